Context: an optimization exercise on an open-source flow, tuned for small area. The choices shown serve that exercise and are no tape-out recipe.
At most, simulation tests tie the RTL to the original design; equivalence was not proved.
The runs stand in the order in which they began. Some may have run side by side, so a run need not build on the results above it, and the first need not be the original design.
Not every run is shown, and edits may drop behaviour that the tests do not exercise.
No functional check of the RTL was part of runs 20, 21 and 23.

===== flow/design.v =====
module ADD_step1
  (
   input  [31:0] floating_point1_in,
   input  [31:0] floating_point2_in,
   output 	 sign_shifted,
   output [25:0] frac_shifted,
   output 	 sign_not_shifted,
   output [25:0] frac_not_shifted,
   output [7:0]  exp_max
   );
   reg  [7:0] 	 unsigned_exp_diff;
   reg 		 cmp_out;  
   wire [31:0] 	 floating_point_shift;
   wire [31:0] 	 floating_point_not_shift;
   reg  [31:0] 	 shifted_floating_point;
   int_compare cmp_exponents (
			      .exp1(floating_point1_in[30:23]), 
			      .exp2(floating_point2_in[30:23]),
			      .u_diff(unsigned_exp_diff),
			      .cmp_out(cmp_out)
			      );
   assign floating_point_shift = cmp_out ? floating_point1_in : floating_point2_in;
   assign floating_point_not_shift = cmp_out ? floating_point2_in : floating_point1_in;
   assign exp_max = cmp_out ? floating_point2_in[30:23] : floating_point1_in[30:23];
   right_shift shift_frac_with_smaller_exp (
	       .fraction({1'b1, floating_point_shift[22:0], 2'b0}),
	       .shift_amount(unsigned_exp_diff),
	       .result(frac_shifted)
	       );
   assign frac_not_shifted = {1'b1, floating_point_not_shift[22:0], 2'b0};
   assign sign_not_shifted = floating_point_not_shift[31];
   assign sign_shifted     = floating_point_shift[31];
endmodule
module ADD_step2
  (
   input  [25:0] frac1,
   input         sign1,
   input  [25:0] frac2,
   input         sign2,
   input  [7:0]  exp_max_in, 
   output        sign_out,
   output [25:0] sum,
   output        carry_out,
   output reg [7:0]  exp_max_out
   );
   reg [26:0] 	 frac1_signed;
   reg [26:0] 	 frac2_signed;
   reg [26:0] 	 sum_signed;
   always_comb begin : exp_max_assignment
      if(sum_signed == 0) exp_max_out = 8'b00000000;
      else exp_max_out = exp_max_in;
   end
   u_to_s change_to_signed1(
			    .sign(sign1),
			    .frac_unsigned(frac1),
			    .frac_signed(frac1_signed)
			    );
   u_to_s change_to_signed2(
			    .sign(sign2),
			    .frac_unsigned(frac2),
			    .frac_signed(frac2_signed)
			    );
  adder_26b add_signed_fracs(
			     .frac1(frac1_signed),
			     .frac2(frac2_signed),
			     .sum(sum_signed),
			     .ovf(carry_out)
			     );
   s_to_u change_to_unsigned(
			     .frac_signed(sum_signed),
			     .sign(sign_out),
			     .frac_unsigned(sum)
			     );
endmodule
module ADD_step3
  (
   input 	 ovf_in,
   input 	 unf_in,
   input 	 dz,  
   input 	 inv,
   input [2:0] 	 frm,
   input [7:0] 	 exponent_max_in,
   input 	 sign_in,
   input [25:0]  frac_in,
   input 	 carry_out,
   output [31:0] floating_point_out,
   output [4:0]  flags
   );
   wire        inexact;
   wire        sign;
   wire [7:0]  exponent;
   wire [22:0] frac;
   assign {sign, exponent, frac} = floating_point_out;
   reg [7:0] exp_minus_shift_amount;
   reg [25:0] shifted_frac;
   reg [7:0]  shifted_amount;
   reg [7:0]  exp_out;
   reg        ovf;
   reg        unf;
   left_shift shift_left (
			  .fraction(frac_in),
			  .result(shifted_frac),
			  .shifted_amount(shifted_amount)
			  );
   subtract SUB (
		 .exp1(exponent_max_in),
		 .shifted_amount(shifted_amount),
		 .result(exp_minus_shift_amount)
		 );
   reg [24:0] round_this;
   always_comb begin
      ovf = 0;
      unf = 0;
      if(carry_out == 1) begin
	 round_this = frac_in[25:1];
	 exp_out    = exponent_max_in + 1;
	 if((exponent_max_in == 8'b11111110) && (~unf_in)) ovf = 1;
      end
      else begin
	 round_this = shifted_frac[24:0];
	 exp_out    = exp_minus_shift_amount;
	 if(({1'b0, exponent_max_in} < shifted_amount) && (~ovf_in)) unf = 1;
      end
   end
   reg [31:0] round_out;
   logic round_flag;
   rounder ROUND (
		  .frm(frm),
		  .sign(sign_in),
		  .exp_in(exp_out),
		  .fraction(round_this),
		  .round_out(round_out),
		  .rounded(round_flag)
		  );
   assign inexact                  = ovf_in | ovf | unf_in | unf | round_flag;
   assign flags                    = {inv, dz, (ovf | ovf_in), (unf | unf_in), inexact};
   assign floating_point_out[31]   = round_out[31];
   assign floating_point_out[30:0] = inv    ? 31'b1111111101111111111111111111111 :
				     ovf_in ? 31'b1111111100000000000000000000000 :
				     ovf    ? 31'b1111111100000000000000000000000 :
				     unf_in ? 31'b0000000000000000000000000000000 :
				     unf    ? 31'b0000000000000000000000000000000 :
				     round_out[30:0];
endmodule
module MUL_step1
  (
   input  [31:0] fp1_in,
   input  [31:0] fp2_in,
   output        sign1,
   output        sign2,
   output [7:0]  exp1,
   output [7:0]  exp2,
   output [25:0] product,
   output        carry_out
   );
   assign sign1 = fp1_in[31];
   assign sign2 = fp2_in[31];
   assign exp1  = fp1_in[30:23];
   assign exp2  = fp2_in[30:23];
   mul_26b MUL (
		.frac_in1({1'b1, fp1_in[22:0], 2'b00}),
		.frac_in2({1'b1, fp2_in[22:0], 2'b00}),
		.frac_out(product),
		.overflow(carry_out)
		);
endmodule  
module MUL_step2
  (
   input        sign1,
   input        sign2,
   input  [7:0] exp1,
   input  [7:0] exp2,
   output       sign_out,
   output [7:0] sum_exp,
   output reg   ovf,
   output reg   unf,
   input        carry
   );
   adder_8b add_EXPs(
		     .carry(carry),
		     .exp1(exp1),
		     .exp2(exp2),
		     .sum(sum_exp),
		     .ovf(ovf),
		     .unf(unf)
		     );
   assign sign_out = sign1 ^ sign2;
endmodule
module int_compare(
	input      [7:0] exp1,
	input      [7:0] exp2,
	output     [7:0] u_diff,
	output reg       cmp_out
);
wire [8:0] u_exp1 = {1'b0, exp1};
wire [8:0] u_exp2 = {1'b0, exp2}; 
reg  [8:0] diff;
assign u_diff = diff[7:0];
always_comb begin 
	diff = u_exp1 - u_exp2;
	case(diff[8]) 
		1'b0: cmp_out = 1'b0;
		1'b1: begin
		      cmp_out = 1'b1; 
		      diff = -diff;
		      end
	endcase
end 
endmodule
module right_shift(
	input      [25:0] fraction,
	input      [7:0]  shift_amount,
	output reg [25:0] result
);
	always_comb begin
		case(shift_amount)
			0 : result = fraction;
			1 : result =  {1'd0, fraction[25:1]}; 
			2 : result =  {2'd0, fraction[25:2]};
			3 : result =  {3'd0, fraction[25:3]};
			4 : result =  {4'd0, fraction[25:4]};
			5 : result =  {5'd0, fraction[25:5]};
			6 : result =  {6'd0, fraction[25:6]};
			7 : result =  {7'd0, fraction[25:7]};
			8 : result =  {8'd0, fraction[25:8]};
			9 : result =  {9'd0, fraction[25:9]};
			10: result = {10'd0, fraction[25:10]}; 
			11: result = {11'd0, fraction[25:11]};
			12: result = {12'd0, fraction[25:12]};
			13: result = {13'd0, fraction[25:13]};
			14: result = {14'd0, fraction[25:14]};
			15: result = {15'd0, fraction[25:15]};
			16: result = {16'd0, fraction[25:16]};
			17: result = {17'd0, fraction[25:17]};
			18: result = {18'd0, fraction[25:18]};
			19: result = {19'd0, fraction[25:19]};
			20: result = {20'd0, fraction[25:20]};
			21: result = {21'd0, fraction[25:21]};
			22: result = {22'd0, fraction[25:22]};
			23: result = {23'd0, fraction[25:23]};
			24: result = {24'd0, fraction[25:24]};
			25: result = {25'd0, fraction[25]};
		   default: result = 26'd0;
	        endcase
	end
endmodule
module u_to_s(
	input             sign,
	input      [25:0] frac_unsigned,
	output reg [26:0] frac_signed
);
always_comb begin
	frac_signed = {1'b0, frac_unsigned};
	if(sign == 1) begin
		frac_signed = -frac_signed;
	end
end
endmodule
module s_to_u(
	input      [26:0] frac_signed,
	output reg        sign,
	output     [25:0] frac_unsigned
);
reg [26:0] rfrac_signed;
assign frac_unsigned = rfrac_signed[25:0];
always_comb begin
        sign = 0;
	rfrac_signed = frac_signed;
	if(frac_signed[26] == 1) begin
		rfrac_signed = -frac_signed;
		sign         = 1;
	end
end
endmodule
module adder_26b(
	input      [26:0] frac1,
	input      [26:0] frac2, 
	output reg [26:0] sum, 
	output reg        ovf
);
always_comb begin 
   sum = frac1 + frac2;
   ovf = 0;
   if(frac1[26] == 1 && frac2[26]== 1 && sum[26] == 0) begin
      ovf = 1;
      sum[26] = 1;
   end
   if(frac1[26] == 0 && frac2[26]== 0 && sum[26] == 1) begin
      ovf = 1;
      sum[26] = 0;
   end
end
endmodule
module mul_26b
(
 input  [25:0] frac_in1,
 input  [25:0] frac_in2,
 output [25:0] frac_out,
 output        overflow
 );
   reg 	[51:0] frac_out_52b;
   assign overflow = frac_out_52b[51];
   assign frac_out = frac_out_52b[50:25];
   always_comb begin : MULTIPLY
      frac_out_52b = frac_in1 * frac_in2;
   end
endmodule   
module adder_8b(
	input carry,
	input [7:0]  exp1,
	input [7:0]  exp2, 
	output [7:0] sum, 
	output 	     ovf,
	output 	     unf
);
   reg [7:0] 	     r_exp1;
   reg [7:0] 	     r_exp2;
   reg [7:0] 	     r_sum;
   always_comb begin
      r_exp1 = exp1 - 8'b10000000;
      r_exp2 = exp2 - 8'b10000000;
      r_sum  = r_exp1 + r_exp2;
   end
   assign sum = (exp1 + exp2) - 8'b10000000;  
   assign ovf = r_sum[7] && ~r_exp1[7] && ~r_exp2[7];
   assign unf = ((carry != 1) || (sum != 8'b11111111)) && (~r_sum[7] && r_exp1[7] && r_exp2[7]);
endmodule
module subtract
(
 input  [7:0] exp1,
 input  [7:0] shifted_amount,
 output [7:0] result
);
   reg [8:0]  u_exp1;
   reg [8:0]  u_shifted_amount;
   reg [8:0]  u_result;
always_comb   begin
   u_exp1           = {1'b0, exp1};
   u_shifted_amount = {1'b0,shifted_amount};
   u_result         = u_exp1 - u_shifted_amount;
end
   assign result = u_result[7:0];
endmodule  
module rounder(
	       input      [2:0]  frm,
	       input 		 sign,
	       input      [7:0]  exp_in,
	       input      [24:0] fraction,
	       output reg [31:0] round_out,
	       output            rounded
	       );
   reg        round_amount;
   localparam RNE = 3'b000;
   localparam RZE = 3'b001;
   localparam RDN = 3'b010;
   localparam RUP = 3'b011;
   localparam RMM = 3'b100;
   always_comb begin
      round_amount = 0;
      if(fraction[24:2] != '1) begin
	 if(frm == RNE) begin
	    if(fraction[1:0] == 2'b11)
	      round_amount = 1;
	 end
	 else if(frm == RZE) begin
	    round_amount = 0;
	 end
	 else if(frm == RDN) begin
	 if(sign == 1 && ((fraction[0] == 1) || (fraction[1] == 1)))
	    round_amount = 1;
	 end
	 else if(frm == RUP) begin
	    if(sign == 0 && ((fraction[0] == 1) || (fraction[1] == 1)))
	      round_amount = 1;
	 end
	 else if(frm == RMM) begin
	    if(fraction[1] == 1)
	      round_amount = 1;
	 end
      end  
   end  
   assign rounded   = round_amount;
   assign round_out = {sign, exp_in, fraction[24:2] + round_amount};
endmodule
module left_shift(
	input      [25:0] fraction,
	output reg [25:0] result,
	output reg [7:0] shifted_amount
);
	always_comb begin
	        result = fraction; 
	        shifted_amount = 0;
		casez(fraction) 
			26'b01????????????????????????: begin result = {fraction[24:0], 1'd0}; shifted_amount = 1;  end
			26'b001???????????????????????: begin result = {fraction[23:0], 2'd0}; shifted_amount = 2;  end
			26'b0001??????????????????????: begin result = {fraction[22:0], 3'd0}; shifted_amount = 3;  end 
			26'b00001?????????????????????: begin result = {fraction[21:0], 4'd0}; shifted_amount = 4;  end
			26'b000001????????????????????: begin result = {fraction[20:0], 5'd0}; shifted_amount = 5;  end
			26'b0000001???????????????????: begin result = {fraction[19:0], 6'd0}; shifted_amount = 6;  end
			26'b00000001??????????????????: begin result = {fraction[18:0], 7'd0}; shifted_amount = 7;  end 
			26'b000000001?????????????????: begin result = {fraction[17:0], 8'd0}; shifted_amount = 8;  end
			26'b0000000001????????????????: begin result = {fraction[16:0], 9'd0}; shifted_amount = 9;  end
			26'b00000000001???????????????: begin result = {fraction[15:0],10'd0}; shifted_amount = 10; end
			26'b000000000001??????????????: begin result = {fraction[14:0],11'd0}; shifted_amount = 11; end
			26'b0000000000001?????????????: begin result = {fraction[13:0],12'd0}; shifted_amount = 12; end
			26'b00000000000001????????????: begin result = {fraction[12:0],13'd0}; shifted_amount = 13; end
			26'b000000000000001???????????: begin result = {fraction[11:0],14'd0}; shifted_amount = 14; end
			26'b0000000000000001??????????: begin result = {fraction[10:0],15'd0}; shifted_amount = 15; end
			26'b00000000000000001?????????: begin result = {fraction[9:0], 16'd0}; shifted_amount = 16; end
			26'b000000000000000001????????: begin result = {fraction[8:0], 17'd0}; shifted_amount = 17; end
			26'b0000000000000000001???????: begin result = {fraction[7:0], 18'd0}; shifted_amount = 18; end
			26'b00000000000000000001??????: begin result = {fraction[6:0], 19'd0}; shifted_amount = 19; end
			26'b000000000000000000001?????: begin result = {fraction[5:0], 20'd0}; shifted_amount = 20; end
			26'b0000000000000000000001????: begin result = {fraction[4:0], 21'd0}; shifted_amount = 21; end
			26'b00000000000000000000001???: begin result = {fraction[3:0], 22'd0}; shifted_amount = 22; end
			26'b000000000000000000000001??: begin result = {fraction[2:0], 23'd0}; shifted_amount = 23; end
			26'b0000000000000000000000001?: begin result = {fraction[1:0], 24'd0}; shifted_amount = 24; end
			26'b00000000000000000000000001: begin result = {fraction[0],   25'd0}; shifted_amount = 25; end
		endcase
	end
endmodule
module FPU_top_level
(
 input 	       clk,
 input 	       nrst,
 input  [31:0] floating_point1,
 input  [31:0] floating_point2,
 input  [2:0]  frm,
 input  [6:0]  funct7,
 output [31:0] floating_point_out,
 output [4:0]  flags
 );
   reg [2:0]   frm2;
   reg [2:0]   frm3;
   reg [6:0]   funct7_2;
   reg [6:0]   funct7_3;
   localparam ADD = 7'b0100000;
   localparam MUL = 7'b0000010;
   reg 	       sign_shifted;
   reg [25:0]  frac_shifted;
   reg 	       sign_not_shifted;
   reg [25:0]  frac_not_shifted;
   reg [7:0]   exp_max;
   reg         mul_sign1;
   reg         mul_sign2;
   reg [7:0]   mul_exp1;
   reg [7:0]   mul_exp2;
   reg [25:0]  product;
   reg         mul_carry_out;
   reg [61:0]  step1_to_step2;
   reg [61:0]  nxt_step1_to_step2;
   reg        add_sign_out;
   reg [25:0] add_sum;
   reg 	      add_carry_out;
   reg [7:0]  add_exp_max;
   reg        mul_sign_out;
   reg [7:0]  sum_exp;
   reg        mul_ovf;
   reg        mul_unf;
   reg        inv;
   reg        inv2;
   reg        inv3;
   reg [37:0] step2_to_step3;
   reg [37:0] nxt_step2_to_step3;
        ADD_step1 addStep1(
			   .floating_point1_in(floating_point1),
			   .floating_point2_in(floating_point2),
			   .sign_shifted(sign_shifted),
			   .frac_shifted(frac_shifted),
			   .sign_not_shifted(sign_not_shifted),
			   .frac_not_shifted(frac_not_shifted),
			   .exp_max(exp_max)
			   );
        MUL_step1 mulStep1(
			   .fp1_in(floating_point1),
			   .fp2_in(floating_point2),
			   .sign1(mul_sign1),
			   .sign2(mul_sign2),
			   .exp1(mul_exp1),
			   .exp2(mul_exp2),
			   .product(product),
			   .carry_out(mul_carry_out)
			   );
   always_comb begin : check_for_invalid_op
      inv = 0;
      if(funct7 == ADD) begin
	 if((floating_point1[30:0] == 31'h7F800000) && 
	    (floating_point2[30:0] == 31'h7F800000) && 
	    (floating_point1[31] ^ floating_point2[31])) begin
	        inv = 1;
	 end
      end
      if(funct7 == MUL) begin
	 if(((floating_point1[30:0] == 31'h00000000)  &&
	     (floating_point2[30:0] == 31'h7F800000)) ||
	    ((floating_point1[30:0] == 31'h7F800000)  &&
	     (floating_point2[30:0] == 31'h00000000))) begin
	        inv = 1;
	 end
      end
   end  
   always_comb begin : select_op_step1to2
      nxt_step1_to_step2 = '0;
      case(funct7)
	ADD: begin
	   nxt_step1_to_step2[61]    = sign_shifted;
	   nxt_step1_to_step2[60:35] = frac_shifted;
	   nxt_step1_to_step2[34]    = sign_not_shifted;
	   nxt_step1_to_step2[33:8]  = frac_not_shifted;
	   nxt_step1_to_step2[7:0]   = exp_max;
	end
	MUL: begin
	   nxt_step1_to_step2[61]    = mul_sign1;
	   nxt_step1_to_step2[60]    = mul_sign2;
           nxt_step1_to_step2[59:52] = mul_exp1;
	   nxt_step1_to_step2[51:44] = mul_exp2;
	   nxt_step1_to_step2[43:18] = product;
	   nxt_step1_to_step2[17]    = mul_carry_out;
	end
      endcase  
   end  
   always_ff @ (posedge clk, negedge nrst) begin : STEP1_to_STEP2
      if(nrst == 0) begin
         frm2           <= 0;
	 step1_to_step2 <= 0;
         funct7_2       <= 0;
	 inv2           <= 0;
      end
      else begin
         frm2           <= frm;
	 step1_to_step2 <= nxt_step1_to_step2;
	 funct7_2       <= funct7;
	 inv2           <= inv;
      end
   end 
	 ADD_step2 add_step2 (
			      .frac1(step1_to_step2[60:35]),     
			      .sign1(step1_to_step2[61]),        
			      .frac2(step1_to_step2[33:8]),      
			      .sign2(step1_to_step2[34]),        
			      .exp_max_in(step1_to_step2[7:0]),  
			      .sign_out(add_sign_out),
			      .sum(add_sum),
			      .carry_out(add_carry_out),
			      .exp_max_out(add_exp_max)
			      );
         MUL_step2 mul_step2 (
			      .sign1(step1_to_step2[61]),    
			      .sign2(step1_to_step2[60]),    
			      .exp1(step1_to_step2[59:52]),  
			      .exp2(step1_to_step2[51:44]),  
			      .sign_out(mul_sign_out),
			      .sum_exp(sum_exp),
			      .ovf(mul_ovf),
			      .unf(mul_unf),
			      .carry(step1_to_step2[17])
			      );
   always_comb begin : select_op_step2to3
      nxt_step2_to_step3 = '0;
      case(funct7_2)
	ADD: begin
	   nxt_step2_to_step3[37:36]= 2'b00;
	   nxt_step2_to_step3[35]   = add_sign_out;
	   nxt_step2_to_step3[34:9] = add_sum;
	   nxt_step2_to_step3[8]    = add_carry_out;
	   nxt_step2_to_step3[7:0]  = add_exp_max;
	end
	MUL: begin
	   nxt_step2_to_step3[37]   = mul_ovf;
       	   nxt_step2_to_step3[36]   = mul_unf;	      
	   nxt_step2_to_step3[35]   = mul_sign_out;
	   nxt_step2_to_step3[34:9] = step1_to_step2[43:18];  
	   nxt_step2_to_step3[8]    = step1_to_step2[17];     
	   nxt_step2_to_step3[7:0]  = sum_exp;
	end
      endcase  
   end  
   always_ff @ (posedge clk, negedge nrst) begin : STEP2_to_STEP3
      if(nrst == 0) begin
	 funct7_3       <= 0;
         step2_to_step3 <= 0;
	 frm3           <= 0;
	 inv3           <= 0;
      end
      else begin
	 funct7_3       <= funct7_2;
	 step2_to_step3 <= nxt_step2_to_step3;
	 frm3           <= frm2;
	 inv3           <= inv2;
      end 
   end  
   reg o;
   always_comb begin
      if((step2_to_step3[7:0] == 8'b11111111) && (step2_to_step3[36] == 1'b0) && (step2_to_step3[8] == 0)) o = 1;
      else o = step2_to_step3[37]; 
   end
   ADD_step3 step3 (
		    .ovf_in(o),
		    .unf_in(step2_to_step3[36]),
		    .dz(1'b0),
		    .inv(inv3),
		    .frm(frm3),
		    .exponent_max_in(step2_to_step3[7:0]),
		    .sign_in(step2_to_step3[35]),
		    .frac_in(step2_to_step3[34:9]),
		    .carry_out(step2_to_step3[8]),
		    .floating_point_out(floating_point_out),
		    .flags(flags)
		    );
 endmodule

===== flow/run.sh =====
#!/bin/bash
# synth_recipe.tcl (not shown) runs the flow's synth.tcl, then flattens the netlist and writes it again
# the make line also repeats each setting of config.mk as NAME=value (left out here)
make -C /OpenROAD-flow-scripts/flow DESIGN_CONFIG=/design/flow/config.mk WORK_HOME=/design/flow/orfs CLKGATE_MAP_FILE= SYNTH_SCRIPT=/design/flow/synth_recipe.tcl finish

===== flow/config.mk =====
export PLATFORM = sky130hd
export DESIGN_NAME = FPU_top_level
export DESIGN_NICKNAME = FPU_top_level
export VERILOG_FILES = /design/flow/design.v
export SDC_FILE = /design/flow/constraint.sdc
export NUM_CORES = 4
export LEC_CHECK = 0
export CAP_MARGIN = 20
export CORE_MARGIN = 2
export CORE_UTILIZATION = 40
export SLEW_MARGIN = 20

===== flow/constraint.sdc =====
create_clock -name core_clock -period 10.0 [get_ports {clk}]
set_input_delay 2.0000 -clock core_clock [delete_from_list [all_inputs] [get_ports {clk}]]
set_output_delay 2.0000 -clock core_clock [all_outputs]
set_load 0.01 [all_outputs]

==> metrics.md, run 1 <==
| Metric | Value |
|---|---|
| Run status | timing/DRC/antenna clean |
| Violation count after the first detailed-routing iteration | 3,633 |
| Number of remaining DRC errors | 0 |
| Number of global-route vias before repair | 32.0k |
| Setup TNS after final layout | 0 ns |
| Tightest slew margin relative to the limit | 28.0% |
| Area Overhead vs Synth | 9.99% |
| Category of the worst setup path capture point | register |
| Number of fillers in the final layout | 8,401 |
| Buffer levels on the longest clock path | 2 |
| First-pass GRT wire length | 187,000 um |
| Ratio of cells with drive above 1 in the final layout | 6.00% |
| Die area | 86,500 sq um |
| Number of flops mapped to enable cells by yosys | 0 |
| Total number of H-tree levels | 4 |
| Clock sinks | 113 |
| Place WS | 0.413 ns |
| Top achievable clock speed | 109 MHz |
| Max-cap violations | 0 |
| Wire length per cell after detailed routing | 22.4 um |
| Total routing resource utilization after global routing | 27.7% |
| Number of CTS-inserted buffers | 17 |
| Setup ws final | 0.815 ns |
| Endpoints failing hold | 0 |
| Total core area | 83,600 sq um |
| TritonCTS clock tree | done |
| RSZ-0062 raised after global routing | false |
| Actual transition at the worst max-transition pin | 1.05 ns |
| Port-buffer cells | 111 |
| Worst Clk Skew | 0.0202 ns |
| Synthesized area per cell | 7.98 sq um |
| Largest fanout on the critical path | 26 |
| Pins over their slew limit | 0 |
| Clock slew at the register clock pins of the worst setup and hold paths | 0.06 ns |
| Final RePlAce weighted congestion | 0.962 |
| Via total after detailed routing | 31.5k |
| Initial core utilization | 40.3% |
| Detailed placer's ending HPWL | 89,900 um |
| Wire length reported by the detailed router | 119,000 um |
| Nets | 4,996 |
| Post-DP Area | 36,400 sq um |
| Pre-Repair DR Iteration Count | 9 |
| Count of hold buffers inserted by post-cts repair | 0 |
| Netlist cell types | 96 |
| Clock latency on the worst-skew pair | 0.45 ns |
| Most used cells in the layout excluding fill and tap cells | sky130_fd_sc_hd__inv_1, sky130_fd_sc_hd__nand2_1, sky130_fd_sc_hd__fa_1 |
| Antenna violations before repair | 4 |
| Critical Setup Path Class | input port to register |
| Maximum number of pins on one net before global-route repair | 59 |
| Number of top-level design ports | 113 |
| Multi-input combinational cell area | 27,200 sq um |
| Post-synthesis cell count | 4,220 |
| Routed vias/inst | 5.95 |
| Total area of sequential cells | 2830 sq um |
| Most common library cell in the layout ignoring fill and taps | sky130_fd_sc_hd__inv_1 |
| End-of-flow core utilization | 44.3% |
| Final std cell area, no fill | 37,000 sq um |
| Proportion of synthesized chip area in sequential cells | 8.40% |
| Share of the clock period used by the worst path | 91.9% |
| Type of the most critical hold path | register to register |
| Placement row count | 106 |
| Number of antenna-violating nets in the routed design | 0 |
| Crit start category | input port |
| Required time worst endpoint | 10.30 ns |
| Proportion of register bits with asynchronous set or reset after synthesis | 100% |
| Number of cells upsized or downsized after cts | 0 |
| Root buffer selected by CTS | sky130_fd_sc_hd__clkbuf_16 |
| Width of the die | 294 um |
| Min cycle time layout | 9.19 ns |
| Vertical die dimension | 294 um |
| Endpoint arrival time on the critical path | 9.48 ns |
| Post-synth design cell area | 33,700 sq um |
| Remaining Overflow, GRT | 0 |
| Syn nets | 5,013 |
| Number of buffers inserted by post-CTS setup repair | 0 |
| Warnings, synthesis | 14 |
| Total of flip-flops plus latches after synthesis | 113 |
| Main flop type after synthesis | sky130_fd_sc_hd__dfrtp_1 |
| Setup violation total in the final timing report | 0 |
==> final cells by class <==
class,instances,share of cell area (%)
Clock buffer,17,1.15
Inverter,642,6.51
Antenna cell,3,0.0203
Tap cell,1080,3.65
Timing Repair Buffer,277,7.03
Sequential cell,113,7.64
Clock inverter,15,0.453
Multi-Input combinational cell,3152,73.6
==> worst max-delay path, cell delays in order <==
cell and delay, ns:
sky130_fd_sc_hd__clkdlybuf4s50_1 0.45, sky130_fd_sc_hd__buf_4 0.32, sky130_fd_sc_hd__nand2_1 0.13, sky130_fd_sc_hd__fa_1 0.52, sky130_fd_sc_hd__inv_1 0.06, sky130_fd_sc_hd__fa_1 0.52
sky130_fd_sc_hd__inv_1 0.05, sky130_fd_sc_hd__fa_1 0.50, sky130_fd_sc_hd__fa_1 0.54, sky130_fd_sc_hd__inv_1 0.07, sky130_fd_sc_hd__fa_1 0.50, sky130_fd_sc_hd__fa_1 0.49
sky130_fd_sc_hd__inv_1 0.05, sky130_fd_sc_hd__fa_1 0.49, sky130_fd_sc_hd__inv_1 0.05, sky130_fd_sc_hd__ha_1 0.32, sky130_fd_sc_hd__nand3_1 0.11, sky130_fd_sc_hd__or2_2 0.32
sky130_fd_sc_hd__nor4b_1 0.40, sky130_fd_sc_hd__o21ai_0 0.13, sky130_fd_sc_hd__buf_4 0.17, sky130_fd_sc_hd__o21ai_0 0.40, sky130_fd_sc_hd__or3_1 0.19, sky130_fd_sc_hd__a21bo_2 0.23
sky130_fd_sc_hd__xor2_1 0.35, sky130_fd_sc_hd__o22ai_1 0.12
==> through the flow <==
stage / cells / hold WS, ns
after detailed placement: 5264 / 0.339
after global routing: 5299 / 0.355
final: 5299 / 0.353
after floorplan: 4220 / 0.331
after CTS: 5296 / 0.354
after global placement: 5264 / 0.334
==> final timing paths <==
kind                       slack [ns]               start                 end  cells past startpoint
setup / recovery                 0.81  floating_point2[1]  step1_to_step2[34]                     26
hold reg to reg                  0.35             frm2[2]             frm3[2]                      0
hold / removal                   0.35             frm2[2]             frm3[2]                      0
min in group asynchronous        1.60                nrst         funct7_2[2]                      1
max in group asynchronous        7.16                nrst  step2_to_step3[18]                      2
setup reg to reg                 3.44  step1_to_step2[43]   step2_to_step3[5]                     20
==> metal layers <==
metal / wire length [um] / up-vias / global-route usage, %
met5: 0 / - / 0
met4: 5280 / 0 / 11.8
met3: 9720 / 328 / 3.66
met2: 54800 / 1653 / 45.1
met1: 49100 / 15500 / 36.8
li1: - / 14000 / -
==> cells by family (layout without fill, tap and decap cells) <==
kind of cell               count (synthesis)  in the layout  share of synthesized area (%)
adders and majority gates                717            717                           37.5
xor gates and xnor gates                 160            160                           4.16
muxes                                     42             42                           1.26
DFF                                      113            113                           8.40
AOI/OAI and AO/OA                        864            864                           17.3
and+or+nand+nor                         1368           1368                           20.5
buffers and inverters                    955            951                           10.9
other                                      1              4                         0.0111
==> flip-flops by register name (all words and copies together) (netlist names) <==
name            flops
inv3                1
frm2                3
frm3                3
step2_to_step3     38
funct7_2            7
step1_to_step2     60
inv2                1
==> synthesized netlist by cell type (28+ instances only) <==
| cell type | n | area share [%] |
|---|---|---|
| sky130_fd_sc_hd__clkbuf_1 | 286 | 3.2 |
| sky130_fd_sc_hd__a31oi_1 | 28 | 0.52 |
| sky130_fd_sc_hd__nand2b_1 | 32 | 0.59 |
| sky130_fd_sc_hd__o22ai_1 | 128 | 2.4 |
| sky130_fd_sc_hd__nand2_1 | 518 | 5.8 |
| sky130_fd_sc_hd__nand3_1 | 65 | 0.97 |
| sky130_fd_sc_hd__xor2_1 | 52 | 1.4 |
| sky130_fd_sc_hd__nor3_1 | 70 | 1.0 |
| sky130_fd_sc_hd__a21o_1 | 30 | 0.67 |
| sky130_fd_sc_hd__nor2_1 | 170 | 1.9 |
| sky130_fd_sc_hd__mux2i_1 | 40 | 1.2 |
| sky130_fd_sc_hd__inv_1 | 637 | 7.1 |
| sky130_fd_sc_hd__ha_1 | 228 | 8.5 |
| sky130_fd_sc_hd__nor4_1 | 52 | 0.97 |
| sky130_fd_sc_hd__nand4_1 | 30 | 0.56 |
| sky130_fd_sc_hd__o21ai_0 | 171 | 2.5 |
| sky130_fd_sc_hd__o31ai_1 | 29 | 0.65 |
| sky130_fd_sc_hd__a21oi_1 | 156 | 2.3 |
| sky130_fd_sc_hd__fa_1 | 489 | 29 |
| sky130_fd_sc_hd__and2_1 | 256 | 4.8 |
| sky130_fd_sc_hd__dfrtp_1 | 113 | 8.4 |
| sky130_fd_sc_hd__xnor2_1 | 108 | 2.8 |
Power of run 1 is not shown: the default activity estimate is doubtful for this run.
==> run 2: changes to the inputs <==
==> flow/design.v (replaced) <==
module ADD_step3
  (
   input         ovf_in,
   input         unf_in,
   input         inv,
   input  [1:0]  rmode,       
   input  [7:0]  exponent_max_in,
   input         sign_in,
   input  [25:0] frac_in,
   input         carry_out,
   output [31:0] floating_point_out,
   output [4:0]  flags
   );
   wire [25:0] norm;
   wire [4:0]  lz;
   left_shift nrm (.fraction(frac_in), .result(norm), .shifted_amount(lz));
   wire        fzero = lz[4] & lz[3] & lz[2];
   wire [24:0] round_this = carry_out ? frac_in[25:1] : norm[24:0];
   wire [4:0]  lzn = ~lz | {5{fzero}};
   wire [8:0]  exp_out;
   subtract sub (.a({1'b0, exponent_max_in}),
                 .b(carry_out ? 9'd0 : {4'b1111, lzn}),
                 .ci(1'b1), .s(exp_out));
   wire        ovf = carry_out & (exponent_max_in == 8'hFE) & ~unf_in;
   wire        unf = ~carry_out & exp_out[8] & ~ovf_in;
   wire [22:0] frac_r;
   wire        rounded;
   rounder rnd (.rmode(rmode), .fraction(round_this), .frac_out(frac_r), .rounded(rounded));
   wire        ovf_all = ovf | ovf_in;
   wire        unf_all = unf | unf_in;
   assign flags = {inv, 1'b0, ovf_all, unf_all, ovf_all | unf_all | rounded};
   assign floating_point_out[31]   = sign_in;
   assign floating_point_out[30:0] = inv     ? 31'h7FBFFFFF :
                                     ovf_all ? 31'h7F800000 :
                                     unf_all ? 31'h00000000 :
                                     {exp_out[7:0], frac_r};
endmodule
module int_compare(
	input  [30:0] a,
	input  [30:0] b,
	output        lt     
);
   assign lt = a < b;
endmodule
module right_shift(
	input      [25:0] fraction,
	input      [7:0]  shift_amount,
	output     [25:0] result
);
   wire [25:0] s = fraction >> shift_amount[4:0];
   assign result = (shift_amount[7:5] == 3'd0) ? s : 26'd0;
endmodule
module mul_26b (
  input  [22:0] ma,
  input  [22:0] mb,
  output [47:0] x,
  output [47:0] y
);
  wire [24:0] A = {2'b01, ma};
  wire [23:0] B = {1'b1, mb};
  wire one0 = B[0] ^ 1'b0;
  wire two0 = (B[1] & ~B[0] & ~1'b0) | (~B[1] & B[0] & 1'b0);
  wire neg0 = B[1] & ~(B[0] & 1'b0);
  wire p0_0 = (one0 & A[0]) ^ neg0;
  wire p0_1 = ((one0 & A[1]) | (two0 & A[0])) ^ neg0;
  wire p0_2 = ((one0 & A[2]) | (two0 & A[1])) ^ neg0;
  wire p0_3 = ((one0 & A[3]) | (two0 & A[2])) ^ neg0;
  wire p0_4 = ((one0 & A[4]) | (two0 & A[3])) ^ neg0;
  wire p0_5 = ((one0 & A[5]) | (two0 & A[4])) ^ neg0;
  wire p0_6 = ((one0 & A[6]) | (two0 & A[5])) ^ neg0;
  wire p0_7 = ((one0 & A[7]) | (two0 & A[6])) ^ neg0;
  wire p0_8 = ((one0 & A[8]) | (two0 & A[7])) ^ neg0;
  wire p0_9 = ((one0 & A[9]) | (two0 & A[8])) ^ neg0;
  wire p0_10 = ((one0 & A[10]) | (two0 & A[9])) ^ neg0;
  wire p0_11 = ((one0 & A[11]) | (two0 & A[10])) ^ neg0;
  wire p0_12 = ((one0 & A[12]) | (two0 & A[11])) ^ neg0;
  wire p0_13 = ((one0 & A[13]) | (two0 & A[12])) ^ neg0;
  wire p0_14 = ((one0 & A[14]) | (two0 & A[13])) ^ neg0;
  wire p0_15 = ((one0 & A[15]) | (two0 & A[14])) ^ neg0;
  wire p0_16 = ((one0 & A[16]) | (two0 & A[15])) ^ neg0;
  wire p0_17 = ((one0 & A[17]) | (two0 & A[16])) ^ neg0;
  wire p0_18 = ((one0 & A[18]) | (two0 & A[17])) ^ neg0;
  wire p0_19 = ((one0 & A[19]) | (two0 & A[18])) ^ neg0;
  wire p0_20 = ((one0 & A[20]) | (two0 & A[19])) ^ neg0;
  wire p0_21 = ((one0 & A[21]) | (two0 & A[20])) ^ neg0;
  wire p0_22 = ((one0 & A[22]) | (two0 & A[21])) ^ neg0;
  wire p0_23 = (one0 | (two0 & A[22])) ^ neg0;
  wire p0_24 = two0 ^ neg0;
  wire nn0 = ~neg0;
  wire one1 = B[2] ^ B[1];
  wire two1 = (B[3] & ~B[2] & ~B[1]) | (~B[3] & B[2] & B[1]);
  wire neg1 = B[3] & ~(B[2] & B[1]);
  wire p1_0 = (one1 & A[0]) ^ neg1;
  wire p1_1 = ((one1 & A[1]) | (two1 & A[0])) ^ neg1;
  wire p1_2 = ((one1 & A[2]) | (two1 & A[1])) ^ neg1;
  wire p1_3 = ((one1 & A[3]) | (two1 & A[2])) ^ neg1;
  wire p1_4 = ((one1 & A[4]) | (two1 & A[3])) ^ neg1;
  wire p1_5 = ((one1 & A[5]) | (two1 & A[4])) ^ neg1;
  wire p1_6 = ((one1 & A[6]) | (two1 & A[5])) ^ neg1;
  wire p1_7 = ((one1 & A[7]) | (two1 & A[6])) ^ neg1;
  wire p1_8 = ((one1 & A[8]) | (two1 & A[7])) ^ neg1;
  wire p1_9 = ((one1 & A[9]) | (two1 & A[8])) ^ neg1;
  wire p1_10 = ((one1 & A[10]) | (two1 & A[9])) ^ neg1;
  wire p1_11 = ((one1 & A[11]) | (two1 & A[10])) ^ neg1;
  wire p1_12 = ((one1 & A[12]) | (two1 & A[11])) ^ neg1;
  wire p1_13 = ((one1 & A[13]) | (two1 & A[12])) ^ neg1;
  wire p1_14 = ((one1 & A[14]) | (two1 & A[13])) ^ neg1;
  wire p1_15 = ((one1 & A[15]) | (two1 & A[14])) ^ neg1;
  wire p1_16 = ((one1 & A[16]) | (two1 & A[15])) ^ neg1;
  wire p1_17 = ((one1 & A[17]) | (two1 & A[16])) ^ neg1;
  wire p1_18 = ((one1 & A[18]) | (two1 & A[17])) ^ neg1;
  wire p1_19 = ((one1 & A[19]) | (two1 & A[18])) ^ neg1;
  wire p1_20 = ((one1 & A[20]) | (two1 & A[19])) ^ neg1;
  wire p1_21 = ((one1 & A[21]) | (two1 & A[20])) ^ neg1;
  wire p1_22 = ((one1 & A[22]) | (two1 & A[21])) ^ neg1;
  wire p1_23 = (one1 | (two1 & A[22])) ^ neg1;
  wire p1_24 = two1 ^ neg1;
  wire nn1 = ~neg1;
  wire one2 = B[4] ^ B[3];
  wire two2 = (B[5] & ~B[4] & ~B[3]) | (~B[5] & B[4] & B[3]);
  wire neg2 = B[5] & ~(B[4] & B[3]);
  wire p2_0 = (one2 & A[0]) ^ neg2;
  wire p2_1 = ((one2 & A[1]) | (two2 & A[0])) ^ neg2;
  wire p2_2 = ((one2 & A[2]) | (two2 & A[1])) ^ neg2;
  wire p2_3 = ((one2 & A[3]) | (two2 & A[2])) ^ neg2;
  wire p2_4 = ((one2 & A[4]) | (two2 & A[3])) ^ neg2;
  wire p2_5 = ((one2 & A[5]) | (two2 & A[4])) ^ neg2;
  wire p2_6 = ((one2 & A[6]) | (two2 & A[5])) ^ neg2;
  wire p2_7 = ((one2 & A[7]) | (two2 & A[6])) ^ neg2;
  wire p2_8 = ((one2 & A[8]) | (two2 & A[7])) ^ neg2;
  wire p2_9 = ((one2 & A[9]) | (two2 & A[8])) ^ neg2;
  wire p2_10 = ((one2 & A[10]) | (two2 & A[9])) ^ neg2;
  wire p2_11 = ((one2 & A[11]) | (two2 & A[10])) ^ neg2;
  wire p2_12 = ((one2 & A[12]) | (two2 & A[11])) ^ neg2;
  wire p2_13 = ((one2 & A[13]) | (two2 & A[12])) ^ neg2;
  wire p2_14 = ((one2 & A[14]) | (two2 & A[13])) ^ neg2;
  wire p2_15 = ((one2 & A[15]) | (two2 & A[14])) ^ neg2;
  wire p2_16 = ((one2 & A[16]) | (two2 & A[15])) ^ neg2;
  wire p2_17 = ((one2 & A[17]) | (two2 & A[16])) ^ neg2;
  wire p2_18 = ((one2 & A[18]) | (two2 & A[17])) ^ neg2;
  wire p2_19 = ((one2 & A[19]) | (two2 & A[18])) ^ neg2;
  wire p2_20 = ((one2 & A[20]) | (two2 & A[19])) ^ neg2;
  wire p2_21 = ((one2 & A[21]) | (two2 & A[20])) ^ neg2;
  wire p2_22 = ((one2 & A[22]) | (two2 & A[21])) ^ neg2;
  wire p2_23 = (one2 | (two2 & A[22])) ^ neg2;
  wire p2_24 = two2 ^ neg2;
  wire nn2 = ~neg2;
  wire one3 = B[6] ^ B[5];
  wire two3 = (B[7] & ~B[6] & ~B[5]) | (~B[7] & B[6] & B[5]);
  wire neg3 = B[7] & ~(B[6] & B[5]);
  wire p3_0 = (one3 & A[0]) ^ neg3;
  wire p3_1 = ((one3 & A[1]) | (two3 & A[0])) ^ neg3;
  wire p3_2 = ((one3 & A[2]) | (two3 & A[1])) ^ neg3;
  wire p3_3 = ((one3 & A[3]) | (two3 & A[2])) ^ neg3;
  wire p3_4 = ((one3 & A[4]) | (two3 & A[3])) ^ neg3;
  wire p3_5 = ((one3 & A[5]) | (two3 & A[4])) ^ neg3;
  wire p3_6 = ((one3 & A[6]) | (two3 & A[5])) ^ neg3;
  wire p3_7 = ((one3 & A[7]) | (two3 & A[6])) ^ neg3;
  wire p3_8 = ((one3 & A[8]) | (two3 & A[7])) ^ neg3;
  wire p3_9 = ((one3 & A[9]) | (two3 & A[8])) ^ neg3;
  wire p3_10 = ((one3 & A[10]) | (two3 & A[9])) ^ neg3;
  wire p3_11 = ((one3 & A[11]) | (two3 & A[10])) ^ neg3;
  wire p3_12 = ((one3 & A[12]) | (two3 & A[11])) ^ neg3;
  wire p3_13 = ((one3 & A[13]) | (two3 & A[12])) ^ neg3;
  wire p3_14 = ((one3 & A[14]) | (two3 & A[13])) ^ neg3;
  wire p3_15 = ((one3 & A[15]) | (two3 & A[14])) ^ neg3;
  wire p3_16 = ((one3 & A[16]) | (two3 & A[15])) ^ neg3;
  wire p3_17 = ((one3 & A[17]) | (two3 & A[16])) ^ neg3;
  wire p3_18 = ((one3 & A[18]) | (two3 & A[17])) ^ neg3;
  wire p3_19 = ((one3 & A[19]) | (two3 & A[18])) ^ neg3;
  wire p3_20 = ((one3 & A[20]) | (two3 & A[19])) ^ neg3;
  wire p3_21 = ((one3 & A[21]) | (two3 & A[20])) ^ neg3;
  wire p3_22 = ((one3 & A[22]) | (two3 & A[21])) ^ neg3;
  wire p3_23 = (one3 | (two3 & A[22])) ^ neg3;
  wire p3_24 = two3 ^ neg3;
  wire nn3 = ~neg3;
  wire one4 = B[8] ^ B[7];
  wire two4 = (B[9] & ~B[8] & ~B[7]) | (~B[9] & B[8] & B[7]);
  wire neg4 = B[9] & ~(B[8] & B[7]);
  wire p4_0 = (one4 & A[0]) ^ neg4;
  wire p4_1 = ((one4 & A[1]) | (two4 & A[0])) ^ neg4;
  wire p4_2 = ((one4 & A[2]) | (two4 & A[1])) ^ neg4;
  wire p4_3 = ((one4 & A[3]) | (two4 & A[2])) ^ neg4;
  wire p4_4 = ((one4 & A[4]) | (two4 & A[3])) ^ neg4;
  wire p4_5 = ((one4 & A[5]) | (two4 & A[4])) ^ neg4;
  wire p4_6 = ((one4 & A[6]) | (two4 & A[5])) ^ neg4;
  wire p4_7 = ((one4 & A[7]) | (two4 & A[6])) ^ neg4;
  wire p4_8 = ((one4 & A[8]) | (two4 & A[7])) ^ neg4;
  wire p4_9 = ((one4 & A[9]) | (two4 & A[8])) ^ neg4;
  wire p4_10 = ((one4 & A[10]) | (two4 & A[9])) ^ neg4;
  wire p4_11 = ((one4 & A[11]) | (two4 & A[10])) ^ neg4;
  wire p4_12 = ((one4 & A[12]) | (two4 & A[11])) ^ neg4;
  wire p4_13 = ((one4 & A[13]) | (two4 & A[12])) ^ neg4;
  wire p4_14 = ((one4 & A[14]) | (two4 & A[13])) ^ neg4;
  wire p4_15 = ((one4 & A[15]) | (two4 & A[14])) ^ neg4;
  wire p4_16 = ((one4 & A[16]) | (two4 & A[15])) ^ neg4;
  wire p4_17 = ((one4 & A[17]) | (two4 & A[16])) ^ neg4;
  wire p4_18 = ((one4 & A[18]) | (two4 & A[17])) ^ neg4;
  wire p4_19 = ((one4 & A[19]) | (two4 & A[18])) ^ neg4;
  wire p4_20 = ((one4 & A[20]) | (two4 & A[19])) ^ neg4;
  wire p4_21 = ((one4 & A[21]) | (two4 & A[20])) ^ neg4;
  wire p4_22 = ((one4 & A[22]) | (two4 & A[21])) ^ neg4;
  wire p4_23 = (one4 | (two4 & A[22])) ^ neg4;
  wire p4_24 = two4 ^ neg4;
  wire nn4 = ~neg4;
  wire one5 = B[10] ^ B[9];
  wire two5 = (B[11] & ~B[10] & ~B[9]) | (~B[11] & B[10] & B[9]);
  wire neg5 = B[11] & ~(B[10] & B[9]);
  wire p5_0 = (one5 & A[0]) ^ neg5;
  wire p5_1 = ((one5 & A[1]) | (two5 & A[0])) ^ neg5;
  wire p5_2 = ((one5 & A[2]) | (two5 & A[1])) ^ neg5;
  wire p5_3 = ((one5 & A[3]) | (two5 & A[2])) ^ neg5;
  wire p5_4 = ((one5 & A[4]) | (two5 & A[3])) ^ neg5;
  wire p5_5 = ((one5 & A[5]) | (two5 & A[4])) ^ neg5;
  wire p5_6 = ((one5 & A[6]) | (two5 & A[5])) ^ neg5;
  wire p5_7 = ((one5 & A[7]) | (two5 & A[6])) ^ neg5;
  wire p5_8 = ((one5 & A[8]) | (two5 & A[7])) ^ neg5;
  wire p5_9 = ((one5 & A[9]) | (two5 & A[8])) ^ neg5;
  wire p5_10 = ((one5 & A[10]) | (two5 & A[9])) ^ neg5;
  wire p5_11 = ((one5 & A[11]) | (two5 & A[10])) ^ neg5;
  wire p5_12 = ((one5 & A[12]) | (two5 & A[11])) ^ neg5;
  wire p5_13 = ((one5 & A[13]) | (two5 & A[12])) ^ neg5;
  wire p5_14 = ((one5 & A[14]) | (two5 & A[13])) ^ neg5;
  wire p5_15 = ((one5 & A[15]) | (two5 & A[14])) ^ neg5;
  wire p5_16 = ((one5 & A[16]) | (two5 & A[15])) ^ neg5;
  wire p5_17 = ((one5 & A[17]) | (two5 & A[16])) ^ neg5;
  wire p5_18 = ((one5 & A[18]) | (two5 & A[17])) ^ neg5;
  wire p5_19 = ((one5 & A[19]) | (two5 & A[18])) ^ neg5;
  wire p5_20 = ((one5 & A[20]) | (two5 & A[19])) ^ neg5;
  wire p5_21 = ((one5 & A[21]) | (two5 & A[20])) ^ neg5;
  wire p5_22 = ((one5 & A[22]) | (two5 & A[21])) ^ neg5;
  wire p5_23 = (one5 | (two5 & A[22])) ^ neg5;
  wire p5_24 = two5 ^ neg5;
  wire nn5 = ~neg5;
  wire one6 = B[12] ^ B[11];
  wire two6 = (B[13] & ~B[12] & ~B[11]) | (~B[13] & B[12] & B[11]);
  wire neg6 = B[13] & ~(B[12] & B[11]);
  wire p6_0 = (one6 & A[0]) ^ neg6;
  wire p6_1 = ((one6 & A[1]) | (two6 & A[0])) ^ neg6;
  wire p6_2 = ((one6 & A[2]) | (two6 & A[1])) ^ neg6;
  wire p6_3 = ((one6 & A[3]) | (two6 & A[2])) ^ neg6;
  wire p6_4 = ((one6 & A[4]) | (two6 & A[3])) ^ neg6;
  wire p6_5 = ((one6 & A[5]) | (two6 & A[4])) ^ neg6;
  wire p6_6 = ((one6 & A[6]) | (two6 & A[5])) ^ neg6;
  wire p6_7 = ((one6 & A[7]) | (two6 & A[6])) ^ neg6;
  wire p6_8 = ((one6 & A[8]) | (two6 & A[7])) ^ neg6;
  wire p6_9 = ((one6 & A[9]) | (two6 & A[8])) ^ neg6;
  wire p6_10 = ((one6 & A[10]) | (two6 & A[9])) ^ neg6;
  wire p6_11 = ((one6 & A[11]) | (two6 & A[10])) ^ neg6;
  wire p6_12 = ((one6 & A[12]) | (two6 & A[11])) ^ neg6;
  wire p6_13 = ((one6 & A[13]) | (two6 & A[12])) ^ neg6;
  wire p6_14 = ((one6 & A[14]) | (two6 & A[13])) ^ neg6;
  wire p6_15 = ((one6 & A[15]) | (two6 & A[14])) ^ neg6;
  wire p6_16 = ((one6 & A[16]) | (two6 & A[15])) ^ neg6;
  wire p6_17 = ((one6 & A[17]) | (two6 & A[16])) ^ neg6;
  wire p6_18 = ((one6 & A[18]) | (two6 & A[17])) ^ neg6;
  wire p6_19 = ((one6 & A[19]) | (two6 & A[18])) ^ neg6;
  wire p6_20 = ((one6 & A[20]) | (two6 & A[19])) ^ neg6;
  wire p6_21 = ((one6 & A[21]) | (two6 & A[20])) ^ neg6;
  wire p6_22 = ((one6 & A[22]) | (two6 & A[21])) ^ neg6;
  wire p6_23 = (one6 | (two6 & A[22])) ^ neg6;
  wire p6_24 = two6 ^ neg6;
  wire nn6 = ~neg6;
  wire one7 = B[14] ^ B[13];
  wire two7 = (B[15] & ~B[14] & ~B[13]) | (~B[15] & B[14] & B[13]);
  wire neg7 = B[15] & ~(B[14] & B[13]);
  wire p7_0 = (one7 & A[0]) ^ neg7;
  wire p7_1 = ((one7 & A[1]) | (two7 & A[0])) ^ neg7;
  wire p7_2 = ((one7 & A[2]) | (two7 & A[1])) ^ neg7;
  wire p7_3 = ((one7 & A[3]) | (two7 & A[2])) ^ neg7;
  wire p7_4 = ((one7 & A[4]) | (two7 & A[3])) ^ neg7;
  wire p7_5 = ((one7 & A[5]) | (two7 & A[4])) ^ neg7;
  wire p7_6 = ((one7 & A[6]) | (two7 & A[5])) ^ neg7;
  wire p7_7 = ((one7 & A[7]) | (two7 & A[6])) ^ neg7;
  wire p7_8 = ((one7 & A[8]) | (two7 & A[7])) ^ neg7;
  wire p7_9 = ((one7 & A[9]) | (two7 & A[8])) ^ neg7;
  wire p7_10 = ((one7 & A[10]) | (two7 & A[9])) ^ neg7;
  wire p7_11 = ((one7 & A[11]) | (two7 & A[10])) ^ neg7;
  wire p7_12 = ((one7 & A[12]) | (two7 & A[11])) ^ neg7;
  wire p7_13 = ((one7 & A[13]) | (two7 & A[12])) ^ neg7;
  wire p7_14 = ((one7 & A[14]) | (two7 & A[13])) ^ neg7;
  wire p7_15 = ((one7 & A[15]) | (two7 & A[14])) ^ neg7;
  wire p7_16 = ((one7 & A[16]) | (two7 & A[15])) ^ neg7;
  wire p7_17 = ((one7 & A[17]) | (two7 & A[16])) ^ neg7;
  wire p7_18 = ((one7 & A[18]) | (two7 & A[17])) ^ neg7;
  wire p7_19 = ((one7 & A[19]) | (two7 & A[18])) ^ neg7;
  wire p7_20 = ((one7 & A[20]) | (two7 & A[19])) ^ neg7;
  wire p7_21 = ((one7 & A[21]) | (two7 & A[20])) ^ neg7;
  wire p7_22 = ((one7 & A[22]) | (two7 & A[21])) ^ neg7;
  wire p7_23 = (one7 | (two7 & A[22])) ^ neg7;
  wire p7_24 = two7 ^ neg7;
  wire nn7 = ~neg7;
  wire one8 = B[16] ^ B[15];
  wire two8 = (B[17] & ~B[16] & ~B[15]) | (~B[17] & B[16] & B[15]);
  wire neg8 = B[17] & ~(B[16] & B[15]);
  wire p8_0 = (one8 & A[0]) ^ neg8;
  wire p8_1 = ((one8 & A[1]) | (two8 & A[0])) ^ neg8;
  wire p8_2 = ((one8 & A[2]) | (two8 & A[1])) ^ neg8;
  wire p8_3 = ((one8 & A[3]) | (two8 & A[2])) ^ neg8;
  wire p8_4 = ((one8 & A[4]) | (two8 & A[3])) ^ neg8;
  wire p8_5 = ((one8 & A[5]) | (two8 & A[4])) ^ neg8;
  wire p8_6 = ((one8 & A[6]) | (two8 & A[5])) ^ neg8;
  wire p8_7 = ((one8 & A[7]) | (two8 & A[6])) ^ neg8;
  wire p8_8 = ((one8 & A[8]) | (two8 & A[7])) ^ neg8;
  wire p8_9 = ((one8 & A[9]) | (two8 & A[8])) ^ neg8;
  wire p8_10 = ((one8 & A[10]) | (two8 & A[9])) ^ neg8;
  wire p8_11 = ((one8 & A[11]) | (two8 & A[10])) ^ neg8;
  wire p8_12 = ((one8 & A[12]) | (two8 & A[11])) ^ neg8;
  wire p8_13 = ((one8 & A[13]) | (two8 & A[12])) ^ neg8;
  wire p8_14 = ((one8 & A[14]) | (two8 & A[13])) ^ neg8;
  wire p8_15 = ((one8 & A[15]) | (two8 & A[14])) ^ neg8;
  wire p8_16 = ((one8 & A[16]) | (two8 & A[15])) ^ neg8;
  wire p8_17 = ((one8 & A[17]) | (two8 & A[16])) ^ neg8;
  wire p8_18 = ((one8 & A[18]) | (two8 & A[17])) ^ neg8;
  wire p8_19 = ((one8 & A[19]) | (two8 & A[18])) ^ neg8;
  wire p8_20 = ((one8 & A[20]) | (two8 & A[19])) ^ neg8;
  wire p8_21 = ((one8 & A[21]) | (two8 & A[20])) ^ neg8;
  wire p8_22 = ((one8 & A[22]) | (two8 & A[21])) ^ neg8;
  wire p8_23 = (one8 | (two8 & A[22])) ^ neg8;
  wire p8_24 = two8 ^ neg8;
  wire nn8 = ~neg8;
  wire one9 = B[18] ^ B[17];
  wire two9 = (B[19] & ~B[18] & ~B[17]) | (~B[19] & B[18] & B[17]);
  wire neg9 = B[19] & ~(B[18] & B[17]);
  wire p9_0 = (one9 & A[0]) ^ neg9;
  wire p9_1 = ((one9 & A[1]) | (two9 & A[0])) ^ neg9;
  wire p9_2 = ((one9 & A[2]) | (two9 & A[1])) ^ neg9;
  wire p9_3 = ((one9 & A[3]) | (two9 & A[2])) ^ neg9;
  wire p9_4 = ((one9 & A[4]) | (two9 & A[3])) ^ neg9;
  wire p9_5 = ((one9 & A[5]) | (two9 & A[4])) ^ neg9;
  wire p9_6 = ((one9 & A[6]) | (two9 & A[5])) ^ neg9;
  wire p9_7 = ((one9 & A[7]) | (two9 & A[6])) ^ neg9;
  wire p9_8 = ((one9 & A[8]) | (two9 & A[7])) ^ neg9;
  wire p9_9 = ((one9 & A[9]) | (two9 & A[8])) ^ neg9;
  wire p9_10 = ((one9 & A[10]) | (two9 & A[9])) ^ neg9;
  wire p9_11 = ((one9 & A[11]) | (two9 & A[10])) ^ neg9;
  wire p9_12 = ((one9 & A[12]) | (two9 & A[11])) ^ neg9;
  wire p9_13 = ((one9 & A[13]) | (two9 & A[12])) ^ neg9;
  wire p9_14 = ((one9 & A[14]) | (two9 & A[13])) ^ neg9;
  wire p9_15 = ((one9 & A[15]) | (two9 & A[14])) ^ neg9;
  wire p9_16 = ((one9 & A[16]) | (two9 & A[15])) ^ neg9;
  wire p9_17 = ((one9 & A[17]) | (two9 & A[16])) ^ neg9;
  wire p9_18 = ((one9 & A[18]) | (two9 & A[17])) ^ neg9;
  wire p9_19 = ((one9 & A[19]) | (two9 & A[18])) ^ neg9;
  wire p9_20 = ((one9 & A[20]) | (two9 & A[19])) ^ neg9;
  wire p9_21 = ((one9 & A[21]) | (two9 & A[20])) ^ neg9;
  wire p9_22 = ((one9 & A[22]) | (two9 & A[21])) ^ neg9;
  wire p9_23 = (one9 | (two9 & A[22])) ^ neg9;
  wire p9_24 = two9 ^ neg9;
  wire nn9 = ~neg9;
  wire one10 = B[20] ^ B[19];
  wire two10 = (B[21] & ~B[20] & ~B[19]) | (~B[21] & B[20] & B[19]);
  wire neg10 = B[21] & ~(B[20] & B[19]);
  wire p10_0 = (one10 & A[0]) ^ neg10;
  wire p10_1 = ((one10 & A[1]) | (two10 & A[0])) ^ neg10;
  wire p10_2 = ((one10 & A[2]) | (two10 & A[1])) ^ neg10;
  wire p10_3 = ((one10 & A[3]) | (two10 & A[2])) ^ neg10;
  wire p10_4 = ((one10 & A[4]) | (two10 & A[3])) ^ neg10;
  wire p10_5 = ((one10 & A[5]) | (two10 & A[4])) ^ neg10;
  wire p10_6 = ((one10 & A[6]) | (two10 & A[5])) ^ neg10;
  wire p10_7 = ((one10 & A[7]) | (two10 & A[6])) ^ neg10;
  wire p10_8 = ((one10 & A[8]) | (two10 & A[7])) ^ neg10;
  wire p10_9 = ((one10 & A[9]) | (two10 & A[8])) ^ neg10;
  wire p10_10 = ((one10 & A[10]) | (two10 & A[9])) ^ neg10;
  wire p10_11 = ((one10 & A[11]) | (two10 & A[10])) ^ neg10;
  wire p10_12 = ((one10 & A[12]) | (two10 & A[11])) ^ neg10;
  wire p10_13 = ((one10 & A[13]) | (two10 & A[12])) ^ neg10;
  wire p10_14 = ((one10 & A[14]) | (two10 & A[13])) ^ neg10;
  wire p10_15 = ((one10 & A[15]) | (two10 & A[14])) ^ neg10;
  wire p10_16 = ((one10 & A[16]) | (two10 & A[15])) ^ neg10;
  wire p10_17 = ((one10 & A[17]) | (two10 & A[16])) ^ neg10;
  wire p10_18 = ((one10 & A[18]) | (two10 & A[17])) ^ neg10;
  wire p10_19 = ((one10 & A[19]) | (two10 & A[18])) ^ neg10;
  wire p10_20 = ((one10 & A[20]) | (two10 & A[19])) ^ neg10;
  wire p10_21 = ((one10 & A[21]) | (two10 & A[20])) ^ neg10;
  wire p10_22 = ((one10 & A[22]) | (two10 & A[21])) ^ neg10;
  wire p10_23 = (one10 | (two10 & A[22])) ^ neg10;
  wire p10_24 = two10 ^ neg10;
  wire nn10 = ~neg10;
  wire one11 = B[22] ^ B[21];
  wire two11 = (B[23] & ~B[22] & ~B[21]) | (~B[23] & B[22] & B[21]);
  wire neg11 = B[23] & ~(B[22] & B[21]);
  wire p11_0 = (one11 & A[0]) ^ neg11;
  wire p11_1 = ((one11 & A[1]) | (two11 & A[0])) ^ neg11;
  wire p11_2 = ((one11 & A[2]) | (two11 & A[1])) ^ neg11;
  wire p11_3 = ((one11 & A[3]) | (two11 & A[2])) ^ neg11;
  wire p11_4 = ((one11 & A[4]) | (two11 & A[3])) ^ neg11;
  wire p11_5 = ((one11 & A[5]) | (two11 & A[4])) ^ neg11;
  wire p11_6 = ((one11 & A[6]) | (two11 & A[5])) ^ neg11;
  wire p11_7 = ((one11 & A[7]) | (two11 & A[6])) ^ neg11;
  wire p11_8 = ((one11 & A[8]) | (two11 & A[7])) ^ neg11;
  wire p11_9 = ((one11 & A[9]) | (two11 & A[8])) ^ neg11;
  wire p11_10 = ((one11 & A[10]) | (two11 & A[9])) ^ neg11;
  wire p11_11 = ((one11 & A[11]) | (two11 & A[10])) ^ neg11;
  wire p11_12 = ((one11 & A[12]) | (two11 & A[11])) ^ neg11;
  wire p11_13 = ((one11 & A[13]) | (two11 & A[12])) ^ neg11;
  wire p11_14 = ((one11 & A[14]) | (two11 & A[13])) ^ neg11;
  wire p11_15 = ((one11 & A[15]) | (two11 & A[14])) ^ neg11;
  wire p11_16 = ((one11 & A[16]) | (two11 & A[15])) ^ neg11;
  wire p11_17 = ((one11 & A[17]) | (two11 & A[16])) ^ neg11;
  wire p11_18 = ((one11 & A[18]) | (two11 & A[17])) ^ neg11;
  wire p11_19 = ((one11 & A[19]) | (two11 & A[18])) ^ neg11;
  wire p11_20 = ((one11 & A[20]) | (two11 & A[19])) ^ neg11;
  wire p11_21 = ((one11 & A[21]) | (two11 & A[20])) ^ neg11;
  wire p11_22 = ((one11 & A[22]) | (two11 & A[21])) ^ neg11;
  wire p11_23 = (one11 | (two11 & A[22])) ^ neg11;
  wire p11_24 = two11 ^ neg11;
  wire nn11 = ~neg11;
  wire hs0 = 1'b1 ^ A[1];
  wire hc0 = 1'b1 & A[1];
  wire hs1 = 1'b1 ^ A[2];
  wire hc1 = 1'b1 & A[2];
  wire hs2 = neg8 ^ p0_16;
  wire hc2 = neg8 & p0_16;
  wire hs3 = p0_17 ^ p1_15;
  wire hc3 = p0_17 & p1_15;
  wire fs4 = neg9 ^ p0_18 ^ p1_16;
  wire fc4 = (neg9 & p0_18) | (neg9 & p1_16) | (p0_18 & p1_16);
  wire hs5 = p2_14 ^ p3_12;
  wire hc5 = p2_14 & p3_12;
  wire fs6 = p0_19 ^ p1_17 ^ p2_15;
  wire fc6 = (p0_19 & p1_17) | (p0_19 & p2_15) | (p1_17 & p2_15);
  wire hs7 = p3_13 ^ p4_11;
  wire hc7 = p3_13 & p4_11;
  wire fs8 = neg10 ^ p0_20 ^ p1_18;
  wire fc8 = (neg10 & p0_20) | (neg10 & p1_18) | (p0_20 & p1_18);
  wire fs9 = p2_16 ^ p3_14 ^ p4_12;
  wire fc9 = (p2_16 & p3_14) | (p2_16 & p4_12) | (p3_14 & p4_12);
  wire hs10 = p5_10 ^ p6_8;
  wire hc10 = p5_10 & p6_8;
  wire fs11 = p0_21 ^ p1_19 ^ p2_17;
  wire fc11 = (p0_21 & p1_19) | (p0_21 & p2_17) | (p1_19 & p2_17);
  wire fs12 = p3_15 ^ p4_13 ^ p5_11;
  wire fc12 = (p3_15 & p4_13) | (p3_15 & p5_11) | (p4_13 & p5_11);
  wire hs13 = p6_9 ^ p7_7;
  wire hc13 = p6_9 & p7_7;
  wire fs14 = neg11 ^ p0_22 ^ p1_20;
  wire fc14 = (neg11 & p0_22) | (neg11 & p1_20) | (p0_22 & p1_20);
  wire fs15 = p2_18 ^ p3_16 ^ p4_14;
  wire fc15 = (p2_18 & p3_16) | (p2_18 & p4_14) | (p3_16 & p4_14);
  wire fs16 = p5_12 ^ p6_10 ^ p7_8;
  wire fc16 = (p5_12 & p6_10) | (p5_12 & p7_8) | (p6_10 & p7_8);
  wire hs17 = p8_6 ^ p9_4;
  wire hc17 = p8_6 & p9_4;
  wire fs18 = p0_23 ^ p1_21 ^ p2_19;
  wire fc18 = (p0_23 & p1_21) | (p0_23 & p2_19) | (p1_21 & p2_19);
  wire fs19 = p3_17 ^ p4_15 ^ p5_13;
  wire fc19 = (p3_17 & p4_15) | (p3_17 & p5_13) | (p4_15 & p5_13);
  wire fs20 = p6_11 ^ p7_9 ^ p8_7;
  wire fc20 = (p6_11 & p7_9) | (p6_11 & p8_7) | (p7_9 & p8_7);
  wire hs21 = p9_5 ^ p10_3;
  wire hc21 = p9_5 & p10_3;
  wire fs22 = A[0] ^ p0_24 ^ p1_22;
  wire fc22 = (A[0] & p0_24) | (A[0] & p1_22) | (p0_24 & p1_22);
  wire fs23 = p2_20 ^ p3_18 ^ p4_16;
  wire fc23 = (p2_20 & p3_18) | (p2_20 & p4_16) | (p3_18 & p4_16);
  wire fs24 = p5_14 ^ p6_12 ^ p7_10;
  wire fc24 = (p5_14 & p6_12) | (p5_14 & p7_10) | (p6_12 & p7_10);
  wire fs25 = p8_8 ^ p9_6 ^ p10_4;
  wire fc25 = (p8_8 & p9_6) | (p8_8 & p10_4) | (p9_6 & p10_4);
  wire fs26 = nn0 ^ hs0 ^ p1_23;
  wire fc26 = (nn0 & hs0) | (nn0 & p1_23) | (hs0 & p1_23);
  wire fs27 = p2_21 ^ p3_19 ^ p4_17;
  wire fc27 = (p2_21 & p3_19) | (p2_21 & p4_17) | (p3_19 & p4_17);
  wire fs28 = p5_15 ^ p6_13 ^ p7_11;
  wire fc28 = (p5_15 & p6_13) | (p5_15 & p7_11) | (p6_13 & p7_11);
  wire fs29 = p8_9 ^ p9_7 ^ p10_5;
  wire fc29 = (p8_9 & p9_7) | (p8_9 & p10_5) | (p9_7 & p10_5);
  wire fs30 = hc0 ^ hs1 ^ p1_24;
  wire fc30 = (hc0 & hs1) | (hc0 & p1_24) | (hs1 & p1_24);
  wire fs31 = p2_22 ^ p3_20 ^ p4_18;
  wire fc31 = (p2_22 & p3_20) | (p2_22 & p4_18) | (p3_20 & p4_18);
  wire fs32 = p5_16 ^ p6_14 ^ p7_12;
  wire fc32 = (p5_16 & p6_14) | (p5_16 & p7_12) | (p6_14 & p7_12);
  wire fs33 = p8_10 ^ p9_8 ^ p10_6;
  wire fc33 = (p8_10 & p9_8) | (p8_10 & p10_6) | (p9_8 & p10_6);
  wire fs34 = A[3] ^ nn1 ^ hc1;
  wire fc34 = (A[3] & nn1) | (A[3] & hc1) | (nn1 & hc1);
  wire fs35 = p2_23 ^ p3_21 ^ p4_19;
  wire fc35 = (p2_23 & p3_21) | (p2_23 & p4_19) | (p3_21 & p4_19);
  wire fs36 = p5_17 ^ p6_15 ^ p7_13;
  wire fc36 = (p5_17 & p6_15) | (p5_17 & p7_13) | (p6_15 & p7_13);
  wire fs37 = p8_11 ^ p9_9 ^ p10_7;
  wire fc37 = (p8_11 & p9_9) | (p8_11 & p10_7) | (p9_9 & p10_7);
  wire fs38 = 1'b1 ^ A[4] ^ p2_24;
  wire fc38 = (1'b1 & A[4]) | (1'b1 & p2_24) | (A[4] & p2_24);
  wire fs39 = p3_22 ^ p4_20 ^ p5_18;
  wire fc39 = (p3_22 & p4_20) | (p3_22 & p5_18) | (p4_20 & p5_18);
  wire fs40 = p6_16 ^ p7_14 ^ p8_12;
  wire fc40 = (p6_16 & p7_14) | (p6_16 & p8_12) | (p7_14 & p8_12);
  wire hs41 = p9_10 ^ p10_8;
  wire hc41 = p9_10 & p10_8;
  wire fs42 = A[5] ^ nn2 ^ p3_23;
  wire fc42 = (A[5] & nn2) | (A[5] & p3_23) | (nn2 & p3_23);
  wire fs43 = p4_21 ^ p5_19 ^ p6_17;
  wire fc43 = (p4_21 & p5_19) | (p4_21 & p6_17) | (p5_19 & p6_17);
  wire fs44 = p7_15 ^ p8_13 ^ p9_11;
  wire fc44 = (p7_15 & p8_13) | (p7_15 & p9_11) | (p8_13 & p9_11);
  wire fs45 = 1'b1 ^ A[6] ^ p3_24;
  wire fc45 = (1'b1 & A[6]) | (1'b1 & p3_24) | (A[6] & p3_24);
  wire fs46 = p4_22 ^ p5_20 ^ p6_18;
  wire fc46 = (p4_22 & p5_20) | (p4_22 & p6_18) | (p5_20 & p6_18);
  wire hs47 = p7_16 ^ p8_14;
  wire hc47 = p7_16 & p8_14;
  wire fs48 = A[7] ^ nn3 ^ p4_23;
  wire fc48 = (A[7] & nn3) | (A[7] & p4_23) | (nn3 & p4_23);
  wire fs49 = p5_21 ^ p6_19 ^ p7_17;
  wire fc49 = (p5_21 & p6_19) | (p5_21 & p7_17) | (p6_19 & p7_17);
  wire fs50 = 1'b1 ^ A[8] ^ p4_24;
  wire fc50 = (1'b1 & A[8]) | (1'b1 & p4_24) | (A[8] & p4_24);
  wire hs51 = p5_22 ^ p6_20;
  wire hc51 = p5_22 & p6_20;
  wire fs52 = A[9] ^ nn4 ^ p5_23;
  wire fc52 = (A[9] & nn4) | (A[9] & p5_23) | (nn4 & p5_23);
  wire hs53 = 1'b1 ^ A[10];
  wire hc53 = 1'b1 & A[10];
  wire hs54 = neg5 ^ p0_10;
  wire hc54 = neg5 & p0_10;
  wire hs55 = p0_11 ^ p1_9;
  wire hc55 = p0_11 & p1_9;
  wire fs56 = neg6 ^ p0_12 ^ p1_10;
  wire fc56 = (neg6 & p0_12) | (neg6 & p1_10) | (p0_12 & p1_10);
  wire hs57 = p2_8 ^ p3_6;
  wire hc57 = p2_8 & p3_6;
  wire fs58 = p0_13 ^ p1_11 ^ p2_9;
  wire fc58 = (p0_13 & p1_11) | (p0_13 & p2_9) | (p1_11 & p2_9);
  wire hs59 = p3_7 ^ p4_5;
  wire hc59 = p3_7 & p4_5;
  wire fs60 = neg7 ^ p0_14 ^ p1_12;
  wire fc60 = (neg7 & p0_14) | (neg7 & p1_12) | (p0_14 & p1_12);
  wire fs61 = p2_10 ^ p3_8 ^ p4_6;
  wire fc61 = (p2_10 & p3_8) | (p2_10 & p4_6) | (p3_8 & p4_6);
  wire hs62 = p5_4 ^ p6_2;
  wire hc62 = p5_4 & p6_2;
  wire fs63 = p0_15 ^ p1_13 ^ p2_11;
  wire fc63 = (p0_15 & p1_13) | (p0_15 & p2_11) | (p1_13 & p2_11);
  wire fs64 = p3_9 ^ p4_7 ^ p5_5;
  wire fc64 = (p3_9 & p4_7) | (p3_9 & p5_5) | (p4_7 & p5_5);
  wire hs65 = p6_3 ^ p7_1;
  wire hc65 = p6_3 & p7_1;
  wire fs66 = p1_14 ^ p2_12 ^ p3_10;
  wire fc66 = (p1_14 & p2_12) | (p1_14 & p3_10) | (p2_12 & p3_10);
  wire fs67 = p4_8 ^ p5_6 ^ p6_4;
  wire fc67 = (p4_8 & p5_6) | (p4_8 & p6_4) | (p5_6 & p6_4);
  wire fs68 = p7_2 ^ p8_0 ^ hs2;
  wire fc68 = (p7_2 & p8_0) | (p7_2 & hs2) | (p8_0 & hs2);
  wire fs69 = p2_13 ^ p3_11 ^ p4_9;
  wire fc69 = (p2_13 & p3_11) | (p2_13 & p4_9) | (p3_11 & p4_9);
  wire fs70 = p5_7 ^ p6_5 ^ p7_3;
  wire fc70 = (p5_7 & p6_5) | (p5_7 & p7_3) | (p6_5 & p7_3);
  wire fs71 = p8_1 ^ hc2 ^ hs3;
  wire fc71 = (p8_1 & hc2) | (p8_1 & hs3) | (hc2 & hs3);
  wire fs72 = p4_10 ^ p5_8 ^ p6_6;
  wire fc72 = (p4_10 & p5_8) | (p4_10 & p6_6) | (p5_8 & p6_6);
  wire fs73 = p7_4 ^ p8_2 ^ p9_0;
  wire fc73 = (p7_4 & p8_2) | (p7_4 & p9_0) | (p8_2 & p9_0);
  wire fs74 = hc3 ^ hs5 ^ fs4;
  wire fc74 = (hc3 & hs5) | (hc3 & fs4) | (hs5 & fs4);
  wire fs75 = p5_9 ^ p6_7 ^ p7_5;
  wire fc75 = (p5_9 & p6_7) | (p5_9 & p7_5) | (p6_7 & p7_5);
  wire fs76 = p8_3 ^ p9_1 ^ hc5;
  wire fc76 = (p8_3 & p9_1) | (p8_3 & hc5) | (p9_1 & hc5);
  wire fs77 = hs7 ^ fc4 ^ fs6;
  wire fc77 = (hs7 & fc4) | (hs7 & fs6) | (fc4 & fs6);
  wire fs78 = p7_6 ^ p8_4 ^ p9_2;
  wire fc78 = (p7_6 & p8_4) | (p7_6 & p9_2) | (p8_4 & p9_2);
  wire fs79 = p10_0 ^ hc7 ^ hs10;
  wire fc79 = (p10_0 & hc7) | (p10_0 & hs10) | (hc7 & hs10);
  wire fs80 = fc6 ^ fs8 ^ fs9;
  wire fc80 = (fc6 & fs8) | (fc6 & fs9) | (fs8 & fs9);
  wire fs81 = p8_5 ^ p9_3 ^ p10_1;
  wire fc81 = (p8_5 & p9_3) | (p8_5 & p10_1) | (p9_3 & p10_1);
  wire fs82 = hc10 ^ hs13 ^ fc8;
  wire fc82 = (hc10 & hs13) | (hc10 & fc8) | (hs13 & fc8);
  wire fs83 = fc9 ^ fs11 ^ fs12;
  wire fc83 = (fc9 & fs11) | (fc9 & fs12) | (fs11 & fs12);
  wire fs84 = p10_2 ^ p11_0 ^ hc13;
  wire fc84 = (p10_2 & p11_0) | (p10_2 & hc13) | (p11_0 & hc13);
  wire fs85 = hs17 ^ fc11 ^ fc12;
  wire fc85 = (hs17 & fc11) | (hs17 & fc12) | (fc11 & fc12);
  wire fs86 = fs14 ^ fs15 ^ fs16;
  wire fc86 = (fs14 & fs15) | (fs14 & fs16) | (fs15 & fs16);
  wire fs87 = p11_1 ^ hc17 ^ hs21;
  wire fc87 = (p11_1 & hc17) | (p11_1 & hs21) | (hc17 & hs21);
  wire fs88 = fc14 ^ fc15 ^ fc16;
  wire fc88 = (fc14 & fc15) | (fc14 & fc16) | (fc15 & fc16);
  wire fs89 = fs18 ^ fs19 ^ fs20;
  wire fc89 = (fs18 & fs19) | (fs18 & fs20) | (fs19 & fs20);
  wire fs90 = p11_2 ^ hc21 ^ fc18;
  wire fc90 = (p11_2 & hc21) | (p11_2 & fc18) | (hc21 & fc18);
  wire fs91 = fc19 ^ fc20 ^ fs22;
  wire fc91 = (fc19 & fc20) | (fc19 & fs22) | (fc20 & fs22);
  wire fs92 = fs23 ^ fs24 ^ fs25;
  wire fc92 = (fs23 & fs24) | (fs23 & fs25) | (fs24 & fs25);
  wire fs93 = p11_3 ^ fc22 ^ fc23;
  wire fc93 = (p11_3 & fc22) | (p11_3 & fc23) | (fc22 & fc23);
  wire fs94 = fc24 ^ fc25 ^ fs26;
  wire fc94 = (fc24 & fc25) | (fc24 & fs26) | (fc25 & fs26);
  wire fs95 = fs27 ^ fs28 ^ fs29;
  wire fc95 = (fs27 & fs28) | (fs27 & fs29) | (fs28 & fs29);
  wire fs96 = p11_4 ^ fc26 ^ fc27;
  wire fc96 = (p11_4 & fc26) | (p11_4 & fc27) | (fc26 & fc27);
  wire fs97 = fc28 ^ fc29 ^ fs30;
  wire fc97 = (fc28 & fc29) | (fc28 & fs30) | (fc29 & fs30);
  wire fs98 = fs31 ^ fs32 ^ fs33;
  wire fc98 = (fs31 & fs32) | (fs31 & fs33) | (fs32 & fs33);
  wire fs99 = p11_5 ^ fs34 ^ fc30;
  wire fc99 = (p11_5 & fs34) | (p11_5 & fc30) | (fs34 & fc30);
  wire fs100 = fc31 ^ fc32 ^ fc33;
  wire fc100 = (fc31 & fc32) | (fc31 & fc33) | (fc32 & fc33);
  wire fs101 = fs35 ^ fs36 ^ fs37;
  wire fc101 = (fs35 & fs36) | (fs35 & fs37) | (fs36 & fs37);
  wire fs102 = p11_6 ^ fc34 ^ hs41;
  wire fc102 = (p11_6 & fc34) | (p11_6 & hs41) | (fc34 & hs41);
  wire fs103 = fc35 ^ fc36 ^ fc37;
  wire fc103 = (fc35 & fc36) | (fc35 & fc37) | (fc36 & fc37);
  wire fs104 = fs38 ^ fs39 ^ fs40;
  wire fc104 = (fs38 & fs39) | (fs38 & fs40) | (fs39 & fs40);
  wire fs105 = p10_9 ^ p11_7 ^ hc41;
  wire fc105 = (p10_9 & p11_7) | (p10_9 & hc41) | (p11_7 & hc41);
  wire fs106 = fc38 ^ fc39 ^ fc40;
  wire fc106 = (fc38 & fc39) | (fc38 & fc40) | (fc39 & fc40);
  wire fs107 = fs42 ^ fs43 ^ fs44;
  wire fc107 = (fs42 & fs43) | (fs42 & fs44) | (fs43 & fs44);
  wire fs108 = p9_12 ^ p10_10 ^ p11_8;
  wire fc108 = (p9_12 & p10_10) | (p9_12 & p11_8) | (p10_10 & p11_8);
  wire fs109 = hs47 ^ fc42 ^ fc43;
  wire fc109 = (hs47 & fc42) | (hs47 & fc43) | (fc42 & fc43);
  wire fs110 = fc44 ^ fs45 ^ fs46;
  wire fc110 = (fc44 & fs45) | (fc44 & fs46) | (fs45 & fs46);
  wire fs111 = p8_15 ^ p9_13 ^ p10_11;
  wire fc111 = (p8_15 & p9_13) | (p8_15 & p10_11) | (p9_13 & p10_11);
  wire fs112 = p11_9 ^ hc47 ^ fc45;
  wire fc112 = (p11_9 & hc47) | (p11_9 & fc45) | (hc47 & fc45);
  wire fs113 = fc46 ^ fs48 ^ fs49;
  wire fc113 = (fc46 & fs48) | (fc46 & fs49) | (fs48 & fs49);
  wire fs114 = p7_18 ^ p8_16 ^ p9_14;
  wire fc114 = (p7_18 & p8_16) | (p7_18 & p9_14) | (p8_16 & p9_14);
  wire fs115 = p10_12 ^ p11_10 ^ hs51;
  wire fc115 = (p10_12 & p11_10) | (p10_12 & hs51) | (p11_10 & hs51);
  wire fs116 = fc48 ^ fc49 ^ fs50;
  wire fc116 = (fc48 & fc49) | (fc48 & fs50) | (fc49 & fs50);
  wire fs117 = p6_21 ^ p7_19 ^ p8_17;
  wire fc117 = (p6_21 & p7_19) | (p6_21 & p8_17) | (p7_19 & p8_17);
  wire fs118 = p9_15 ^ p10_13 ^ p11_11;
  wire fc118 = (p9_15 & p10_13) | (p9_15 & p11_11) | (p10_13 & p11_11);
  wire fs119 = hc51 ^ fc50 ^ fs52;
  wire fc119 = (hc51 & fc50) | (hc51 & fs52) | (fc50 & fs52);
  wire fs120 = hs53 ^ p5_24 ^ p6_22;
  wire fc120 = (hs53 & p5_24) | (hs53 & p6_22) | (p5_24 & p6_22);
  wire fs121 = p7_20 ^ p8_18 ^ p9_16;
  wire fc121 = (p7_20 & p8_18) | (p7_20 & p9_16) | (p8_18 & p9_16);
  wire fs122 = p10_14 ^ p11_12 ^ fc52;
  wire fc122 = (p10_14 & p11_12) | (p10_14 & fc52) | (p11_12 & fc52);
  wire fs123 = A[11] ^ nn5 ^ hc53;
  wire fc123 = (A[11] & nn5) | (A[11] & hc53) | (nn5 & hc53);
  wire fs124 = p6_23 ^ p7_21 ^ p8_19;
  wire fc124 = (p6_23 & p7_21) | (p6_23 & p8_19) | (p7_21 & p8_19);
  wire fs125 = p9_17 ^ p10_15 ^ p11_13;
  wire fc125 = (p9_17 & p10_15) | (p9_17 & p11_13) | (p10_15 & p11_13);
  wire fs126 = 1'b1 ^ A[12] ^ p6_24;
  wire fc126 = (1'b1 & A[12]) | (1'b1 & p6_24) | (A[12] & p6_24);
  wire fs127 = p7_22 ^ p8_20 ^ p9_18;
  wire fc127 = (p7_22 & p8_20) | (p7_22 & p9_18) | (p8_20 & p9_18);
  wire hs128 = p10_16 ^ p11_14;
  wire hc128 = p10_16 & p11_14;
  wire fs129 = A[13] ^ nn6 ^ p7_23;
  wire fc129 = (A[13] & nn6) | (A[13] & p7_23) | (nn6 & p7_23);
  wire fs130 = p8_21 ^ p9_19 ^ p10_17;
  wire fc130 = (p8_21 & p9_19) | (p8_21 & p10_17) | (p9_19 & p10_17);
  wire fs131 = 1'b1 ^ A[14] ^ p7_24;
  wire fc131 = (1'b1 & A[14]) | (1'b1 & p7_24) | (A[14] & p7_24);
  wire hs132 = p8_22 ^ p9_20;
  wire hc132 = p8_22 & p9_20;
  wire fs133 = A[15] ^ nn7 ^ p8_23;
  wire fc133 = (A[15] & nn7) | (A[15] & p8_23) | (nn7 & p8_23);
  wire hs134 = 1'b1 ^ A[16];
  wire hc134 = 1'b1 & A[16];
  wire hs135 = neg3 ^ p0_6;
  wire hc135 = neg3 & p0_6;
  wire hs136 = p0_7 ^ p1_5;
  wire hc136 = p0_7 & p1_5;
  wire fs137 = neg4 ^ p0_8 ^ p1_6;
  wire fc137 = (neg4 & p0_8) | (neg4 & p1_6) | (p0_8 & p1_6);
  wire hs138 = p2_4 ^ p3_2;
  wire hc138 = p2_4 & p3_2;
  wire fs139 = p0_9 ^ p1_7 ^ p2_5;
  wire fc139 = (p0_9 & p1_7) | (p0_9 & p2_5) | (p1_7 & p2_5);
  wire hs140 = p3_3 ^ p4_1;
  wire hc140 = p3_3 & p4_1;
  wire fs141 = p1_8 ^ p2_6 ^ p3_4;
  wire fc141 = (p1_8 & p2_6) | (p1_8 & p3_4) | (p2_6 & p3_4);
  wire fs142 = p4_2 ^ p5_0 ^ hs54;
  wire fc142 = (p4_2 & p5_0) | (p4_2 & hs54) | (p5_0 & hs54);
  wire fs143 = p2_7 ^ p3_5 ^ p4_3;
  wire fc143 = (p2_7 & p3_5) | (p2_7 & p4_3) | (p3_5 & p4_3);
  wire fs144 = p5_1 ^ hc54 ^ hs55;
  wire fc144 = (p5_1 & hc54) | (p5_1 & hs55) | (hc54 & hs55);
  wire fs145 = p4_4 ^ p5_2 ^ p6_0;
  wire fc145 = (p4_4 & p5_2) | (p4_4 & p6_0) | (p5_2 & p6_0);
  wire fs146 = hc55 ^ hs57 ^ fs56;
  wire fc146 = (hc55 & hs57) | (hc55 & fs56) | (hs57 & fs56);
  wire fs147 = p5_3 ^ p6_1 ^ hc57;
  wire fc147 = (p5_3 & p6_1) | (p5_3 & hc57) | (p6_1 & hc57);
  wire fs148 = hs59 ^ fc56 ^ fs58;
  wire fc148 = (hs59 & fc56) | (hs59 & fs58) | (fc56 & fs58);
  wire fs149 = p7_0 ^ hc59 ^ hs62;
  wire fc149 = (p7_0 & hc59) | (p7_0 & hs62) | (hc59 & hs62);
  wire fs150 = fc58 ^ fs60 ^ fs61;
  wire fc150 = (fc58 & fs60) | (fc58 & fs61) | (fs60 & fs61);
  wire fs151 = hc62 ^ hs65 ^ fc60;
  wire fc151 = (hc62 & hs65) | (hc62 & fc60) | (hs65 & fc60);
  wire fs152 = fc61 ^ fs63 ^ fs64;
  wire fc152 = (fc61 & fs63) | (fc61 & fs64) | (fs63 & fs64);
  wire fs153 = hc65 ^ fc63 ^ fc64;
  wire fc153 = (hc65 & fc63) | (hc65 & fc64) | (fc63 & fc64);
  wire fs154 = fs66 ^ fs67 ^ fs68;
  wire fc154 = (fs66 & fs67) | (fs66 & fs68) | (fs67 & fs68);
  wire fs155 = fc66 ^ fc67 ^ fs69;
  wire fc155 = (fc66 & fc67) | (fc66 & fs69) | (fc67 & fs69);
  wire fs156 = fs70 ^ fc68 ^ fs71;
  wire fc156 = (fs70 & fc68) | (fs70 & fs71) | (fc68 & fs71);
  wire fs157 = fc69 ^ fc70 ^ fs72;
  wire fc157 = (fc69 & fc70) | (fc69 & fs72) | (fc70 & fs72);
  wire fs158 = fs73 ^ fc71 ^ fs74;
  wire fc158 = (fs73 & fc71) | (fs73 & fs74) | (fc71 & fs74);
  wire fs159 = fc72 ^ fc73 ^ fs75;
  wire fc159 = (fc72 & fc73) | (fc72 & fs75) | (fc73 & fs75);
  wire fs160 = fs76 ^ fc74 ^ fs77;
  wire fc160 = (fs76 & fc74) | (fs76 & fs77) | (fc74 & fs77);
  wire fs161 = fc75 ^ fs78 ^ fc76;
  wire fc161 = (fc75 & fs78) | (fc75 & fc76) | (fs78 & fc76);
  wire fs162 = fs79 ^ fc77 ^ fs80;
  wire fc162 = (fs79 & fc77) | (fs79 & fs80) | (fc77 & fs80);
  wire fs163 = fc78 ^ fs81 ^ fc79;
  wire fc163 = (fc78 & fs81) | (fc78 & fc79) | (fs81 & fc79);
  wire fs164 = fc80 ^ fs82 ^ fs83;
  wire fc164 = (fc80 & fs82) | (fc80 & fs83) | (fs82 & fs83);
  wire fs165 = fc81 ^ fs84 ^ fc82;
  wire fc165 = (fc81 & fs84) | (fc81 & fc82) | (fs84 & fc82);
  wire fs166 = fc83 ^ fs85 ^ fs86;
  wire fc166 = (fc83 & fs85) | (fc83 & fs86) | (fs85 & fs86);
  wire fs167 = fc84 ^ fs87 ^ fc85;
  wire fc167 = (fc84 & fs87) | (fc84 & fc85) | (fs87 & fc85);
  wire fs168 = fc86 ^ fs88 ^ fs89;
  wire fc168 = (fc86 & fs88) | (fc86 & fs89) | (fs88 & fs89);
  wire fs169 = fc87 ^ fc88 ^ fc89;
  wire fc169 = (fc87 & fc88) | (fc87 & fc89) | (fc88 & fc89);
  wire fs170 = fs90 ^ fs91 ^ fs92;
  wire fc170 = (fs90 & fs91) | (fs90 & fs92) | (fs91 & fs92);
  wire fs171 = fc90 ^ fc91 ^ fc92;
  wire fc171 = (fc90 & fc91) | (fc90 & fc92) | (fc91 & fc92);
  wire fs172 = fs93 ^ fs94 ^ fs95;
  wire fc172 = (fs93 & fs94) | (fs93 & fs95) | (fs94 & fs95);
  wire fs173 = fc93 ^ fc94 ^ fc95;
  wire fc173 = (fc93 & fc94) | (fc93 & fc95) | (fc94 & fc95);
  wire fs174 = fs96 ^ fs97 ^ fs98;
  wire fc174 = (fs96 & fs97) | (fs96 & fs98) | (fs97 & fs98);
  wire fs175 = fc96 ^ fc97 ^ fc98;
  wire fc175 = (fc96 & fc97) | (fc96 & fc98) | (fc97 & fc98);
  wire fs176 = fs99 ^ fs100 ^ fs101;
  wire fc176 = (fs99 & fs100) | (fs99 & fs101) | (fs100 & fs101);
  wire fs177 = fs102 ^ fc99 ^ fc100;
  wire fc177 = (fs102 & fc99) | (fs102 & fc100) | (fc99 & fc100);
  wire fs178 = fc101 ^ fs103 ^ fs104;
  wire fc178 = (fc101 & fs103) | (fc101 & fs104) | (fs103 & fs104);
  wire fs179 = fc102 ^ fs105 ^ fc103;
  wire fc179 = (fc102 & fs105) | (fc102 & fc103) | (fs105 & fc103);
  wire fs180 = fc104 ^ fs106 ^ fs107;
  wire fc180 = (fc104 & fs106) | (fc104 & fs107) | (fs106 & fs107);
  wire fs181 = fs108 ^ fc105 ^ fc106;
  wire fc181 = (fs108 & fc105) | (fs108 & fc106) | (fc105 & fc106);
  wire fs182 = fc107 ^ fs109 ^ fs110;
  wire fc182 = (fc107 & fs109) | (fc107 & fs110) | (fs109 & fs110);
  wire fs183 = fc108 ^ fs111 ^ fc109;
  wire fc183 = (fc108 & fs111) | (fc108 & fc109) | (fs111 & fc109);
  wire fs184 = fc110 ^ fs112 ^ fs113;
  wire fc184 = (fc110 & fs112) | (fc110 & fs113) | (fs112 & fs113);
  wire fs185 = fc111 ^ fs114 ^ fs115;
  wire fc185 = (fc111 & fs114) | (fc111 & fs115) | (fs114 & fs115);
  wire fs186 = fc112 ^ fc113 ^ fs116;
  wire fc186 = (fc112 & fc113) | (fc112 & fs116) | (fc113 & fs116);
  wire fs187 = fc114 ^ fs117 ^ fs118;
  wire fc187 = (fc114 & fs117) | (fc114 & fs118) | (fs117 & fs118);
  wire fs188 = fc115 ^ fc116 ^ fs119;
  wire fc188 = (fc115 & fc116) | (fc115 & fs119) | (fc116 & fs119);
  wire fs189 = fc117 ^ fc118 ^ fs120;
  wire fc189 = (fc117 & fc118) | (fc117 & fs120) | (fc118 & fs120);
  wire fs190 = fs121 ^ fc119 ^ fs122;
  wire fc190 = (fs121 & fc119) | (fs121 & fs122) | (fc119 & fs122);
  wire fs191 = fs123 ^ fc120 ^ fc121;
  wire fc191 = (fs123 & fc120) | (fs123 & fc121) | (fc120 & fc121);
  wire fs192 = fs124 ^ fs125 ^ fc122;
  wire fc192 = (fs124 & fs125) | (fs124 & fc122) | (fs125 & fc122);
  wire fs193 = fc123 ^ hs128 ^ fc124;
  wire fc193 = (fc123 & hs128) | (fc123 & fc124) | (hs128 & fc124);
  wire fs194 = fc125 ^ fs126 ^ fs127;
  wire fc194 = (fc125 & fs126) | (fc125 & fs127) | (fs126 & fs127);
  wire fs195 = p11_15 ^ hc128 ^ fc126;
  wire fc195 = (p11_15 & hc128) | (p11_15 & fc126) | (hc128 & fc126);
  wire fs196 = fc127 ^ fs129 ^ fs130;
  wire fc196 = (fc127 & fs129) | (fc127 & fs130) | (fs129 & fs130);
  wire fs197 = p10_18 ^ p11_16 ^ hs132;
  wire fc197 = (p10_18 & p11_16) | (p10_18 & hs132) | (p11_16 & hs132);
  wire fs198 = fc129 ^ fc130 ^ fs131;
  wire fc198 = (fc129 & fc130) | (fc129 & fs131) | (fc130 & fs131);
  wire fs199 = p9_21 ^ p10_19 ^ p11_17;
  wire fc199 = (p9_21 & p10_19) | (p9_21 & p11_17) | (p10_19 & p11_17);
  wire fs200 = hc132 ^ fc131 ^ fs133;
  wire fc200 = (hc132 & fc131) | (hc132 & fs133) | (fc131 & fs133);
  wire fs201 = hs134 ^ p8_24 ^ p9_22;
  wire fc201 = (hs134 & p8_24) | (hs134 & p9_22) | (p8_24 & p9_22);
  wire fs202 = p10_20 ^ p11_18 ^ fc133;
  wire fc202 = (p10_20 & p11_18) | (p10_20 & fc133) | (p11_18 & fc133);
  wire fs203 = A[17] ^ nn8 ^ hc134;
  wire fc203 = (A[17] & nn8) | (A[17] & hc134) | (nn8 & hc134);
  wire fs204 = p9_23 ^ p10_21 ^ p11_19;
  wire fc204 = (p9_23 & p10_21) | (p9_23 & p11_19) | (p10_21 & p11_19);
  wire fs205 = 1'b1 ^ A[18] ^ p9_24;
  wire fc205 = (1'b1 & A[18]) | (1'b1 & p9_24) | (A[18] & p9_24);
  wire hs206 = p10_22 ^ p11_20;
  wire hc206 = p10_22 & p11_20;
  wire fs207 = A[19] ^ nn9 ^ p10_23;
  wire fc207 = (A[19] & nn9) | (A[19] & p10_23) | (nn9 & p10_23);
  wire hs208 = 1'b1 ^ A[20];
  wire hc208 = 1'b1 & A[20];
  wire hs209 = neg2 ^ p0_4;
  wire hc209 = neg2 & p0_4;
  wire hs210 = p0_5 ^ p1_3;
  wire hc210 = p0_5 & p1_3;
  wire fs211 = p1_4 ^ p2_2 ^ p3_0;
  wire fc211 = (p1_4 & p2_2) | (p1_4 & p3_0) | (p2_2 & p3_0);
  wire fs212 = p2_3 ^ p3_1 ^ hc135;
  wire fc212 = (p2_3 & p3_1) | (p2_3 & hc135) | (p3_1 & hc135);
  wire fs213 = p4_0 ^ hc136 ^ hs138;
  wire fc213 = (p4_0 & hc136) | (p4_0 & hs138) | (hc136 & hs138);
  wire fs214 = hc138 ^ hs140 ^ fc137;
  wire fc214 = (hc138 & hs140) | (hc138 & fc137) | (hs140 & fc137);
  wire fs215 = hc140 ^ fc139 ^ fs141;
  wire fc215 = (hc140 & fc139) | (hc140 & fs141) | (fc139 & fs141);
  wire fs216 = fc141 ^ fs143 ^ fc142;
  wire fc216 = (fc141 & fs143) | (fc141 & fc142) | (fs143 & fc142);
  wire fs217 = fc143 ^ fs145 ^ fc144;
  wire fc217 = (fc143 & fs145) | (fc143 & fc144) | (fs145 & fc144);
  wire fs218 = fc145 ^ fs147 ^ fc146;
  wire fc218 = (fc145 & fs147) | (fc145 & fc146) | (fs147 & fc146);
  wire fs219 = fc147 ^ fs149 ^ fc148;
  wire fc219 = (fc147 & fs149) | (fc147 & fc148) | (fs149 & fc148);
  wire fs220 = fc149 ^ fc150 ^ fs151;
  wire fc220 = (fc149 & fc150) | (fc149 & fs151) | (fc150 & fs151);
  wire fs221 = fc151 ^ fc152 ^ fs153;
  wire fc221 = (fc151 & fc152) | (fc151 & fs153) | (fc152 & fs153);
  wire fs222 = fc153 ^ fs155 ^ fc154;
  wire fc222 = (fc153 & fs155) | (fc153 & fc154) | (fs155 & fc154);
  wire fs223 = fc155 ^ fs157 ^ fc156;
  wire fc223 = (fc155 & fs157) | (fc155 & fc156) | (fs157 & fc156);
  wire fs224 = fc157 ^ fs159 ^ fc158;
  wire fc224 = (fc157 & fs159) | (fc157 & fc158) | (fs159 & fc158);
  wire fs225 = fc159 ^ fs161 ^ fc160;
  wire fc225 = (fc159 & fs161) | (fc159 & fc160) | (fs161 & fc160);
  wire fs226 = fc161 ^ fs163 ^ fc162;
  wire fc226 = (fc161 & fs163) | (fc161 & fc162) | (fs163 & fc162);
  wire fs227 = fc163 ^ fc164 ^ fs165;
  wire fc227 = (fc163 & fc164) | (fc163 & fs165) | (fc164 & fs165);
  wire fs228 = fc165 ^ fc166 ^ fs167;
  wire fc228 = (fc165 & fc166) | (fc165 & fs167) | (fc166 & fs167);
  wire fs229 = fc167 ^ fc168 ^ fs169;
  wire fc229 = (fc167 & fc168) | (fc167 & fs169) | (fc168 & fs169);
  wire fs230 = fc169 ^ fc170 ^ fs171;
  wire fc230 = (fc169 & fc170) | (fc169 & fs171) | (fc170 & fs171);
  wire fs231 = fc171 ^ fc172 ^ fs173;
  wire fc231 = (fc171 & fc172) | (fc171 & fs173) | (fc172 & fs173);
  wire fs232 = fc173 ^ fc174 ^ fs175;
  wire fc232 = (fc173 & fc174) | (fc173 & fs175) | (fc174 & fs175);
  wire fs233 = fc175 ^ fc176 ^ fs177;
  wire fc233 = (fc175 & fc176) | (fc175 & fs177) | (fc176 & fs177);
  wire fs234 = fc177 ^ fc178 ^ fs179;
  wire fc234 = (fc177 & fc178) | (fc177 & fs179) | (fc178 & fs179);
  wire fs235 = fc179 ^ fc180 ^ fs181;
  wire fc235 = (fc179 & fc180) | (fc179 & fs181) | (fc180 & fs181);
  wire fs236 = fc181 ^ fc182 ^ fs183;
  wire fc236 = (fc181 & fc182) | (fc181 & fs183) | (fc182 & fs183);
  wire fs237 = fs185 ^ fc183 ^ fc184;
  wire fc237 = (fs185 & fc183) | (fs185 & fc184) | (fc183 & fc184);
  wire fs238 = fs187 ^ fc185 ^ fc186;
  wire fc238 = (fs187 & fc185) | (fs187 & fc186) | (fc185 & fc186);
  wire fs239 = fc187 ^ fs189 ^ fc188;
  wire fc239 = (fc187 & fs189) | (fc187 & fc188) | (fs189 & fc188);
  wire fs240 = fc189 ^ fs191 ^ fc190;
  wire fc240 = (fc189 & fs191) | (fc189 & fc190) | (fs191 & fc190);
  wire fs241 = fc191 ^ fs193 ^ fs194;
  wire fc241 = (fc191 & fs193) | (fc191 & fs194) | (fs193 & fs194);
  wire fs242 = fc193 ^ fc194 ^ fs195;
  wire fc242 = (fc193 & fc194) | (fc193 & fs195) | (fc194 & fs195);
  wire fs243 = fs197 ^ fc195 ^ fc196;
  wire fc243 = (fs197 & fc195) | (fs197 & fc196) | (fc195 & fc196);
  wire fs244 = fs199 ^ fc197 ^ fc198;
  wire fc244 = (fs199 & fc197) | (fs199 & fc198) | (fc197 & fc198);
  wire fs245 = fc199 ^ fs201 ^ fc200;
  wire fc245 = (fc199 & fs201) | (fc199 & fc200) | (fs201 & fc200);
  wire fs246 = fs203 ^ fc201 ^ fs204;
  wire fc246 = (fs203 & fc201) | (fs203 & fs204) | (fc201 & fs204);
  wire fs247 = fc203 ^ hs206 ^ fc204;
  wire fc247 = (fc203 & hs206) | (fc203 & fc204) | (hs206 & fc204);
  wire fs248 = p11_21 ^ hc206 ^ fc205;
  wire fc248 = (p11_21 & hc206) | (p11_21 & fc205) | (hc206 & fc205);
  wire fs249 = hs208 ^ p10_24 ^ p11_22;
  wire fc249 = (hs208 & p10_24) | (hs208 & p11_22) | (p10_24 & p11_22);
  wire fs250 = A[21] ^ nn10 ^ hc208;
  wire fc250 = (A[21] & nn10) | (A[21] & hc208) | (nn10 & hc208);
  wire hs251 = 1'b1 ^ A[22];
  wire hc251 = 1'b1 & A[22];
  wire hs252 = neg1 ^ p0_2;
  wire hc252 = neg1 & p0_2;
  wire hs253 = p0_3 ^ p1_1;
  wire hc253 = p0_3 & p1_1;
  wire fs254 = p1_2 ^ p2_0 ^ hs209;
  wire fc254 = (p1_2 & p2_0) | (p1_2 & hs209) | (p2_0 & hs209);
  wire fs255 = p2_1 ^ hc209 ^ hs210;
  wire fc255 = (p2_1 & hc209) | (p2_1 & hs210) | (hc209 & hs210);
  wire fs256 = hc210 ^ hs135 ^ fs211;
  wire fc256 = (hc210 & hs135) | (hc210 & fs211) | (hs135 & fs211);
  wire fs257 = hs136 ^ fc211 ^ fs212;
  wire fc257 = (hs136 & fc211) | (hs136 & fs212) | (fc211 & fs212);
  wire fs258 = fs137 ^ fc212 ^ fs213;
  wire fc258 = (fs137 & fc212) | (fs137 & fs213) | (fc212 & fs213);
  wire fs259 = fs139 ^ fc213 ^ fs214;
  wire fc259 = (fs139 & fc213) | (fs139 & fs214) | (fc213 & fs214);
  wire fs260 = fs142 ^ fc214 ^ fs215;
  wire fc260 = (fs142 & fc214) | (fs142 & fs215) | (fc214 & fs215);
  wire fs261 = fs144 ^ fc215 ^ fs216;
  wire fc261 = (fs144 & fc215) | (fs144 & fs216) | (fc215 & fs216);
  wire fs262 = fs146 ^ fc216 ^ fs217;
  wire fc262 = (fs146 & fc216) | (fs146 & fs217) | (fc216 & fs217);
  wire fs263 = fs148 ^ fc217 ^ fs218;
  wire fc263 = (fs148 & fc217) | (fs148 & fs218) | (fc217 & fs218);
  wire fs264 = fs150 ^ fc218 ^ fs219;
  wire fc264 = (fs150 & fc218) | (fs150 & fs219) | (fc218 & fs219);
  wire fs265 = fs152 ^ fc219 ^ fs220;
  wire fc265 = (fs152 & fc219) | (fs152 & fs220) | (fc219 & fs220);
  wire fs266 = fs154 ^ fc220 ^ fs221;
  wire fc266 = (fs154 & fc220) | (fs154 & fs221) | (fc220 & fs221);
  wire fs267 = fs156 ^ fc221 ^ fs222;
  wire fc267 = (fs156 & fc221) | (fs156 & fs222) | (fc221 & fs222);
  wire fs268 = fs158 ^ fc222 ^ fs223;
  wire fc268 = (fs158 & fc222) | (fs158 & fs223) | (fc222 & fs223);
  wire fs269 = fs160 ^ fc223 ^ fs224;
  wire fc269 = (fs160 & fc223) | (fs160 & fs224) | (fc223 & fs224);
  wire fs270 = fs162 ^ fc224 ^ fs225;
  wire fc270 = (fs162 & fc224) | (fs162 & fs225) | (fc224 & fs225);
  wire fs271 = fs164 ^ fc225 ^ fs226;
  wire fc271 = (fs164 & fc225) | (fs164 & fs226) | (fc225 & fs226);
  wire fs272 = fs166 ^ fc226 ^ fs227;
  wire fc272 = (fs166 & fc226) | (fs166 & fs227) | (fc226 & fs227);
  wire fs273 = fs168 ^ fc227 ^ fs228;
  wire fc273 = (fs168 & fc227) | (fs168 & fs228) | (fc227 & fs228);
  wire fs274 = fs170 ^ fc228 ^ fs229;
  wire fc274 = (fs170 & fc228) | (fs170 & fs229) | (fc228 & fs229);
  wire fs275 = fs172 ^ fc229 ^ fs230;
  wire fc275 = (fs172 & fc229) | (fs172 & fs230) | (fc229 & fs230);
  wire fs276 = fs174 ^ fc230 ^ fs231;
  wire fc276 = (fs174 & fc230) | (fs174 & fs231) | (fc230 & fs231);
  wire fs277 = fs176 ^ fc231 ^ fs232;
  wire fc277 = (fs176 & fc231) | (fs176 & fs232) | (fc231 & fs232);
  wire fs278 = fs178 ^ fc232 ^ fs233;
  wire fc278 = (fs178 & fc232) | (fs178 & fs233) | (fc232 & fs233);
  wire fs279 = fs180 ^ fc233 ^ fs234;
  wire fc279 = (fs180 & fc233) | (fs180 & fs234) | (fc233 & fs234);
  wire fs280 = fs182 ^ fc234 ^ fs235;
  wire fc280 = (fs182 & fc234) | (fs182 & fs235) | (fc234 & fs235);
  wire fs281 = fs184 ^ fc235 ^ fs236;
  wire fc281 = (fs184 & fc235) | (fs184 & fs236) | (fc235 & fs236);
  wire fs282 = fs186 ^ fc236 ^ fs237;
  wire fc282 = (fs186 & fc236) | (fs186 & fs237) | (fc236 & fs237);
  wire fs283 = fs188 ^ fc237 ^ fs238;
  wire fc283 = (fs188 & fc237) | (fs188 & fs238) | (fc237 & fs238);
  wire fs284 = fs190 ^ fc238 ^ fs239;
  wire fc284 = (fs190 & fc238) | (fs190 & fs239) | (fc238 & fs239);
  wire fs285 = fs192 ^ fc239 ^ fs240;
  wire fc285 = (fs192 & fc239) | (fs192 & fs240) | (fc239 & fs240);
  wire fs286 = fs241 ^ fc192 ^ fc240;
  wire fc286 = (fs241 & fc192) | (fs241 & fc240) | (fc192 & fc240);
  wire fs287 = fs196 ^ fc241 ^ fs242;
  wire fc287 = (fs196 & fc241) | (fs196 & fs242) | (fc241 & fs242);
  wire fs288 = fs198 ^ fc242 ^ fs243;
  wire fc288 = (fs198 & fc242) | (fs198 & fs243) | (fc242 & fs243);
  wire fs289 = fs200 ^ fc243 ^ fs244;
  wire fc289 = (fs200 & fc243) | (fs200 & fs244) | (fc243 & fs244);
  wire fs290 = fs202 ^ fc244 ^ fs245;
  wire fc290 = (fs202 & fc244) | (fs202 & fs245) | (fc244 & fs245);
  wire fs291 = fs246 ^ fc202 ^ fc245;
  wire fc291 = (fs246 & fc202) | (fs246 & fc245) | (fc202 & fc245);
  wire fs292 = fs205 ^ fc246 ^ fs247;
  wire fc292 = (fs205 & fc246) | (fs205 & fs247) | (fc246 & fs247);
  wire fs293 = fs207 ^ fc247 ^ fs248;
  wire fc293 = (fs207 & fc247) | (fs207 & fs248) | (fc247 & fs248);
  wire fs294 = fs249 ^ fc207 ^ fc248;
  wire fc294 = (fs249 & fc207) | (fs249 & fc248) | (fc207 & fc248);
  wire fs295 = p11_23 ^ fs250 ^ fc249;
  wire fc295 = (p11_23 & fs250) | (p11_23 & fc249) | (fs250 & fc249);
  wire fs296 = hs251 ^ p11_24 ^ fc250;
  wire fc296 = (hs251 & p11_24) | (hs251 & fc250) | (p11_24 & fc250);
  wire fs297 = 1'b1 ^ nn11 ^ hc251;
  wire fc297 = (1'b1 & nn11) | (1'b1 & hc251) | (nn11 & hc251);
  assign x[0] = neg0;
  assign y[0] = p0_0;
  assign x[1] = p0_1;
  assign y[1] = 1'b0;
  assign x[2] = hs252;
  assign y[2] = p1_0;
  assign x[3] = hc252;
  assign y[3] = hs253;
  assign x[4] = hc253;
  assign y[4] = fs254;
  assign x[5] = fc254;
  assign y[5] = fs255;
  assign x[6] = fc255;
  assign y[6] = fs256;
  assign x[7] = fc256;
  assign y[7] = fs257;
  assign x[8] = fc257;
  assign y[8] = fs258;
  assign x[9] = fc258;
  assign y[9] = fs259;
  assign x[10] = fc259;
  assign y[10] = fs260;
  assign x[11] = fc260;
  assign y[11] = fs261;
  assign x[12] = fc261;
  assign y[12] = fs262;
  assign x[13] = fc262;
  assign y[13] = fs263;
  assign x[14] = fc263;
  assign y[14] = fs264;
  assign x[15] = fc264;
  assign y[15] = fs265;
  assign x[16] = fc265;
  assign y[16] = fs266;
  assign x[17] = fc266;
  assign y[17] = fs267;
  assign x[18] = fc267;
  assign y[18] = fs268;
  assign x[19] = fc268;
  assign y[19] = fs269;
  assign x[20] = fc269;
  assign y[20] = fs270;
  assign x[21] = fc270;
  assign y[21] = fs271;
  assign x[22] = fc271;
  assign y[22] = fs272;
  assign x[23] = fc272;
  assign y[23] = fs273;
  assign x[24] = fc273;
  assign y[24] = fs274;
  assign x[25] = fc274;
  assign y[25] = fs275;
  assign x[26] = fc275;
  assign y[26] = fs276;
  assign x[27] = fc276;
  assign y[27] = fs277;
  assign x[28] = fc277;
  assign y[28] = fs278;
  assign x[29] = fc278;
  assign y[29] = fs279;
  assign x[30] = fc279;
  assign y[30] = fs280;
  assign x[31] = fc280;
  assign y[31] = fs281;
  assign x[32] = fc281;
  assign y[32] = fs282;
  assign x[33] = fc282;
  assign y[33] = fs283;
  assign x[34] = fc283;
  assign y[34] = fs284;
  assign x[35] = fc284;
  assign y[35] = fs285;
  assign x[36] = fc285;
  assign y[36] = fs286;
  assign x[37] = fc286;
  assign y[37] = fs287;
  assign x[38] = fc287;
  assign y[38] = fs288;
  assign x[39] = fc288;
  assign y[39] = fs289;
  assign x[40] = fc289;
  assign y[40] = fs290;
  assign x[41] = fc290;
  assign y[41] = fs291;
  assign x[42] = fc291;
  assign y[42] = fs292;
  assign x[43] = fc292;
  assign y[43] = fs293;
  assign x[44] = fc293;
  assign y[44] = fs294;
  assign x[45] = fc294;
  assign y[45] = fs295;
  assign x[46] = fc295;
  assign y[46] = fs296;
  assign x[47] = fc296;
  assign y[47] = fs297;
endmodule
module cpa_hi (
  input  [26:0] a,
  input  [26:0] b,
  input          ci,
  output [26:0] s
);
  wire [26:0] p = a ^ b;
  wire [26:0] g0 = a & b;
  wire [26:0] G0, P0;
  assign G0[0] = g0[0] | (p[0] & ci);
  assign P0[0] = 1'b0;
  assign G0[26:1] = g0[26:1];
  assign P0[26:1] = p[26:1];
  wire G1_1 = G0[1] | (P0[1] & G0[0]);
  wire P1_1 = P0[1] & P0[0];
  wire G1_3 = G0[3] | (P0[3] & G0[2]);
  wire P1_3 = P0[3] & P0[2];
  wire G1_5 = G0[5] | (P0[5] & G0[4]);
  wire P1_5 = P0[5] & P0[4];
  wire G1_7 = G0[7] | (P0[7] & G0[6]);
  wire P1_7 = P0[7] & P0[6];
  wire G1_9 = G0[9] | (P0[9] & G0[8]);
  wire P1_9 = P0[9] & P0[8];
  wire G1_11 = G0[11] | (P0[11] & G0[10]);
  wire P1_11 = P0[11] & P0[10];
  wire G1_13 = G0[13] | (P0[13] & G0[12]);
  wire P1_13 = P0[13] & P0[12];
  wire G1_15 = G0[15] | (P0[15] & G0[14]);
  wire P1_15 = P0[15] & P0[14];
  wire G1_17 = G0[17] | (P0[17] & G0[16]);
  wire P1_17 = P0[17] & P0[16];
  wire G1_19 = G0[19] | (P0[19] & G0[18]);
  wire P1_19 = P0[19] & P0[18];
  wire G1_21 = G0[21] | (P0[21] & G0[20]);
  wire P1_21 = P0[21] & P0[20];
  wire G1_23 = G0[23] | (P0[23] & G0[22]);
  wire P1_23 = P0[23] & P0[22];
  wire G1_25 = G0[25] | (P0[25] & G0[24]);
  wire P1_25 = P0[25] & P0[24];
  wire G2_2 = G0[2] | (P0[2] & G1_1);
  wire P2_2 = P0[2] & P1_1;
  wire G2_3 = G1_3 | (P1_3 & G1_1);
  wire P2_3 = P1_3 & P1_1;
  wire G2_6 = G0[6] | (P0[6] & G1_5);
  wire P2_6 = P0[6] & P1_5;
  wire G2_7 = G1_7 | (P1_7 & G1_5);
  wire P2_7 = P1_7 & P1_5;
  wire G2_10 = G0[10] | (P0[10] & G1_9);
  wire P2_10 = P0[10] & P1_9;
  wire G2_11 = G1_11 | (P1_11 & G1_9);
  wire P2_11 = P1_11 & P1_9;
  wire G2_14 = G0[14] | (P0[14] & G1_13);
  wire P2_14 = P0[14] & P1_13;
  wire G2_15 = G1_15 | (P1_15 & G1_13);
  wire P2_15 = P1_15 & P1_13;
  wire G2_18 = G0[18] | (P0[18] & G1_17);
  wire P2_18 = P0[18] & P1_17;
  wire G2_19 = G1_19 | (P1_19 & G1_17);
  wire P2_19 = P1_19 & P1_17;
  wire G2_22 = G0[22] | (P0[22] & G1_21);
  wire P2_22 = P0[22] & P1_21;
  wire G2_23 = G1_23 | (P1_23 & G1_21);
  wire P2_23 = P1_23 & P1_21;
  wire G2_26 = G0[26] | (P0[26] & G1_25);
  wire P2_26 = P0[26] & P1_25;
  wire G3_4 = G0[4] | (P0[4] & G2_3);
  wire P3_4 = P0[4] & P2_3;
  wire G3_5 = G1_5 | (P1_5 & G2_3);
  wire P3_5 = P1_5 & P2_3;
  wire G3_6 = G2_6 | (P2_6 & G2_3);
  wire P3_6 = P2_6 & P2_3;
  wire G3_7 = G2_7 | (P2_7 & G2_3);
  wire P3_7 = P2_7 & P2_3;
  wire G3_12 = G0[12] | (P0[12] & G2_11);
  wire P3_12 = P0[12] & P2_11;
  wire G3_13 = G1_13 | (P1_13 & G2_11);
  wire P3_13 = P1_13 & P2_11;
  wire G3_14 = G2_14 | (P2_14 & G2_11);
  wire P3_14 = P2_14 & P2_11;
  wire G3_15 = G2_15 | (P2_15 & G2_11);
  wire P3_15 = P2_15 & P2_11;
  wire G3_20 = G0[20] | (P0[20] & G2_19);
  wire P3_20 = P0[20] & P2_19;
  wire G3_21 = G1_21 | (P1_21 & G2_19);
  wire P3_21 = P1_21 & P2_19;
  wire G3_22 = G2_22 | (P2_22 & G2_19);
  wire P3_22 = P2_22 & P2_19;
  wire G3_23 = G2_23 | (P2_23 & G2_19);
  wire P3_23 = P2_23 & P2_19;
  wire G4_8 = G0[8] | (P0[8] & G3_7);
  wire P4_8 = P0[8] & P3_7;
  wire G4_9 = G1_9 | (P1_9 & G3_7);
  wire P4_9 = P1_9 & P3_7;
  wire G4_10 = G2_10 | (P2_10 & G3_7);
  wire P4_10 = P2_10 & P3_7;
  wire G4_11 = G2_11 | (P2_11 & G3_7);
  wire P4_11 = P2_11 & P3_7;
  wire G4_12 = G3_12 | (P3_12 & G3_7);
  wire P4_12 = P3_12 & P3_7;
  wire G4_13 = G3_13 | (P3_13 & G3_7);
  wire P4_13 = P3_13 & P3_7;
  wire G4_14 = G3_14 | (P3_14 & G3_7);
  wire P4_14 = P3_14 & P3_7;
  wire G4_15 = G3_15 | (P3_15 & G3_7);
  wire P4_15 = P3_15 & P3_7;
  wire G4_24 = G0[24] | (P0[24] & G3_23);
  wire P4_24 = P0[24] & P3_23;
  wire G4_25 = G1_25 | (P1_25 & G3_23);
  wire P4_25 = P1_25 & P3_23;
  wire G4_26 = G2_26 | (P2_26 & G3_23);
  wire P4_26 = P2_26 & P3_23;
  wire G5_16 = G0[16] | (P0[16] & G4_15);
  wire P5_16 = P0[16] & P4_15;
  wire G5_17 = G1_17 | (P1_17 & G4_15);
  wire P5_17 = P1_17 & P4_15;
  wire G5_18 = G2_18 | (P2_18 & G4_15);
  wire P5_18 = P2_18 & P4_15;
  wire G5_19 = G2_19 | (P2_19 & G4_15);
  wire P5_19 = P2_19 & P4_15;
  wire G5_20 = G3_20 | (P3_20 & G4_15);
  wire P5_20 = P3_20 & P4_15;
  wire G5_21 = G3_21 | (P3_21 & G4_15);
  wire P5_21 = P3_21 & P4_15;
  wire G5_22 = G3_22 | (P3_22 & G4_15);
  wire P5_22 = P3_22 & P4_15;
  wire G5_23 = G3_23 | (P3_23 & G4_15);
  wire P5_23 = P3_23 & P4_15;
  wire G5_24 = G4_24 | (P4_24 & G4_15);
  wire P5_24 = P4_24 & P4_15;
  wire G5_25 = G4_25 | (P4_25 & G4_15);
  wire P5_25 = P4_25 & P4_15;
  wire G5_26 = G4_26 | (P4_26 & G4_15);
  wire P5_26 = P4_26 & P4_15;
  assign s[0] = p[0] ^ ci;
  assign s[1] = p[1] ^ G0[0];
  assign s[2] = p[2] ^ G1_1;
  assign s[3] = p[3] ^ G2_2;
  assign s[4] = p[4] ^ G2_3;
  assign s[5] = p[5] ^ G3_4;
  assign s[6] = p[6] ^ G3_5;
  assign s[7] = p[7] ^ G3_6;
  assign s[8] = p[8] ^ G3_7;
  assign s[9] = p[9] ^ G4_8;
  assign s[10] = p[10] ^ G4_9;
  assign s[11] = p[11] ^ G4_10;
  assign s[12] = p[12] ^ G4_11;
  assign s[13] = p[13] ^ G4_12;
  assign s[14] = p[14] ^ G4_13;
  assign s[15] = p[15] ^ G4_14;
  assign s[16] = p[16] ^ G4_15;
  assign s[17] = p[17] ^ G5_16;
  assign s[18] = p[18] ^ G5_17;
  assign s[19] = p[19] ^ G5_18;
  assign s[20] = p[20] ^ G5_19;
  assign s[21] = p[21] ^ G5_20;
  assign s[22] = p[22] ^ G5_21;
  assign s[23] = p[23] ^ G5_22;
  assign s[24] = p[24] ^ G5_23;
  assign s[25] = p[25] ^ G5_24;
  assign s[26] = p[26] ^ G5_25;
endmodule
module cpa_lo (
  input  [20:0] a,
  input  [20:0] b,
  input          ci,
  output         co
);
  wire [20:0] p = a ^ b;
  wire [20:0] g0 = a & b;
  wire [20:0] G0, P0;
  assign G0[0] = g0[0] | (p[0] & ci);
  assign P0[0] = 1'b0;
  assign G0[20:1] = g0[20:1];
  assign P0[20:1] = p[20:1];
  wire G1_1 = G0[1] | (P0[1] & G0[0]);
  wire P1_1 = P0[1] & P0[0];
  wire G1_3 = G0[3] | (P0[3] & G0[2]);
  wire P1_3 = P0[3] & P0[2];
  wire G1_5 = G0[5] | (P0[5] & G0[4]);
  wire P1_5 = P0[5] & P0[4];
  wire G1_7 = G0[7] | (P0[7] & G0[6]);
  wire P1_7 = P0[7] & P0[6];
  wire G1_9 = G0[9] | (P0[9] & G0[8]);
  wire P1_9 = P0[9] & P0[8];
  wire G1_11 = G0[11] | (P0[11] & G0[10]);
  wire P1_11 = P0[11] & P0[10];
  wire G1_13 = G0[13] | (P0[13] & G0[12]);
  wire P1_13 = P0[13] & P0[12];
  wire G1_15 = G0[15] | (P0[15] & G0[14]);
  wire P1_15 = P0[15] & P0[14];
  wire G1_17 = G0[17] | (P0[17] & G0[16]);
  wire P1_17 = P0[17] & P0[16];
  wire G1_19 = G0[19] | (P0[19] & G0[18]);
  wire P1_19 = P0[19] & P0[18];
  wire G2_2 = G0[2] | (P0[2] & G1_1);
  wire P2_2 = P0[2] & P1_1;
  wire G2_3 = G1_3 | (P1_3 & G1_1);
  wire P2_3 = P1_3 & P1_1;
  wire G2_6 = G0[6] | (P0[6] & G1_5);
  wire P2_6 = P0[6] & P1_5;
  wire G2_7 = G1_7 | (P1_7 & G1_5);
  wire P2_7 = P1_7 & P1_5;
  wire G2_10 = G0[10] | (P0[10] & G1_9);
  wire P2_10 = P0[10] & P1_9;
  wire G2_11 = G1_11 | (P1_11 & G1_9);
  wire P2_11 = P1_11 & P1_9;
  wire G2_14 = G0[14] | (P0[14] & G1_13);
  wire P2_14 = P0[14] & P1_13;
  wire G2_15 = G1_15 | (P1_15 & G1_13);
  wire P2_15 = P1_15 & P1_13;
  wire G2_18 = G0[18] | (P0[18] & G1_17);
  wire P2_18 = P0[18] & P1_17;
  wire G2_19 = G1_19 | (P1_19 & G1_17);
  wire P2_19 = P1_19 & P1_17;
  wire G3_4 = G0[4] | (P0[4] & G2_3);
  wire P3_4 = P0[4] & P2_3;
  wire G3_5 = G1_5 | (P1_5 & G2_3);
  wire P3_5 = P1_5 & P2_3;
  wire G3_6 = G2_6 | (P2_6 & G2_3);
  wire P3_6 = P2_6 & P2_3;
  wire G3_7 = G2_7 | (P2_7 & G2_3);
  wire P3_7 = P2_7 & P2_3;
  wire G3_12 = G0[12] | (P0[12] & G2_11);
  wire P3_12 = P0[12] & P2_11;
  wire G3_13 = G1_13 | (P1_13 & G2_11);
  wire P3_13 = P1_13 & P2_11;
  wire G3_14 = G2_14 | (P2_14 & G2_11);
  wire P3_14 = P2_14 & P2_11;
  wire G3_15 = G2_15 | (P2_15 & G2_11);
  wire P3_15 = P2_15 & P2_11;
  wire G3_20 = G0[20] | (P0[20] & G2_19);
  wire P3_20 = P0[20] & P2_19;
  wire G4_8 = G0[8] | (P0[8] & G3_7);
  wire P4_8 = P0[8] & P3_7;
  wire G4_9 = G1_9 | (P1_9 & G3_7);
  wire P4_9 = P1_9 & P3_7;
  wire G4_10 = G2_10 | (P2_10 & G3_7);
  wire P4_10 = P2_10 & P3_7;
  wire G4_11 = G2_11 | (P2_11 & G3_7);
  wire P4_11 = P2_11 & P3_7;
  wire G4_12 = G3_12 | (P3_12 & G3_7);
  wire P4_12 = P3_12 & P3_7;
  wire G4_13 = G3_13 | (P3_13 & G3_7);
  wire P4_13 = P3_13 & P3_7;
  wire G4_14 = G3_14 | (P3_14 & G3_7);
  wire P4_14 = P3_14 & P3_7;
  wire G4_15 = G3_15 | (P3_15 & G3_7);
  wire P4_15 = P3_15 & P3_7;
  wire G5_16 = G0[16] | (P0[16] & G4_15);
  wire P5_16 = P0[16] & P4_15;
  wire G5_17 = G1_17 | (P1_17 & G4_15);
  wire P5_17 = P1_17 & P4_15;
  wire G5_18 = G2_18 | (P2_18 & G4_15);
  wire P5_18 = P2_18 & P4_15;
  wire G5_19 = G2_19 | (P2_19 & G4_15);
  wire P5_19 = P2_19 & P4_15;
  wire G5_20 = G3_20 | (P3_20 & G4_15);
  wire P5_20 = P3_20 & P4_15;
  assign co = G5_20;
endmodule
module adder_8b(
	input  [7:0] a,
	input  [7:0] b,
	input        ci,
	output [8:0] s
);
   assign s = {1'b0, a} + {1'b0, b} + {8'd0, ci};
endmodule
module subtract(
	input  [8:0] a,
	input  [8:0] b,
	input        ci,
	output [8:0] s
);
   assign s = a + b + {8'd0, ci};
endmodule
module rounder(
	input  [1:0]  rmode,      
	input  [24:0] fraction,
	output [22:0] frac_out,
	output        rounded
);
   wire [1:0] g = fraction[1:0];
   wire       up = (rmode == 2'd1) ? (g == 2'b11) :
                   (rmode == 2'd2) ? (g != 2'b00) :
                   (rmode == 2'd3) ? g[1] : 1'b0;
   assign rounded  = up & ~(&fraction[24:2]);
   assign frac_out = fraction[24:2] + {22'd0, rounded};
endmodule
module left_shift(
	input      [25:0] fraction,
	output     [25:0] result,
	output     [4:0]  shifted_amount
);
   wire [25:0] s4 = fraction;
   assign shifted_amount[4] = (s4[25:10] == 16'd0);
   wire [25:0] s3 = shifted_amount[4] ? {s4[9:0], 16'd0} : s4;
   assign shifted_amount[3] = (s3[25:18] == 8'd0);
   wire [25:0] s2 = shifted_amount[3] ? {s3[17:0], 8'd0} : s3;
   assign shifted_amount[2] = (s2[25:22] == 4'd0);
   wire [25:0] s1 = shifted_amount[2] ? {s2[21:0], 4'd0} : s2;
   assign shifted_amount[1] = (s1[25:24] == 2'd0);
   wire [25:0] s0 = shifted_amount[1] ? {s1[23:0], 2'd0} : s1;
   assign shifted_amount[0] = ~s0[25];
   assign result = shifted_amount[0] ? {s0[24:0], 1'b0} : s0;
endmodule
module FPU_top_level
(
 input         clk,
 input         nrst,
 input  [31:0] floating_point1,
 input  [31:0] floating_point2,
 input  [2:0]  frm,
 input  [6:0]  funct7,
 output [31:0] floating_point_out,
 output [4:0]  flags
 );
   wire        op_mul = funct7[1];
   wire        swap;
   int_compare cmp (.a(floating_point1[30:0]), .b(floating_point2[30:0]), .lt(swap));
   wire [31:0] big   = swap ? floating_point2 : floating_point1;
   wire [31:0] sml = swap ? floating_point1 : floating_point2;
   wire        rsign = op_mul ? (floating_point1[31] ^ floating_point2[31]) : big[31];
   reg  [1:0]  rmode;    
   always_comb begin
      case (frm)
        3'd0:    rmode = 2'd1;
        3'd2:    rmode = rsign ? 2'd2 : 2'd0;
        3'd3:    rmode = rsign ? 2'd0 : 2'd2;
        3'd4:    rmode = 2'd3;
        default: rmode = 2'd0;
      endcase
   end
   reg  [31:0] r1_big, r1_small;
   reg  [1:0]  r1_rmode;
   reg         r1_mul;
   always_ff @(posedge clk) begin
      r1_big   <= big;
      r1_small <= sml;
      r1_rmode <= rmode;
   end
   always_ff @(posedge clk, negedge nrst) begin
      if (!nrst) r1_mul <= 1'b0;
      else       r1_mul <= op_mul;
   end
   wire        sb = r1_big[31];
   wire        ss = r1_small[31];
   wire [7:0]  eb = r1_big[30:23];
   wire [7:0]  es = r1_small[30:23];
   wire [22:0] mb = r1_big[22:0];
   wire [22:0] ms = r1_small[22:0];
   wire        eff_sub = sb ^ ss;
   wire [8:0]  esum;
   adder_8b exp_add (.a(eb), .b(r1_mul ? es : ~es), .ci(~r1_mul), .s(esum));
   wire [25:0] frac_sh;
   right_shift align (.fraction({1'b1, ms, 2'b00}), .shift_amount(esum[7:0]), .result(frac_sh));
   wire [47:0] px, py;
   mul_26b mul (.ma(mb), .mb(ms), .x(px), .y(py));
   wire        pc21;
   cpa_lo lo (.a(px[20:0]), .b(py[20:0]), .ci(1'b0), .co(pc21));
   wire [26:0] ca = r1_mul ? px[47:21] : {2'b01, mb, 2'b00};
   wire [26:0] cb = r1_mul ? py[47:21] : ({1'b0, frac_sh} ^ {27{eff_sub}});
   wire        cc = r1_mul ? pc21 : eff_sub;
   wire [26:0] t;
   cpa_hi hi (.a(ca), .b(cb), .ci(cc), .s(t));
   wire        zero26 = (t[25:0] == 26'd0);
   wire        add_neg2 = ~eff_sub & sb & zero26;      
   wire        add_zexp = zero26 & ~(~eff_sub & sb);   
   wire        add_carry = t[26] & ~add_neg2;
   wire        add_sign  = sb & ~(eff_sub & zero26);
   wire [7:0]  add_exp   = add_zexp ? 8'd0 : eb;
   wire        add_ovf   = (eb == 8'hFF) & ~add_zexp & ~add_carry;
   wire [7:0]  mul_exp   = {~esum[7], esum[6:0]};
   wire        e127      = (esum == 9'd127);
   wire        mul_unf   = ~esum[8] & ~esum[7] & ~(t[26] & e127);
   wire        mul_ovf   = (esum[8] & esum[7]) | ((esum == 9'd383) & ~t[26]);
   wire        mb_zero = (mb == 23'd0);
   wire        ms_zero = (ms == 23'd0);
   wire        big_inf = (eb == 8'hFF) & mb_zero;
   wire        sml_inf = (es == 8'hFF) & ms_zero;
   wire        sml_zero = (es == 8'h00) & ms_zero;
   wire        inv = r1_mul ? (big_inf & sml_zero) : (big_inf & sml_inf & eff_sub);
   reg  [25:0] r2_frac;
   reg         r2_carry, r2_sign;
   reg  [7:0]  r2_exp;
   reg  [1:0]  r2_rmode;
   reg         r2_ovf, r2_unf, r2_inv;
   always_ff @(posedge clk) begin
      r2_frac  <= t[25:0];
      r2_carry <= r1_mul ? t[26] : add_carry;
      r2_sign  <= r1_mul ? eff_sub : add_sign;
      r2_exp   <= r1_mul ? mul_exp : add_exp;
      r2_rmode <= r1_rmode;
   end
   always_ff @(posedge clk, negedge nrst) begin
      if (!nrst) begin
         r2_ovf <= 1'b0;
         r2_unf <= 1'b0;
         r2_inv <= 1'b0;
      end else begin
         r2_ovf <= r1_mul ? mul_ovf : add_ovf;
         r2_unf <= r1_mul & mul_unf;
         r2_inv <= inv;
      end
   end
   ADD_step3 step3 (
      .ovf_in(r2_ovf), .unf_in(r2_unf), .inv(r2_inv), .rmode(r2_rmode),
      .exponent_max_in(r2_exp), .sign_in(r2_sign), .frac_in(r2_frac),
      .carry_out(r2_carry),
      .floating_point_out(floating_point_out), .flags(flags));
endmodule
==> metrics.md, run 2 <==
| Metric | Value |
|---|---|
| Origin of the worst min-delay path | r1_rmode[0] |
| Number of global-route vias before repair | 22.2k (-31%) |
| Setup TNS after final layout | 0 ns (unchanged) |
| Max-cap violations | 0 (unchanged) |
| Total number of H-tree levels | 3 (-1) |
| Largest cells by area after synthesis | sky130_fd_sc_hd__fa_1, sky130_fd_sc_hd__xnor2_1, sky130_fd_sc_hd__dfxtp_1, sky130_fd_sc_hd__a22oi_1, sky130_fd_sc_hd__ha_1 |
| Root buffer selected by CTS | sky130_fd_sc_hd__clkbuf_16 |
| Hold Path End | r2_rmode[0] |
| Violation count after the first detailed-routing iteration | 2,206 (-39%) |
| Place WS | 0.435 ns (+0.0227 ns) |
| Actual transition at the worst max-transition pin | 1.11 ns (+0.0610 ns) |
| Proportion of synthesized chip area in sequential cells | 9.25% (+0.85 points) |
| Die area | 61,000 sq um (-30%) |
| Top achievable clock speed | 104 MHz (-4.1%) |
| RSZ-0062 raised after global routing | false |
| Routed vias/inst | 6.07 (+2.0%) |
| Warnings, synthesis | 1 (-13) |
| Pre-Repair DR Iteration Count | 6 (-3) |
| Worst hold-check slack | 0.336 ns (-0.0171 ns) |
| Required time worst endpoint | 10.22 ns (-0.08 ns) |
| Number of antenna-violating nets in the routed design | 0 (unchanged) |
| Area Overhead vs Synth | 9.95% (about the same) |
| Setup slack on the worst flop-to-flop path | 0.42 ns (-3.02 ns) |
| Worst reg2reg startpoint | r1_small[6] |
| Number of cells upsized or downsized after cts | 0 (unchanged) |
| Worst Clk Skew | 0.0124 ns (-0.00779 ns) |
| Number of remaining DRC errors | 0 (unchanged) |
| Port-buffer cells | 105 (-5.4%) |
| Non-filler cells in the finished layout | 3,587 (-32%) |
| Slowest cell delay on critical path | 0.74 ns (+0.20 ns) |
| Area share of the largest cell type after synthesis | 22.5% (-6.6 points) |
| Number of placed instances, taps included | 3,570 (-32%) |
| Main flop type after synthesis | sky130_fd_sc_hd__dfxtp_1 |
| Type of the most critical hold path | register to register |
| Final RePlAce weighted congestion | 0.966 (+0.38%) |
| Maximum number of pins on one net before global-route repair | 69 (+17%) |
| Vertical die dimension | 247 um (-16%) |
| Largest area contributor in the netlist | sky130_fd_sc_hd__fa_1 |
| Post-synth top cells | sky130_fd_sc_hd__inv_1, sky130_fd_sc_hd__xnor2_1, sky130_fd_sc_hd__fa_1 |
| Setup violation total in the final timing report | 0 (unchanged) |
| Largest fanout on the critical path | 13 (-50%) |
| Cell depth of the worst flop-to-flop path | 37 (+85%) |
| Number of top-level design ports | 113 (unchanged) |
| Critical Setup Path Class | register to register |
| Via total after detailed routing | 21.8k (-31%) |
| Crit start category | register |
| Initial core utilization | 40.2% (-0.082 points) |
| Width of the die | 247 um (-16%) |
| Netlist cell types | 94 (-2.1%) |
| Syn nets | 3,298 (-34%) |
| End of the worst register-to-register path | r2_exp[0] |
| Most common library cell in the layout ignoring fill and taps | sky130_fd_sc_hd__inv_1 |
| Run status | timing/DRC/antenna clean |
| Total of flip-flops plus latches after synthesis | 108 (-4.4%) |
| Clock sinks | 108 (-4.4%) |
| Most used cell along the critical path | sky130_fd_sc_hd__fa_1 |
| Number of CTS-inserted buffers | 9 (-8) |
| Nets | 3,287 (-34%) |
| Post-synth design cell area | 23,600 sq um (-30%) |
| Registers with the highest flip-flop counts | r1_big x32, r1_small x32, r2_frac x26 |
| Ratio of cells with drive above 1 in the final layout | 8.32% (+2.3 points) |
| Detailed placer's ending HPWL | 64,500 um (-28%) |
| Most used cells in the layout excluding fill and tap cells | sky130_fd_sc_hd__inv_1, sky130_fd_sc_hd__xnor2_1, sky130_fd_sc_hd__fa_1 |
| Clock slew at the register clock pins of the worst setup and hold paths | 0.08 ns (+0.02 ns) |
| Endpoints failing hold | 0 (unchanged) |
| Most frequent cell after synthesis | sky130_fd_sc_hd__inv_1 |
| Endpoint arrival time on the critical path | 9.80 ns (+0.32 ns) |
| Category of the worst setup path capture point | register |
| Worst hold path depth | 0 (unchanged) |
| Total routing resource utilization after global routing | 27.7% (+0.064 points) |
| Setup ws final | 0.420 ns (-0.394 ns) |
| Wire length reported by the detailed router | 84,500 um (-29%) |
| Critical-path top delay cell | sky130_fd_sc_hd__ha_1 |
| Share of the clock period used by the worst path | 95.8% (+3.9 points) |
| Tightest slew margin relative to the limit | 25.4% (-2.6 points) |
| Buffer levels on the longest clock path | 2 (unchanged) |
| Post-synthesis cell count | 2,819 (-33%) |
| Number of flops mapped to enable cells by yosys | 0 (unchanged) |
| Remaining Overflow, GRT | 0 (unchanged) |
| TritonCTS clock tree | done |
| Antenna violations before repair | 3 (-1) |
| Proportion of register bits with asynchronous set or reset after synthesis | 3.70% (-96 points) |
| Min cycle time layout | 9.58 ns (+0.394 ns) |
| Count of hold buffers inserted by post-cts repair | 0 (unchanged) |
| Number of buffers inserted by post-CTS setup repair | 0 (unchanged) |
| Clock latency on the worst-skew pair | 0.37 ns (-0.08 ns) |
| Placement row count | 89 (-16%) |
| Synthesized area per cell | 8.37 sq um (+4.9%) |
| Pins over their slew limit | 0 (unchanged) |
| Wire length per cell after detailed routing | 23.6 um (+5.0%) |
| Total core area | 58,700 sq um (-30%) |
| First-pass GRT wire length | 131,000 um (-30%) |
-- run 2: cell type report --
cell class              count  area (sq um)
fillers                  5785         32700
multi-input cells        2154         19400
flip-flops and latches    108          2180
repair buffers            225          1950
inverters                 310          1170
well taps                 773           967
clock buffers              10           229
clock inverters             6          93.8
diodes                      1          2.50
-- run 2: logic make-up after synthesis --
| kind of cell | after synthesis | share of synthesized area [%] |
|---|---|---|
| compound gates | 755 | 22.5 |
| xor+xnor | 355 | 13.2 |
| fa+ha+maj | 403 | 29.8 |
| buf+inv | 557 | 9.02 |
| flops | 108 | 9.25 |
| mux | 109 | 4.84 |
| other cells | 1 | 0.0159 |
| simple gates | 531 | 11.5 |
-- run 2: worst max-delay path: cells and delay by family, from the launching register on --
kind / cells / cell delay [ns]
simple gates: 8 / 1.50
flops: 1 / 0.33
fa+ha+maj: 9 / 3.98
xor+xnor: 2 / 0.38
compound gates: 12 / 2.50
buf+inv: 6 / 0.73
-- run 2: metrics by stage --
step / util [%] / instance area [sq um]
6_report: 44.2 / 25900
5_1_grt: 44.2 / 25900
4_1_cts: 44.2 / 25900
3_5_place_dp: 43.6 / 25600
3_3_place_gp: 43.6 / 25600
2_1_floorplan: - / 23600
-- run 2: worst max path at each step --
stage / startpoint / end / depth (start not counted)
floorplan: r1_small[1] / r2_exp[0] / 35
global placement: r1_small[3] / r2_exp[1] / 34
detailed placement: r1_small[3] / r2_exp[5] / 34
CTS: r1_small[3] / r2_exp[0] / 34
global route: r1_small[6] / r2_exp[1] / 37
finish: r1_small[6] / r2_exp[0] / 37
-- run 2: per-layer routing --
metal	track usage (%)	vias to the layer above	routed length, um
met5	0	-	34
met4	12.2	4	4000
met3	4.99	238	7040
li1	-	9747	-
met2	44.7	1115	38900
met1	36.3	10700	34500
Power of run 2 is not shown: default switching activity piles up to over one toggle a cycle in this logic, so the estimate is an artifact.
==> run 3: changes to the inputs <==
--- a/flow/config.mk
+++ b/flow/config.mk
@@ -5,6 +5,7 @@
 export SDC_FILE = /design/flow/constraint.sdc
 export NUM_CORES = 4
 export LEC_CHECK = 0
+export ABC_AREA = 1
 export CAP_MARGIN = 20
 export CORE_MARGIN = 2
 export CORE_UTILIZATION = 40
==> metrics.md, run 3 <==
| Metric | Value |
|---|---|
| Run status | timing/DRC/antenna clean |
| Category of the worst setup path capture point | register |
| Wire length per cell after detailed routing | 21.0 um (-11%) |
| Main flop type after synthesis | sky130_fd_sc_hd__dfxtp_1 |
| Maximum number of pins on one net before global-route repair | 101 (+46%) |
| End-of-flow core utilization | 44.6% (+0.38 points) |
| Nets | 3,586 (+9.1%) |
| Pins over their slew limit | 0 (unchanged) |
| Worst Path Buf+Inv | 7 (+1) |
| Total number of H-tree levels | 3 (unchanged) |
| Syn nets | 3,561 (+8.0%) |
| Clock latency on the worst-skew pair | 0.38 ns (about the same) |
| Max-cap violations | 0 (unchanged) |
| Type of the most critical hold path | register to register |
| Proportion of register bits with asynchronous set or reset after synthesis | 3.70% (unchanged) |
| Clock sinks | 108 (unchanged) |
| Die area | 58,900 sq um (-3.4%) |
| Buffer levels on the longest clock path | 2 (unchanged) |
| Tightest slew margin relative to the limit | 31.3% (+5.8 points) |
| Wire length reported by the detailed router | 81,200 um (-3.9%) |
| Ratio of cells with drive above 1 in the final layout | 7.55% (-0.77 points) |
| Non-filler cells in the finished layout | 3,868 (+7.8%) |
| CP delay by family, top | adder cells |
| Number of flops mapped to enable cells by yosys | 0 (unchanged) |
| Post-synth design cell area | 22,800 sq um (-3.5%) |
| Remaining Overflow, GRT | 0 (unchanged) |
| Largest fanout on the critical path | 12 (-1) |
| Final RePlAce weighted congestion | 0.976 (+0.98%) |
| Antenna diode count | 0 (-1) |
| Number of antenna-violating nets in the routed design | 0 (unchanged) |
| Vertical die dimension | 243 um (-1.7%) |
| Most used cell along the critical path | sky130_fd_sc_hd__fa_1 |
| Total of flip-flops plus latches after synthesis | 108 (unchanged) |
| Clock slew at the register clock pins of the worst setup and hold paths | 0.09 ns (about the same) |
| Total core area | 56,400 sq um (-3.9%) |
| Area Overhead vs Synth | 10.4% |
| Largest cells by area after synthesis | sky130_fd_sc_hd__fa_1, sky130_fd_sc_hd__xor2_1, sky130_fd_sc_hd__dfxtp_1, sky130_fd_sc_hd__ha_1, sky130_fd_sc_hd__nand2_1 |
| Detailed placer's ending HPWL | 64,700 um (+0.28%) |
| Actual transition at the worst max-transition pin | 1.03 ns (-0.0811 ns) |
| Pre-Repair DR Iteration Count | 5 (-1) |
| Setup ws final | 0.615 ns (+0.195 ns) |
| Port-buffer cells | 105 (unchanged) |
| Number of global-route vias before repair | 21.6k (-3.0%) |
| Share of the clock period used by the worst path | 93.8% (-2.0 points) |
| Number of placed instances, taps included | 3,848 (+7.8%) |
| Proportion of synthesized chip area in sequential cells | 9.58% (+0.33 points) |
| Worst hold-check slack | 0.335 ns (-0.00128 ns) |
| Most frequent cell after synthesis | sky130_fd_sc_hd__nand2_1 |
| Netlist cell types | 58 (-38%) |
| Top achievable clock speed | 107 MHz (+2.1%) |
| Total routing resource utilization after global routing | 27.1% (-0.63 points) |
| Post-synth top cells | sky130_fd_sc_hd__nand2_1, sky130_fd_sc_hd__inv_1, sky130_fd_sc_hd__xor2_1 |
| Number of remaining DRC errors | 0 (unchanged) |
| Antenna violations before repair | 0 (-3) |
| Worst Clk Skew | 0.0155 ns (+0.00305 ns) |
| Via total after detailed routing | 21.8k (-0.0092%) |
| Most common library cell in the layout ignoring fill and taps | sky130_fd_sc_hd__nand2_1 |
| Warnings, synthesis | 1 (unchanged) |
| Critical Setup Path Class | register to register |
| Slowest cell delay on critical path | 0.56 ns (-0.18 ns) |
| Width of the die | 243 um (-1.7%) |
| Endpoint arrival time on the critical path | 9.60 ns (-0.20 ns) |
| Setup violation total in the final timing report | 0 (unchanged) |
| Most used cells in the layout excluding fill and tap cells | sky130_fd_sc_hd__nand2_1, sky130_fd_sc_hd__inv_1, sky130_fd_sc_hd__xor2_1 |
| Number of top-level design ports | 113 (unchanged) |
| Crit start category | register |
| Post-synthesis cell count | 3,082 (+9.3%) |
| Required time worst endpoint | 10.21 ns (about the same) |
| Critical-path top delay cell | sky130_fd_sc_hd__fa_1 |
| Endpoints failing hold | 0 (unchanged) |
| Root buffer selected by CTS | sky130_fd_sc_hd__clkbuf_16 |
| First-pass GRT wire length | 125,000 um (-4.6%) |
| Routed vias/inst | 5.63 (-7.3%) |
| TritonCTS clock tree | done |
| Violation count after the first detailed-routing iteration | 2,215 (+0.41%) |
| Initial core utilization | 40.4% (+0.18 points) |
| Synthesized area per cell | 7.39 sq um (-12%) |
| Min cycle time layout | 9.38 ns (-0.195 ns) |
| Number of CTS-inserted buffers | 9 (unchanged) |
| Place WS | 0.340 ns (-0.0955 ns) |
| Largest area contributor in the netlist | sky130_fd_sc_hd__fa_1 |
| Registers with the highest flip-flop counts | r1_big x32, r1_small x32, r2_frac x26 |
| Placement row count | 87 (-2.2%) |
| Area share of the largest cell type after synthesis | 23.3% (+0.81 points) |
run 3: stage by stage:
| step | area, sq um | setup TNS [ns] |
|---|---|---|
| finish | 25100 | 0 |
| global placement | 24800 | 0 |
| global route | 25100 | -0.0167 |
| floorplan | 22800 | 0 |
| CTS | 25100 | 0 |
| detailed placement | 24800 | 0 |
run 3: worst reg2reg max path: cells and delay by family, from the launching register on:
kind,cells,cell delay [ns]
adder cells (fa/ha/maj),10,3.97
AND/OR/NAND/NOR,19,2.55
AO/OA/AOI/OAI,6,1.07
buffers and inverters,7,1.04
flip-flops,1,0.45
XOR/XNOR,1,0.18
run 3: routing by layer:
layer	track usage [%]	vias up	wire, um
li1	-	10000	-
met1	36.3	10400	34100
met2	43.4	1083	36500
met3	5.25	218	7240
met4	10.1	0	3340
met5	0	-	0
run 3: timing repair:
action / in CTS / in global routing
hold buffers: 0 / 0
resized for setup: 0 / 12
endpoints found under the setup margin: 0 / 11
buffers inserted: 0 / 4
run 3: area by class of cell:
cell class / instances / area (sq um)
well taps: 756 / 946
clock inverters: 7 / 86.3
fillers: 5838 / 31200
flip-flops and latches: 108 / 2180
repair buffers: 213 / 1870
clock buffers: 9 / 225
inverters: 479 / 1810
multi-input cells: 2296 / 18000
run 3: path summary, 6_finish.rpt:
check | start | to | slack, ns | cells past startpoint
worst max-delay path | r1_small[5] | r2_exp[1] | 0.62 | 43
worst min-delay path | r1_rmode[1] | r2_rmode[1] | 0.33 | 0
worst max register to register | r1_small[5] | r2_exp[1] | 0.62 | 43
worst min register to register | r1_rmode[1] | r2_rmode[1] | 0.33 | 0
max in group asynchronous | nrst | r1_mul | 7.99 | 1
min in group asynchronous | nrst | r2_unf | 1.83 | 1
run 3: cells by family after synthesis:
family / synth area share, %
AND/OR/NAND/NOR: 17.3
buffers and inverters: 11.6
AO/OA/AOI/OAI: 16.2
adder cells (fa/ha/maj): 30.9
XOR/XNOR: 13.8
flip-flops: 9.58
multiplexers: 0.615
other: 0.0165
Power of run 3 is left out for the same reason.
==> run 4: changes to the inputs <==
--- a/flow/design.v
+++ b/flow/design.v
@@ -1,35 +1,47 @@
 module ADD_step3
   (
-   input         ovf_in,
-   input         unf_in,
+   input         mul,
+   input         x,
+   input         y,
    input         inv,
    input  [1:0]  rmode,       
-   input  [7:0]  exponent_max_in,
+   input  [7:0]  exponent_in,
    input         sign_in,
-   input  [25:0] frac_in,
-   input         carry_out,
+   input  [26:0] sum,
    output [31:0] floating_point_out,
    output [4:0]  flags
    );
+   wire [25:0] frac = sum[25:0];
+   wire        t26  = sum[26];
    wire [25:0] norm;
    wire [4:0]  lz;
-   left_shift nrm (.fraction(frac_in), .result(norm), .shifted_amount(lz));
+   left_shift nrm (.fraction(frac), .result(norm), .shifted_amount(lz));
    wire        fzero = lz[4] & lz[3] & lz[2];
-   wire [24:0] round_this = carry_out ? frac_in[25:1] : norm[24:0];
+   wire        add_z    = ~mul & fzero;
+   wire        neg2     = add_z & ~x & sign_in;    
+   wire        zexp     = add_z & ~(~x & sign_in);
+   wire        carry    = t26 & ~neg2;
+   wire [7:0]  exp      = zexp ? 8'd0 : exponent_in;
+   wire        sign     = sign_in & ~(add_z & x);
+   wire        e255_in  = (exponent_in == 8'hFF);
+   wire        ovf_in   = mul ? (x | (e255_in & ~y & ~t26))
+                              : (e255_in & ~zexp & ~carry);
+   wire        unf_in   = y & ~(t26 & e255_in);
+   wire [24:0] round_this = t26 ? frac[25:1] : norm[24:0];
    wire [4:0]  lzn = ~lz | {5{fzero}};
    wire [8:0]  exp_out;
-   subtract sub (.a({1'b0, exponent_max_in}),
-                 .b(carry_out ? 9'd0 : {4'b1111, lzn}),
+   subtract sub (.a({1'b0, exp}),
+                 .b(carry ? 9'd0 : {4'b1111, lzn}),
                  .ci(1'b1), .s(exp_out));
-   wire        ovf = carry_out & (exponent_max_in == 8'hFE) & ~unf_in;
-   wire        unf = ~carry_out & exp_out[8] & ~ovf_in;
+   wire        ovf = carry & (exp == 8'hFE) & ~unf_in;
+   wire        unf = ~carry & exp_out[8] & ~ovf_in;
    wire [22:0] frac_r;
    wire        rounded;
    rounder rnd (.rmode(rmode), .fraction(round_this), .frac_out(frac_r), .rounded(rounded));
    wire        ovf_all = ovf | ovf_in;
    wire        unf_all = unf | unf_in;
    assign flags = {inv, 1'b0, ovf_all, unf_all, ovf_all | unf_all | rounded};
-   assign floating_point_out[31]   = sign_in;
+   assign floating_point_out[31]   = sign;
    assign floating_point_out[30:0] = inv     ? 31'h7FBFFFFF :
                                      ovf_all ? 31'h7F800000 :
                                      unf_all ? 31'h00000000 :
@@ -1138,127 +1150,97 @@
   wire P1_23 = P0[23] & P0[22];
   wire G1_25 = G0[25] | (P0[25] & G0[24]);
   wire P1_25 = P0[25] & P0[24];
-  wire G2_2 = G0[2] | (P0[2] & G1_1);
-  wire P2_2 = P0[2] & P1_1;
   wire G2_3 = G1_3 | (P1_3 & G1_1);
   wire P2_3 = P1_3 & P1_1;
-  wire G2_6 = G0[6] | (P0[6] & G1_5);
-  wire P2_6 = P0[6] & P1_5;
   wire G2_7 = G1_7 | (P1_7 & G1_5);
   wire P2_7 = P1_7 & P1_5;
-  wire G2_10 = G0[10] | (P0[10] & G1_9);
-  wire P2_10 = P0[10] & P1_9;
   wire G2_11 = G1_11 | (P1_11 & G1_9);
   wire P2_11 = P1_11 & P1_9;
-  wire G2_14 = G0[14] | (P0[14] & G1_13);
-  wire P2_14 = P0[14] & P1_13;
   wire G2_15 = G1_15 | (P1_15 & G1_13);
   wire P2_15 = P1_15 & P1_13;
-  wire G2_18 = G0[18] | (P0[18] & G1_17);
-  wire P2_18 = P0[18] & P1_17;
   wire G2_19 = G1_19 | (P1_19 & G1_17);
   wire P2_19 = P1_19 & P1_17;
-  wire G2_22 = G0[22] | (P0[22] & G1_21);
-  wire P2_22 = P0[22] & P1_21;
   wire G2_23 = G1_23 | (P1_23 & G1_21);
   wire P2_23 = P1_23 & P1_21;
-  wire G2_26 = G0[26] | (P0[26] & G1_25);
-  wire P2_26 = P0[26] & P1_25;
-  wire G3_4 = G0[4] | (P0[4] & G2_3);
-  wire P3_4 = P0[4] & P2_3;
-  wire G3_5 = G1_5 | (P1_5 & G2_3);
-  wire P3_5 = P1_5 & P2_3;
-  wire G3_6 = G2_6 | (P2_6 & G2_3);
-  wire P3_6 = P2_6 & P2_3;
   wire G3_7 = G2_7 | (P2_7 & G2_3);
   wire P3_7 = P2_7 & P2_3;
-  wire G3_12 = G0[12] | (P0[12] & G2_11);
-  wire P3_12 = P0[12] & P2_11;
-  wire G3_13 = G1_13 | (P1_13 & G2_11);
-  wire P3_13 = P1_13 & P2_11;
-  wire G3_14 = G2_14 | (P2_14 & G2_11);
-  wire P3_14 = P2_14 & P2_11;
   wire G3_15 = G2_15 | (P2_15 & G2_11);
   wire P3_15 = P2_15 & P2_11;
-  wire G3_20 = G0[20] | (P0[20] & G2_19);
-  wire P3_20 = P0[20] & P2_19;
-  wire G3_21 = G1_21 | (P1_21 & G2_19);
-  wire P3_21 = P1_21 & P2_19;
-  wire G3_22 = G2_22 | (P2_22 & G2_19);
-  wire P3_22 = P2_22 & P2_19;
   wire G3_23 = G2_23 | (P2_23 & G2_19);
   wire P3_23 = P2_23 & P2_19;
-  wire G4_8 = G0[8] | (P0[8] & G3_7);
-  wire P4_8 = P0[8] & P3_7;
-  wire G4_9 = G1_9 | (P1_9 & G3_7);
-  wire P4_9 = P1_9 & P3_7;
-  wire G4_10 = G2_10 | (P2_10 & G3_7);
-  wire P4_10 = P2_10 & P3_7;
-  wire G4_11 = G2_11 | (P2_11 & G3_7);
-  wire P4_11 = P2_11 & P3_7;
-  wire G4_12 = G3_12 | (P3_12 & G3_7);
-  wire P4_12 = P3_12 & P3_7;
-  wire G4_13 = G3_13 | (P3_13 & G3_7);
-  wire P4_13 = P3_13 & P3_7;
-  wire G4_14 = G3_14 | (P3_14 & G3_7);
-  wire P4_14 = P3_14 & P3_7;
   wire G4_15 = G3_15 | (P3_15 & G3_7);
   wire P4_15 = P3_15 & P3_7;
-  wire G4_24 = G0[24] | (P0[24] & G3_23);
-  wire P4_24 = P0[24] & P3_23;
-  wire G4_25 = G1_25 | (P1_25 & G3_23);
-  wire P4_25 = P1_25 & P3_23;
-  wire G4_26 = G2_26 | (P2_26 & G3_23);
-  wire P4_26 = P2_26 & P3_23;
-  wire G5_16 = G0[16] | (P0[16] & G4_15);
-  wire P5_16 = P0[16] & P4_15;
-  wire G5_17 = G1_17 | (P1_17 & G4_15);
-  wire P5_17 = P1_17 & P4_15;
-  wire G5_18 = G2_18 | (P2_18 & G4_15);
-  wire P5_18 = P2_18 & P4_15;
-  wire G5_19 = G2_19 | (P2_19 & G4_15);
-  wire P5_19 = P2_19 & P4_15;
-  wire G5_20 = G3_20 | (P3_20 & G4_15);
-  wire P5_20 = P3_20 & P4_15;
-  wire G5_21 = G3_21 | (P3_21 & G4_15);
-  wire P5_21 = P3_21 & P4_15;
-  wire G5_22 = G3_22 | (P3_22 & G4_15);
-  wire P5_22 = P3_22 & P4_15;
   wire G5_23 = G3_23 | (P3_23 & G4_15);
   wire P5_23 = P3_23 & P4_15;
-  wire G5_24 = G4_24 | (P4_24 & G4_15);
-  wire P5_24 = P4_24 & P4_15;
-  wire G5_25 = G4_25 | (P4_25 & G4_15);
-  wire P5_25 = P4_25 & P4_15;
-  wire G5_26 = G4_26 | (P4_26 & G4_15);
-  wire P5_26 = P4_26 & P4_15;
+  wire G6_11 = G2_11 | (P2_11 & G3_7);
+  wire P6_11 = P2_11 & P3_7;
+  wire G6_19 = G2_19 | (P2_19 & G4_15);
+  wire P6_19 = P2_19 & P4_15;
+  wire G7_5 = G1_5 | (P1_5 & G2_3);
+  wire P7_5 = P1_5 & P2_3;
+  wire G7_9 = G1_9 | (P1_9 & G3_7);
+  wire P7_9 = P1_9 & P3_7;
+  wire G7_13 = G1_13 | (P1_13 & G6_11);
+  wire P7_13 = P1_13 & P6_11;
+  wire G7_17 = G1_17 | (P1_17 & G4_15);
+  wire P7_17 = P1_17 & P4_15;
+  wire G7_21 = G1_21 | (P1_21 & G6_19);
+  wire P7_21 = P1_21 & P6_19;
+  wire G7_25 = G1_25 | (P1_25 & G5_23);
+  wire P7_25 = P1_25 & P5_23;
+  wire G8_2 = G0[2] | (P0[2] & G1_1);
+  wire P8_2 = P0[2] & P1_1;
+  wire G8_4 = G0[4] | (P0[4] & G2_3);
+  wire P8_4 = P0[4] & P2_3;
+  wire G8_6 = G0[6] | (P0[6] & G7_5);
+  wire P8_6 = P0[6] & P7_5;
+  wire G8_8 = G0[8] | (P0[8] & G3_7);
+  wire P8_8 = P0[8] & P3_7;
+  wire G8_10 = G0[10] | (P0[10] & G7_9);
+  wire P8_10 = P0[10] & P7_9;
+  wire G8_12 = G0[12] | (P0[12] & G6_11);
+  wire P8_12 = P0[12] & P6_11;
+  wire G8_14 = G0[14] | (P0[14] & G7_13);
+  wire P8_14 = P0[14] & P7_13;
+  wire G8_16 = G0[16] | (P0[16] & G4_15);
+  wire P8_16 = P0[16] & P4_15;
+  wire G8_18 = G0[18] | (P0[18] & G7_17);
+  wire P8_18 = P0[18] & P7_17;
+  wire G8_20 = G0[20] | (P0[20] & G6_19);
+  wire P8_20 = P0[20] & P6_19;
+  wire G8_22 = G0[22] | (P0[22] & G7_21);
+  wire P8_22 = P0[22] & P7_21;
+  wire G8_24 = G0[24] | (P0[24] & G5_23);
+  wire P8_24 = P0[24] & P5_23;
+  wire G8_26 = G0[26] | (P0[26] & G7_25);
+  wire P8_26 = P0[26] & P7_25;
   assign s[0] = p[0] ^ ci;
   assign s[1] = p[1] ^ G0[0];
   assign s[2] = p[2] ^ G1_1;
-  assign s[3] = p[3] ^ G2_2;
+  assign s[3] = p[3] ^ G8_2;
   assign s[4] = p[4] ^ G2_3;
-  assign s[5] = p[5] ^ G3_4;
-  assign s[6] = p[6] ^ G3_5;
-  assign s[7] = p[7] ^ G3_6;
+  assign s[5] = p[5] ^ G8_4;
+  assign s[6] = p[6] ^ G7_5;
+  assign s[7] = p[7] ^ G8_6;
   assign s[8] = p[8] ^ G3_7;
-  assign s[9] = p[9] ^ G4_8;
-  assign s[10] = p[10] ^ G4_9;
-  assign s[11] = p[11] ^ G4_10;
-  assign s[12] = p[12] ^ G4_11;
-  assign s[13] = p[13] ^ G4_12;
-  assign s[14] = p[14] ^ G4_13;
-  assign s[15] = p[15] ^ G4_14;
+  assign s[9] = p[9] ^ G8_8;
+  assign s[10] = p[10] ^ G7_9;
+  assign s[11] = p[11] ^ G8_10;
+  assign s[12] = p[12] ^ G6_11;
+  assign s[13] = p[13] ^ G8_12;
+  assign s[14] = p[14] ^ G7_13;
+  assign s[15] = p[15] ^ G8_14;
   assign s[16] = p[16] ^ G4_15;
-  assign s[17] = p[17] ^ G5_16;
-  assign s[18] = p[18] ^ G5_17;
-  assign s[19] = p[19] ^ G5_18;
-  assign s[20] = p[20] ^ G5_19;
-  assign s[21] = p[21] ^ G5_20;
-  assign s[22] = p[22] ^ G5_21;
-  assign s[23] = p[23] ^ G5_22;
+  assign s[17] = p[17] ^ G8_16;
+  assign s[18] = p[18] ^ G7_17;
+  assign s[19] = p[19] ^ G8_18;
+  assign s[20] = p[20] ^ G6_19;
+  assign s[21] = p[21] ^ G8_20;
+  assign s[22] = p[22] ^ G7_21;
+  assign s[23] = p[23] ^ G8_22;
   assign s[24] = p[24] ^ G5_23;
-  assign s[25] = p[25] ^ G5_24;
-  assign s[26] = p[26] ^ G5_25;
+  assign s[25] = p[25] ^ G8_24;
+  assign s[26] = p[26] ^ G7_25;
 endmodule
 module cpa_lo (
   input  [20:0] a,
@@ -1275,89 +1257,45 @@
   assign P0[20:1] = p[20:1];
   wire G1_1 = G0[1] | (P0[1] & G0[0]);
   wire P1_1 = P0[1] & P0[0];
-  wire G1_3 = G0[3] | (P0[3] & G0[2]);
-  wire P1_3 = P0[3] & P0[2];
-  wire G1_5 = G0[5] | (P0[5] & G0[4]);
-  wire P1_5 = P0[5] & P0[4];
-  wire G1_7 = G0[7] | (P0[7] & G0[6]);
-  wire P1_7 = P0[7] & P0[6];
-  wire G1_9 = G0[9] | (P0[9] & G0[8]);
-  wire P1_9 = P0[9] & P0[8];
-  wire G1_11 = G0[11] | (P0[11] & G0[10]);
-  wire P1_11 = P0[11] & P0[10];
-  wire G1_13 = G0[13] | (P0[13] & G0[12]);
-  wire P1_13 = P0[13] & P0[12];
-  wire G1_15 = G0[15] | (P0[15] & G0[14]);
-  wire P1_15 = P0[15] & P0[14];
-  wire G1_17 = G0[17] | (P0[17] & G0[16]);
-  wire P1_17 = P0[17] & P0[16];
-  wire G1_19 = G0[19] | (P0[19] & G0[18]);
-  wire P1_19 = P0[19] & P0[18];
   wire G2_2 = G0[2] | (P0[2] & G1_1);
   wire P2_2 = P0[2] & P1_1;
-  wire G2_3 = G1_3 | (P1_3 & G1_1);
-  wire P2_3 = P1_3 & P1_1;
-  wire G2_6 = G0[6] | (P0[6] & G1_5);
-  wire P2_6 = P0[6] & P1_5;
-  wire G2_7 = G1_7 | (P1_7 & G1_5);
-  wire P2_7 = P1_7 & P1_5;
-  wire G2_10 = G0[10] | (P0[10] & G1_9);
-  wire P2_10 = P0[10] & P1_9;
-  wire G2_11 = G1_11 | (P1_11 & G1_9);
-  wire P2_11 = P1_11 & P1_9;
-  wire G2_14 = G0[14] | (P0[14] & G1_13);
-  wire P2_14 = P0[14] & P1_13;
-  wire G2_15 = G1_15 | (P1_15 & G1_13);
-  wire P2_15 = P1_15 & P1_13;
-  wire G2_18 = G0[18] | (P0[18] & G1_17);
-  wire P2_18 = P0[18] & P1_17;
-  wire G2_19 = G1_19 | (P1_19 & G1_17);
-  wire P2_19 = P1_19 & P1_17;
-  wire G3_4 = G0[4] | (P0[4] & G2_3);
-  wire P3_4 = P0[4] & P2_3;
-  wire G3_5 = G1_5 | (P1_5 & G2_3);
-  wire P3_5 = P1_5 & P2_3;
-  wire G3_6 = G2_6 | (P2_6 & G2_3);
-  wire P3_6 = P2_6 & P2_3;
-  wire G3_7 = G2_7 | (P2_7 & G2_3);
-  wire P3_7 = P2_7 & P2_3;
-  wire G3_12 = G0[12] | (P0[12] & G2_11);
-  wire P3_12 = P0[12] & P2_11;
-  wire G3_13 = G1_13 | (P1_13 & G2_11);
-  wire P3_13 = P1_13 & P2_11;
-  wire G3_14 = G2_14 | (P2_14 & G2_11);
-  wire P3_14 = P2_14 & P2_11;
-  wire G3_15 = G2_15 | (P2_15 & G2_11);
-  wire P3_15 = P2_15 & P2_11;
-  wire G3_20 = G0[20] | (P0[20] & G2_19);
-  wire P3_20 = P0[20] & P2_19;
-  wire G4_8 = G0[8] | (P0[8] & G3_7);
-  wire P4_8 = P0[8] & P3_7;
-  wire G4_9 = G1_9 | (P1_9 & G3_7);
-  wire P4_9 = P1_9 & P3_7;
-  wire G4_10 = G2_10 | (P2_10 & G3_7);
-  wire P4_10 = P2_10 & P3_7;
-  wire G4_11 = G2_11 | (P2_11 & G3_7);
-  wire P4_11 = P2_11 & P3_7;
-  wire G4_12 = G3_12 | (P3_12 & G3_7);
-  wire P4_12 = P3_12 & P3_7;
-  wire G4_13 = G3_13 | (P3_13 & G3_7);
-  wire P4_13 = P3_13 & P3_7;
-  wire G4_14 = G3_14 | (P3_14 & G3_7);
-  wire P4_14 = P3_14 & P3_7;
-  wire G4_15 = G3_15 | (P3_15 & G3_7);
-  wire P4_15 = P3_15 & P3_7;
-  wire G5_16 = G0[16] | (P0[16] & G4_15);
-  wire P5_16 = P0[16] & P4_15;
-  wire G5_17 = G1_17 | (P1_17 & G4_15);
-  wire P5_17 = P1_17 & P4_15;
-  wire G5_18 = G2_18 | (P2_18 & G4_15);
-  wire P5_18 = P2_18 & P4_15;
-  wire G5_19 = G2_19 | (P2_19 & G4_15);
-  wire P5_19 = P2_19 & P4_15;
-  wire G5_20 = G3_20 | (P3_20 & G4_15);
-  wire P5_20 = P3_20 & P4_15;
-  assign co = G5_20;
+  wire G3_3 = G0[3] | (P0[3] & G2_2);
+  wire P3_3 = P0[3] & P2_2;
+  wire G4_4 = G0[4] | (P0[4] & G3_3);
+  wire P4_4 = P0[4] & P3_3;
+  wire G5_5 = G0[5] | (P0[5] & G4_4);
+  wire P5_5 = P0[5] & P4_4;
+  wire G6_6 = G0[6] | (P0[6] & G5_5);
+  wire P6_6 = P0[6] & P5_5;
+  wire G7_7 = G0[7] | (P0[7] & G6_6);
+  wire P7_7 = P0[7] & P6_6;
+  wire G8_8 = G0[8] | (P0[8] & G7_7);
+  wire P8_8 = P0[8] & P7_7;
+  wire G9_9 = G0[9] | (P0[9] & G8_8);
+  wire P9_9 = P0[9] & P8_8;
+  wire G10_10 = G0[10] | (P0[10] & G9_9);
+  wire P10_10 = P0[10] & P9_9;
+  wire G11_11 = G0[11] | (P0[11] & G10_10);
+  wire P11_11 = P0[11] & P10_10;
+  wire G12_12 = G0[12] | (P0[12] & G11_11);
+  wire P12_12 = P0[12] & P11_11;
+  wire G13_13 = G0[13] | (P0[13] & G12_12);
+  wire P13_13 = P0[13] & P12_12;
+  wire G14_14 = G0[14] | (P0[14] & G13_13);
+  wire P14_14 = P0[14] & P13_13;
+  wire G15_15 = G0[15] | (P0[15] & G14_14);
+  wire P15_15 = P0[15] & P14_14;
+  wire G16_16 = G0[16] | (P0[16] & G15_15);
+  wire P16_16 = P0[16] & P15_15;
+  wire G17_17 = G0[17] | (P0[17] & G16_16);
+  wire P17_17 = P0[17] & P16_16;
+  wire G18_18 = G0[18] | (P0[18] & G17_17);
+  wire P18_18 = P0[18] & P17_17;
+  wire G19_19 = G0[19] | (P0[19] & G18_18);
+  wire P19_19 = P0[19] & P18_18;
+  wire G20_20 = G0[20] | (P0[20] & G19_19);
+  wire P20_20 = P0[20] & P19_19;
+  assign co = G20_20;
 endmodule
 module adder_8b(
 	input  [7:0] a,
@@ -1464,49 +1402,40 @@
    wire        cc = r1_mul ? pc21 : eff_sub;
    wire [26:0] t;
    cpa_hi hi (.a(ca), .b(cb), .ci(cc), .s(t));
-   wire        zero26 = (t[25:0] == 26'd0);
-   wire        add_neg2 = ~eff_sub & sb & zero26;      
-   wire        add_zexp = zero26 & ~(~eff_sub & sb);   
-   wire        add_carry = t[26] & ~add_neg2;
-   wire        add_sign  = sb & ~(eff_sub & zero26);
-   wire [7:0]  add_exp   = add_zexp ? 8'd0 : eb;
-   wire        add_ovf   = (eb == 8'hFF) & ~add_zexp & ~add_carry;
-   wire [7:0]  mul_exp   = {~esum[7], esum[6:0]};
-   wire        e127      = (esum == 9'd127);
-   wire        mul_unf   = ~esum[8] & ~esum[7] & ~(t[26] & e127);
-   wire        mul_ovf   = (esum[8] & esum[7]) | ((esum == 9'd383) & ~t[26]);
+   wire [7:0]  mul_exp = {~esum[7], esum[6:0]};
+   wire        mul_big = esum[8] & esum[7];      
+   wire        mul_low = ~esum[8] & ~esum[7];    
    wire        mb_zero = (mb == 23'd0);
    wire        ms_zero = (ms == 23'd0);
    wire        big_inf = (eb == 8'hFF) & mb_zero;
    wire        sml_inf = (es == 8'hFF) & ms_zero;
    wire        sml_zero = (es == 8'h00) & ms_zero;
    wire        inv = r1_mul ? (big_inf & sml_zero) : (big_inf & sml_inf & eff_sub);
-   reg  [25:0] r2_frac;
-   reg         r2_carry, r2_sign;
+   reg  [26:0] r2_t;
+   reg         r2_sign, r2_x;
    reg  [7:0]  r2_exp;
    reg  [1:0]  r2_rmode;
-   reg         r2_ovf, r2_unf, r2_inv;
+   reg         r2_mul, r2_y, r2_inv;
    always_ff @(posedge clk) begin
-      r2_frac  <= t[25:0];
-      r2_carry <= r1_mul ? t[26] : add_carry;
-      r2_sign  <= r1_mul ? eff_sub : add_sign;
-      r2_exp   <= r1_mul ? mul_exp : add_exp;
+      r2_t     <= t;
+      r2_sign  <= r1_mul ? eff_sub : sb;
+      r2_exp   <= r1_mul ? mul_exp : eb;
+      r2_x     <= r1_mul ? mul_big : eff_sub;
       r2_rmode <= r1_rmode;
    end
    always_ff @(posedge clk, negedge nrst) begin
       if (!nrst) begin
-         r2_ovf <= 1'b0;
-         r2_unf <= 1'b0;
+         r2_mul <= 1'b0;
+         r2_y   <= 1'b0;
          r2_inv <= 1'b0;
       end else begin
-         r2_ovf <= r1_mul ? mul_ovf : add_ovf;
-         r2_unf <= r1_mul & mul_unf;
+         r2_mul <= r1_mul;
+         r2_y   <= r1_mul & mul_low;
          r2_inv <= inv;
       end
    end
    ADD_step3 step3 (
-      .ovf_in(r2_ovf), .unf_in(r2_unf), .inv(r2_inv), .rmode(r2_rmode),
-      .exponent_max_in(r2_exp), .sign_in(r2_sign), .frac_in(r2_frac),
-      .carry_out(r2_carry),
+      .mul(r2_mul), .x(r2_x), .y(r2_y), .inv(r2_inv), .rmode(r2_rmode),
+      .exponent_in(r2_exp), .sign_in(r2_sign), .sum(r2_t),
       .floating_point_out(floating_point_out), .flags(flags));
 endmodule
==> metrics.md, run 4 <==
| Metric | Value |
|---|---|
| Run status | timing/DRC/antenna clean |
| Category of the worst setup path capture point | output pin |
| Total number of cells along the worst setup path | 36 (-16%) |
| Post-synth top cells | sky130_fd_sc_hd__inv_1, sky130_fd_sc_hd__nand2_1, sky130_fd_sc_hd__xor2_1 |
| Syn nets | 3,572 (+0.31%) |
| Antenna violations before repair | 2 (+2) |
| Final std cell area, no fill | 24,600 sq um (-2.1%) |
| Tightest slew margin relative to the limit | 30.3% (-0.99 points) |
| Antenna diode count | 0 (unchanged) |
| Worst hold path depth | 0 (unchanged) |
| Largest area contributor in the netlist | sky130_fd_sc_hd__fa_1 |
| Type of the most critical hold path | register to register |
| Ratio of cells with drive above 1 in the final layout | 5.01% (-2.5 points) |
| Endpoints failing hold | 0 (unchanged) |
| Largest fanout on the critical path | 32 (+20) |
| Post-DP Area | 24,300 sq um (-1.9%) |
| Routed vias/inst | 5.57 (-1.0%) |
| Port-buffer cells | 105 (unchanged) |
| Total routing resource utilization after global routing | 26.7% (-0.41 points) |
| Worst Clk Skew | 0.0112 ns (-0.00429 ns) |
| Critical-path top delay cell | sky130_fd_sc_hd__clkdlybuf4s50_1 |
| Number of antenna-violating nets in the routed design | 0 (unchanged) |
| Wire length per cell after detailed routing | 20.7 um (-1.5%) |
| Worst Path Buf+Inv | 6 (-1) |
| Number of global-route vias before repair | 21.1k (-2.2%) |
| Nets | 3,552 (-0.95%) |
| Area Overhead vs Synth | 8.83% |
| Clock sinks | 109 (+0.93%) |
| Number of remaining DRC errors | 0 (unchanged) |
| Netlist cell types | 55 (-5.2%) |
| Violation count after the first detailed-routing iteration | 2,102 (-5.1%) |
| Area share of the largest cell type after synthesis | 24.2% (+0.88 points) |
| Total number of H-tree levels | 3 (unchanged) |
| Pre-Repair DR Iteration Count | 6 (+1) |
| Number of CTS-inserted buffers | 9 (unchanged) |
| First-pass GRT wire length | 123,000 um (-1.8%) |
| Setup TNS after final layout | 0 ns (unchanged) |
| TritonCTS clock tree | done |
| Buffer levels on the longest clock path | 2 (unchanged) |
| Actual transition at the worst max-transition pin | 1.03 ns (+0.00311 ns) |
| Wire length reported by the detailed router | 79,200 um (-2.5%) |
| Via total after detailed routing | 21.3k (-2.1%) |
| Width of the die | 242 um (-0.35%) |
| Cell depth of the worst flop-to-flop path | 57 (+33%) |
| Registers with the highest flip-flop counts | r1_big x32, r1_small x32, r2_t x27 |
| Detailed placer's ending HPWL | 60,800 um (-6.0%) |
| Root buffer selected by CTS | sky130_fd_sc_hd__clkbuf_16 |
| Proportion of synthesized chip area in sequential cells | 9.74% (+0.16 points) |
| Slowest cell delay on critical path | 0.54 ns (-0.02 ns) |
| Placement row count | 87 (unchanged) |
| Post-synthesis cell count | 3,086 (+0.13%) |
| Final RePlAce weighted congestion | 0.969 (-0.70%) |
| Number of cells upsized or downsized after cts | 0 (unchanged) |
| Setup violation total in the final timing report | 0 (unchanged) |
| Number of buffers inserted by post-CTS setup repair | 0 (unchanged) |
| Worst hold-check slack | 0.328 ns (-0.00705 ns) |
| Min cycle time layout | 9.14 ns (-0.247 ns) |
| Vertical die dimension | 242 um (-0.35%) |
| End-of-flow core utilization | 43.8% (-0.78 points) |
| Most common library cell in the layout ignoring fill and taps | sky130_fd_sc_hd__inv_1 |
| Top achievable clock speed | 109 MHz (+2.7%) |
| Warnings, synthesis | 1 (unchanged) |
| Count of hold buffers inserted by post-cts repair | 0 (unchanged) |
| Maximum number of pins on one net before global-route repair | 85 (-16%) |
| Max-cap violations | 0 (unchanged) |
| Endpoint arrival time on the critical path | 7.14 ns (-2.46 ns) |
| Pins over their slew limit | 0 (unchanged) |
| Share of the clock period used by the worst path | 91.4% (-2.5 points) |
| Total core area | 56,200 sq um (-0.39%) |
| Required time worst endpoint | 8.00 ns (-2.21 ns) |
| Proportion of register bits with asynchronous set or reset after synthesis | 3.67% (-0.034 points) |
| Number of top-level design ports | 113 (unchanged) |
| Most used cells in the layout excluding fill and tap cells | sky130_fd_sc_hd__inv_1, sky130_fd_sc_hd__nand2_1, sky130_fd_sc_hd__xor2_1 |
| Clock slew at the register clock pins of the worst setup and hold paths | 0.07 ns (-0.02 ns) |
| Clock latency on the worst-skew pair | 0.37 ns (about the same) |
| Post-synth design cell area | 22,600 sq um (-0.72%) |
| Remaining Overflow, GRT | 0 (unchanged) |
| Die area | 58,500 sq um (-0.71%) |
| CP delay by family, top | simple AND/OR/NAND/NOR gates |
| Crit start category | register |
| Most frequent cell after synthesis | sky130_fd_sc_hd__inv_1 |
| Number of flops mapped to enable cells by yosys | 0 (unchanged) |
| Largest cells by area after synthesis | sky130_fd_sc_hd__fa_1, sky130_fd_sc_hd__xor2_1, sky130_fd_sc_hd__dfxtp_1, sky130_fd_sc_hd__inv_1, sky130_fd_sc_hd__nand2_1 |
| Initial core utilization | 40.3% (-0.14 points) |
| Total of flip-flops plus latches after synthesis | 109 (+0.93%) |
| RSZ-0062 raised after global routing | false |
| Synthesized area per cell | 7.33 sq um (-0.85%) |
| Critical Setup Path Class | register to output pin |
| Main flop type after synthesis | sky130_fd_sc_hd__dfxtp_1 |
==> run 4: changes by cell type after synthesis, moves of 10 or more <==
cell | before | now
sky130_fd_sc_hd__inv_2 | 17 | 30
sky130_fd_sc_hd__nand3_2 | 13 | 3
sky130_fd_sc_hd__o21ai_1 | 7 | 50
sky130_fd_sc_hd__nand3_1 | 154 | 59
sky130_fd_sc_hd__nor2_1 | 145 | 166
sky130_fd_sc_hd__xor2_1 | 332 | 322
sky130_fd_sc_hd__inv_1 | 452 | 504
sky130_fd_sc_hd__o21ai_0 | 222 | 206
sky130_fd_sc_hd__nand2_2 | 23 | 7
==> run 4: path summary, 6_finish.rpt <==
| kind | from | end | slack (ns) |
|---|---|---|---|
| worst max register to register | r1_small[1] | r2_t[24] | 0.90 |
| min in group asynchronous | nrst | r2_inv | 1.82 |
| worst max-delay path | r2_t[12] | floating_point_out[20] | 0.86 |
| worst min register to register | r1_rmode[0] | r2_rmode[0] | 0.33 |
| max in group asynchronous | nrst | r1_mul | 7.99 |
| worst min-delay path | r1_rmode[0] | r2_rmode[0] | 0.33 |
==> run 4: stage by stage <==
step | cells | worst slack, ns
after floorplan | 3086 | 2.01
after global placement | 3811 | 1.09
after detailed placement | 3811 | 0.895
after CTS | 3827 | 0.857
after global routing | 3827 | 0.0549
final | 3827 | 0.863
==> run 4: logic make-up (layout without fill, tap and decap cells) <==
family                   Yosys count  in the layout  share of synthesized area (%)
XOR/XNOR                         344            344                           13.3
multiplexers                       6              6                          0.266
AND/OR/NAND/NOR                  783            783                           14.6
buffers and inverters            745            730                           12.7
other                              1              1                         0.0166
AO/OA/AOI/OAI                    688            688                           17.6
flip-flops                       109            109                           9.74
adder cells (fa/ha/maj)          410            410                           31.7
==> run 4: per-layer routing <==
metal / track usage (%) / up-vias / routed length, um
li1: - / 9847 / -
met1: 36.6 / 10100 / 33500
met2: 41.7 / 1129 / 35000
met3: 4.77 / 231 / 7260
met4: 10.6 / 4 / 3420
met5: 0 / - / 31
==> run 4: cell type report <==
class                      count  area, sq um
multi-input combinational   2232        17600
clock inverter                 6         95.1
inverter                     548         2060
clock buffer                  10          229
tap                          756          946
sequential                   109         2200
fill                        5827        31600
timing repair buffer         166         1510
Power of run 4 is left out for the same reason.
==> run 5: changes to the inputs <==
--- a/flow/design.v
+++ b/flow/design.v
@@ -52,7 +52,15 @@
 	input  [30:0] b,
 	output        lt     
 );
-   assign lt = a < b;
+   wire [31:0] c;    
+   assign c[0] = 1'b0;
+   genvar i;
+   generate
+      for (i = 0; i < 31; i = i + 1) begin : g
+         assign c[i+1] = (~a[i] & b[i]) | (~(a[i] ^ b[i]) & c[i]);
+      end
+   endgenerate
+   assign lt = c[31];
 endmodule
 module right_shift(
 	input      [25:0] fraction,
@@ -1303,7 +1311,16 @@
 	input        ci,
 	output [8:0] s
 );
-   assign s = {1'b0, a} + {1'b0, b} + {8'd0, ci};
+   wire [8:0] c;
+   assign c[0] = ci;
+   genvar i;
+   generate
+      for (i = 0; i < 8; i = i + 1) begin : g
+         assign s[i]   = a[i] ^ b[i] ^ c[i];
+         assign c[i+1] = (a[i] & b[i]) | (c[i] & (a[i] ^ b[i]));
+      end
+   endgenerate
+   assign s[8] = c[8];
 endmodule
 module subtract(
 	input  [8:0] a,
@@ -1311,7 +1328,15 @@
 	input        ci,
 	output [8:0] s
 );
-   assign s = a + b + {8'd0, ci};
+   wire [9:0] c;
+   assign c[0] = ci;
+   genvar i;
+   generate
+      for (i = 0; i < 9; i = i + 1) begin : g
+         assign s[i]   = a[i] ^ b[i] ^ c[i];
+         assign c[i+1] = (a[i] & b[i]) | (c[i] & (a[i] ^ b[i]));
+      end
+   endgenerate
 endmodule
 module rounder(
 	input  [1:0]  rmode,      
==> flow/flow/run.sh (new file) <==
#!/bin/bash
# Own layout flow: the standard synthesis, then full-adder polarity clean-up
# of the netlist (flow/fixinv.py: removes inverters between full adders; the
# registers are untouched), then the standard layout with the smallest buffer
# on the ports.  Each step's full output goes to a log file in this folder.
set -euo pipefail
W=$(pwd)
R=$W/orfs/results/$FLOW_PLATFORM/FPU_top_level/base

bash standard.sh synth > synth.log 2>&1

cp "$R/1_2_yosys.v" "$W/1_2_yosys.standard.v"
python3 flow/fixinv.py "$W/1_2_yosys.standard.v" "$R/1_2_yosys.v" > fixinv.log 2>&1
rm -f "$R/1_synth.odb" "$R/1_synth.sdc"

export BUFFER_PORTS_ARGS="-buffer_cell sky130_fd_sc_hd__buf_1"
bash standard.sh finish > layout.log 2>&1
==> flow/flow/fixinv.py (new file) <==
#!/usr/bin/env python3
"""Remove inverters around full-adder cells in a flat sky130 gate netlist.

A full adder is self-dual: fa(~a, ~b, ~c) = (~cout, ~sum).  The script picks,
for every fa cell, whether to implement it in true or complemented form so
that as few nets as possible need an inverter, then rebuilds the inverters.
Registers and every other cell are left as they are.

usage: fixinv.py IN.v OUT.v
"""
import re
import sys
import collections

src = open(sys.argv[1]).read()

m = re.search(r'\bmodule\s', src)
cell_re = re.compile(r'^\s*(sky130_fd_sc_hd__\w+)\s+(\\\S+\s|\S+)\s*\((.*?)\);\s*$', re.S | re.M)
pin_re = re.compile(r'\.(\w+)\(\s*(\\\S+\s|[^()\s]+)\s*\)')

OUTPINS = {'X', 'Y', 'Q', 'Q_N', 'SUM', 'COUT', 'HI', 'LO'}

cells = []  # [type, name, [(pin, net)], span]
for mm in cell_re.finditer(src):
    typ, name, body = mm.group(1), mm.group(2), mm.group(3)
    pins = [(p, n.strip()) for p, n in pin_re.findall(body)]
    cells.append([typ, name, pins, mm.span()])

# output ports of the module
hdr = src[:cells[0][3][0]] if cells else src
outputs = set()
for mm in re.finditer(r'^\s*output\s+(?:\[(\d+):(\d+)\]\s*)?(\\\S+\s|\w+)\s*;', src, re.M):
    nm = mm.group(3).strip()
    if mm.group(1):
        hi, lo = int(mm.group(1)), int(mm.group(2))
        for i in range(min(hi, lo), max(hi, lo) + 1):
            outputs.add(f'{nm}[{i}]')
    else:
        outputs.add(nm)


def is_inv(t):
    return re.match(r'sky130_fd_sc_hd__(clk)?inv_\d+$', t) is not None


def is_fa(t):
    return re.match(r'sky130_fd_sc_hd__fa_\d+$', t) is not None


driver = {}
for ci, (typ, name, pins, span) in enumerate(cells):
    for p, n in pins:
        if p in OUTPINS:
            driver[n] = (ci, p)

# inverters that may be removed: output does not drive a port
removable = set()
for ci, (typ, name, pins, span) in enumerate(cells):
    if is_inv(typ):
        y = dict(pins)['Y']
        if y not in outputs:
            removable.add(ci)


def root(n):
    par = 0
    seen = 0
    while n in driver and driver[n][0] in removable:
        n = dict(cells[driver[n][0]][2])['A']
        par ^= 1
        seen += 1
        if seen > 100:
            raise SystemExit('inverter loop')
    return n, par


# load requirements: list of (cell index, pin, source net, parity)
loads = []
for ci, (typ, name, pins, span) in enumerate(cells):
    if ci in removable:
        continue
    for p, n in pins:
        if p in OUTPINS or p == 'CLK':
            continue
        s, par = root(n)
        loads.append((ci, p, s, par))

fa_cells = [ci for ci, c in enumerate(cells) if is_fa(c[0])]
flip = collections.defaultdict(int)

# per source: loads that need it
by_src = collections.defaultdict(list)
for li, (ci, p, s, par) in enumerate(loads):
    by_src[s].append(li)


def phys(s):
    d = driver.get(s)
    if d and is_fa(cells[d[0]][0]):
        return flip[d[0]]
    return 0


def need(li):
    ci, p, s, par = loads[li]
    return par ^ (flip[ci] if is_fa(cells[ci][0]) else 0)


def src_cost(s):
    ph = phys(s)
    return 1 if any(need(li) != ph for li in by_src[s]) else 0


def touched(ci):
    srcs = set()
    for p, n in cells[ci][2]:
        if p in OUTPINS:
            srcs.add(n)
        elif p != 'CLK':
            srcs.add(root(n)[0])
    return srcs


tsets = {ci: list(touched(ci)) for ci in fa_cells}
before = sum(src_cost(s) for s in by_src)
import random
rng = random.Random(1)
cur = before
best = cur
best_flip = dict(flip)
T = 0.6
steps = 60 * len(fa_cells) + 1000
for k in range(steps):
    ci = fa_cells[rng.randrange(len(fa_cells))]
    ss = tsets[ci]
    c0 = sum(src_cost(s) for s in ss)
    flip[ci] ^= 1
    c1 = sum(src_cost(s) for s in ss)
    d = c1 - c0
    temp = T * (1 - k / steps) + 1e-3
    if d <= 0 or rng.random() < pow(2.718, -d / temp):
        cur += d
        if cur < best:
            best = cur
            best_flip = dict(flip)
    else:
        flip[ci] ^= 1
flip = collections.defaultdict(int, best_flip)
improved = True
while improved:
    improved = False
    for ci in fa_cells:
        ss = tsets[ci]
        c0 = sum(src_cost(s) for s in ss)
        flip[ci] ^= 1
        if sum(src_cost(s) for s in ss) < c0:
            improved = True
        else:
            flip[ci] ^= 1
after = sum(src_cost(s) for s in by_src)

# rebuild connections
newpin = {}  # (ci, pin) -> net
invs = []
ninv = 0
for s, lis in by_src.items():
    ph = phys(s)
    inv_net = None
    for li in lis:
        ci, p, _, _ = loads[li]
        if need(li) == ph:
            newpin[(ci, p)] = s
        else:
            if inv_net is None:
                ninv += 1
                inv_net = f'_fixinv_{ninv}_'
                invs.append((f'_fixinv_cell_{ninv}_', s, inv_net))
            newpin[(ci, p)] = inv_net

out = []
pos = 0
for ci, (typ, name, pins, span) in enumerate(cells):
    out.append(src[pos:span[0]])
    pos = span[1]
    if ci in removable:
        continue
    plist = []
    for p, n in pins:
        n2 = newpin.get((ci, p), n)
        if n2.startswith('\\') and not n2.endswith(' '):
            n2 += ' '
        plist.append(f'    .{p}({n2})')
    out.append(f'  {typ} {name.strip()} ' + ('' if name.strip().startswith('\\') is False else '') + '(\n' + ',\n'.join(plist) + '\n  );')
tail = src[pos:]
decl = ''.join(f'  wire {net};\n' for _, _, net in invs)
icells = ''.join(f'  sky130_fd_sc_hd__inv_1 {cn} (\n    .A({s}{" " if s.startswith(chr(92)) and not s.endswith(" ") else ""}),\n    .Y({net})\n  );\n'
                 for cn, s, net in invs)
endm = tail.rfind('endmodule')
tail = tail[:endm] + icells + tail[endm:]
text = ''.join(out) + tail
# declare new wires after the module header (before the first cell)
first = text.find('  sky130_fd_sc_hd__')
text = text[:first] + decl + text[first:]
open(sys.argv[2], 'w').write(text)
nrem = len(removable)
print(f'fixinv: {len(fa_cells)} fa cells, {sum(flip.values())} flipped; '
      f'inverted sources {before} -> {after}; inverters removed {nrem}, added {ninv}')
==> flow/standard.sh (new file) <==
#!/bin/bash
# synth_recipe.tcl (not shown) runs the flow's synth.tcl, then flattens the netlist and writes it again
# the make line also repeats each setting of config.mk as NAME=value (left out here)
make -C /OpenROAD-flow-scripts/flow DESIGN_CONFIG=/design/flow/config.mk WORK_HOME=/design/flow/orfs CLKGATE_MAP_FILE= SYNTH_SCRIPT=/design/flow/synth_recipe.tcl "${@:-finish}"
removed: flow/run.sh
==> metrics.md, run 5 <==
| Metric | Value |
|---|---|
| Run status | timing/DRC/antenna clean |
| Total core area | 53,700 sq um (-4.4%) |
| End-of-flow core utilization | 43.3% (-0.52 points) |
| Wire length the detailed router placed on met1 | 32,700 um (-2.3%) |
| Clock slew at the register clock pins of the worst setup and hold paths | 0.08 ns (about the same) |
| Endpoints failing hold | 0 (unchanged) |
| Routed wl met3 | 7190 um (-0.96%) |
| Critical Setup Path Class | register to output pin |
| Crit start category | register |
| Maximum number of pins on one net before global-route repair | 121 (+42%) |
| Root buffer selected by CTS | sky130_fd_sc_hd__clkbuf_16 |
| Min cycle time layout | 9.54 ns (+0.407 ns) |
| Setup ws final | 0.455 ns (-0.407 ns) |
| Place WS | 0.439 ns (-0.456 ns) |
| Initial core utilization | 40.4% (+0.13 points) |
| Pre-Repair DR Iteration Count | 5 (-1) |
| Wire length per cell after detailed routing | 22.0 um (+6.3%) |
| Number of top-level design ports | 113 (unchanged) |
| Slowest cell delay on critical path | 0.40 ns (-0.14 ns) |
| Area Overhead vs Synth | 7.19% |
| Routed length on met2 | 35,100 um (+0.28%) |
| Antenna violations before repair | 0 (-2) |
| Tightest slew margin relative to the limit | 26.8% (-3.5 points) |
| Wire length reported by the detailed router | 78,800 um (-0.47%) |
| Type of the most critical hold path | register to register |
| Number of CTS-inserted buffers | 9 (unchanged) |
| Largest fanout on the critical path | 22 (-31%) |
| Pins over their slew limit | 0 (unchanged) |
| Endpoint arrival time on the critical path | 7.54 ns (+0.40 ns) |
| Violation count after the first detailed-routing iteration | 2,123 (+1.0%) |
| Routed vias/inst | 5.70 (+2.3%) |
| Critical-path top delay cell | sky130_fd_sc_hd__fa_1 |
| Via total after detailed routing | 20.4k (-4.2%) |
| Category of the worst setup path capture point | output pin |
| Max-cap violations | 0 (unchanged) |
| Synthesized area per cell | 7.57 sq um (+3.4%) |
| Detailed placer's ending HPWL | 60,600 um (-0.29%) |
| Setup violation total in the final timing report | 0 (unchanged) |
| Multi-input combinational cell area | 17,100 sq um (-2.7%) |
| Final std cell area, no fill | 23,200 sq um (-5.5%) |
| Number of antenna-violating nets in the routed design | 0 (unchanged) |
| Clock latency on the worst-skew pair | 0.38 ns (about the same) |
| Count of hold buffers inserted by post-cts repair | 0 (unchanged) |
| Clock sinks | 109 (unchanged) |
| Total area of sequential cells | 2200 sq um (unchanged) |
| Top achievable clock speed | 105 MHz (-4.3%) |
| Setup slack on the worst flop-to-flop path | 0.97 ns (+0.07 ns) |
| TritonCTS clock tree | done |
| Vertical die dimension | 237 um (-2.0%) |
| Buffer levels on the longest clock path | 2 (unchanged) |
| Post-synthesis cell count | 2,864 (-7.2%) |
| Warnings, synthesis | 1 (unchanged) |
| Nets | 3,368 (-5.2%) |
| Uppermost layer routed | met4 |
| Required time worst endpoint | 8.00 ns (about the same) |
| Actual transition at the worst max-transition pin | 1.10 ns (+0.0645 ns) |
| Number of fillers in the final layout | 5,491 (-5.8%) |
| Remaining Overflow, GRT | 0 (unchanged) |
| Ratio of cells with drive above 1 in the final layout | 5.37% (+0.35 points) |
| Number of remaining DRC errors | 0 (unchanged) |
| Most used cells in the layout excluding fill and tap cells | sky130_fd_sc_hd__inv_1, sky130_fd_sc_hd__nand2_1, sky130_fd_sc_hd__xor2_1 |
| First-pass GRT wire length | 120,000 um (-2.6%) |
| Post-DP Area | 22,900 sq um (-5.8%) |
| Total number of H-tree levels | 3 (unchanged) |
| Worst Clk Skew | 0.00894 ns (-0.00227 ns) |
| Syn nets | 3,350 (-6.2%) |
| Share of the clock period used by the worst path | 95.4% (+4.1 points) |
| Total routing resource utilization after global routing | 27.8% (+1.1 points) |
| Port-buffer cells | 105 (unchanged) |
| Width of the die | 237 um (-2.0%) |
| Registers with the highest flip-flop counts | r1_big x32, r1_small x32, r2_t x27 |
| Post-synth design cell area | 21,700 sq um (-4.1%) |
| Final RePlAce weighted congestion | 0.970 (+0.10%) |
| Most common library cell in the layout ignoring fill and taps | sky130_fd_sc_hd__inv_1 |
| Number of global-route vias before repair | 20.3k (-4.0%) |
| Placement row count | 85 (-2.3%) |
| Most used cell along the critical path | sky130_fd_sc_hd__fa_1 |
| Antenna diode count | 0 (unchanged) |
| Die area | 56,100 sq um (-4.0%) |
## run 5: cell count changes in the layout (fill, tap and decap cells not counted), moves of 13 or more
cell and change:
sky130_fd_sc_hd__buf_1 +105, sky130_fd_sc_hd__clkdlybuf4s50_1 -105, sky130_fd_sc_hd__nand2_1 -72, sky130_fd_sc_hd__inv_1 -66
sky130_fd_sc_hd__o21ai_1 -43, sky130_fd_sc_hd__buf_4 +36, sky130_fd_sc_hd__inv_2 -30, sky130_fd_sc_hd__o21ai_0 +22
sky130_fd_sc_hd__nor2_1 +15, sky130_fd_sc_hd__clkinv_1 -13, sky130_fd_sc_hd__nand4_1 -13
## run 5: final timing paths
kind,startpoint,end,cells after the start
setup / recovery,r2_t[20],floating_point_out[8],34
hold / removal,r1_rmode[1],r2_rmode[1],0
setup reg to reg,r1_small[6],r2_t[25],48
hold reg to reg,r1_rmode[1],r2_rmode[1],0
max in group asynchronous,nrst,r1_mul,1
min in group asynchronous,nrst,r1_mul,1
## run 5: what timing repair did
action                     in CTS  in global routing
resized for setup               0                  7
setup buffers                   0                  5
setup endpoints to repair       0                 28
## run 5: metrics by stage
step	hold slack, ns	cells	setup TNS, ns
3_5_place_dp	0.316	3561	0
5_1_grt	0.338	3583	-0.134
6_report	0.330	3583	0
3_3_place_gp	0.313	3561	0
2_1_floorplan	0.310	2864	0
4_1_cts	0.333	3577	0
## run 5: cell type report
| type | count | area share (%) |
|---|---|---|
| clock inverter | 5 | 0.178 |
| sequential | 109 | 9.48 |
| timing repair buffer | 202 | 4.83 |
| multi-input combinational | 2118 | 73.5 |
| inverter | 442 | 7.18 |
| tap | 696 | 3.75 |
| clock buffer | 11 | 1.09 |
## run 5: critical path: cells and delay by family, from the launching register on
| family | cells | cell delay (ns) |
|---|---|---|
| AOI/OAI and AO/OA | 5 | 0.98 |
| adders and majority gates | 8 | 2.69 |
| buffers and inverters | 7 | 0.96 |
| DFF | 1 | 0.36 |
| and+or+nand+nor | 14 | 2.14 |
## run 5: layer usage
layer | track usage (%) | up-vias
li1 | - | 9321
met1 | 37.1 | 9764
met2 | 43.7 | 1105
met3 | 5.05 | 236
met4 | 13.0 | 0
met5 | 0 | -
Power of run 5 is left out for the same reason.
==> run 6: changes to the inputs <==
--- a/flow/config.mk
+++ b/flow/config.mk
@@ -9,4 +9,5 @@
 export CAP_MARGIN = 20
 export CORE_MARGIN = 2
 export CORE_UTILIZATION = 40
+export GPL_TIMING_DRIVEN = 0
 export SLEW_MARGIN = 20
==> metrics.md, run 6 <==
| Metric | Value |
|---|---|
| Number of antenna-violating nets in the routed design | 0 (unchanged) |
| Type of the most critical hold path | register to register |
| Ratio of cells with drive above 1 in the final layout | 7.01% (+1.6 points) |
| Nets | 3,506 (+4.1%) |
| Setup TNS after final layout | 0 ns (unchanged) |
| Buffer levels on the longest clock path | 2 (unchanged) |
| Total core area | 53,700 sq um (unchanged) |
| Die area | 56,100 sq um (unchanged) |
| Min cycle time layout | 9.63 ns (+0.0878 ns) |
| Wire length per cell after detailed routing | 27.9 um (+27%) |
| Maximum number of pins on one net before global-route repair | 20 (-83%) |
| Worst reg2reg startpoint | r1_small[11] |
| Most common library cell in the layout ignoring fill and taps | sky130_fd_sc_hd__inv_1 |
| End-of-flow core utilization | 44.5% (+1.2 points) |
| Setup violation total in the final timing report | 0 (unchanged) |
| Via total after detailed routing | 21.8k (+6.9%) |
| Actual transition at the worst max-transition pin | 1.17 ns (+0.0724 ns) |
| Detailed placer's ending HPWL | 83,400 um (+38%) |
| Critical Setup Path Class | register to register |
| Share of the clock period used by the worst path | 96.3% (+0.88 points) |
| Final RePlAce weighted congestion | 1.03 (+5.9%) |
| Clock latency on the worst-skew pair | 0.38 ns (about the same) |
| Top achievable clock speed | 104 MHz (-0.91%) |
| Required time worst endpoint | 10.26 ns (+2.26 ns) |
| Clock slew at the register clock pins of the worst setup and hold paths | 0.08 ns (about the same) |
| Worst Clk Skew | 0.0168 ns (+0.00785 ns) |
| Root buffer selected by CTS | sky130_fd_sc_hd__clkbuf_16 |
| Endpoints failing hold | 0 (unchanged) |
| Violation count after the first detailed-routing iteration | 2,406 (+13%) |
| Initial core utilization | 40.4% (unchanged) |
| Registers with the highest flip-flop counts | r1_big x32, r1_small x32, r2_t x27 |
| Most used cells in the layout excluding fill and tap cells | sky130_fd_sc_hd__inv_1, sky130_fd_sc_hd__nand2_1, sky130_fd_sc_hd__xor2_1 |
| Multi-input combinational cell area | 17,200 sq um (+0.48%) |
| Area Overhead vs Synth | 10.2% |
| Number of remaining DRC errors | 0 (unchanged) |
| Run status | timing/DRC/antenna clean |
| Total routing resource utilization after global routing | 36.8% (+9.0 points) |
| Syn nets | 3,350 (unchanged) |
| Critical-path top delay cell | sky130_fd_sc_hd__clkbuf_1 |
| Number of top-level design ports | 113 (unchanged) |
| Post-synthesis cell count | 2,864 (unchanged) |
| Width of the die | 237 um (unchanged) |
| Worst Path Buf+Inv | 3 (-4) |
| Beginning of the critical path | r1_small[11] |
| Origin of the worst min-delay path | r1_rmode[0] |
| Max-cap violations | 0 (unchanged) |
| Post-synth design cell area | 21,700 sq um (unchanged) |
| Crit start category | register |
| Slowest cell delay on critical path | 0.80 ns (+0.40 ns) |
| Number of fillers in the final layout | 5,562 (+1.3%) |
| Category of the worst setup path capture point | register |
| Remaining Overflow, GRT | 0 (unchanged) |
| Count of hold buffers inserted by post-cts repair | 0 (unchanged) |
| Antenna diode count | 0 (unchanged) |
| Number of global-route vias before repair | 21.5k (+6.3%) |
| Warnings, synthesis | 1 (unchanged) |
| Placement row count | 85 (unchanged) |
| Port-buffer cells | 105 (unchanged) |
| TritonCTS clock tree | done |
| Largest fanout on the critical path | 10 (-55%) |
| Total area of sequential cells | 2220 sq um (+0.80%) |
| Setup slack on the worst flop-to-flop path | 0.37 ns (-0.60 ns) |
| Synthesized area per cell | 7.57 sq um (unchanged) |
| First-pass GRT wire length | 149,000 um (+24%) |
| Tightest slew margin relative to the limit | 22.0% (-4.7 points) |
| Wire length reported by the detailed router | 104,000 um (+32%) |
| Vertical die dimension | 237 um (unchanged) |
| Number of CTS-inserted buffers | 9 (unchanged) |
| Antenna violations before repair | 1 (+1) |
| CP delay by family, top | adder cells |
| Clock sinks | 109 (unchanged) |
| Routed vias/inst | 5.87 (+3.0%) |
| Endpoint arrival time on the critical path | 9.89 ns (+2.35 ns) |
| Total number of H-tree levels | 3 (unchanged) |
| Pins over their slew limit | 0 (unchanged) |
| Pre-Repair DR Iteration Count | 6 (+1) |
run 6: routing by layer:
metal	up-vias	share of wire, %	GRT usage, %
met4	2	3.0	10.3
met3	187	12	11.4
met2	1227	42	54.1
met5	-	0.013	0
met1	10800	43	51.9
li1	9624	-	-
run 6: timing repair:
item | 4_1_cts | 5_1_grt
endpoints found under the setup margin | 19 | 33
resized for setup | 41 | 161
pin swaps | 0 | 3
setup buffers | 2 | 40
run 6: path summary, 6_finish.rpt:
| path | endpoint | depth (start not counted) |
|---|---|---|
| worst max-delay path | r2_t[25] | 42 |
| min in group asynchronous | r2_inv | 1 |
| worst min register to register | r2_rmode[0] | 0 |
| max in group asynchronous | r1_mul | 1 |
| worst max register to register | r2_t[25] | 42 |
| worst min-delay path | r2_rmode[0] | 0 |
run 6: stage by stage:
| step | instances | worst slack [ns] | area [sq um] | hold WS [ns] |
|---|---|---|---|---|
| global placement | 3665 | -1.33 | 23000 | 0.314 |
| detailed placement | 3666 | -0.694 | 23000 | 0.318 |
| CTS | 3683 | 0.00582 | 23400 | 0.336 |
| floorplan | 2864 | 1.51 | 21700 | 0.310 |
| finish | 3721 | 0.368 | 23900 | 0.332 |
| global route | 3721 | -0.0111 | 23900 | 0.342 |
run 6: cell type report:
type	instances	area share (%)
clock inverter	7	0.340
buffer	193	3.71
timing repair buffer	148	3.13
multi-input combinational	2117	71.8
tap	696	3.64
inverter	442	7.11
clock buffer	9	0.942
sequential	109	9.29
Power of run 6 is left out for the same reason.
==> run 7: changes to the inputs <==
==> flow/flow/run.sh (replaced) <==
#!/bin/bash
# Own layout flow: the standard synthesis; full-adder polarity clean-up of the
# netlist (flow/fixinv.py); an area re-mapping of the other combinational
# cells with ABC (flow/reabc.tcl; registers and adders untouched); then the
# standard layout with the smallest buffer on the ports.  Each step's full
# output goes to a log file in this folder.
set -euo pipefail
W=$(pwd)
R=$W/orfs/results/$FLOW_PLATFORM/FPU_top_level/base
export LIB=$FLOW_HOME/platforms/$FLOW_PLATFORM/lib/sky130_fd_sc_hd__tt_025C_1v80.lib

bash standard.sh synth > synth.log 2>&1

cp "$R/1_2_yosys.v" "$W/1_2_yosys.standard.v"
python3 flow/fixinv.py "$W/1_2_yosys.standard.v" "$W/1_2_yosys.fixinv.v" > fixinv.log 2>&1
NETIN=$W/1_2_yosys.fixinv.v NETOUT=$W/1_2_yosys.reabc.v \
  ABC_SCRIPT='+strash;dch;map,-a;topo;upsize;dnsize' \
  yosys -c flow/reabc.tcl > reabc.log 2>&1
cp "$W/1_2_yosys.reabc.v" "$R/1_2_yosys.v"
rm -f "$R/1_synth.odb" "$R/1_synth.sdc"

export BUFFER_PORTS_ARGS="-buffer_cell sky130_fd_sc_hd__buf_1"
bash standard.sh finish > layout.log 2>&1
==> flow/flow/reabc.tcl (new file) <==
# Re-map the combinational logic of the standard netlist for area.  Registers
# and full/half adders stay as they are (black boxes); every other cell is
# read as its liberty function and mapped again by ABC.
yosys read_liberty -ignore_miss_func $::env(LIB)
yosys blackbox sky130_fd_sc_hd__dfxtp_1 sky130_fd_sc_hd__dfrtp_1 sky130_fd_sc_hd__fa_1 sky130_fd_sc_hd__ha_1 sky130_fd_sc_hd__conb_1
yosys read_verilog $::env(NETIN)
yosys hierarchy -top $::env(FLOW_TOP)
yosys flatten
yosys opt -purge
yosys abc -liberty $::env(LIB) -dont_use sky130_fd_sc_hd__lpflow_bleeder_1 -dont_use sky130_fd_sc_hd__lpflow_clkbufkapwr_1 -dont_use sky130_fd_sc_hd__lpflow_clkbufkapwr_16 -dont_use sky130_fd_sc_hd__lpflow_clkbufkapwr_2 -dont_use sky130_fd_sc_hd__lpflow_clkbufkapwr_4 -dont_use sky130_fd_sc_hd__lpflow_clkbufkapwr_8 -dont_use sky130_fd_sc_hd__lpflow_clkinvkapwr_1 -dont_use sky130_fd_sc_hd__lpflow_clkinvkapwr_16 -dont_use sky130_fd_sc_hd__lpflow_clkinvkapwr_2 -dont_use sky130_fd_sc_hd__lpflow_clkinvkapwr_4 -dont_use sky130_fd_sc_hd__lpflow_clkinvkapwr_8 -dont_use sky130_fd_sc_hd__lpflow_decapkapwr_12 -dont_use sky130_fd_sc_hd__lpflow_decapkapwr_3 -dont_use sky130_fd_sc_hd__lpflow_decapkapwr_4 -dont_use sky130_fd_sc_hd__lpflow_decapkapwr_6 -dont_use sky130_fd_sc_hd__lpflow_decapkapwr_8 -dont_use sky130_fd_sc_hd__lpflow_inputiso0n_1 -dont_use sky130_fd_sc_hd__lpflow_inputiso0p_1 -dont_use sky130_fd_sc_hd__lpflow_inputiso1n_1 -dont_use sky130_fd_sc_hd__lpflow_inputiso1p_1 -dont_use sky130_fd_sc_hd__lpflow_inputisolatch_1 -dont_use sky130_fd_sc_hd__lpflow_isobufsrc_1 -dont_use sky130_fd_sc_hd__lpflow_isobufsrc_16 -dont_use sky130_fd_sc_hd__lpflow_isobufsrc_2 -dont_use sky130_fd_sc_hd__lpflow_isobufsrc_4 -dont_use sky130_fd_sc_hd__lpflow_isobufsrc_8 -dont_use sky130_fd_sc_hd__lpflow_isobufsrckapwr_16 -dont_use sky130_fd_sc_hd__lpflow_lsbuf_lh_hl_isowell_tap_1 -dont_use sky130_fd_sc_hd__lpflow_lsbuf_lh_hl_isowell_tap_2 -dont_use sky130_fd_sc_hd__lpflow_lsbuf_lh_hl_isowell_tap_4 -dont_use sky130_fd_sc_hd__lpflow_lsbuf_lh_isowell_4 -dont_use sky130_fd_sc_hd__lpflow_lsbuf_lh_isowell_tap_1 -dont_use sky130_fd_sc_hd__lpflow_lsbuf_lh_isowell_tap_2 -dont_use sky130_fd_sc_hd__lpflow_lsbuf_lh_isowell_tap_4 -dont_use sky130_fd_sc_hd__probe_p_8 -dont_use sky130_fd_sc_hd__probec_p_8  -script $::env(ABC_SCRIPT)
yosys opt_clean -purge
yosys rename -hide w:* i:* o:* %u %d
yosys rename -hide c:* t:sky130_fd_sc_hd__df* %d
yosys stat -liberty $::env(LIB)
yosys write_verilog -noattr $::env(NETOUT)
--- a/flow/config.mk
+++ b/flow/config.mk
@@ -9,5 +9,4 @@
 export CAP_MARGIN = 20
 export CORE_MARGIN = 2
 export CORE_UTILIZATION = 40
-export GPL_TIMING_DRIVEN = 0
 export SLEW_MARGIN = 20
==> metrics.md, run 7 <==
| Metric | Value |
|---|---|
| Pre-Repair DR Iteration Count | 6 (unchanged) |
| Remaining Overflow, GRT | 0 (unchanged) |
| First-pass GRT wire length | 117,000 um (-21%) |
| Endpoints failing hold | 0 (unchanged) |
| Required time worst endpoint | 8.00 ns (-2.26 ns) |
| Largest fanout on the critical path | 20 (+10) |
| Root buffer selected by CTS | sky130_fd_sc_hd__clkbuf_16 |
| Area Overhead vs Synth | 12.0% |
| Most used cells in the layout excluding fill and tap cells | sky130_fd_sc_hd__xor2_1, sky130_fd_sc_hd__fa_1, sky130_fd_sc_hd__nand2_1, sky130_fd_sc_hd__o22ai_1, sky130_fd_sc_hd__clkinv_1 |
| Antenna diode count | 0 (unchanged) |
| Warnings, synthesis | 1 (unchanged) |
| Critical-path top delay cell | sky130_fd_sc_hd__dfxtp_1 |
| Ratio of cells with drive above 1 in the final layout | 6.28% (-0.73 points) |
| Post-DP Area | 22,100 sq um (-3.8%) |
| Maximum number of pins on one net before global-route repair | 121 (+510%) |
| Total core area | 50,000 sq um (-7.0%) |
| Slowest cell delay on critical path | 0.48 ns (-0.32 ns) |
| Setup violation total in the final timing report | 0 (unchanged) |
| Tightest slew margin relative to the limit | 42.0% (+20 points) |
| Most used cell along the critical path | sky130_fd_sc_hd__fa_1 |
| Via total after detailed routing | 19.4k (-11%) |
| Placement row count | 82 (-3.5%) |
| RSZ-0062 raised after global routing | false |
| Top achievable clock speed | 106 MHz (+2.5%) |
| Violation count after the first detailed-routing iteration | 1,925 (-20%) |
| Buffer levels on the longest clock path | 2 (unchanged) |
| Clock slew at the register clock pins of the worst setup and hold paths | 0.08 ns (about the same) |
| Width of the die | 228 um (-3.6%) |
| Most common library cell in the layout ignoring fill and taps | sky130_fd_sc_hd__xor2_1 |
| Die area | 52,200 sq um (-7.0%) |
| Synthesized area per cell | 8.31 sq um (+9.7%) |
| Detailed placer's ending HPWL | 58,700 um (-30%) |
| Number of global-route vias before repair | 20.0k (-7.1%) |
| TritonCTS clock tree | done |
| Setup TNS after final layout | 0 ns (unchanged) |
| Worst Clk Skew | 0.0167 ns (-0.0000987 ns) |
| Post-synthesis cell count | 2,424 (-15%) |
| Final RePlAce weighted congestion | 0.999 (-2.7%) |
| Antenna violations before repair | 0 (-1) |
| Share of the clock period used by the worst path | 93.9% (-2.4 points) |
| Total number of H-tree levels | 3 (unchanged) |
| Worst hold path depth | 0 (unchanged) |
| Cell depth of the worst flop-to-flop path | 46 (+9.5%) |
| Count of hold buffers inserted by post-cts repair | 0 (unchanged) |
| Max-cap violations | 0 (unchanged) |
| Number of top-level design ports | 113 (unchanged) |
| Initial core utilization | 40.3% (-0.068 points) |
| Wire length reported by the detailed router | 75,400 um (-27%) |
| Final std cell area, no fill | 22,600 sq um (-5.6%) |
| Number of remaining DRC errors | 0 (unchanged) |
| Syn nets | 2,910 (-13%) |
| Clock latency on the worst-skew pair | 0.38 ns (about the same) |
| Critical Setup Path Class | register to output pin |
| Category of the worst setup path capture point | output pin |
| Vertical die dimension | 228 um (-3.6%) |
| Wire length per cell after detailed routing | 22.7 um (-18%) |
| Type of the most critical hold path | register to register |
| Routed vias/inst | 5.86 (-0.11%) |
| Post-synth design cell area | 20,100 sq um (-7.1%) |
| Crit start category | register |
| Clock sinks | 109 (unchanged) |
| Number of antenna-violating nets in the routed design | 0 (unchanged) |
| Actual transition at the worst max-transition pin | 0.870 ns (-0.299 ns) |
| Nets | 3,125 (-11%) |
| Pins over their slew limit | 0 (unchanged) |
| Total routing resource utilization after global routing | 28.9% (-7.9 points) |
| Registers with the highest flip-flop counts | r1_big x32, r1_small x32, r2_t x27 |
| Min cycle time layout | 9.39 ns (-0.240 ns) |
| Run status | timing/DRC/antenna clean |
| Endpoint arrival time on the critical path | 7.39 ns (-2.50 ns) |
| Port-buffer cells | 105 (unchanged) |
| Number of CTS-inserted buffers | 9 (unchanged) |
run 7: path summary, 6_finish.rpt:
check	start	end	slack (ns)
worst max register to register	r1_small[1]	r2_t[25]	0.64
min in group asynchronous	nrst	r2_y	1.44
worst max-delay path	r2_t[15]	floating_point_out[16]	0.61
max in group asynchronous	nrst	r1_mul	8.34
worst min-delay path	r1_rmode[0]	r2_rmode[0]	0.36
worst min register to register	r1_rmode[0]	r2_rmode[0]	0.36
run 7: through the flow:
step / cells / util, % / setup slack (ns) / hold slack, ns
4_1_cts: 3312 / 44.9 / 0.136 / 0.371
3_3_place_gp: 3295 / 44.3 / 0.414 / 0.373
3_5_place_dp: 3295 / 44.3 / 0.226 / 0.350
2_1_floorplan: 2424 / - / 0.164 / 0.310
6_report: 3316 / 45.1 / 0.607 / 0.360
5_1_grt: 3316 / 45.1 / 0.0106 / 0.370
run 7: area by class of cell:
cell class | instances | area [sq um]
clock buffer | 9 | 225
clock inverter | 7 | 78.8
fill | 5118 | 27400
inverter | 275 | 1060
multi-input combinational | 2040 | 17000
sequential | 109 | 2210
tap | 672 | 841
timing repair buffer | 203 | 1140
timing repair inverter | 1 | 7.51
run 7: metal layers:
| layer | vias to the layer above | GRT usage (%) | wire (um) |
|---|---|---|---|
| met1 | 9343 | 36.3 | 30100 |
| met2 | 989 | 48.5 | 35200 |
| met4 | 0 | 14.4 | 4290 |
| li1 | 8869 | - | - |
| met3 | 245 | 4.47 | 5760 |
| met5 | - | 0 | 0 |
run 7: timing repair:
item                       in CTS  in global routing
setup endpoints to repair      14                 26
resized for setup               0                 34
buffers inserted                1                  3
pin swaps                       1                  0
gates cloned                    0                  1
run 7: worst max-delay path: cells and delay by family (launching register included):
family	cells	cell delay (ns)
buf+inv	8	1.29
fa+ha+maj	8	2.72
simple gates	12	1.52
flops	1	0.48
compound gates	6	0.99
Power of run 7 is left out for the same reason.
==> run 8: changes to the inputs <==
--- a/flow/config.mk
+++ b/flow/config.mk
@@ -9,4 +9,5 @@
 export CAP_MARGIN = 20
 export CORE_MARGIN = 2
 export CORE_UTILIZATION = 40
+export CTS_BUF_LIST = sky130_fd_sc_hd__clkbuf_4 sky130_fd_sc_hd__clkbuf_8
 export SLEW_MARGIN = 20
==> metrics.md, run 8 <==
| Metric | Value |
|---|---|
| Placement row count | 82 (unchanged) |
| Ratio of cells with drive above 1 in the final layout | 6.35% (+0.076 points) |
| Clock sinks | 109 (unchanged) |
| Number of remaining DRC errors | 0 (unchanged) |
| Count of hold buffers inserted by post-cts repair | 0 (unchanged) |
| Clock latency on the worst-skew pair | 0.42 ns (+0.04 ns) |
| Nets | 3,125 (unchanged) |
| Setup slack on the worst flop-to-flop path | 0.63 ns (about the same) |
| Buffer levels on the longest clock path | 2 (unchanged) |
| Maximum number of pins on one net before global-route repair | 121 (unchanged) |
| Root buffer selected by CTS | sky130_fd_sc_hd__clkbuf_8 |
| Endpoints failing hold | 0 (unchanged) |
| Worst reg2reg startpoint | r1_small[1] |
| Number of antenna-violating nets in the routed design | 0 (unchanged) |
| Remaining Overflow, GRT | 0 (unchanged) |
| Area Overhead vs Synth | 11.5% |
| Die area | 52,200 sq um (unchanged) |
| RSZ-0062 raised after global routing | true |
| Total core area | 50,000 sq um (unchanged) |
| Width of the die | 228 um (unchanged) |
| Actual transition at the worst max-transition pin | 0.882 ns (+0.0114 ns) |
| Registers with the highest flip-flop counts | r1_big x32, r1_small x32, r2_t x27 |
| Syn nets | 2,910 (unchanged) |
| Most common library cell in the layout ignoring fill and taps | sky130_fd_sc_hd__xor2_1 |
| Port-buffer cells | 105 (unchanged) |
| Total number of H-tree levels | 3 (unchanged) |
| Required time worst endpoint | 8.00 ns (about the same) |
| Final RePlAce weighted congestion | 0.999 (unchanged) |
| Violation count after the first detailed-routing iteration | 1,968 (+2.2%) |
| Number of placed instances, taps included | 3,295 (unchanged) |
| Total routing resource utilization after global routing | 28.9% (-0.059 points) |
| Worst Clk Skew | 0.0243 ns (+0.00764 ns) |
| Pre-Repair DR Iteration Count | 5 (-1) |
| End of the worst register-to-register path | r2_t[25] |
| Clock slew at the register clock pins of the worst setup and hold paths | 0.12 ns (+0.04 ns) |
| Via total after detailed routing | 19.5k (+0.19%) |
| Type of the most critical hold path | register to register |
| Tightest slew margin relative to the limit | 40.7% (-1.3 points) |
| Largest fanout on the critical path | 20 (unchanged) |
| Share of the clock period used by the worst path | 94.5% (+0.54 points) |
| Run status | timing/DRC/antenna clean |
| Endpoint arrival time on the critical path | 7.45 ns (+0.06 ns) |
| TritonCTS clock tree | done |
| Detailed placer's ending HPWL | 58,700 um (unchanged) |
| Crit start category | register |
| Cell depth of the worst flop-to-flop path | 46 (unchanged) |
| First-pass GRT wire length | 117,000 um (-0.17%) |
| End point of the critical path | floating_point_out[16] |
| Number of global-route vias before repair | 20.0k (+0.10%) |
| Post-synthesis cell count | 2,424 (unchanged) |
| Most used cells in the layout excluding fill and tap cells | sky130_fd_sc_hd__xor2_1, sky130_fd_sc_hd__fa_1, sky130_fd_sc_hd__o22ai_1 |
| Min cycle time layout | 9.45 ns (+0.0537 ns) |
| Number of top-level design ports | 113 (unchanged) |
| Beginning of the critical path | r2_t[15] |
| Top achievable clock speed | 106 MHz (-0.57%) |
| Wire length per cell after detailed routing | 22.7 um (-0.13%) |
| Critical Setup Path Class | register to output pin |
| Slowest cell delay on critical path | 0.49 ns (about the same) |
| Number of CTS-inserted buffers | 9 (unchanged) |
| Critical-path top delay cell | sky130_fd_sc_hd__dfxtp_1 |
| Post-synth design cell area | 20,100 sq um (unchanged) |
| Pins over their slew limit | 0 (unchanged) |
| Max-cap violations | 0 (unchanged) |
| Routed vias/inst | 5.88 (+0.19%) |
| Initial core utilization | 40.3% (unchanged) |
| Warnings, synthesis | 1 (unchanged) |
| Antenna diode count | 0 (unchanged) |
| Setup violation total in the final timing report | 0 (unchanged) |
| Category of the worst setup path capture point | output pin |
| Vertical die dimension | 228 um (unchanged) |
| Antenna violations before repair | 0 (unchanged) |
| Non-filler cells in the finished layout | 3,316 (unchanged) |
| Synthesized area per cell | 8.31 sq um (unchanged) |
| Wire length reported by the detailed router | 75,300 um (-0.13%) |
| Most used cell along the critical path | sky130_fd_sc_hd__fa_1 |
[run 8: per-layer routing]
metal / global-route usage (%) / vias up / part of all wire [%]
met2: 48.6 / 1005 / 47
met4: 13.9 / 0 / 5.6
met1: 36.2 / 9387 / 40
met3: 4.52 / 243 / 7.8
met5: 0 / - / 0
li1: - / 8848 / -
[run 8: repair_timing]
action / CTS / global route
endpoints found under the setup margin: 19 / 26
cloned: 0 / 1
setup buffers: 1 / 3
gates resized for setup: 0 / 36
pin swaps: 1 / 0
[run 8: worst min path at each step]
stage,from,end,slack [ns],cells after the start
final,r1_rmode[0],r2_rmode[0],0.37,0
after global placement,r1_rmode[0],r2_rmode[0],0.37,0
after floorplan,r1_rmode[0],r2_rmode[0],0.31,0
after CTS,r1_rmode[1],r2_rmode[1],0.38,0
after global routing,r1_rmode[0],r2_rmode[0],0.38,0
after detailed placement,r1_rmode[1],r2_rmode[1],0.35,0
[run 8: layout make-up]
type	count	area [sq um]
clock buffer	9	124
multi-input combinational	2040	17000
fill	5126	27500
sequential	109	2210
timing repair inverter	1	7.51
tap	672	841
timing repair buffer	203	1140
clock inverter	7	78.8
inverter	275	1070
[run 8: critical path: cells and delay by family, from the launching register on]
kind,cells,cell delay (ns)
AOI/OAI and AO/OA,6,0.98
buffers and inverters,8,1.30
DFF,1,0.49
and+or+nand+nor,12,1.52
adders and majority gates,8,2.71
[run 8: stage by stage]
| step | TNS (ns) | hold slack (ns) | setup slack [ns] | utilization, % | area [sq um] |
|---|---|---|---|---|---|
| after floorplan | 0 | 0.310 | 0.164 | - | 20100 |
| after global placement | 0 | 0.373 | 0.414 | 44.3 | 22100 |
| after detailed placement | 0 | 0.350 | 0.226 | 44.3 | 22100 |
| after CTS | 0 | 0.377 | 0.0725 | 44.7 | 22300 |
| after global routing | -0.0123 | 0.376 | -0.0123 | 45.0 | 22500 |
| final | 0 | 0.365 | 0.554 | 45.0 | 22500 |
Power of run 8 is left out for the same reason.
==> run 9: too many edits to list; what changed since run 8 <==
flow/design.v: 1466 -> 1579 lines; modules unchanged: 10
  mul_26b: edited, 1049 -> 1162 lines, shown in part
==> module mul_26b, changes in run 9, first 40 of 1222 lines <==
@@ -6,358 +6,471 @@
 );
   wire [24:0] A = {2'b01, ma};
   wire [23:0] B = {1'b1, mb};
-  wire one0 = B[0] ^ 1'b0;
-  wire two0 = (B[1] & ~B[0] & ~1'b0) | (~B[1] & B[0] & 1'b0);
-  wire neg0 = B[1] & ~(B[0] & 1'b0);
-  wire p0_0 = (one0 & A[0]) ^ neg0;
-  wire p0_1 = ((one0 & A[1]) | (two0 & A[0])) ^ neg0;
-  wire p0_2 = ((one0 & A[2]) | (two0 & A[1])) ^ neg0;
-  wire p0_3 = ((one0 & A[3]) | (two0 & A[2])) ^ neg0;
-  wire p0_4 = ((one0 & A[4]) | (two0 & A[3])) ^ neg0;
-  wire p0_5 = ((one0 & A[5]) | (two0 & A[4])) ^ neg0;
-  wire p0_6 = ((one0 & A[6]) | (two0 & A[5])) ^ neg0;
-  wire p0_7 = ((one0 & A[7]) | (two0 & A[6])) ^ neg0;
-  wire p0_8 = ((one0 & A[8]) | (two0 & A[7])) ^ neg0;
-  wire p0_9 = ((one0 & A[9]) | (two0 & A[8])) ^ neg0;
-  wire p0_10 = ((one0 & A[10]) | (two0 & A[9])) ^ neg0;
-  wire p0_11 = ((one0 & A[11]) | (two0 & A[10])) ^ neg0;
-  wire p0_12 = ((one0 & A[12]) | (two0 & A[11])) ^ neg0;
-  wire p0_13 = ((one0 & A[13]) | (two0 & A[12])) ^ neg0;
-  wire p0_14 = ((one0 & A[14]) | (two0 & A[13])) ^ neg0;
-  wire p0_15 = ((one0 & A[15]) | (two0 & A[14])) ^ neg0;
-  wire p0_16 = ((one0 & A[16]) | (two0 & A[15])) ^ neg0;
-  wire p0_17 = ((one0 & A[17]) | (two0 & A[16])) ^ neg0;
-  wire p0_18 = ((one0 & A[18]) | (two0 & A[17])) ^ neg0;
-  wire p0_19 = ((one0 & A[19]) | (two0 & A[18])) ^ neg0;
-  wire p0_20 = ((one0 & A[20]) | (two0 & A[19])) ^ neg0;
-  wire p0_21 = ((one0 & A[21]) | (two0 & A[20])) ^ neg0;
-  wire p0_22 = ((one0 & A[22]) | (two0 & A[21])) ^ neg0;
-  wire p0_23 = (one0 | (two0 & A[22])) ^ neg0;
-  wire p0_24 = two0 ^ neg0;
+  wire [11:0] rg, rp;
+  assign rg[0] = B[1] & B[0];
+  assign rp[0] = B[1];
+  assign rg[1] = B[3] & B[2];
+  assign rp[1] = B[3];
+  assign rg[2] = B[5] & B[4];
+  assign rp[2] = B[5];
+  assign rg[3] = B[7] & B[6];
--- a/flow/config.mk
+++ b/flow/config.mk
@@ -9,5 +9,4 @@
 export CAP_MARGIN = 20
 export CORE_MARGIN = 2
 export CORE_UTILIZATION = 40
-export CTS_BUF_LIST = sky130_fd_sc_hd__clkbuf_4 sky130_fd_sc_hd__clkbuf_8
 export SLEW_MARGIN = 20
==> metrics.md, run 9 <==
| Metric | Value |
|---|---|
| Clock slew at the register clock pins of the worst setup and hold paths | 0.08 ns (-0.04 ns) |
| Min cycle time layout | 9.40 ns (-0.0496 ns) |
| Count of hold buffers inserted by post-cts repair | 0 (unchanged) |
| Setup violation total in the final timing report | 0 (unchanged) |
| Warnings, synthesis | 1 (unchanged) |
| Wire length reported by the detailed router | 78,000 um (+3.7%) |
| Vertical die dimension | 223 um (-2.2%) |
| Placement row count | 80 (-2.4%) |
| Endpoint arrival time on the critical path | 9.66 ns (+2.21 ns) |
| Die area | 49,900 sq um (-4.4%) |
| Tightest slew margin relative to the limit | 34.2% (-6.4 points) |
| Area Overhead vs Synth | 15.1% |
| Post-synthesis cell count | 2,487 (+2.6%) |
| Routed vias/inst | 6.07 (+3.4%) |
| RSZ-0062 raised after global routing | true |
| Endpoints failing hold | 0 (unchanged) |
| Max-cap violations | 0 (unchanged) |
| Port-buffer cells | 105 (unchanged) |
| Initial core utilization | 40.4% (+0.072 points) |
| Syn nets | 2,962 (+1.8%) |
| Critical-path top delay cell | sky130_fd_sc_hd__dfrtp_4 |
| Most used cell along the critical path | sky130_fd_sc_hd__fa_1 |
| Remaining Overflow, GRT | 0 (unchanged) |
| Antenna violations before repair | 2 (+2) |
| Crit start category | register |
| Number of remaining DRC errors | 0 (unchanged) |
| Buffer levels on the longest clock path | 2 (unchanged) |
| Critical Setup Path Class | register to register |
| Post-synth design cell area | 19,200 sq um (-4.5%) |
| Largest fanout on the critical path | 7 (-65%) |
| Number of CTS-inserted buffers | 9 (unchanged) |
| Root buffer selected by CTS | sky130_fd_sc_hd__clkbuf_16 |
| Worst Clk Skew | 0.0145 ns (-0.00981 ns) |
| Required time worst endpoint | 10.26 ns (+2.26 ns) |
| Top achievable clock speed | 106 MHz (+0.53%) |
| Total number of H-tree levels | 3 (unchanged) |
| Maximum number of pins on one net before global-route repair | 115 (-5.0%) |
| Run status | timing/DRC/antenna clean |
| Final RePlAce weighted congestion | 1.01 (+1.5%) |
| Via total after detailed routing | 20.7k (+6.0%) |
| Wire length per cell after detailed routing | 22.9 um (+1.1%) |
| Total core area | 47,600 sq um (-4.6%) |
| Number of fillers in the final layout | 4,815 (-6.1%) |
| Type of the most critical hold path | register to register |
| TritonCTS clock tree | done |
| Number of top-level design ports | 113 (unchanged) |
| Clock latency on the worst-skew pair | 0.38 ns (-0.04 ns) |
| Total area of sequential cells | 2210 sq um (unchanged) |
| Nets | 3,255 (+4.2%) |
| Final std cell area, no fill | 22,100 sq um (-1.4%) |
| Synthesized area per cell | 7.74 sq um (-6.9%) |
| Slowest cell delay on critical path | 0.54 ns (+0.05 ns) |
| End-of-flow core utilization | 46.5% (+1.5 points) |
| Pre-Repair DR Iteration Count | 6 (+1) |
| Detailed placer's ending HPWL | 61,600 um (+4.9%) |
| Most common library cell in the layout ignoring fill and taps | sky130_fd_sc_hd__nand2_1 |
| Number of global-route vias before repair | 19.7k (-1.4%) |
| Clock sinks | 109 (unchanged) |
| Violation count after the first detailed-routing iteration | 2,778 (+41%) |
| Total routing resource utilization after global routing | 31.2% (+2.3 points) |
| Pins over their slew limit | 0 (unchanged) |
| Width of the die | 223 um (-2.2%) |
| Post-DP Area | 21,700 sq um (-1.9%) |
| Multi-input combinational cell area | 15,900 sq um (-6.4%) |
| Share of the clock period used by the worst path | 94.0% (-0.50 points) |
| Actual transition at the worst max-transition pin | 0.985 ns (+0.103 ns) |
| Most used cells in the layout excluding fill and tap cells | sky130_fd_sc_hd__nand2_1, sky130_fd_sc_hd__clkinv_1, sky130_fd_sc_hd__fa_1 |
| Number of antenna-violating nets in the routed design | 0 (unchanged) |
| Registers with the highest flip-flop counts | r1_big x32, r1_small x32, r2_t x27 |
| Category of the worst setup path capture point | register |
| Ratio of cells with drive above 1 in the final layout | 8.65% (+2.3 points) |
| Setup TNS after final layout | 0 ns (unchanged) |
| First-pass GRT wire length | 118,000 um (+1.4%) |
run 9: changes by cell type in the layout (fill, tap and decap cells not counted), sizes merged, moves of 7 or more:
cell and delta:
xor2 -269, o22ai -138, a21oi +124, nand2 +124, o221ai +113, buf +79, nor2 +59, clkinv +52
a22oi +34, xnor2 -24, o21a +19, ha -11, mux2i -11, clkinvlp -7
run 9: final cells by class:
class                      instances  area share, %
timing repair buffer             282           7.87
clock buffer                       9           1.02
clock inverter                     7          0.356
antenna                            1         0.0113
sequential                       109           9.97
inverter                         322           5.49
tap                              615           3.47
multi-input combinational       2056           71.8
run 9: per-layer routing:
metal  up-vias  track usage, %  wire length (um)
met5         -               0                12
met4         2            14.5              4200
met3       252            6.49              8520
met2      1278            48.1             33700
met1      9719            42.0             31600
li1       9405               -                 -
run 9: repair_timing:
action / in CTS / in global routing
endpoints found under the hold margin: 0 / 0
setup buffers: 0 / 7
gates resized for setup: 1 / 34
pin swaps: 0 / 13
setup endpoints to repair: 2 / 20
run 9: worst paths after layout:
path                       slack (ns)         from  cells past startpoint     endpoint
hold / removal                   0.33  r1_rmode[0]                      0  r2_rmode[0]
max in group asynchronous        8.36         nrst                      1       r1_mul
min in group asynchronous        1.43         nrst                      1       r1_mul
setup / recovery                 0.60       r1_mul                     40     r2_t[24]
setup reg to reg                 0.60       r1_mul                     40     r2_t[24]
hold reg to reg                  0.33  r1_rmode[0]                      0  r2_rmode[0]
run 9: metrics by stage:
step	worst slack (ns)	hold WS, ns	instances
3_3_place_gp	0.285	0.316	3377
6_report	0.603	0.331	3401
5_1_grt	-0.0593	0.342	3400
2_1_floorplan	0.0336	0.310	2487
4_1_cts	0.244	0.331	3393
3_5_place_dp	0.287	0.312	3377
run 9: worst max-delay path, delay by kind of cell (launching register included):
kind	cells	cell delay (ns)
AOI/OAI and AO/OA	10	1.77
adders and majority gates	9	3.85
and+or+nand+nor	15	1.89
buffers and inverters	4	0.69
xor gates and xnor gates	2	0.55
DFF	1	0.54
Power of run 9 is left out for the same reason.
==> run 10: changes to the inputs <==
--- a/flow/flow/run.sh
+++ b/flow/flow/run.sh
@@ -20,4 +20,5 @@
 rm -f "$R/1_synth.odb" "$R/1_synth.sdc"
 
 export BUFFER_PORTS_ARGS="-buffer_cell sky130_fd_sc_hd__buf_1"
+export GPL_KEEP_OVERFLOW=0
 bash standard.sh finish > layout.log 2>&1
==> metrics.md, run 10 <==
| Metric | Value |
|---|---|
| Clock slew at the register clock pins of the worst setup and hold paths | 0.07 ns (about the same) |
| Total area of sequential cells | 2210 sq um (+0.34%) |
| Final RePlAce weighted congestion | 0.941 (-7.2%) |
| Worst hold-check slack | 0.332 ns (+0.000819 ns) |
| Post-DP Area | 20,700 sq um (-4.7%) |
| Post-synthesis cell count | 2,487 (unchanged) |
| Routed vias/inst | 6.21 (+2.2%) |
| Buffer levels on the longest clock path | 2 (unchanged) |
| Remaining Overflow, GRT | 0 (unchanged) |
| Type of the most critical hold path | register to register |
| Ratio of cells with drive above 1 in the final layout | 8.33% (-0.32 points) |
| Port-buffer cells | 105 (unchanged) |
| Most used cell along the critical path | sky130_fd_sc_hd__o21a_1 |
| Slowest cell delay on critical path | 1.08 ns (+0.54 ns) |
| Beginning of the critical path | r1_big[7] |
| Run status | timing/DRC/antenna clean |
| Worst reg2reg startpoint | r1_big[7] |
| Via total after detailed routing | 20.4k (-1.1%) |
| Number of global-route vias before repair | 19.5k (-1.1%) |
| Clock sinks | 109 (unchanged) |
| Total number of H-tree levels | 3 (unchanged) |
| TritonCTS clock tree | done |
| Root buffer selected by CTS | sky130_fd_sc_hd__clkbuf_16 |
| Setup violation total in the final timing report | 0 (unchanged) |
| Final std cell area, no fill | 22,000 sq um (-0.63%) |
| Number of CTS-inserted buffers | 9 (unchanged) |
| Top achievable clock speed | 105 MHz (-1.5%) |
| Crit start category | register |
| Non-filler cells in the finished layout | 3,292 (-3.2%) |
| Number of placed instances, taps included | 3,218 (-4.7%) |
| Category of the worst setup path capture point | register |
| Endpoints failing hold | 0 (unchanged) |
| Post-synth design cell area | 19,200 sq um (unchanged) |
| End of the worst register-to-register path | r2_t[25] |
| Tightest slew margin relative to the limit | 19.7% (-15 points) |
| Pre-Repair DR Iteration Count | 6 (unchanged) |
| Setup ws final | 0.456 ns (-0.147 ns) |
| Antenna violations before repair | 1 (-1) |
| Origin of the worst min-delay path | r1_rmode[1] |
| Number of top-level design ports | 113 (unchanged) |
| Number of fillers in the final layout | 4,794 (-0.44%) |
| Number of remaining DRC errors | 0 (unchanged) |
| Violation count after the first detailed-routing iteration | 2,391 (-14%) |
| Largest fanout on the critical path | 22 (+15) |
| Min cycle time layout | 9.54 ns (+0.147 ns) |
| Number of antenna-violating nets in the routed design | 0 (unchanged) |
| Required time worst endpoint | 10.27 ns (about the same) |
| Wire length reported by the detailed router | 78,400 um (+0.48%) |
| Worst Clk Skew | 0.00918 ns (-0.00533 ns) |
| Critical Setup Path Class | register to register |
| Syn nets | 2,962 (unchanged) |
| Wire length per cell after detailed routing | 23.8 um (+3.8%) |
| First-pass GRT wire length | 116,000 um (-1.9%) |
| Antenna diode count | 0 (-1) |
| Clock latency on the worst-skew pair | 0.39 ns (about the same) |
| Area Overhead vs Synth | 14.4% |
| Die area | 49,900 sq um (unchanged) |
| Share of the clock period used by the worst path | 95.4% (+1.5 points) |
| Place WS | -1.86 ns (-2.14 ns) |
| Placement row count | 80 (unchanged) |
| Actual transition at the worst max-transition pin | 1.20 ns (+0.218 ns) |
| Setup slack on the worst flop-to-flop path | 0.46 ns (-0.15 ns) |
| Pins over their slew limit | 0 (unchanged) |
| Cell depth of the worst flop-to-flop path | 45 (+13%) |
| Most common library cell in the layout ignoring fill and taps | sky130_fd_sc_hd__nand2_1 |
| Warnings, synthesis | 1 (unchanged) |
| Endpoint arrival time on the critical path | 9.82 ns (+0.16 ns) |
| Total core area | 47,600 sq um (unchanged) |
| Width of the die | 223 um (unchanged) |
| Initial core utilization | 40.4% (unchanged) |
| Maximum number of pins on one net before global-route repair | 85 (-26%) |
| Synthesized area per cell | 7.74 sq um (unchanged) |
| Detailed placer's ending HPWL | 55,000 um (-11%) |
| Registers with the highest flip-flop counts | r1_big x32, r1_small x32, r2_t x27 |
| End point of the critical path | r2_t[25] |
| Nets | 3,147 (-3.3%) |
| Max-cap violations | 0 (unchanged) |
| Total routing resource utilization after global routing | 30.4% (-0.74 points) |
| Critical-path top delay cell | sky130_fd_sc_hd__dfxtp_1 |
| Most used cells in the layout excluding fill and tap cells | sky130_fd_sc_hd__nand2_1, sky130_fd_sc_hd__fa_1, sky130_fd_sc_hd__clkinv_1 |
| Count of hold buffers inserted by post-cts repair | 0 (unchanged) |
| Multi-input combinational cell area | 16,300 sq um (+2.7%) |
| Vertical die dimension | 223 um (unchanged) |
-- run 10: worst min-delay path by stage --
stage,endpoint,slack [ns],cells after the start
after detailed placement,r2_rmode[1],0.32,0
after CTS,r2_rmode[1],0.34,0
final,r2_rmode[1],0.33,0
after global routing,r2_rmode[0],0.35,0
after global placement,r2_rmode[0],0.32,0
after floorplan,r2_rmode[0],0.31,0
-- run 10: final cells by class --
type	instances	share of cell area (%)
Clock inverter	6	0.347
Multi-Input combinational cell	2063	74.2
Timing Repair Buffer	162	4.47
Timing Repair inverter	5	0.114
Sequential cell	109	10.1
Inverter	322	6.22
Tap cell	615	3.50
Clock buffer	10	1.09
-- run 10: timing repair --
item | 4_1_cts | 5_1_grt
gates resized for setup | 71 | 96
setup endpoints to repair | 43 | 34
pin swaps | 8 | 21
buffers inserted | 11 | 34
gates cloned | 5 | 8
-- run 10: routing by layer --
| metal | vias up | part of all wire, % | global-route usage [%] | routed length (um) |
|---|---|---|---|---|
| met5 | - | 0 | 0 | 0 |
| met2 | 1270 | 44 | 48.1 | 34700 |
| met4 | 0 | 4.6 | 12.3 | 3580 |
| met3 | 262 | 11 | 7.14 | 8930 |
| met1 | 9722 | 40 | 40.3 | 31200 |
| li1 | 9180 | - | - | - |
-- run 10: through the flow --
stage	TNS, ns	util, %
global route	-0.0506	46.2
global placement	-57.41	42.8
CTS	-0.0537	44.8
floorplan	0	-
detailed placement	-27.50	43.4
finish	0	46.2
-- run 10: critical path, delay by kind of cell, from the launching register on --
family | cells | cell delay, ns
AOI/OAI and AO/OA | 20 | 3.30
adders and majority gates | 7 | 2.60
xor gates and xnor gates | 1 | 0.15
DFF | 1 | 1.08
and+or+nand+nor | 14 | 1.14
buffers and inverters | 3 | 1.12
Power of run 10 is left out for the same reason.
==> run 11: changes to the inputs <==
--- a/flow/design.v
+++ b/flow/design.v
@@ -1369,54 +1369,30 @@
   input          ci,
   output         co
 );
-  wire [20:0] p = a ^ b;
-  wire [20:0] g0 = a & b;
-  wire [20:0] G0, P0;
-  assign G0[0] = g0[0] | (p[0] & ci);
-  assign P0[0] = 1'b0;
-  assign G0[20:1] = g0[20:1];
-  assign P0[20:1] = p[20:1];
-  wire G1_1 = G0[1] | (P0[1] & G0[0]);
-  wire P1_1 = P0[1] & P0[0];
-  wire G2_2 = G0[2] | (P0[2] & G1_1);
-  wire P2_2 = P0[2] & P1_1;
-  wire G3_3 = G0[3] | (P0[3] & G2_2);
-  wire P3_3 = P0[3] & P2_2;
-  wire G4_4 = G0[4] | (P0[4] & G3_3);
-  wire P4_4 = P0[4] & P3_3;
-  wire G5_5 = G0[5] | (P0[5] & G4_4);
-  wire P5_5 = P0[5] & P4_4;
-  wire G6_6 = G0[6] | (P0[6] & G5_5);
-  wire P6_6 = P0[6] & P5_5;
-  wire G7_7 = G0[7] | (P0[7] & G6_6);
-  wire P7_7 = P0[7] & P6_6;
-  wire G8_8 = G0[8] | (P0[8] & G7_7);
-  wire P8_8 = P0[8] & P7_7;
-  wire G9_9 = G0[9] | (P0[9] & G8_8);
-  wire P9_9 = P0[9] & P8_8;
-  wire G10_10 = G0[10] | (P0[10] & G9_9);
-  wire P10_10 = P0[10] & P9_9;
-  wire G11_11 = G0[11] | (P0[11] & G10_10);
-  wire P11_11 = P0[11] & P10_10;
-  wire G12_12 = G0[12] | (P0[12] & G11_11);
-  wire P12_12 = P0[12] & P11_11;
-  wire G13_13 = G0[13] | (P0[13] & G12_12);
-  wire P13_13 = P0[13] & P12_12;
-  wire G14_14 = G0[14] | (P0[14] & G13_13);
-  wire P14_14 = P0[14] & P13_13;
-  wire G15_15 = G0[15] | (P0[15] & G14_14);
-  wire P15_15 = P0[15] & P14_14;
-  wire G16_16 = G0[16] | (P0[16] & G15_15);
-  wire P16_16 = P0[16] & P15_15;
-  wire G17_17 = G0[17] | (P0[17] & G16_16);
-  wire P17_17 = P0[17] & P16_16;
-  wire G18_18 = G0[18] | (P0[18] & G17_17);
-  wire P18_18 = P0[18] & P17_17;
-  wire G19_19 = G0[19] | (P0[19] & G18_18);
-  wire P19_19 = P0[19] & P18_18;
-  wire G20_20 = G0[20] | (P0[20] & G19_19);
-  wire P20_20 = P0[20] & P19_19;
-  assign co = G20_20;
+  wire [21:0] c;
+  assign c[0] = ci;
+  assign c[1] = (a[0] & b[0]) | (a[0] & c[0]) | (b[0] & c[0]);
+  assign c[2] = (a[1] & b[1]) | (a[1] & c[1]) | (b[1] & c[1]);
+  assign c[3] = (a[2] & b[2]) | (a[2] & c[2]) | (b[2] & c[2]);
+  assign c[4] = (a[3] & b[3]) | (a[3] & c[3]) | (b[3] & c[3]);
+  assign c[5] = (a[4] & b[4]) | (a[4] & c[4]) | (b[4] & c[4]);
+  assign c[6] = (a[5] & b[5]) | (a[5] & c[5]) | (b[5] & c[5]);
+  assign c[7] = (a[6] & b[6]) | (a[6] & c[6]) | (b[6] & c[6]);
+  assign c[8] = (a[7] & b[7]) | (a[7] & c[7]) | (b[7] & c[7]);
+  assign c[9] = (a[8] & b[8]) | (a[8] & c[8]) | (b[8] & c[8]);
+  assign c[10] = (a[9] & b[9]) | (a[9] & c[9]) | (b[9] & c[9]);
+  assign c[11] = (a[10] & b[10]) | (a[10] & c[10]) | (b[10] & c[10]);
+  assign c[12] = (a[11] & b[11]) | (a[11] & c[11]) | (b[11] & c[11]);
+  assign c[13] = (a[12] & b[12]) | (a[12] & c[12]) | (b[12] & c[12]);
+  assign c[14] = (a[13] & b[13]) | (a[13] & c[13]) | (b[13] & c[13]);
+  assign c[15] = (a[14] & b[14]) | (a[14] & c[14]) | (b[14] & c[14]);
+  assign c[16] = (a[15] & b[15]) | (a[15] & c[15]) | (b[15] & c[15]);
+  assign c[17] = (a[16] & b[16]) | (a[16] & c[16]) | (b[16] & c[16]);
+  assign c[18] = (a[17] & b[17]) | (a[17] & c[17]) | (b[17] & c[17]);
+  assign c[19] = (a[18] & b[18]) | (a[18] & c[18]) | (b[18] & c[18]);
+  assign c[20] = (a[19] & b[19]) | (a[19] & c[19]) | (b[19] & c[19]);
+  assign c[21] = (a[20] & b[20]) | (a[20] & c[20]) | (b[20] & c[20]);
+  assign co = c[21];
 endmodule
 module adder_8b(
 	input  [7:0] a,
==> flow/flow/run.sh (replaced) <==
#!/bin/bash
# Own layout flow:
#  1. the standard synthesis (bash standard.sh synth);
#  2. flow/fixinv.py: full-adder polarity clean-up (removes inverters between
#     full adders; registers untouched);
#  3. flow/reabc.tcl: ABC re-maps the other combinational cells for area;
#     cells whose pre-placement slack is below KEEP_NS (flow/slack.tcl,
#     flow/keepmark.py) and all registers and adders are left as they are;
#  4. the standard layout, with the smallest buffer on the ports and without
#     keeping global placement's timing-driven buffers.
# Each step's full output goes to a log file in this folder.
set -euo pipefail
W=$(pwd)
R=$W/orfs/results/$FLOW_PLATFORM/FPU_top_level/base
export PLATFORM_DIR=$FLOW_HOME/platforms/$FLOW_PLATFORM
export LIB=$PLATFORM_DIR/lib/sky130_fd_sc_hd__tt_025C_1v80.lib
KEEP_NS=${KEEP_NS:-2.0}

bash standard.sh synth > synth.log 2>&1

cp "$R/1_2_yosys.v" "$W/1_2_yosys.standard.v"
python3 flow/fixinv.py "$W/1_2_yosys.standard.v" "$W/1_2_yosys.fixinv.v" > fixinv.log 2>&1
NETIN=$W/1_2_yosys.fixinv.v SLACKOUT=$W/slack.txt \
  openroad -no_init -exit flow/slack.tcl > slack.log 2>&1
python3 flow/keepmark.py mark "$W/1_2_yosys.fixinv.v" "$W/slack.txt" "$KEEP_NS" "$W/1_2_yosys.marked.v" > keepmark.log 2>&1
NETIN=$W/1_2_yosys.marked.v NETOUT=$W/1_2_yosys.reabc_marked.v \
  ABC_SCRIPT='+strash;dch;map,-a;topo;upsize;dnsize' \
  yosys -c flow/reabc.tcl > reabc.log 2>&1
python3 flow/keepmark.py unmark "$W/1_2_yosys.reabc_marked.v" "$W/1_2_yosys.reabc.v" >> keepmark.log 2>&1
cp "$W/1_2_yosys.reabc.v" "$R/1_2_yosys.v"
rm -f "$R/1_synth.odb" "$R/1_synth.sdc"

export BUFFER_PORTS_ARGS="-buffer_cell sky130_fd_sc_hd__buf_1"
export GPL_KEEP_OVERFLOW=0
bash standard.sh finish > layout.log 2>&1
==> flow/flow/keepmark.py (new file) <==
#!/usr/bin/env python3
"""Mark timing-critical cells so that the ABC re-mapping leaves them alone.

usage: keepmark.py mark IN.v SLACK.txt THRESHOLD OUT.v
       keepmark.py unmark IN.v OUT.v

mark: every cell whose worst output slack (ns, from SLACK.txt: "name slack"
lines) is below THRESHOLD gets its type renamed to KEEP__<type>, and a
blackbox module for each such type is appended (ports taken from the
liberty file in $LIB).
unmark: renames KEEP__<type> back to <type> and drops the blackbox modules.
"""
import os
import re
import sys

mode = sys.argv[1]
cell_re = re.compile(r'^(\s*)(sky130_fd_sc_hd__\w+)(\s+)(\\\S+\s|\S+)(\s*\()', re.M)

if mode == 'mark':
    src = open(sys.argv[2]).read()
    slack = {}
    for line in open(sys.argv[3]):
        p = line.split()
        if len(p) == 2:
            slack[p[0]] = float(p[1])
    thr = float(sys.argv[4])
    used = set()

    def rep(m):
        typ, name = m.group(2), m.group(4).strip()
        key = name[1:] if name.startswith('\\') else name
        s = slack.get(key, 1e9)
        if s < thr and not re.search(r'__(df|fa_|ha_|conb)', typ):
            used.add(typ)
            return f'{m.group(1)}KEEP__{typ}{m.group(3)}{m.group(4)}{m.group(5)}'
        return m.group(0)

    out = cell_re.sub(rep, src)
    lib = open(os.environ['LIB']).read()
    mods = []
    for typ in sorted(used):
        i = lib.index(f'cell ("{typ}")') if f'cell ("{typ}")' in lib else lib.index(f'cell ({typ})')
        j = lib.find('\n    cell (', i + 10)
        body = lib[i:j if j > 0 else len(lib)]
        pins = re.findall(r'(?<![\w])pin \("?(\w+)"?\)\s*\{(.*?)direction\s*:\s*"?(\w+)"?', body, re.S)
        ports = [(p, d) for p, _, d in pins]
        decl = ', '.join(p for p, _ in ports)
        lines = [f'(* blackbox *)\nmodule KEEP__{typ} ({decl});']
        for p, d in ports:
            lines.append(f'  {"output" if d == "output" else "input"} {p};')
        lines.append('endmodule\n')
        mods.append('\n'.join(lines))
    open(sys.argv[5], 'w').write(out + '\n' + '\n'.join(mods))
    print(f'keepmark: {sum(1 for _ in re.finditer("KEEP__", out))} cells kept, {len(used)} types')
else:
    src = open(sys.argv[2]).read()
    src = re.sub(r'\(\* blackbox \*\)\s*module KEEP__.*?endmodule\s*', '', src, flags=re.S)
    src = re.sub(r'^(\s*)module\s+KEEP__\w+.*?endmodule\s*', '', src, flags=re.S | re.M)
    src = src.replace('KEEP__sky130', 'sky130')
    open(sys.argv[3], 'w').write(src)
==> flow/flow/slack.tcl (new file) <==
# Worst output-pin slack of every cell of $NETIN, before placement.
read_lef $::env(PLATFORM_DIR)/lef/sky130_fd_sc_hd.tlef
read_lef $::env(PLATFORM_DIR)/lef/sky130_fd_sc_hd_merged.lef
read_liberty $::env(LIB)
read_verilog $::env(NETIN)
link_design $::env(FLOW_TOP)
read_sdc $::env(FLOW_SDC)
set f [open $::env(SLACKOUT) w]
foreach inst [get_cells *] {
  set worst 1e9
  foreach pin [get_pins -of_objects $inst -filter "direction == output"] {
    set s [get_property $pin slack_max]
    if {$s != "" && $s < $worst} { set worst $s }
  }
  puts $f "[get_name $inst] $worst"
}
close $f
==> metrics.md, run 11 <==
| Metric | Value |
|---|---|
| Run status | timing/DRC/antenna clean |
| Clock latency on the worst-skew pair | 0.37 ns (-0.02 ns) |
| Remaining Overflow, GRT | 0 (unchanged) |
| Actual transition at the worst max-transition pin | 1.19 ns (-0.0156 ns) |
| Number of CTS-inserted buffers | 9 (unchanged) |
| Final RePlAce weighted congestion | 0.968 (+2.9%) |
| Worst Clk Skew | 0.0182 ns (+0.00897 ns) |
| Worst Path Buf+Inv | 1 (-2) |
| Port-buffer cells | 105 (unchanged) |
| Required time worst endpoint | 10.26 ns (about the same) |
| CP delay by family, top | adder cells |
| Endpoints failing hold | 0 (unchanged) |
| Width of the die | 225 um (+0.76%) |
| Worst hold path depth | 0 (unchanged) |
| Category of the worst setup path capture point | register |
| Total routing resource utilization after global routing | 31.4% (+0.92 points) |
| Cell depth of the worst flop-to-flop path | 37 (-18%) |
| End-of-flow core utilization | 45.2% (-0.99 points) |
| Number of remaining DRC errors | 0 (unchanged) |
| Synthesized area per cell | 7.58 sq um (-2.1%) |
| Number of fillers in the final layout | 4,867 (+1.5%) |
| Clock slew at the register clock pins of the worst setup and hold paths | 0.08 ns (about the same) |
| Total core area | 48,500 sq um (+1.9%) |
| Post-synth design cell area | 19,500 sq um (+1.6%) |
| Setup slack on the worst flop-to-flop path | 0.29 ns (-0.17 ns) |
| Violation count after the first detailed-routing iteration | 2,348 (-1.8%) |
| Most used cells in the layout excluding fill and tap cells | sky130_fd_sc_hd__nand2_1, sky130_fd_sc_hd__fa_1, sky130_fd_sc_hd__clkinv_1 |
| Largest fanout on the critical path | 22 (unchanged) |
| Number of top-level design ports | 113 (unchanged) |
| Number of global-route vias before repair | 20.0k (+2.7%) |
| Critical-path top delay cell | sky130_fd_sc_hd__clkinv_1 |
| Antenna diode count | 0 (unchanged) |
| Pins over their slew limit | 0 (unchanged) |
| Syn nets | 3,035 (+2.5%) |
| Total number of H-tree levels | 3 (unchanged) |
| Initial core utilization | 40.3% (-0.13 points) |
| Buffer levels on the longest clock path | 2 (unchanged) |
| Via total after detailed routing | 20.7k (+1.4%) |
| Pre-Repair DR Iteration Count | 7 (+1) |
| Nets | 3,166 (+0.60%) |
| First-pass GRT wire length | 121,000 um (+4.0%) |
| Origin of the worst min-delay path | r1_rmode[0] |
| Vertical die dimension | 225 um (+0.76%) |
| Registers with the highest flip-flop counts | r1_big x32, r1_small x32, r2_t x27 |
| Detailed placer's ending HPWL | 58,600 um (+6.5%) |
| Clock sinks | 109 (unchanged) |
| Ratio of cells with drive above 1 in the final layout | 8.14% (-0.19 points) |
| Number of antenna-violating nets in the routed design | 0 (unchanged) |
| Die area | 50,600 sq um (+1.5%) |
| Type of the most critical hold path | register to register |
| TritonCTS clock tree | done |
| Hold Path End | r2_rmode[0] |
| Count of hold buffers inserted by post-cts repair | 0 (unchanged) |
| Min cycle time layout | 9.71 ns (+0.169 ns) |
| Critical Setup Path Class | register to register |
| Post-synthesis cell count | 2,580 (+3.7%) |
| Warnings, synthesis | 1 (unchanged) |
| Crit start category | register |
| Worst reg2reg startpoint | r1_big[9] |
| Most common library cell in the layout ignoring fill and taps | sky130_fd_sc_hd__nand2_1 |
| Setup violation total in the final timing report | 0 (unchanged) |
| Slowest cell delay on critical path | 1.25 ns (+0.17 ns) |
| Antenna violations before repair | 1 (unchanged) |
| Maximum number of pins on one net before global-route repair | 82 (-3.5%) |
| Most used cell along the critical path | sky130_fd_sc_hd__nand3_1 |
| End of the worst register-to-register path | r2_t[25] |
| Root buffer selected by CTS | sky130_fd_sc_hd__clkbuf_16 |
| Wire length reported by the detailed router | 79,900 um (+1.9%) |
| Worst hold-check slack | 0.332 ns (-0.000329 ns) |
| Placement row count | 81 (+1.3%) |
| Top achievable clock speed | 103 MHz (-1.7%) |
| Tightest slew margin relative to the limit | 20.7% (+1.0 points) |
| Share of the clock period used by the worst path | 97.1% (+1.7 points) |
| Area Overhead vs Synth | 12.3% |
| Endpoint arrival time on the critical path | 9.97 ns (+0.15 ns) |
| Routed vias/inst | 6.21 (about the same) |
| Wire length per cell after detailed routing | 23.9 um (+0.48%) |
| Max-cap violations | 0 (unchanged) |
[run 11: changes by cell type in the layout (fill, tap and decap cells not counted), moves of 13 or more]
cell / change
sky130_fd_sc_hd__inv_1: +86
sky130_fd_sc_hd__ha_1: -19
sky130_fd_sc_hd__clkinv_1: -38
sky130_fd_sc_hd__nor2_4: -15
sky130_fd_sc_hd__a22oi_1: -14
sky130_fd_sc_hd__a21oi_1: -38
sky130_fd_sc_hd__o21ai_0: +47
sky130_fd_sc_hd__nand2_1: +18
sky130_fd_sc_hd__nand2_2: +13
sky130_fd_sc_hd__o21a_1: -19
[run 11: final cells by class]
| type | instances | area [sq um] | share of cell area (%) |
|---|---|---|---|
| multi-input cells | 2067 | 16200 | 73.8 |
| flip-flops and latches | 109 | 2220 | 10.1 |
| inverters | 355 | 1410 | 6.42 |
| repair buffers | 167 | 1010 | 4.59 |
| well taps | 622 | 778 | 3.55 |
| clock buffers | 9 | 225 | 1.03 |
| clock inverters | 7 | 91.3 | 0.416 |
| repair inverters | 2 | 10.0 | 0.0456 |
[run 11: how the worst max path moves through the flow]
stage	slack (ns)	endpoint	cells past startpoint	startpoint
floorplan	0.51	r2_t[25]	43	r1_mul
global placement	-3.30	r2_t[25]	41	r1_mul
detailed placement	-1.62	r2_t[25]	53	r1_small[1]
CTS	0.05	r2_t[24]	54	r1_small[1]
global route	-0.04	r2_t[25]	56	r1_small[1]
finish	0.29	r2_t[25]	37	r1_big[9]
[run 11: per-layer routing]
metal | up-vias | GRT usage, % | wire, um | part of all wire, %
met3 | 278 | 9.14 | 9200 | 12
met1 | 9946 | 42.1 | 32500 | 41
met5 | - | 1.08 | 0 | 0
li1 | 9251 | - | - | -
met4 | 0 | 13.9 | 4100 | 5.1
met2 | 1251 | 46.7 | 34100 | 43
[run 11: metrics by stage]
stage	setup TNS [ns]	setup slack [ns]	cell area, sq um	instances
after floorplan	0	0.513	19500	2580
after detailed placement	-30.83	-1.62	20800	3266
after global routing	-0.0365	-0.0365	21900	3338
after global placement	-64.08	-3.30	20500	3256
final	0	0.287	21900	3338
after CTS	0	0.0491	21500	3312
[run 11: repair_timing]
action | 4_1_cts | 5_1_grt
cloned | 4 | 0
gates resized for setup | 51 | 65
setup endpoints to repair | 45 | 35
pin swaps | 4 | 18
buffers inserted | 26 | 24
Power of run 11 is left out for the same reason.
==> run 12: changes to the inputs <==
--- a/flow/flow/run.sh
+++ b/flow/flow/run.sh
@@ -14,7 +14,7 @@
 R=$W/orfs/results/$FLOW_PLATFORM/FPU_top_level/base
 export PLATFORM_DIR=$FLOW_HOME/platforms/$FLOW_PLATFORM
 export LIB=$PLATFORM_DIR/lib/sky130_fd_sc_hd__tt_025C_1v80.lib
-KEEP_NS=${KEEP_NS:-2.0}
+KEEP_NS=${KEEP_NS:--100}
 
 bash standard.sh synth > synth.log 2>&1
 
==> metrics.md, run 12 <==
| Metric | Value |
|---|---|
| Wire length reported by the detailed router | 78,300 um (-2.0%) |
| Pins over their slew limit | 0 (unchanged) |
| TritonCTS clock tree | done |
| Slowest cell delay on critical path | 0.41 ns (-0.84 ns) |
| Setup violation total in the final timing report | 0 (unchanged) |
| Top achievable clock speed | 104 MHz (+0.90%) |
| Synthesized area per cell | 7.74 sq um (+2.1%) |
| Clock latency on the worst-skew pair | 0.37 ns (about the same) |
| Total number of H-tree levels | 3 (unchanged) |
| Antenna diode count | 0 (unchanged) |
| Routed wl met3 | 9230 um (+0.34%) |
| Total routing resource utilization after global routing | 30.9% (-0.44 points) |
| Tightest slew margin relative to the limit | 20.3% (-0.43 points) |
| Wire length the detailed router placed on met1 | 32,200 um (-1.1%) |
| Largest fanout on the critical path | 17 (-23%) |
| Cell depth of the worst flop-to-flop path | 57 (+54%) |
| Routed vias/inst | 6.27 (+1.1%) |
| Total core area | 46,700 sq um (-3.9%) |
| Most used cell along the critical path | sky130_fd_sc_hd__fa_1 |
| Warnings, synthesis | 1 (unchanged) |
| Most used cells in the layout excluding fill and tap cells | sky130_fd_sc_hd__nand2_1, sky130_fd_sc_hd__clkinv_1, sky130_fd_sc_hd__fa_1 |
| Run status | timing/DRC/antenna clean |
| Clock slew at the register clock pins of the worst setup and hold paths | 0.07 ns (about the same) |
| Critical-path top delay cell | sky130_fd_sc_hd__fa_1 |
| Area Overhead vs Synth | 14.5% |
| Number of CTS-inserted buffers | 9 (unchanged) |
| Crit start category | register |
| Syn nets | 2,904 (-4.3%) |
| Port-buffer cells | 105 (unchanged) |
| Root buffer selected by CTS | sky130_fd_sc_hd__clkbuf_16 |
| Critical Setup Path Class | register to output pin |
| Antenna violations before repair | 1 (unchanged) |
| Min cycle time layout | 9.63 ns (-0.0865 ns) |
| Width of the die | 222 um (-1.5%) |
| Nets | 3,089 (-2.4%) |
| Max-cap violations | 0 (unchanged) |
| Number of global-route vias before repair | 19.5k (-2.7%) |
| Via total after detailed routing | 20.4k (-1.8%) |
| Most common library cell in the layout ignoring fill and taps | sky130_fd_sc_hd__nand2_1 |
| Non-filler cells in the finished layout | 3,245 (-2.8%) |
| Number of fillers in the final layout | 4,772 (-2.0%) |
| Count of hold buffers inserted by post-cts repair | 0 (unchanged) |
| Uppermost layer routed | met5 |
| Post-synth design cell area | 18,900 sq um (-3.0%) |
| Registers with the highest flip-flop counts | r1_big x32, r1_small x32, r2_t x27 |
| Clock sinks | 109 (unchanged) |
| Vertical die dimension | 222 um (-1.5%) |
| Routed length on met2 | 33,700 um (-1.0%) |
| Required time worst endpoint | 8.00 ns (-2.26 ns) |
| Initial core utilization | 40.6% (+0.35 points) |
| Type of the most critical hold path | register to register |
| Wire length per cell after detailed routing | 24.1 um (+0.77%) |
| Number of remaining DRC errors | 0 (unchanged) |
| Post-synthesis cell count | 2,449 (-5.1%) |
| Actual transition at the worst max-transition pin | 1.19 ns (+0.00640 ns) |
| Pre-Repair DR Iteration Count | 6 (-1) |
| Number of top-level design ports | 113 (unchanged) |
| Category of the worst setup path capture point | output pin |
| Remaining Overflow, GRT | 0 (unchanged) |
| Detailed placer's ending HPWL | 57,000 um (-2.7%) |
| Violation count after the first detailed-routing iteration | 2,432 (+3.6%) |
| Number of placed instances, taps included | 3,177 (-2.7%) |
| Number of antenna-violating nets in the routed design | 0 (unchanged) |
| Worst Clk Skew | 0.0120 ns (-0.00616 ns) |
| First-pass GRT wire length | 117,000 um (-3.0%) |
| Buffer levels on the longest clock path | 2 (unchanged) |
| Final RePlAce weighted congestion | 0.960 (-0.82%) |
| Worst hold path depth | 0 (unchanged) |
| Placement row count | 79 (-2.5%) |
| Ratio of cells with drive above 1 in the final layout | 8.04% (-0.10 points) |
| Share of the clock period used by the worst path | 96.3% (-0.86 points) |
| Endpoint arrival time on the critical path | 7.63 ns (-2.34 ns) |
| Endpoints failing hold | 0 (unchanged) |
| Die area | 49,100 sq um (-3.0%) |
| Maximum number of pins on one net before global-route repair | 84 (+2.4%) |
==> run 12: changes by cell type in the layout (fill, tap and decap cells not counted), sizes merged, moves of 11 or more <==
cell	previous run	this run
a21oi	215	252
o221ai	117	83
a22oi	34	76
nor2	234	245
or2	17	4
nand2	434	357
inv	98	12
o21ai	248	264
clkinv	247	304
nand3	46	26
clkinvlp	19	8
==> run 12: area by class of cell <==
type	count	area [sq um]	area share, %
clock buffer	9	225	1.04
sequential	109	2210	10.2
inverter	317	1270	5.87
multi-input combinational	2028	16100	74.1
tap	607	759	3.50
clock inverter	6	58.8	0.271
timing repair buffer	168	1080	4.98
timing repair inverter	1	7.51	0.0346
==> run 12: what timing repair did <==
item / in CTS / in global routing
gates cloned: 5 / 1
pin swaps: 12 / 19
setup endpoints to repair: 49 / 33
setup buffers: 19 / 27
resized for setup: 83 / 65
==> run 12: path summary, 6_finish.rpt <==
path                             start                      to  slack [ns]
min                        r1_rmode[0]             r2_rmode[0]        0.33
max                           r2_t[18]  floating_point_out[14]        0.37
max reg2reg                r1_small[0]                r2_t[25]        0.50
max in group asynchronous         nrst                  r1_mul        8.36
min reg2reg                r1_rmode[0]             r2_rmode[0]        0.33
min in group asynchronous         nrst                  r2_inv        1.44
==> run 12: metrics by stage <==
step                      util, %  setup slack (ns)  cell area (sq um)  setup TNS (ns)  hold slack [ns]
after floorplan                 -            0.0435              19000               0            0.310
after detailed placement     43.9             -2.53              20500          -48.84            0.315
after CTS                    45.5           0.00439              21200               0            0.331
final                        46.5             0.374              21700               0            0.329
after global placement       43.1             -2.72              20100          -67.32            0.318
after global routing         46.5           -0.0676              21700          -0.121            0.356
==> run 12: worst max-delay path: cells and delay by family, from the launching register on <==
kind	cells	cell delay, ns
fa+ha+maj	8	2.95
simple gates	11	1.82
buf+inv	8	1.29
compound gates	6	0.81
flops	1	0.37
==> run 12: metal layers <==
layer | vias to the layer above | global-route usage (%)
met5 | - | 0
met4 | 2 | 10.7
met3 | 227 | 8.28
met2 | 1281 | 46.9
met1 | 9756 | 42.5
li1 | 9095 | -
Power of run 12 is left out for the same reason.
==> run 13: changes to the inputs <==
--- a/flow/config.mk
+++ b/flow/config.mk
@@ -6,7 +6,7 @@
 export NUM_CORES = 4
 export LEC_CHECK = 0
 export ABC_AREA = 1
-export CAP_MARGIN = 20
+export CAP_MARGIN = 5
 export CORE_MARGIN = 2
 export CORE_UTILIZATION = 40
-export SLEW_MARGIN = 20
+export SLEW_MARGIN = 5
==> metrics.md, run 13 <==
| Metric | Value |
|---|---|
| Critical Setup Path Class | register to register |
| Clock latency on the worst-skew pair | 0.37 ns (about the same) |
| Routed vias/inst | 6.33 (+0.90%) |
| Via total after detailed routing | 20.6k (+0.96%) |
| Ratio of cells with drive above 1 in the final layout | 8.14% (+0.11 points) |
| Cell depth of the worst flop-to-flop path | 53 (-7.0%) |
| Initial core utilization | 40.6% (unchanged) |
| Place WS | -2.38 ns (+0.149 ns) |
| Run status | timing/DRC/antenna clean |
| Number of placed instances, taps included | 3,173 (-0.13%) |
| Clock slew at the register clock pins of the worst setup and hold paths | 0.08 ns (about the same) |
| Worst hold path depth | 0 (unchanged) |
| Max-cap violations | 0 (unchanged) |
| Crit start category | register |
| Total number of cells along the worst setup path | 53 (+61%) |
| Antenna diode count | 0 (unchanged) |
| Most used cells in the layout excluding fill and tap cells | sky130_fd_sc_hd__nand2_1, sky130_fd_sc_hd__clkinv_1, sky130_fd_sc_hd__fa_1 |
| Actual transition at the worst max-transition pin | 1.34 ns (+0.143 ns) |
| Final RePlAce weighted congestion | 0.960 (unchanged) |
| Final std cell area, no fill | 21,700 sq um (about the same) |
| Vertical die dimension | 222 um (unchanged) |
| Number of global-route vias before repair | 19.8k (+1.7%) |
| Number of CTS-inserted buffers | 9 (unchanged) |
| Wire length reported by the detailed router | 79,100 um (+1.0%) |
| Port-buffer cells | 105 (unchanged) |
| Number of fillers in the final layout | 4,767 (-0.10%) |
| End of the worst register-to-register path | r2_t[25] |
| Number of antenna-violating nets in the routed design | 0 (unchanged) |
| Maximum number of pins on one net before global-route repair | 124 (+48%) |
| Non-filler cells in the finished layout | 3,247 (+0.062%) |
| Origin of the worst min-delay path | r1_rmode[0] |
| Nets | 3,091 (+0.065%) |
| Post-synthesis cell count | 2,449 (unchanged) |
| Type of the most critical hold path | register to register |
| Top achievable clock speed | 103 MHz (-0.78%) |
| Setup ws final | 0.298 ns (-0.0755 ns) |
| Most common library cell in the layout ignoring fill and taps | sky130_fd_sc_hd__nand2_1 |
| Detailed placer's ending HPWL | 56,700 um (-0.50%) |
| Required time worst endpoint | 10.25 ns (+2.25 ns) |
| Buffer levels on the longest clock path | 2 (unchanged) |
| Syn nets | 2,904 (unchanged) |
| TritonCTS clock tree | done |
| Endpoint arrival time on the critical path | 9.95 ns (+2.32 ns) |
| Post-DP Area | 20,400 sq um (-0.60%) |
| Min cycle time layout | 9.70 ns (+0.0755 ns) |
| Die area | 49,100 sq um (unchanged) |
| CP delay by family, top | compound AO/OA/AOI/OAI gates |
| Most used cell along the critical path | sky130_fd_sc_hd__nor2_2 |
| Endpoints failing hold | 0 (unchanged) |
| Worst Path Buf+Inv | 5 (-3) |
| Placement row count | 79 (unchanged) |
| Post-synth design cell area | 18,900 sq um (unchanged) |
| Count of hold buffers inserted by post-cts repair | 0 (unchanged) |
| Total number of H-tree levels | 3 (unchanged) |
| Synthesized area per cell | 7.74 sq um (unchanged) |
| Share of the clock period used by the worst path | 97.0% (+0.76 points) |
| Pre-Repair DR Iteration Count | 7 (+1) |
| Setup violation total in the final timing report | 0 (unchanged) |
| Worst Clk Skew | 0.0135 ns (+0.00154 ns) |
| Total routing resource utilization after global routing | 31.1% (+0.15 points) |
| Category of the worst setup path capture point | register |
| Wire length per cell after detailed routing | 24.3 um (+0.95%) |
| Largest fanout on the critical path | 23 (+6) |
| Warnings, synthesis | 1 (unchanged) |
| Number of remaining DRC errors | 0 (unchanged) |
| First-pass GRT wire length | 118,000 um (+0.81%) |
| Violation count after the first detailed-routing iteration | 2,389 (-1.8%) |
| Area Overhead vs Synth | 14.5% (about the same) |
| Width of the die | 222 um (unchanged) |
| Critical-path top delay cell | sky130_fd_sc_hd__fa_1 |
| Hold Path End | r2_rmode[0] |
| Antenna violations before repair | 1 (unchanged) |
| Registers with the highest flip-flop counts | r1_big x32, r1_small x32, r2_t x27 |
| Setup slack on the worst flop-to-flop path | 0.30 ns (-0.20 ns) |
| Tightest slew margin relative to the limit | 10.7% (-9.6 points) |
| Remaining Overflow, GRT | 0 (unchanged) |
| Clock sinks | 109 (unchanged) |
| Slowest cell delay on critical path | 0.53 ns (+0.12 ns) |
| Worst reg2reg startpoint | r1_small[0] |
| Root buffer selected by CTS | sky130_fd_sc_hd__clkbuf_16 |
| Total core area | 46,700 sq um (unchanged) |
| Number of top-level design ports | 113 (unchanged) |
| Pins over their slew limit | 0 (unchanged) |
==> run 13: repair_timing <==
| item | 4_1_cts | 5_1_grt |
|---|---|---|
| pin swaps | 11 | 28 |
| setup buffers | 19 | 27 |
| cloned | 7 | 6 |
| gates resized for setup | 80 | 80 |
| endpoints found under the hold margin | 0 | 0 |
| setup endpoints to repair | 56 | 41 |
==> run 13: how the worst max path moves through the flow <==
stage | startpoint | endpoint
CTS | r1_small[0] | r2_t[25]
global route | r1_small[0] | r2_t[25]
finish | r1_small[0] | r2_t[25]
floorplan | r1_mul | r2_t[24]
global placement | r1_mul | r2_t[24]
detailed placement | r1_small[1] | r2_t[25]
==> run 13: layer usage <==
metal	share of wire, %	up-vias	wire, um	global-route usage [%]
met1	42	9844	32900	42.6
met5	0.018	-	14	0
li1	-	9103	-	-
met4	4.0	2	3140	11.5
met2	43	1360	33900	47.2
met3	12	247	9120	7.99
==> run 13: layout make-up <==
| cell class | count | area (sq um) | share of cell area, % |
|---|---|---|---|
| clock buffer | 9 | 225 | 1.04 |
| clock inverter | 6 | 57.6 | 0.265 |
| inverter | 317 | 1270 | 5.88 |
| multi-input combinational | 2032 | 16100 | 74.4 |
| sequential | 109 | 2210 | 10.2 |
| tap | 607 | 759 | 3.50 |
| timing repair buffer | 163 | 987 | 4.55 |
| timing repair inverter | 4 | 25.0 | 0.115 |
==> run 13: worst register-to-register path, delay by kind of cell, from the launching register on <==
kind / cells / cell delay [ns]
compound gates: 20 / 3.23
fa+ha+maj: 7 / 2.91
simple gates: 20 / 2.26
buf+inv: 5 / 0.63
flops: 1 / 0.39
xor+xnor: 1 / 0.16
==> run 13: metrics by stage <==
step / util (%) / TNS, ns / hold slack, ns
2_1_floorplan: - / 0 / 0.310
3_3_place_gp: 43.1 / -67.32 / 0.318
3_5_place_dp: 43.6 / -62.13 / 0.316
4_1_cts: 45.3 / 0 / 0.332
5_1_grt: 46.5 / -0.293 / 0.348
6_report: 46.5 / 0 / 0.330
Power of run 13 is left out for the same reason.
==> run 14: changes to the inputs <==
--- a/flow/flow/run.sh
+++ b/flow/flow/run.sh
@@ -14,7 +14,7 @@
 R=$W/orfs/results/$FLOW_PLATFORM/FPU_top_level/base
 export PLATFORM_DIR=$FLOW_HOME/platforms/$FLOW_PLATFORM
 export LIB=$PLATFORM_DIR/lib/sky130_fd_sc_hd__tt_025C_1v80.lib
-KEEP_NS=${KEEP_NS:--100}
+KEEP_NS=${KEEP_NS:-0.5}
 
 bash standard.sh synth > synth.log 2>&1
 
--- a/flow/config.mk
+++ b/flow/config.mk
@@ -6,7 +6,7 @@
 export NUM_CORES = 4
 export LEC_CHECK = 0
 export ABC_AREA = 1
-export CAP_MARGIN = 5
+export CAP_MARGIN = 20
 export CORE_MARGIN = 2
 export CORE_UTILIZATION = 40
-export SLEW_MARGIN = 5
+export SLEW_MARGIN = 20
==> metrics.md, run 14 <==
| Metric | Value |
|---|---|
| Detailed placer's ending HPWL | 57,000 um (+0.51%) |
| Required time worst endpoint | 8.00 ns (-2.25 ns) |
| Die area | 49,100 sq um (unchanged) |
| End-of-flow core utilization | 46.5% (about the same) |
| Type of the most critical hold path | register to register |
| Warnings, synthesis | 1 (unchanged) |
| Setup ws final | 0.374 ns (+0.0755 ns) |
| Number of antenna-violating nets in the routed design | 0 (unchanged) |
| Initial core utilization | 40.6% (unchanged) |
| Via total after detailed routing | 20.4k (-0.95%) |
| Final RePlAce weighted congestion | 0.960 (unchanged) |
| Number of remaining DRC errors | 0 (unchanged) |
| Min cycle time layout | 9.63 ns (-0.0755 ns) |
| Number of CTS-inserted buffers | 9 (unchanged) |
| Clock slew at the register clock pins of the worst setup and hold paths | 0.07 ns (about the same) |
| Endpoints failing hold | 0 (unchanged) |
| Total routing resource utilization after global routing | 30.9% (-0.15 points) |
| Category of the worst setup path capture point | output pin |
| Crit start category | register |
| Synthesized area per cell | 7.74 sq um (unchanged) |
| Run status | timing/DRC/antenna clean |
| Registers with the highest flip-flop counts | r1_big x32, r1_small x32, r2_t x27 |
| Remaining Overflow, GRT | 0 (unchanged) |
| Clock sinks | 109 (unchanged) |
| Maximum number of pins on one net before global-route repair | 84 (-32%) |
| Vertical die dimension | 222 um (unchanged) |
| Most used cell along the critical path | sky130_fd_sc_hd__fa_1 |
| Endpoint arrival time on the critical path | 7.63 ns (-2.32 ns) |
| Most used cells in the layout excluding fill and tap cells | sky130_fd_sc_hd__nand2_1, sky130_fd_sc_hd__clkinv_1, sky130_fd_sc_hd__fa_1 |
| Number of global-route vias before repair | 19.5k (-1.7%) |
| Nets | 3,089 (-0.065%) |
| Root buffer selected by CTS | sky130_fd_sc_hd__clkbuf_16 |
| Number of top-level design ports | 113 (unchanged) |
| Ratio of cells with drive above 1 in the final layout | 8.04% (-0.11 points) |
| Wire length reported by the detailed router | 78,300 um (-1.0%) |
| Placement row count | 79 (unchanged) |
| First-pass GRT wire length | 117,000 um (-0.81%) |
| Place WS | -2.53 ns (-0.149 ns) |
| Most common library cell in the layout ignoring fill and taps | sky130_fd_sc_hd__nand2_1 |
| Critical Setup Path Class | register to output pin |
| Worst Clk Skew | 0.0120 ns (-0.00154 ns) |
| Total core area | 46,700 sq um (unchanged) |
| Wire length per cell after detailed routing | 24.1 um (-0.94%) |
| Pins over their slew limit | 0 (unchanged) |
| Pre-Repair DR Iteration Count | 6 (-1) |
| Final std cell area, no fill | 21,700 sq um (about the same) |
| Top achievable clock speed | 104 MHz (+0.78%) |
| Antenna violations before repair | 1 (unchanged) |
| Area Overhead vs Synth | 14.5% (about the same) |
| Slowest cell delay on critical path | 0.41 ns (-0.12 ns) |
| Total number of H-tree levels | 3 (unchanged) |
| Antenna diode count | 0 (unchanged) |
| Post-DP Area | 20,500 sq um (+0.61%) |
| Buffer levels on the longest clock path | 2 (unchanged) |
| Syn nets | 2,904 (unchanged) |
| Max-cap violations | 0 (unchanged) |
| Width of the die | 222 um (unchanged) |
| Critical-path top delay cell | sky130_fd_sc_hd__fa_1 |
| Post-synthesis cell count | 2,449 (unchanged) |
| Violation count after the first detailed-routing iteration | 2,432 (+1.8%) |
| Setup violation total in the final timing report | 0 (unchanged) |
| Port-buffer cells | 105 (unchanged) |
| Share of the clock period used by the worst path | 96.3% (-0.76 points) |
| Largest fanout on the critical path | 17 (-26%) |
| Clock latency on the worst-skew pair | 0.37 ns (about the same) |
| Post-synth design cell area | 18,900 sq um (unchanged) |
| Setup TNS after final layout | 0 ns (unchanged) |
| Actual transition at the worst max-transition pin | 1.19 ns (-0.143 ns) |
| Routed vias/inst | 6.27 (-0.89%) |
| Tightest slew margin relative to the limit | 20.3% (+9.6 points) |
| TritonCTS clock tree | done |
run 14: worst paths after layout:
check / start / to / slack, ns / cells after the start
worst max-delay path: r2_t[18] / floating_point_out[14] / 0.37 / 33
worst min-delay path: r1_rmode[0] / r2_rmode[0] / 0.33 / 0
worst max register to register: r1_small[0] / r2_t[25] / 0.50 / 57
worst min register to register: r1_rmode[0] / r2_rmode[0] / 0.33 / 0
max in group asynchronous: nrst / r1_mul / 8.36 / 1
min in group asynchronous: nrst / r2_inv / 1.44 / 1
run 14: area by class of cell:
cell class,count,area [sq um]
clock buffer,9,225
fill,4772,25000
tap,607,759
timing repair inverter,1,7.51
sequential,109,2210
clock inverter,6,58.8
timing repair buffer,168,1080
multi-input combinational,2028,16100
inverter,317,1270
run 14: stage by stage:
step | std cells | hold slack, ns
global placement | 3161 | 0.318
floorplan | 2449 | 0.310
CTS | 3216 | 0.331
finish | 3245 | 0.329
global route | 3245 | 0.356
detailed placement | 3177 | 0.315
run 14: repair_timing:
action	in CTS	in global routing
hold buffers	0	0
setup buffers	19	27
gates resized for setup	83	65
pin swaps	12	19
setup endpoints to repair	49	33
cloned	5	1
run 14: metal layers:
| metal | up-vias | global-route usage, % | part of all wire (%) |
|---|---|---|---|
| met4 | 2 | 10.7 | 4.0 |
| li1 | 9095 | - | - |
| met2 | 1281 | 46.9 | 43 |
| met5 | - | 0 | 0.014 |
| met1 | 9756 | 42.5 | 41 |
| met3 | 227 | 8.28 | 12 |
run 14: critical path: cells and delay by family, from the launching register on:
kind                     cells  cell delay (ns)
AO/OA/AOI/OAI                6             0.81
adder cells (fa/ha/maj)      8             2.95
buffers and inverters        8             1.29
flip-flops                   1             0.37
AND/OR/NAND/NOR             11             1.82
Power of run 14 is left out for the same reason.
==> run 15: changes to the inputs <==
--- a/flow/flow/run.sh
+++ b/flow/flow/run.sh
@@ -14,7 +14,7 @@
 R=$W/orfs/results/$FLOW_PLATFORM/FPU_top_level/base
 export PLATFORM_DIR=$FLOW_HOME/platforms/$FLOW_PLATFORM
 export LIB=$PLATFORM_DIR/lib/sky130_fd_sc_hd__tt_025C_1v80.lib
-KEEP_NS=${KEEP_NS:-0.5}
+KEEP_NS=${KEEP_NS:-1.5}
 
 bash standard.sh synth > synth.log 2>&1
 
==> metrics.md, run 15 <==
| Metric | Value |
|---|---|
| Area Overhead vs Synth | 12.8% |
| Buffer levels on the longest clock path | 2 (unchanged) |
| Endpoint arrival time on the critical path | 9.97 ns (+2.34 ns) |
| Wire length reported by the detailed router | 80,000 um (+2.2%) |
| Vertical die dimension | 224 um (+1.0%) |
| CP delay by family, top | compound AO/OA/AOI/OAI gates |
| Min cycle time layout | 9.68 ns (+0.0583 ns) |
| Crit start category | register |
| Nets | 3,141 (+1.7%) |
| Via total after detailed routing | 20.8k (+2.1%) |
| Clock latency on the worst-skew pair | 0.42 ns (+0.05 ns) |
| Clock slew at the register clock pins of the worst setup and hold paths | 0.09 ns (+0.02 ns) |
| Non-filler cells in the finished layout | 3,309 (+2.0%) |
| Registers with the highest flip-flop counts | r1_big x32, r1_small x32, r2_t x27 |
| Setup violation total in the final timing report | 0 (unchanged) |
| Post-synthesis cell count | 2,532 (+3.4%) |
| Total core area | 47,700 sq um (+2.3%) |
| Width of the die | 224 um (+1.0%) |
| Number of CTS-inserted buffers | 9 (unchanged) |
| Worst Clk Skew | 0.0342 ns (+0.0222 ns) |
| Worst Path Buf+Inv | 1 (-7) |
| Number of global-route vias before repair | 19.8k (+1.6%) |
| Most common library cell in the layout ignoring fill and taps | sky130_fd_sc_hd__nand2_1 |
| Ratio of cells with drive above 1 in the final layout | 7.99% (-0.047 points) |
| Most used cell along the critical path | sky130_fd_sc_hd__fa_1 |
| Count of hold buffers inserted by post-cts repair | 0 (unchanged) |
| Run status | timing/DRC/antenna clean |
| Synthesized area per cell | 7.64 sq um (-1.3%) |
| Number of top-level design ports | 113 (unchanged) |
| Tightest slew margin relative to the limit | 14.4% (-5.9 points) |
| Antenna violations before repair | 0 (-1) |
| Violation count after the first detailed-routing iteration | 2,495 (+2.6%) |
| Total routing resource utilization after global routing | 31.1% (+0.20 points) |
| Pins over their slew limit | 0 (unchanged) |
| Clock sinks | 109 (unchanged) |
| Number of remaining DRC errors | 0 (unchanged) |
| Required time worst endpoint | 10.29 ns (+2.29 ns) |
| RSZ-0062 raised after global routing | true |
| Total number of H-tree levels | 3 (unchanged) |
| Syn nets | 2,987 (+2.9%) |
| Final RePlAce weighted congestion | 0.957 (-0.35%) |
| Port-buffer cells | 105 (unchanged) |
| Die area | 50,100 sq um (+2.0%) |
| Share of the clock period used by the worst path | 96.8% (+0.58 points) |
| Category of the worst setup path capture point | register |
| Remaining Overflow, GRT | 0 (unchanged) |
| Critical-path top delay cell | sky130_fd_sc_hd__clkinv_1 |
| Post-DP Area | 20,700 sq um (+0.95%) |
| Pre-Repair DR Iteration Count | 7 (+1) |
| Largest fanout on the critical path | 25 (+8) |
| Detailed placer's ending HPWL | 58,200 um (+2.1%) |
| TritonCTS clock tree | done |
| Number of antenna-violating nets in the routed design | 0 (unchanged) |
| Critical Setup Path Class | register to register |
| Endpoints failing hold | 0 (unchanged) |
| Root buffer selected by CTS | sky130_fd_sc_hd__clkbuf_16 |
| Number of placed instances, taps included | 3,240 (+2.0%) |
| Maximum number of pins on one net before global-route repair | 82 (-2.4%) |
| Type of the most critical hold path | register to register |
| Initial core utilization | 40.5% (-0.12 points) |
| First-pass GRT wire length | 119,000 um (+1.4%) |
| Slowest cell delay on critical path | 1.18 ns (+0.77 ns) |
| Warnings, synthesis | 1 (unchanged) |
| Final std cell area, no fill | 21,800 sq um (+0.59%) |
| Post-synth design cell area | 19,300 sq um (+2.0%) |
| Placement row count | 80 (+1.3%) |
| Routed vias/inst | 6.28 (+0.13%) |
| Top achievable clock speed | 103 MHz (-0.60%) |
| Most used cells in the layout excluding fill and tap cells | sky130_fd_sc_hd__nand2_1, sky130_fd_sc_hd__fa_1, sky130_fd_sc_hd__clkinv_1 |
| Actual transition at the worst max-transition pin | 1.28 ns (+0.0888 ns) |
| Wire length per cell after detailed routing | 24.2 um (+0.20%) |
| Max-cap violations | 0 (unchanged) |
run 15: metal layers:
metal	up-vias	track usage [%]	share of wire, %
li1	9231	-	-
met1	10000	42.0	41
met3	224	8.15	11
met2	1308	47.9	43
met4	0	11.7	4.0
met5	-	0	0
run 15: layout make-up:
type,count,area (sq um)
fill,4818,25900
multi-input combinational,2052,16100
sequential,109,2220
inverter,347,1400
timing repair buffer,164,943
tap,615,769
clock buffer,9,225
clock inverter,7,86.3
timing repair inverter,3,21.3
antenna,3,7.51
run 15: per-stage QoR:
stage                     setup WS [ns]  TNS [ns]  hold slack (ns)  utilization (%)
after floorplan                   0.578         0            0.310                -
after global placement            -3.01    -62.89            0.313             42.7
after detailed placement          -1.96    -41.61            0.312             43.3
after CTS                        0.0103         0            0.332             44.6
after global routing            -0.0795    -0.139            0.339             45.7
final                             0.315         0            0.332             45.7
run 15: worst paths after layout:
path	start	endpoint	slack [ns]	depth (start not counted)
setup / recovery	r1_big[9]	r2_t[25]	0.32	37
hold / removal	r1_rmode[0]	r2_rmode[0]	0.33	0
setup reg to reg	r1_big[9]	r2_t[25]	0.32	37
hold reg to reg	r1_rmode[0]	r2_rmode[0]	0.33	0
max in group asynchronous	nrst	r1_mul	8.40	1
min in group asynchronous	nrst	r1_mul	1.41	1
run 15: repair_timing:
action	CTS	global route
pin swaps	2	23
endpoints found under the setup margin	50	43
buffers inserted	15	30
resized for setup	58	67
gates cloned	1	4
Power of run 15 is left out for the same reason.
==> run 16: changes to the inputs <==
--- a/flow/flow/run.sh
+++ b/flow/flow/run.sh
@@ -14,7 +14,7 @@
 R=$W/orfs/results/$FLOW_PLATFORM/FPU_top_level/base
 export PLATFORM_DIR=$FLOW_HOME/platforms/$FLOW_PLATFORM
 export LIB=$PLATFORM_DIR/lib/sky130_fd_sc_hd__tt_025C_1v80.lib
-KEEP_NS=${KEEP_NS:-1.5}
+KEEP_NS=${KEEP_NS:-1.0}
 
 bash standard.sh synth > synth.log 2>&1
 
--- a/flow/config.mk
+++ b/flow/config.mk
@@ -9,4 +9,5 @@
 export CAP_MARGIN = 20
 export CORE_MARGIN = 2
 export CORE_UTILIZATION = 40
+export CTS_BUF_LIST = sky130_fd_sc_hd__clkbuf_8
 export SLEW_MARGIN = 20
==> metrics.md, run 16 <==
| Metric | Value |
|---|---|
| Run status | timing/DRC/antenna clean |
| Via total after detailed routing | 20.6k (-0.92%) |
| Most common library cell in the layout ignoring fill and taps | sky130_fd_sc_hd__nand2_1 |
| Number of top-level design ports | 113 (unchanged) |
| Clock sinks | 109 (unchanged) |
| Area Overhead vs Synth | 12.9% (about the same) |
| Placement row count | 79 (-1.3%) |
| Tightest slew margin relative to the limit | 18.9% (+4.5 points) |
| Wire length reported by the detailed router | 78,600 um (-1.7%) |
| Crit start category | register |
| Share of the clock period used by the worst path | 96.1% (-0.77 points) |
| Slowest cell delay on critical path | 0.58 ns (-0.60 ns) |
| Vertical die dimension | 222 um (-0.84%) |
| Hold Path End | r2_rmode[0] |
| Port-buffer cells | 105 (unchanged) |
| Number of CTS-inserted buffers | 9 (unchanged) |
| Maximum number of pins on one net before global-route repair | 82 (unchanged) |
| Max-cap violations | 0 (unchanged) |
| Endpoints failing hold | 0 (unchanged) |
| Worst hold path depth | 0 (unchanged) |
| Synthesized area per cell | 7.71 sq um (+1.0%) |
| Cell depth of the worst flop-to-flop path | 54 (+46%) |
| Total routing resource utilization after global routing | 31.1% (about the same) |
| Most used cells in the layout excluding fill and tap cells | sky130_fd_sc_hd__nand2_1, sky130_fd_sc_hd__clkinv_1, sky130_fd_sc_hd__fa_1 |
| Number of global-route vias before repair | 19.4k (-1.9%) |
| Most used cell along the critical path | sky130_fd_sc_hd__nand2_1 |
| Post-synth design cell area | 19,000 sq um (-1.7%) |
| Die area | 49,300 sq um (-1.7%) |
| Multi-input combinational cell area | 16,000 sq um (-0.67%) |
| Width of the die | 222 um (-0.84%) |
| Clock latency on the worst-skew pair | 0.43 ns (about the same) |
| End of the worst register-to-register path | r2_t[25] |
| Worst reg2reg startpoint | r1_small[2] |
| Root buffer selected by CTS | sky130_fd_sc_hd__clkbuf_8 |
| Setup TNS after final layout | 0 ns (unchanged) |
| Pins over their slew limit | 0 (unchanged) |
| Critical-path top delay cell | sky130_fd_sc_hd__fa_1 |
| Nets | 3,104 (-1.2%) |
| Warnings, synthesis | 1 (unchanged) |
| Total number of H-tree levels | 3 (unchanged) |
| Clock slew at the register clock pins of the worst setup and hold paths | 0.11 ns (+0.02 ns) |
| Category of the worst setup path capture point | register |
| Registers with the highest flip-flop counts | r1_big x32, r1_small x32, r2_t x27 |
| Number of fillers in the final layout | 4,718 (-2.1%) |
| First-pass GRT wire length | 118,000 um (-0.72%) |
| Critical Setup Path Class | register to register |
| Final RePlAce weighted congestion | 0.959 (+0.22%) |
| CP delay by family, top | adder cells |
| Min cycle time layout | 9.61 ns (-0.0774 ns) |
| Required time worst endpoint | 10.32 ns (+0.03 ns) |
| Endpoint arrival time on the critical path | 9.93 ns (-0.04 ns) |
| Initial core utilization | 40.6% (+0.15 points) |
| Place WS | -1.91 ns (+0.0429 ns) |
| Syn nets | 2,919 (-2.3%) |
| TritonCTS clock tree | done |
| Detailed placer's ending HPWL | 56,400 um (-3.2%) |
| Post-synthesis cell count | 2,464 (-2.7%) |
| Number of antenna-violating nets in the routed design | 0 (unchanged) |
| Total core area | 46,800 sq um (-2.1%) |
| Type of the most critical hold path | register to register |
| Setup ws final | 0.393 ns (+0.0774 ns) |
| Top achievable clock speed | 104 MHz (+0.81%) |
| Setup violation total in the final timing report | 0 (unchanged) |
| Number of remaining DRC errors | 0 (unchanged) |
| Buffer levels on the longest clock path | 2 (unchanged) |
| Origin of the worst min-delay path | r1_rmode[0] |
| Worst Clk Skew | 0.0196 ns (-0.0146 ns) |
| Violation count after the first detailed-routing iteration | 2,721 (+9.1%) |
| Antenna violations before repair | 1 (+1) |
| Pre-Repair DR Iteration Count | 7 (unchanged) |
| Ratio of cells with drive above 1 in the final layout | 7.50% (-0.49 points) |
| Largest fanout on the critical path | 5 (-80%) |
| Worst Path Buf+Inv | 5 (+4) |
| Routed vias/inst | 6.32 (+0.53%) |
| Remaining Overflow, GRT | 0 (unchanged) |
| Actual transition at the worst max-transition pin | 1.21 ns (-0.0767 ns) |
| Setup slack on the worst flop-to-flop path | 0.39 ns (+0.08 ns) |
| Total area of sequential cells | 2220 sq um (-0.11%) |
| Antenna diode count | 0 (-3) |
| Wire length per cell after detailed routing | 24.1 um (-0.24%) |
-- run 16: timing repair --
action,in CTS,in global routing
pin swaps,6,26
buffers inserted,12,41
hold buffers,0,0
endpoints found under the setup margin,51,38
gates resized for setup,55,58
cloned,4,2
-- run 16: worst max path at each step --
stage                      startpoint       end  slack [ns]  depth (start not counted)
final                     r1_small[2]  r2_t[25]        0.39                         54
after global routing      r1_small[2]  r2_t[25]       -0.01                         54
after CTS                 r1_small[1]  r2_t[24]       0.008                         53
after detailed placement  r1_small[1]  r2_t[25]       -1.91                         51
after global placement    r1_small[1]  r2_t[25]       -2.89                         52
after floorplan                r1_mul  r2_t[25]        0.11                         41
-- run 16: area by class of cell --
class	count	area share, %
multi-input combinational	2043	74.7
inverter	315	5.74
clock inverter	7	0.426
sequential	109	10.3
clock buffer	9	0.577
tap	607	3.54
timing repair inverter	1	0.0233
timing repair buffer	170	4.64
-- run 16: metrics by stage --
| stage | cell area [sq um] | cells | hold WS, ns | util, % |
|---|---|---|---|---|
| floorplan | 19000 | 2464 | 0.310 | - |
| global placement | 20200 | 3174 | 0.313 | 43.1 |
| detailed placement | 20400 | 3186 | 0.316 | 43.7 |
| CTS | 21000 | 3218 | 0.342 | 44.8 |
| global route | 21500 | 3261 | 0.363 | 45.9 |
| finish | 21500 | 3261 | 0.341 | 45.9 |
-- run 16: layer usage --
| metal | GRT usage, % | part of all wire [%] |
|---|---|---|
| met1 | 42.2 | 41 |
| met2 | 47.3 | 43 |
| met3 | 8.31 | 12 |
| met4 | 11.8 | 4.2 |
| met5 | 0 | 0.022 |
Power of run 16 is left out for the same reason.
==> run 17: changes to the inputs <==
--- a/flow/config.mk
+++ b/flow/config.mk
@@ -9,5 +9,4 @@
 export CAP_MARGIN = 20
 export CORE_MARGIN = 2
 export CORE_UTILIZATION = 40
-export CTS_BUF_LIST = sky130_fd_sc_hd__clkbuf_8
 export SLEW_MARGIN = 20
==> metrics.md, run 17 <==
| Metric | Value |
|---|---|
| Max-cap violations | 0 (unchanged) |
| Most common library cell in the layout ignoring fill and taps | sky130_fd_sc_hd__nand2_1 |
| Root buffer selected by CTS | sky130_fd_sc_hd__clkbuf_16 |
| Antenna violations before repair | 0 (-1) |
| Share of the clock period used by the worst path | 97.1% (+0.99 points) |
| Antenna diode count | 0 (unchanged) |
| TritonCTS clock tree | done |
| Remaining Overflow, GRT | 0 (unchanged) |
| Worst Path Buf+Inv | 2 (-3) |
| Placement row count | 79 (unchanged) |
| Warnings, synthesis | 1 (unchanged) |
| Wire length reported by the detailed router | 78,200 um (-0.59%) |
| Clock slew at the register clock pins of the worst setup and hold paths | 0.08 ns (-0.03 ns) |
| Port-buffer cells | 105 (unchanged) |
| Endpoint arrival time on the critical path | 9.96 ns (+0.03 ns) |
| Category of the worst setup path capture point | register |
| Synthesized area per cell | 7.71 sq um (unchanged) |
| Top achievable clock speed | 103 MHz (-1.0%) |
| Min cycle time layout | 9.71 ns (+0.0988 ns) |
| Setup violation total in the final timing report | 0 (unchanged) |
| Critical Setup Path Class | register to register |
| Run status | timing/DRC/antenna clean |
| Violation count after the first detailed-routing iteration | 2,488 (-8.6%) |
| Actual transition at the worst max-transition pin | 1.19 ns (-0.0171 ns) |
| Number of global-route vias before repair | 19.4k (-0.12%) |
| Buffer levels on the longest clock path | 2 (unchanged) |
| Count of hold buffers inserted by post-cts repair | 0 (unchanged) |
| Total number of H-tree levels | 3 (unchanged) |
| Pre-Repair DR Iteration Count | 7 (unchanged) |
| First-pass GRT wire length | 118,000 um (-0.22%) |
| Die area | 49,300 sq um (unchanged) |
| CP delay by family, top | adder cells |
| Post-synthesis cell count | 2,464 (unchanged) |
| Number of top-level design ports | 113 (unchanged) |
| Critical-path top delay cell | sky130_fd_sc_hd__clkinv_1 |
| Number of antenna-violating nets in the routed design | 0 (unchanged) |
| Final RePlAce weighted congestion | 0.959 (unchanged) |
| Ratio of cells with drive above 1 in the final layout | 7.04% (-0.46 points) |
| Maximum number of pins on one net before global-route repair | 82 (unchanged) |
| Clock sinks | 109 (unchanged) |
| Multi-input combinational cell area | 16,000 sq um (about the same) |
| Worst Clk Skew | 0.0143 ns (-0.00536 ns) |
| Pins over their slew limit | 0 (unchanged) |
| Width of the die | 222 um (unchanged) |
| Nets | 3,092 (-0.39%) |
| Via total after detailed routing | 20.5k (-0.62%) |
| Post-synth design cell area | 19,000 sq um (unchanged) |
| Most used cells in the layout excluding fill and tap cells | sky130_fd_sc_hd__nand2_1, sky130_fd_sc_hd__clkinv_1, sky130_fd_sc_hd__fa_1 |
| Number of fillers in the final layout | 4,712 (-0.13%) |
| Slowest cell delay on critical path | 1.15 ns (+0.57 ns) |
| Routed vias/inst | 6.30 (-0.25%) |
| Total core area | 46,800 sq um (unchanged) |
| Initial core utilization | 40.6% (unchanged) |
| Total area of sequential cells | 2220 sq um (unchanged) |
| Largest fanout on the critical path | 23 (+18) |
| Vertical die dimension | 222 um (unchanged) |
| Clock latency on the worst-skew pair | 0.37 ns (-0.06 ns) |
| Area Overhead vs Synth | 13.0% (about the same) |
| Registers with the highest flip-flop counts | r1_big x32, r1_small x32, r2_t x27 |
| Type of the most critical hold path | register to register |
| Final std cell area, no fill | 21,500 sq um (about the same) |
| Wire length per cell after detailed routing | 24.1 um (-0.23%) |
| Detailed placer's ending HPWL | 56,400 um (unchanged) |
| Endpoints failing hold | 0 (unchanged) |
| Syn nets | 2,919 (unchanged) |
| Number of remaining DRC errors | 0 (unchanged) |
| Required time worst endpoint | 10.25 ns (-0.07 ns) |
| End-of-flow core utilization | 45.9% (about the same) |
| Total routing resource utilization after global routing | 31.0% (-0.097 points) |
| Crit start category | register |
| Tightest slew margin relative to the limit | 20.1% (+1.1 points) |
| Post-DP Area | 20,400 sq um (unchanged) |
| Number of CTS-inserted buffers | 9 (unchanged) |
==> run 17: worst paths after layout <==
path                          endpoint         from  cells after the start  slack (ns)
max                           r2_t[25]    r1_big[8]                     39        0.29
min                        r2_rmode[0]  r1_rmode[0]                      0        0.33
max reg2reg                   r2_t[25]    r1_big[8]                     39        0.29
min reg2reg                r2_rmode[0]  r1_rmode[0]                      0        0.33
max in group asynchronous       r1_mul         nrst                      1        8.36
min in group asynchronous       r1_mul         nrst                      1        1.44
==> run 17: through the flow <==
step | hold WS [ns] | setup slack, ns | setup TNS [ns] | cells
final | 0.333 | 0.294 | 0 | 3249
after global routing | 0.357 | -0.0387 | -0.0387 | 3249
after CTS | 0.334 | 0.00320 | 0 | 3217
after detailed placement | 0.316 | -1.91 | -39.60 | 3186
after global placement | 0.313 | -2.89 | -73.00 | 3174
after floorplan | 0.310 | 0.112 | 0 | 2464
==> run 17: cell type report <==
type,count,area share [%]
Timing Repair inverter,1,0.0233
Timing Repair Buffer,158,4.21
Tap cell,607,3.54
Multi-Input combinational cell,2043,74.7
Sequential cell,109,10.3
Clock inverter,6,0.286
Clock buffer,10,1.17
Inverter,315,5.72
==> run 17: routing by layer <==
metal,up-vias,global-route usage [%],share of wire (%)
li1,9118,-,-
met1,9762,42.4,41
met2,1353,47.4,43
met3,236,7.69,11
met4,0,11.5,3.9
met5,-,0,0
==> run 17: what timing repair did <==
item	4_1_cts	5_1_grt
endpoints found under the setup margin	51	42
cloned	4	2
pin swaps	6	25
gates resized for setup	48	65
setup buffers	11	30
Power of run 17 is left out for the same reason.
==> run 18: changes to the inputs <==
--- a/flow/config.mk
+++ b/flow/config.mk
@@ -9,4 +9,5 @@
 export CAP_MARGIN = 20
 export CORE_MARGIN = 2
 export CORE_UTILIZATION = 40
+export PLACE_DENSITY = 0.75
 export SLEW_MARGIN = 20
==> metrics.md, run 18 <==
| Metric | Value |
|---|---|
| Min cycle time layout | 9.59 ns (-0.120 ns) |
| Total number of H-tree levels | 3 (unchanged) |
| Endpoints failing hold | 0 (unchanged) |
| Routed vias/inst | 6.26 (-0.69%) |
| Ratio of cells with drive above 1 in the final layout | 7.34% (+0.30 points) |
| Run status | timing/DRC/antenna clean |
| Area Overhead vs Synth | 13.3% |
| Number of CTS-inserted buffers | 9 (unchanged) |
| Wire length reported by the detailed router | 71,000 um (-9.2%) |
| Violation count after the first detailed-routing iteration | 2,707 (+8.8%) |
| Antenna diode count | 0 (unchanged) |
| Critical Setup Path Class | register to register |
| Nets | 3,107 (+0.49%) |
| Number of global-route vias before repair | 18.8k (-2.8%) |
| Crit start category | register |
| Top achievable clock speed | 104 MHz (+1.3%) |
| Tightest slew margin relative to the limit | 25.0% (+4.9 points) |
| Root buffer selected by CTS | sky130_fd_sc_hd__clkbuf_16 |
| Clock sinks | 109 (unchanged) |
| Worst hold-check slack | 0.338 ns (+0.00461 ns) |
| Worst Clk Skew | 0.0133 ns (-0.000971 ns) |
| Warnings, synthesis | 1 (unchanged) |
| Post-synth design cell area | 19,000 sq um (unchanged) |
| First-pass GRT wire length | 109,000 um (-7.5%) |
| Synthesized area per cell | 7.71 sq um (unchanged) |
| Setup violation total in the final timing report | 0 (unchanged) |
| Port-buffer cells | 105 (unchanged) |
| Number of remaining DRC errors | 0 (unchanged) |
| Buffer levels on the longest clock path | 2 (unchanged) |
| Place WS | -1.90 ns (+0.0160 ns) |
| Clock latency on the worst-skew pair | 0.38 ns (about the same) |
| Vertical die dimension | 222 um (unchanged) |
| Placement row count | 79 (unchanged) |
| Setup ws final | 0.414 ns (+0.120 ns) |
| Most common library cell in the layout ignoring fill and taps | sky130_fd_sc_hd__nand2_1 |
| Pre-Repair DR Iteration Count | 9 (+2) |
| Initial core utilization | 40.6% (unchanged) |
| Total core area | 46,800 sq um (unchanged) |
| Number of antenna-violating nets in the routed design | 0 (unchanged) |
| Slowest cell delay on critical path | 0.60 ns (-0.55 ns) |
| TritonCTS clock tree | done |
| Max-cap violations | 0 (unchanged) |
| Detailed placer's ending HPWL | 51,400 um (-8.9%) |
| Share of the clock period used by the worst path | 95.9% (-1.2 points) |
| Non-filler cells in the finished layout | 3,264 (+0.46%) |
| Syn nets | 2,919 (unchanged) |
| Required time worst endpoint | 10.26 ns (about the same) |
| Number of top-level design ports | 113 (unchanged) |
| Maximum number of pins on one net before global-route repair | 82 (unchanged) |
| Most used cells in the layout excluding fill and tap cells | sky130_fd_sc_hd__nand2_1, sky130_fd_sc_hd__clkinv_1, sky130_fd_sc_hd__fa_1 |
| Type of the most critical hold path | register to register |
| Via total after detailed routing | 20.4k (-0.23%) |
| Category of the worst setup path capture point | register |
| Remaining Overflow, GRT | 0 (unchanged) |
| Number of placed instances, taps included | 3,185 (-0.031%) |
| Critical-path top delay cell | sky130_fd_sc_hd__fa_1 |
| Total routing resource utilization after global routing | 28.0% (-3.0 points) |
| Wire length per cell after detailed routing | 21.7 um (-9.6%) |
| Post-synthesis cell count | 2,464 (unchanged) |
| Pins over their slew limit | 0 (unchanged) |
| Actual transition at the worst max-transition pin | 1.12 ns (-0.0727 ns) |
| Largest fanout on the critical path | 25 (+8.7%) |
| Clock slew at the register clock pins of the worst setup and hold paths | 0.08 ns (about the same) |
| Antenna violations before repair | 1 (+1) |
| Registers with the highest flip-flop counts | r1_big x32, r1_small x32, r2_t x27 |
| Endpoint arrival time on the critical path | 9.85 ns (-0.11 ns) |
| Final RePlAce weighted congestion | 1.02 (+6.5%) |
| Width of the die | 222 um (unchanged) |
| Die area | 49,300 sq um (unchanged) |
run 18: timing repair:
action,4_1_cts,5_1_grt
cloned,4,2
setup buffers,6,50
hold buffers,0,0
pin swaps,6,31
setup endpoints to repair,51,35
resized for setup,40,67
run 18: layout make-up:
class                      instances  area, sq um
timing repair inverter             1         5.00
inverter                         315         1220
multi-input combinational       2043        16000
timing repair buffer             173         1040
clock buffer                       9          225
tap                              607          759
fill                            4567        25200
clock inverter                     7         82.6
sequential                       109         2220
run 18: final timing paths:
kind                             startpoint     endpoint  slack, ns  cells past startpoint
worst max-delay path            r1_small[0]     r2_t[25]       0.41                     49
worst min-delay path            r1_rmode[0]  r2_rmode[0]       0.34                      0
worst max register to register  r1_small[0]     r2_t[25]       0.41                     49
worst min register to register  r1_rmode[0]  r2_rmode[0]       0.34                      0
max in group asynchronous              nrst       r1_mul       8.38                      1
min in group asynchronous              nrst       r2_inv       1.42                      1
run 18: metal layers:
layer	up-vias	wire, um	track usage [%]
met5	-	0	0
met4	0	3220	11.4
met3	280	9970	9.00
met2	1532	29500	41.7
met1	9473	28200	37.5
li1	9136	-	-
run 18: stage by stage:
step	setup TNS (ns)	instance area [sq um]	utilization, %
2_1_floorplan	0	19000	-
3_3_place_gp	-48.47	20200	43.1
3_5_place_dp	-30.79	20400	43.6
4_1_cts	0	20900	44.7
5_1_grt	-0.307	21500	46.1
6_report	0	21500	46.1
run 18: critical path: cells and delay by family (launching register included):
family | cells | cell delay, ns
fa+ha+maj | 7 | 3.13
simple gates | 21 | 2.65
compound gates | 18 | 2.60
buf+inv | 2 | 0.52
flops | 1 | 0.40
xor+xnor | 1 | 0.16
Power of run 18 is left out for the same reason.
==> run 19: changes to the inputs <==
--- a/flow/config.mk
+++ b/flow/config.mk
@@ -8,6 +8,5 @@
 export ABC_AREA = 1
 export CAP_MARGIN = 20
 export CORE_MARGIN = 2
-export CORE_UTILIZATION = 40
-export PLACE_DENSITY = 0.75
+export CORE_UTILIZATION = 50
 export SLEW_MARGIN = 20
==> metrics.md, run 19 <==
| Metric | Value |
|---|---|
| Routed vias/inst | 6.44 (+2.9%) |
| Most common library cell in the layout ignoring fill and taps | sky130_fd_sc_hd__nand2_1 |
| Setup TNS after final layout | 0 ns (unchanged) |
| Top achievable clock speed | 103 MHz (-1.2%) |
| Number of CTS-inserted buffers | 9 (unchanged) |
| Worst hold path depth | 0 (unchanged) |
| Vertical die dimension | 199 um (-10%) |
| Worst Path Buf+Inv | 4 (+2) |
| Antenna violations before repair | 1 (unchanged) |
| Endpoints failing hold | 0 (unchanged) |
| Nets | 3,088 (-0.61%) |
| Pre-Repair DR Iteration Count | 6 (-3) |
| Initial core utilization | 50.6% (+9.9 points) |
| Detailed placer's ending HPWL | 55,400 um (+7.8%) |
| Pins over their slew limit | 0 (unchanged) |
| Wire length reported by the detailed router | 75,300 um (+6.1%) |
| Total number of H-tree levels | 3 (unchanged) |
| TritonCTS clock tree | done |
| Wire length per cell after detailed routing | 23.9 um (+10%) |
| Worst hold-check slack | 0.331 ns (-0.00695 ns) |
| Buffer levels on the longest clock path | 2 (unchanged) |
| Port-buffer cells | 105 (unchanged) |
| Post-synth design cell area | 19,000 sq um (unchanged) |
| First-pass GRT wire length | 112,000 um (+3.3%) |
| Total routing resource utilization after global routing | 38.1% (+10 points) |
| Number of fillers in the final layout | 3,670 (-20%) |
| Placement row count | 71 (-10%) |
| Tightest slew margin relative to the limit | 20.4% (-4.6 points) |
| Setup violation total in the final timing report | 0 (unchanged) |
| Final RePlAce weighted congestion | 0.991 (-3.0%) |
| Type of the most critical hold path | register to register |
| Run status | timing/DRC/antenna clean |
| Share of the clock period used by the worst path | 97.0% (+1.1 points) |
| Critical Setup Path Class | register to register |
| Synthesized area per cell | 7.71 sq um (unchanged) |
| Total core area | 37,600 sq um (-20%) |
| Final std cell area, no fill | 21,400 sq um (-0.65%) |
| Via total after detailed routing | 20.3k (-0.76%) |
| Category of the worst setup path capture point | register |
| Ratio of cells with drive above 1 in the final layout | 6.94% (-0.40 points) |
| Number of top-level design ports | 113 (unchanged) |
| Violation count after the first detailed-routing iteration | 2,374 (-12%) |
| End-of-flow core utilization | 56.9% (+11 points) |
| End of the worst register-to-register path | r2_t[25] |
| Required time worst endpoint | 10.26 ns (about the same) |
| Antenna diode count | 0 (unchanged) |
| Critical-path top delay cell | sky130_fd_sc_hd__nand2_1 |
| Worst Clk Skew | 0.0148 ns (+0.00154 ns) |
| Number of global-route vias before repair | 18.6k (-1.1%) |
| Width of the die | 199 um (-10%) |
| Warnings, synthesis | 1 (unchanged) |
| Clock latency on the worst-skew pair | 0.37 ns (about the same) |
| Post-synthesis cell count | 2,464 (unchanged) |
| Syn nets | 2,919 (unchanged) |
| Die area | 39,600 sq um (-20%) |
| Clock slew at the register clock pins of the worst setup and hold paths | 0.08 ns (about the same) |
| Root buffer selected by CTS | sky130_fd_sc_hd__clkbuf_16 |
| Post-DP Area | 20,400 sq um (-0.12%) |
| Slowest cell delay on critical path | 0.70 ns (+0.10 ns) |
| Largest fanout on the critical path | 19 (-24%) |
| Remaining Overflow, GRT | 0 (unchanged) |
| Endpoint arrival time on the critical path | 9.96 ns (+0.11 ns) |
| Origin of the worst min-delay path | r1_rmode[1] |
| Clock sinks | 109 (unchanged) |
| Most used cells in the layout excluding fill and tap cells | sky130_fd_sc_hd__nand2_1, sky130_fd_sc_hd__clkinv_1, sky130_fd_sc_hd__fa_1 |
| Area Overhead vs Synth | 12.6% |
| Number of remaining DRC errors | 0 (unchanged) |
| Min cycle time layout | 9.70 ns (+0.115 ns) |
| Hold Path End | r2_rmode[1] |
| CP delay by family, top | compound AO/OA/AOI/OAI gates |
| Count of hold buffers inserted by post-cts repair | 0 (unchanged) |
| Setup slack on the worst flop-to-flop path | 0.30 ns (-0.11 ns) |
| Number of antenna-violating nets in the routed design | 0 (unchanged) |
| Most used cell along the critical path | sky130_fd_sc_hd__nand2_2 |
| Worst reg2reg startpoint | r1_small[2] |
| Crit start category | register |
| Max-cap violations | 0 (unchanged) |
| Cell depth of the worst flop-to-flop path | 47 (-4.1%) |
| Actual transition at the worst max-transition pin | 1.19 ns (+0.0708 ns) |
| Registers with the highest flip-flop counts | r1_big x32, r1_small x32, r2_t x27 |
| Beginning of the critical path | r1_small[2] |
| Maximum number of pins on one net before global-route repair | 83 (+1.2%) |
## run 19: cell count changes in the layout (fill, tap and decap cells not counted), sizes merged
cell	previous run	this run
buf	173	155
clkinv	300	294
inv	14	20
clkinvlp	9	6
bufinv	0	1
clkbuf	9	10
## run 19: worst max path at each step
stage	end	slack [ns]	cells past startpoint
after CTS	r2_t[24]	0.002	54
after global routing	r2_t[25]	-0.12	57
final	r2_t[25]	0.30	47
after detailed placement	r2_t[25]	-1.89	51
after floorplan	r2_t[25]	0.11	41
after global placement	r2_t[25]	-2.62	48
## run 19: repair_timing
item,CTS,global route
buffers inserted,8,27
gates cloned,2,3
gates resized for setup,43,73
pin swaps,4,30
setup endpoints to repair,51,35
## run 19: layout make-up
cell class                      count  area (sq um)  area share [%]
Clock buffer                       10           239            1.12
Clock inverter                      6          83.8           0.392
Inverter                          315          1220            5.73
Multi-Input combinational cell   2043         16000            75.0
Sequential cell                   109          2220            10.4
Tap cell                          511           639            2.99
Timing Repair Buffer              155           942            4.40
## run 19: per-stage QoR
step / setup slack, ns / std cells
finish: 0.299 / 3149
global route: -0.116 / 3149
CTS: 0.00184 / 3118
detailed placement: -1.89 / 3092
global placement: -2.62 / 3078
floorplan: 0.112 / 2464
## run 19: worst reg2reg max path: cells and delay by family, from the launching register on
family | cells | cell delay, ns
AO/OA/AOI/OAI | 21 | 3.47
buffers and inverters | 4 | 1.00
adder cells (fa/ha/maj) | 6 | 2.58
XOR/XNOR | 1 | 0.16
flip-flops | 1 | 0.38
AND/OR/NAND/NOR | 15 | 2.00
## run 19: layer usage
metal / track usage [%] / wire, um
met1: 51.9 / 30500
met2: 53.8 / 31000
met3: 14.3 / 10100
met4: 15.8 / 3620
met5: 1.02 / 69
Power of run 19 is left out for the same reason.
==> run 20: changes to the inputs <==
--- a/flow/design.v
+++ b/flow/design.v
@@ -73,89 +73,25 @@
 module mul_26b (
   input  [22:0] ma,
   input  [22:0] mb,
+  input  [12:1] rcin,
   output [47:0] x,
   output [47:0] y
 );
   wire [24:0] A = {2'b01, ma};
   wire [23:0] B = {1'b1, mb};
-  wire [11:0] rg, rp;
-  assign rg[0] = B[1] & B[0];
-  assign rp[0] = B[1];
-  assign rg[1] = B[3] & B[2];
-  assign rp[1] = B[3];
-  assign rg[2] = B[5] & B[4];
-  assign rp[2] = B[5];
-  assign rg[3] = B[7] & B[6];
-  assign rp[3] = B[7];
-  assign rg[4] = B[9] & B[8];
-  assign rp[4] = B[9];
-  assign rg[5] = B[11] & B[10];
-  assign rp[5] = B[11];
-  assign rg[6] = B[13] & B[12];
-  assign rp[6] = B[13];
-  assign rg[7] = B[15] & B[14];
-  assign rp[7] = B[15];
-  assign rg[8] = B[17] & B[16];
-  assign rp[8] = B[17];
-  assign rg[9] = B[19] & B[18];
-  assign rp[9] = B[19];
-  assign rg[10] = B[21] & B[20];
-  assign rp[10] = B[21];
-  assign rg[11] = B[23] & B[22];
-  assign rp[11] = B[23];
-  wire rG1_1 = rg[1] | (rp[1] & rg[0]);
-  wire rP1_1 = rp[1] & rp[0];
-  wire rG1_3 = rg[3] | (rp[3] & rg[2]);
-  wire rP1_3 = rp[3] & rp[2];
-  wire rG1_5 = rg[5] | (rp[5] & rg[4]);
-  wire rP1_5 = rp[5] & rp[4];
-  wire rG1_7 = rg[7] | (rp[7] & rg[6]);
-  wire rP1_7 = rp[7] & rp[6];
-  wire rG1_9 = rg[9] | (rp[9] & rg[8]);
-  wire rP1_9 = rp[9] & rp[8];
-  wire rG1_11 = rg[11] | (rp[11] & rg[10]);
-  wire rP1_11 = rp[11] & rp[10];
-  wire rG2_2 = rg[2] | (rp[2] & rG1_1);
-  wire rP2_2 = rp[2] & rP1_1;
-  wire rG2_3 = rG1_3 | (rP1_3 & rG1_1);
-  wire rP2_3 = rP1_3 & rP1_1;
-  wire rG2_6 = rg[6] | (rp[6] & rG1_5);
-  wire rP2_6 = rp[6] & rP1_5;
-  wire rG2_7 = rG1_7 | (rP1_7 & rG1_5);
-  wire rP2_7 = rP1_7 & rP1_5;
-  wire rG2_10 = rg[10] | (rp[10] & rG1_9);
-  wire rP2_10 = rp[10] & rP1_9;
-  wire rG2_11 = rG1_11 | (rP1_11 & rG1_9);
-  wire rP2_11 = rP1_11 & rP1_9;
-  wire rG3_4 = rg[4] | (rp[4] & rG2_3);
-  wire rP3_4 = rp[4] & rP2_3;
-  wire rG3_5 = rG1_5 | (rP1_5 & rG2_3);
-  wire rP3_5 = rP1_5 & rP2_3;
-  wire rG3_6 = rG2_6 | (rP2_6 & rG2_3);
-  wire rP3_6 = rP2_6 & rP2_3;
-  wire rG3_7 = rG2_7 | (rP2_7 & rG2_3);
-  wire rP3_7 = rP2_7 & rP2_3;
-  wire rG4_8 = rg[8] | (rp[8] & rG3_7);
-  wire rP4_8 = rp[8] & rP3_7;
-  wire rG4_9 = rG1_9 | (rP1_9 & rG3_7);
-  wire rP4_9 = rP1_9 & rP3_7;
-  wire rG4_10 = rG2_10 | (rP2_10 & rG3_7);
-  wire rP4_10 = rP2_10 & rP3_7;
-  wire rG4_11 = rG2_11 | (rP2_11 & rG3_7);
-  wire rP4_11 = rP2_11 & rP3_7;
   wire rc0 = 1'b0;
-  wire rc1 = rg[0];
-  wire rc2 = rG1_1;
-  wire rc3 = rG2_2;
-  wire rc4 = rG2_3;
-  wire rc5 = rG3_4;
-  wire rc6 = rG3_5;
-  wire rc7 = rG3_6;
-  wire rc8 = rG3_7;
-  wire rc9 = rG4_8;
-  wire rc10 = rG4_9;
-  wire rc11 = rG4_10;
-  wire rc12 = rG4_11;
+  wire rc1 = rcin[1];
+  wire rc2 = rcin[2];
+  wire rc3 = rcin[3];
+  wire rc4 = rcin[4];
+  wire rc5 = rcin[5];
+  wire rc6 = rcin[6];
+  wire rc7 = rcin[7];
+  wire rc8 = rcin[8];
+  wire rc9 = rcin[9];
+  wire rc10 = rcin[10];
+  wire rc11 = rcin[11];
+  wire rc12 = rcin[12];
   wire t0 = B[0] ^ rc0;
   wire one0 = ~B[1] & t0;
   wire neg0 = B[1] & t0;
@@ -1232,6 +1168,101 @@
   assign x[47] = fc296;
   assign y[47] = fs297;
 endmodule
+module recode_carries (
+  input  [22:0] mb,
+  output [12:1] rc
+);
+  wire [23:0] B = {1'b1, mb};
+  wire [11:0] rg, rp;
+  assign rg[0] = B[1] & B[0];
+  assign rp[0] = B[1];
+  assign rg[1] = B[3] & B[2];
+  assign rp[1] = B[3];
+  assign rg[2] = B[5] & B[4];
+  assign rp[2] = B[5];
+  assign rg[3] = B[7] & B[6];
+  assign rp[3] = B[7];
+  assign rg[4] = B[9] & B[8];
+  assign rp[4] = B[9];
+  assign rg[5] = B[11] & B[10];
+  assign rp[5] = B[11];
+  assign rg[6] = B[13] & B[12];
+  assign rp[6] = B[13];
+  assign rg[7] = B[15] & B[14];
+  assign rp[7] = B[15];
+  assign rg[8] = B[17] & B[16];
+  assign rp[8] = B[17];
+  assign rg[9] = B[19] & B[18];
+  assign rp[9] = B[19];
+  assign rg[10] = B[21] & B[20];
+  assign rp[10] = B[21];
+  assign rg[11] = B[23] & B[22];
+  assign rp[11] = B[23];
+  wire rG1_1 = rg[1] | (rp[1] & rg[0]);
+  wire rP1_1 = rp[1] & rp[0];
+  wire rG1_3 = rg[3] | (rp[3] & rg[2]);
+  wire rP1_3 = rp[3] & rp[2];
+  wire rG1_5 = rg[5] | (rp[5] & rg[4]);
+  wire rP1_5 = rp[5] & rp[4];
+  wire rG1_7 = rg[7] | (rp[7] & rg[6]);
+  wire rP1_7 = rp[7] & rp[6];
+  wire rG1_9 = rg[9] | (rp[9] & rg[8]);
+  wire rP1_9 = rp[9] & rp[8];
+  wire rG1_11 = rg[11] | (rp[11] & rg[10]);
+  wire rP1_11 = rp[11] & rp[10];
+  wire rG2_2 = rg[2] | (rp[2] & rG1_1);
+  wire rP2_2 = rp[2] & rP1_1;
+  wire rG2_3 = rG1_3 | (rP1_3 & rG1_1);
+  wire rP2_3 = rP1_3 & rP1_1;
+  wire rG2_6 = rg[6] | (rp[6] & rG1_5);
+  wire rP2_6 = rp[6] & rP1_5;
+  wire rG2_7 = rG1_7 | (rP1_7 & rG1_5);
+  wire rP2_7 = rP1_7 & rP1_5;
+  wire rG2_10 = rg[10] | (rp[10] & rG1_9);
+  wire rP2_10 = rp[10] & rP1_9;
+  wire rG2_11 = rG1_11 | (rP1_11 & rG1_9);
+  wire rP2_11 = rP1_11 & rP1_9;
+  wire rG3_4 = rg[4] | (rp[4] & rG2_3);
+  wire rP3_4 = rp[4] & rP2_3;
+  wire rG3_5 = rG1_5 | (rP1_5 & rG2_3);
+  wire rP3_5 = rP1_5 & rP2_3;
+  wire rG3_6 = rG2_6 | (rP2_6 & rG2_3);
+  wire rP3_6 = rP2_6 & rP2_3;
+  wire rG3_7 = rG2_7 | (rP2_7 & rG2_3);
+  wire rP3_7 = rP2_7 & rP2_3;
+  wire rG4_8 = rg[8] | (rp[8] & rG3_7);
+  wire rP4_8 = rp[8] & rP3_7;
+  wire rG4_9 = rG1_9 | (rP1_9 & rG3_7);
+  wire rP4_9 = rP1_9 & rP3_7;
+  wire rG4_10 = rG2_10 | (rP2_10 & rG3_7);
+  wire rP4_10 = rP2_10 & rP3_7;
+  wire rG4_11 = rG2_11 | (rP2_11 & rG3_7);
+  wire rP4_11 = rP2_11 & rP3_7;
+  wire rc1 = rg[0];
+  wire rc2 = rG1_1;
+  wire rc3 = rG2_2;
+  wire rc4 = rG2_3;
+  wire rc5 = rG3_4;
+  wire rc6 = rG3_5;
+  wire rc7 = rG3_6;
+  wire rc8 = rG3_7;
+  wire rc9 = rG4_8;
+  wire rc10 = rG4_9;
+  wire rc11 = rG4_10;
+  wire rc12 = rG4_11;
+  assign rc[1] = rc1;
+  assign rc[2] = rc2;
+  assign rc[3] = rc3;
+  assign rc[4] = rc4;
+  assign rc[5] = rc5;
+  assign rc[6] = rc6;
+  assign rc[7] = rc7;
+  assign rc[8] = rc8;
+  assign rc[9] = rc9;
+  assign rc[10] = rc10;
+  assign rc[11] = rc11;
+  assign rc[12] = rc12;
+endmodule
 module cpa_hi (
   input  [26:0] a,
   input  [26:0] b,
@@ -1484,12 +1515,16 @@
         default: rmode = 2'd0;
       endcase
    end
+   wire [12:1] rc;
+   recode_carries rcc (.mb(sml[22:0]), .rc(rc));
    reg  [31:0] r1_big, r1_small;
+   reg  [12:1] r1_rc;
    reg  [1:0]  r1_rmode;
    reg         r1_mul;
    always_ff @(posedge clk) begin
       r1_big   <= big;
       r1_small <= sml;
+      r1_rc    <= rc;
       r1_rmode <= rmode;
    end
    always_ff @(posedge clk, negedge nrst) begin
@@ -1508,7 +1543,7 @@
    wire [25:0] frac_sh;
    right_shift align (.fraction({1'b1, ms, 2'b00}), .shift_amount(esum[7:0]), .result(frac_sh));
    wire [47:0] px, py;
-   mul_26b mul (.ma(mb), .mb(ms), .x(px), .y(py));
+   mul_26b mul (.ma(mb), .mb(ms), .rcin(r1_rc), .x(px), .y(py));
    wire        pc21;
    cpa_lo lo (.a(px[20:0]), .b(py[20:0]), .ci(1'b0), .co(pc21));
    wire [26:0] ca = r1_mul ? px[47:21] : {2'b01, mb, 2'b00};
--- a/flow/config.mk
+++ b/flow/config.mk
@@ -8,5 +8,5 @@
 export ABC_AREA = 1
 export CAP_MARGIN = 20
 export CORE_MARGIN = 2
-export CORE_UTILIZATION = 50
+export CORE_UTILIZATION = 40
 export SLEW_MARGIN = 20
==> metrics.md, run 20 <==
| Metric | Value |
|---|---|
| Run status | timing/DRC/antenna clean |
| Most used cell along the critical path | sky130_fd_sc_hd__fa_1 |
| Share of the clock period used by the worst path | 95.4% (-1.6 points) |
| Hold Path End | r2_rmode[1] |
| Setup violation total in the final timing report | 0 (unchanged) |
| Post-synth design cell area | 19,400 sq um (+2.3%) |
| Min cycle time layout | 9.54 ns (-0.164 ns) |
| Number of antenna-violating nets in the routed design | 0 (unchanged) |
| Number of fillers in the final layout | 4,891 (+33%) |
| Worst Clk Skew | 0.0132 ns (-0.00161 ns) |
| RSZ-0062 raised after global routing | false |
| End-of-flow core utilization | 45.4% (-12 points) |
| Setup ws final | 0.463 ns (+0.164 ns) |
| Maximum number of pins on one net before global-route repair | 124 (+49%) |
| Setup slack on the worst flop-to-flop path | 0.47 ns (+0.17 ns) |
| Placement row count | 80 (+13%) |
| Worst hold path depth | 0 (unchanged) |
| Origin of the worst min-delay path | r1_rmode[1] |
| Most common library cell in the layout ignoring fill and taps | sky130_fd_sc_hd__nand2_1 |
| Worst reg2reg startpoint | r1_big[14] |
| Port-buffer cells | 105 (unchanged) |
| Synthesized area per cell | 7.70 sq um (-0.13%) |
| Area Overhead vs Synth | 11.6% |
| Number of placed instances, taps included | 3,255 (+5.3%) |
| Via total after detailed routing | 20.6k (+1.8%) |
| Max-cap violations | 0 (unchanged) |
| Final RePlAce weighted congestion | 0.968 (-2.3%) |
| TritonCTS clock tree | done |
| Critical-path top delay cell | sky130_fd_sc_hd__fa_1 |
| Largest fanout on the critical path | 21 (+2) |
| Number of CTS-inserted buffers | 17 (+8) |
| Number of global-route vias before repair | 20.0k (+7.6%) |
| Number of remaining DRC errors | 0 (unchanged) |
| Beginning of the critical path | r2_t[24] |
| Cell depth of the worst flop-to-flop path | 36 (-23%) |
| End of the worst register-to-register path | r2_t[25] |
| Pins over their slew limit | 0 (unchanged) |
| Count of hold buffers inserted by post-cts repair | 0 (unchanged) |
| Width of the die | 224 um (+13%) |
| Critical Setup Path Class | register to output pin |
| Root buffer selected by CTS | sky130_fd_sc_hd__clkbuf_16 |
| Number of top-level design ports | 113 (unchanged) |
| Antenna violations before repair | 0 (-1) |
| Clock latency on the worst-skew pair | 0.43 ns (+0.06 ns) |
| Total routing resource utilization after global routing | 31.2% (-6.8 points) |
| Detailed placer's ending HPWL | 57,800 um (+4.3%) |
| Most used cells in the layout excluding fill and tap cells | sky130_fd_sc_hd__nand2_1, sky130_fd_sc_hd__clkinv_1, sky130_fd_sc_hd__fa_1 |
| First-pass GRT wire length | 120,000 um (+6.5%) |
| Wire length reported by the detailed router | 79,400 um (+5.5%) |
| Clock slew at the register clock pins of the worst setup and hold paths | 0.06 ns (-0.02 ns) |
| Registers with the highest flip-flop counts | r1_big x32, r1_small x32, r2_t x27 |
| CP delay by family, top | adder cells |
| Total core area | 47,800 sq um (+27%) |
| Initial core utilization | 40.6% (-9.9 points) |
| Routed vias/inst | 6.24 (-3.0%) |
| Category of the worst setup path capture point | output pin |
| Total number of H-tree levels | 4 (+1) |
| Endpoint arrival time on the critical path | 7.54 ns (-2.42 ns) |
| Crit start category | register |
| Top achievable clock speed | 105 MHz (+1.7%) |
| Worst Path Buf+Inv | 7 (+3) |
| Warnings, synthesis | 1 (unchanged) |
| Endpoints failing hold | 0 (unchanged) |
| Place WS | -1.04 ns (+0.852 ns) |
| Pre-Repair DR Iteration Count | 9 (+3) |
| Antenna diode count | 0 (unchanged) |
| Vertical die dimension | 224 um (+13%) |
| Required time worst endpoint | 8.00 ns (-2.26 ns) |
| Non-filler cells in the finished layout | 3,305 (+5.0%) |
| Slowest cell delay on critical path | 0.39 ns (-0.31 ns) |
| Type of the most critical hold path | register to register |
| Violation count after the first detailed-routing iteration | 2,535 (+6.8%) |
| Wire length per cell after detailed routing | 24.0 um (+0.53%) |
| Remaining Overflow, GRT | 0 (unchanged) |
| Syn nets | 2,980 (+2.1%) |
| Buffer levels on the longest clock path | 2 (unchanged) |
| Die area | 50,400 sq um (+27%) |
| Actual transition at the worst max-transition pin | 1.26 ns (+0.0709 ns) |
| Post-synthesis cell count | 2,524 (+2.4%) |
| Tightest slew margin relative to the limit | 16.0% (-4.4 points) |
| Ratio of cells with drive above 1 in the final layout | 5.35% (-1.6 points) |
| Nets | 3,133 (+1.5%) |
| Clock sinks | 121 (+11%) |
-- run 20: worst register-to-register path, delay by kind of cell (launching register included) --
family | cells | cell delay (ns)
flops | 1 | 1.15
simple gates | 9 | 0.75
fa+ha+maj | 7 | 3.27
xor+xnor | 1 | 0.15
buf+inv | 2 | 1.18
compound gates | 17 | 2.93
-- run 20: repair_timing --
action | CTS | global route
cloned | 1 | 2
setup endpoints to repair | 36 | 33
buffers inserted | 3 | 10
pin swaps | 3 | 4
resized for setup | 15 | 17
-- run 20: per-layer routing --
layer / up-vias / share of wire [%] / GRT usage (%) / routed length (um)
li1: 9244 / - / - / -
met1: 9817 / 41 / 43.2 / 32800
met2: 1303 / 42 / 46.0 / 33400
met3: 266 / 12 / 8.44 / 9520
met4: 0 / 4.7 / 13.1 / 3720
met5: - / 0 / 0 / 0
-- run 20: through the flow --
step	hold WS [ns]	area, sq um	setup TNS [ns]
after CTS	0.327	21500	0
after floorplan	0.310	19400	0
after global routing	0.332	21700	0
after detailed placement	0.312	20900	-17.43
after global placement	0.318	20600	-48.61
final	0.326	21700	0
-- run 20: worst max path at each step --
stage	end	cells past startpoint	slack [ns]
global route	floating_point_out[13]	32	0.008
floorplan	floating_point_out[10]	26	0.06
CTS	r2_t[24]	43	0.01
detailed placement	floating_point_out[15]	30	-1.04
finish	floating_point_out[13]	32	0.46
global placement	floating_point_out[15]	27	-1.84
-- run 20: cell type report --
class / instances / area [sq um] / area share (%)
repair buffers: 131 / 679 / 3.13
inverters: 334 / 1270 / 5.86
multi-input cells: 2072 / 15900 / 73.4
well taps: 615 / 769 / 3.55
clock inverters: 13 / 135 / 0.623
clock buffers: 19 / 453 / 2.09
flip-flops and latches: 121 / 2470 / 11.4
Power of run 20 is left out for the same reason.
==> run 21: changes to the inputs <==
--- a/flow/flow/run.sh
+++ b/flow/flow/run.sh
@@ -14,7 +14,7 @@
 R=$W/orfs/results/$FLOW_PLATFORM/FPU_top_level/base
 export PLATFORM_DIR=$FLOW_HOME/platforms/$FLOW_PLATFORM
 export LIB=$PLATFORM_DIR/lib/sky130_fd_sc_hd__tt_025C_1v80.lib
-KEEP_NS=${KEEP_NS:-1.0}
+KEEP_NS=${KEEP_NS:--100}
 
 bash standard.sh synth > synth.log 2>&1
 
==> metrics.md, run 21 <==
| Metric | Value |
|---|---|
| Share of the clock period used by the worst path | 95.4% (unchanged) |
| Top achievable clock speed | 105 MHz (unchanged) |
| Pre-Repair DR Iteration Count | 9 (unchanged) |
| Number of top-level design ports | 113 (unchanged) |
| Number of global-route vias before repair | 20.0k (unchanged) |
| Violation count after the first detailed-routing iteration | 2,535 (unchanged) |
| Routed vias/inst | 6.24 (unchanged) |
| Area Overhead vs Synth | 11.6% (unchanged) |
| Worst reg2reg startpoint | r1_big[14] |
| Number of fillers in the final layout | 4,891 (unchanged) |
| Number of antenna-violating nets in the routed design | 0 (unchanged) |
| Max-cap violations | 0 (unchanged) |
| Cell depth of the worst flop-to-flop path | 36 (unchanged) |
| Wire length reported by the detailed router | 79,400 um (unchanged) |
| Maximum number of pins on one net before global-route repair | 124 (unchanged) |
| Remaining Overflow, GRT | 0 (unchanged) |
| Vertical die dimension | 224 um (unchanged) |
| Critical-path top delay cell | sky130_fd_sc_hd__fa_1 |
| RSZ-0062 raised after global routing | false |
| Antenna diode count | 0 (unchanged) |
| Endpoints failing hold | 0 (unchanged) |
| Ratio of cells with drive above 1 in the final layout | 5.35% (unchanged) |
| Number of CTS-inserted buffers | 17 (unchanged) |
| Required time worst endpoint | 8.00 ns (about the same) |
| First-pass GRT wire length | 120,000 um (unchanged) |
| Most common library cell in the layout ignoring fill and taps | sky130_fd_sc_hd__nand2_1 |
| Syn nets | 2,980 (unchanged) |
| Setup violation total in the final timing report | 0 (unchanged) |
| Multi-input combinational cell area | 15,900 sq um (unchanged) |
| Initial core utilization | 40.6% (unchanged) |
| Synthesized area per cell | 7.70 sq um (unchanged) |
| Crit start category | register |
| Worst Clk Skew | 0.0132 ns (unchanged) |
| Root buffer selected by CTS | sky130_fd_sc_hd__clkbuf_16 |
| Port-buffer cells | 105 (unchanged) |
| Category of the worst setup path capture point | output pin |
| Type of the most critical hold path | register to register |
| Via total after detailed routing | 20.6k (unchanged) |
| Endpoint arrival time on the critical path | 7.54 ns (about the same) |
| Total number of H-tree levels | 4 (unchanged) |
| Origin of the worst min-delay path | r1_rmode[1] |
| Setup slack on the worst flop-to-flop path | 0.47 ns (about the same) |
| Run status | timing/DRC/antenna clean |
| Actual transition at the worst max-transition pin | 1.26 ns (unchanged) |
| Most used cell along the critical path | sky130_fd_sc_hd__fa_1 |
| Buffer levels on the longest clock path | 2 (unchanged) |
| Total routing resource utilization after global routing | 31.2% (unchanged) |
| Detailed placer's ending HPWL | 57,800 um (unchanged) |
| Total core area | 47,800 sq um (unchanged) |
| Nets | 3,133 (unchanged) |
| Min cycle time layout | 9.54 ns (unchanged) |
| Post-synth design cell area | 19,400 sq um (unchanged) |
| Hold Path End | r2_rmode[1] |
| Most used cells in the layout excluding fill and tap cells | sky130_fd_sc_hd__nand2_1, sky130_fd_sc_hd__clkinv_1, sky130_fd_sc_hd__fa_1 |
| End-of-flow core utilization | 45.4% (unchanged) |
| Total area of sequential cells | 2470 sq um (unchanged) |
| Post-synthesis cell count | 2,524 (unchanged) |
| Clock latency on the worst-skew pair | 0.43 ns (about the same) |
| Largest fanout on the critical path | 21 (unchanged) |
| Clock slew at the register clock pins of the worst setup and hold paths | 0.06 ns (about the same) |
| Wire length per cell after detailed routing | 24.0 um (unchanged) |
| Warnings, synthesis | 1 (unchanged) |
| Placement row count | 80 (unchanged) |
| Registers with the highest flip-flop counts | r1_big x32, r1_small x32, r2_t x27 |
| Final RePlAce weighted congestion | 0.968 (unchanged) |
| TritonCTS clock tree | done |
| Pins over their slew limit | 0 (unchanged) |
| Worst hold path depth | 0 (unchanged) |
| End of the worst register-to-register path | r2_t[25] |
| Width of the die | 224 um (unchanged) |
| Clock sinks | 121 (unchanged) |
| Antenna violations before repair | 0 (unchanged) |
| Critical Setup Path Class | register to output pin |
| Die area | 50,400 sq um (unchanged) |
| Number of remaining DRC errors | 0 (unchanged) |
| Slowest cell delay on critical path | 0.39 ns (about the same) |
| Tightest slew margin relative to the limit | 16.0% (unchanged) |
[run 21: what timing repair did]
action | in CTS | in global routing
gates cloned | 1 | 2
setup buffers | 3 | 10
hold buffers | 0 | 0
pin swaps | 3 | 4
setup endpoints to repair | 36 | 33
resized for setup | 15 | 17
[run 21: area by class of cell]
cell class,instances,share of cell area [%]
well taps,615,3.55
clock buffers,19,2.09
clock inverters,13,0.623
multi-input cells,2072,73.4
repair buffers,131,3.13
inverters,334,5.86
flip-flops and latches,121,11.4
[run 21: per-layer routing]
| layer | vias up | global-route usage (%) | part of all wire [%] |
|---|---|---|---|
| met4 | 0 | 13.1 | 4.7 |
| met5 | - | 0 | 0 |
| met2 | 1303 | 46.0 | 42 |
| met3 | 266 | 8.44 | 12 |
| met1 | 9817 | 43.2 | 41 |
| li1 | 9244 | - | - |
[run 21: per-stage QoR]
step	worst slack (ns)	instances	instance area, sq um	hold WS, ns	setup TNS, ns
after floorplan	0.0603	2524	19400	0.310	0
after global placement	-1.84	3244	20600	0.318	-48.61
after detailed placement	-1.04	3255	20900	0.312	-17.43
after CTS	0.0108	3291	21500	0.327	0
after global routing	0.00811	3305	21700	0.332	0
final	0.463	3305	21700	0.326	0
[run 21: worst max-delay path, delay by kind of cell, from the launching register on]
kind / cells / cell delay, ns
adder cells (fa/ha/maj): 8 / 2.49
buffers and inverters: 7 / 1.19
AO/OA/AOI/OAI: 6 / 0.89
flip-flops: 1 / 0.34
AND/OR/NAND/NOR: 11 / 2.19
[run 21: worst max path at each step]
stage	from	slack, ns	endpoint	cells after the start
after floorplan	r2_t[24]	0.06	floating_point_out[10]	26
after global placement	r2_t[24]	-1.84	floating_point_out[15]	27
after detailed placement	r2_t[11]	-1.04	floating_point_out[15]	30
after CTS	r1_mul	0.01	r2_t[24]	43
after global routing	r2_t[19]	0.008	floating_point_out[13]	32
final	r2_t[24]	0.46	floating_point_out[13]	32
Power of run 21 is left out for the same reason.
==> run 22: changes to the inputs <==
==> flow/design.v: back to that of run 11 <==
--- a/flow/flow/run.sh
+++ b/flow/flow/run.sh
@@ -14,7 +14,7 @@
 R=$W/orfs/results/$FLOW_PLATFORM/FPU_top_level/base
 export PLATFORM_DIR=$FLOW_HOME/platforms/$FLOW_PLATFORM
 export LIB=$PLATFORM_DIR/lib/sky130_fd_sc_hd__tt_025C_1v80.lib
-KEEP_NS=${KEEP_NS:--100}
+KEEP_NS=${KEEP_NS:-1.0}
 
 bash standard.sh synth > synth.log 2>&1
 
@@ -24,7 +24,7 @@
   openroad -no_init -exit flow/slack.tcl > slack.log 2>&1
 python3 flow/keepmark.py mark "$W/1_2_yosys.fixinv.v" "$W/slack.txt" "$KEEP_NS" "$W/1_2_yosys.marked.v" > keepmark.log 2>&1
 NETIN=$W/1_2_yosys.marked.v NETOUT=$W/1_2_yosys.reabc_marked.v \
-  ABC_SCRIPT='+strash;dch;map,-a;topo;upsize;dnsize' \
+  ABC_SCRIPT='+strash;dch;map,-a;topo;buffer;upsize;dnsize' \
   yosys -c flow/reabc.tcl > reabc.log 2>&1
 python3 flow/keepmark.py unmark "$W/1_2_yosys.reabc_marked.v" "$W/1_2_yosys.reabc.v" >> keepmark.log 2>&1
 cp "$W/1_2_yosys.reabc.v" "$R/1_2_yosys.v"
==> metrics.md, run 22 <==
| Metric | Value |
|---|---|
| Number of antenna-violating nets in the routed design | 0 (unchanged) |
| Critical Setup Path Class | register to output pin |
| Port-buffer cells | 105 (unchanged) |
| Via total after detailed routing | 20.5k (-0.82%) |
| Pins over their slew limit | 0 (unchanged) |
| Vertical die dimension | 225 um (+0.32%) |
| Category of the worst setup path capture point | output pin |
| Number of global-route vias before repair | 19.6k (-2.0%) |
| Initial core utilization | 40.2% (-0.41 points) |
| Total core area | 48,600 sq um (+1.7%) |
| Nets | 3,104 (-0.93%) |
| Antenna violations before repair | 0 (unchanged) |
| Max-cap violations | 0 (unchanged) |
| Routed vias/inst | 6.25 (about the same) |
| Number of fillers in the final layout | 5,015 (+2.5%) |
| Post-synth design cell area | 19,600 sq um (+0.65%) |
| Registers with the highest flip-flop counts | r1_big x32, r1_small x32, r2_t x27 |
| Min cycle time layout | 9.56 ns (+0.0191 ns) |
| Multi-input combinational cell area | 16,000 sq um (+0.30%) |
| Clock sinks | 109 (-9.9%) |
| Count of hold buffers inserted by post-cts repair | 0 (unchanged) |
| Actual transition at the worst max-transition pin | 1.20 ns (-0.0587 ns) |
| Type of the most critical hold path | register to register |
| Syn nets | 3,071 (+3.1%) |
| Buffer levels on the longest clock path | 2 (unchanged) |
| Synthesized area per cell | 7.48 sq um (-2.9%) |
| Top achievable clock speed | 105 MHz (-0.20%) |
| Clock latency on the worst-skew pair | 0.37 ns (-0.06 ns) |
| Non-filler cells in the finished layout | 3,276 (-0.88%) |
| Width of the die | 225 um (+0.32%) |
| Total routing resource utilization after global routing | 30.1% (-1.1 points) |
| Number of top-level design ports | 113 (unchanged) |
| Number of remaining DRC errors | 0 (unchanged) |
| Tightest slew margin relative to the limit | 19.4% (+3.3 points) |
| Maximum number of pins on one net before global-route repair | 72 (-42%) |
| Worst Clk Skew | 0.0132 ns (-0.0000305 ns) |
| Violation count after the first detailed-routing iteration | 2,695 (+6.3%) |
| First-pass GRT wire length | 117,000 um (-2.5%) |
| Die area | 50,700 sq um (+0.64%) |
| Final RePlAce weighted congestion | 0.976 (+0.89%) |
| TritonCTS clock tree | done |
| Endpoint arrival time on the critical path | 7.56 ns (+0.02 ns) |
| Most used cells in the layout excluding fill and tap cells | sky130_fd_sc_hd__nand2_1, sky130_fd_sc_hd__inv_1, sky130_fd_sc_hd__fa_1 |
| Endpoints failing hold | 0 (unchanged) |
| Warnings, synthesis | 1 (unchanged) |
| Antenna diode count | 0 (unchanged) |
| Ratio of cells with drive above 1 in the final layout | 7.12% (+1.8 points) |
| Share of the clock period used by the worst path | 95.6% (+0.19 points) |
| Post-synthesis cell count | 2,616 (+3.6%) |
| Wire length per cell after detailed routing | 23.7 um (-1.4%) |
| Most common library cell in the layout ignoring fill and taps | sky130_fd_sc_hd__nand2_1 |
| Slowest cell delay on critical path | 0.45 ns (+0.06 ns) |
| Largest fanout on the critical path | 14 (-33%) |
| Crit start category | register |
| Most used cell along the critical path | sky130_fd_sc_hd__fa_1 |
| Number of CTS-inserted buffers | 9 (-8) |
| Placement row count | 81 (+1.3%) |
| Wire length reported by the detailed router | 77,600 um (-2.3%) |
| Number of placed instances, taps included | 3,205 (-1.5%) |
| Total area of sequential cells | 2220 sq um (-10%) |
| Critical-path top delay cell | sky130_fd_sc_hd__dfxtp_1 |
| Total number of H-tree levels | 3 (-1) |
| Root buffer selected by CTS | sky130_fd_sc_hd__clkbuf_16 |
| Setup TNS after final layout | 0 ns (unchanged) |
| Detailed placer's ending HPWL | 56,200 um (-2.7%) |
| Run status | timing/DRC/antenna clean |
| Setup violation total in the final timing report | 0 (unchanged) |
| Required time worst endpoint | 8.00 ns (about the same) |
| Remaining Overflow, GRT | 0 (unchanged) |
| Clock slew at the register clock pins of the worst setup and hold paths | 0.08 ns (+0.02 ns) |
| Area Overhead vs Synth | 10.2% |
| Pre-Repair DR Iteration Count | 6 (-3) |
run 22: final timing paths:
path / start / endpoint / slack [ns] / cells after the start
worst min register to register: r1_rmode[0] / r2_rmode[0] / 0.33 / 0
worst max-delay path: r2_t[25] / floating_point_out[5] / 0.44 / 30
max in group asynchronous: nrst / r1_mul / 8.35 / 1
worst min-delay path: r1_rmode[0] / r2_rmode[0] / 0.33 / 0
min in group asynchronous: nrst / r1_mul / 1.44 / 1
worst max register to register: r1_small[1] / r2_t[25] / 0.46 / 54
run 22: critical path: cells and delay by family, from the launching register on:
family                     cells  cell delay (ns)
and+or+nand+nor               10             1.64
DFF                            1             0.45
buffers and inverters          5             0.86
AOI/OAI and AO/OA              7             1.32
adders and majority gates      8             2.92
run 22: layer usage:
layer / vias to the layer above / track usage (%) / wire [um]
met5: - / 0 / 0
met2: 1278 / 45.1 / 33300
met4: 0 / 12.5 / 3440
met3: 233 / 8.12 / 8750
li1: 9097 / - / -
met1: 9853 / 41.1 / 32100
run 22: what timing repair did:
item | in CTS | in global routing
gates resized for setup | 32 | 63
buffers inserted | 14 | 36
setup endpoints to repair | 41 | 35
gates cloned | 5 | 1
pin swaps | 4 | 22
run 22: final cells by class:
type                       count  area share (%)
timing repair buffer         170            4.80
inverter                     315            5.68
clock buffer                   9            1.04
tap                          622            3.61
timing repair inverter         2          0.0464
clock inverter                 7           0.470
sequential                   109            10.3
multi-input combinational   2042            74.1
run 22: stage by stage:
step / instance area (sq um) / setup WS, ns / utilization, % / hold WS, ns
detailed placement: 20500 / -1.58 / 42.1 / 0.320
floorplan: 19600 / 0.282 / - / 0.310
CTS: 21100 / 0.00887 / 43.3 / 0.336
global route: 21600 / -0.0760 / 44.3 / 0.347
global placement: 20100 / -4.48 / 41.4 / 0.320
finish: 21600 / 0.444 / 44.3 / 0.331
Power of run 22 is left out for the same reason.
==> run 23: changes to the inputs <==
--- a/flow/design.v
+++ b/flow/design.v
@@ -548,103 +548,103 @@
   wire hs3 = p0_17 ^ p1_15;
   wire hc3 = p0_17 & p1_15;
   wire fs4 = neg9 ^ p0_18 ^ p1_16;
-  wire fc4 = (neg9 & p0_18) | (neg9 & p1_16) | (p0_18 & p1_16);
+  wire fc4 = (neg9 & p0_18) | (p1_16 & (neg9 ^ p0_18));
   wire hs5 = p2_14 ^ p3_12;
   wire hc5 = p2_14 & p3_12;
   wire fs6 = p0_19 ^ p1_17 ^ p2_15;
-  wire fc6 = (p0_19 & p1_17) | (p0_19 & p2_15) | (p1_17 & p2_15);
+  wire fc6 = (p0_19 & p1_17) | (p2_15 & (p0_19 ^ p1_17));
   wire hs7 = p3_13 ^ p4_11;
   wire hc7 = p3_13 & p4_11;
   wire fs8 = neg10 ^ p0_20 ^ p1_18;
-  wire fc8 = (neg10 & p0_20) | (neg10 & p1_18) | (p0_20 & p1_18);
+  wire fc8 = (neg10 & p0_20) | (p1_18 & (neg10 ^ p0_20));
   wire fs9 = p2_16 ^ p3_14 ^ p4_12;
-  wire fc9 = (p2_16 & p3_14) | (p2_16 & p4_12) | (p3_14 & p4_12);
+  wire fc9 = (p2_16 & p3_14) | (p4_12 & (p2_16 ^ p3_14));
   wire hs10 = p5_10 ^ p6_8;
   wire hc10 = p5_10 & p6_8;
   wire fs11 = p0_21 ^ p1_19 ^ p2_17;
-  wire fc11 = (p0_21 & p1_19) | (p0_21 & p2_17) | (p1_19 & p2_17);
+  wire fc11 = (p0_21 & p1_19) | (p2_17 & (p0_21 ^ p1_19));
   wire fs12 = p3_15 ^ p4_13 ^ p5_11;
-  wire fc12 = (p3_15 & p4_13) | (p3_15 & p5_11) | (p4_13 & p5_11);
+  wire fc12 = (p3_15 & p4_13) | (p5_11 & (p3_15 ^ p4_13));
   wire hs13 = p6_9 ^ p7_7;
   wire hc13 = p6_9 & p7_7;
   wire fs14 = neg11 ^ p0_22 ^ p1_20;
-  wire fc14 = (neg11 & p0_22) | (neg11 & p1_20) | (p0_22 & p1_20);
+  wire fc14 = (neg11 & p0_22) | (p1_20 & (neg11 ^ p0_22));
   wire fs15 = p2_18 ^ p3_16 ^ p4_14;
-  wire fc15 = (p2_18 & p3_16) | (p2_18 & p4_14) | (p3_16 & p4_14);
+  wire fc15 = (p2_18 & p3_16) | (p4_14 & (p2_18 ^ p3_16));
   wire fs16 = p5_12 ^ p6_10 ^ p7_8;
-  wire fc16 = (p5_12 & p6_10) | (p5_12 & p7_8) | (p6_10 & p7_8);
+  wire fc16 = (p5_12 & p6_10) | (p7_8 & (p5_12 ^ p6_10));
   wire hs17 = p8_6 ^ p9_4;
   wire hc17 = p8_6 & p9_4;
   wire fs18 = p0_23 ^ p1_21 ^ p2_19;
-  wire fc18 = (p0_23 & p1_21) | (p0_23 & p2_19) | (p1_21 & p2_19);
+  wire fc18 = (p0_23 & p1_21) | (p2_19 & (p0_23 ^ p1_21));
   wire fs19 = p3_17 ^ p4_15 ^ p5_13;
-  wire fc19 = (p3_17 & p4_15) | (p3_17 & p5_13) | (p4_15 & p5_13);
+  wire fc19 = (p3_17 & p4_15) | (p5_13 & (p3_17 ^ p4_15));
   wire fs20 = p6_11 ^ p7_9 ^ p8_7;
-  wire fc20 = (p6_11 & p7_9) | (p6_11 & p8_7) | (p7_9 & p8_7);
+  wire fc20 = (p6_11 & p7_9) | (p8_7 & (p6_11 ^ p7_9));
   wire hs21 = p9_5 ^ p10_3;
   wire hc21 = p9_5 & p10_3;
   wire fs22 = q0 ^ p0_24 ^ p1_22;
-  wire fc22 = (q0 & p0_24) | (q0 & p1_22) | (p0_24 & p1_22);
+  wire fc22 = (q0 & p0_24) | (p1_22 & (q0 ^ p0_24));
   wire fs23 = p2_20 ^ p3_18 ^ p4_16;
-  wire fc23 = (p2_20 & p3_18) | (p2_20 & p4_16) | (p3_18 & p4_16);
+  wire fc23 = (p2_20 & p3_18) | (p4_16 & (p2_20 ^ p3_18));
   wire fs24 = p5_14 ^ p6_12 ^ p7_10;
-  wire fc24 = (p5_14 & p6_12) | (p5_14 & p7_10) | (p6_12 & p7_10);
+  wire fc24 = (p5_14 & p6_12) | (p7_10 & (p5_14 ^ p6_12));
   wire fs25 = p8_8 ^ p9_6 ^ p10_4;
-  wire fc25 = (p8_8 & p9_6) | (p8_8 & p10_4) | (p9_6 & p10_4);
+  wire fc25 = (p8_8 & p9_6) | (p10_4 & (p8_8 ^ p9_6));
   wire fs26 = q1 ^ p1_23 ^ p2_21;
-  wire fc26 = (q1 & p1_23) | (q1 & p2_21) | (p1_23 & p2_21);
+  wire fc26 = (q1 & p1_23) | (p2_21 & (q1 ^ p1_23));
   wire fs27 = p3_19 ^ p4_17 ^ p5_15;
-  wire fc27 = (p3_19 & p4_17) | (p3_19 & p5_15) | (p4_17 & p5_15);
+  wire fc27 = (p3_19 & p4_17) | (p5_15 & (p3_19 ^ p4_17));
   wire fs28 = p6_13 ^ p7_11 ^ p8_9;
-  wire fc28 = (p6_13 & p7_11) | (p6_13 & p8_9) | (p7_11 & p8_9);
+  wire fc28 = (p6_13 & p7_11) | (p8_9 & (p6_13 ^ p7_11));
   wire fs29 = p9_7 ^ p10_5 ^ p11_3;
-  wire fc29 = (p9_7 & p10_5) | (p9_7 & p11_3) | (p10_5 & p11_3);
+  wire fc29 = (p9_7 & p10_5) | (p11_3 & (p9_7 ^ p10_5));
   wire fs30 = p1_24 ^ p2_22 ^ p3_20;
-  wire fc30 = (p1_24 & p2_22) | (p1_24 & p3_20) | (p2_22 & p3_20);
+  wire fc30 = (p1_24 & p2_22) | (p3_20 & (p1_24 ^ p2_22));
   wire fs31 = p4_18 ^ p5_16 ^ p6_14;
-  wire fc31 = (p4_18 & p5_16) | (p4_18 & p6_14) | (p5_16 & p6_14);
+  wire fc31 = (p4_18 & p5_16) | (p6_14 & (p4_18 ^ p5_16));
   wire fs32 = p7_12 ^ p8_10 ^ p9_8;
-  wire fc32 = (p7_12 & p8_10) | (p7_12 & p9_8) | (p8_10 & p9_8);
+  wire fc32 = (p7_12 & p8_10) | (p9_8 & (p7_12 ^ p8_10));
   wire fs33 = p10_6 ^ p11_4 ^ hc0;
-  wire fc33 = (p10_6 & p11_4) | (p10_6 & hc0) | (p11_4 & hc0);
+  wire fc33 = (p10_6 & p11_4) | (hc0 & (p10_6 ^ p11_4));
   wire fs34 = nn1 ^ q3 ^ p2_23;
-  wire fc34 = (nn1 & q3) | (nn1 & p2_23) | (q3 & p2_23);
+  wire fc34 = (nn1 & q3) | (p2_23 & (nn1 ^ q3));
   wire fs35 = p3_21 ^ p4_19 ^ p5_17;
-  wire fc35 = (p3_21 & p4_19) | (p3_21 & p5_17) | (p4_19 & p5_17);
+  wire fc35 = (p3_21 & p4_19) | (p5_17 & (p3_21 ^ p4_19));
   wire fs36 = p6_15 ^ p7_13 ^ p8_11;
-  wire fc36 = (p6_15 & p7_13) | (p6_15 & p8_11) | (p7_13 & p8_11);
+  wire fc36 = (p6_15 & p7_13) | (p8_11 & (p6_15 ^ p7_13));
   wire fs37 = p9_9 ^ p10_7 ^ p11_5;
-  wire fc37 = (p9_9 & p10_7) | (p9_9 & p11_5) | (p10_7 & p11_5);
+  wire fc37 = (p9_9 & p10_7) | (p11_5 & (p9_9 ^ p10_7));
   wire fs38 = 1'b1 ^ q4 ^ p2_24;
-  wire fc38 = (1'b1 & q4) | (1'b1 & p2_24) | (q4 & p2_24);
+  wire fc38 = (1'b1 & q4) | (p2_24 & (1'b1 ^ q4));
   wire fs39 = p3_22 ^ p4_20 ^ p5_18;
-  wire fc39 = (p3_22 & p4_20) | (p3_22 & p5_18) | (p4_20 & p5_18);
+  wire fc39 = (p3_22 & p4_20) | (p5_18 & (p3_22 ^ p4_20));
   wire fs40 = p6_16 ^ p7_14 ^ p8_12;
-  wire fc40 = (p6_16 & p7_14) | (p6_16 & p8_12) | (p7_14 & p8_12);
+  wire fc40 = (p6_16 & p7_14) | (p8_12 & (p6_16 ^ p7_14));
   wire hs41 = p9_10 ^ p10_8;
   wire hc41 = p9_10 & p10_8;
   wire fs42 = nn2 ^ q5 ^ p3_23;
-  wire fc42 = (nn2 & q5) | (nn2 & p3_23) | (q5 & p3_23);
+  wire fc42 = (nn2 & q5) | (p3_23 & (nn2 ^ q5));
   wire fs43 = p4_21 ^ p5_19 ^ p6_17;
-  wire fc43 = (p4_21 & p5_19) | (p4_21 & p6_17) | (p5_19 & p6_17);
+  wire fc43 = (p4_21 & p5_19) | (p6_17 & (p4_21 ^ p5_19));
   wire fs44 = p7_15 ^ p8_13 ^ p9_11;
-  wire fc44 = (p7_15 & p8_13) | (p7_15 & p9_11) | (p8_13 & p9_11);
+  wire fc44 = (p7_15 & p8_13) | (p9_11 & (p7_15 ^ p8_13));
   wire fs45 = 1'b1 ^ q6 ^ p3_24;
-  wire fc45 = (1'b1 & q6) | (1'b1 & p3_24) | (q6 & p3_24);
+  wire fc45 = (1'b1 & q6) | (p3_24 & (1'b1 ^ q6));
   wire fs46 = p4_22 ^ p5_20 ^ p6_18;
-  wire fc46 = (p4_22 & p5_20) | (p4_22 & p6_18) | (p5_20 & p6_18);
+  wire fc46 = (p4_22 & p5_20) | (p6_18 & (p4_22 ^ p5_20));
   wire hs47 = p7_16 ^ p8_14;
   wire hc47 = p7_16 & p8_14;
   wire fs48 = nn3 ^ q7 ^ p4_23;
-  wire fc48 = (nn3 & q7) | (nn3 & p4_23) | (q7 & p4_23);
+  wire fc48 = (nn3 & q7) | (p4_23 & (nn3 ^ q7));
   wire fs49 = p5_21 ^ p6_19 ^ p7_17;
-  wire fc49 = (p5_21 & p6_19) | (p5_21 & p7_17) | (p6_19 & p7_17);
+  wire fc49 = (p5_21 & p6_19) | (p7_17 & (p5_21 ^ p6_19));
   wire fs50 = 1'b1 ^ q8 ^ p4_24;
-  wire fc50 = (1'b1 & q8) | (1'b1 & p4_24) | (q8 & p4_24);
+  wire fc50 = (1'b1 & q8) | (p4_24 & (1'b1 ^ q8));
   wire hs51 = p5_22 ^ p6_20;
   wire hc51 = p5_22 & p6_20;
   wire fs52 = nn4 ^ q9 ^ p5_23;
-  wire fc52 = (nn4 & q9) | (nn4 & p5_23) | (q9 & p5_23);
+  wire fc52 = (nn4 & q9) | (p5_23 & (nn4 ^ q9));
   wire hs53 = 1'b1 ^ q10;
   wire hc53 = 1'b1 & q10;
   wire hs54 = neg5 ^ p0_10;
@@ -652,161 +652,161 @@
   wire hs55 = p0_11 ^ p1_9;
   wire hc55 = p0_11 & p1_9;
   wire fs56 = neg6 ^ p0_12 ^ p1_10;
-  wire fc56 = (neg6 & p0_12) | (neg6 & p1_10) | (p0_12 & p1_10);
+  wire fc56 = (neg6 & p0_12) | (p1_10 & (neg6 ^ p0_12));
   wire hs57 = p2_8 ^ p3_6;
   wire hc57 = p2_8 & p3_6;
   wire fs58 = p0_13 ^ p1_11 ^ p2_9;
-  wire fc58 = (p0_13 & p1_11) | (p0_13 & p2_9) | (p1_11 & p2_9);
+  wire fc58 = (p0_13 & p1_11) | (p2_9 & (p0_13 ^ p1_11));
   wire hs59 = p3_7 ^ p4_5;
   wire hc59 = p3_7 & p4_5;
   wire fs60 = neg7 ^ p0_14 ^ p1_12;
-  wire fc60 = (neg7 & p0_14) | (neg7 & p1_12) | (p0_14 & p1_12);
+  wire fc60 = (neg7 & p0_14) | (p1_12 & (neg7 ^ p0_14));
   wire fs61 = p2_10 ^ p3_8 ^ p4_6;
-  wire fc61 = (p2_10 & p3_8) | (p2_10 & p4_6) | (p3_8 & p4_6);
+  wire fc61 = (p2_10 & p3_8) | (p4_6 & (p2_10 ^ p3_8));
   wire hs62 = p5_4 ^ p6_2;
   wire hc62 = p5_4 & p6_2;
   wire fs63 = p0_15 ^ p1_13 ^ p2_11;
-  wire fc63 = (p0_15 & p1_13) | (p0_15 & p2_11) | (p1_13 & p2_11);
+  wire fc63 = (p0_15 & p1_13) | (p2_11 & (p0_15 ^ p1_13));
   wire fs64 = p3_9 ^ p4_7 ^ p5_5;
-  wire fc64 = (p3_9 & p4_7) | (p3_9 & p5_5) | (p4_7 & p5_5);
+  wire fc64 = (p3_9 & p4_7) | (p5_5 & (p3_9 ^ p4_7));
   wire hs65 = p6_3 ^ p7_1;
   wire hc65 = p6_3 & p7_1;
   wire fs66 = p1_14 ^ p2_12 ^ p3_10;
-  wire fc66 = (p1_14 & p2_12) | (p1_14 & p3_10) | (p2_12 & p3_10);
+  wire fc66 = (p1_14 & p2_12) | (p3_10 & (p1_14 ^ p2_12));
   wire fs67 = p4_8 ^ p5_6 ^ p6_4;
-  wire fc67 = (p4_8 & p5_6) | (p4_8 & p6_4) | (p5_6 & p6_4);
+  wire fc67 = (p4_8 & p5_6) | (p6_4 & (p4_8 ^ p5_6));
   wire fs68 = p7_2 ^ p8_0 ^ hs2;
-  wire fc68 = (p7_2 & p8_0) | (p7_2 & hs2) | (p8_0 & hs2);
+  wire fc68 = (p7_2 & p8_0) | (hs2 & (p7_2 ^ p8_0));
   wire fs69 = p2_13 ^ p3_11 ^ p4_9;
-  wire fc69 = (p2_13 & p3_11) | (p2_13 & p4_9) | (p3_11 & p4_9);
+  wire fc69 = (p2_13 & p3_11) | (p4_9 & (p2_13 ^ p3_11));
   wire fs70 = p5_7 ^ p6_5 ^ p7_3;
-  wire fc70 = (p5_7 & p6_5) | (p5_7 & p7_3) | (p6_5 & p7_3);
+  wire fc70 = (p5_7 & p6_5) | (p7_3 & (p5_7 ^ p6_5));
   wire fs71 = p8_1 ^ hc2 ^ hs3;
-  wire fc71 = (p8_1 & hc2) | (p8_1 & hs3) | (hc2 & hs3);
+  wire fc71 = (p8_1 & hc2) | (hs3 & (p8_1 ^ hc2));
   wire fs72 = p4_10 ^ p5_8 ^ p6_6;
-  wire fc72 = (p4_10 & p5_8) | (p4_10 & p6_6) | (p5_8 & p6_6);
+  wire fc72 = (p4_10 & p5_8) | (p6_6 & (p4_10 ^ p5_8));
   wire fs73 = p7_4 ^ p8_2 ^ p9_0;
-  wire fc73 = (p7_4 & p8_2) | (p7_4 & p9_0) | (p8_2 & p9_0);
+  wire fc73 = (p7_4 & p8_2) | (p9_0 & (p7_4 ^ p8_2));
   wire fs74 = hc3 ^ hs5 ^ fs4;
-  wire fc74 = (hc3 & hs5) | (hc3 & fs4) | (hs5 & fs4);
+  wire fc74 = (hc3 & hs5) | (fs4 & (hc3 ^ hs5));
   wire fs75 = p5_9 ^ p6_7 ^ p7_5;
-  wire fc75 = (p5_9 & p6_7) | (p5_9 & p7_5) | (p6_7 & p7_5);
+  wire fc75 = (p5_9 & p6_7) | (p7_5 & (p5_9 ^ p6_7));
   wire fs76 = p8_3 ^ p9_1 ^ hc5;
-  wire fc76 = (p8_3 & p9_1) | (p8_3 & hc5) | (p9_1 & hc5);
+  wire fc76 = (p8_3 & p9_1) | (hc5 & (p8_3 ^ p9_1));
   wire fs77 = hs7 ^ fc4 ^ fs6;
-  wire fc77 = (hs7 & fc4) | (hs7 & fs6) | (fc4 & fs6);
+  wire fc77 = (hs7 & fc4) | (fs6 & (hs7 ^ fc4));
   wire fs78 = p7_6 ^ p8_4 ^ p9_2;
-  wire fc78 = (p7_6 & p8_4) | (p7_6 & p9_2) | (p8_4 & p9_2);
+  wire fc78 = (p7_6 & p8_4) | (p9_2 & (p7_6 ^ p8_4));
   wire fs79 = p10_0 ^ hc7 ^ hs10;
-  wire fc79 = (p10_0 & hc7) | (p10_0 & hs10) | (hc7 & hs10);
+  wire fc79 = (p10_0 & hc7) | (hs10 & (p10_0 ^ hc7));
   wire fs80 = fc6 ^ fs8 ^ fs9;
-  wire fc80 = (fc6 & fs8) | (fc6 & fs9) | (fs8 & fs9);
+  wire fc80 = (fc6 & fs8) | (fs9 & (fc6 ^ fs8));
   wire fs81 = p8_5 ^ p9_3 ^ p10_1;
-  wire fc81 = (p8_5 & p9_3) | (p8_5 & p10_1) | (p9_3 & p10_1);
+  wire fc81 = (p8_5 & p9_3) | (p10_1 & (p8_5 ^ p9_3));
   wire fs82 = hc10 ^ hs13 ^ fc8;
-  wire fc82 = (hc10 & hs13) | (hc10 & fc8) | (hs13 & fc8);
+  wire fc82 = (hc10 & hs13) | (fc8 & (hc10 ^ hs13));
   wire fs83 = fc9 ^ fs11 ^ fs12;
-  wire fc83 = (fc9 & fs11) | (fc9 & fs12) | (fs11 & fs12);
+  wire fc83 = (fc9 & fs11) | (fs12 & (fc9 ^ fs11));
   wire fs84 = p10_2 ^ p11_0 ^ hc13;
-  wire fc84 = (p10_2 & p11_0) | (p10_2 & hc13) | (p11_0 & hc13);
+  wire fc84 = (p10_2 & p11_0) | (hc13 & (p10_2 ^ p11_0));
   wire fs85 = hs17 ^ fc11 ^ fc12;
-  wire fc85 = (hs17 & fc11) | (hs17 & fc12) | (fc11 & fc12);
+  wire fc85 = (hs17 & fc11) | (fc12 & (hs17 ^ fc11));
   wire fs86 = fs14 ^ fs15 ^ fs16;
-  wire fc86 = (fs14 & fs15) | (fs14 & fs16) | (fs15 & fs16);
+  wire fc86 = (fs14 & fs15) | (fs16 & (fs14 ^ fs15));
   wire fs87 = p11_1 ^ hc17 ^ hs21;
-  wire fc87 = (p11_1 & hc17) | (p11_1 & hs21) | (hc17 & hs21);
+  wire fc87 = (p11_1 & hc17) | (hs21 & (p11_1 ^ hc17));
   wire fs88 = fc14 ^ fc15 ^ fc16;
-  wire fc88 = (fc14 & fc15) | (fc14 & fc16) | (fc15 & fc16);
+  wire fc88 = (fc14 & fc15) | (fc16 & (fc14 ^ fc15));
   wire fs89 = fs18 ^ fs19 ^ fs20;
-  wire fc89 = (fs18 & fs19) | (fs18 & fs20) | (fs19 & fs20);
+  wire fc89 = (fs18 & fs19) | (fs20 & (fs18 ^ fs19));
   wire fs90 = p11_2 ^ hc21 ^ fc18;
-  wire fc90 = (p11_2 & hc21) | (p11_2 & fc18) | (hc21 & fc18);
+  wire fc90 = (p11_2 & hc21) | (fc18 & (p11_2 ^ hc21));
   wire fs91 = fc19 ^ fc20 ^ fs22;
-  wire fc91 = (fc19 & fc20) | (fc19 & fs22) | (fc20 & fs22);
+  wire fc91 = (fc19 & fc20) | (fs22 & (fc19 ^ fc20));
   wire fs92 = fs23 ^ fs24 ^ fs25;
-  wire fc92 = (fs23 & fs24) | (fs23 & fs25) | (fs24 & fs25);
+  wire fc92 = (fs23 & fs24) | (fs25 & (fs23 ^ fs24));
   wire fs93 = hs0 ^ fc22 ^ fc23;
-  wire fc93 = (hs0 & fc22) | (hs0 & fc23) | (fc22 & fc23);
+  wire fc93 = (hs0 & fc22) | (fc23 & (hs0 ^ fc22));
   wire fs94 = fc24 ^ fc25 ^ fs26;
-  wire fc94 = (fc24 & fc25) | (fc24 & fs26) | (fc25 & fs26);
+  wire fc94 = (fc24 & fc25) | (fs26 & (fc24 ^ fc25));
   wire fs95 = fs27 ^ fs28 ^ fs29;
-  wire fc95 = (fs27 & fs28) | (fs27 & fs29) | (fs28 & fs29);
+  wire fc95 = (fs27 & fs28) | (fs29 & (fs27 ^ fs28));
   wire fs96 = hs1 ^ fc26 ^ fc27;
-  wire fc96 = (hs1 & fc26) | (hs1 & fc27) | (fc26 & fc27);
+  wire fc96 = (hs1 & fc26) | (fc27 & (hs1 ^ fc26));
   wire fs97 = fc28 ^ fc29 ^ fs30;
-  wire fc97 = (fc28 & fc29) | (fc28 & fs30) | (fc29 & fs30);
+  wire fc97 = (fc28 & fc29) | (fs30 & (fc28 ^ fc29));
   wire fs98 = fs31 ^ fs32 ^ fs33;
-  wire fc98 = (fs31 & fs32) | (fs31 & fs33) | (fs32 & fs33);
+  wire fc98 = (fs31 & fs32) | (fs33 & (fs31 ^ fs32));
   wire fs99 = hc1 ^ fc30 ^ fc31;
-  wire fc99 = (hc1 & fc30) | (hc1 & fc31) | (fc30 & fc31);
+  wire fc99 = (hc1 & fc30) | (fc31 & (hc1 ^ fc30));
   wire fs100 = fc32 ^ fs34 ^ fs35;
-  wire fc100 = (fc32 & fs34) | (fc32 & fs35) | (fs34 & fs35);
+  wire fc100 = (fc32 & fs34) | (fs35 & (fc32 ^ fs34));
   wire fs101 = fs36 ^ fs37 ^ fc33;
-  wire fc101 = (fs36 & fs37) | (fs36 & fc33) | (fs37 & fc33);
+  wire fc101 = (fs36 & fs37) | (fc33 & (fs36 ^ fs37));
   wire fs102 = p11_6 ^ hs41 ^ fc34;
-  wire fc102 = (p11_6 & hs41) | (p11_6 & fc34) | (hs41 & fc34);
+  wire fc102 = (p11_6 & hs41) | (fc34 & (p11_6 ^ hs41));
   wire fs103 = fc35 ^ fc36 ^ fc37;
-  wire fc103 = (fc35 & fc36) | (fc35 & fc37) | (fc36 & fc37);
+  wire fc103 = (fc35 & fc36) | (fc37 & (fc35 ^ fc36));
   wire fs104 = fs38 ^ fs39 ^ fs40;
-  wire fc104 = (fs38 & fs39) | (fs38 & fs40) | (fs39 & fs40);
+  wire fc104 = (fs38 & fs39) | (fs40 & (fs38 ^ fs39));
   wire fs105 = p10_9 ^ p11_7 ^ hc41;
-  wire fc105 = (p10_9 & p11_7) | (p10_9 & hc41) | (p11_7 & hc41);
+  wire fc105 = (p10_9 & p11_7) | (hc41 & (p10_9 ^ p11_7));
   wire fs106 = fc38 ^ fc39 ^ fc40;
-  wire fc106 = (fc38 & fc39) | (fc38 & fc40) | (fc39 & fc40);
+  wire fc106 = (fc38 & fc39) | (fc40 & (fc38 ^ fc39));
   wire fs107 = fs42 ^ fs43 ^ fs44;
-  wire fc107 = (fs42 & fs43) | (fs42 & fs44) | (fs43 & fs44);
+  wire fc107 = (fs42 & fs43) | (fs44 & (fs42 ^ fs43));
   wire fs108 = p9_12 ^ p10_10 ^ p11_8;
-  wire fc108 = (p9_12 & p10_10) | (p9_12 & p11_8) | (p10_10 & p11_8);
+  wire fc108 = (p9_12 & p10_10) | (p11_8 & (p9_12 ^ p10_10));
   wire fs109 = hs47 ^ fc42 ^ fc43;
-  wire fc109 = (hs47 & fc42) | (hs47 & fc43) | (fc42 & fc43);
+  wire fc109 = (hs47 & fc42) | (fc43 & (hs47 ^ fc42));
   wire fs110 = fc44 ^ fs45 ^ fs46;
-  wire fc110 = (fc44 & fs45) | (fc44 & fs46) | (fs45 & fs46);
+  wire fc110 = (fc44 & fs45) | (fs46 & (fc44 ^ fs45));
   wire fs111 = p8_15 ^ p9_13 ^ p10_11;
-  wire fc111 = (p8_15 & p9_13) | (p8_15 & p10_11) | (p9_13 & p10_11);
+  wire fc111 = (p8_15 & p9_13) | (p10_11 & (p8_15 ^ p9_13));
   wire fs112 = p11_9 ^ hc47 ^ fc45;
-  wire fc112 = (p11_9 & hc47) | (p11_9 & fc45) | (hc47 & fc45);
+  wire fc112 = (p11_9 & hc47) | (fc45 & (p11_9 ^ hc47));
   wire fs113 = fc46 ^ fs48 ^ fs49;
-  wire fc113 = (fc46 & fs48) | (fc46 & fs49) | (fs48 & fs49);
+  wire fc113 = (fc46 & fs48) | (fs49 & (fc46 ^ fs48));
   wire fs114 = p7_18 ^ p8_16 ^ p9_14;
-  wire fc114 = (p7_18 & p8_16) | (p7_18 & p9_14) | (p8_16 & p9_14);
+  wire fc114 = (p7_18 & p8_16) | (p9_14 & (p7_18 ^ p8_16));
   wire fs115 = p10_12 ^ p11_10 ^ hs51;
-  wire fc115 = (p10_12 & p11_10) | (p10_12 & hs51) | (p11_10 & hs51);
+  wire fc115 = (p10_12 & p11_10) | (hs51 & (p10_12 ^ p11_10));
   wire fs116 = fc48 ^ fc49 ^ fs50;
-  wire fc116 = (fc48 & fc49) | (fc48 & fs50) | (fc49 & fs50);
+  wire fc116 = (fc48 & fc49) | (fs50 & (fc48 ^ fc49));
   wire fs117 = p6_21 ^ p7_19 ^ p8_17;
-  wire fc117 = (p6_21 & p7_19) | (p6_21 & p8_17) | (p7_19 & p8_17);
+  wire fc117 = (p6_21 & p7_19) | (p8_17 & (p6_21 ^ p7_19));
   wire fs118 = p9_15 ^ p10_13 ^ p11_11;
-  wire fc118 = (p9_15 & p10_13) | (p9_15 & p11_11) | (p10_13 & p11_11);
+  wire fc118 = (p9_15 & p10_13) | (p11_11 & (p9_15 ^ p10_13));
   wire fs119 = hc51 ^ fc50 ^ fs52;
-  wire fc119 = (hc51 & fc50) | (hc51 & fs52) | (fc50 & fs52);
+  wire fc119 = (hc51 & fc50) | (fs52 & (hc51 ^ fc50));
   wire fs120 = p5_24 ^ p6_22 ^ p7_20;
-  wire fc120 = (p5_24 & p6_22) | (p5_24 & p7_20) | (p6_22 & p7_20);
+  wire fc120 = (p5_24 & p6_22) | (p7_20 & (p5_24 ^ p6_22));
   wire fs121 = p8_18 ^ p9_16 ^ p10_14;
-  wire fc121 = (p8_18 & p9_16) | (p8_18 & p10_14) | (p9_16 & p10_14);
+  wire fc121 = (p8_18 & p9_16) | (p10_14 & (p8_18 ^ p9_16));
   wire fs122 = p11_12 ^ hs53 ^ fc52;
-  wire fc122 = (p11_12 & hs53) | (p11_12 & fc52) | (hs53 & fc52);
+  wire fc122 = (p11_12 & hs53) | (fc52 & (p11_12 ^ hs53));
   wire fs123 = nn5 ^ q11 ^ p6_23;
-  wire fc123 = (nn5 & q11) | (nn5 & p6_23) | (q11 & p6_23);
+  wire fc123 = (nn5 & q11) | (p6_23 & (nn5 ^ q11));
   wire fs124 = p7_21 ^ p8_19 ^ p9_17;
-  wire fc124 = (p7_21 & p8_19) | (p7_21 & p9_17) | (p8_19 & p9_17);
+  wire fc124 = (p7_21 & p8_19) | (p9_17 & (p7_21 ^ p8_19));
   wire fs125 = p10_15 ^ p11_13 ^ hc53;
-  wire fc125 = (p10_15 & p11_13) | (p10_15 & hc53) | (p11_13 & hc53);
+  wire fc125 = (p10_15 & p11_13) | (hc53 & (p10_15 ^ p11_13));
   wire fs126 = 1'b1 ^ q12 ^ p6_24;
-  wire fc126 = (1'b1 & q12) | (1'b1 & p6_24) | (q12 & p6_24);
+  wire fc126 = (1'b1 & q12) | (p6_24 & (1'b1 ^ q12));
   wire fs127 = p7_22 ^ p8_20 ^ p9_18;
-  wire fc127 = (p7_22 & p8_20) | (p7_22 & p9_18) | (p8_20 & p9_18);
+  wire fc127 = (p7_22 & p8_20) | (p9_18 & (p7_22 ^ p8_20));
   wire hs128 = p10_16 ^ p11_14;
   wire hc128 = p10_16 & p11_14;
   wire fs129 = nn6 ^ q13 ^ p7_23;
-  wire fc129 = (nn6 & q13) | (nn6 & p7_23) | (q13 & p7_23);
+  wire fc129 = (nn6 & q13) | (p7_23 & (nn6 ^ q13));
   wire fs130 = p8_21 ^ p9_19 ^ p10_17;
-  wire fc130 = (p8_21 & p9_19) | (p8_21 & p10_17) | (p9_19 & p10_17);
+  wire fc130 = (p8_21 & p9_19) | (p10_17 & (p8_21 ^ p9_19));
   wire fs131 = 1'b1 ^ q14 ^ p7_24;
-  wire fc131 = (1'b1 & q14) | (1'b1 & p7_24) | (q14 & p7_24);
+  wire fc131 = (1'b1 & q14) | (p7_24 & (1'b1 ^ q14));
   wire hs132 = p8_22 ^ p9_20;
   wire hc132 = p8_22 & p9_20;
   wire fs133 = nn7 ^ q15 ^ p8_23;
-  wire fc133 = (nn7 & q15) | (nn7 & p8_23) | (q15 & p8_23);
+  wire fc133 = (nn7 & q15) | (p8_23 & (nn7 ^ q15));
   wire hs134 = 1'b1 ^ q16;
   wire hc134 = 1'b1 & q16;
   wire hs135 = neg3 ^ p0_6;
@@ -814,147 +814,147 @@
   wire hs136 = p0_7 ^ p1_5;
   wire hc136 = p0_7 & p1_5;
   wire fs137 = neg4 ^ p0_8 ^ p1_6;
-  wire fc137 = (neg4 & p0_8) | (neg4 & p1_6) | (p0_8 & p1_6);
+  wire fc137 = (neg4 & p0_8) | (p1_6 & (neg4 ^ p0_8));
   wire hs138 = p2_4 ^ p3_2;
   wire hc138 = p2_4 & p3_2;
   wire fs139 = p0_9 ^ p1_7 ^ p2_5;
-  wire fc139 = (p0_9 & p1_7) | (p0_9 & p2_5) | (p1_7 & p2_5);
+  wire fc139 = (p0_9 & p1_7) | (p2_5 & (p0_9 ^ p1_7));
   wire hs140 = p3_3 ^ p4_1;
   wire hc140 = p3_3 & p4_1;
   wire fs141 = p1_8 ^ p2_6 ^ p3_4;
-  wire fc141 = (p1_8 & p2_6) | (p1_8 & p3_4) | (p2_6 & p3_4);
+  wire fc141 = (p1_8 & p2_6) | (p3_4 & (p1_8 ^ p2_6));
   wire fs142 = p4_2 ^ p5_0 ^ hs54;
-  wire fc142 = (p4_2 & p5_0) | (p4_2 & hs54) | (p5_0 & hs54);
+  wire fc142 = (p4_2 & p5_0) | (hs54 & (p4_2 ^ p5_0));
   wire fs143 = p2_7 ^ p3_5 ^ p4_3;
-  wire fc143 = (p2_7 & p3_5) | (p2_7 & p4_3) | (p3_5 & p4_3);
+  wire fc143 = (p2_7 & p3_5) | (p4_3 & (p2_7 ^ p3_5));
   wire fs144 = p5_1 ^ hc54 ^ hs55;
-  wire fc144 = (p5_1 & hc54) | (p5_1 & hs55) | (hc54 & hs55);
+  wire fc144 = (p5_1 & hc54) | (hs55 & (p5_1 ^ hc54));
   wire fs145 = p4_4 ^ p5_2 ^ p6_0;
-  wire fc145 = (p4_4 & p5_2) | (p4_4 & p6_0) | (p5_2 & p6_0);
+  wire fc145 = (p4_4 & p5_2) | (p6_0 & (p4_4 ^ p5_2));
   wire fs146 = hc55 ^ hs57 ^ fs56;
-  wire fc146 = (hc55 & hs57) | (hc55 & fs56) | (hs57 & fs56);
+  wire fc146 = (hc55 & hs57) | (fs56 & (hc55 ^ hs57));
   wire fs147 = p5_3 ^ p6_1 ^ hc57;
-  wire fc147 = (p5_3 & p6_1) | (p5_3 & hc57) | (p6_1 & hc57);
+  wire fc147 = (p5_3 & p6_1) | (hc57 & (p5_3 ^ p6_1));
   wire fs148 = hs59 ^ fc56 ^ fs58;
-  wire fc148 = (hs59 & fc56) | (hs59 & fs58) | (fc56 & fs58);
+  wire fc148 = (hs59 & fc56) | (fs58 & (hs59 ^ fc56));
   wire fs149 = p7_0 ^ hc59 ^ hs62;
-  wire fc149 = (p7_0 & hc59) | (p7_0 & hs62) | (hc59 & hs62);
+  wire fc149 = (p7_0 & hc59) | (hs62 & (p7_0 ^ hc59));
   wire fs150 = fc58 ^ fs60 ^ fs61;
-  wire fc150 = (fc58 & fs60) | (fc58 & fs61) | (fs60 & fs61);
+  wire fc150 = (fc58 & fs60) | (fs61 & (fc58 ^ fs60));
   wire fs151 = hc62 ^ hs65 ^ fc60;
-  wire fc151 = (hc62 & hs65) | (hc62 & fc60) | (hs65 & fc60);
+  wire fc151 = (hc62 & hs65) | (fc60 & (hc62 ^ hs65));
   wire fs152 = fc61 ^ fs63 ^ fs64;
-  wire fc152 = (fc61 & fs63) | (fc61 & fs64) | (fs63 & fs64);
+  wire fc152 = (fc61 & fs63) | (fs64 & (fc61 ^ fs63));
   wire fs153 = hc65 ^ fc63 ^ fc64;
-  wire fc153 = (hc65 & fc63) | (hc65 & fc64) | (fc63 & fc64);
+  wire fc153 = (hc65 & fc63) | (fc64 & (hc65 ^ fc63));
   wire fs154 = fs66 ^ fs67 ^ fs68;
-  wire fc154 = (fs66 & fs67) | (fs66 & fs68) | (fs67 & fs68);
+  wire fc154 = (fs66 & fs67) | (fs68 & (fs66 ^ fs67));
   wire fs155 = fc66 ^ fc67 ^ fs69;
-  wire fc155 = (fc66 & fc67) | (fc66 & fs69) | (fc67 & fs69);
+  wire fc155 = (fc66 & fc67) | (fs69 & (fc66 ^ fc67));
   wire fs156 = fs70 ^ fc68 ^ fs71;
-  wire fc156 = (fs70 & fc68) | (fs70 & fs71) | (fc68 & fs71);
+  wire fc156 = (fs70 & fc68) | (fs71 & (fs70 ^ fc68));
   wire fs157 = fc69 ^ fc70 ^ fs72;
-  wire fc157 = (fc69 & fc70) | (fc69 & fs72) | (fc70 & fs72);
+  wire fc157 = (fc69 & fc70) | (fs72 & (fc69 ^ fc70));
   wire fs158 = fs73 ^ fc71 ^ fs74;
-  wire fc158 = (fs73 & fc71) | (fs73 & fs74) | (fc71 & fs74);
+  wire fc158 = (fs73 & fc71) | (fs74 & (fs73 ^ fc71));
   wire fs159 = fc72 ^ fc73 ^ fs75;
-  wire fc159 = (fc72 & fc73) | (fc72 & fs75) | (fc73 & fs75);
+  wire fc159 = (fc72 & fc73) | (fs75 & (fc72 ^ fc73));
   wire fs160 = fs76 ^ fc74 ^ fs77;
-  wire fc160 = (fs76 & fc74) | (fs76 & fs77) | (fc74 & fs77);
+  wire fc160 = (fs76 & fc74) | (fs77 & (fs76 ^ fc74));
   wire fs161 = fc75 ^ fs78 ^ fc76;
-  wire fc161 = (fc75 & fs78) | (fc75 & fc76) | (fs78 & fc76);
+  wire fc161 = (fc75 & fs78) | (fc76 & (fc75 ^ fs78));
   wire fs162 = fs79 ^ fc77 ^ fs80;
-  wire fc162 = (fs79 & fc77) | (fs79 & fs80) | (fc77 & fs80);
+  wire fc162 = (fs79 & fc77) | (fs80 & (fs79 ^ fc77));
   wire fs163 = fc78 ^ fs81 ^ fc79;
-  wire fc163 = (fc78 & fs81) | (fc78 & fc79) | (fs81 & fc79);
+  wire fc163 = (fc78 & fs81) | (fc79 & (fc78 ^ fs81));
   wire fs164 = fc80 ^ fs82 ^ fs83;
-  wire fc164 = (fc80 & fs82) | (fc80 & fs83) | (fs82 & fs83);
+  wire fc164 = (fc80 & fs82) | (fs83 & (fc80 ^ fs82));
   wire fs165 = fc81 ^ fs84 ^ fc82;
-  wire fc165 = (fc81 & fs84) | (fc81 & fc82) | (fs84 & fc82);
+  wire fc165 = (fc81 & fs84) | (fc82 & (fc81 ^ fs84));
   wire fs166 = fc83 ^ fs85 ^ fs86;
-  wire fc166 = (fc83 & fs85) | (fc83 & fs86) | (fs85 & fs86);
+  wire fc166 = (fc83 & fs85) | (fs86 & (fc83 ^ fs85));
   wire fs167 = fc84 ^ fs87 ^ fc85;
-  wire fc167 = (fc84 & fs87) | (fc84 & fc85) | (fs87 & fc85);
+  wire fc167 = (fc84 & fs87) | (fc85 & (fc84 ^ fs87));
   wire fs168 = fc86 ^ fs88 ^ fs89;
-  wire fc168 = (fc86 & fs88) | (fc86 & fs89) | (fs88 & fs89);
+  wire fc168 = (fc86 & fs88) | (fs89 & (fc86 ^ fs88));
   wire fs169 = fc87 ^ fc88 ^ fc89;
-  wire fc169 = (fc87 & fc88) | (fc87 & fc89) | (fc88 & fc89);
+  wire fc169 = (fc87 & fc88) | (fc89 & (fc87 ^ fc88));
   wire fs170 = fs90 ^ fs91 ^ fs92;
-  wire fc170 = (fs90 & fs91) | (fs90 & fs92) | (fs91 & fs92);
+  wire fc170 = (fs90 & fs91) | (fs92 & (fs90 ^ fs91));
   wire fs171 = fc90 ^ fc91 ^ fc92;
-  wire fc171 = (fc90 & fc91) | (fc90 & fc92) | (fc91 & fc92);
+  wire fc171 = (fc90 & fc91) | (fc92 & (fc90 ^ fc91));
   wire fs172 = fs93 ^ fs94 ^ fs95;
-  wire fc172 = (fs93 & fs94) | (fs93 & fs95) | (fs94 & fs95);
+  wire fc172 = (fs93 & fs94) | (fs95 & (fs93 ^ fs94));
   wire fs173 = fc93 ^ fc94 ^ fc95;
-  wire fc173 = (fc93 & fc94) | (fc93 & fc95) | (fc94 & fc95);
+  wire fc173 = (fc93 & fc94) | (fc95 & (fc93 ^ fc94));
   wire fs174 = fs96 ^ fs97 ^ fs98;
-  wire fc174 = (fs96 & fs97) | (fs96 & fs98) | (fs97 & fs98);
+  wire fc174 = (fs96 & fs97) | (fs98 & (fs96 ^ fs97));
   wire fs175 = fc96 ^ fc97 ^ fs99;
-  wire fc175 = (fc96 & fc97) | (fc96 & fs99) | (fc97 & fs99);
+  wire fc175 = (fc96 & fc97) | (fs99 & (fc96 ^ fc97));
   wire fs176 = fs100 ^ fc98 ^ fs101;
-  wire fc176 = (fs100 & fc98) | (fs100 & fs101) | (fc98 & fs101);
+  wire fc176 = (fs100 & fc98) | (fs101 & (fs100 ^ fc98));
   wire fs177 = fc99 ^ fc100 ^ fs102;
-  wire fc177 = (fc99 & fc100) | (fc99 & fs102) | (fc100 & fs102);
+  wire fc177 = (fc99 & fc100) | (fs102 & (fc99 ^ fc100));
   wire fs178 = fs103 ^ fs104 ^ fc101;
-  wire fc178 = (fs103 & fs104) | (fs103 & fc101) | (fs104 & fc101);
+  wire fc178 = (fs103 & fs104) | (fc101 & (fs103 ^ fs104));
   wire fs179 = fs105 ^ fc102 ^ fc103;
-  wire fc179 = (fs105 & fc102) | (fs105 & fc103) | (fc102 & fc103);
+  wire fc179 = (fs105 & fc102) | (fc103 & (fs105 ^ fc102));
   wire fs180 = fc104 ^ fs106 ^ fs107;
-  wire fc180 = (fc104 & fs106) | (fc104 & fs107) | (fs106 & fs107);
+  wire fc180 = (fc104 & fs106) | (fs107 & (fc104 ^ fs106));
   wire fs181 = fs108 ^ fc105 ^ fc106;
-  wire fc181 = (fs108 & fc105) | (fs108 & fc106) | (fc105 & fc106);
+  wire fc181 = (fs108 & fc105) | (fc106 & (fs108 ^ fc105));
   wire fs182 = fc107 ^ fs109 ^ fs110;
-  wire fc182 = (fc107 & fs109) | (fc107 & fs110) | (fs109 & fs110);
+  wire fc182 = (fc107 & fs109) | (fs110 & (fc107 ^ fs109));
   wire fs183 = fc108 ^ fs111 ^ fc109;
-  wire fc183 = (fc108 & fs111) | (fc108 & fc109) | (fs111 & fc109);
+  wire fc183 = (fc108 & fs111) | (fc109 & (fc108 ^ fs111));
   wire fs184 = fc110 ^ fs112 ^ fs113;
-  wire fc184 = (fc110 & fs112) | (fc110 & fs113) | (fs112 & fs113);
+  wire fc184 = (fc110 & fs112) | (fs113 & (fc110 ^ fs112));
   wire fs185 = fc111 ^ fs114 ^ fs115;
-  wire fc185 = (fc111 & fs114) | (fc111 & fs115) | (fs114 & fs115);
+  wire fc185 = (fc111 & fs114) | (fs115 & (fc111 ^ fs114));
   wire fs186 = fc112 ^ fc113 ^ fs116;
-  wire fc186 = (fc112 & fc113) | (fc112 & fs116) | (fc113 & fs116);
+  wire fc186 = (fc112 & fc113) | (fs116 & (fc112 ^ fc113));
   wire fs187 = fc114 ^ fs117 ^ fs118;
-  wire fc187 = (fc114 & fs117) | (fc114 & fs118) | (fs117 & fs118);
+  wire fc187 = (fc114 & fs117) | (fs118 & (fc114 ^ fs117));
   wire fs188 = fc115 ^ fc116 ^ fs119;
-  wire fc188 = (fc115 & fc116) | (fc115 & fs119) | (fc116 & fs119);
+  wire fc188 = (fc115 & fc116) | (fs119 & (fc115 ^ fc116));
   wire fs189 = fc117 ^ fc118 ^ fs120;
-  wire fc189 = (fc117 & fc118) | (fc117 & fs120) | (fc118 & fs120);
+  wire fc189 = (fc117 & fc118) | (fs120 & (fc117 ^ fc118));
   wire fs190 = fs121 ^ fc119 ^ fs122;
-  wire fc190 = (fs121 & fc119) | (fs121 & fs122) | (fc119 & fs122);
+  wire fc190 = (fs121 & fc119) | (fs122 & (fs121 ^ fc119));
   wire fs191 = fc120 ^ fc121 ^ fs123;
-  wire fc191 = (fc120 & fc121) | (fc120 & fs123) | (fc121 & fs123);
+  wire fc191 = (fc120 & fc121) | (fs123 & (fc120 ^ fc121));
   wire fs192 = fs124 ^ fs125 ^ fc122;
-  wire fc192 = (fs124 & fs125) | (fs124 & fc122) | (fs125 & fc122);
+  wire fc192 = (fs124 & fs125) | (fc122 & (fs124 ^ fs125));
   wire fs193 = hs128 ^ fc123 ^ fc124;
-  wire fc193 = (hs128 & fc123) | (hs128 & fc124) | (fc123 & fc124);
+  wire fc193 = (hs128 & fc123) | (fc124 & (hs128 ^ fc123));
   wire fs194 = fs126 ^ fs127 ^ fc125;
-  wire fc194 = (fs126 & fs127) | (fs126 & fc125) | (fs127 & fc125);
+  wire fc194 = (fs126 & fs127) | (fc125 & (fs126 ^ fs127));
   wire fs195 = p11_15 ^ hc128 ^ fc126;
-  wire fc195 = (p11_15 & hc128) | (p11_15 & fc126) | (hc128 & fc126);
+  wire fc195 = (p11_15 & hc128) | (fc126 & (p11_15 ^ hc128));
   wire fs196 = fc127 ^ fs129 ^ fs130;
-  wire fc196 = (fc127 & fs129) | (fc127 & fs130) | (fs129 & fs130);
+  wire fc196 = (fc127 & fs129) | (fs130 & (fc127 ^ fs129));
   wire fs197 = p10_18 ^ p11_16 ^ hs132;
-  wire fc197 = (p10_18 & p11_16) | (p10_18 & hs132) | (p11_16 & hs132);
+  wire fc197 = (p10_18 & p11_16) | (hs132 & (p10_18 ^ p11_16));
   wire fs198 = fc129 ^ fc130 ^ fs131;
-  wire fc198 = (fc129 & fc130) | (fc129 & fs131) | (fc130 & fs131);
+  wire fc198 = (fc129 & fc130) | (fs131 & (fc129 ^ fc130));
   wire fs199 = p9_21 ^ p10_19 ^ p11_17;
-  wire fc199 = (p9_21 & p10_19) | (p9_21 & p11_17) | (p10_19 & p11_17);
+  wire fc199 = (p9_21 & p10_19) | (p11_17 & (p9_21 ^ p10_19));
   wire fs200 = hc132 ^ fc131 ^ fs133;
-  wire fc200 = (hc132 & fc131) | (hc132 & fs133) | (fc131 & fs133);
+  wire fc200 = (hc132 & fc131) | (fs133 & (hc132 ^ fc131));
   wire fs201 = p8_24 ^ p9_22 ^ p10_20;
-  wire fc201 = (p8_24 & p9_22) | (p8_24 & p10_20) | (p9_22 & p10_20);
+  wire fc201 = (p8_24 & p9_22) | (p10_20 & (p8_24 ^ p9_22));
   wire fs202 = p11_18 ^ hs134 ^ fc133;
-  wire fc202 = (p11_18 & hs134) | (p11_18 & fc133) | (hs134 & fc133);
+  wire fc202 = (p11_18 & hs134) | (fc133 & (p11_18 ^ hs134));
   wire fs203 = nn8 ^ q17 ^ p9_23;
-  wire fc203 = (nn8 & q17) | (nn8 & p9_23) | (q17 & p9_23);
+  wire fc203 = (nn8 & q17) | (p9_23 & (nn8 ^ q17));
   wire fs204 = p10_21 ^ p11_19 ^ hc134;
-  wire fc204 = (p10_21 & p11_19) | (p10_21 & hc134) | (p11_19 & hc134);
+  wire fc204 = (p10_21 & p11_19) | (hc134 & (p10_21 ^ p11_19));
   wire fs205 = 1'b1 ^ q18 ^ p9_24;
-  wire fc205 = (1'b1 & q18) | (1'b1 & p9_24) | (q18 & p9_24);
+  wire fc205 = (1'b1 & q18) | (p9_24 & (1'b1 ^ q18));
   wire hs206 = p10_22 ^ p11_20;
   wire hc206 = p10_22 & p11_20;
   wire fs207 = nn9 ^ q19 ^ p10_23;
-  wire fc207 = (nn9 & q19) | (nn9 & p10_23) | (q19 & p10_23);
+  wire fc207 = (nn9 & q19) | (p10_23 & (nn9 ^ q19));
   wire hs208 = 1'b1 ^ q20;
   wire hc208 = 1'b1 & q20;
   wire hs209 = neg2 ^ p0_4;
@@ -962,85 +962,85 @@
   wire hs210 = p0_5 ^ p1_3;
   wire hc210 = p0_5 & p1_3;
   wire fs211 = p1_4 ^ p2_2 ^ p3_0;
-  wire fc211 = (p1_4 & p2_2) | (p1_4 & p3_0) | (p2_2 & p3_0);
+  wire fc211 = (p1_4 & p2_2) | (p3_0 & (p1_4 ^ p2_2));
   wire fs212 = p2_3 ^ p3_1 ^ hc135;
-  wire fc212 = (p2_3 & p3_1) | (p2_3 & hc135) | (p3_1 & hc135);
+  wire fc212 = (p2_3 & p3_1) | (hc135 & (p2_3 ^ p3_1));
   wire fs213 = p4_0 ^ hc136 ^ hs138;
-  wire fc213 = (p4_0 & hc136) | (p4_0 & hs138) | (hc136 & hs138);
+  wire fc213 = (p4_0 & hc136) | (hs138 & (p4_0 ^ hc136));
   wire fs214 = hc138 ^ hs140 ^ fc137;
-  wire fc214 = (hc138 & hs140) | (hc138 & fc137) | (hs140 & fc137);
+  wire fc214 = (hc138 & hs140) | (fc137 & (hc138 ^ hs140));
   wire fs215 = hc140 ^ fc139 ^ fs141;
-  wire fc215 = (hc140 & fc139) | (hc140 & fs141) | (fc139 & fs141);
+  wire fc215 = (hc140 & fc139) | (fs141 & (hc140 ^ fc139));
   wire fs216 = fc141 ^ fs143 ^ fc142;
-  wire fc216 = (fc141 & fs143) | (fc141 & fc142) | (fs143 & fc142);
+  wire fc216 = (fc141 & fs143) | (fc142 & (fc141 ^ fs143));
   wire fs217 = fc143 ^ fs145 ^ fc144;
-  wire fc217 = (fc143 & fs145) | (fc143 & fc144) | (fs145 & fc144);
+  wire fc217 = (fc143 & fs145) | (fc144 & (fc143 ^ fs145));
   wire fs218 = fc145 ^ fs147 ^ fc146;
-  wire fc218 = (fc145 & fs147) | (fc145 & fc146) | (fs147 & fc146);
+  wire fc218 = (fc145 & fs147) | (fc146 & (fc145 ^ fs147));
   wire fs219 = fc147 ^ fs149 ^ fc148;
-  wire fc219 = (fc147 & fs149) | (fc147 & fc148) | (fs149 & fc148);
+  wire fc219 = (fc147 & fs149) | (fc148 & (fc147 ^ fs149));
   wire fs220 = fc149 ^ fc150 ^ fs151;
-  wire fc220 = (fc149 & fc150) | (fc149 & fs151) | (fc150 & fs151);
+  wire fc220 = (fc149 & fc150) | (fs151 & (fc149 ^ fc150));
   wire fs221 = fc151 ^ fc152 ^ fs153;
-  wire fc221 = (fc151 & fc152) | (fc151 & fs153) | (fc152 & fs153);
+  wire fc221 = (fc151 & fc152) | (fs153 & (fc151 ^ fc152));
   wire fs222 = fc153 ^ fs155 ^ fc154;
-  wire fc222 = (fc153 & fs155) | (fc153 & fc154) | (fs155 & fc154);
+  wire fc222 = (fc153 & fs155) | (fc154 & (fc153 ^ fs155));
   wire fs223 = fc155 ^ fs157 ^ fc156;
-  wire fc223 = (fc155 & fs157) | (fc155 & fc156) | (fs157 & fc156);
+  wire fc223 = (fc155 & fs157) | (fc156 & (fc155 ^ fs157));
   wire fs224 = fc157 ^ fs159 ^ fc158;
-  wire fc224 = (fc157 & fs159) | (fc157 & fc158) | (fs159 & fc158);
+  wire fc224 = (fc157 & fs159) | (fc158 & (fc157 ^ fs159));
   wire fs225 = fc159 ^ fs161 ^ fc160;
-  wire fc225 = (fc159 & fs161) | (fc159 & fc160) | (fs161 & fc160);
+  wire fc225 = (fc159 & fs161) | (fc160 & (fc159 ^ fs161));
   wire fs226 = fc161 ^ fs163 ^ fc162;
-  wire fc226 = (fc161 & fs163) | (fc161 & fc162) | (fs163 & fc162);
+  wire fc226 = (fc161 & fs163) | (fc162 & (fc161 ^ fs163));
   wire fs227 = fc163 ^ fc164 ^ fs165;
-  wire fc227 = (fc163 & fc164) | (fc163 & fs165) | (fc164 & fs165);
+  wire fc227 = (fc163 & fc164) | (fs165 & (fc163 ^ fc164));
   wire fs228 = fc165 ^ fc166 ^ fs167;
-  wire fc228 = (fc165 & fc166) | (fc165 & fs167) | (fc166 & fs167);
+  wire fc228 = (fc165 & fc166) | (fs167 & (fc165 ^ fc166));
   wire fs229 = fc167 ^ fc168 ^ fs169;
-  wire fc229 = (fc167 & fc168) | (fc167 & fs169) | (fc168 & fs169);
+  wire fc229 = (fc167 & fc168) | (fs169 & (fc167 ^ fc168));
   wire fs230 = fc169 ^ fc170 ^ fs171;
-  wire fc230 = (fc169 & fc170) | (fc169 & fs171) | (fc170 & fs171);
+  wire fc230 = (fc169 & fc170) | (fs171 & (fc169 ^ fc170));
   wire fs231 = fc171 ^ fc172 ^ fs173;
-  wire fc231 = (fc171 & fc172) | (fc171 & fs173) | (fc172 & fs173);
+  wire fc231 = (fc171 & fc172) | (fs173 & (fc171 ^ fc172));
   wire fs232 = fc173 ^ fs175 ^ fc174;
-  wire fc232 = (fc173 & fs175) | (fc173 & fc174) | (fs175 & fc174);
+  wire fc232 = (fc173 & fs175) | (fc174 & (fc173 ^ fs175));
   wire fs233 = fc175 ^ fs177 ^ fc176;
-  wire fc233 = (fc175 & fs177) | (fc175 & fc176) | (fs177 & fc176);
+  wire fc233 = (fc175 & fs177) | (fc176 & (fc175 ^ fs177));
   wire fs234 = fc177 ^ fs179 ^ fs180;
-  wire fc234 = (fc177 & fs179) | (fc177 & fs180) | (fs179 & fs180);
+  wire fc234 = (fc177 & fs179) | (fs180 & (fc177 ^ fs179));
   wire fs235 = fc179 ^ fc180 ^ fs181;
-  wire fc235 = (fc179 & fc180) | (fc179 & fs181) | (fc180 & fs181);
+  wire fc235 = (fc179 & fc180) | (fs181 & (fc179 ^ fc180));
   wire fs236 = fc181 ^ fc182 ^ fs183;
-  wire fc236 = (fc181 & fc182) | (fc181 & fs183) | (fc182 & fs183);
+  wire fc236 = (fc181 & fc182) | (fs183 & (fc181 ^ fc182));
   wire fs237 = fs185 ^ fc183 ^ fc184;
-  wire fc237 = (fs185 & fc183) | (fs185 & fc184) | (fc183 & fc184);
+  wire fc237 = (fs185 & fc183) | (fc184 & (fs185 ^ fc183));
   wire fs238 = fs187 ^ fc185 ^ fc186;
-  wire fc238 = (fs187 & fc185) | (fs187 & fc186) | (fc185 & fc186);
+  wire fc238 = (fs187 & fc185) | (fc186 & (fs187 ^ fc185));
   wire fs239 = fc187 ^ fs189 ^ fc188;
-  wire fc239 = (fc187 & fs189) | (fc187 & fc188) | (fs189 & fc188);
+  wire fc239 = (fc187 & fs189) | (fc188 & (fc187 ^ fs189));
   wire fs240 = fc189 ^ fs191 ^ fc190;
-  wire fc240 = (fc189 & fs191) | (fc189 & fc190) | (fs191 & fc190);
+  wire fc240 = (fc189 & fs191) | (fc190 & (fc189 ^ fs191));
   wire fs241 = fc191 ^ fs193 ^ fs194;
-  wire fc241 = (fc191 & fs193) | (fc191 & fs194) | (fs193 & fs194);
+  wire fc241 = (fc191 & fs193) | (fs194 & (fc191 ^ fs193));
   wire fs242 = fc193 ^ fs195 ^ fs196;
-  wire fc242 = (fc193 & fs195) | (fc193 & fs196) | (fs195 & fs196);
+  wire fc242 = (fc193 & fs195) | (fs196 & (fc193 ^ fs195));
   wire fs243 = fs197 ^ fc195 ^ fc196;
-  wire fc243 = (fs197 & fc195) | (fs197 & fc196) | (fc195 & fc196);
+  wire fc243 = (fs197 & fc195) | (fc196 & (fs197 ^ fc195));
   wire fs244 = fs199 ^ fc197 ^ fc198;
-  wire fc244 = (fs199 & fc197) | (fs199 & fc198) | (fc197 & fc198);
+  wire fc244 = (fs199 & fc197) | (fc198 & (fs199 ^ fc197));
   wire fs245 = fc199 ^ fs201 ^ fc200;
-  wire fc245 = (fc199 & fs201) | (fc199 & fc200) | (fs201 & fc200);
+  wire fc245 = (fc199 & fs201) | (fc200 & (fc199 ^ fs201));
   wire fs246 = fc201 ^ fs203 ^ fs204;
-  wire fc246 = (fc201 & fs203) | (fc201 & fs204) | (fs203 & fs204);
+  wire fc246 = (fc201 & fs203) | (fs204 & (fc201 ^ fs203));
   wire fs247 = hs206 ^ fc203 ^ fs205;
-  wire fc247 = (hs206 & fc203) | (hs206 & fs205) | (fc203 & fs205);
+  wire fc247 = (hs206 & fc203) | (fs205 & (hs206 ^ fc203));
   wire fs248 = p11_21 ^ hc206 ^ fc205;
-  wire fc248 = (p11_21 & hc206) | (p11_21 & fc205) | (hc206 & fc205);
+  wire fc248 = (p11_21 & hc206) | (fc205 & (p11_21 ^ hc206));
   wire fs249 = p10_24 ^ p11_22 ^ hs208;
-  wire fc249 = (p10_24 & p11_22) | (p10_24 & hs208) | (p11_22 & hs208);
+  wire fc249 = (p10_24 & p11_22) | (hs208 & (p10_24 ^ p11_22));
   wire fs250 = nn10 ^ q21 ^ p11_23;
-  wire fc250 = (nn10 & q21) | (nn10 & p11_23) | (q21 & p11_23);
+  wire fc250 = (nn10 & q21) | (p11_23 & (nn10 ^ q21));
   wire hs251 = 1'b1 ^ q22;
   wire hc251 = 1'b1 & q22;
   wire hs252 = neg1 ^ p0_2;
@@ -1048,93 +1048,93 @@
   wire hs253 = p0_3 ^ p1_1;
   wire hc253 = p0_3 & p1_1;
   wire fs254 = p1_2 ^ p2_0 ^ hs209;
-  wire fc254 = (p1_2 & p2_0) | (p1_2 & hs209) | (p2_0 & hs209);
+  wire fc254 = (p1_2 & p2_0) | (hs209 & (p1_2 ^ p2_0));
   wire fs255 = p2_1 ^ hc209 ^ hs210;
-  wire fc255 = (p2_1 & hc209) | (p2_1 & hs210) | (hc209 & hs210);
+  wire fc255 = (p2_1 & hc209) | (hs210 & (p2_1 ^ hc209));
   wire fs256 = hc210 ^ hs135 ^ fs211;
-  wire fc256 = (hc210 & hs135) | (hc210 & fs211) | (hs135 & fs211);
+  wire fc256 = (hc210 & hs135) | (fs211 & (hc210 ^ hs135));
   wire fs257 = hs136 ^ fc211 ^ fs212;
-  wire fc257 = (hs136 & fc211) | (hs136 & fs212) | (fc211 & fs212);
+  wire fc257 = (hs136 & fc211) | (fs212 & (hs136 ^ fc211));
   wire fs258 = fs137 ^ fc212 ^ fs213;
-  wire fc258 = (fs137 & fc212) | (fs137 & fs213) | (fc212 & fs213);
+  wire fc258 = (fs137 & fc212) | (fs213 & (fs137 ^ fc212));
   wire fs259 = fs139 ^ fc213 ^ fs214;
-  wire fc259 = (fs139 & fc213) | (fs139 & fs214) | (fc213 & fs214);
+  wire fc259 = (fs139 & fc213) | (fs214 & (fs139 ^ fc213));
   wire fs260 = fs142 ^ fc214 ^ fs215;
-  wire fc260 = (fs142 & fc214) | (fs142 & fs215) | (fc214 & fs215);
+  wire fc260 = (fs142 & fc214) | (fs215 & (fs142 ^ fc214));
   wire fs261 = fs144 ^ fc215 ^ fs216;
-  wire fc261 = (fs144 & fc215) | (fs144 & fs216) | (fc215 & fs216);
+  wire fc261 = (fs144 & fc215) | (fs216 & (fs144 ^ fc215));
   wire fs262 = fs146 ^ fc216 ^ fs217;
-  wire fc262 = (fs146 & fc216) | (fs146 & fs217) | (fc216 & fs217);
+  wire fc262 = (fs146 & fc216) | (fs217 & (fs146 ^ fc216));
   wire fs263 = fs148 ^ fc217 ^ fs218;
-  wire fc263 = (fs148 & fc217) | (fs148 & fs218) | (fc217 & fs218);
+  wire fc263 = (fs148 & fc217) | (fs218 & (fs148 ^ fc217));
   wire fs264 = fs150 ^ fc218 ^ fs219;
-  wire fc264 = (fs150 & fc218) | (fs150 & fs219) | (fc218 & fs219);
+  wire fc264 = (fs150 & fc218) | (fs219 & (fs150 ^ fc218));
   wire fs265 = fs152 ^ fc219 ^ fs220;
-  wire fc265 = (fs152 & fc219) | (fs152 & fs220) | (fc219 & fs220);
+  wire fc265 = (fs152 & fc219) | (fs220 & (fs152 ^ fc219));
   wire fs266 = fs154 ^ fc220 ^ fs221;
-  wire fc266 = (fs154 & fc220) | (fs154 & fs221) | (fc220 & fs221);
+  wire fc266 = (fs154 & fc220) | (fs221 & (fs154 ^ fc220));
   wire fs267 = fs156 ^ fc221 ^ fs222;
-  wire fc267 = (fs156 & fc221) | (fs156 & fs222) | (fc221 & fs222);
+  wire fc267 = (fs156 & fc221) | (fs222 & (fs156 ^ fc221));
   wire fs268 = fs158 ^ fc222 ^ fs223;
-  wire fc268 = (fs158 & fc222) | (fs158 & fs223) | (fc222 & fs223);
+  wire fc268 = (fs158 & fc222) | (fs223 & (fs158 ^ fc222));
   wire fs269 = fs160 ^ fc223 ^ fs224;
-  wire fc269 = (fs160 & fc223) | (fs160 & fs224) | (fc223 & fs224);
+  wire fc269 = (fs160 & fc223) | (fs224 & (fs160 ^ fc223));
   wire fs270 = fs162 ^ fc224 ^ fs225;
-  wire fc270 = (fs162 & fc224) | (fs162 & fs225) | (fc224 & fs225);
+  wire fc270 = (fs162 & fc224) | (fs225 & (fs162 ^ fc224));
   wire fs271 = fs164 ^ fc225 ^ fs226;
-  wire fc271 = (fs164 & fc225) | (fs164 & fs226) | (fc225 & fs226);
+  wire fc271 = (fs164 & fc225) | (fs226 & (fs164 ^ fc225));
   wire fs272 = fs166 ^ fc226 ^ fs227;
-  wire fc272 = (fs166 & fc226) | (fs166 & fs227) | (fc226 & fs227);
+  wire fc272 = (fs166 & fc226) | (fs227 & (fs166 ^ fc226));
   wire fs273 = fs168 ^ fc227 ^ fs228;
-  wire fc273 = (fs168 & fc227) | (fs168 & fs228) | (fc227 & fs228);
+  wire fc273 = (fs168 & fc227) | (fs228 & (fs168 ^ fc227));
   wire fs274 = fs170 ^ fc228 ^ fs229;
-  wire fc274 = (fs170 & fc228) | (fs170 & fs229) | (fc228 & fs229);
+  wire fc274 = (fs170 & fc228) | (fs229 & (fs170 ^ fc228));
   wire fs275 = fs172 ^ fc229 ^ fs230;
-  wire fc275 = (fs172 & fc229) | (fs172 & fs230) | (fc229 & fs230);
+  wire fc275 = (fs172 & fc229) | (fs230 & (fs172 ^ fc229));
   wire fs276 = fs174 ^ fc230 ^ fs231;
-  wire fc276 = (fs174 & fc230) | (fs174 & fs231) | (fc230 & fs231);
+  wire fc276 = (fs174 & fc230) | (fs231 & (fs174 ^ fc230));
   wire fs277 = fs176 ^ fc231 ^ fs232;
-  wire fc277 = (fs176 & fc231) | (fs176 & fs232) | (fc231 & fs232);
+  wire fc277 = (fs176 & fc231) | (fs232 & (fs176 ^ fc231));
   wire fs278 = fs178 ^ fc232 ^ fs233;
-  wire fc278 = (fs178 & fc232) | (fs178 & fs233) | (fc232 & fs233);
+  wire fc278 = (fs178 & fc232) | (fs233 & (fs178 ^ fc232));
   wire fs279 = fc178 ^ fs234 ^ fc233;
-  wire fc279 = (fc178 & fs234) | (fc178 & fc233) | (fs234 & fc233);
+  wire fc279 = (fc178 & fs234) | (fc233 & (fc178 ^ fs234));
   wire fs280 = fs182 ^ fc234 ^ fs235;
-  wire fc280 = (fs182 & fc234) | (fs182 & fs235) | (fc234 & fs235);
+  wire fc280 = (fs182 & fc234) | (fs235 & (fs182 ^ fc234));
   wire fs281 = fs184 ^ fc235 ^ fs236;
-  wire fc281 = (fs184 & fc235) | (fs184 & fs236) | (fc235 & fs236);
+  wire fc281 = (fs184 & fc235) | (fs236 & (fs184 ^ fc235));
   wire fs282 = fs186 ^ fc236 ^ fs237;
-  wire fc282 = (fs186 & fc236) | (fs186 & fs237) | (fc236 & fs237);
+  wire fc282 = (fs186 & fc236) | (fs237 & (fs186 ^ fc236));
   wire fs283 = fs188 ^ fc237 ^ fs238;
-  wire fc283 = (fs188 & fc237) | (fs188 & fs238) | (fc237 & fs238);
+  wire fc283 = (fs188 & fc237) | (fs238 & (fs188 ^ fc237));
   wire fs284 = fs190 ^ fc238 ^ fs239;
-  wire fc284 = (fs190 & fc238) | (fs190 & fs239) | (fc238 & fs239);
+  wire fc284 = (fs190 & fc238) | (fs239 & (fs190 ^ fc238));
   wire fs285 = fs192 ^ fc239 ^ fs240;
-  wire fc285 = (fs192 & fc239) | (fs192 & fs240) | (fc239 & fs240);
+  wire fc285 = (fs192 & fc239) | (fs240 & (fs192 ^ fc239));
   wire fs286 = fc192 ^ fs241 ^ fc240;
-  wire fc286 = (fc192 & fs241) | (fc192 & fc240) | (fs241 & fc240);
+  wire fc286 = (fc192 & fs241) | (fc240 & (fc192 ^ fs241));
   wire fs287 = fc194 ^ fs242 ^ fc241;
-  wire fc287 = (fc194 & fs242) | (fc194 & fc241) | (fs242 & fc241);
+  wire fc287 = (fc194 & fs242) | (fc241 & (fc194 ^ fs242));
   wire fs288 = fs198 ^ fc242 ^ fs243;
-  wire fc288 = (fs198 & fc242) | (fs198 & fs243) | (fc242 & fs243);
+  wire fc288 = (fs198 & fc242) | (fs243 & (fs198 ^ fc242));
   wire fs289 = fs200 ^ fc243 ^ fs244;
-  wire fc289 = (fs200 & fc243) | (fs200 & fs244) | (fc243 & fs244);
+  wire fc289 = (fs200 & fc243) | (fs244 & (fs200 ^ fc243));
   wire fs290 = fs202 ^ fc244 ^ fs245;
-  wire fc290 = (fs202 & fc244) | (fs202 & fs245) | (fc244 & fs245);
+  wire fc290 = (fs202 & fc244) | (fs245 & (fs202 ^ fc244));
   wire fs291 = fc202 ^ fs246 ^ fc245;
-  wire fc291 = (fc202 & fs246) | (fc202 & fc245) | (fs246 & fc245);
+  wire fc291 = (fc202 & fs246) | (fc245 & (fc202 ^ fs246));
   wire fs292 = fc204 ^ fs247 ^ fc246;
-  wire fc292 = (fc204 & fs247) | (fc204 & fc246) | (fs247 & fc246);
+  wire fc292 = (fc204 & fs247) | (fc246 & (fc204 ^ fs247));
   wire fs293 = fs207 ^ fc247 ^ fs248;
-  wire fc293 = (fs207 & fc247) | (fs207 & fs248) | (fc247 & fs248);
+  wire fc293 = (fs207 & fc247) | (fs248 & (fs207 ^ fc247));
   wire fs294 = fc207 ^ fs249 ^ fc248;
-  wire fc294 = (fc207 & fs249) | (fc207 & fc248) | (fs249 & fc248);
+  wire fc294 = (fc207 & fs249) | (fc248 & (fc207 ^ fs249));
   wire fs295 = hc208 ^ fs250 ^ fc249;
-  wire fc295 = (hc208 & fs250) | (hc208 & fc249) | (fs250 & fc249);
+  wire fc295 = (hc208 & fs250) | (fc249 & (hc208 ^ fs250));
   wire fs296 = p11_24 ^ hs251 ^ fc250;
-  wire fc296 = (p11_24 & hs251) | (p11_24 & fc250) | (hs251 & fc250);
+  wire fc296 = (p11_24 & hs251) | (fc250 & (p11_24 ^ hs251));
   wire fs297 = nn11 ^ rc12 ^ hc251;
-  wire fc297 = (nn11 & rc12) | (nn11 & hc251) | (rc12 & hc251);
+  wire fc297 = (nn11 & rc12) | (hc251 & (nn11 ^ rc12));
   assign x[0] = neg0;
   assign y[0] = p0_0;
   assign x[1] = p0_1;
--- a/flow/flow/run.sh
+++ b/flow/flow/run.sh
@@ -24,7 +24,7 @@
   openroad -no_init -exit flow/slack.tcl > slack.log 2>&1
 python3 flow/keepmark.py mark "$W/1_2_yosys.fixinv.v" "$W/slack.txt" "$KEEP_NS" "$W/1_2_yosys.marked.v" > keepmark.log 2>&1
 NETIN=$W/1_2_yosys.marked.v NETOUT=$W/1_2_yosys.reabc_marked.v \
-  ABC_SCRIPT='+strash;dch;map,-a;topo;buffer;upsize;dnsize' \
+  ABC_SCRIPT='+strash;dch;map,-a;topo;upsize;dnsize' \
   yosys -c flow/reabc.tcl > reabc.log 2>&1
 python3 flow/keepmark.py unmark "$W/1_2_yosys.reabc_marked.v" "$W/1_2_yosys.reabc.v" >> keepmark.log 2>&1
 cp "$W/1_2_yosys.reabc.v" "$R/1_2_yosys.v"
==> metrics.md, run 23 <==
| Metric | Value |
|---|---|
| Registers with the highest flip-flop counts | r1_big x32, r1_small x32, r2_t x27 |
| Remaining Overflow, GRT | 0 (unchanged) |
| Crit start category | register |
| Most used cell along the critical path | sky130_fd_sc_hd__fa_1 |
| Die area | 49,000 sq um (-3.3%) |
| Warnings, synthesis | 1 (unchanged) |
| Met3 Use GR | 9.84% (+1.7 points) |
| Width of the die | 221 um (-1.7%) |
| Worst reg2reg startpoint | r1_big[6] |
| Count of hold buffers inserted by post-cts repair | 0 (unchanged) |
| Post-synthesis cell count | 2,434 (-7.0%) |
| Area Overhead vs Synth | 15.2% |
| Number of antenna-violating nets in the routed design | 0 (unchanged) |
| Tightest slew margin relative to the limit | 16.3% (-3.1 points) |
| Total core area | 46,700 sq um (-4.1%) |
| GR Layer Usage met2 | 47.4% (+2.3 points) |
| Type of the most critical hold path | register to register |
| Violation count after the first detailed-routing iteration | 2,856 (+6.0%) |
| Ratio of cells with drive above 1 in the final layout | 9.01% (+1.9 points) |
| Final RePlAce weighted congestion | 0.970 (-0.68%) |
| Worst Clk Skew | 0.0117 ns (-0.00150 ns) |
| Required time worst endpoint | 8.00 ns (about the same) |
| Largest fanout on the critical path | 13 (-1) |
| Clock slew at the register clock pins of the worst setup and hold paths | 0.08 ns (about the same) |
| Root buffer selected by CTS | sky130_fd_sc_hd__clkbuf_16 |
| Beginning of the critical path | r2_t[13] |
| Maximum number of pins on one net before global-route repair | 81 (+13%) |
| Buffer levels on the longest clock path | 2 (unchanged) |
| Busiest layer in global routing | met2 |
| Setup slack on the worst flop-to-flop path | 0.32 ns (-0.14 ns) |
| Endpoints failing hold | 0 (unchanged) |
| Cell depth of the worst flop-to-flop path | 42 (-22%) |
| Antenna diode count | 0 (unchanged) |
| Most common library cell in the layout ignoring fill and taps | sky130_fd_sc_hd__nand2_1 |
| Clock latency on the worst-skew pair | 0.37 ns (about the same) |
| Total routing resource utilization after global routing | 31.4% (+1.2 points) |
| Endpoint arrival time on the critical path | 7.70 ns (+0.14 ns) |
| Via total after detailed routing | 20.7k (+1.0%) |
| Wire length per cell after detailed routing | 24.5 um (+3.5%) |
| End point of the critical path | floating_point_out[19] |
| First-pass GRT wire length | 119,000 um (+1.6%) |
| Critical Setup Path Class | register to output pin |
| Pre-Repair DR Iteration Count | 7 (+1) |
| Routed vias/inst | 6.38 (+2.2%) |
| Number of CTS-inserted buffers | 9 (unchanged) |
| Initial core utilization | 40.5% (+0.31 points) |
| TritonCTS clock tree | done |
| Critical-path top delay cell | sky130_fd_sc_hd__fa_1 |
| Synthesized area per cell | 7.77 sq um (+3.9%) |
| Max-cap violations | 0 (unchanged) |
| Syn nets | 2,890 (-5.9%) |
| Placement row count | 79 (-2.5%) |
| Nets | 3,082 (-0.71%) |
| Pins over their slew limit | 0 (unchanged) |
| Actual transition at the worst max-transition pin | 1.25 ns (+0.0553 ns) |
| Run status | timing/DRC/antenna clean |
| Setup violation total in the final timing report | 0 (unchanged) |
| Port-buffer cells | 105 (unchanged) |
| Number of global-route vias before repair | 19.8k (+1.1%) |
| Slowest cell delay on critical path | 0.42 ns (-0.03 ns) |
| Setup TNS after final layout | 0 ns (unchanged) |
| Number of fillers in the final layout | 4,632 (-7.6%) |
| Min cycle time layout | 9.70 ns (+0.145 ns) |
| Number of remaining DRC errors | 0 (unchanged) |
| Vertical die dimension | 221 um (-1.7%) |
| Share of the clock period used by the worst path | 97.0% (+1.5 points) |
| Post-synth design cell area | 18,900 sq um (-3.3%) |
| Antenna violations before repair | 0 (unchanged) |
| Wire length reported by the detailed router | 79,400 um (+2.3%) |
| Total number of H-tree levels | 3 (unchanged) |
| Detailed placer's ending HPWL | 56,500 um (+0.47%) |
| Top achievable clock speed | 103 MHz (-1.5%) |
| Most used cells in the layout excluding fill and tap cells | sky130_fd_sc_hd__nand2_1, sky130_fd_sc_hd__fa_1, sky130_fd_sc_hd__clkinv_1 |
| Number of top-level design ports | 113 (unchanged) |
| Category of the worst setup path capture point | output pin |
| Global routing met1 resource utilization | 41.5% (+0.38 points) |
| End of the worst register-to-register path | r2_t[25] |
| Clock sinks | 109 (unchanged) |
run 23: how the worst min path moves through the flow:
stage | to | from | cells after the start
6_report | r2_rmode[0] | r1_rmode[0] | 0
5_1_grt | r2_rmode[0] | r1_rmode[0] | 0
2_1_floorplan | r2_rmode[0] | r1_rmode[0] | 0
3_5_place_dp | r2_rmode[0] | r1_rmode[0] | 0
3_3_place_gp | r2_rmode[0] | r1_rmode[0] | 0
4_1_cts | r2_rmode[0] | r1_rmode[0] | 0
run 23: layout make-up:
class                           instances  area [sq um]  share of cell area (%)
Timing Repair Buffer                  174          1070                    4.90
Clock buffer                            9           225                    1.03
Inverter                              302          1220                    5.62
Sequential cell                       109          2220                    10.2
Clock inverter                          7          57.6                   0.264
Multi-Input combinational cell       2030         16200                    74.5
Tap cell                              607           759                    3.49
run 23: layer usage:
metal | part of all wire (%) | wire, um
met1 | 39 | 31100
met3 | 13 | 10300
met4 | 5.4 | 4280
met2 | 42 | 33700
met5 | 0 | 0
run 23: stage by stage:
step	instance area, sq um	cells	setup WS, ns	hold WS (ns)	utilization [%]
after global placement	20100	3146	-3.01	0.317	43.0
after detailed placement	20300	3156	-2.69	0.315	43.6
after CTS	21200	3202	0.00411	0.334	45.4
final	21800	3238	0.299	0.331	46.7
after global routing	21800	3238	-0.0706	0.351	46.7
after floorplan	18900	2434	0.0101	0.310	-
run 23: worst max-delay path, delay by kind of cell, from the launching register on:
| family | cells | cell delay, ns |
|---|---|---|
| DFF | 1 | 0.38 |
| adders and majority gates | 8 | 2.98 |
| AOI/OAI and AO/OA | 6 | 1.09 |
| and+or+nand+nor | 11 | 1.63 |
| buffers and inverters | 8 | 1.25 |
run 23: repair_timing:
| action | CTS | global route |
|---|---|---|
| resized for setup | 101 | 83 |
| gates cloned | 6 | 2 |
| buffers inserted | 24 | 33 |
| pin swaps | 18 | 33 |
| setup endpoints to repair | 58 | 33 |
Power of run 23 is left out for the same reason.

==> afterwards: timing with drivers on the ports <==
Ports are ideal in the flow. The routed layouts listed here were re-timed in OpenROAD.
Step 1: set_driving_cell puts a clkbuf_16 on clk and a buf_2 on each other input, an assumption about the parent block.
Step 2 adds t to the input delays and takes it off the output delays; t is the mean of the earliest and latest rising clock arrival at the registers after step 1. Input paths then give back, and output paths get back, about the clock's delay inside the block.
Three values: ideal, step 1, step 2; two values: the first two.
run	shift t [ns]	slack for setup (ns)	worst setup path at the end	pins driven straight from the clock port
run 1	0.489	0.815 / 0.838 / 0.357	input to register	1
run 2	0.413	0.420 / 0.420 / 0.420	register to register	1
run 3	0.421	0.615 / 0.615 / 0.615	register to register	1
run 4	0.412	0.863 / 0.815 / 0.902	register to register	1
run 5	0.425	0.455 / 0.403 / 0.828	register to output	1
run 6	0.427	0.368 / 0.368 / 0.368	register to register	1
run 7	0.422	0.607 / 0.559 / 0.643	register to register	1
run 8	0.452	0.554 / 0.510 / 0.633	register to register	1
run 9	0.429	0.603 / 0.603 / 0.603	register to register	1
run 10	0.432	0.456 / 0.456 / 0.456	register to register	1
run 11	0.413	0.287 / 0.287 / 0.287	register to register	1
run 12	0.424	0.374 / 0.317 / 0.503	register to register	1
run 13	0.415	0.298 / 0.298 / 0.298	register to register	1
run 14	0.424	0.374 / 0.317 / 0.503	register to register	1
run 15	0.456	0.315 / 0.270 / 0.315	register to register	1
run 16	0.467	0.393 / 0.372 / 0.393	register to register	1
run 17	0.413	0.294 / 0.294 / 0.294	register to register	1
run 18	0.416	0.414 / 0.414 / 0.414	register to register	1
run 19	0.425	0.299 / 0.277 / 0.299	register to register	1
run 20	0.472	0.463 / 0.415 / 0.473	register to register	1
run 21	0.472	0.463 / 0.415 / 0.473	register to register	1
run 22	0.419	0.444 / 0.394 / 0.459	register to register	1
run 23	0.412	0.299 / 0.248 / 0.320	register to register	1
After both steps setup and hold are still met in every run listed. For run 1, which loses most, drivers alone change the setup slack by +0.023 ns; drivers and shift together by -0.458 ns.
